What follows belongs to an exercise in optimizing a design on an open flow for small area and a short achievable clock period; a production flow would make more cautious choices. Where RTL was checked, it was by simulation tests only, not by an equivalence proof against the original. Runs are listed by start time; runs that overlapped did not see each other's results, and the first one shown may already differ from the original design. Not every run is shown, and edits may drop behaviour that the tests do not exercise. Function not checked in runs 2, 4, 10 to 13, 18 to 23, 25 and 26: the RTL went through the layout flow alone. No activity file was given, so power comes from the tool's default toggle rates.

`design/flow/run.sh`:
```
#!/bin/bash
# synth_recipe.tcl (not shown) runs the flow's synth.tcl, then flattens the netlist and writes it again
# the make line also repeats each setting of config.mk as NAME=value (left out here)
make -C /OpenROAD-flow-scripts/flow DESIGN_CONFIG=/design/flow/config.mk WORK_HOME=/design/flow/orfs CLKGATE_MAP_FILE= SYNTH_SCRIPT=/design/flow/synth_recipe.tcl finish
```
`design/flow/design.v`:
```
module ksa16(
    input  [15:0] a,
    input  [15:0] b,
    output [16:0] sum
);
    wire [15:0] g, p;   
    wire [15:0] c;      
    assign g = a & b;
    assign p = a ^ b;
    assign c[0]  = g[0];
    assign c[1]  = g[1] | (p[1] & g[0]);
    assign c[2]  = g[2] | (p[2] & g[1]) | (p[2] & p[1] & g[0]);
    assign c[3]  = g[3] | (p[3] & g[2]) | (p[3] & p[2] & g[1]) | (p[3] & p[2] & p[1] & g[0]);
    assign c[4]  = g[4] | (p[4] & g[3]) | (p[4] & p[3] & g[2]) | (p[4] & p[3] & p[2] & g[1]) | (p[4] & p[3] & p[2] & p[1] & g[0]);
    assign c[5]  = g[5] | (p[5] & g[4]) | (p[5] & p[4] & g[3]) | (p[5] & p[4] & p[3] & g[2]) | (p[5] & p[4] & p[3] & p[2] & g[1]) | (p[5] & p[4] & p[3] & p[2] & p[1] & g[0]);
    assign c[6]  = g[6] | (p[6] & g[5]) | (p[6] & p[5] & g[4]) | (p[6] & p[5] & p[4] & g[3]) | (p[6] & p[5] & p[4] & p[3] & g[2]) | (p[6] & p[5] & p[4] & p[3] & p[2] & g[1]) | (p[6] & p[5] & p[4] & p[3] & p[2] & p[1] & g[0]);
    assign c[7]  = g[7] | (p[7] & g[6]) | (p[7] & p[6] & g[5]) | (p[7] & p[6] & p[5] & g[4]) | (p[7] & p[6] & p[5] & p[4] & g[3]) | (p[7] & p[6] & p[5] & p[4] & p[3] & g[2]) | (p[7] & p[6] & p[5] & p[4] & p[3] & p[2] & g[1]) | (p[7] & p[6] & p[5] & p[4] & p[3] & p[2] & p[1] & g[0]);
    assign c[8]  = g[8] | (p[8] & g[7]) | (p[8] & p[7] & g[6]) | (p[8] & p[7] & p[6] & g[5]) | (p[8] & p[7] & p[6] & p[5] & g[4]) | (p[8] & p[7] & p[6] & p[5] & p[4] & g[3]) | (p[8] & p[7] & p[6] & p[5] & p[4] & p[3] & g[2]) | (p[8] & p[7] & p[6] & p[5] & p[4] & p[3] & p[2] & g[1]) | (p[8] & p[7] & p[6] & p[5] & p[4] & p[3] & p[2] & p[1] & g[0]);
    assign c[9]  = g[9] | (p[9] & g[8]) | (p[9] & p[8] & g[7]) | (p[9] & p[8] & p[7] & g[6]) | (p[9] & p[8] & p[7] & p[6] & g[5]) | (p[9] & p[8] & p[7] & p[6] & p[5] & g[4]) | (p[9] & p[8] & p[7] & p[6] & p[5] & p[4] & g[3]) | (p[9] & p[8] & p[7] & p[6] & p[5] & p[4] & p[3] & g[2]) | (p[9] & p[8] & p[7] & p[6] & p[5] & p[4] & p[3] & p[2] & g[1]) | (p[9] & p[8] & p[7] & p[6] & p[5] & p[4] & p[3] & p[2] & p[1] & g[0]);
    assign c[10] = g[10] | (p[10] & g[9]) | (p[10] & p[9] & g[8]) | (p[10] & p[9] & p[8] & g[7]) | (p[10] & p[9] & p[8] & p[7] & g[6]) | (p[10] & p[9] & p[8] & p[7] & p[6] & g[5]) | (p[10] & p[9] & p[8] & p[7] & p[6] & p[5] & g[4]) | (p[10] & p[9] & p[8] & p[7] & p[6] & p[5] & p[4] & g[3]) | (p[10] & p[9] & p[8] & p[7] & p[6] & p[5] & p[4] & p[3] & g[2]) | (p[10] & p[9] & p[8] & p[7] & p[6] & p[5] & p[4] & p[3] & p[2] & g[1]) | (p[10] & p[9] & p[8] & p[7] & p[6] & p[5] & p[4] & p[3] & p[2] & p[1] & g[0]);
    assign c[11] = g[11] | (p[11] & g[10]) | (p[11] & p[10] & g[9]) | (p[11] & p[10] & p[9] & g[8]) | (p[11] & p[10] & p[9] & p[8] & g[7]) | (p[11] & p[10] & p[9] & p[8] & p[7] & g[6]) | (p[11] & p[10] & p[9] & p[8] & p[7] & p[6] & g[5]) | (p[11] & p[10] & p[9] & p[8] & p[7] & p[6] & p[5] & g[4]) | (p[11] & p[10] & p[9] & p[8] & p[7] & p[6] & p[5] & p[4] & g[3]) | (p[11] & p[10] & p[9] & p[8] & p[7] & p[6] & p[5] & p[4] & p[3] & g[2]) | (p[11] & p[10] & p[9] & p[8] & p[7] & p[6] & p[5] & p[4] & p[3] & p[2] & g[1]) | (p[11] & p[10] & p[9] & p[8] & p[7] & p[6] & p[5] & p[4] & p[3] & p[2] & p[1] & g[0]);
    assign c[12] = g[12] | (p[12]&g[11]) | (p[12]&p[11]&g[10]) | (p[12]&p[11]&p[10]&g[9]) | (p[12]&p[11]&p[10]&p[9]&g[8]) | (p[12]&p[11]&p[10]&p[9]&p[8]&g[7]) | (p[12]&p[11]&p[10]&p[9]&p[8]&p[7]&g[6]) | (p[12]&p[11]&p[10]&p[9]&p[8]&p[7]&p[6]&g[5]) | (p[12]&p[11]&p[10]&p[9]&p[8]&p[7]&p[6]&p[5]&g[4]) | (p[12]&p[11]&p[10]&p[9]&p[8]&p[7]&p[6]&p[5]&p[4]&g[3]) | (p[12]&p[11]&p[10]&p[9]&p[8]&p[7]&p[6]&p[5]&p[4]&p[3]&g[2]) | (p[12]&p[11]&p[10]&p[9]&p[8]&p[7]&p[6]&p[5]&p[4]&p[3]&p[2]&g[1]) | (p[12]&p[11]&p[10]&p[9]&p[8]&p[7]&p[6]&p[5]&p[4]&p[3]&p[2]&p[1]&g[0]);
    assign c[13] = g[13] | (p[13]&g[12]) | (p[13]&p[12]&g[11]) | (p[13]&p[12]&p[11]&g[10]) | (p[13]&p[12]&p[11]&p[10]&g[9]) | (p[13]&p[12]&p[11]&p[10]&p[9]&g[8]) | (p[13]&p[12]&p[11]&p[10]&p[9]&p[8]&g[7]) | (p[13]&p[12]&p[11]&p[10]&p[9]&p[8]&p[7]&g[6]) | (p[13]&p[12]&p[11]&p[10]&p[9]&p[8]&p[7]&p[6]&g[5]) | (p[13]&p[12]&p[11]&p[10]&p[9]&p[8]&p[7]&p[6]&p[5]&g[4]) | (p[13]&p[12]&p[11]&p[10]&p[9]&p[8]&p[7]&p[6]&p[5]&p[4]&g[3]) | (p[13]&p[12]&p[11]&p[10]&p[9]&p[8]&p[7]&p[6]&p[5]&p[4]&p[3]&g[2]) | (p[13]&p[12]&p[11]&p[10]&p[9]&p[8]&p[7]&p[6]&p[5]&p[4]&p[3]&p[2]&g[1]) | (p[13]&p[12]&p[11]&p[10]&p[9]&p[8]&p[7]&p[6]&p[5]&p[4]&p[3]&p[2]&p[1]&g[0]);
    assign c[14] = g[14] | (p[14]&g[13]) | (p[14]&p[13]&g[12]) | (p[14]&p[13]&p[12]&g[11]) | (p[14]&p[13]&p[12]&p[11]&g[10]) | (p[14]&p[13]&p[12]&p[11]&p[10]&g[9]) | (p[14]&p[13]&p[12]&p[11]&p[10]&p[9]&g[8]) | (p[14]&p[13]&p[12]&p[11]&p[10]&p[9]&p[8]&g[7]) | (p[14]&p[13]&p[12]&p[11]&p[10]&p[9]&p[8]&p[7]&g[6]) | (p[14]&p[13]&p[12]&p[11]&p[10]&p[9]&p[8]&p[7]&p[6]&g[5]) | (p[14]&p[13]&p[12]&p[11]&p[10]&p[9]&p[8]&p[7]&p[6]&p[5]&g[4]) | (p[14]&p[13]&p[12]&p[11]&p[10]&p[9]&p[8]&p[7]&p[6]&p[5]&p[4]&g[3]) | (p[14]&p[13]&p[12]&p[11]&p[10]&p[9]&p[8]&p[7]&p[6]&p[5]&p[4]&p[3]&g[2]) | (p[14]&p[13]&p[12]&p[11]&p[10]&p[9]&p[8]&p[7]&p[6]&p[5]&p[4]&p[3]&p[2]&g[1]) | (p[14]&p[13]&p[12]&p[11]&p[10]&p[9]&p[8]&p[7]&p[6]&p[5]&p[4]&p[3]&p[2]&p[1]&g[0]);
    assign c[15] = g[15] | (p[15]&g[14]) | (p[15]&p[14]&g[13]) | (p[15]&p[14]&p[13]&g[12]) | (p[15]&p[14]&p[13]&p[12]&g[11]) | (p[15]&p[14]&p[13]&p[12]&p[11]&g[10]) | (p[15]&p[14]&p[13]&p[12]&p[11]&p[10]&g[9]) | (p[15]&p[14]&p[13]&p[12]&p[11]&p[10]&p[9]&g[8]) | (p[15]&p[14]&p[13]&p[12]&p[11]&p[10]&p[9]&p[8]&g[7]) | (p[15]&p[14]&p[13]&p[12]&p[11]&p[10]&p[9]&p[8]&p[7]&g[6]) | (p[15]&p[14]&p[13]&p[12]&p[11]&p[10]&p[9]&p[8]&p[7]&p[6]&g[5]) | (p[15]&p[14]&p[13]&p[12]&p[11]&p[10]&p[9]&p[8]&p[7]&p[6]&p[5]&g[4]) | (p[15]&p[14]&p[13]&p[12]&p[11]&p[10]&p[9]&p[8]&p[7]&p[6]&p[5]&p[4]&g[3]) | (p[15]&p[14]&p[13]&p[12]&p[11]&p[10]&p[9]&p[8]&p[7]&p[6]&p[5]&p[4]&p[3]&g[2]) | (p[15]&p[14]&p[13]&p[12]&p[11]&p[10]&p[9]&p[8]&p[7]&p[6]&p[5]&p[4]&p[3]&p[2]&g[1]) | (p[15]&p[14]&p[13]&p[12]&p[11]&p[10]&p[9]&p[8]&p[7]&p[6]&p[5]&p[4]&p[3]&p[2]&p[1]&g[0]);
    assign sum[0]  = p[0];
    assign sum[1]  = p[1]  ^ c[0];
    assign sum[2]  = p[2]  ^ c[1];
    assign sum[3]  = p[3]  ^ c[2];
    assign sum[4]  = p[4]  ^ c[3];
    assign sum[5]  = p[5]  ^ c[4];
    assign sum[6]  = p[6]  ^ c[5];
    assign sum[7]  = p[7]  ^ c[6];
    assign sum[8]  = p[8]  ^ c[7];
    assign sum[9]  = p[9]  ^ c[8];
    assign sum[10] = p[10] ^ c[9];
    assign sum[11] = p[11] ^ c[10];
    assign sum[12] = p[12] ^ c[11];
    assign sum[13] = p[13] ^ c[12];
    assign sum[14] = p[14] ^ c[13];
    assign sum[15] = p[15] ^ c[14];
    assign sum[16] = c[15];   
endmodule
module my_mult #(parameter N=8)(
	input [N-1:0]a,
	input [N-1:0]b,
	output [2*N-1:0]y
	);
wire [N-1:0]rt[N-2:0];
assign {rt[0],y[0]} = { N-1 + 1{b[0]}} & a;
genvar i;
generate
	for (i=1;i<N-1;i=i+1) begin
		assign {rt[i],y[i]} = rt[i-1] + ( { N-1 + 1{b[i]}} & a);
	end
	endgenerate
assign y[15:7] = rt[6] + ({N-1 +1{b[N-1]}} & a);
endmodule
module top #(N=4) (
	input clk,
	input rst,
	input [N*8-1:0] a,
	input [N*8-1:0] b,
	output [N*17-1:0] y
	);
	reg [7:0] p [1:N];
	reg [7:0] q [1:N];
	always @(posedge clk or posedge rst) begin
		if(rst) begin		
			p[1]<=0;
			p[2]<=0;
			p[3]<=0;
			p[4]<=0;
			q[1]<=0;
			q[2]<=0;
			q[3]<=0;
			q[4]<=0;
		end
		else begin	 
			p[1]<= a[7:0];
			p[2]<= a[15:8];
			p[3]<= a[23:16];
			p[4]<= a[31:24];
			q[1]<= b[7:0];
			q[2]<= b[15:8];
			q[3]<= b[23:16];
			q[4]<= b[31:24];
	end
	end
	wire [15:0] x [1:2*N];
	wire [16:0] z [1:N];
	my_mult mut_inst1(p[1],q[1],x[1]);
	my_mult mut_inst2(p[2],q[3],x[2]);
	my_mult mut_inst3(p[1],q[2],x[3]);
	my_mult mut_inst4(p[2],q[4],x[4]);
	my_mult mut_inst5(p[3],q[1],x[5]);
	my_mult mut_inst6(p[4],q[3],x[6]);
	my_mult mut_inst7(p[3],q[2],x[7]);
	my_mult mut_inst8(p[4],q[4],x[8]);
	(*dont_touch ="true" *)ksa16 ksa_i1(x[1],x[2],z[1]);
	(*dont_touch ="true" *)ksa16 ksa_i2(x[3],x[4],z[2]);
	(*dont_touch ="true" *)ksa16 ksa_i3(x[5],x[6],z[3]);
	(*dont_touch ="true" *)ksa16 ksa_i4(x[7],x[8],z[4]);
	assign y[16:0]=z[1];
	assign y[33:17]=z[2];
	assign y[50:34]=z[3];
	assign y[67:51]=z[4];
	endmodule
```
`design/flow/constraint.sdc`:
```
create_clock -name core_clock -period 12.0 [get_ports {clk}]
set_input_delay 2.4000 -clock core_clock [delete_from_list [all_inputs] [get_ports {clk}]]
set_output_delay 2.4000 -clock core_clock [all_outputs]
set_load 0.01 [all_outputs]
```
`design/flow/config.mk`:
```
export PLATFORM = sky130hd
export DESIGN_NAME = top
export DESIGN_NICKNAME = top
export VERILOG_FILES = /design/flow/design.v
export SDC_FILE = /design/flow/constraint.sdc
export NUM_CORES = 4
export LEC_CHECK = 0
export CAP_MARGIN = 20
export CORE_MARGIN = 2
export CORE_UTILIZATION = 40
export SLEW_MARGIN = 20
```
==> out/results.ini, run 1 <==
[grt]
antenna_found_initial=5
globalRouteTotalUtil_pct=19.79
grt_max_degree=65
overflow=0
grt_pass1_vias=20100
grt_pass1_wl_um=96920

[synthesis]
yosysWarnings=5
avgSynthCellArea_um2=7.883
synth_edf_count=0
yosysSeqAreaShare_pct=6.969
synth_most_common_cell=ha_1
netlist_area_um2=22980
synth_cell_types=45
synth_cells=2915
synth_seq_cells=64
ys.flop_type=dfrtp_1
synth_area_leaders=ha_1, and2_1, xnor2_1
synthTopCellsByCount=ha_1, and2_1, xnor2_1
async_flop_share_pct=100.0
yosysTopAreaCell=ha_1
syn_nets=3545
synth.top_cell.area_share_pct=27.44

[cts]
cts_resized=0
holdBufCountCts=0
clkSlewWorstSetupHoldPaths_ps=70
cts_buffer_depth=2
cts_buffers=9
ctsRootBufferMaster=clkbuf_16
post-cts-setup-buffers=0
clkSinkCount=64
htree_levels=3
cts_tree=done

[floorplanning]
coreArea_um2=56600
initial_core_util_pct=40.60
die-area_um2=59380
io_pins=134
row_count=87
die_x_um=243.7
fp.dieH_um=243.7

[setup_path]
worstSetupEndpoint=y[15]
startpoint_type=flop
cp_common_cell=ha_1
crit_path_end_kind=output pin
critPathSlowestCell=clkdlybuf4s50_1
required_ps=9600
path_class=flop to output pin
worst-path-max-fanout=16
cp_slowest_stage_delay_ps=550
worstPathArrival_ps=9000
crit_start=p[1][0]$_DFF_PP0_

[run_status]
outcome=complete, no violations

[route]
drc=0
drt_iter0_markers=616
vias=19860
routedWlPerCell_um=15.44
vias_per_cell=5.267
postRouteAntennaNets=0
finalWirelength_um=58240
firstDrtPassIters=5

[finish]
post-route-util_pct=45.10
layout-drive-gt1-share_pct=2.027
syn_to_final_growth_pct=11.10
layout.nets=3635
fin_cells=3771

[timing]
clock.fmax_mhz=87.71
relSlewSlack_pct=49.74
fin_crit_ps=11400
whs_ps=2438
hold_violations=0
worst_pin_slew_ps=753.9
report.final.slew_viol_count=0
setup_ws_ps=598.9
post-route-period-util_pct=95.01
setup_viol=0

[worst_hold_path]
hp-start=b[7]
hold_class=input port to flop

[placement]
port_buffers=133
dp_cells=3750
place_ws_ps=695.4
place.gp.congestion=0.8654
dp.final_hpwl_um=48370

[flow_run]
drv_cap=0

[worst min path at each step]
stage | to | slack [ps] | depth (start not counted)
global placement | q[3][7]$_DFF_PP0_ | 2850 | 1
finish | q[1][7]$_DFF_PP0_ | 2440 | 1
detailed placement | q[3][7]$_DFF_PP0_ | 2850 | 1
global route | p[1][4]$_DFF_PP0_ | 2420 | 1
floorplan | p[1][0]$_DFF_PP0_ | 2430 | 0
CTS | q[1][7]$_DFF_PP0_ | 2410 | 1
[cell type report]
| type | instances | area (um2) |
|---|---|---|
| diodes | 5 | 12.51 |
| clock buffers | 9 | 225.2 |
| clock inverters | 7 | 101.3 |
| fillers | 5672 | 31070 |
| inverters | 214 | 804.5 |
| multi-input cells | 2573 | 20420 |
| flip-flops and latches | 64 | 1614 |
| well taps | 756 | 945.9 |
| repair buffers | 143 | 1410 |
[placed cells by master, fill, tap and decap left out, types with 3 or more instances in the layout]
cell,synthesis,layout
or3_1,3,3
nand2_1,118,118
dfrtp_1,64,54
nand3_1,4,4
a211oi_1,5,5
and2_1,466,466
o41a_1,11,11
nor2_1,196,196
nand4_1,3,3
a21o_1,127,127
o211ai_1,3,3
clkdlybuf4s50_1,0,133
xor2_1,88,87
o21ai_0,103,103
buf_4,0,9
fa_1,60,60
o21a_1,61,61
o41ai_2,2,12
a31oi_1,3,3
ha_1,504,504
nand2b_1,54,54
nor2b_1,98,98
o21ai_1,6,6
inv_1,214,213
xnor2_1,298,298
o21bai_1,18,18
clkbuf_16,0,9
o41ai_1,45,35
nor4_1,4,4
a21oi_1,210,210
dfrtp_2,0,10
nor3_1,59,59
diode_2,0,5
inv_6,0,3
[layer usage]
| metal | GRT usage [%] | vias to the layer above | wire length [um] |
|---|---|---|---|
| li1 | - | 10110 | - |
| met1 | 25.00 | 9449 | 27060 |
| met2 | 35.59 | 236 | 28220 |
| met3 | 2.148 | 64 | 1715 |
| met4 | 5.093 | 0 | 1238 |
| met5 | 0 | - | 0 |
[sequential cells by signal, indices dropped and copies added, names as in the netlist]
name	count
p	32
q	32
[worst max-delay path: cells and delay by family (launching register included)]
family | cells | cell delay (ps)
AO/OA/AOI/OAI | 11 | 2740
XOR/XNOR | 6 | 950
adder cells (fa/ha/maj) | 10 | 2980
buffers and inverters | 1 | 550
flip-flops | 1 | 540
AND/OR/NAND/NOR | 4 | 830
[logic make-up (layout without fill, tap and decap cells)]
logic type	count (synthesis)	after routing	share of synthesized area, %
buffers and inverters	278	373	4.541
adder cells (fa/ha/maj)	564	564	32.67
other	0	5	0
flip-flops	64	64	6.969
AND/OR/NAND/NOR	1007	1007	23.66
XOR/XNOR	386	386	14.71
AO/OA/AOI/OAI	616	616	17.45
[through the flow]
step | TNS, ps | area (um2)
2_1_floorplan | 0 | 22980
3_3_place_gp | 0 | 25090
3_5_place_dp | 0 | 25090
4_1_cts | 0 | 25420
5_1_grt | -13.88 | 25520
6_report | 0 | 25530
Power of run 1 is left out: the tool's default activity adds up to more than one toggle a clock period on the data nets, which glitch-free logic cannot reach.
==> run 2, diff against run 1 <==
==> design/flow/design.v (replaced) <==
module top (
  input         clk,
  input         rst,
  input  [31:0] a,
  input  [31:0] b,
  output [67:0] y
);
  reg [7:0] p0, p1, p2, p3;
  reg [7:0] q0, q1, q2, q3;
  always @(posedge clk or posedge rst) begin
    if (rst) begin
      p0 <= 8'd0; p1 <= 8'd0; p2 <= 8'd0; p3 <= 8'd0;
    end else begin
      p0 <= a[7:0]; p1 <= a[15:8]; p2 <= a[23:16]; p3 <= a[31:24];
    end
  end
  always @(posedge clk) begin
    q0 <= b[7:0]; q1 <= b[15:8]; q2 <= b[23:16]; q3 <= b[31:24];
  end
  wire c11_pp1 = p0[0] & q0[0];
  wire c11_pp2 = p0[0] & q0[1];
  wire c11_pp3 = p0[0] & q0[2];
  wire c11_pp4 = p0[0] & q0[3];
  wire c11_pp5 = p0[0] & q0[4];
  wire c11_pp6 = p0[0] & q0[5];
  wire c11_pp7 = p0[0] & q0[6];
  wire c11_pp8 = p0[0] & q0[7];
  wire c11_pp9 = p0[1] & q0[0];
  wire c11_pp10 = p0[1] & q0[1];
  wire c11_pp11 = p0[1] & q0[2];
  wire c11_pp12 = p0[1] & q0[3];
  wire c11_pp13 = p0[1] & q0[4];
  wire c11_pp14 = p0[1] & q0[5];
  wire c11_pp15 = p0[1] & q0[6];
  wire c11_pp16 = p0[1] & q0[7];
  wire c11_pp17 = p0[2] & q0[0];
  wire c11_pp18 = p0[2] & q0[1];
  wire c11_pp19 = p0[2] & q0[2];
  wire c11_pp20 = p0[2] & q0[3];
  wire c11_pp21 = p0[2] & q0[4];
  wire c11_pp22 = p0[2] & q0[5];
  wire c11_pp23 = p0[2] & q0[6];
  wire c11_pp24 = p0[2] & q0[7];
  wire c11_pp25 = p0[3] & q0[0];
  wire c11_pp26 = p0[3] & q0[1];
  wire c11_pp27 = p0[3] & q0[2];
  wire c11_pp28 = p0[3] & q0[3];
  wire c11_pp29 = p0[3] & q0[4];
  wire c11_pp30 = p0[3] & q0[5];
  wire c11_pp31 = p0[3] & q0[6];
  wire c11_pp32 = p0[3] & q0[7];
  wire c11_pp33 = p0[4] & q0[0];
  wire c11_pp34 = p0[4] & q0[1];
  wire c11_pp35 = p0[4] & q0[2];
  wire c11_pp36 = p0[4] & q0[3];
  wire c11_pp37 = p0[4] & q0[4];
  wire c11_pp38 = p0[4] & q0[5];
  wire c11_pp39 = p0[4] & q0[6];
  wire c11_pp40 = p0[4] & q0[7];
  wire c11_pp41 = p0[5] & q0[0];
  wire c11_pp42 = p0[5] & q0[1];
  wire c11_pp43 = p0[5] & q0[2];
  wire c11_pp44 = p0[5] & q0[3];
  wire c11_pp45 = p0[5] & q0[4];
  wire c11_pp46 = p0[5] & q0[5];
  wire c11_pp47 = p0[5] & q0[6];
  wire c11_pp48 = p0[5] & q0[7];
  wire c11_pp49 = p0[6] & q0[0];
  wire c11_pp50 = p0[6] & q0[1];
  wire c11_pp51 = p0[6] & q0[2];
  wire c11_pp52 = p0[6] & q0[3];
  wire c11_pp53 = p0[6] & q0[4];
  wire c11_pp54 = p0[6] & q0[5];
  wire c11_pp55 = p0[6] & q0[6];
  wire c11_pp56 = p0[6] & q0[7];
  wire c11_pp57 = p0[7] & q0[0];
  wire c11_pp58 = p0[7] & q0[1];
  wire c11_pp59 = p0[7] & q0[2];
  wire c11_pp60 = p0[7] & q0[3];
  wire c11_pp61 = p0[7] & q0[4];
  wire c11_pp62 = p0[7] & q0[5];
  wire c11_pp63 = p0[7] & q0[6];
  wire c11_pp64 = p0[7] & q0[7];
  wire c11_pp65 = p1[0] & q2[0];
  wire c11_pp66 = p1[0] & q2[1];
  wire c11_pp67 = p1[0] & q2[2];
  wire c11_pp68 = p1[0] & q2[3];
  wire c11_pp69 = p1[0] & q2[4];
  wire c11_pp70 = p1[0] & q2[5];
  wire c11_pp71 = p1[0] & q2[6];
  wire c11_pp72 = p1[0] & q2[7];
  wire c11_pp73 = p1[1] & q2[0];
  wire c11_pp74 = p1[1] & q2[1];
  wire c11_pp75 = p1[1] & q2[2];
  wire c11_pp76 = p1[1] & q2[3];
  wire c11_pp77 = p1[1] & q2[4];
  wire c11_pp78 = p1[1] & q2[5];
  wire c11_pp79 = p1[1] & q2[6];
  wire c11_pp80 = p1[1] & q2[7];
  wire c11_pp81 = p1[2] & q2[0];
  wire c11_pp82 = p1[2] & q2[1];
  wire c11_pp83 = p1[2] & q2[2];
  wire c11_pp84 = p1[2] & q2[3];
  wire c11_pp85 = p1[2] & q2[4];
  wire c11_pp86 = p1[2] & q2[5];
  wire c11_pp87 = p1[2] & q2[6];
  wire c11_pp88 = p1[2] & q2[7];
  wire c11_pp89 = p1[3] & q2[0];
  wire c11_pp90 = p1[3] & q2[1];
  wire c11_pp91 = p1[3] & q2[2];
  wire c11_pp92 = p1[3] & q2[3];
  wire c11_pp93 = p1[3] & q2[4];
  wire c11_pp94 = p1[3] & q2[5];
  wire c11_pp95 = p1[3] & q2[6];
  wire c11_pp96 = p1[3] & q2[7];
  wire c11_pp97 = p1[4] & q2[0];
  wire c11_pp98 = p1[4] & q2[1];
  wire c11_pp99 = p1[4] & q2[2];
  wire c11_pp100 = p1[4] & q2[3];
  wire c11_pp101 = p1[4] & q2[4];
  wire c11_pp102 = p1[4] & q2[5];
  wire c11_pp103 = p1[4] & q2[6];
  wire c11_pp104 = p1[4] & q2[7];
  wire c11_pp105 = p1[5] & q2[0];
  wire c11_pp106 = p1[5] & q2[1];
  wire c11_pp107 = p1[5] & q2[2];
  wire c11_pp108 = p1[5] & q2[3];
  wire c11_pp109 = p1[5] & q2[4];
  wire c11_pp110 = p1[5] & q2[5];
  wire c11_pp111 = p1[5] & q2[6];
  wire c11_pp112 = p1[5] & q2[7];
  wire c11_pp113 = p1[6] & q2[0];
  wire c11_pp114 = p1[6] & q2[1];
  wire c11_pp115 = p1[6] & q2[2];
  wire c11_pp116 = p1[6] & q2[3];
  wire c11_pp117 = p1[6] & q2[4];
  wire c11_pp118 = p1[6] & q2[5];
  wire c11_pp119 = p1[6] & q2[6];
  wire c11_pp120 = p1[6] & q2[7];
  wire c11_pp121 = p1[7] & q2[0];
  wire c11_pp122 = p1[7] & q2[1];
  wire c11_pp123 = p1[7] & q2[2];
  wire c11_pp124 = p1[7] & q2[3];
  wire c11_pp125 = p1[7] & q2[4];
  wire c11_pp126 = p1[7] & q2[5];
  wire c11_pp127 = p1[7] & q2[6];
  wire c11_pp128 = p1[7] & q2[7];
  wire c11_s129 = c11_pp7 ^ c11_pp14;
  wire c11_c130 = c11_pp7 & c11_pp14;
  wire c11_s131, c11_c132;
  assign {c11_c132, c11_s131} = c11_pp8 + c11_pp15 + c11_pp22;
  wire c11_s133, c11_c134;
  assign {c11_c134, c11_s133} = c11_pp29 + c11_pp36 + c11_pp43;
  wire c11_s135, c11_c136;
  assign {c11_c136, c11_s135} = c11_pp16 + c11_pp23 + c11_pp30;
  wire c11_s137 = c11_pp37 ^ c11_pp44;
  wire c11_c138 = c11_pp37 & c11_pp44;
  wire c11_s139 = c11_pp24 ^ c11_pp31;
  wire c11_c140 = c11_pp24 & c11_pp31;
  wire c11_s141 = c11_pp5 ^ c11_pp12;
  wire c11_c142 = c11_pp5 & c11_pp12;
  wire c11_s143, c11_c144;
  assign {c11_c144, c11_s143} = c11_pp6 + c11_pp13 + c11_pp20;
  wire c11_s145, c11_c146;
  assign {c11_c146, c11_s145} = c11_pp27 + c11_pp34 + c11_pp41;
  wire c11_s147, c11_c148;
  assign {c11_c148, c11_s147} = c11_pp21 + c11_pp28 + c11_pp35;
  wire c11_s149, c11_c150;
  assign {c11_c150, c11_s149} = c11_pp42 + c11_pp49 + c11_pp71;
  wire c11_s151, c11_c152;
  assign {c11_c152, c11_s151} = c11_pp78 + c11_pp85 + c11_pp92;
  wire c11_s153, c11_c154;
  assign {c11_c154, c11_s153} = c11_pp50 + c11_pp57 + c11_pp72;
  wire c11_s155, c11_c156;
  assign {c11_c156, c11_s155} = c11_pp79 + c11_pp86 + c11_pp93;
  wire c11_s157, c11_c158;
  assign {c11_c158, c11_s157} = c11_pp100 + c11_pp107 + c11_pp114;
  wire c11_s159 = c11_pp121 ^ c11_c130;
  wire c11_c160 = c11_pp121 & c11_c130;
  wire c11_s161, c11_c162;
  assign {c11_c162, c11_s161} = c11_pp51 + c11_pp58 + c11_pp80;
  wire c11_s163, c11_c164;
  assign {c11_c164, c11_s163} = c11_pp87 + c11_pp94 + c11_pp101;
  wire c11_s165, c11_c166;
  assign {c11_c166, c11_s165} = c11_pp108 + c11_pp115 + c11_pp122;
  wire c11_s167, c11_c168;
  assign {c11_c168, c11_s167} = c11_s137 + c11_c132 + c11_c134;
  wire c11_s169, c11_c170;
  assign {c11_c170, c11_s169} = c11_pp38 + c11_pp45 + c11_pp52;
  wire c11_s171, c11_c172;
  assign {c11_c172, c11_s171} = c11_pp59 + c11_pp88 + c11_pp95;
  wire c11_s173, c11_c174;
  assign {c11_c174, c11_s173} = c11_pp102 + c11_pp109 + c11_pp116;
  wire c11_s175, c11_c176;
  assign {c11_c176, c11_s175} = c11_pp123 + c11_c138 + c11_s139;
  wire c11_s177, c11_c178;
  assign {c11_c178, c11_s177} = c11_pp32 + c11_pp39 + c11_pp46;
  wire c11_s179, c11_c180;
  assign {c11_c180, c11_s179} = c11_pp53 + c11_pp60 + c11_pp96;
  wire c11_s181, c11_c182;
  assign {c11_c182, c11_s181} = c11_pp103 + c11_pp110 + c11_pp117;
  wire c11_s183, c11_c184;
  assign {c11_c184, c11_s183} = c11_pp40 + c11_pp47 + c11_pp54;
  wire c11_s185, c11_c186;
  assign {c11_c186, c11_s185} = c11_pp4 + c11_pp11 + c11_pp18;
  wire c11_s187, c11_c188;
  assign {c11_c188, c11_s187} = c11_pp19 + c11_pp26 + c11_pp33;
  wire c11_s189, c11_c190;
  assign {c11_c190, c11_s189} = c11_pp69 + c11_pp76 + c11_pp83;
  wire c11_s191, c11_c192;
  assign {c11_c192, c11_s191} = c11_pp70 + c11_pp77 + c11_pp84;
  wire c11_s193, c11_c194;
  assign {c11_c194, c11_s193} = c11_pp91 + c11_pp98 + c11_pp105;
  wire c11_s195 = c11_c142 ^ c11_s143;
  wire c11_c196 = c11_c142 & c11_s143;
  wire c11_s197, c11_c198;
  assign {c11_c198, c11_s197} = c11_pp99 + c11_pp106 + c11_pp113;
  wire c11_s199, c11_c200;
  assign {c11_c200, c11_s199} = c11_s129 + c11_c144 + c11_c146;
  wire c11_s201, c11_c202;
  assign {c11_c202, c11_s201} = c11_s147 + c11_s149 + c11_s151;
  wire c11_s203, c11_c204;
  assign {c11_c204, c11_s203} = c11_c148 + c11_c150 + c11_c152;
  wire c11_s205, c11_c206;
  assign {c11_c206, c11_s205} = c11_s153 + c11_s155 + c11_s157;
  wire c11_s207, c11_c208;
  assign {c11_c208, c11_s207} = c11_s131 + c11_s133 + c11_s159;
  wire c11_s209, c11_c210;
  assign {c11_c210, c11_s209} = c11_c154 + c11_c156 + c11_c158;
  wire c11_s211, c11_c212;
  assign {c11_c212, c11_s211} = c11_c160 + c11_s161 + c11_s163;
  wire c11_s213, c11_c214;
  assign {c11_c214, c11_s213} = c11_s165 + c11_s135 + c11_s167;
  wire c11_s215, c11_c216;
  assign {c11_c216, c11_s215} = c11_c162 + c11_c164 + c11_c166;
  wire c11_s217, c11_c218;
  assign {c11_c218, c11_s217} = c11_c136 + c11_s169 + c11_s171;
  wire c11_s219, c11_c220;
  assign {c11_c220, c11_s219} = c11_s173 + c11_c168 + c11_s175;
  wire c11_s221, c11_c222;
  assign {c11_c222, c11_s221} = c11_pp124 + c11_c140 + c11_c170;
  wire c11_s223, c11_c224;
  assign {c11_c224, c11_s223} = c11_c172 + c11_c174 + c11_s177;
  wire c11_s225, c11_c226;
  assign {c11_c226, c11_s225} = c11_s179 + c11_s181 + c11_c176;
  wire c11_s227, c11_c228;
  assign {c11_c228, c11_s227} = c11_pp61 + c11_pp104 + c11_pp111;
  wire c11_s229, c11_c230;
  assign {c11_c230, c11_s229} = c11_pp118 + c11_pp125 + c11_c178;
  wire c11_s231, c11_c232;
  assign {c11_c232, c11_s231} = c11_c180 + c11_c182 + c11_s183;
  wire c11_s233, c11_c234;
  assign {c11_c234, c11_s233} = c11_pp48 + c11_pp55 + c11_pp62;
  wire c11_s235, c11_c236;
  assign {c11_c236, c11_s235} = c11_pp112 + c11_pp119 + c11_pp126;
  wire c11_s237, c11_c238;
  assign {c11_c238, c11_s237} = c11_pp3 + c11_pp10 + c11_pp17;
  wire c11_s239, c11_c240;
  assign {c11_c240, c11_s239} = c11_pp25 + c11_pp68 + c11_pp75;
  wire c11_s241 = c11_pp82 ^ c11_pp89;
  wire c11_c242 = c11_pp82 & c11_pp89;
  wire c11_s243, c11_c244;
  assign {c11_c244, c11_s243} = c11_pp90 + c11_pp97 + c11_s141;
  wire c11_s245, c11_c246;
  assign {c11_c246, c11_s245} = c11_c186 + c11_s187 + c11_s189;
  wire c11_s247, c11_c248;
  assign {c11_c248, c11_s247} = c11_c188 + c11_c190 + c11_s191;
  wire c11_s249, c11_c250;
  assign {c11_c250, c11_s249} = c11_s193 + c11_s145 + c11_s195;
  wire c11_s251, c11_c252;
  assign {c11_c252, c11_s251} = c11_c192 + c11_c194 + c11_s197;
  wire c11_s253, c11_c254;
  assign {c11_c254, c11_s253} = c11_c196 + c11_s199 + c11_s201;
  wire c11_s255, c11_c256;
  assign {c11_c256, c11_s255} = c11_c198 + c11_c200 + c11_c202;
  wire c11_s257, c11_c258;
  assign {c11_c258, c11_s257} = c11_s203 + c11_s205 + c11_s207;
  wire c11_s259, c11_c260;
  assign {c11_c260, c11_s259} = c11_c204 + c11_c206 + c11_s209;
  wire c11_s261, c11_c262;
  assign {c11_c262, c11_s261} = c11_c208 + c11_s211 + c11_s213;
  wire c11_s263, c11_c264;
  assign {c11_c264, c11_s263} = c11_c210 + c11_c212 + c11_s215;
  wire c11_s265, c11_c266;
  assign {c11_c266, c11_s265} = c11_s217 + c11_c214 + c11_s219;
  wire c11_s267, c11_c268;
  assign {c11_c268, c11_s267} = c11_c216 + c11_c218 + c11_s221;
  wire c11_s269, c11_c270;
  assign {c11_c270, c11_s269} = c11_s223 + c11_c220 + c11_s225;
  wire c11_s271, c11_c272;
  assign {c11_c272, c11_s271} = c11_s227 + c11_c222 + c11_c224;
  wire c11_s273, c11_c274;
  assign {c11_c274, c11_s273} = c11_s229 + c11_s231 + c11_c226;
  wire c11_s275, c11_c276;
  assign {c11_c276, c11_s275} = c11_c228 + c11_c184 + c11_s233;
  wire c11_s277, c11_c278;
  assign {c11_c278, c11_s277} = c11_s235 + c11_c230 + c11_c232;
  wire c11_s279, c11_c280;
  assign {c11_c280, c11_s279} = c11_pp56 + c11_pp63 + c11_pp120;
  wire c11_s281, c11_c282;
  assign {c11_c282, c11_s281} = c11_pp127 + c11_c234 + c11_c236;
  wire c11_s283 = c11_pp2 ^ c11_pp9;
  wire c11_c284 = c11_pp2 & c11_pp9;
  wire c11_s285, c11_c286;
  assign {c11_c286, c11_s285} = c11_pp67 + c11_pp74 + c11_pp81;
  wire c11_s287, c11_c288;
  assign {c11_c288, c11_s287} = c11_s241 + c11_c238 + c11_s239;
  wire c11_s289, c11_c290;
  assign {c11_c290, c11_s289} = c11_c242 + c11_c240 + c11_s243;
  wire c11_s291, c11_c292;
  assign {c11_c292, c11_s291} = c11_c244 + c11_c246 + c11_s247;
  wire c11_s293, c11_c294;
  assign {c11_c294, c11_s293} = c11_c248 + c11_s251 + c11_c250;
  wire c11_s295, c11_c296;
  assign {c11_c296, c11_s295} = c11_c252 + c11_c254 + c11_s255;
  wire c11_s297, c11_c298;
  assign {c11_c298, c11_s297} = c11_c256 + c11_s259 + c11_c258;
  wire c11_s299, c11_c300;
  assign {c11_c300, c11_s299} = c11_c260 + c11_s263 + c11_c262;
  wire c11_s301, c11_c302;
  assign {c11_c302, c11_s301} = c11_c264 + c11_s267 + c11_c266;
  wire c11_s303, c11_c304;
  assign {c11_c304, c11_s303} = c11_c268 + c11_s271 + c11_c270;
  wire c11_s305, c11_c306;
  assign {c11_c306, c11_s305} = c11_s275 + c11_c272 + c11_s277;
  wire c11_s307, c11_c308;
  assign {c11_c308, c11_s307} = c11_s279 + c11_c276 + c11_s281;
  wire c11_s309, c11_c310;
  assign {c11_c310, c11_s309} = c11_pp64 + c11_pp128 + c11_c280;
  wire c11_s311 = c11_pp66 ^ c11_pp73;
  wire c11_c312 = c11_pp66 & c11_pp73;
  wire c11_s313, c11_c314;
  assign {c11_c314, c11_s313} = c11_c284 + c11_s285 + c11_s237;
  wire c11_s315, c11_c316;
  assign {c11_c316, c11_s315} = c11_c286 + c11_s185 + c11_s287;
  wire c11_s317, c11_c318;
  assign {c11_c318, c11_s317} = c11_c288 + c11_s245 + c11_s289;
  wire c11_s319, c11_c320;
  assign {c11_c320, c11_s319} = c11_c290 + c11_s249 + c11_s291;
  wire c11_s321, c11_c322;
  assign {c11_c322, c11_s321} = c11_c292 + c11_s253 + c11_s293;
  wire c11_s323, c11_c324;
  assign {c11_c324, c11_s323} = c11_s257 + c11_c294 + c11_s295;
  wire c11_s325, c11_c326;
  assign {c11_c326, c11_s325} = c11_c296 + c11_s261 + c11_s297;
  wire c11_s327, c11_c328;
  assign {c11_c328, c11_s327} = c11_s265 + c11_c298 + c11_s299;
  wire c11_s329, c11_c330;
  assign {c11_c330, c11_s329} = c11_s269 + c11_c300 + c11_s301;
  wire c11_s331, c11_c332;
  assign {c11_c332, c11_s331} = c11_s273 + c11_c302 + c11_s303;
  wire c11_s333, c11_c334;
  assign {c11_c334, c11_s333} = c11_c274 + c11_s305 + c11_c304;
  wire c11_s335, c11_c336;
  assign {c11_c336, c11_s335} = c11_c278 + c11_s307 + c11_c306;
  wire c11_s337, c11_c338;
  assign {c11_c338, c11_s337} = c11_c282 + c11_s309 + c11_c308;
  assign y[16:0] = {1'b0, c11_c338, c11_c336, c11_c334, c11_c332, c11_c330, c11_c328, c11_c326, c11_c324, c11_c322, c11_c320, c11_c318, c11_c316, c11_c314, c11_c312, c11_s311, c11_pp1} + {1'b0, c11_c310, c11_s337, c11_s335, c11_s333, c11_s331, c11_s329, c11_s327, c11_s325, c11_s323, c11_s321, c11_s319, c11_s317, c11_s315, c11_s313, c11_s283, c11_pp65};
  wire c12_pp339 = p0[0] & q1[0];
  wire c12_pp340 = p0[0] & q1[1];
  wire c12_pp341 = p0[0] & q1[2];
  wire c12_pp342 = p0[0] & q1[3];
  wire c12_pp343 = p0[0] & q1[4];
  wire c12_pp344 = p0[0] & q1[5];
  wire c12_pp345 = p0[0] & q1[6];
  wire c12_pp346 = p0[0] & q1[7];
  wire c12_pp347 = p0[1] & q1[0];
  wire c12_pp348 = p0[1] & q1[1];
  wire c12_pp349 = p0[1] & q1[2];
  wire c12_pp350 = p0[1] & q1[3];
  wire c12_pp351 = p0[1] & q1[4];
  wire c12_pp352 = p0[1] & q1[5];
  wire c12_pp353 = p0[1] & q1[6];
  wire c12_pp354 = p0[1] & q1[7];
  wire c12_pp355 = p0[2] & q1[0];
  wire c12_pp356 = p0[2] & q1[1];
  wire c12_pp357 = p0[2] & q1[2];
  wire c12_pp358 = p0[2] & q1[3];
  wire c12_pp359 = p0[2] & q1[4];
  wire c12_pp360 = p0[2] & q1[5];
  wire c12_pp361 = p0[2] & q1[6];
  wire c12_pp362 = p0[2] & q1[7];
  wire c12_pp363 = p0[3] & q1[0];
  wire c12_pp364 = p0[3] & q1[1];
  wire c12_pp365 = p0[3] & q1[2];
  wire c12_pp366 = p0[3] & q1[3];
  wire c12_pp367 = p0[3] & q1[4];
  wire c12_pp368 = p0[3] & q1[5];
  wire c12_pp369 = p0[3] & q1[6];
  wire c12_pp370 = p0[3] & q1[7];
  wire c12_pp371 = p0[4] & q1[0];
  wire c12_pp372 = p0[4] & q1[1];
  wire c12_pp373 = p0[4] & q1[2];
  wire c12_pp374 = p0[4] & q1[3];
  wire c12_pp375 = p0[4] & q1[4];
  wire c12_pp376 = p0[4] & q1[5];
  wire c12_pp377 = p0[4] & q1[6];
  wire c12_pp378 = p0[4] & q1[7];
  wire c12_pp379 = p0[5] & q1[0];
  wire c12_pp380 = p0[5] & q1[1];
  wire c12_pp381 = p0[5] & q1[2];
  wire c12_pp382 = p0[5] & q1[3];
  wire c12_pp383 = p0[5] & q1[4];
  wire c12_pp384 = p0[5] & q1[5];
  wire c12_pp385 = p0[5] & q1[6];
  wire c12_pp386 = p0[5] & q1[7];
  wire c12_pp387 = p0[6] & q1[0];
  wire c12_pp388 = p0[6] & q1[1];
  wire c12_pp389 = p0[6] & q1[2];
  wire c12_pp390 = p0[6] & q1[3];
  wire c12_pp391 = p0[6] & q1[4];
  wire c12_pp392 = p0[6] & q1[5];
  wire c12_pp393 = p0[6] & q1[6];
  wire c12_pp394 = p0[6] & q1[7];
  wire c12_pp395 = p0[7] & q1[0];
  wire c12_pp396 = p0[7] & q1[1];
  wire c12_pp397 = p0[7] & q1[2];
  wire c12_pp398 = p0[7] & q1[3];
  wire c12_pp399 = p0[7] & q1[4];
  wire c12_pp400 = p0[7] & q1[5];
  wire c12_pp401 = p0[7] & q1[6];
  wire c12_pp402 = p0[7] & q1[7];
  wire c12_pp403 = p1[0] & q3[0];
  wire c12_pp404 = p1[0] & q3[1];
  wire c12_pp405 = p1[0] & q3[2];
  wire c12_pp406 = p1[0] & q3[3];
  wire c12_pp407 = p1[0] & q3[4];
  wire c12_pp408 = p1[0] & q3[5];
  wire c12_pp409 = p1[0] & q3[6];
  wire c12_pp410 = p1[0] & q3[7];
  wire c12_pp411 = p1[1] & q3[0];
  wire c12_pp412 = p1[1] & q3[1];
  wire c12_pp413 = p1[1] & q3[2];
  wire c12_pp414 = p1[1] & q3[3];
  wire c12_pp415 = p1[1] & q3[4];
  wire c12_pp416 = p1[1] & q3[5];
  wire c12_pp417 = p1[1] & q3[6];
  wire c12_pp418 = p1[1] & q3[7];
  wire c12_pp419 = p1[2] & q3[0];
  wire c12_pp420 = p1[2] & q3[1];
  wire c12_pp421 = p1[2] & q3[2];
  wire c12_pp422 = p1[2] & q3[3];
  wire c12_pp423 = p1[2] & q3[4];
  wire c12_pp424 = p1[2] & q3[5];
  wire c12_pp425 = p1[2] & q3[6];
  wire c12_pp426 = p1[2] & q3[7];
  wire c12_pp427 = p1[3] & q3[0];
  wire c12_pp428 = p1[3] & q3[1];
  wire c12_pp429 = p1[3] & q3[2];
  wire c12_pp430 = p1[3] & q3[3];
  wire c12_pp431 = p1[3] & q3[4];
  wire c12_pp432 = p1[3] & q3[5];
  wire c12_pp433 = p1[3] & q3[6];
  wire c12_pp434 = p1[3] & q3[7];
  wire c12_pp435 = p1[4] & q3[0];
  wire c12_pp436 = p1[4] & q3[1];
  wire c12_pp437 = p1[4] & q3[2];
  wire c12_pp438 = p1[4] & q3[3];
  wire c12_pp439 = p1[4] & q3[4];
  wire c12_pp440 = p1[4] & q3[5];
  wire c12_pp441 = p1[4] & q3[6];
  wire c12_pp442 = p1[4] & q3[7];
  wire c12_pp443 = p1[5] & q3[0];
  wire c12_pp444 = p1[5] & q3[1];
  wire c12_pp445 = p1[5] & q3[2];
  wire c12_pp446 = p1[5] & q3[3];
  wire c12_pp447 = p1[5] & q3[4];
  wire c12_pp448 = p1[5] & q3[5];
  wire c12_pp449 = p1[5] & q3[6];
  wire c12_pp450 = p1[5] & q3[7];
  wire c12_pp451 = p1[6] & q3[0];
  wire c12_pp452 = p1[6] & q3[1];
  wire c12_pp453 = p1[6] & q3[2];
  wire c12_pp454 = p1[6] & q3[3];
  wire c12_pp455 = p1[6] & q3[4];
  wire c12_pp456 = p1[6] & q3[5];
  wire c12_pp457 = p1[6] & q3[6];
  wire c12_pp458 = p1[6] & q3[7];
  wire c12_pp459 = p1[7] & q3[0];
  wire c12_pp460 = p1[7] & q3[1];
  wire c12_pp461 = p1[7] & q3[2];
  wire c12_pp462 = p1[7] & q3[3];
  wire c12_pp463 = p1[7] & q3[4];
  wire c12_pp464 = p1[7] & q3[5];
  wire c12_pp465 = p1[7] & q3[6];
  wire c12_pp466 = p1[7] & q3[7];
  wire c12_s467 = c12_pp345 ^ c12_pp352;
  wire c12_c468 = c12_pp345 & c12_pp352;
  wire c12_s469, c12_c470;
  assign {c12_c470, c12_s469} = c12_pp346 + c12_pp353 + c12_pp360;
  wire c12_s471, c12_c472;
  assign {c12_c472, c12_s471} = c12_pp367 + c12_pp374 + c12_pp381;
  wire c12_s473, c12_c474;
  assign {c12_c474, c12_s473} = c12_pp354 + c12_pp361 + c12_pp368;
  wire c12_s475 = c12_pp375 ^ c12_pp382;
  wire c12_c476 = c12_pp375 & c12_pp382;
  wire c12_s477 = c12_pp362 ^ c12_pp369;
  wire c12_c478 = c12_pp362 & c12_pp369;
  wire c12_s479 = c12_pp343 ^ c12_pp350;
  wire c12_c480 = c12_pp343 & c12_pp350;
  wire c12_s481, c12_c482;
  assign {c12_c482, c12_s481} = c12_pp344 + c12_pp351 + c12_pp358;
  wire c12_s483, c12_c484;
  assign {c12_c484, c12_s483} = c12_pp365 + c12_pp372 + c12_pp379;
  wire c12_s485, c12_c486;
  assign {c12_c486, c12_s485} = c12_pp359 + c12_pp366 + c12_pp373;
  wire c12_s487, c12_c488;
  assign {c12_c488, c12_s487} = c12_pp380 + c12_pp387 + c12_pp409;
  wire c12_s489, c12_c490;
  assign {c12_c490, c12_s489} = c12_pp416 + c12_pp423 + c12_pp430;
  wire c12_s491, c12_c492;
  assign {c12_c492, c12_s491} = c12_pp388 + c12_pp395 + c12_pp410;
  wire c12_s493, c12_c494;
  assign {c12_c494, c12_s493} = c12_pp417 + c12_pp424 + c12_pp431;
  wire c12_s495, c12_c496;
  assign {c12_c496, c12_s495} = c12_pp438 + c12_pp445 + c12_pp452;
  wire c12_s497 = c12_pp459 ^ c12_c468;
  wire c12_c498 = c12_pp459 & c12_c468;
  wire c12_s499, c12_c500;
  assign {c12_c500, c12_s499} = c12_pp389 + c12_pp396 + c12_pp418;
  wire c12_s501, c12_c502;
  assign {c12_c502, c12_s501} = c12_pp425 + c12_pp432 + c12_pp439;
  wire c12_s503, c12_c504;
  assign {c12_c504, c12_s503} = c12_pp446 + c12_pp453 + c12_pp460;
  wire c12_s505, c12_c506;
  assign {c12_c506, c12_s505} = c12_s475 + c12_c470 + c12_c472;
  wire c12_s507, c12_c508;
  assign {c12_c508, c12_s507} = c12_pp376 + c12_pp383 + c12_pp390;
  wire c12_s509, c12_c510;
  assign {c12_c510, c12_s509} = c12_pp397 + c12_pp426 + c12_pp433;
  wire c12_s511, c12_c512;
  assign {c12_c512, c12_s511} = c12_pp440 + c12_pp447 + c12_pp454;
  wire c12_s513, c12_c514;
  assign {c12_c514, c12_s513} = c12_pp461 + c12_c476 + c12_s477;
  wire c12_s515, c12_c516;
  assign {c12_c516, c12_s515} = c12_pp370 + c12_pp377 + c12_pp384;
  wire c12_s517, c12_c518;
  assign {c12_c518, c12_s517} = c12_pp391 + c12_pp398 + c12_pp434;
  wire c12_s519, c12_c520;
  assign {c12_c520, c12_s519} = c12_pp441 + c12_pp448 + c12_pp455;
  wire c12_s521, c12_c522;
  assign {c12_c522, c12_s521} = c12_pp378 + c12_pp385 + c12_pp392;
  wire c12_s523, c12_c524;
  assign {c12_c524, c12_s523} = c12_pp342 + c12_pp349 + c12_pp356;
  wire c12_s525, c12_c526;
  assign {c12_c526, c12_s525} = c12_pp357 + c12_pp364 + c12_pp371;
  wire c12_s527, c12_c528;
  assign {c12_c528, c12_s527} = c12_pp407 + c12_pp414 + c12_pp421;
  wire c12_s529, c12_c530;
  assign {c12_c530, c12_s529} = c12_pp408 + c12_pp415 + c12_pp422;
  wire c12_s531, c12_c532;
  assign {c12_c532, c12_s531} = c12_pp429 + c12_pp436 + c12_pp443;
  wire c12_s533 = c12_c480 ^ c12_s481;
  wire c12_c534 = c12_c480 & c12_s481;
  wire c12_s535, c12_c536;
  assign {c12_c536, c12_s535} = c12_pp437 + c12_pp444 + c12_pp451;
  wire c12_s537, c12_c538;
  assign {c12_c538, c12_s537} = c12_s467 + c12_c482 + c12_c484;
  wire c12_s539, c12_c540;
  assign {c12_c540, c12_s539} = c12_s485 + c12_s487 + c12_s489;
  wire c12_s541, c12_c542;
  assign {c12_c542, c12_s541} = c12_c486 + c12_c488 + c12_c490;
  wire c12_s543, c12_c544;
  assign {c12_c544, c12_s543} = c12_s491 + c12_s493 + c12_s495;
  wire c12_s545, c12_c546;
  assign {c12_c546, c12_s545} = c12_s469 + c12_s471 + c12_s497;
  wire c12_s547, c12_c548;
  assign {c12_c548, c12_s547} = c12_c492 + c12_c494 + c12_c496;
  wire c12_s549, c12_c550;
  assign {c12_c550, c12_s549} = c12_c498 + c12_s499 + c12_s501;
  wire c12_s551, c12_c552;
  assign {c12_c552, c12_s551} = c12_s503 + c12_s473 + c12_s505;
  wire c12_s553, c12_c554;
  assign {c12_c554, c12_s553} = c12_c500 + c12_c502 + c12_c504;
  wire c12_s555, c12_c556;
  assign {c12_c556, c12_s555} = c12_c474 + c12_s507 + c12_s509;
  wire c12_s557, c12_c558;
  assign {c12_c558, c12_s557} = c12_s511 + c12_c506 + c12_s513;
  wire c12_s559, c12_c560;
  assign {c12_c560, c12_s559} = c12_pp462 + c12_c478 + c12_c508;
  wire c12_s561, c12_c562;
  assign {c12_c562, c12_s561} = c12_c510 + c12_c512 + c12_s515;
  wire c12_s563, c12_c564;
  assign {c12_c564, c12_s563} = c12_s517 + c12_s519 + c12_c514;
  wire c12_s565, c12_c566;
  assign {c12_c566, c12_s565} = c12_pp399 + c12_pp442 + c12_pp449;
  wire c12_s567, c12_c568;
  assign {c12_c568, c12_s567} = c12_pp456 + c12_pp463 + c12_c516;
  wire c12_s569, c12_c570;
  assign {c12_c570, c12_s569} = c12_c518 + c12_c520 + c12_s521;
  wire c12_s571, c12_c572;
  assign {c12_c572, c12_s571} = c12_pp386 + c12_pp393 + c12_pp400;
  wire c12_s573, c12_c574;
  assign {c12_c574, c12_s573} = c12_pp450 + c12_pp457 + c12_pp464;
  wire c12_s575, c12_c576;
  assign {c12_c576, c12_s575} = c12_pp341 + c12_pp348 + c12_pp355;
  wire c12_s577, c12_c578;
  assign {c12_c578, c12_s577} = c12_pp363 + c12_pp406 + c12_pp413;
  wire c12_s579 = c12_pp420 ^ c12_pp427;
  wire c12_c580 = c12_pp420 & c12_pp427;
  wire c12_s581, c12_c582;
  assign {c12_c582, c12_s581} = c12_pp428 + c12_pp435 + c12_s479;
  wire c12_s583, c12_c584;
  assign {c12_c584, c12_s583} = c12_c524 + c12_s525 + c12_s527;
  wire c12_s585, c12_c586;
  assign {c12_c586, c12_s585} = c12_c526 + c12_c528 + c12_s529;
  wire c12_s587, c12_c588;
  assign {c12_c588, c12_s587} = c12_s531 + c12_s483 + c12_s533;
  wire c12_s589, c12_c590;
  assign {c12_c590, c12_s589} = c12_c530 + c12_c532 + c12_s535;
  wire c12_s591, c12_c592;
  assign {c12_c592, c12_s591} = c12_c534 + c12_s537 + c12_s539;
  wire c12_s593, c12_c594;
  assign {c12_c594, c12_s593} = c12_c536 + c12_c538 + c12_c540;
  wire c12_s595, c12_c596;
  assign {c12_c596, c12_s595} = c12_s541 + c12_s543 + c12_s545;
  wire c12_s597, c12_c598;
  assign {c12_c598, c12_s597} = c12_c542 + c12_c544 + c12_s547;
  wire c12_s599, c12_c600;
  assign {c12_c600, c12_s599} = c12_c546 + c12_s549 + c12_s551;
  wire c12_s601, c12_c602;
  assign {c12_c602, c12_s601} = c12_c548 + c12_c550 + c12_s553;
  wire c12_s603, c12_c604;
  assign {c12_c604, c12_s603} = c12_s555 + c12_c552 + c12_s557;
  wire c12_s605, c12_c606;
  assign {c12_c606, c12_s605} = c12_c554 + c12_c556 + c12_s559;
  wire c12_s607, c12_c608;
  assign {c12_c608, c12_s607} = c12_s561 + c12_c558 + c12_s563;
  wire c12_s609, c12_c610;
  assign {c12_c610, c12_s609} = c12_s565 + c12_c560 + c12_c562;
  wire c12_s611, c12_c612;
  assign {c12_c612, c12_s611} = c12_s567 + c12_s569 + c12_c564;
  wire c12_s613, c12_c614;
  assign {c12_c614, c12_s613} = c12_c566 + c12_c522 + c12_s571;
  wire c12_s615, c12_c616;
  assign {c12_c616, c12_s615} = c12_s573 + c12_c568 + c12_c570;
  wire c12_s617, c12_c618;
  assign {c12_c618, c12_s617} = c12_pp394 + c12_pp401 + c12_pp458;
  wire c12_s619, c12_c620;
  assign {c12_c620, c12_s619} = c12_pp465 + c12_c572 + c12_c574;
  wire c12_s621 = c12_pp340 ^ c12_pp347;
  wire c12_c622 = c12_pp340 & c12_pp347;
  wire c12_s623, c12_c624;
  assign {c12_c624, c12_s623} = c12_pp405 + c12_pp412 + c12_pp419;
  wire c12_s625, c12_c626;
  assign {c12_c626, c12_s625} = c12_s579 + c12_c576 + c12_s577;
  wire c12_s627, c12_c628;
  assign {c12_c628, c12_s627} = c12_c580 + c12_c578 + c12_s581;
  wire c12_s629, c12_c630;
  assign {c12_c630, c12_s629} = c12_c582 + c12_c584 + c12_s585;
  wire c12_s631, c12_c632;
  assign {c12_c632, c12_s631} = c12_c586 + c12_s589 + c12_c588;
  wire c12_s633, c12_c634;
  assign {c12_c634, c12_s633} = c12_c590 + c12_c592 + c12_s593;
  wire c12_s635, c12_c636;
  assign {c12_c636, c12_s635} = c12_c594 + c12_s597 + c12_c596;
  wire c12_s637, c12_c638;
  assign {c12_c638, c12_s637} = c12_c598 + c12_s601 + c12_c600;
  wire c12_s639, c12_c640;
  assign {c12_c640, c12_s639} = c12_c602 + c12_s605 + c12_c604;
  wire c12_s641, c12_c642;
  assign {c12_c642, c12_s641} = c12_c606 + c12_s609 + c12_c608;
  wire c12_s643, c12_c644;
  assign {c12_c644, c12_s643} = c12_s613 + c12_c610 + c12_s615;
  wire c12_s645, c12_c646;
  assign {c12_c646, c12_s645} = c12_s617 + c12_c614 + c12_s619;
  wire c12_s647, c12_c648;
  assign {c12_c648, c12_s647} = c12_pp402 + c12_pp466 + c12_c618;
  wire c12_s649 = c12_pp404 ^ c12_pp411;
  wire c12_c650 = c12_pp404 & c12_pp411;
  wire c12_s651, c12_c652;
  assign {c12_c652, c12_s651} = c12_c622 + c12_s623 + c12_s575;
  wire c12_s653, c12_c654;
  assign {c12_c654, c12_s653} = c12_c624 + c12_s523 + c12_s625;
  wire c12_s655, c12_c656;
  assign {c12_c656, c12_s655} = c12_c626 + c12_s583 + c12_s627;
  wire c12_s657, c12_c658;
  assign {c12_c658, c12_s657} = c12_c628 + c12_s587 + c12_s629;
  wire c12_s659, c12_c660;
  assign {c12_c660, c12_s659} = c12_c630 + c12_s591 + c12_s631;
  wire c12_s661, c12_c662;
  assign {c12_c662, c12_s661} = c12_s595 + c12_c632 + c12_s633;
  wire c12_s663, c12_c664;
  assign {c12_c664, c12_s663} = c12_c634 + c12_s599 + c12_s635;
  wire c12_s665, c12_c666;
  assign {c12_c666, c12_s665} = c12_s603 + c12_c636 + c12_s637;
  wire c12_s667, c12_c668;
  assign {c12_c668, c12_s667} = c12_s607 + c12_c638 + c12_s639;
  wire c12_s669, c12_c670;
  assign {c12_c670, c12_s669} = c12_s611 + c12_c640 + c12_s641;
  wire c12_s671, c12_c672;
  assign {c12_c672, c12_s671} = c12_c612 + c12_s643 + c12_c642;
  wire c12_s673, c12_c674;
  assign {c12_c674, c12_s673} = c12_c616 + c12_s645 + c12_c644;
  wire c12_s675, c12_c676;
  assign {c12_c676, c12_s675} = c12_c620 + c12_s647 + c12_c646;
  assign y[33:17] = {1'b0, c12_c676, c12_c674, c12_c672, c12_c670, c12_c668, c12_c666, c12_c664, c12_c662, c12_c660, c12_c658, c12_c656, c12_c654, c12_c652, c12_c650, c12_s649, c12_pp339} + {1'b0, c12_c648, c12_s675, c12_s673, c12_s671, c12_s669, c12_s667, c12_s665, c12_s663, c12_s661, c12_s659, c12_s657, c12_s655, c12_s653, c12_s651, c12_s621, c12_pp403};
  wire c21_pp677 = p2[0] & q0[0];
  wire c21_pp678 = p2[0] & q0[1];
  wire c21_pp679 = p2[0] & q0[2];
  wire c21_pp680 = p2[0] & q0[3];
  wire c21_pp681 = p2[0] & q0[4];
  wire c21_pp682 = p2[0] & q0[5];
  wire c21_pp683 = p2[0] & q0[6];
  wire c21_pp684 = p2[0] & q0[7];
  wire c21_pp685 = p2[1] & q0[0];
  wire c21_pp686 = p2[1] & q0[1];
  wire c21_pp687 = p2[1] & q0[2];
  wire c21_pp688 = p2[1] & q0[3];
  wire c21_pp689 = p2[1] & q0[4];
  wire c21_pp690 = p2[1] & q0[5];
  wire c21_pp691 = p2[1] & q0[6];
  wire c21_pp692 = p2[1] & q0[7];
  wire c21_pp693 = p2[2] & q0[0];
  wire c21_pp694 = p2[2] & q0[1];
  wire c21_pp695 = p2[2] & q0[2];
  wire c21_pp696 = p2[2] & q0[3];
  wire c21_pp697 = p2[2] & q0[4];
  wire c21_pp698 = p2[2] & q0[5];
  wire c21_pp699 = p2[2] & q0[6];
  wire c21_pp700 = p2[2] & q0[7];
  wire c21_pp701 = p2[3] & q0[0];
  wire c21_pp702 = p2[3] & q0[1];
  wire c21_pp703 = p2[3] & q0[2];
  wire c21_pp704 = p2[3] & q0[3];
  wire c21_pp705 = p2[3] & q0[4];
  wire c21_pp706 = p2[3] & q0[5];
  wire c21_pp707 = p2[3] & q0[6];
  wire c21_pp708 = p2[3] & q0[7];
  wire c21_pp709 = p2[4] & q0[0];
  wire c21_pp710 = p2[4] & q0[1];
  wire c21_pp711 = p2[4] & q0[2];
  wire c21_pp712 = p2[4] & q0[3];
  wire c21_pp713 = p2[4] & q0[4];
  wire c21_pp714 = p2[4] & q0[5];
  wire c21_pp715 = p2[4] & q0[6];
  wire c21_pp716 = p2[4] & q0[7];
  wire c21_pp717 = p2[5] & q0[0];
  wire c21_pp718 = p2[5] & q0[1];
  wire c21_pp719 = p2[5] & q0[2];
  wire c21_pp720 = p2[5] & q0[3];
  wire c21_pp721 = p2[5] & q0[4];
  wire c21_pp722 = p2[5] & q0[5];
  wire c21_pp723 = p2[5] & q0[6];
  wire c21_pp724 = p2[5] & q0[7];
  wire c21_pp725 = p2[6] & q0[0];
  wire c21_pp726 = p2[6] & q0[1];
  wire c21_pp727 = p2[6] & q0[2];
  wire c21_pp728 = p2[6] & q0[3];
  wire c21_pp729 = p2[6] & q0[4];
  wire c21_pp730 = p2[6] & q0[5];
  wire c21_pp731 = p2[6] & q0[6];
  wire c21_pp732 = p2[6] & q0[7];
  wire c21_pp733 = p2[7] & q0[0];
  wire c21_pp734 = p2[7] & q0[1];
  wire c21_pp735 = p2[7] & q0[2];
  wire c21_pp736 = p2[7] & q0[3];
  wire c21_pp737 = p2[7] & q0[4];
  wire c21_pp738 = p2[7] & q0[5];
  wire c21_pp739 = p2[7] & q0[6];
  wire c21_pp740 = p2[7] & q0[7];
  wire c21_pp741 = p3[0] & q2[0];
  wire c21_pp742 = p3[0] & q2[1];
  wire c21_pp743 = p3[0] & q2[2];
  wire c21_pp744 = p3[0] & q2[3];
  wire c21_pp745 = p3[0] & q2[4];
  wire c21_pp746 = p3[0] & q2[5];
  wire c21_pp747 = p3[0] & q2[6];
  wire c21_pp748 = p3[0] & q2[7];
  wire c21_pp749 = p3[1] & q2[0];
  wire c21_pp750 = p3[1] & q2[1];
  wire c21_pp751 = p3[1] & q2[2];
  wire c21_pp752 = p3[1] & q2[3];
  wire c21_pp753 = p3[1] & q2[4];
  wire c21_pp754 = p3[1] & q2[5];
  wire c21_pp755 = p3[1] & q2[6];
  wire c21_pp756 = p3[1] & q2[7];
  wire c21_pp757 = p3[2] & q2[0];
  wire c21_pp758 = p3[2] & q2[1];
  wire c21_pp759 = p3[2] & q2[2];
  wire c21_pp760 = p3[2] & q2[3];
  wire c21_pp761 = p3[2] & q2[4];
  wire c21_pp762 = p3[2] & q2[5];
  wire c21_pp763 = p3[2] & q2[6];
  wire c21_pp764 = p3[2] & q2[7];
  wire c21_pp765 = p3[3] & q2[0];
  wire c21_pp766 = p3[3] & q2[1];
  wire c21_pp767 = p3[3] & q2[2];
  wire c21_pp768 = p3[3] & q2[3];
  wire c21_pp769 = p3[3] & q2[4];
  wire c21_pp770 = p3[3] & q2[5];
  wire c21_pp771 = p3[3] & q2[6];
  wire c21_pp772 = p3[3] & q2[7];
  wire c21_pp773 = p3[4] & q2[0];
  wire c21_pp774 = p3[4] & q2[1];
  wire c21_pp775 = p3[4] & q2[2];
  wire c21_pp776 = p3[4] & q2[3];
  wire c21_pp777 = p3[4] & q2[4];
  wire c21_pp778 = p3[4] & q2[5];
  wire c21_pp779 = p3[4] & q2[6];
  wire c21_pp780 = p3[4] & q2[7];
  wire c21_pp781 = p3[5] & q2[0];
  wire c21_pp782 = p3[5] & q2[1];
  wire c21_pp783 = p3[5] & q2[2];
  wire c21_pp784 = p3[5] & q2[3];
  wire c21_pp785 = p3[5] & q2[4];
  wire c21_pp786 = p3[5] & q2[5];
  wire c21_pp787 = p3[5] & q2[6];
  wire c21_pp788 = p3[5] & q2[7];
  wire c21_pp789 = p3[6] & q2[0];
  wire c21_pp790 = p3[6] & q2[1];
  wire c21_pp791 = p3[6] & q2[2];
  wire c21_pp792 = p3[6] & q2[3];
  wire c21_pp793 = p3[6] & q2[4];
  wire c21_pp794 = p3[6] & q2[5];
  wire c21_pp795 = p3[6] & q2[6];
  wire c21_pp796 = p3[6] & q2[7];
  wire c21_pp797 = p3[7] & q2[0];
  wire c21_pp798 = p3[7] & q2[1];
  wire c21_pp799 = p3[7] & q2[2];
  wire c21_pp800 = p3[7] & q2[3];
  wire c21_pp801 = p3[7] & q2[4];
  wire c21_pp802 = p3[7] & q2[5];
  wire c21_pp803 = p3[7] & q2[6];
  wire c21_pp804 = p3[7] & q2[7];
  wire c21_s805 = c21_pp683 ^ c21_pp690;
  wire c21_c806 = c21_pp683 & c21_pp690;
  wire c21_s807, c21_c808;
  assign {c21_c808, c21_s807} = c21_pp684 + c21_pp691 + c21_pp698;
  wire c21_s809, c21_c810;
  assign {c21_c810, c21_s809} = c21_pp705 + c21_pp712 + c21_pp719;
  wire c21_s811, c21_c812;
  assign {c21_c812, c21_s811} = c21_pp692 + c21_pp699 + c21_pp706;
  wire c21_s813 = c21_pp713 ^ c21_pp720;
  wire c21_c814 = c21_pp713 & c21_pp720;
  wire c21_s815 = c21_pp700 ^ c21_pp707;
  wire c21_c816 = c21_pp700 & c21_pp707;
  wire c21_s817 = c21_pp681 ^ c21_pp688;
  wire c21_c818 = c21_pp681 & c21_pp688;
  wire c21_s819, c21_c820;
  assign {c21_c820, c21_s819} = c21_pp682 + c21_pp689 + c21_pp696;
  wire c21_s821, c21_c822;
  assign {c21_c822, c21_s821} = c21_pp703 + c21_pp710 + c21_pp717;
  wire c21_s823, c21_c824;
  assign {c21_c824, c21_s823} = c21_pp697 + c21_pp704 + c21_pp711;
  wire c21_s825, c21_c826;
  assign {c21_c826, c21_s825} = c21_pp718 + c21_pp725 + c21_pp747;
  wire c21_s827, c21_c828;
  assign {c21_c828, c21_s827} = c21_pp754 + c21_pp761 + c21_pp768;
  wire c21_s829, c21_c830;
  assign {c21_c830, c21_s829} = c21_pp726 + c21_pp733 + c21_pp748;
  wire c21_s831, c21_c832;
  assign {c21_c832, c21_s831} = c21_pp755 + c21_pp762 + c21_pp769;
  wire c21_s833, c21_c834;
  assign {c21_c834, c21_s833} = c21_pp776 + c21_pp783 + c21_pp790;
  wire c21_s835 = c21_pp797 ^ c21_c806;
  wire c21_c836 = c21_pp797 & c21_c806;
  wire c21_s837, c21_c838;
  assign {c21_c838, c21_s837} = c21_pp727 + c21_pp734 + c21_pp756;
  wire c21_s839, c21_c840;
  assign {c21_c840, c21_s839} = c21_pp763 + c21_pp770 + c21_pp777;
  wire c21_s841, c21_c842;
  assign {c21_c842, c21_s841} = c21_pp784 + c21_pp791 + c21_pp798;
  wire c21_s843, c21_c844;
  assign {c21_c844, c21_s843} = c21_s813 + c21_c808 + c21_c810;
  wire c21_s845, c21_c846;
  assign {c21_c846, c21_s845} = c21_pp714 + c21_pp721 + c21_pp728;
  wire c21_s847, c21_c848;
  assign {c21_c848, c21_s847} = c21_pp735 + c21_pp764 + c21_pp771;
  wire c21_s849, c21_c850;
  assign {c21_c850, c21_s849} = c21_pp778 + c21_pp785 + c21_pp792;
  wire c21_s851, c21_c852;
  assign {c21_c852, c21_s851} = c21_pp799 + c21_c814 + c21_s815;
  wire c21_s853, c21_c854;
  assign {c21_c854, c21_s853} = c21_pp708 + c21_pp715 + c21_pp722;
  wire c21_s855, c21_c856;
  assign {c21_c856, c21_s855} = c21_pp729 + c21_pp736 + c21_pp772;
  wire c21_s857, c21_c858;
  assign {c21_c858, c21_s857} = c21_pp779 + c21_pp786 + c21_pp793;
  wire c21_s859, c21_c860;
  assign {c21_c860, c21_s859} = c21_pp716 + c21_pp723 + c21_pp730;
  wire c21_s861, c21_c862;
  assign {c21_c862, c21_s861} = c21_pp680 + c21_pp687 + c21_pp694;
  wire c21_s863, c21_c864;
  assign {c21_c864, c21_s863} = c21_pp695 + c21_pp702 + c21_pp709;
  wire c21_s865, c21_c866;
  assign {c21_c866, c21_s865} = c21_pp745 + c21_pp752 + c21_pp759;
  wire c21_s867, c21_c868;
  assign {c21_c868, c21_s867} = c21_pp746 + c21_pp753 + c21_pp760;
  wire c21_s869, c21_c870;
  assign {c21_c870, c21_s869} = c21_pp767 + c21_pp774 + c21_pp781;
  wire c21_s871 = c21_c818 ^ c21_s819;
  wire c21_c872 = c21_c818 & c21_s819;
  wire c21_s873, c21_c874;
  assign {c21_c874, c21_s873} = c21_pp775 + c21_pp782 + c21_pp789;
  wire c21_s875, c21_c876;
  assign {c21_c876, c21_s875} = c21_s805 + c21_c820 + c21_c822;
  wire c21_s877, c21_c878;
  assign {c21_c878, c21_s877} = c21_s823 + c21_s825 + c21_s827;
  wire c21_s879, c21_c880;
  assign {c21_c880, c21_s879} = c21_c824 + c21_c826 + c21_c828;
  wire c21_s881, c21_c882;
  assign {c21_c882, c21_s881} = c21_s829 + c21_s831 + c21_s833;
  wire c21_s883, c21_c884;
  assign {c21_c884, c21_s883} = c21_s807 + c21_s809 + c21_s835;
  wire c21_s885, c21_c886;
  assign {c21_c886, c21_s885} = c21_c830 + c21_c832 + c21_c834;
  wire c21_s887, c21_c888;
  assign {c21_c888, c21_s887} = c21_c836 + c21_s837 + c21_s839;
  wire c21_s889, c21_c890;
  assign {c21_c890, c21_s889} = c21_s841 + c21_s811 + c21_s843;
  wire c21_s891, c21_c892;
  assign {c21_c892, c21_s891} = c21_c838 + c21_c840 + c21_c842;
  wire c21_s893, c21_c894;
  assign {c21_c894, c21_s893} = c21_c812 + c21_s845 + c21_s847;
  wire c21_s895, c21_c896;
  assign {c21_c896, c21_s895} = c21_s849 + c21_c844 + c21_s851;
  wire c21_s897, c21_c898;
  assign {c21_c898, c21_s897} = c21_pp800 + c21_c816 + c21_c846;
  wire c21_s899, c21_c900;
  assign {c21_c900, c21_s899} = c21_c848 + c21_c850 + c21_s853;
  wire c21_s901, c21_c902;
  assign {c21_c902, c21_s901} = c21_s855 + c21_s857 + c21_c852;
  wire c21_s903, c21_c904;
  assign {c21_c904, c21_s903} = c21_pp737 + c21_pp780 + c21_pp787;
  wire c21_s905, c21_c906;
  assign {c21_c906, c21_s905} = c21_pp794 + c21_pp801 + c21_c854;
  wire c21_s907, c21_c908;
  assign {c21_c908, c21_s907} = c21_c856 + c21_c858 + c21_s859;
  wire c21_s909, c21_c910;
  assign {c21_c910, c21_s909} = c21_pp724 + c21_pp731 + c21_pp738;
  wire c21_s911, c21_c912;
  assign {c21_c912, c21_s911} = c21_pp788 + c21_pp795 + c21_pp802;
  wire c21_s913, c21_c914;
  assign {c21_c914, c21_s913} = c21_pp679 + c21_pp686 + c21_pp693;
  wire c21_s915, c21_c916;
  assign {c21_c916, c21_s915} = c21_pp701 + c21_pp744 + c21_pp751;
  wire c21_s917 = c21_pp758 ^ c21_pp765;
  wire c21_c918 = c21_pp758 & c21_pp765;
  wire c21_s919, c21_c920;
  assign {c21_c920, c21_s919} = c21_pp766 + c21_pp773 + c21_s817;
  wire c21_s921, c21_c922;
  assign {c21_c922, c21_s921} = c21_c862 + c21_s863 + c21_s865;
  wire c21_s923, c21_c924;
  assign {c21_c924, c21_s923} = c21_c864 + c21_c866 + c21_s867;
  wire c21_s925, c21_c926;
  assign {c21_c926, c21_s925} = c21_s869 + c21_s821 + c21_s871;
  wire c21_s927, c21_c928;
  assign {c21_c928, c21_s927} = c21_c868 + c21_c870 + c21_s873;
  wire c21_s929, c21_c930;
  assign {c21_c930, c21_s929} = c21_c872 + c21_s875 + c21_s877;
  wire c21_s931, c21_c932;
  assign {c21_c932, c21_s931} = c21_c874 + c21_c876 + c21_c878;
  wire c21_s933, c21_c934;
  assign {c21_c934, c21_s933} = c21_s879 + c21_s881 + c21_s883;
  wire c21_s935, c21_c936;
  assign {c21_c936, c21_s935} = c21_c880 + c21_c882 + c21_s885;
  wire c21_s937, c21_c938;
  assign {c21_c938, c21_s937} = c21_c884 + c21_s887 + c21_s889;
  wire c21_s939, c21_c940;
  assign {c21_c940, c21_s939} = c21_c886 + c21_c888 + c21_s891;
  wire c21_s941, c21_c942;
  assign {c21_c942, c21_s941} = c21_s893 + c21_c890 + c21_s895;
  wire c21_s943, c21_c944;
  assign {c21_c944, c21_s943} = c21_c892 + c21_c894 + c21_s897;
  wire c21_s945, c21_c946;
  assign {c21_c946, c21_s945} = c21_s899 + c21_c896 + c21_s901;
  wire c21_s947, c21_c948;
  assign {c21_c948, c21_s947} = c21_s903 + c21_c898 + c21_c900;
  wire c21_s949, c21_c950;
  assign {c21_c950, c21_s949} = c21_s905 + c21_s907 + c21_c902;
  wire c21_s951, c21_c952;
  assign {c21_c952, c21_s951} = c21_c904 + c21_c860 + c21_s909;
  wire c21_s953, c21_c954;
  assign {c21_c954, c21_s953} = c21_s911 + c21_c906 + c21_c908;
  wire c21_s955, c21_c956;
  assign {c21_c956, c21_s955} = c21_pp732 + c21_pp739 + c21_pp796;
  wire c21_s957, c21_c958;
  assign {c21_c958, c21_s957} = c21_pp803 + c21_c910 + c21_c912;
  wire c21_s959 = c21_pp678 ^ c21_pp685;
  wire c21_c960 = c21_pp678 & c21_pp685;
  wire c21_s961, c21_c962;
  assign {c21_c962, c21_s961} = c21_pp743 + c21_pp750 + c21_pp757;
  wire c21_s963, c21_c964;
  assign {c21_c964, c21_s963} = c21_s917 + c21_c914 + c21_s915;
  wire c21_s965, c21_c966;
  assign {c21_c966, c21_s965} = c21_c918 + c21_c916 + c21_s919;
  wire c21_s967, c21_c968;
  assign {c21_c968, c21_s967} = c21_c920 + c21_c922 + c21_s923;
  wire c21_s969, c21_c970;
  assign {c21_c970, c21_s969} = c21_c924 + c21_s927 + c21_c926;
  wire c21_s971, c21_c972;
  assign {c21_c972, c21_s971} = c21_c928 + c21_c930 + c21_s931;
  wire c21_s973, c21_c974;
  assign {c21_c974, c21_s973} = c21_c932 + c21_s935 + c21_c934;
  wire c21_s975, c21_c976;
  assign {c21_c976, c21_s975} = c21_c936 + c21_s939 + c21_c938;
  wire c21_s977, c21_c978;
  assign {c21_c978, c21_s977} = c21_c940 + c21_s943 + c21_c942;
  wire c21_s979, c21_c980;
  assign {c21_c980, c21_s979} = c21_c944 + c21_s947 + c21_c946;
  wire c21_s981, c21_c982;
  assign {c21_c982, c21_s981} = c21_s951 + c21_c948 + c21_s953;
  wire c21_s983, c21_c984;
  assign {c21_c984, c21_s983} = c21_s955 + c21_c952 + c21_s957;
  wire c21_s985, c21_c986;
  assign {c21_c986, c21_s985} = c21_pp740 + c21_pp804 + c21_c956;
  wire c21_s987 = c21_pp742 ^ c21_pp749;
  wire c21_c988 = c21_pp742 & c21_pp749;
  wire c21_s989, c21_c990;
  assign {c21_c990, c21_s989} = c21_c960 + c21_s961 + c21_s913;
  wire c21_s991, c21_c992;
  assign {c21_c992, c21_s991} = c21_c962 + c21_s861 + c21_s963;
  wire c21_s993, c21_c994;
  assign {c21_c994, c21_s993} = c21_c964 + c21_s921 + c21_s965;
  wire c21_s995, c21_c996;
  assign {c21_c996, c21_s995} = c21_c966 + c21_s925 + c21_s967;
  wire c21_s997, c21_c998;
  assign {c21_c998, c21_s997} = c21_c968 + c21_s929 + c21_s969;
  wire c21_s999, c21_c1000;
  assign {c21_c1000, c21_s999} = c21_s933 + c21_c970 + c21_s971;
  wire c21_s1001, c21_c1002;
  assign {c21_c1002, c21_s1001} = c21_c972 + c21_s937 + c21_s973;
  wire c21_s1003, c21_c1004;
  assign {c21_c1004, c21_s1003} = c21_s941 + c21_c974 + c21_s975;
  wire c21_s1005, c21_c1006;
  assign {c21_c1006, c21_s1005} = c21_s945 + c21_c976 + c21_s977;
  wire c21_s1007, c21_c1008;
  assign {c21_c1008, c21_s1007} = c21_s949 + c21_c978 + c21_s979;
  wire c21_s1009, c21_c1010;
  assign {c21_c1010, c21_s1009} = c21_c950 + c21_s981 + c21_c980;
  wire c21_s1011, c21_c1012;
  assign {c21_c1012, c21_s1011} = c21_c954 + c21_s983 + c21_c982;
  wire c21_s1013, c21_c1014;
  assign {c21_c1014, c21_s1013} = c21_c958 + c21_s985 + c21_c984;
  assign y[50:34] = {1'b0, c21_c1014, c21_c1012, c21_c1010, c21_c1008, c21_c1006, c21_c1004, c21_c1002, c21_c1000, c21_c998, c21_c996, c21_c994, c21_c992, c21_c990, c21_c988, c21_s987, c21_pp677} + {1'b0, c21_c986, c21_s1013, c21_s1011, c21_s1009, c21_s1007, c21_s1005, c21_s1003, c21_s1001, c21_s999, c21_s997, c21_s995, c21_s993, c21_s991, c21_s989, c21_s959, c21_pp741};
  wire c22_pp1015 = p2[0] & q1[0];
  wire c22_pp1016 = p2[0] & q1[1];
  wire c22_pp1017 = p2[0] & q1[2];
  wire c22_pp1018 = p2[0] & q1[3];
  wire c22_pp1019 = p2[0] & q1[4];
  wire c22_pp1020 = p2[0] & q1[5];
  wire c22_pp1021 = p2[0] & q1[6];
  wire c22_pp1022 = p2[0] & q1[7];
  wire c22_pp1023 = p2[1] & q1[0];
  wire c22_pp1024 = p2[1] & q1[1];
  wire c22_pp1025 = p2[1] & q1[2];
  wire c22_pp1026 = p2[1] & q1[3];
  wire c22_pp1027 = p2[1] & q1[4];
  wire c22_pp1028 = p2[1] & q1[5];
  wire c22_pp1029 = p2[1] & q1[6];
  wire c22_pp1030 = p2[1] & q1[7];
  wire c22_pp1031 = p2[2] & q1[0];
  wire c22_pp1032 = p2[2] & q1[1];
  wire c22_pp1033 = p2[2] & q1[2];
  wire c22_pp1034 = p2[2] & q1[3];
  wire c22_pp1035 = p2[2] & q1[4];
  wire c22_pp1036 = p2[2] & q1[5];
  wire c22_pp1037 = p2[2] & q1[6];
  wire c22_pp1038 = p2[2] & q1[7];
  wire c22_pp1039 = p2[3] & q1[0];
  wire c22_pp1040 = p2[3] & q1[1];
  wire c22_pp1041 = p2[3] & q1[2];
  wire c22_pp1042 = p2[3] & q1[3];
  wire c22_pp1043 = p2[3] & q1[4];
  wire c22_pp1044 = p2[3] & q1[5];
  wire c22_pp1045 = p2[3] & q1[6];
  wire c22_pp1046 = p2[3] & q1[7];
  wire c22_pp1047 = p2[4] & q1[0];
  wire c22_pp1048 = p2[4] & q1[1];
  wire c22_pp1049 = p2[4] & q1[2];
  wire c22_pp1050 = p2[4] & q1[3];
  wire c22_pp1051 = p2[4] & q1[4];
  wire c22_pp1052 = p2[4] & q1[5];
  wire c22_pp1053 = p2[4] & q1[6];
  wire c22_pp1054 = p2[4] & q1[7];
  wire c22_pp1055 = p2[5] & q1[0];
  wire c22_pp1056 = p2[5] & q1[1];
  wire c22_pp1057 = p2[5] & q1[2];
  wire c22_pp1058 = p2[5] & q1[3];
  wire c22_pp1059 = p2[5] & q1[4];
  wire c22_pp1060 = p2[5] & q1[5];
  wire c22_pp1061 = p2[5] & q1[6];
  wire c22_pp1062 = p2[5] & q1[7];
  wire c22_pp1063 = p2[6] & q1[0];
  wire c22_pp1064 = p2[6] & q1[1];
  wire c22_pp1065 = p2[6] & q1[2];
  wire c22_pp1066 = p2[6] & q1[3];
  wire c22_pp1067 = p2[6] & q1[4];
  wire c22_pp1068 = p2[6] & q1[5];
  wire c22_pp1069 = p2[6] & q1[6];
  wire c22_pp1070 = p2[6] & q1[7];
  wire c22_pp1071 = p2[7] & q1[0];
  wire c22_pp1072 = p2[7] & q1[1];
  wire c22_pp1073 = p2[7] & q1[2];
  wire c22_pp1074 = p2[7] & q1[3];
  wire c22_pp1075 = p2[7] & q1[4];
  wire c22_pp1076 = p2[7] & q1[5];
  wire c22_pp1077 = p2[7] & q1[6];
  wire c22_pp1078 = p2[7] & q1[7];
  wire c22_pp1079 = p3[0] & q3[0];
  wire c22_pp1080 = p3[0] & q3[1];
  wire c22_pp1081 = p3[0] & q3[2];
  wire c22_pp1082 = p3[0] & q3[3];
  wire c22_pp1083 = p3[0] & q3[4];
  wire c22_pp1084 = p3[0] & q3[5];
  wire c22_pp1085 = p3[0] & q3[6];
  wire c22_pp1086 = p3[0] & q3[7];
  wire c22_pp1087 = p3[1] & q3[0];
  wire c22_pp1088 = p3[1] & q3[1];
  wire c22_pp1089 = p3[1] & q3[2];
  wire c22_pp1090 = p3[1] & q3[3];
  wire c22_pp1091 = p3[1] & q3[4];
  wire c22_pp1092 = p3[1] & q3[5];
  wire c22_pp1093 = p3[1] & q3[6];
  wire c22_pp1094 = p3[1] & q3[7];
  wire c22_pp1095 = p3[2] & q3[0];
  wire c22_pp1096 = p3[2] & q3[1];
  wire c22_pp1097 = p3[2] & q3[2];
  wire c22_pp1098 = p3[2] & q3[3];
  wire c22_pp1099 = p3[2] & q3[4];
  wire c22_pp1100 = p3[2] & q3[5];
  wire c22_pp1101 = p3[2] & q3[6];
  wire c22_pp1102 = p3[2] & q3[7];
  wire c22_pp1103 = p3[3] & q3[0];
  wire c22_pp1104 = p3[3] & q3[1];
  wire c22_pp1105 = p3[3] & q3[2];
  wire c22_pp1106 = p3[3] & q3[3];
  wire c22_pp1107 = p3[3] & q3[4];
  wire c22_pp1108 = p3[3] & q3[5];
  wire c22_pp1109 = p3[3] & q3[6];
  wire c22_pp1110 = p3[3] & q3[7];
  wire c22_pp1111 = p3[4] & q3[0];
  wire c22_pp1112 = p3[4] & q3[1];
  wire c22_pp1113 = p3[4] & q3[2];
  wire c22_pp1114 = p3[4] & q3[3];
  wire c22_pp1115 = p3[4] & q3[4];
  wire c22_pp1116 = p3[4] & q3[5];
  wire c22_pp1117 = p3[4] & q3[6];
  wire c22_pp1118 = p3[4] & q3[7];
  wire c22_pp1119 = p3[5] & q3[0];
  wire c22_pp1120 = p3[5] & q3[1];
  wire c22_pp1121 = p3[5] & q3[2];
  wire c22_pp1122 = p3[5] & q3[3];
  wire c22_pp1123 = p3[5] & q3[4];
  wire c22_pp1124 = p3[5] & q3[5];
  wire c22_pp1125 = p3[5] & q3[6];
  wire c22_pp1126 = p3[5] & q3[7];
  wire c22_pp1127 = p3[6] & q3[0];
  wire c22_pp1128 = p3[6] & q3[1];
  wire c22_pp1129 = p3[6] & q3[2];
  wire c22_pp1130 = p3[6] & q3[3];
  wire c22_pp1131 = p3[6] & q3[4];
  wire c22_pp1132 = p3[6] & q3[5];
  wire c22_pp1133 = p3[6] & q3[6];
  wire c22_pp1134 = p3[6] & q3[7];
  wire c22_pp1135 = p3[7] & q3[0];
  wire c22_pp1136 = p3[7] & q3[1];
  wire c22_pp1137 = p3[7] & q3[2];
  wire c22_pp1138 = p3[7] & q3[3];
  wire c22_pp1139 = p3[7] & q3[4];
  wire c22_pp1140 = p3[7] & q3[5];
  wire c22_pp1141 = p3[7] & q3[6];
  wire c22_pp1142 = p3[7] & q3[7];
  wire c22_s1143 = c22_pp1021 ^ c22_pp1028;
  wire c22_c1144 = c22_pp1021 & c22_pp1028;
  wire c22_s1145, c22_c1146;
  assign {c22_c1146, c22_s1145} = c22_pp1022 + c22_pp1029 + c22_pp1036;
  wire c22_s1147, c22_c1148;
  assign {c22_c1148, c22_s1147} = c22_pp1043 + c22_pp1050 + c22_pp1057;
  wire c22_s1149, c22_c1150;
  assign {c22_c1150, c22_s1149} = c22_pp1030 + c22_pp1037 + c22_pp1044;
  wire c22_s1151 = c22_pp1051 ^ c22_pp1058;
  wire c22_c1152 = c22_pp1051 & c22_pp1058;
  wire c22_s1153 = c22_pp1038 ^ c22_pp1045;
  wire c22_c1154 = c22_pp1038 & c22_pp1045;
  wire c22_s1155 = c22_pp1019 ^ c22_pp1026;
  wire c22_c1156 = c22_pp1019 & c22_pp1026;
  wire c22_s1157, c22_c1158;
  assign {c22_c1158, c22_s1157} = c22_pp1020 + c22_pp1027 + c22_pp1034;
  wire c22_s1159, c22_c1160;
  assign {c22_c1160, c22_s1159} = c22_pp1041 + c22_pp1048 + c22_pp1055;
  wire c22_s1161, c22_c1162;
  assign {c22_c1162, c22_s1161} = c22_pp1035 + c22_pp1042 + c22_pp1049;
  wire c22_s1163, c22_c1164;
  assign {c22_c1164, c22_s1163} = c22_pp1056 + c22_pp1063 + c22_pp1085;
  wire c22_s1165, c22_c1166;
  assign {c22_c1166, c22_s1165} = c22_pp1092 + c22_pp1099 + c22_pp1106;
  wire c22_s1167, c22_c1168;
  assign {c22_c1168, c22_s1167} = c22_pp1064 + c22_pp1071 + c22_pp1086;
  wire c22_s1169, c22_c1170;
  assign {c22_c1170, c22_s1169} = c22_pp1093 + c22_pp1100 + c22_pp1107;
  wire c22_s1171, c22_c1172;
  assign {c22_c1172, c22_s1171} = c22_pp1114 + c22_pp1121 + c22_pp1128;
  wire c22_s1173 = c22_pp1135 ^ c22_c1144;
  wire c22_c1174 = c22_pp1135 & c22_c1144;
  wire c22_s1175, c22_c1176;
  assign {c22_c1176, c22_s1175} = c22_pp1065 + c22_pp1072 + c22_pp1094;
  wire c22_s1177, c22_c1178;
  assign {c22_c1178, c22_s1177} = c22_pp1101 + c22_pp1108 + c22_pp1115;
  wire c22_s1179, c22_c1180;
  assign {c22_c1180, c22_s1179} = c22_pp1122 + c22_pp1129 + c22_pp1136;
  wire c22_s1181, c22_c1182;
  assign {c22_c1182, c22_s1181} = c22_s1151 + c22_c1146 + c22_c1148;
  wire c22_s1183, c22_c1184;
  assign {c22_c1184, c22_s1183} = c22_pp1052 + c22_pp1059 + c22_pp1066;
  wire c22_s1185, c22_c1186;
  assign {c22_c1186, c22_s1185} = c22_pp1073 + c22_pp1102 + c22_pp1109;
  wire c22_s1187, c22_c1188;
  assign {c22_c1188, c22_s1187} = c22_pp1116 + c22_pp1123 + c22_pp1130;
  wire c22_s1189, c22_c1190;
  assign {c22_c1190, c22_s1189} = c22_pp1137 + c22_c1152 + c22_s1153;
  wire c22_s1191, c22_c1192;
  assign {c22_c1192, c22_s1191} = c22_pp1046 + c22_pp1053 + c22_pp1060;
  wire c22_s1193, c22_c1194;
  assign {c22_c1194, c22_s1193} = c22_pp1067 + c22_pp1074 + c22_pp1110;
  wire c22_s1195, c22_c1196;
  assign {c22_c1196, c22_s1195} = c22_pp1117 + c22_pp1124 + c22_pp1131;
  wire c22_s1197, c22_c1198;
  assign {c22_c1198, c22_s1197} = c22_pp1054 + c22_pp1061 + c22_pp1068;
  wire c22_s1199, c22_c1200;
  assign {c22_c1200, c22_s1199} = c22_pp1018 + c22_pp1025 + c22_pp1032;
  wire c22_s1201, c22_c1202;
  assign {c22_c1202, c22_s1201} = c22_pp1033 + c22_pp1040 + c22_pp1047;
  wire c22_s1203, c22_c1204;
  assign {c22_c1204, c22_s1203} = c22_pp1083 + c22_pp1090 + c22_pp1097;
  wire c22_s1205, c22_c1206;
  assign {c22_c1206, c22_s1205} = c22_pp1084 + c22_pp1091 + c22_pp1098;
  wire c22_s1207, c22_c1208;
  assign {c22_c1208, c22_s1207} = c22_pp1105 + c22_pp1112 + c22_pp1119;
  wire c22_s1209 = c22_c1156 ^ c22_s1157;
  wire c22_c1210 = c22_c1156 & c22_s1157;
  wire c22_s1211, c22_c1212;
  assign {c22_c1212, c22_s1211} = c22_pp1113 + c22_pp1120 + c22_pp1127;
  wire c22_s1213, c22_c1214;
  assign {c22_c1214, c22_s1213} = c22_s1143 + c22_c1158 + c22_c1160;
  wire c22_s1215, c22_c1216;
  assign {c22_c1216, c22_s1215} = c22_s1161 + c22_s1163 + c22_s1165;
  wire c22_s1217, c22_c1218;
  assign {c22_c1218, c22_s1217} = c22_c1162 + c22_c1164 + c22_c1166;
  wire c22_s1219, c22_c1220;
  assign {c22_c1220, c22_s1219} = c22_s1167 + c22_s1169 + c22_s1171;
  wire c22_s1221, c22_c1222;
  assign {c22_c1222, c22_s1221} = c22_s1145 + c22_s1147 + c22_s1173;
  wire c22_s1223, c22_c1224;
  assign {c22_c1224, c22_s1223} = c22_c1168 + c22_c1170 + c22_c1172;
  wire c22_s1225, c22_c1226;
  assign {c22_c1226, c22_s1225} = c22_c1174 + c22_s1175 + c22_s1177;
  wire c22_s1227, c22_c1228;
  assign {c22_c1228, c22_s1227} = c22_s1179 + c22_s1149 + c22_s1181;
  wire c22_s1229, c22_c1230;
  assign {c22_c1230, c22_s1229} = c22_c1176 + c22_c1178 + c22_c1180;
  wire c22_s1231, c22_c1232;
  assign {c22_c1232, c22_s1231} = c22_c1150 + c22_s1183 + c22_s1185;
  wire c22_s1233, c22_c1234;
  assign {c22_c1234, c22_s1233} = c22_s1187 + c22_c1182 + c22_s1189;
  wire c22_s1235, c22_c1236;
  assign {c22_c1236, c22_s1235} = c22_pp1138 + c22_c1154 + c22_c1184;
  wire c22_s1237, c22_c1238;
  assign {c22_c1238, c22_s1237} = c22_c1186 + c22_c1188 + c22_s1191;
  wire c22_s1239, c22_c1240;
  assign {c22_c1240, c22_s1239} = c22_s1193 + c22_s1195 + c22_c1190;
  wire c22_s1241, c22_c1242;
  assign {c22_c1242, c22_s1241} = c22_pp1075 + c22_pp1118 + c22_pp1125;
  wire c22_s1243, c22_c1244;
  assign {c22_c1244, c22_s1243} = c22_pp1132 + c22_pp1139 + c22_c1192;
  wire c22_s1245, c22_c1246;
  assign {c22_c1246, c22_s1245} = c22_c1194 + c22_c1196 + c22_s1197;
  wire c22_s1247, c22_c1248;
  assign {c22_c1248, c22_s1247} = c22_pp1062 + c22_pp1069 + c22_pp1076;
  wire c22_s1249, c22_c1250;
  assign {c22_c1250, c22_s1249} = c22_pp1126 + c22_pp1133 + c22_pp1140;
  wire c22_s1251, c22_c1252;
  assign {c22_c1252, c22_s1251} = c22_pp1017 + c22_pp1024 + c22_pp1031;
  wire c22_s1253, c22_c1254;
  assign {c22_c1254, c22_s1253} = c22_pp1039 + c22_pp1082 + c22_pp1089;
  wire c22_s1255 = c22_pp1096 ^ c22_pp1103;
  wire c22_c1256 = c22_pp1096 & c22_pp1103;
  wire c22_s1257, c22_c1258;
  assign {c22_c1258, c22_s1257} = c22_pp1104 + c22_pp1111 + c22_s1155;
  wire c22_s1259, c22_c1260;
  assign {c22_c1260, c22_s1259} = c22_c1200 + c22_s1201 + c22_s1203;
  wire c22_s1261, c22_c1262;
  assign {c22_c1262, c22_s1261} = c22_c1202 + c22_c1204 + c22_s1205;
  wire c22_s1263, c22_c1264;
  assign {c22_c1264, c22_s1263} = c22_s1207 + c22_s1159 + c22_s1209;
  wire c22_s1265, c22_c1266;
  assign {c22_c1266, c22_s1265} = c22_c1206 + c22_c1208 + c22_s1211;
  wire c22_s1267, c22_c1268;
  assign {c22_c1268, c22_s1267} = c22_c1210 + c22_s1213 + c22_s1215;
  wire c22_s1269, c22_c1270;
  assign {c22_c1270, c22_s1269} = c22_c1212 + c22_c1214 + c22_c1216;
  wire c22_s1271, c22_c1272;
  assign {c22_c1272, c22_s1271} = c22_s1217 + c22_s1219 + c22_s1221;
  wire c22_s1273, c22_c1274;
  assign {c22_c1274, c22_s1273} = c22_c1218 + c22_c1220 + c22_s1223;
  wire c22_s1275, c22_c1276;
  assign {c22_c1276, c22_s1275} = c22_c1222 + c22_s1225 + c22_s1227;
  wire c22_s1277, c22_c1278;
  assign {c22_c1278, c22_s1277} = c22_c1224 + c22_c1226 + c22_s1229;
  wire c22_s1279, c22_c1280;
  assign {c22_c1280, c22_s1279} = c22_s1231 + c22_c1228 + c22_s1233;
  wire c22_s1281, c22_c1282;
  assign {c22_c1282, c22_s1281} = c22_c1230 + c22_c1232 + c22_s1235;
  wire c22_s1283, c22_c1284;
  assign {c22_c1284, c22_s1283} = c22_s1237 + c22_c1234 + c22_s1239;
  wire c22_s1285, c22_c1286;
  assign {c22_c1286, c22_s1285} = c22_s1241 + c22_c1236 + c22_c1238;
  wire c22_s1287, c22_c1288;
  assign {c22_c1288, c22_s1287} = c22_s1243 + c22_s1245 + c22_c1240;
  wire c22_s1289, c22_c1290;
  assign {c22_c1290, c22_s1289} = c22_c1242 + c22_c1198 + c22_s1247;
  wire c22_s1291, c22_c1292;
  assign {c22_c1292, c22_s1291} = c22_s1249 + c22_c1244 + c22_c1246;
  wire c22_s1293, c22_c1294;
  assign {c22_c1294, c22_s1293} = c22_pp1070 + c22_pp1077 + c22_pp1134;
  wire c22_s1295, c22_c1296;
  assign {c22_c1296, c22_s1295} = c22_pp1141 + c22_c1248 + c22_c1250;
  wire c22_s1297 = c22_pp1016 ^ c22_pp1023;
  wire c22_c1298 = c22_pp1016 & c22_pp1023;
  wire c22_s1299, c22_c1300;
  assign {c22_c1300, c22_s1299} = c22_pp1081 + c22_pp1088 + c22_pp1095;
  wire c22_s1301, c22_c1302;
  assign {c22_c1302, c22_s1301} = c22_s1255 + c22_c1252 + c22_s1253;
  wire c22_s1303, c22_c1304;
  assign {c22_c1304, c22_s1303} = c22_c1256 + c22_c1254 + c22_s1257;
  wire c22_s1305, c22_c1306;
  assign {c22_c1306, c22_s1305} = c22_c1258 + c22_c1260 + c22_s1261;
  wire c22_s1307, c22_c1308;
  assign {c22_c1308, c22_s1307} = c22_c1262 + c22_s1265 + c22_c1264;
  wire c22_s1309, c22_c1310;
  assign {c22_c1310, c22_s1309} = c22_c1266 + c22_c1268 + c22_s1269;
  wire c22_s1311, c22_c1312;
  assign {c22_c1312, c22_s1311} = c22_c1270 + c22_s1273 + c22_c1272;
  wire c22_s1313, c22_c1314;
  assign {c22_c1314, c22_s1313} = c22_c1274 + c22_s1277 + c22_c1276;
  wire c22_s1315, c22_c1316;
  assign {c22_c1316, c22_s1315} = c22_c1278 + c22_s1281 + c22_c1280;
  wire c22_s1317, c22_c1318;
  assign {c22_c1318, c22_s1317} = c22_c1282 + c22_s1285 + c22_c1284;
  wire c22_s1319, c22_c1320;
  assign {c22_c1320, c22_s1319} = c22_s1289 + c22_c1286 + c22_s1291;
  wire c22_s1321, c22_c1322;
  assign {c22_c1322, c22_s1321} = c22_s1293 + c22_c1290 + c22_s1295;
  wire c22_s1323, c22_c1324;
  assign {c22_c1324, c22_s1323} = c22_pp1078 + c22_pp1142 + c22_c1294;
  wire c22_s1325 = c22_pp1080 ^ c22_pp1087;
  wire c22_c1326 = c22_pp1080 & c22_pp1087;
  wire c22_s1327, c22_c1328;
  assign {c22_c1328, c22_s1327} = c22_c1298 + c22_s1299 + c22_s1251;
  wire c22_s1329, c22_c1330;
  assign {c22_c1330, c22_s1329} = c22_c1300 + c22_s1199 + c22_s1301;
  wire c22_s1331, c22_c1332;
  assign {c22_c1332, c22_s1331} = c22_c1302 + c22_s1259 + c22_s1303;
  wire c22_s1333, c22_c1334;
  assign {c22_c1334, c22_s1333} = c22_c1304 + c22_s1263 + c22_s1305;
  wire c22_s1335, c22_c1336;
  assign {c22_c1336, c22_s1335} = c22_c1306 + c22_s1267 + c22_s1307;
  wire c22_s1337, c22_c1338;
  assign {c22_c1338, c22_s1337} = c22_s1271 + c22_c1308 + c22_s1309;
  wire c22_s1339, c22_c1340;
  assign {c22_c1340, c22_s1339} = c22_c1310 + c22_s1275 + c22_s1311;
  wire c22_s1341, c22_c1342;
  assign {c22_c1342, c22_s1341} = c22_s1279 + c22_c1312 + c22_s1313;
  wire c22_s1343, c22_c1344;
  assign {c22_c1344, c22_s1343} = c22_s1283 + c22_c1314 + c22_s1315;
  wire c22_s1345, c22_c1346;
  assign {c22_c1346, c22_s1345} = c22_s1287 + c22_c1316 + c22_s1317;
  wire c22_s1347, c22_c1348;
  assign {c22_c1348, c22_s1347} = c22_c1288 + c22_s1319 + c22_c1318;
  wire c22_s1349, c22_c1350;
  assign {c22_c1350, c22_s1349} = c22_c1292 + c22_s1321 + c22_c1320;
  wire c22_s1351, c22_c1352;
  assign {c22_c1352, c22_s1351} = c22_c1296 + c22_s1323 + c22_c1322;
  assign y[67:51] = {1'b0, c22_c1352, c22_c1350, c22_c1348, c22_c1346, c22_c1344, c22_c1342, c22_c1340, c22_c1338, c22_c1336, c22_c1334, c22_c1332, c22_c1330, c22_c1328, c22_c1326, c22_s1325, c22_pp1015} + {1'b0, c22_c1324, c22_s1351, c22_s1349, c22_s1347, c22_s1345, c22_s1343, c22_s1341, c22_s1339, c22_s1337, c22_s1335, c22_s1333, c22_s1331, c22_s1329, c22_s1327, c22_s1297, c22_pp1079};
endmodule
==> out/results.ini, run 2 <==
[cts]
cts_buffers=9  ; unchanged
cts_resized=0  ; unchanged
ctsRootBufferMaster=clkbuf_16
clkSinkCount=64  ; unchanged
cts_tree=done
clkSlewWorstSetupHoldPaths_ps=60  ; about the same
post-cts-setup-buffers=0  ; unchanged
cts_buffer_depth=2  ; unchanged
holdBufCountCts=0  ; unchanged
htree_levels=3  ; unchanged

[synthesis]
synth_most_common_cell=fa_1
synth.top_cell.area_share_pct=46.62  ; +19 points
synth_area_leaders=fa_1, and2_1, ha_1
synth_cells=1789  ; -39%
synth_edf_count=0  ; unchanged
yosysWarnings=1  ; -4
avgSynthCellArea_um2=9.312  ; +18%
netlist_area_um2=16660  ; -28%
async_flop_share_pct=50.00  ; -50 points
syn_nets=2343  ; -34%
synthTopCellsByCount=fa_1, inv_1, nand2_1
yosysTopAreaCell=fa_1
synth_cell_types=63  ; +40%
yosysSeqAreaShare_pct=8.652  ; +1.7 points
ys.flop_type=dfxtp_1
synth_seq_cells=64  ; unchanged

[grt]
grt_max_degree=33  ; -49%
overflow=0  ; unchanged
grt_pass1_wl_um=69140  ; -29%
grt_pass1_vias=13560  ; -33%
antenna_found_initial=0  ; -5
globalRouteTotalUtil_pct=20.12  ; +0.32 points

[setup_path]
startpoint_type=flop
crit_start=q0[3]$_DFF_P_
worstPathArrival_ps=6300  ; -2700 ps
critPathSlowestCell=dfxtp_1
cp_slowest_stage_delay_ps=760  ; +210 ps
cp_common_cell=fa_1
crit_path_end_kind=output pin
required_ps=9600  ; about the same
worst-path-max-fanout=16  ; unchanged
cp_cell_sequence=and2_1, fa_1, inv_1, fa_1, fa_1, fa_1, fa_1, fa_1, inv_1, ha_1, o21ai_0, a21oi_1, o21ai_0, a32o_1, a311oi_1, clkdlybuf4s50_1
path_class=flop to output pin

[timing]
clock.fmax_mhz=114.9  ; +31%
final.setup.tns_ps=0  ; unchanged
fin_crit_ps=8704  ; -2697 ps
hold_violations=0  ; unchanged
report.final.slew_viol_count=0  ; unchanged
worst_pin_slew_ps=844.5  ; +90.60 ps
rsz0062_at_grt=no
whs_ps=2431  ; -6.250 ps
relSlewSlack_pct=43.62  ; -6.1 points
setup_viol=0  ; unchanged
post-route-period-util_pct=72.53  ; -22 points

[finish]
multi_input_area_um2=13820  ; -32%
num-fill-cells=3930  ; -31%
final_common_cell=fa_1
layout-drive-gt1-share_pct=1.607  ; -0.42 points
seq_area_um2=1441  ; -11%
diodes=0  ; -5
syn_to_final_growth_pct=12.50
layout_common_cells=fa_1, inv_1, nand2_1
post-route-util_pct=45.69  ; +0.59 points
layout.nets=2416  ; -34%

[floorplanning]
initial_core_util_pct=40.62  ; about the same
coreArea_um2=41020  ; -28%
io_pins=134  ; unchanged
die-area_um2=43300  ; -27%
die_x_um=208.1  ; -15%
row_count=74  ; -15%
fp.dieH_um=208.1  ; -15%

[route]
routedWlPerCell_um=17.16  ; +11%
postRouteAntennaNets=0  ; unchanged
finalWirelength_um=41170  ; -29%
drt_iter0_markers=595  ; -3.4%
vias=12320  ; -38%
vias_per_cell=5.133  ; -2.5%
firstDrtPassIters=5  ; unchanged
drc=0  ; unchanged

[worst_hold_path]
hold_class=input port to async pin

[placement]
dp.final_hpwl_um=33860  ; -30%
port_buffers=133  ; unchanged
place.gp.congestion=0.8327  ; -3.8%

[run_status]
outcome=complete, no violations

[flow_run]
drv_cap=0  ; unchanged

run 2: cell types whose count changed after synthesis, sizes merged, moves of 73 or more:
| cell | delta |
|---|---|
| ha | -404 |
| fa | +328 |
| xnor2 | -269 |
| and2 | -205 |
| nand2 | +169 |
| a21oi | -161 |
| nor2 | -158 |
| a21o | -108 |
| nor2b | -88 |
| inv | +86 |
| o21ai | -80 |
| xor2 | -73 |
run 2: path summary, 6_finish.rpt:
check | end
min | p3[6]$_DFF_PP0_
max | y[48]
min in group core_clock | p3[3]$_DFF_PP0_
max in group asynchronous | p2[0]$_DFF_PP0_
run 2: stage by stage:
stage                     cells  area (um2)  worst slack, ps
after floorplan            1789       16660             4405
after global placement     2383       18390             3736
after detailed placement   2383       18390             3639
after CTS                  2399       18740             3258
after global routing       2399       18740             2897
final                      2399       18740             3296
run 2: cell families (layout without fill, tap and decap cells):
logic type	after synthesis	after routing	share of synthesized area, %
AO/OA/AOI/OAI	170	170	6.895
buffers and inverters	372	450	8.397
XOR/XNOR	44	44	2.313
flip-flops	64	64	8.652
AND/OR/NAND/NOR	649	649	19.48
multiplexers	2	2	0.1277
adder cells (fa/ha/maj)	488	488	54.13
run 2: cell type report:
| type | count | area share, % |
|---|---|---|
| repair buffers | 134 | 7.143 |
| clock inverters | 7 | 0.6676 |
| flip-flops and latches | 64 | 7.691 |
| inverters | 300 | 6.008 |
| clock buffers | 9 | 1.202 |
| well taps | 532 | 3.552 |
| multi-input cells | 1353 | 73.74 |
run 2: worst max-delay path: cells and delay by family, from the launching register on:
family / cells / cell delay [ps]
and+or+nand+nor: 1 / 250
DFF: 1 / 760
adders and majority gates: 7 / 3070
buffers and inverters: 3 / 690
AOI/OAI and AO/OA: 5 / 1180
run 2: routing by layer:
| metal | track usage [%] | share of wire [%] | vias to the layer above |
|---|---|---|---|
| met5 | 0 | 0 | - |
| met4 | 4.887 | 2.2 | 0 |
| met3 | 2.928 | 5.3 | 56 |
| met2 | 35.35 | 51 | 360 |
| met1 | 26.19 | 42 | 6326 |
| li1 | - | - | 5573 |
Power of run 2 is not shown: the default activity estimate is doubtful for this run.
==> run 3: too many edits to list; what changed since run 2 <==
design/flow/design.v: 1376 -> 1429 lines; modules unchanged: 0
  top: edited, 1376 -> 1429 lines, shown in part
==> module top, changes in run 3, first 66 of 1137 lines <==
@@ -5,146 +5,183 @@
   input  [31:0] b,
   output [67:0] y
 );
-  reg [7:0] p0, p1, p2, p3;
-  reg [7:0] q0, q1, q2, q3;
+  reg [6:0] c11_ql;
+  reg [10:0] c11_q0;
+  reg [10:0] c11_q1;
+  reg [6:0] c12_ql;
+  reg [10:0] c12_q0;
+  reg [10:0] c12_q1;
+  reg [6:0] c21_ql;
+  reg [10:0] c21_q0;
+  reg [10:0] c21_q1;
+  reg [6:0] c22_ql;
+  reg [10:0] c22_q0;
+  reg [10:0] c22_q1;
   always @(posedge clk or posedge rst) begin
     if (rst) begin
-      p0 <= 8'd0; p1 <= 8'd0; p2 <= 8'd0; p3 <= 8'd0;
+      c11_ql <= 7'd0;
+      c11_q0 <= 11'd0;
+      c11_q1 <= 11'd0;
+      c12_ql <= 7'd0;
+      c12_q0 <= 11'd0;
+      c12_q1 <= 11'd0;
+      c21_ql <= 7'd0;
+      c21_q0 <= 11'd0;
+      c21_q1 <= 11'd0;
+      c22_ql <= 7'd0;
+      c22_q0 <= 11'd0;
+      c22_q1 <= 11'd0;
     end else begin
-      p0 <= a[7:0]; p1 <= a[15:8]; p2 <= a[23:16]; p3 <= a[31:24];
+      c11_ql <= c11_ql_d;
+      c11_q0 <= c11_q0_d;
+      c11_q1 <= c11_q1_d;
+      c12_ql <= c12_ql_d;
+      c12_q0 <= c12_q0_d;
+      c12_q1 <= c12_q1_d;
+      c21_ql <= c21_ql_d;
+      c21_q0 <= c21_q0_d;
+      c21_q1 <= c21_q1_d;
+      c22_ql <= c22_ql_d;
+      c22_q0 <= c22_q0_d;
+      c22_q1 <= c22_q1_d;
     end
   end
-  always @(posedge clk) begin
-    q0 <= b[7:0]; q1 <= b[15:8]; q2 <= b[23:16]; q3 <= b[31:24];
-  end
-  wire c11_pp1 = p0[0] & q0[0];
-  wire c11_pp2 = p0[0] & q0[1];
-  wire c11_pp3 = p0[0] & q0[2];
-  wire c11_pp4 = p0[0] & q0[3];
-  wire c11_pp5 = p0[0] & q0[4];
-  wire c11_pp6 = p0[0] & q0[5];
-  wire c11_pp7 = p0[0] & q0[6];
-  wire c11_pp8 = p0[0] & q0[7];
-  wire c11_pp9 = p0[1] & q0[0];
-  wire c11_pp10 = p0[1] & q0[1];
-  wire c11_pp11 = p0[1] & q0[2];
-  wire c11_pp12 = p0[1] & q0[3];
-  wire c11_pp13 = p0[1] & q0[4];
-  wire c11_pp14 = p0[1] & q0[5];
==> out/results.ini, run 3 <==
[route]
drc=0  ; unchanged
vias_per_cell=4.921  ; -4.1%
postRouteAntennaNets=0  ; unchanged
finalWirelength_um=43850  ; +6.5%
drt_iter0_markers=669  ; +12%
firstDrtPassIters=5  ; unchanged
vias=11790  ; -4.3%
routedWlPerCell_um=18.31  ; +6.7%

[synthesis]
yosysTopAreaCell=fa_1
synth-xor-area-share_pct=2.211  ; -0.10 points
synth_seq_cells=108  ; +69%
synth_cells=1745  ; -2.5%
avgSynthCellArea_um2=9.990  ; +7.3%
synth_most_common_cell=fa_1
synth_cell_types=35  ; -44%
synth.top_cell.area_share_pct=45.48  ; -1.1 points
syn_nets=2303  ; -1.7%
yosys.area_share.simple_pct=16.28  ; -3.2 points
synth_top_family_by_area=adder cells
yosysWarnings=1  ; unchanged
synth_adder_area_share_pct=52.37  ; -1.8 points
synth_edf_count=0  ; unchanged
synth_compound_gate_area_share_pct=3.948  ; -2.9 points
yosysSeqAreaShare_pct=15.50  ; +6.9 points
async_flop_share_pct=100.0  ; +50 points
synthTopCellsByCount=fa_1, inv_1, nand2_1
ys.flop_type=dfrtp_1
synth_area_leaders=fa_1, dfrtp_1, and2_1
netlist_area_um2=17430  ; +4.6%
synthMuxAreaShare_pct=0  ; -0.13 points

[cts]
holdBufCountCts=0  ; unchanged
cts_resized=0  ; unchanged
clkSinkCount=108  ; +69%
clkSlewWorstSetupHoldPaths_ps=80  ; +20 ps
cts_buffer_depth=2  ; unchanged
post-cts-setup-buffers=0  ; unchanged
cts_tree=done
htree_levels=3  ; unchanged
ctsRootBufferMaster=clkbuf_16
cts_buffers=9  ; unchanged

[timing]
clock.fmax_mhz=159.2  ; +39%
final.setup.tns_ps=0  ; unchanged
relSlewSlack_pct=37.70  ; -5.9 points
worst_pin_slew_ps=931.7  ; +87.12 ps
hold_violations=0  ; unchanged
fin_crit_ps=6283  ; -2421 ps
post-route-period-util_pct=52.36  ; -20 points
rsz0062_at_grt=no
setup_viol=0  ; unchanged
report.final.slew_viol_count=0  ; unchanged

[setup_path]
path_class=input port to flop
cp_slowest_stage_delay_ps=1000  ; +240 ps
critPathSlowestCell=clkdlybuf4s50_1
crit_path_end_kind=flop
cp_num_buf_inv=2  ; -1
cp_common_cell=fa_1
startpoint_type=input port
required_ps=12300  ; +2700 ps
critPathTopFamily=adder cells
cp_cell_sequence=clkdlybuf4s50_1, nand2_1, fa_1, fa_1, fa_1, fa_1, fa_1, fa_1, inv_1
worst-path-max-fanout=16  ; unchanged
worstPathArrival_ps=6580  ; +280 ps

[run_status]
outcome=complete, no violations

[grt]
overflow=0  ; unchanged
grt_max_degree=59  ; +79%
grt_pass1_wl_um=71970  ; +4.1%
grt_pass1_vias=13070  ; -3.6%
globalRouteTotalUtil_pct=21.15  ; +1.0 points
antenna_found_initial=0  ; unchanged

[placement]
dp.final_hpwl_um=32480  ; -4.1%
dp_cells=2379  ; -0.17%
place.gp.congestion=0.8214  ; -1.4%
port_buffers=133  ; unchanged

[floorplanning]
initial_core_util_pct=40.47  ; -0.15 points
coreArea_um2=43080  ; +5.0%
row_count=76  ; +2.7%
die-area_um2=45260  ; +4.5%
die_x_um=212.8  ; +2.2%
io_pins=134  ; unchanged
fp.dieH_um=212.8  ; +2.2%

[worst_hold_path]
hold_class=input port to async pin

[finish]
syn_to_final_growth_pct=11.29
layout.nets=2363  ; -2.2%
layout-drive-gt1-share_pct=1.436  ; -0.17 points
diodes=0  ; unchanged
layout_common_cells=fa_1, inv_1, nand2_1
fin_cells=2395  ; -0.17%
final_common_cell=fa_1

[power]
peakVddDrop_v=0.0002173
power.density_nw_per_um2=188.1
leakage_nw=8.956

[flow_run]
drv_cap=0  ; unchanged

-- run 3: cell types whose count changed after synthesis, sizes merged, moves of 11 or more --
cell / change
o21ai: -12
dfxtp: -32
a21oi: -14
dfrtp: +76
nor2: -16
and3: -11
inv: +35
buf: +22
nand2: -25
-- run 3: kinds of logic (layout without fill, tap and decap cells) --
kind of cell	after synthesis	in the layout
fa+ha+maj	492	492
flops	108	108
compound gates	106	106
simple gates	569	569
xor+xnor	44	44
buf+inv	426	491
-- run 3: final timing paths --
kind | cells after the start | slack [ps] | end | start
hold / removal | 2 | 2480 | c22_ql[3]$_DFF_PP0_ | rst
max in group asynchronous | 3 | 8320 | c12_q0[6]$_DFF_PP0_ | rst
setup / recovery | 9 | 5720 | c22_q1[3]$_DFF_PP0_ | b[12]
min in group core_clock | 6 | 3300 | c12_ql[2]$_DFF_PP0_ | b[25]
-- run 3: area by class of cell --
| class | count | area (um2) |
|---|---|---|
| Fill cell | 4106 | 23680 |
| Timing Repair Buffer | 140 | 1384 |
| Multi-Input combinational cell | 1211 | 13040 |
| Clock buffer | 13 | 260.3 |
| Sequential cell | 108 | 2703 |
| Inverter | 335 | 1260 |
| Clock inverter | 3 | 21.27 |
| Tap cell | 585 | 732.0 |
-- run 3: power breakdown --
group	total [mW]	switching, mW	internal [mW]
Combinational	2.74	1.40	1.33
Clock	0.308	0.156	0.152
Sequential	0.604	0.0595	0.545
Total	3.65	1.62	2.03
-- run 3: through the flow --
stage	setup WS (ps)	hold WS, ps	instance area [um2]	util [%]	total power, mW
final	5717	2480	19400	45.04	3.649
after global placement	5409	2944	19120	44.38	3.348
after floorplan	6223	2640	17430	-	2.376
after detailed placement	5336	2960	19120	44.38	3.384
after CTS	5764	2516	19400	45.04	3.727
after global routing	5597	2552	19400	45.04	4.095
-- run 3: metal layers --
layer	up-vias	track usage, %	part of all wire [%]
li1	5199	-	-
met1	6172	30.92	46
met2	394	32.45	45
met3	20	5.015	8.0
met4	0	3.714	0.94
met5	-	0	0
==> run 4, diff against run 3 <==
==> design/flow/design.v: back to that of run 2 <==
--- a/design/flow/config.mk
+++ b/design/flow/config.mk
@@ -8,4 +8,5 @@
 export CAP_MARGIN = 20
 export CORE_MARGIN = 2
 export CORE_UTILIZATION = 40
+export SETUP_SLACK_MARGIN = 5
 export SLEW_MARGIN = 20
==> out/results.ini, run 4 <==
[run_status]
outcome=complete, no violations

[placement]
dp_cells=2383  ; +0.17%
port_buffers=133  ; unchanged
place.gp.congestion=0.8547  ; +4.1%
placed_cell_area_um2=18510  ; -3.2%
dp.final_hpwl_um=34290  ; +5.6%

[timing]
setup_viol=0  ; unchanged
worst_pin_slew_ps=461.0  ; -470.7 ps
hold_violations=0  ; unchanged
final.setup.tns_ps=0  ; unchanged
relSlewSlack_pct=69.27  ; +32 points
clock.fmax_mhz=129.9  ; -18%
post-route-period-util_pct=64.15  ; +12 points
fin_crit_ps=7698  ; +1415 ps
report.final.slew_viol_count=0  ; unchanged
rsz0062_at_grt=yes

[synthesis]
synth_cell_types=63  ; +80%
synth.top_cell.area_share_pct=46.62  ; +1.1 points
avgSynthCellArea_um2=9.312  ; -6.8%
synth_seq_cells=64  ; -41%
yosysSeqAreaShare_pct=8.652  ; -6.9 points
synth_area_leaders=fa_1, and2_1, ha_1
yosysWarnings=1  ; unchanged
netlist_area_um2=16660  ; -4.4%
async_flop_share_pct=50.00  ; -50 points
syn_nets=2343  ; +1.7%
synth_edf_count=0  ; unchanged
yosysTopAreaCell=fa_1
synth_cells=1789  ; +2.5%
ys.flop_type=dfxtp_1
synth_most_common_cell=fa_1
synthTopCellsByCount=fa_1, inv_1, nand2_1

[setup_path]
cp_common_cell=fa_2
crit_path_end_kind=output pin
path_class=flop to output pin
cp_num_cells=17  ; +8
startpoint_type=flop
critPathTopFamily=adder cells
critPathSlowestCell=fa_2
worst-path-max-fanout=6  ; -10
required_ps=9600  ; -2700 ps
cp_slowest_stage_delay_ps=590  ; -410 ps
cp_num_buf_inv=5  ; +3
cp_cell_sequence=buf_6, and2_4, ha_4, fa_1, inv_1, fa_2, fa_2, fa_2, fa_1, inv_1, ha_4, buf_4, nand2_1, o211ai_2, a221o_1, or4b_4, buf_6
worstPathArrival_ps=5300  ; -1280 ps

[finish]
syn_to_final_growth_pct=29.52
num-fill-cells=3701  ; -9.9%
final_area_um2=21580  ; +11%
fin_cells=2578  ; +7.6%
layout-drive-gt1-share_pct=27.52  ; +26 points
final_common_cell=fa_1
layout.nets=2595  ; +9.8%
layout_common_cells=fa_1, inv_1, nand2_1
diodes=0  ; unchanged

[grt]
grt_pass1_wl_um=77580  ; +7.8%
grt_pass1_vias=15010  ; +15%
antenna_found_initial=0  ; unchanged
globalRouteTotalUtil_pct=22.62  ; +1.5 points
grt_max_degree=33  ; -44%
overflow=0  ; unchanged

[flow_run]
drv_cap=0  ; unchanged

[route]
vias_per_cell=5.179  ; +5.3%
routedWlPerCell_um=18.29  ; about the same
finalWirelength_um=47160  ; +7.5%
drc=0  ; unchanged
drt_iter0_markers=693  ; +3.6%
postRouteAntennaNets=0  ; unchanged
firstDrtPassIters=5  ; unchanged
vias=13350  ; +13%

[cts]
htree_levels=3  ; unchanged
cts_buffer_depth=2  ; unchanged
clkSinkCount=64  ; -41%
cts_tree=done
cts_buffers=9  ; unchanged
clkSlewWorstSetupHoldPaths_ps=70  ; about the same
ctsRootBufferMaster=clkbuf_16
holdBufCountCts=0  ; unchanged

[worst_hold_path]
hold_class=input port to async pin

[floorplanning]
io_pins=134  ; unchanged
die-area_um2=43300  ; -4.3%
row_count=74  ; -2.6%
fp.dieH_um=208.1  ; -2.2%
initial_core_util_pct=40.62  ; +0.15 points
coreArea_um2=41020  ; -4.8%
die_x_um=208.1  ; -2.2%

[run 4: worst max-delay path by stage]
stage,end,startpoint,slack (ps)
after floorplan,y[65],p2[0]$_DFF_PP0_,4760
after global placement,y[12],q0[3]$_DFF_P_,3950
after detailed placement,y[12],q0[3]$_DFF_P_,3870
after CTS,y[65],p2[0]$_DFF_PP0_,4270
after global routing,y[65],p2[4]$_DFF_PP0_,4150
final,y[65],p2[2]$_DFF_PP0_,4300
[run 4: area by class of cell]
cell class | instances | area (um2) | area share (%)
multi-input combinational | 1353 | 15160 | 70.28
timing repair buffer | 313 | 2700 | 12.51
sequential | 64 | 1592 | 7.376
inverter | 300 | 1129 | 5.231
tap | 532 | 665.6 | 3.085
clock buffer | 9 | 225.2 | 1.044
clock inverter | 7 | 102.6 | 0.4755
[run 4: logic make-up after synthesis]
| family | count (synthesis) | share of synthesized area, % |
|---|---|---|
| AND/OR/NAND/NOR | 649 | 19.48 |
| XOR/XNOR | 44 | 2.313 |
| buffers and inverters | 372 | 8.397 |
| flip-flops | 64 | 8.652 |
| multiplexers | 2 | 0.1277 |
| adder cells (fa/ha/maj) | 488 | 54.13 |
| AO/OA/AOI/OAI | 170 | 6.895 |
[run 4: routing by layer]
layer	GRT usage, %	part of all wire, %	routed length [um]
met1	28.40	41	19120
met4	4.341	1.7	816
met5	0	0	0
met3	3.804	5.3	2499
met2	41.11	52	24720
[run 4: timing repair]
item                                   CTS  global route
resized for setup                      477           120
endpoints found under the hold margin    0             0
setup endpoints to repair               47            45
pin swaps                              142            95
buffers inserted                       144            35
gates cloned                             0             0
[run 4: through the flow]
| step | worst slack [ps] | hold slack, ps | utilization, % |
|---|---|---|---|
| 2_1_floorplan | 4759 | 2428 | - |
| 3_3_place_gp | 3948 | 2820 | 45.14 |
| 3_5_place_dp | 3871 | 2848 | 45.14 |
| 4_1_cts | 4275 | 2459 | 51.15 |
| 5_1_grt | 4149 | 2463 | 52.61 |
| 6_report | 4302 | 2455 | 52.61 |
Power of run 4 is not shown: default switching activity piles up to over one toggle a cycle in this logic, so the estimate is an artifact.
==> run 5, diff against run 4 <==
==> design/flow/design.v: back to that of run 3 <==
--- a/design/flow/config.mk
+++ b/design/flow/config.mk
@@ -5,8 +5,8 @@
 export SDC_FILE = /design/flow/constraint.sdc
 export NUM_CORES = 4
 export LEC_CHECK = 0
+export ABC_CLOCK_PERIOD_IN_PS = 1500
 export CAP_MARGIN = 20
 export CORE_MARGIN = 2
 export CORE_UTILIZATION = 40
-export SETUP_SLACK_MARGIN = 5
 export SLEW_MARGIN = 20
==> out/results.ini, run 5 <==
[synthesis]
async_flop_share_pct=100.0  ; +50 points
syn_nets=2303  ; -1.7%
yosysWarnings=1  ; unchanged
synth_edf_count=0  ; unchanged
avgSynthCellArea_um2=9.990  ; +7.3%
synth_area_leaders=fa_1, dfrtp_1, and2_1
synth_cell_types=35  ; -44%
ys.flop_type=dfrtp_1
yosysSeqAreaShare_pct=15.50  ; +6.9 points
synth_most_common_cell=fa_1
synthTopCellsByCount=fa_1, inv_1, nand2_1
yosysTopAreaCell=fa_1
synth_seq_cells=108  ; +69%
netlist_area_um2=17430  ; +4.6%
synth.top_cell.area_share_pct=45.48  ; -1.1 points
synth_cells=1745  ; -2.5%

[power]
internal_power_mw=2.029
swShare_pct=44.40
pwr-share-comb_pct=75.0
leakage_nw=8.956
sequentialPowerShare_pct=16.6
power.density_nw_per_um2=188.1
peakVddDrop_v=0.0002173
p_sw_mw=1.620
p_clk_share_pct=8.5

[setup_path]
path_class=input port to flop
critPathTopFamily=adder cells
cp_common_cell=fa_1
cp_slowest_stage_delay_ps=1000  ; +410 ps
critPathSlowestCell=clkdlybuf4s50_1
required_ps=12300  ; +2700 ps
crit_path_end_kind=flop
cp_cell_sequence=clkdlybuf4s50_1, nand2_1, fa_1, fa_1, fa_1, fa_1, fa_1, fa_1, inv_1
startpoint_type=input port
worst-path-max-fanout=16  ; +10
cp_num_buf_inv=2  ; -3
worstPathArrival_ps=6580  ; +1280 ps

[cts]
htree_levels=3  ; unchanged
clkSinkCount=108  ; +69%
clkSlewWorstSetupHoldPaths_ps=80  ; about the same
cts_tree=done
ctsRootBufferMaster=clkbuf_16
cts_resized=0  ; -100%
post-cts-setup-buffers=0  ; -100%
holdBufCountCts=0  ; unchanged
cts_buffers=9  ; unchanged
cts_buffer_depth=2  ; unchanged

[route]
firstDrtPassIters=5  ; unchanged
drc=0  ; unchanged
vias=11790  ; -12%
drt_iter0_markers=669  ; -3.5%
finalWirelength_um=43850  ; -7.0%
routedWlPerCell_um=18.31  ; about the same
postRouteAntennaNets=0  ; unchanged
vias_per_cell=4.921  ; -5.0%

[timing]
report.final.slew_viol_count=0  ; unchanged
hold_violations=0  ; unchanged
fin_crit_ps=6283  ; -1415 ps
rsz0062_at_grt=no
whs_ps=2480  ; +25.16 ps
relSlewSlack_pct=37.70  ; -32 points
post-route-period-util_pct=52.36  ; -12 points
final.setup.tns_ps=0  ; unchanged
clock.fmax_mhz=159.2  ; +23%
setup_viol=0  ; unchanged
worst_pin_slew_ps=931.7  ; +470.7 ps

[finish]
layout-drive-gt1-share_pct=1.436  ; -26 points
layout.nets=2363  ; -8.9%
diodes=0  ; unchanged
layout_common_cells=fa_1, inv_1, nand2_1
syn_to_final_growth_pct=11.29
final_common_cell=fa_1

[floorplanning]
io_pins=134  ; unchanged
initial_core_util_pct=40.47  ; -0.15 points
coreArea_um2=43080  ; +5.0%
row_count=76  ; +2.7%
fp.dieH_um=212.8  ; +2.2%
die-area_um2=45260  ; +4.5%
die_x_um=212.8  ; +2.2%

[grt]
grt_pass1_vias=13070  ; -13%
overflow=0  ; unchanged
grt_pass1_wl_um=71970  ; -7.2%
antenna_found_initial=0  ; unchanged
grt_max_degree=59  ; +79%
globalRouteTotalUtil_pct=21.15  ; -1.5 points

[placement]
place.gp.congestion=0.8214  ; -3.9%
port_buffers=133  ; unchanged
dp.final_hpwl_um=32480  ; -5.3%

[run_status]
outcome=complete, no violations

[worst_hold_path]
hold_class=input port to async pin

[flow_run]
drv_cap=0  ; unchanged

-- run 5: changes by cell type after synthesis, moves of 16 or more --
cell / change
nand2_1: -25
nor2_1: -16
dfxtp_1: -32
inv_1: +35
buf_4: +24
dfrtp_1: +76
-- run 5: cell type report --
type | count | area, um2
Fill cell | 4106 | 23680
Clock inverter | 3 | 21.27
Tap cell | 585 | 732.0
Multi-Input combinational cell | 1211 | 13040
Clock buffer | 13 | 260.3
Sequential cell | 108 | 2703
Timing Repair Buffer | 140 | 1384
Inverter | 335 | 1260
-- run 5: power groups by stage --
| stage | combinational, mW | sequential, mW | clock, mW |
|---|---|---|---|
| final | 2.74 | 0.604 | 0.308 |
| after global routing | 3.14 | 0.621 | 0.336 |
| after CTS | 2.80 | 0.607 | 0.324 |
| after detailed placement | 2.77 | 0.612 | 0 |
| after global placement | 2.74 | 0.613 | 0 |
| after floorplan | 1.78 | 0.593 | 0 |
-- run 5: final timing paths --
| path | startpoint | to | slack [ps] | cells past startpoint |
|---|---|---|---|---|
| min | rst | c22_ql[3]$_DFF_PP0_ | 2480 | 2 |
| max in group asynchronous | rst | c12_q0[6]$_DFF_PP0_ | 8320 | 3 |
| max | b[12] | c22_q1[3]$_DFF_PP0_ | 5720 | 9 |
| min in group core_clock | b[25] | c12_ql[2]$_DFF_PP0_ | 3300 | 6 |
-- run 5: cells by family after synthesis --
group | count (synthesis) | share of synthesized area, %
adder cells (fa/ha/maj) | 492 | 52.37
XOR/XNOR | 44 | 2.211
buffers and inverters | 426 | 9.690
flip-flops | 108 | 15.50
AND/OR/NAND/NOR | 569 | 16.28
AO/OA/AOI/OAI | 106 | 3.948
-- run 5: metal layers --
layer	global-route usage, %	share of wire (%)	vias up
met2	32.45	45	394
met4	3.714	0.94	0
met5	0	0	-
met1	30.92	46	6172
met3	5.015	8.0	20
li1	-	-	5199
-- run 5: through the flow --
step | total power, mW | std cells | worst slack (ps) | cell area, um2 | util [%]
after floorplan | 2.376 | 1745 | 6223 | 17430 | -
after global placement | 3.348 | 2379 | 5409 | 19120 | 44.38
after detailed placement | 3.384 | 2379 | 5336 | 19120 | 44.38
after CTS | 3.727 | 2395 | 5764 | 19400 | 45.04
after global routing | 4.095 | 2395 | 5597 | 19400 | 45.04
final | 3.649 | 2395 | 5717 | 19400 | 45.04
==> run 6, diff against run 5 <==
==> design/flow/config.mk (replaced) <==
export PLATFORM = sky130hd
export DESIGN_NAME = top
export DESIGN_NICKNAME = top
export VERILOG_FILES = /design/flow/design.v
export SDC_FILE = /design/flow/constraint.sdc
export NUM_CORES = 4
export LEC_CHECK = 0
export CAP_MARGIN = 20
export CORE_MARGIN = 2
export CORE_UTILIZATION = 40
export SLEW_MARGIN = 70
==> out/results.ini, run 6 <==
[floorplanning]
io_pins=134  ; unchanged
die_x_um=212.8  ; unchanged
fp.dieH_um=212.8  ; unchanged
coreArea_um2=43080  ; unchanged
initial_core_util_pct=40.47  ; unchanged
die-area_um2=45260  ; unchanged
row_count=76  ; unchanged

[finish]
layout_common_cells=fa_1, inv_1, nand2_1
final_common_cell=fa_1
layout-drive-gt1-share_pct=4.857  ; +3.4 points
num-fill-cells=4164  ; +1.4%
diodes=0  ; unchanged
seq_area_um2=2703  ; unchanged
multi_input_area_um2=13040  ; unchanged
layout.nets=2366  ; +0.13%
fin_cells=2397  ; +0.084%
syn_to_final_growth_pct=10.43

[timing]
worst_pin_slew_ps=446.1  ; -485.6 ps
relSlewSlack_pct=70.08  ; +32 points
clock.fmax_mhz=169.5  ; +6.5%
fin_crit_ps=5898  ; -384.9 ps
final.setup.tns_ps=0  ; unchanged
setup_viol=0  ; unchanged
report.final.slew_viol_count=0  ; unchanged
rsz0062_at_grt=no
hold_violations=0  ; unchanged
post-route-period-util_pct=49.15  ; -3.2 points

[synthesis]
synth_top_family_by_area=adder cells
synth_area_leaders=fa_1, dfrtp_1, and2_1
synth_adder_area_share_pct=52.37  ; unchanged
synth_most_common_cell=fa_1
synthMuxAreaShare_pct=0  ; unchanged
synth-xor-area-share_pct=2.211  ; unchanged
synth_cell_types=35  ; unchanged
yosys.area_share.simple_pct=16.28  ; unchanged
synth_seq_cells=108  ; unchanged
synth_edf_count=0  ; unchanged
async_flop_share_pct=100.0  ; unchanged
yosysWarnings=1  ; unchanged
yosysTopAreaCell=fa_1
synthTopCellsByCount=fa_1, inv_1, nand2_1
avgSynthCellArea_um2=9.990  ; unchanged
synth.top_cell.area_share_pct=45.48  ; unchanged
yosysSeqAreaShare_pct=15.50  ; unchanged
synth_cells=1745  ; unchanged
synth_compound_gate_area_share_pct=3.948  ; unchanged
ys.flop_type=dfrtp_1
netlist_area_um2=17430  ; unchanged
syn_nets=2303  ; unchanged

[cts]
ctsRootBufferMaster=clkbuf_16
cts_tree=done
clkSinkCount=108  ; unchanged
holdBufCountCts=0  ; unchanged
cts_resized=0  ; unchanged
clkSlewWorstSetupHoldPaths_ps=80  ; about the same
cts_buffers=9  ; unchanged
htree_levels=3  ; unchanged
post-cts-setup-buffers=0  ; unchanged
cts_buffer_depth=2  ; unchanged

[grt]
grt_pass1_vias=13050  ; -0.15%
grt_pass1_wl_um=71860  ; -0.15%
grt_max_degree=59  ; unchanged
antenna_found_initial=0  ; unchanged
globalRouteTotalUtil_pct=21.18  ; +0.033 points
overflow=0  ; unchanged

[setup_path]
startpoint_type=input port
worstPathArrival_ps=6190  ; -390 ps
worst-path-max-fanout=16  ; unchanged
crit_path_end_kind=flop
required_ps=12290  ; about the same
path_class=input port to flop

[power]
p_clk_share_pct=9.8  ; +1.3 points
leakage_nw=9.025  ; +0.77%
sequentialPowerShare_pct=16.4  ; -0.2 points
swShare_pct=43.81  ; -0.59 points
peakVddDrop_v=0.0002083  ; -4.1%
internal_power_mw=2.076  ; +2.3%
power.density_nw_per_um2=191.9  ; +2.0%
pwr-share-comb_pct=73.8  ; -1.2 points
p_sw_mw=1.619  ; -0.11%

[route]
vias=11850  ; +0.58%
drt_iter0_markers=652  ; -2.5%
finalWirelength_um=43930  ; +0.19%
vias_per_cell=4.945  ; +0.49%
postRouteAntennaNets=0  ; unchanged
firstDrtPassIters=7  ; +2
drc=0  ; unchanged
routedWlPerCell_um=18.33  ; +0.10%

[placement]
dp_cells=2379  ; unchanged
port_buffers=133  ; unchanged
place.gp.congestion=0.8214  ; unchanged
dp.final_hpwl_um=32610  ; +0.40%

[run_status]
outcome=complete, no violations

[flow_run]
drv_cap=0  ; unchanged

[worst_hold_path]
hold_class=input port to async pin

-- run 6: cell types whose count changed in the layout (fill, tap and decap cells not counted), sizes merged --
cell	previous run	this run
buf	7	68
clkbuf	13	10
bufinv	0	3
clkdlybuf4s50	133	75
clkinvlp	1	0
-- run 6: routing by layer --
metal	vias up	global-route usage, %	wire [um]
li1	5198	-	-
met1	6242	31.11	20550
met5	-	0	0
met3	25	4.574	3076
met4	0	4.630	581
met2	388	32.26	19730
-- run 6: worst max-delay path, stage by stage --
cell,delay (ps)
clkdlybuf4s50_1,460
buf_4,260
nand2_1,120
fa_1,440
fa_1,580
fa_1,460
fa_1,430
fa_1,490
fa_1,520
inv_1,40
-- run 6: power by group through the flow --
stage | sequential (mW) | clock [mW] | combinational (mW)
final | 0.605 | 0.362 | 2.73
after global routing | 0.622 | 0.389 | 3.12
after CTS | 0.607 | 0.378 | 2.79
after detailed placement | 0.612 | 0 | 2.76
after global placement | 0.613 | 0 | 2.74
after floorplan | 0.593 | 0 | 1.78
-- run 6: cell type report --
class                   count  area share, %
inverters                 335          6.597
flip-flops and latches    108          14.04
well taps                 585          3.802
clock buffers              10          1.241
repair buffers            143          6.058
clock inverters             5         0.5200
multi-input cells        1211          67.74
-- run 6: through the flow --
step           total power [mW]  cell area, um2  hold WS, ps  setup WS, ps  utilization, %
2_1_floorplan             2.376           17430         2640          6223               -
3_3_place_gp              3.348           19120         2944          5409           44.38
3_5_place_dp              3.376           18850         2880          5682           43.76
4_1_cts                   3.772           19190         2436          6112           44.54
5_1_grt                   4.135           19250         2476          5996           44.69
6_report                  3.695           19250         2440          6102           44.69
-- run 6: cells by family after synthesis --
| family | after synthesis |
|---|---|
| adder cells (fa/ha/maj) | 492 |
| AND/OR/NAND/NOR | 569 |
| XOR/XNOR | 44 |
| AO/OA/AOI/OAI | 106 |
| flip-flops | 108 |
| buffers and inverters | 426 |
-- run 6: final timing paths --
check | startpoint | endpoint | slack, ps | cells after the start
worst max-delay path | b[10] | c22_q1[3]$_DFF_PP0_ | 6100 | 10
worst min-delay path | rst | c22_ql[4]$_DFF_PP0_ | 2440 | 2
max in group asynchronous | rst | c12_q0[6]$_DFF_PP0_ | 8810 | 4
min in group core_clock | a[24] | c21_ql[0]$_DFF_PP0_ | 2650 | 3
==> run 7, diff against run 6 <==
--- a/design/flow/config.mk
+++ b/design/flow/config.mk
@@ -8,4 +8,4 @@
 export CAP_MARGIN = 20
 export CORE_MARGIN = 2
 export CORE_UTILIZATION = 40
-export SLEW_MARGIN = 70
+export SLEW_MARGIN = 90
==> out/results.ini, run 7 <==
[cts]
clkSlewWorstSetupHoldPaths_ps=80  ; about the same
cts_buffer_depth=2  ; unchanged
clkSinkCount=108  ; unchanged
cts_tree=done
cts_buffers=9  ; unchanged
htree_levels=3  ; unchanged
ctsRootBufferMaster=clkbuf_16
holdBufCountCts=0  ; unchanged

[route]
wl_met2_um=22540  ; +14%
firstDrtPassIters=5  ; -2
finalWirelength_um=48110  ; +9.5%
wl_met1_um=22080  ; +7.5%
vias=12560  ; +5.9%
drc=0  ; unchanged
vias_per_cell=4.855  ; -1.8%
routedWlPerCell_um=18.60  ; +1.5%
wl_met3_um=2863  ; -6.9%
postRouteAntennaNets=0  ; unchanged
top_layer=met4
drt_iter0_markers=722  ; +11%

[run_status]
outcome=complete, no violations

[placement]
place_ws_ps=318.6  ; -5363 ps
place.gp.congestion=0.8214  ; unchanged
dp.final_hpwl_um=40230  ; +23%
port_buffers=133  ; unchanged

[finish]
syn_to_final_growth_pct=39.87
num-fill-cells=3554  ; -15%
layout_common_cells=fa_1, inv_1, and2_1
diodes=0  ; unchanged
layout.nets=2555  ; +8.0%
layout-drive-gt1-share_pct=31.93  ; +27 points
post-route-util_pct=56.60  ; +12 points
final_common_cell=fa_1

[floorplanning]
io_pins=134  ; unchanged
fp.dieH_um=212.8  ; unchanged
row_count=76  ; unchanged
initial_core_util_pct=40.47  ; unchanged
die-area_um2=45260  ; unchanged
die_x_um=212.8  ; unchanged
coreArea_um2=43080  ; unchanged

[timing]
worst_pin_slew_ps=221.9  ; -224.1 ps
post-route-period-util_pct=93.88  ; +45 points
setup_ws_ps=734.7  ; -5367 ps
clock.fmax_mhz=88.77  ; -48%
fin_crit_ps=11270  ; +5367 ps
final.setup.tns_ps=0  ; unchanged
report.final.slew_viol_count=0  ; unchanged
hold_violations=0  ; unchanged
rsz0062_at_grt=no
setup_viol=0  ; unchanged
relSlewSlack_pct=85.20  ; +15 points

[flow_run]
drv_cap=0  ; unchanged

[grt]
antenna_found_initial=0  ; unchanged
globalRouteTotalUtil_pct=22.72  ; +1.5 points
grt_pass1_vias=14130  ; +8.2%
grt_max_degree=20  ; -66%
grt_pass1_wl_um=77550  ; +7.9%
overflow=0  ; unchanged

[synthesis]
synthTopCellsByCount=fa_1, inv_1, nand2_1
syn_nets=2303  ; unchanged
synth_area_leaders=fa_1, dfrtp_1, and2_1
avgSynthCellArea_um2=9.990  ; unchanged
yosysWarnings=1  ; unchanged
synth.top_cell.area_share_pct=45.48  ; unchanged
synth_most_common_cell=fa_1
async_flop_share_pct=100.0  ; unchanged
synth_cell_types=35  ; unchanged
ys.flop_type=dfrtp_1
netlist_area_um2=17430  ; unchanged
synth_cells=1745  ; unchanged
synth_seq_cells=108  ; unchanged
synth_edf_count=0  ; unchanged
yosysTopAreaCell=fa_1
yosysSeqAreaShare_pct=15.50  ; unchanged

[setup_path]
worst-path-max-fanout=2  ; -14
startpoint_type=flop
path_class=flop to output pin
crit_path_end_kind=output pin
required_ps=9600  ; -2690 ps
worstPathArrival_ps=8870  ; +2680 ps

[worst_hold_path]
hold_class=input port to async pin

[power]
power.density_nw_per_um2=200.1  ; +4.2%
leakage_nw=11.27  ; +25%
finalPower_mw=4.878  ; +32%
peakVddDrop_v=0.0002447  ; +17%

## run 7: changes by cell type in the layout (fill, tap and decap cells not counted), moves of 34 or more
cell / before / now
nand2_4: 0 / 158
buf_8: 1 / 82
ha_1: 96 / 53
nand2_1: 262 / 26
nand2_2: 0 / 78
buf_2: 49 / 15
buf_6: 2 / 79
## run 7: per-layer routing
| layer | up-vias | track usage, % |
|---|---|---|
| li1 | 5597 | - |
| met1 | 6585 | 33.30 |
| met2 | 340 | 35.72 |
| met3 | 33 | 4.427 |
| met4 | 0 | 3.617 |
| met5 | - | 0 |
## run 7: layout make-up
type / instances / area [um2] / share of cell area, %
clock inverters: 2 / 10.01 / 0.04105
well taps: 585 / 732.0 / 3.002
inverters: 335 / 1274 / 5.224
flip-flops and latches: 108 / 2706 / 11.10
clock buffers: 13 / 260.3 / 1.067
multi-input cells: 1211 / 15810 / 64.83
repair buffers: 332 / 3593 / 14.74
## run 7: report_power, final
part           total [mW]  internal [mW]  leakage [nW]  switching, mW
Clock               0.309          0.151         0.135          0.158
Sequential          0.644          0.547          1.31         0.0969
Combinational        3.93           2.07          9.82           1.85
Total                4.88           2.77          11.3           2.11
## run 7: timing repair
action,in CTS,in global routing
hold endpoints to repair,0,0
setup buffers,1,0
endpoints found under the setup margin,1,2
resized for setup,1,5
pin swaps,1,2
## run 7: kinds of logic after synthesis
kind of cell             synth area share [%]
AO/OA/AOI/OAI                           3.948
AND/OR/NAND/NOR                         16.28
XOR/XNOR                                2.211
flip-flops                              15.50
adder cells (fa/ha/maj)                 52.37
buffers and inverters                   9.690
## run 7: worst paths after layout
path / from / to / slack (ps) / depth (start not counted)
max in group asynchronous: rst / c12_q1[7]$_DFF_PP0_ / 9200 / 7
min: rst / c22_ql[4]$_DFF_PP0_ / 1890 / 2
max: c22_ql[6]$_DFF_PP0_ / y[65] / 730 / 25
min in group core_clock: b[0] / c11_ql[0]$_DFF_PP0_ / 2390 / 3
## run 7: worst max-delay path: stages, from the launching register on
cell and delay [ps]:
dfrtp_1 370, inv_1 80, fa_4 300, inv_1 70, fa_2 370, a21o_1 200
a21oi_4 160, clkbuf_2 150, o21ai_4 60, clkbuf_2 120, a221oi_4 240, clkdlybuf4s50_1 570
clkdlybuf4s50_1 500, clkdlybuf4s50_1 490, clkdlybuf4s50_1 500, clkdlybuf4s50_1 490, clkdlybuf4s50_1 480, clkdlybuf4s50_1 480
clkdlybuf4s50_1 470, clkdlybuf4s50_1 480, clkdlybuf4s50_1 490, clkdlybuf4s50_1 490, clkdlybuf4s50_1 500, dlymetal6s2s_1 150
xnor2_2 120, clkbuf_2 150
## run 7: through the flow
stage | cells | hold WS (ps) | cell area, um2
after floorplan | 1745 | 2640 | 17430
after global placement | 2379 | 2944 | 19120
after detailed placement | 2536 | 2318 | 23260
after CTS | 2551 | 1869 | 23540
after global routing | 2586 | 1873 | 24380
final | 2586 | 1893 | 24380
==> run 8, diff against run 7 <==
==> design/flow/config.mk (replaced) <==
export PLATFORM = sky130hd
export DESIGN_NAME = top
export DESIGN_NICKNAME = top
export VERILOG_FILES = /design/flow/design.v
export SDC_FILE = /design/flow/constraint.sdc
export NUM_CORES = 4
export LEC_CHECK = 0
export CAP_MARGIN = 60
export CORE_MARGIN = 2
export CORE_UTILIZATION = 40
export SLEW_MARGIN = 70
==> out/results.ini, run 8 <==
[run_status]
outcome=complete, no violations

[synthesis]
avgSynthCellArea_um2=9.990  ; unchanged
synth_edf_count=0  ; unchanged
async_flop_share_pct=100.0  ; unchanged
netlist_area_um2=17430  ; unchanged
synth.top_cell.area_share_pct=45.48  ; unchanged
synth_cells=1745  ; unchanged
synth_most_common_cell=fa_1
yosysTopAreaCell=fa_1
yosysWarnings=1  ; unchanged
syn_nets=2303  ; unchanged
yosysSeqAreaShare_pct=15.50  ; unchanged
synthTopCellsByCount=fa_1, inv_1, nand2_1
ys.flop_type=dfrtp_1
synth_area_leaders=fa_1, dfrtp_1, and2_1
synth_seq_cells=108  ; unchanged
synth_cell_types=35  ; unchanged

[floorplanning]
die_x_um=212.8  ; unchanged
io_pins=134  ; unchanged
fp.dieH_um=212.8  ; unchanged
die-area_um2=45260  ; unchanged
coreArea_um2=43080  ; unchanged
row_count=76  ; unchanged
initial_core_util_pct=40.47  ; unchanged

[timing]
worst_pin_slew_ps=446.1  ; +224.1 ps
report.final.slew_viol_count=0  ; unchanged
post-route-period-util_pct=49.15  ; -45 points
hold_violations=0  ; unchanged
fin_crit_ps=5898  ; -5367 ps
setup_viol=0  ; unchanged
rsz0062_at_grt=no
relSlewSlack_pct=70.08  ; -15 points
clock.fmax_mhz=169.5  ; +91%
final.setup.tns_ps=0  ; unchanged

[grt]
globalRouteTotalUtil_pct=21.18  ; -1.5 points
antenna_found_initial=0  ; unchanged
grt_pass1_vias=13050  ; -7.6%
overflow=0  ; unchanged
grt_max_degree=59  ; +200%
grt_pass1_wl_um=71860  ; -7.3%

[setup_path]
required_ps=12290  ; +2690 ps
startpoint_type=input port
critPathSlowestCell=fa_1
cp_common_cell=fa_1
cp_num_cells=10  ; -60%
worst-path-max-fanout=16  ; +14
cp_slowest_stage_delay_ps=580  ; about the same
crit_start=b[10]
critPathTopFamily=adder cells
crit_path_end_kind=flop
path_class=input port to flop
worstPathArrival_ps=6190  ; -2680 ps
cp_num_buf_inv=3  ; -15
cp_cell_sequence=clkdlybuf4s50_1, buf_4, nand2_1, fa_1, fa_1, fa_1, fa_1, fa_1, fa_1, inv_1

[finish]
layout-drive-gt1-share_pct=4.857  ; -27 points
syn_to_final_growth_pct=10.43
layout.nets=2366  ; -7.4%
num-fill-cells=4164  ; +17%
layout_common_cells=fa_1, inv_1, nand2_1
final_common_cell=fa_1
diodes=0  ; unchanged

[power]
power.density_nw_per_um2=191.9  ; -4.1%
peakVddDrop_v=0.0002083  ; -15%
finalPower_mw=3.695  ; -24%
leakage_nw=9.025  ; -20%

[route]
vias=11850  ; -5.6%
vias_per_cell=4.945  ; +1.9%
wl_met2_um=19730  ; -12%
postRouteAntennaNets=0  ; unchanged
wl_met1_um=20550  ; -7.0%
routedWlPerCell_um=18.33  ; -1.5%
wl_met3_um=3076  ; +7.4%
drt_iter0_markers=652  ; -9.7%
drc=0  ; unchanged
finalWirelength_um=43930  ; -8.7%
firstDrtPassIters=7  ; +2
top_layer=met4

[cts]
clkSlewWorstSetupHoldPaths_ps=80  ; about the same
post-cts-setup-buffers=0  ; -1
cts_resized=0  ; -1
cts_buffer_depth=2  ; unchanged
htree_levels=3  ; unchanged
cts_buffers=9  ; unchanged
holdBufCountCts=0  ; unchanged
ctsRootBufferMaster=clkbuf_16
cts_tree=done
clkSinkCount=108  ; unchanged

[placement]
place.gp.congestion=0.8214  ; unchanged
dp.final_hpwl_um=32610  ; -19%
port_buffers=133  ; unchanged

[worst_hold_path]
hold_class=input port to async pin

[flow_run]
drv_cap=0  ; unchanged

## run 8: worst paths after layout
check	slack (ps)	end
min	2440	c22_ql[4]$_DFF_PP0_
max	6100	c22_q1[3]$_DFF_PP0_
min in group core_clock	2650	c21_ql[0]$_DFF_PP0_
max in group asynchronous	8810	c12_q0[6]$_DFF_PP0_
## run 8: cell families after synthesis
group / synth area share [%]
AND/OR/NAND/NOR: 16.28
adder cells (fa/ha/maj): 52.37
buffers and inverters: 9.690
flip-flops: 15.50
AO/OA/AOI/OAI: 3.948
XOR/XNOR: 2.211
## run 8: where the power goes
group / internal, mW / leakage (nW) / switching [mW]
Combinational: 1.32 / 7.54 / 1.40
Clock: 0.208 / 0.168 / 0.154
Sequential: 0.545 / 1.31 / 0.0602
## run 8: per-stage QoR
step	cell area [um2]	instances	hold WS (ps)	util, %	setup WS [ps]
6_report	19250	2397	2440	44.69	6102
5_1_grt	19250	2397	2476	44.69	5996
4_1_cts	19190	2394	2436	44.54	6112
3_5_place_dp	18850	2379	2880	43.76	5682
3_3_place_gp	19120	2379	2944	44.38	5409
2_1_floorplan	17430	1745	2640	-	6223
## run 8: area by class of cell
class,instances,area [um2],area share [%]
clock inverter,5,100.1,0.5200
tap,585,732.0,3.802
sequential,108,2703,14.04
clock buffer,10,239.0,1.241
inverter,335,1270,6.597
multi-input combinational,1211,13040,67.74
timing repair buffer,143,1166,6.058
## run 8: layer usage
layer	global-route usage [%]	vias to the layer above
li1	-	5198
met1	31.11	6242
met2	32.26	388
met3	4.574	25
met4	4.630	0
met5	0	-
==> run 9, diff against run 8 <==
==> design/flow/flow/run.sh (new file) <==
#!/bin/bash
# Own layout flow: the standard flow, with two changes.
#  1. After the standard synthesis, polarity.py removes inverters around the full adders
#     (a netlist rewrite that keeps every register and the logic function).
#  2. Port buffers are buf_2 cells instead of the default delay-buffer cells.
# Each tool's output goes to a log file of its own in this folder.
set -euo pipefail
here=$(pwd)
R=$here/orfs/results/$FLOW_PLATFORM/top/base
bash standard.sh "$R/1_2_yosys.v" > synth.log 2>&1
cp "$R/1_2_yosys.v" "$here/1_2_yosys.std.v"
python3 flow/polarity.py "$here/1_2_yosys.std.v" "$R/1_2_yosys.v" > polarity.log 2>&1
export BUFFER_PORTS_ARGS="-buffer_cell sky130_fd_sc_hd__buf_2"
bash standard.sh > layout.log 2>&1
==> design/flow/flow/polarity.py (new file) <==
#!/usr/bin/env python3
"""Remove inverters around full adders in a flat sky130hd netlist from Yosys.

A full adder is self-dual: inverting its three inputs inverts both outputs. Yosys's
full-adder extraction often leaves an inverter between two adders. For each full adder
this pass checks whether computing it on inverted inputs (and so giving inverted outputs)
needs fewer inverters, counting AND2<->NAND2 swaps of single-load partial products, and
rewires it when the cell area goes down. The logic function of every register input and
output port is unchanged. Usage: polarity.py IN.v OUT.v"""
import re, sys
from collections import defaultdict

P = 'sky130_fd_sc_hd__'
AREA = {'inv': 3.7536, 'and2': 6.256, 'nand2': 3.7536}
OUTPINS = {'X', 'Y', 'Q', 'Q_N', 'COUT', 'SUM', 'HI', 'LO'}

src = open(sys.argv[1]).read()
m = re.search(r'^module\s+(\w+)\s*\(', src, re.M)
start = m.start()
endm = src.index('endmodule', start)
body = src[start:endm]
pre, post = src[:start], src[endm:]

decl_lines, ports = [], set()
cells = {}          # name -> [type, {pin: net}]
order = []
cell_re = re.compile(r'^\s*(\S+)\s+(\S+)\s*\((.*?)\);', re.S | re.M)
pin_re = re.compile(r'\.(\w+)\s*\(\s*(.*?)\s*\)\s*(?:,|$)', re.S)
header_end = body.index(';') + 1
header = body[:header_end]
rest = body[header_end:]
pos = 0
for st in re.finditer(r'[^;]*;', rest, re.S):
    s = st.group(0).strip()
    if not s:
        continue
    if re.match(r'(input|output|inout)\b', s):
        decl_lines.append(s)
        for nm in re.findall(r'([\\\w][^\s,;]*)\s*(?=[,;]|$)', s.split(']')[-1] if ']' in s else s[len(s.split()[0]):]):
            ports.add(nm.strip())
        continue
    if re.match(r'wire\b', s):
        w = re.match(r'wire\s+(\[[^\]]*\]\s*)?(.*);', s, re.S)
        nm = w.group(2).strip()
        if nm in ports:
            decl_lines.append(s)
        continue
    if s.startswith('assign'):
        raise SystemExit('polarity.py: unexpected assign: ' + s[:80])
    mm = re.match(r'(\S+)\s+(\\\S+\s|\S+)\s*\((.*)\)\s*;', s, re.S)
    if not mm:
        raise SystemExit('polarity.py: cannot parse: ' + s[:120])
    typ, name, pins = mm.group(1), mm.group(2).strip(), mm.group(3)
    pd = {}
    for pm in re.finditer(r'\.(\w+)\s*\(\s*((?:\\\S+\s)|[^()]*?)\s*\)', pins):
        pd[pm.group(1)] = pm.group(2).strip()
    cells[name] = [typ, pd]
    order.append(name)

def base(t):
    return t[len(P):].rsplit('_', 1)[0] if t.startswith(P) else t

def is_port_net(n):
    return n.split('[')[0] in ports or n in ports

drv, loads = {}, defaultdict(set)
def rebuild():
    drv.clear(); loads.clear()
    for c, (t, pd) in cells.items():
        for p, n in pd.items():
            if p in OUTPINS:
                drv[n] = (c, p)
            else:
                loads[n].add((c, p))
rebuild()

cnt = [0]
def newnet():
    cnt[0] += 1
    return f'_pol{cnt[0]}_'
def newcell():
    cnt[0] += 1
    return f'_polc{cnt[0]}_'

def connect(c, p, n):
    old = cells[c][1][p]
    if p in OUTPINS:
        if drv.get(old) == (c, p):
            del drv[old]
        drv[n] = (c, p)
    else:
        loads[old].discard((c, p))
        loads[n].add((c, p))
    cells[c][1][p] = n

def add_inv(a, y):
    c = newcell()
    cells[c] = [P + 'inv_1', {'A': a, 'Y': y}]
    order.append(c)
    drv[y] = (c, 'Y'); loads[a].add((c, 'A'))
    return c

def del_cell(c):
    t, pd = cells.pop(c)
    for p, n in pd.items():
        if p in OUTPINS:
            if drv.get(n) == (c, p):
                del drv[n]
        else:
            loads[n].discard((c, p))

def inv_loads(n):
    return [c for (c, p) in loads[n] if base(cells[c][0]) in ('inv', 'clkinv')]

def plan_input(n, fa):
    """cost and action to get ~n at one input of fa"""
    d = drv.get(n)
    if d and base(cells[d[0]][0]) in ('inv', 'clkinv'):
        m = cells[d[0]][1]['A']
        others = [l for l in loads[n] if l[0] != fa]
        cost = -AREA['inv'] if not others and not is_port_net(n) else 0.0
        return cost, ('use', m, d[0] if cost else None)
    il = inv_loads(n)
    if il:
        return 0.0, ('use', cells[il[0]][1]['Y'], None)
    if d and not is_port_net(n) and len(loads[n]) == 1:
        b = base(cells[d[0]][0])
        if b == 'and2':
            return AREA['nand2'] - AREA['and2'], ('swap', d[0], 'nand2')
        if b == 'nand2':
            return AREA['and2'] - AREA['nand2'], ('swap', d[0], 'and2')
    return AREA['inv'], ('newinv', n)

def plan_output(o):
    il = [c for c in inv_loads(o) if not is_port_net(cells[c][1]['Y'])]
    pil = [c for c in inv_loads(o) if is_port_net(cells[c][1]['Y'])]
    if len(pil) > 1:
        return None
    invs = pil + il
    rest = [l for l in loads[o] if l[0] not in invs]
    cost = -AREA['inv'] * len(invs)
    if rest or is_port_net(o) or not invs:
        cost += AREA['inv']
    return cost

def flip(fa):
    t, pd = cells[fa]
    for p in ('A', 'B', 'CIN'):
        n = pd[p]
        cost, act = plan_input(n, fa)
        if act[0] == 'use':
            connect(fa, p, act[1])
            if act[2] and not loads[n]:
                del_cell(act[2])
        elif act[0] == 'swap':
            dc = act[1]
            dt, dpd = cells[dc]
            op = 'X' if 'X' in dpd else 'Y'
            out = dpd.pop(op)
            del drv[out]
            np_ = 'Y' if act[2] == 'nand2' else 'X'
            dpd[np_] = out
            drv[out] = (dc, np_)
            cells[dc][0] = P + act[2] + '_1'
        else:
            m = newnet()
            add_inv(n, m)
            connect(fa, p, m)
    for p in ('SUM', 'COUT'):
        o = pd[p]
        il = inv_loads(o)
        pil = [c for c in il if is_port_net(cells[c][1]['Y'])]
        il = pil + [c for c in il if c not in pil]
        if il:
            target = cells[il[0]][1]['Y']
            del_cell(il[0])
            for c in il[1:]:
                q = cells[c][1]['Y']
                del_cell(c)
                for (lc, lp) in list(loads[q]):
                    connect(lc, lp, target)
            connect(fa, p, target)
            if loads[o] or is_port_net(o):
                add_inv(target, o)
        else:
            m = newnet()
            connect(fa, p, m)
            add_inv(m, o)

def area():
    a = 0
    for t, _ in cells.values():
        b = base(t)
        if b in AREA:
            a += AREA[b]
    return a

a0 = area()
for it in range(30):
    changed = 0
    for fa in list(order):
        if fa not in cells or base(cells[fa][0]) != 'fa':
            continue
        pd = cells[fa][1]
        cost = 0.0
        ok = True
        seen = set()
        for p in ('A', 'B', 'CIN'):
            n = pd[p]
            c, act = plan_input(n, fa)
            if n in seen:
                ok = False
            seen.add(n)
            cost += c
        for p in ('SUM', 'COUT'):
            c = plan_output(pd[p])
            if c is None:
                ok = False
                break
            cost += c
        if ok and cost < -0.5:
            flip(fa)
            changed += 1
    if not changed:
        break
order = [c for c in order if c in cells]
a1 = area()
sys.stderr.write(f'polarity.py: {it+1} passes, inv/and2/nand2 area {a0:.1f} -> {a1:.1f}\n')

nets = set()
for c in order:
    for n in cells[c][1].values():
        if not n.startswith("1'") and not is_port_net(n):
            nets.add(n)
out = [pre, header, '\n']
for d in decl_lines:
    out.append('  ' + d + '\n')
for n in sorted(nets):
    out.append(f'  wire {n}{" " if n.startswith(chr(92)) else ""};\n')
for c in order:
    t, pd = cells[c]
    pins = ',\n'.join(f'    .{p}({n}{" " if n.startswith(chr(92)) else ""})' for p, n in pd.items())
    out.append(f'  {t} {c}{" " if c.startswith(chr(92)) else ""} (\n{pins}\n  );\n')
out.append(post)
open(sys.argv[2], 'w').write(''.join(out))
==> design/flow/standard.sh (new file) <==
#!/bin/bash
# synth_recipe.tcl (not shown) runs the flow's synth.tcl, then flattens the netlist and writes it again
# the make line also repeats each setting of config.mk as NAME=value (left out here)
make -C /OpenROAD-flow-scripts/flow DESIGN_CONFIG=/design/flow/config.mk WORK_HOME=/design/flow/orfs CLKGATE_MAP_FILE= SYNTH_SCRIPT=/design/flow/synth_recipe.tcl "${@:-finish}"
--- a/design/flow/config.mk
+++ b/design/flow/config.mk
@@ -5,7 +5,7 @@
 export SDC_FILE = /design/flow/constraint.sdc
 export NUM_CORES = 4
 export LEC_CHECK = 0
-export CAP_MARGIN = 60
+export CAP_MARGIN = 20
 export CORE_MARGIN = 2
 export CORE_UTILIZATION = 40
 export SLEW_MARGIN = 70
removed: design/flow/run.sh
==> out/results.ini, run 9 <==
[run_status]
outcome=complete, no violations

[finish]
layout_common_cells=nand2_1, fa_1, inv_1
multi_input_area_um2=12580  ; -3.5%
final_common_cell=nand2_1
layout.nets=2203  ; -6.9%
post-route-util_pct=43.43  ; -1.3 points
fin_cells=2185  ; -8.8%
syn_to_final_growth_pct=7.734
num-fill-cells=3888  ; -6.6%
final_area_um2=17650  ; -8.3%
layout-drive-gt1-share_pct=9.576  ; +4.7 points
seq_area_um2=2703  ; unchanged

[timing]
worst_pin_slew_ps=439.8  ; -6.306 ps
fin_crit_ps=5583  ; -315.2 ps
report.final.slew_viol_count=0  ; unchanged
setup_ws_ps=6417  ; +315.2 ps
post-route-period-util_pct=46.52  ; -2.6 points
hold_violations=0  ; unchanged
clock.fmax_mhz=179.1  ; +5.6%
relSlewSlack_pct=70.68  ; +0.60 points
setup_viol=0  ; unchanged
final.setup.tns_ps=0  ; unchanged
rsz0062_at_grt=no

[route]
routedWlPerCell_um=17.24  ; -5.9%
vias_per_cell=5.141  ; +4.0%
finalWirelength_um=37670  ; -14%
postRouteAntennaNets=0  ; unchanged
vias=11230  ; -5.2%
drt_iter0_markers=641  ; -1.7%
firstDrtPassIters=5  ; -2
drc=0  ; unchanged

[placement]
dp_cells=2163  ; -9.1%
placed_cell_area_um2=17310  ; -8.2%
place.gp.congestion=0.8026  ; -2.3%
place_ws_ps=6037  ; +354.7 ps
dp.final_hpwl_um=31140  ; -4.5%
port_buffers=133  ; unchanged

[setup_path]
cp_slowest_stage_delay_ps=590  ; about the same
crit_path_end_kind=flop
cp_cell_sequence=buf_2, nand2_1, fa_1, fa_1, fa_1, fa_1, fa_1, fa_1, inv_1
required_ps=12280  ; about the same
worst-path-max-fanout=16  ; unchanged
critPathTopFamily=adder cells
cp_num_buf_inv=2  ; -1
worstPathArrival_ps=5860  ; -330 ps
critPathSlowestCell=fa_1
path_class=input port to flop
startpoint_type=input port
cp_common_cell=fa_1

[worst_hold_path]
hold_class=input port to async pin

[cts]
htree_levels=3  ; unchanged
clkSlewWorstSetupHoldPaths_ps=80  ; about the same
clkSinkCount=108  ; unchanged
cts_tree=done
ctsRootBufferMaster=clkbuf_16
cts_buffers=9  ; unchanged
holdBufCountCts=0  ; unchanged
post-cts-setup-buffers=0  ; unchanged
cts_buffer_depth=2  ; unchanged
cts_resized=0  ; unchanged

[floorplanning]
initial_core_util_pct=40.32  ; -0.15 points
row_count=74  ; -2.6%
die_x_um=206.4  ; -3.0%
coreArea_um2=40650  ; -5.6%
die-area_um2=42600  ; -5.9%
io_pins=134  ; unchanged
fp.dieH_um=206.4  ; -3.0%

[synthesis]
syn_nets=2146  ; -6.8%
avgSynthCellArea_um2=10.32  ; +3.3%
synth_cells=1588  ; -9.0%
yosysWarnings=1  ; unchanged
netlist_area_um2=16390  ; -6.0%

[grt]
overflow=0  ; unchanged
grt_max_degree=56  ; -5.1%
grt_pass1_vias=12590  ; -3.5%
globalRouteTotalUtil_pct=19.41  ; -1.8 points
antenna_found_initial=2  ; +2
grt_pass1_wl_um=63910  ; -11%

[power]
power.density_nw_per_um2=186.6  ; -2.8%
leakage_nw=7.813  ; -13%
peakVddDrop_v=0.0001278  ; -39%

[flow_run]
drv_cap=0  ; unchanged

## run 9: layout make-up
| type | count | share of cell area [%] |
|---|---|---|
| Tap cell | 532 | 3.770 |
| Inverter | 178 | 3.855 |
| Clock buffer | 10 | 1.354 |
| Antenna cell | 3 | 0.04252 |
| Timing Repair Buffer | 137 | 4.125 |
| Clock inverter | 6 | 0.2622 |
| Multi-Input combinational cell | 1211 | 71.28 |
| Sequential cell | 108 | 15.31 |
## run 9: per-stage QoR
stage               hold slack (ps)  power (mW)
floorplan                      2640       2.384
global placement               2525       3.048
detailed placement             2426       3.088
CTS                            2008       3.399
global route                   1981       3.729
finish                         1960       3.294
## run 9: final timing paths
path                       start                   to  slack [ps]  cells after the start
hold / removal               rst  c11_ql[1]$_DFF_PP0_        1960                      2
setup / recovery            a[3]  c11_q1[3]$_DFF_PP0_        6420                      9
min in group core_clock    a[31]  c22_q1[9]$_DFF_PP0_        2610                      4
max in group asynchronous    rst  c22_q0[9]$_DFF_PP0_        9330                      4
## run 9: routing by layer
metal,global-route usage (%),routed length [um],vias up
met5,0,7,-
met4,5.306,846,2
met3,2.870,2236,54
met2,34.79,20060,360
met1,24.36,14520,5935
li1,-,-,4883
## run 9: power breakdown
part	leakage (nW)	switching (mW)	internal [mW]	total (mW)
Combinational	6.36	1.34	1.06	2.40
Sequential	1.31	0.0567	0.545	0.602
Clock	0.136	0.148	0.148	0.296
Total	7.81	1.54	1.75	3.29
==> run 10, diff against run 9 <==
--- a/design/flow/design.v
+++ b/design/flow/design.v
@@ -1422,8 +1422,12 @@
   wire [6:0] c22_ql_d = c22_lo;
   wire [10:0] c22_q0_d = {1'b0, c22_c1352, c22_c1350, c22_c1348, c22_c1346, c22_c1344, c22_c1342, c22_c1340, c22_c1338, c22_c1336, c22_c1334};
   wire [10:0] c22_q1_d = {1'b0, c22_c1324, c22_s1351, c22_s1349, c22_s1347, c22_s1345, c22_s1343, c22_s1341, c22_s1339, c22_s1337, c22_s1335};
-  assign y[16:0] = {c11_q0 + c11_q1 + c11_ql[6], c11_ql[5:0]};
-  assign y[33:17] = {c12_q0 + c12_q1 + c12_ql[6], c12_ql[5:0]};
-  assign y[50:34] = {c21_q0 + c21_q1 + c21_ql[6], c21_ql[5:0]};
-  assign y[67:51] = {c22_q0 + c22_q1 + c22_ql[6], c22_ql[5:0]};
+  wire [12:0] c11_hs = {1'b0, c11_q0, c11_ql[6]} + {1'b0, c11_q1, c11_ql[6]};
+  assign y[16:0] = {c11_hs[11:1], c11_ql[5:0]};
+  wire [12:0] c12_hs = {1'b0, c12_q0, c12_ql[6]} + {1'b0, c12_q1, c12_ql[6]};
+  assign y[33:17] = {c12_hs[11:1], c12_ql[5:0]};
+  wire [12:0] c21_hs = {1'b0, c21_q0, c21_ql[6]} + {1'b0, c21_q1, c21_ql[6]};
+  assign y[50:34] = {c21_hs[11:1], c21_ql[5:0]};
+  wire [12:0] c22_hs = {1'b0, c22_q0, c22_ql[6]} + {1'b0, c22_q1, c22_ql[6]};
+  assign y[67:51] = {c22_hs[11:1], c22_ql[5:0]};
 endmodule
==> out/results.ini, run 10 <==
[route]
top_layer=met4
drc=0  ; unchanged
vias_per_cell=5.186  ; +0.87%
routedWlPerCell_um=17.27  ; +0.16%
wl_met2_um=19890  ; -0.85%
finalWirelength_um=38270  ; +1.6%
vias=11490  ; +2.3%
postRouteAntennaNets=0  ; unchanged
firstDrtPassIters=4  ; -1
drt_iter0_markers=706  ; +10%
wl_met1_um=15600  ; +7.4%
wl_met3_um=1809  ; -19%

[grt]
antenna_found_initial=0  ; -2
grt_pass1_vias=12940  ; +2.7%
grt_pass1_wl_um=65720  ; +2.8%
overflow=0  ; unchanged
grt_max_degree=50  ; -11%
globalRouteTotalUtil_pct=19.24  ; -0.16 points

[setup_path]
startpoint_type=input port
critPathSlowestCell=fa_1
cp_cell_sequence=buf_2, nand2_1, fa_1, fa_1, fa_1, fa_1, fa_1, fa_1, inv_1
cp_num_buf_inv=2  ; unchanged
cp_common_cell=fa_1
critPathTopFamily=adder cells
cp_slowest_stage_delay_ps=580  ; about the same
required_ps=12280  ; about the same
crit_path_end_kind=flop
worst-path-max-fanout=16  ; unchanged
worstPathArrival_ps=5820  ; -40 ps
path_class=input port to flop

[placement]
port_buffers=133  ; unchanged
place.gp.congestion=0.8298  ; +3.4%
dp.final_hpwl_um=31420  ; +0.88%

[finish]
seq_area_um2=2703  ; unchanged
syn_to_final_growth_pct=7.699  ; about the same
final_common_cell=nand2_1
multi_input_area_um2=12880  ; +2.3%
num-fill-cells=3963  ; +1.9%
diodes=0  ; -3
layout_common_cells=nand2_1, fa_1, inv_1
layout.nets=2237  ; +1.5%
layout-drive-gt1-share_pct=9.976  ; +0.40 points

[synthesis]
avgSynthCellArea_um2=10.27  ; -0.50%
yosysWarnings=1  ; unchanged
syn_nets=2185  ; +1.8%
synth_cells=1627  ; +2.5%
netlist_area_um2=16710  ; +1.9%

[timing]
rsz0062_at_grt=no
relSlewSlack_pct=69.86  ; -0.83 points
worst_pin_slew_ps=452.2  ; +12.39 ps
setup_viol=0  ; unchanged
post-route-period-util_pct=46.14  ; -0.39 points
hold_violations=0  ; unchanged
final.setup.tns_ps=0  ; unchanged
report.final.slew_viol_count=0  ; unchanged
whs_ps=2003  ; +42.58 ps
clock.fmax_mhz=180.6  ; +0.84%
fin_crit_ps=5536  ; -46.47 ps

[cts]
holdBufCountCts=0  ; unchanged
cts_tree=done
clkSinkCount=108  ; unchanged
cts_resized=0  ; unchanged
cts_buffer_depth=2  ; unchanged
clkSlewWorstSetupHoldPaths_ps=70  ; about the same
post-cts-setup-buffers=0  ; unchanged
htree_levels=3  ; unchanged
cts_buffers=9  ; unchanged
ctsRootBufferMaster=clkbuf_16

[floorplanning]
fp.dieH_um=208.4  ; +0.95%
die-area_um2=43420  ; +1.9%
row_count=74  ; unchanged
io_pins=134  ; unchanged
die_x_um=208.4  ; +0.95%
coreArea_um2=41020  ; +0.91%
initial_core_util_pct=40.73  ; +0.41 points

[worst_hold_path]
hold_class=input port to async pin

[flow_run]
drv_cap=0  ; unchanged

[power]
leakage_nw=7.991  ; +2.3%
power.density_nw_per_um2=194.7  ; +4.3%
peakVddDrop_v=0.00009377  ; -27%

[run_status]
outcome=complete, no violations

run 10: worst paths after layout:
kind | from | to | slack, ps | cells past startpoint
max | b[4] | c21_q1[3]$_DFF_PP0_ | 6460 | 9
min | rst | c12_ql[6]$_DFF_PP0_ | 2000 | 2
max in group asynchronous | rst | c21_q1[8]$_DFF_PP0_ | 9230 | 4
min in group core_clock | a[0] | c12_ql[0]$_DFF_PP0_ | 2630 | 3
run 10: report_power, final:
part | switching (mW) | internal, mW | leakage (nW) | total, mW
registers | 0.0527 | 0.545 | 1.31 | 0.598
logic | 1.42 | 1.13 | 6.51 | 2.55
clock network | 0.141 | 0.209 | 0.169 | 0.350
run 10: layer usage:
layer	vias to the layer above	global-route usage, %
li1	5014	-
met1	6100	25.00
met2	324	33.65
met3	54	2.355
met4	0	6.003
met5	-	0
run 10: through the flow:
stage                     utilization [%]  setup WS, ps  instance area [um2]  power (mW)  cells
after floorplan                         -          6224                16710       2.512   1627
after global placement              42.91          6076                17600       3.212   2199
after detailed placement            42.99          6061                17630       3.246   2200
after CTS                           43.85          6473                17980       3.612   2216
after global routing                43.87          6289                17990       3.954   2216
final                               43.87          6464                17990       3.502   2216
run 10: cell type report:
cell class | instances | share of cell area (%)
Multi-Input combinational cell | 1242 | 71.56
Sequential cell | 108 | 15.02
Timing Repair Buffer | 135 | 3.908
Inverter | 183 | 3.860
Tap cell | 532 | 3.700
Clock buffer | 10 | 1.328
Clock inverter | 6 | 0.6189
## Run 11: large edit since run 10, in outline
design/flow/design.v: 1433 -> 1385 lines; modules unchanged: 0
  top: edited, 1433 -> 1385 lines, shown in part
==> module top, changes in run 11, first 72 of 2719 lines <==
@@ -5,1429 +5,1381 @@
   input  [31:0] b,
   output [67:0] y
 );
-  reg [6:0] c11_ql;
-  reg [10:0] c11_q0;
-  reg [10:0] c11_q1;
-  reg [6:0] c12_ql;
-  reg [10:0] c12_q0;
-  reg [10:0] c12_q1;
-  reg [6:0] c21_ql;
-  reg [10:0] c21_q0;
-  reg [10:0] c21_q1;
-  reg [6:0] c22_ql;
-  reg [10:0] c22_q0;
-  reg [10:0] c22_q1;
+  reg [35:0] c11_r;
+  reg [35:0] c12_r;
+  reg [35:0] c21_r;
+  reg [35:0] c22_r;
   always @(posedge clk or posedge rst) begin
     if (rst) begin
-      c11_ql <= 7'd0;
-      c11_q0 <= 11'd0;
-      c11_q1 <= 11'd0;
-      c12_ql <= 7'd0;
-      c12_q0 <= 11'd0;
-      c12_q1 <= 11'd0;
-      c21_ql <= 7'd0;
-      c21_q0 <= 11'd0;
-      c21_q1 <= 11'd0;
-      c22_ql <= 7'd0;
-      c22_q0 <= 11'd0;
-      c22_q1 <= 11'd0;
+      c11_r <= 36'd0;
+      c12_r <= 36'd0;
+      c21_r <= 36'd0;
+      c22_r <= 36'd0;
     end else begin
-      c11_ql <= c11_ql_d;
-      c11_q0 <= c11_q0_d;
-      c11_q1 <= c11_q1_d;
-      c12_ql <= c12_ql_d;
-      c12_q0 <= c12_q0_d;
-      c12_q1 <= c12_q1_d;
-      c21_ql <= c21_ql_d;
-      c21_q0 <= c21_q0_d;
-      c21_q1 <= c21_q1_d;
-      c22_ql <= c22_ql_d;
-      c22_q0 <= c22_q0_d;
-      c22_q1 <= c22_q1_d;
+      c11_r <= c11_d;
+      c12_r <= c12_d;
+      c21_r <= c21_d;
+      c22_r <= c22_d;
     end
   end
-  wire [7:0] ea0 = a[7:0];
-  wire [7:0] eb0 = b[7:0];
-  wire [7:0] ea1 = a[15:8];
-  wire [7:0] eb1 = b[15:8];
-  wire [7:0] ea2 = a[23:16];
-  wire [7:0] eb2 = b[23:16];
-  wire [7:0] ea3 = a[31:24];
-  wire [7:0] eb3 = b[31:24];
-  wire c11_pp1 = ea0[0] & eb0[0];
-  wire c11_pp2 = ea0[0] & eb0[1];
-  wire c11_pp3 = ea0[0] & eb0[2];
-  wire c11_pp4 = ea0[0] & eb0[3];
-  wire c11_pp5 = ea0[0] & eb0[4];
-  wire c11_pp6 = ea0[0] & eb0[5];
-  wire c11_pp7 = ea0[0] & eb0[6];
--- a/design/flow/flow/polarity.py
+++ b/design/flow/flow/polarity.py
@@ -224,6 +224,84 @@
     if not changed:
         break
 order = [c for c in order if c in cells]
+
+# Timing-driven input order of the full adders: the latest input goes to CIN, the fastest
+# pin, and the earliest to A, the slowest. Arrival times come from a rough delay model.
+FA_D = {'A': (0.60, 0.48), 'B': (0.57, 0.46), 'CIN': (0.55, 0.43)}   # (SUM, COUT)
+def cell_delay(t):
+    b = base(t)
+    return {'inv': 0.10, 'clkinv': 0.10, 'nand2': 0.13, 'nor2': 0.15, 'ha': 0.35,
+            'buf': 0.15, 'clkbuf': 0.15}.get(b, 0.20)
+rebuild()
+arr = {}
+SEQ = ('df', 'sdf', 'edf')
+def arrival(n, stack=0):
+    if n in arr:
+        return arr[n]
+    d = drv.get(n)
+    if d is None:
+        arr[n] = 0.4
+        return 0.4
+    c, p = d
+    t, pd = cells[c]
+    b = base(t)
+    if b.startswith(SEQ) or b in ('conb',):
+        arr[n] = 0.4
+        return 0.4
+    ins = [pd[q] for q in pd if q not in OUTPINS]
+    if b == 'fa':
+        ats = {q: arrival(pd[q], stack + 1) for q in ('A', 'B', 'CIN')}
+        res = {}
+        for q in ('A', 'B', 'CIN'):
+            res[q] = ats[q]
+        su = max(res[q] + FA_D[q][0] for q in res)
+        co = max(res[q] + FA_D[q][1] for q in res)
+        arr[pd['SUM']] = su
+        arr[pd['COUT']] = co
+        return arr[n]
+    a = max([arrival(x, stack + 1) for x in ins] or [0.0]) + cell_delay(t)
+    for q in pd:
+        if q in OUTPINS:
+            arr[pd[q]] = a
+    return a
+import sys as _s
+_s.setrecursionlimit(100000)
+swaps = 0
+def fa_topo():
+    seen, out = set(), []
+    def visit(c):
+        if c in seen:
+            return
+        seen.add(c)
+        t, pd = cells[c]
+        if not base(t).startswith(SEQ):
+            for q, n in pd.items():
+                if q not in OUTPINS and n in drv:
+                    visit(drv[n][0])
+        out.append(c)
+    for c in list(cells):
+        visit(c)
+    return out
+for c in fa_topo():
+    t, pd = cells[c]
+    if base(t) == 'fa':
+        nets = [pd['A'], pd['B'], pd['CIN']]
+        ats = sorted(nets, key=lambda n: arrival(n))
+        if ats != nets:
+            for q in ('A', 'B', 'CIN'):
+                loads[pd[q]].discard((c, q))
+            pd['A'], pd['B'], pd['CIN'] = ats
+            for q in ('A', 'B', 'CIN'):
+                loads[pd[q]].add((c, q))
+            swaps += 1
+    # recompute this cell's outputs
+    for q in pd:
+        if q in OUTPINS:
+            arr.pop(pd[q], None)
+    for q in pd:
+        if q in OUTPINS:
+            arrival(pd[q])
+sys.stderr.write(f'polarity.py: reordered the inputs of {swaps} full adders\n')
 a1 = area()
 sys.stderr.write(f'polarity.py: {it+1} passes, inv/and2/nand2 area {a0:.1f} -> {a1:.1f}\n')
 
==> out/results.ini, run 11 <==
[route]
postRouteAntennaNets=0  ; unchanged
firstDrtPassIters=7  ; +3
vias=11210  ; -2.5%
vias_per_cell=5.157  ; -0.56%
drc=0  ; unchanged
routedWlPerCell_um=17.80  ; +3.1%
finalWirelength_um=38670  ; +1.1%
drt_iter0_markers=677  ; -4.1%

[grt]
grtUsageMet1_pct=23.97  ; -1.0 points
grt_busiest_layer=met2
grt_pass1_wl_um=64580  ; -1.7%
grt_pass1_vias=12740  ; -1.6%
met3_usage_pct=3.953  ; +1.6 points
overflow=0  ; unchanged
globalRouteTotalUtil_pct=19.13  ; -0.12 points
grt_max_degree=75  ; +50%
met2_usage_pct=33.67  ; about the same
antenna_found_initial=2  ; +2

[cts]
post-cts-setup-buffers=0  ; unchanged
cts_resized=0  ; unchanged
clkSlewWorstSetupHoldPaths_ps=60  ; about the same
holdBufCountCts=0  ; unchanged
clkSinkCount=144  ; +33%
cts_buffers=17  ; +8
cts_tree=done
htree_levels=4  ; +1
cts_buffer_depth=2  ; unchanged
ctsRootBufferMaster=clkbuf_16

[setup_path]
crit_start=c22_r[9]$_DFF_PP0_
cp_num_buf_inv=1  ; -1
startpoint_type=flop
crit_path_end_kind=output pin
critPathSlowestCell=fa_1
cp_slowest_stage_delay_ps=470  ; -110 ps
worst-path-max-fanout=3  ; -13
required_ps=9600  ; -2680 ps
worstSetupEndpoint=y[66]
cp_num_cells=10  ; +1
critPathTopFamily=adder cells
worstPathArrival_ps=3330  ; -2490 ps
cp_cell_sequence=fa_1, ha_1, fa_1, ha_1, nand2_1, o311ai_4, nand3_1, and3_1, xnor2_1, buf_2
path_class=flop to output pin

[placement]
place.gp.congestion=0.8195  ; -1.2%
dp.final_hpwl_um=31110  ; -0.98%
place_ws_ps=6691  ; +629.6 ps
placed_cell_area_um2=17800  ; +0.97%
port_buffers=133  ; unchanged

[floorplanning]
io_pins=134  ; unchanged
initial_core_util_pct=40.34  ; -0.39 points
fp.dieH_um=209.0  ; +0.29%
die-area_um2=43670  ; +0.59%
die_x_um=209.0  ; +0.29%
row_count=75  ; +1.4%
coreArea_um2=41670  ; +1.6%

[finish]
layout-drive-gt1-share_pct=11.41  ; +1.4 points
layout.nets=2147  ; -4.0%
final_area_um2=18450  ; +2.6%
layout_common_cells=nand2_1, fa_1, dfrtp_1
seq_area_um2=3603  ; +33%
num-fill-cells=3985  ; +0.56%
final_common_cell=nand2_1
syn_to_final_growth_pct=9.790
multi_input_area_um2=12310  ; -4.4%

[synthesis]
syn_nets=2078  ; -4.9%
avgSynthCellArea_um2=10.86  ; +5.7%
synth_cells=1548  ; -4.9%
yosysWarnings=1  ; unchanged
netlist_area_um2=16810  ; +0.60%

[worst_hold_path]
hold_class=input port to async pin

[power]
power.density_nw_per_um2=276.0  ; +42%
peakVddDrop_v=0.0002992  ; +220%
leakage_nw=7.951  ; -0.50%

[timing]
setup_viol=0  ; unchanged
fin_crit_ps=5734  ; +198.0 ps
hold_violations=0  ; unchanged
relSlewSlack_pct=71.87  ; +2.0 points
post-route-period-util_pct=47.79  ; +1.6 points
clock.fmax_mhz=174.4  ; -3.5%
worst_pin_slew_ps=421.9  ; -30.29 ps
setup_ws_ps=6266  ; -198.0 ps
rsz0062_at_grt=no
report.final.slew_viol_count=0  ; unchanged
final.setup.tns_ps=0  ; unchanged

[flow_run]
drv_cap=0  ; unchanged

[run_status]
outcome=complete, no violations

==> run 11: report_power, final <==
group / total [mW] / leakage (nW) / switching, mW / internal (mW)
Sequential: 0.783 / 1.76 / 0.0948 / 0.688
Combinational: 3.76 / 5.91 / 2.10 / 1.65
Clock: 0.550 / 0.289 / 0.218 / 0.332
Total: 5.09 / 7.95 / 2.42 / 2.67
==> run 11: how the worst min path moves through the flow <==
| stage | start | endpoint | slack, ps | cells after the start |
|---|---|---|---|---|
| floorplan | b[0] | c11_r[27]$_DFF_PP0_ | 2640 | 2 |
| global placement | rst | c22_r[31]$_DFF_PP0_ | 2550 | 2 |
| detailed placement | rst | c22_r[32]$_DFF_PP0_ | 2470 | 2 |
| CTS | rst | c22_r[28]$_DFF_PP0_ | 1980 | 2 |
| global route | rst | c22_r[32]$_DFF_PP0_ | 1980 | 2 |
| finish | rst | c22_r[28]$_DFF_PP0_ | 1970 | 2 |
==> run 11: metrics by stage <==
| stage | cells | util, % | hold WS (ps) | total power, mW |
|---|---|---|---|---|
| 6_report | 2173 | 44.29 | 1969 | 5.092 |
| 5_1_grt | 2169 | 44.26 | 1981 | 5.653 |
| 4_1_cts | 2168 | 44.19 | 1982 | 5.223 |
| 3_5_place_dp | 2136 | 42.73 | 2465 | 4.641 |
| 3_3_place_gp | 2135 | 42.63 | 2545 | 4.582 |
| 2_1_floorplan | 1548 | - | 2640 | 3.474 |
==> run 11: area by class of cell <==
| type | instances | share of cell area (%) |
|---|---|---|
| well taps | 539 | 3.655 |
| repair buffers | 136 | 3.886 |
| inverters | 137 | 2.875 |
| diodes | 4 | 0.05425 |
| clock inverters | 13 | 0.8815 |
| clock buffers | 19 | 2.400 |
| flip-flops and latches | 144 | 19.53 |
| multi-input cells | 1181 | 66.72 |
==> run 11: layer usage <==
| layer | up-vias | share of wire (%) |
|---|---|---|
| met3 | 56 | 6.9 |
| met5 | - | 0 |
| li1 | 4781 | - |
| met2 | 410 | 53 |
| met1 | 5959 | 38 |
| met4 | 0 | 2.2 |
==> run 12, diff against run 11 <==
--- a/design/flow/design.v
+++ b/design/flow/design.v
@@ -5,16 +5,16 @@
   input  [31:0] b,
   output [67:0] y
 );
-  reg [35:0] c11_r;
-  reg [35:0] c12_r;
-  reg [35:0] c21_r;
-  reg [35:0] c22_r;
+  reg [34:0] c11_r;
+  reg [34:0] c12_r;
+  reg [34:0] c21_r;
+  reg [34:0] c22_r;
   always @(posedge clk or posedge rst) begin
     if (rst) begin
-      c11_r <= 36'd0;
-      c12_r <= 36'd0;
-      c21_r <= 36'd0;
-      c22_r <= 36'd0;
+      c11_r <= 35'd0;
+      c12_r <= 35'd0;
+      c21_r <= 35'd0;
+      c22_r <= 35'd0;
     end else begin
       c11_r <= c11_d;
       c12_r <= c12_d;
@@ -328,12 +328,14 @@
   assign {c11_c328, c11_s327} = c11_pp127 + c11_c314 + c11_c316;
   wire c11_s329, c11_c330;
   assign {c11_c330, c11_s329} = c11_s325 + c11_c318 + c11_s327;
+  wire c11_s331, c11_c332;
+  assign {c11_c332, c11_s331} = c11_c320 + c11_s329 + c11_c322;
   wire c11_s333, c11_c334;
   assign {c11_c334, c11_s333} = c11_pp64 + c11_pp128 + c11_c326;
   wire c11_s335, c11_c336;
   assign {c11_c336, c11_s335} = c11_c328 + c11_s333 + c11_c330;
   wire [5:0] c11_lo337 = {c11_s159, c11_s145, c11_s135, c11_pp73, c11_pp1} + {1'b0, 1'b0, 1'b0, c11_s129, c11_pp65};
-  wire [35:0] c11_d = {c11_c336, c11_s335, c11_c334, c11_lo337[5], c11_lo337[4], c11_lo337[3], c11_lo337[2], c11_lo337[1], c11_lo337[0], c11_c322, c11_s329, c11_c320, c11_c310, c11_s321, c11_c308, c11_s309, c11_c292, c11_c272, c11_s291, c11_c270, c11_s289, c11_s271, c11_c248, c11_s269, c11_s247, c11_s245, c11_c222, c11_c198, c11_s221, c11_s219, c11_c196, c11_s197, c11_c176, c11_c160, c11_s175, c11_s173};
+  wire [34:0] c11_d = {c11_c332, c11_c336, c11_s331, c11_s335, c11_c334, c11_lo337[5], c11_lo337[4], c11_lo337[3], c11_lo337[2], c11_lo337[1], c11_lo337[0], c11_c310, c11_s321, c11_c308, c11_s309, c11_c292, c11_c272, c11_s291, c11_c270, c11_s289, c11_s271, c11_c248, c11_s269, c11_s247, c11_s245, c11_c222, c11_c198, c11_s221, c11_s219, c11_c196, c11_s197, c11_c176, c11_c160, c11_s175, c11_s173};
   wire c11_s177, c11_c178;
   assign {c11_c178, c11_s177} = c11_r[0] + c11_r[1] + c11_r[2];
   wire c11_s199 = c11_r[3] ^ c11_r[4];
@@ -358,10 +360,8 @@
   assign {c11_c312, c11_s311} = c11_r[19] + c11_r[20] + c11_c294;
   wire c11_s323, c11_c324;
   assign {c11_c324, c11_s323} = c11_r[21] + c11_r[22] + c11_r[23];
-  wire c11_s331, c11_c332;
-  assign {c11_c332, c11_s331} = c11_r[24] + c11_r[25] + c11_r[26];
-  wire [13:0] c11_hs338 = {1'b0, {1'b0, c11_r[33], c11_r[34], c11_s331, c11_s323, c11_s311, c11_s295, c11_s275, c11_c226, c11_s225, c11_c178, c11_s177}, c11_r[32]} + {1'b0, {1'b0, c11_r[35], c11_c332, c11_c324, c11_c312, c11_c296, c11_c276, 1'b0, c11_s251, 1'b0, c11_s199, 1'b0}, c11_r[32]};
-  assign y[16:0] = {c11_hs338[12:1], {c11_r[31], c11_r[30], c11_r[29], c11_r[28], c11_r[27]}};
+  wire [13:0] c11_hs338 = {1'b0, {1'b0, c11_r[30], c11_r[31], c11_r[32], c11_s323, c11_s311, c11_s295, c11_s275, c11_c226, c11_s225, c11_c178, c11_s177}, c11_r[29]} + {1'b0, {1'b0, c11_r[33], c11_r[34], c11_c324, c11_c312, c11_c296, c11_c276, 1'b0, c11_s251, 1'b0, c11_s199, 1'b0}, c11_r[29]};
+  assign y[16:0] = {c11_hs338[12:1], {c11_r[28], c11_r[27], c11_r[26], c11_r[25], c11_r[24]}};
   wire c12_pp1 = a[0] & b[8];
   wire c12_pp2 = a[0] & b[9];
   wire c12_pp3 = a[0] & b[10];
@@ -668,12 +668,14 @@
   assign {c12_c328, c12_s327} = c12_pp127 + c12_c314 + c12_c316;
   wire c12_s329, c12_c330;
   assign {c12_c330, c12_s329} = c12_s325 + c12_c318 + c12_s327;
+  wire c12_s331, c12_c332;
+  assign {c12_c332, c12_s331} = c12_c320 + c12_s329 + c12_c322;
   wire c12_s333, c12_c334;
   assign {c12_c334, c12_s333} = c12_pp64 + c12_pp128 + c12_c326;
   wire c12_s335, c12_c336;
   assign {c12_c336, c12_s335} = c12_c328 + c12_s333 + c12_c330;
   wire [5:0] c12_lo337 = {c12_s159, c12_s145, c12_s135, c12_pp73, c12_pp1} + {1'b0, 1'b0, 1'b0, c12_s129, c12_pp65};
-  wire [35:0] c12_d = {c12_c336, c12_s335, c12_c334, c12_lo337[5], c12_lo337[4], c12_lo337[3], c12_lo337[2], c12_lo337[1], c12_lo337[0], c12_c322, c12_s329, c12_c320, c12_c310, c12_s321, c12_c308, c12_s309, c12_c292, c12_c272, c12_s291, c12_c270, c12_s289, c12_s271, c12_c248, c12_s269, c12_s247, c12_s245, c12_c222, c12_c198, c12_s221, c12_s219, c12_c196, c12_s197, c12_c176, c12_c160, c12_s175, c12_s173};
+  wire [34:0] c12_d = {c12_c332, c12_c336, c12_s331, c12_s335, c12_c334, c12_lo337[5], c12_lo337[4], c12_lo337[3], c12_lo337[2], c12_lo337[1], c12_lo337[0], c12_c310, c12_s321, c12_c308, c12_s309, c12_c292, c12_c272, c12_s291, c12_c270, c12_s289, c12_s271, c12_c248, c12_s269, c12_s247, c12_s245, c12_c222, c12_c198, c12_s221, c12_s219, c12_c196, c12_s197, c12_c176, c12_c160, c12_s175, c12_s173};
   wire c12_s177, c12_c178;
   assign {c12_c178, c12_s177} = c12_r[0] + c12_r[1] + c12_r[2];
   wire c12_s199 = c12_r[3] ^ c12_r[4];
@@ -698,10 +700,8 @@
   assign {c12_c312, c12_s311} = c12_r[19] + c12_r[20] + c12_c294;
   wire c12_s323, c12_c324;
   assign {c12_c324, c12_s323} = c12_r[21] + c12_r[22] + c12_r[23];
-  wire c12_s331, c12_c332;
-  assign {c12_c332, c12_s331} = c12_r[24] + c12_r[25] + c12_r[26];
-  wire [13:0] c12_hs338 = {1'b0, {1'b0, c12_r[33], c12_r[34], c12_s331, c12_s323, c12_s311, c12_s295, c12_s275, c12_c226, c12_s225, c12_c178, c12_s177}, c12_r[32]} + {1'b0, {1'b0, c12_r[35], c12_c332, c12_c324, c12_c312, c12_c296, c12_c276, 1'b0, c12_s251, 1'b0, c12_s199, 1'b0}, c12_r[32]};
-  assign y[33:17] = {c12_hs338[12:1], {c12_r[31], c12_r[30], c12_r[29], c12_r[28], c12_r[27]}};
+  wire [13:0] c12_hs338 = {1'b0, {1'b0, c12_r[30], c12_r[31], c12_r[32], c12_s323, c12_s311, c12_s295, c12_s275, c12_c226, c12_s225, c12_c178, c12_s177}, c12_r[29]} + {1'b0, {1'b0, c12_r[33], c12_r[34], c12_c324, c12_c312, c12_c296, c12_c276, 1'b0, c12_s251, 1'b0, c12_s199, 1'b0}, c12_r[29]};
+  assign y[33:17] = {c12_hs338[12:1], {c12_r[28], c12_r[27], c12_r[26], c12_r[25], c12_r[24]}};
   wire c21_pp1 = a[16] & b[0];
   wire c21_pp2 = a[16] & b[1];
   wire c21_pp3 = a[16] & b[2];
@@ -1008,12 +1008,14 @@
   assign {c21_c328, c21_s327} = c21_pp127 + c21_c314 + c21_c316;
   wire c21_s329, c21_c330;
   assign {c21_c330, c21_s329} = c21_s325 + c21_c318 + c21_s327;
+  wire c21_s331, c21_c332;
+  assign {c21_c332, c21_s331} = c21_c320 + c21_s329 + c21_c322;
   wire c21_s333, c21_c334;
   assign {c21_c334, c21_s333} = c21_pp64 + c21_pp128 + c21_c326;
   wire c21_s335, c21_c336;
   assign {c21_c336, c21_s335} = c21_c328 + c21_s333 + c21_c330;
   wire [5:0] c21_lo337 = {c21_s159, c21_s145, c21_s135, c21_pp73, c21_pp1} + {1'b0, 1'b0, 1'b0, c21_s129, c21_pp65};
-  wire [35:0] c21_d = {c21_c336, c21_s335, c21_c334, c21_lo337[5], c21_lo337[4], c21_lo337[3], c21_lo337[2], c21_lo337[1], c21_lo337[0], c21_c322, c21_s329, c21_c320, c21_c310, c21_s321, c21_c308, c21_s309, c21_c292, c21_c272, c21_s291, c21_c270, c21_s289, c21_s271, c21_c248, c21_s269, c21_s247, c21_s245, c21_c222, c21_c198, c21_s221, c21_s219, c21_c196, c21_s197, c21_c176, c21_c160, c21_s175, c21_s173};
+  wire [34:0] c21_d = {c21_c332, c21_c336, c21_s331, c21_s335, c21_c334, c21_lo337[5], c21_lo337[4], c21_lo337[3], c21_lo337[2], c21_lo337[1], c21_lo337[0], c21_c310, c21_s321, c21_c308, c21_s309, c21_c292, c21_c272, c21_s291, c21_c270, c21_s289, c21_s271, c21_c248, c21_s269, c21_s247, c21_s245, c21_c222, c21_c198, c21_s221, c21_s219, c21_c196, c21_s197, c21_c176, c21_c160, c21_s175, c21_s173};
   wire c21_s177, c21_c178;
   assign {c21_c178, c21_s177} = c21_r[0] + c21_r[1] + c21_r[2];
   wire c21_s199 = c21_r[3] ^ c21_r[4];
@@ -1038,10 +1040,8 @@
   assign {c21_c312, c21_s311} = c21_r[19] + c21_r[20] + c21_c294;
   wire c21_s323, c21_c324;
   assign {c21_c324, c21_s323} = c21_r[21] + c21_r[22] + c21_r[23];
-  wire c21_s331, c21_c332;
-  assign {c21_c332, c21_s331} = c21_r[24] + c21_r[25] + c21_r[26];
-  wire [13:0] c21_hs338 = {1'b0, {1'b0, c21_r[33], c21_r[34], c21_s331, c21_s323, c21_s311, c21_s295, c21_s275, c21_c226, c21_s225, c21_c178, c21_s177}, c21_r[32]} + {1'b0, {1'b0, c21_r[35], c21_c332, c21_c324, c21_c312, c21_c296, c21_c276, 1'b0, c21_s251, 1'b0, c21_s199, 1'b0}, c21_r[32]};
-  assign y[50:34] = {c21_hs338[12:1], {c21_r[31], c21_r[30], c21_r[29], c21_r[28], c21_r[27]}};
+  wire [13:0] c21_hs338 = {1'b0, {1'b0, c21_r[30], c21_r[31], c21_r[32], c21_s323, c21_s311, c21_s295, c21_s275, c21_c226, c21_s225, c21_c178, c21_s177}, c21_r[29]} + {1'b0, {1'b0, c21_r[33], c21_r[34], c21_c324, c21_c312, c21_c296, c21_c276, 1'b0, c21_s251, 1'b0, c21_s199, 1'b0}, c21_r[29]};
+  assign y[50:34] = {c21_hs338[12:1], {c21_r[28], c21_r[27], c21_r[26], c21_r[25], c21_r[24]}};
   wire c22_pp1 = a[16] & b[8];
   wire c22_pp2 = a[16] & b[9];
   wire c22_pp3 = a[16] & b[10];
@@ -1348,12 +1348,14 @@
   assign {c22_c328, c22_s327} = c22_pp127 + c22_c314 + c22_c316;
   wire c22_s329, c22_c330;
   assign {c22_c330, c22_s329} = c22_s325 + c22_c318 + c22_s327;
+  wire c22_s331, c22_c332;
+  assign {c22_c332, c22_s331} = c22_c320 + c22_s329 + c22_c322;
   wire c22_s333, c22_c334;
   assign {c22_c334, c22_s333} = c22_pp64 + c22_pp128 + c22_c326;
   wire c22_s335, c22_c336;
   assign {c22_c336, c22_s335} = c22_c328 + c22_s333 + c22_c330;
   wire [5:0] c22_lo337 = {c22_s159, c22_s145, c22_s135, c22_pp73, c22_pp1} + {1'b0, 1'b0, 1'b0, c22_s129, c22_pp65};
-  wire [35:0] c22_d = {c22_c336, c22_s335, c22_c334, c22_lo337[5], c22_lo337[4], c22_lo337[3], c22_lo337[2], c22_lo337[1], c22_lo337[0], c22_c322, c22_s329, c22_c320, c22_c310, c22_s321, c22_c308, c22_s309, c22_c292, c22_c272, c22_s291, c22_c270, c22_s289, c22_s271, c22_c248, c22_s269, c22_s247, c22_s245, c22_c222, c22_c198, c22_s221, c22_s219, c22_c196, c22_s197, c22_c176, c22_c160, c22_s175, c22_s173};
+  wire [34:0] c22_d = {c22_c332, c22_c336, c22_s331, c22_s335, c22_c334, c22_lo337[5], c22_lo337[4], c22_lo337[3], c22_lo337[2], c22_lo337[1], c22_lo337[0], c22_c310, c22_s321, c22_c308, c22_s309, c22_c292, c22_c272, c22_s291, c22_c270, c22_s289, c22_s271, c22_c248, c22_s269, c22_s247, c22_s245, c22_c222, c22_c198, c22_s221, c22_s219, c22_c196, c22_s197, c22_c176, c22_c160, c22_s175, c22_s173};
   wire c22_s177, c22_c178;
   assign {c22_c178, c22_s177} = c22_r[0] + c22_r[1] + c22_r[2];
   wire c22_s199 = c22_r[3] ^ c22_r[4];
@@ -1378,8 +1380,6 @@
   assign {c22_c312, c22_s311} = c22_r[19] + c22_r[20] + c22_c294;
   wire c22_s323, c22_c324;
   assign {c22_c324, c22_s323} = c22_r[21] + c22_r[22] + c22_r[23];
-  wire c22_s331, c22_c332;
-  assign {c22_c332, c22_s331} = c22_r[24] + c22_r[25] + c22_r[26];
-  wire [13:0] c22_hs338 = {1'b0, {1'b0, c22_r[33], c22_r[34], c22_s331, c22_s323, c22_s311, c22_s295, c22_s275, c22_c226, c22_s225, c22_c178, c22_s177}, c22_r[32]} + {1'b0, {1'b0, c22_r[35], c22_c332, c22_c324, c22_c312, c22_c296, c22_c276, 1'b0, c22_s251, 1'b0, c22_s199, 1'b0}, c22_r[32]};
-  assign y[67:51] = {c22_hs338[12:1], {c22_r[31], c22_r[30], c22_r[29], c22_r[28], c22_r[27]}};
+  wire [13:0] c22_hs338 = {1'b0, {1'b0, c22_r[30], c22_r[31], c22_r[32], c22_s323, c22_s311, c22_s295, c22_s275, c22_c226, c22_s225, c22_c178, c22_s177}, c22_r[29]} + {1'b0, {1'b0, c22_r[33], c22_r[34], c22_c324, c22_c312, c22_c296, c22_c276, 1'b0, c22_s251, 1'b0, c22_s199, 1'b0}, c22_r[29]};
+  assign y[67:51] = {c22_hs338[12:1], {c22_r[28], c22_r[27], c22_r[26], c22_r[25], c22_r[24]}};
 endmodule
==> out/results.ini, run 12 <==
[grt]
grt_pass1_vias=12660  ; -0.60%
overflow=0  ; unchanged
grt_max_degree=74  ; -1.3%
antenna_found_initial=2  ; unchanged
globalRouteTotalUtil_pct=19.33  ; +0.21 points
grt_pass1_wl_um=64820  ; +0.37%

[setup_path]
cp_num_buf_inv=1  ; unchanged
cp_cell_sequence=fa_1, ha_1, fa_1, ha_1, or3_1, and3_1, a21oi_1, xnor2_1, buf_2
startpoint_type=flop
cp_slowest_stage_delay_ps=480  ; about the same
required_ps=9600  ; about the same
crit_path_end_kind=output pin
critPathSlowestCell=fa_1
critPathTopFamily=adder cells
worst-path-max-fanout=5  ; +2
path_class=flop to output pin
cp_num_cells=9  ; -1
worstSetupEndpoint=y[32]
worstPathArrival_ps=3300  ; -30 ps
crit_start=c12_r[9]$_DFF_PP0_

[worst_hold_path]
hold_class=input port to async pin

[route]
vias_per_cell=5.124  ; -0.63%
drt_iter0_markers=654  ; -3.4%
finalWirelength_um=38640  ; about the same
postRouteAntennaNets=0  ; unchanged
firstDrtPassIters=5  ; -2
routedWlPerCell_um=18.01  ; +1.2%
drc=0  ; unchanged
vias=10990  ; -1.9%

[cts]
clkSinkCount=140  ; -2.8%
cts_buffer_depth=2  ; unchanged
ctsRootBufferMaster=clkbuf_16
holdBufCountCts=0  ; unchanged
cts_resized=0  ; unchanged
htree_levels=4  ; unchanged
post-cts-setup-buffers=0  ; unchanged
clkSlewWorstSetupHoldPaths_ps=60  ; about the same
cts_buffers=17  ; unchanged
cts_tree=done

[timing]
relSlewSlack_pct=70.98  ; -0.89 points
rsz0062_at_grt=no
report.final.slew_viol_count=0  ; unchanged
worst_pin_slew_ps=435.3  ; +13.41 ps
fin_crit_ps=5702  ; -32.33 ps
clock.fmax_mhz=175.4  ; +0.57%
final.setup.tns_ps=0  ; unchanged
hold_violations=0  ; unchanged
setup_viol=0  ; unchanged
post-route-period-util_pct=47.52  ; -0.27 points

[floorplanning]
fp.dieH_um=207.4  ; -0.77%
die_x_um=207.4  ; -0.77%
io_pins=134  ; unchanged
die-area_um2=43000  ; -1.5%
coreArea_um2=40830  ; -2.0%
row_count=74  ; -1.3%
initial_core_util_pct=40.51  ; +0.18 points

[finish]
layout.nets=2130  ; -0.79%
layout-drive-gt1-share_pct=10.91  ; -0.50 points
fin_cells=2145  ; -1.3%
num-fill-cells=3903  ; -2.1%
diodes=0  ; -4
final_common_cell=nand2_1
syn_to_final_growth_pct=9.969
layout_common_cells=nand2_1, fa_1, dfrtp_1

[power]
power.density_nw_per_um2=272.7  ; -1.2%
leakage_nw=7.944  ; about the same
peakVddDrop_v=0.0001586  ; -47%

[synthesis]
synth_cells=1531  ; -1.1%
syn_nets=2061  ; -0.82%
netlist_area_um2=16540  ; -1.6%
avgSynthCellArea_um2=10.80  ; -0.48%
yosysWarnings=1  ; unchanged

[placement]
dp_cells=2113  ; -1.1%
port_buffers=133  ; unchanged
dp.final_hpwl_um=30950  ; -0.49%
place.gp.congestion=0.8403  ; +2.5%

[run_status]
outcome=complete, no violations

[flow_run]
drv_cap=0  ; unchanged

## run 12: area by class of cell
type | instances | area [um2] | share of cell area [%]
Clock buffer | 20 | 446.7 | 2.455
Clock inverter | 12 | 193.9 | 1.066
Inverter | 138 | 534.3 | 2.937
Multi-Input combinational cell | 1168 | 12140 | 66.76
Sequential cell | 140 | 3503 | 19.26
Tap cell | 532 | 665.6 | 3.659
Timing Repair Buffer | 135 | 703.2 | 3.865
## run 12: worst min-delay path by stage
stage | start | to | slack [ps] | cells past startpoint
after floorplan | b[0] | c11_r[24]$_DFF_PP0_ | 2640 | 2
after global placement | rst | c22_r[24]$_DFF_PP0_ | 2530 | 2
after detailed placement | rst | c21_r[24]$_DFF_PP0_ | 2450 | 2
after CTS | rst | c12_r[24]$_DFF_PP0_ | 1960 | 2
after global routing | rst | c21_r[25]$_DFF_PP0_ | 1960 | 2
final | rst | c21_r[24]$_DFF_PP0_ | 1950 | 2
## run 12: power breakdown
group	internal, mW	switching, mW
logic	1.58	2.03
clock network	0.373	0.210
registers	0.675	0.0954
total	2.62	2.34
## run 12: per-layer routing
layer	vias up	global-route usage (%)	share of wire (%)
met5	-	0	0.028
met4	2	4.803	1.6
met3	42	3.949	6.5
met2	375	33.85	53
met1	5871	24.60	39
li1	4702	-	-
## run 12: per-stage QoR
step | hold slack (ps) | power (mW) | util, % | setup WS [ps] | cell area, um2
2_1_floorplan | 2640 | 3.296 | - | 5847 | 16540
3_3_place_gp | 2531 | 4.399 | 42.84 | 6689 | 17490
3_5_place_dp | 2446 | 4.490 | 42.97 | 6696 | 17540
4_1_cts | 1960 | 5.104 | 44.54 | 6255 | 18180
5_1_grt | 1962 | 5.532 | 44.55 | 6046 | 18190
6_report | 1953 | 4.960 | 44.55 | 6298 | 18190
==> run 13: too many edits to list; what changed since run 12 <==
design/flow/design.v: 1385 -> 1385 lines; modules unchanged: 0
  top: edited, 1385 -> 1385 lines, shown in part
==> module top, changes in run 13, first 54 of 455 lines <==
@@ -5,16 +5,16 @@
   input  [31:0] b,
   output [67:0] y
 );
-  reg [34:0] c11_r;
-  reg [34:0] c12_r;
-  reg [34:0] c21_r;
-  reg [34:0] c22_r;
+  reg [27:0] c11_r;
+  reg [27:0] c12_r;
+  reg [27:0] c21_r;
+  reg [27:0] c22_r;
   always @(posedge clk or posedge rst) begin
     if (rst) begin
-      c11_r <= 35'd0;
-      c12_r <= 35'd0;
-      c21_r <= 35'd0;
-      c22_r <= 35'd0;
+      c11_r <= 28'd0;
+      c12_r <= 28'd0;
+      c21_r <= 28'd0;
+      c22_r <= 28'd0;
     end else begin
       c11_r <= c11_d;
       c12_r <= c12_d;
@@ -198,6 +198,8 @@
   assign {c11_c174, c11_s173} = c11_s167 + c11_c154 + c11_c156;
   wire c11_s175, c11_c176;
   assign {c11_c176, c11_s175} = c11_s169 + c11_s171 + c11_c158;
+  wire c11_s177, c11_c178;
+  assign {c11_c178, c11_s177} = c11_s173 + c11_s175 + c11_c160;
   wire c11_s179, c11_c180;
   assign {c11_c180, c11_s179} = c11_pp7 + c11_pp14 + c11_pp21;
   wire c11_s181, c11_c182;
@@ -218,6 +220,8 @@
   assign {c11_c196, c11_s195} = c11_c172 + c11_s189 + c11_s191;
   wire c11_s197, c11_c198;
   assign {c11_c198, c11_s197} = c11_c174 + c11_s193 + c11_s195;
+  wire c11_s199 = c11_c176 ^ c11_s197;
+  wire c11_c200 = c11_c176 & c11_s197;
   wire c11_s201, c11_c202;
   assign {c11_c202, c11_s201} = c11_pp8 + c11_pp15 + c11_pp22;
   wire c11_s203, c11_c204;
@@ -240,6 +244,8 @@
   assign {c11_c220, c11_s219} = c11_s211 + c11_c192 + c11_s213;
   wire c11_s221, c11_c222;
   assign {c11_c222, c11_s221} = c11_s215 + c11_c194 + c11_s217;
+  wire c11_s223, c11_c224;
+  assign {c11_c224, c11_s223} = c11_c196 + c11_s219 + c11_s221;
   wire c11_s227, c11_c228;
   assign {c11_c228, c11_s227} = c11_pp16 + c11_pp23 + c11_pp30;
   wire c11_s229, c11_c230;
@@ -262,6 +268,8 @@
   assign {c11_c246, c11_s245} = c11_s237 + c11_s239 + c11_c218;
==> out/results.ini, run 13 <==
[floorplanning]
row_count=72  ; -2.7%
initial_core_util_pct=40.50  ; about the same
die_x_um=201.8  ; -2.7%
coreArea_um2=38650  ; -5.4%
io_pins=134  ; unchanged
fp.dieH_um=201.8  ; -2.7%
die-area_um2=40730  ; -5.3%

[power]
leakage_nw=6.955  ; -12%
power.density_nw_per_um2=209.1  ; -23%
peakVddDrop_v=0.0001709  ; +7.8%
finalPower_mw=3.528  ; -29%

[setup_path]
crit_start=a[19]
path_class=input port to flop
required_ps=12250  ; +2650 ps
worstPathArrival_ps=5710  ; +2410 ps
crit_path_end_kind=flop
critPathSlowestCell=fa_1
worstSetupEndpoint=c22_r[20]$_DFF_PP0_
startpoint_type=input port
worst-path-max-fanout=16  ; +11
cp_cell_sequence=buf_2, nand2_1, fa_1, fa_1, fa_1, fa_1, inv_1, ha_1, ha_1, a31o_2
cp_slowest_stage_delay_ps=580  ; +100 ps
cp_common_cell=fa_1

[grt]
met3_usage_pct=3.176  ; -0.77 points
grt_pass1_wl_um=58280  ; -10%
globalRouteTotalUtil_pct=18.35  ; -0.98 points
antenna_found_initial=6  ; +4
overflow=0  ; unchanged
grt_max_degree=53  ; -28%
met2_usage_pct=31.82  ; -2.0 points
grt_pass1_vias=11640  ; -8.0%
grt_busiest_layer=met2
grtUsageMet1_pct=23.66  ; -0.94 points

[cts]
clkSlewWorstSetupHoldPaths_ps=70  ; about the same
cts_buffer_depth=2  ; unchanged
htree_levels=3  ; -1
ctsRootBufferMaster=clkbuf_16
cts_buffers=9  ; -8
cts_tree=done
clkSinkCount=112  ; -20%
holdBufCountCts=0  ; unchanged
cts_resized=0  ; unchanged
post-cts-setup-buffers=0  ; unchanged

[route]
firstDrtPassIters=5  ; unchanged
routedWlPerCell_um=17.09  ; -5.1%
drt_iter0_markers=539  ; -18%
postRouteAntennaNets=0  ; unchanged
finalWirelength_um=34680  ; -10%
vias_per_cell=5.118  ; -0.13%
vias=10380  ; -5.5%
drc=0  ; unchanged

[synthesis]
netlist_area_um2=15650  ; -5.4%
yosysWarnings=1  ; unchanged
syn_nets=1979  ; -4.0%
avgSynthCellArea_um2=10.80  ; about the same
synth_cells=1449  ; -5.4%

[finish]
num-fill-cells=3647  ; -6.6%
final_common_cell=nand2_1
layout-drive-gt1-share_pct=11.08  ; +0.17 points
layout_common_cells=nand2_1, fa_1, buf_2
syn_to_final_growth_pct=7.809
layout.nets=2033  ; -4.6%

[run_status]
outcome=complete, no violations

[timing]
setup_viol=0  ; unchanged
setup_ws_ps=6543  ; +245.3 ps
rsz0062_at_grt=no
relSlewSlack_pct=72.21  ; +1.2 points
clock.fmax_mhz=183.3  ; +4.5%
whs_ps=2013  ; +60.18 ps
report.final.slew_viol_count=0  ; unchanged
hold_violations=0  ; unchanged
post-route-period-util_pct=45.47  ; -2.0 points
worst_pin_slew_ps=416.9  ; -18.39 ps
final.setup.tns_ps=0  ; unchanged
fin_crit_ps=5457  ; -245.3 ps

[placement]
dp.final_hpwl_um=29190  ; -5.7%
place.gp.congestion=0.8372  ; -0.37%
port_buffers=133  ; unchanged
place_ws_ps=6175  ; -520.4 ps

[flow_run]
drv_cap=0  ; unchanged

[worst_hold_path]
hold_class=input port to async pin

run 13: cell count changes in the layout (fill, tap and decap cells not counted), moves of 5 or more:
cell	delta
inv_1	-36
dfrtp_1	-28
and2_1	-13
nor2_1	-10
clkbuf_16	-8
o21ai_1	+8
a21o_1	-6
nand2_1	+6
o21bai_1	-5
run 13: routing by layer:
layer / share of wire [%] / vias to the layer above
met4: 2.1 / 4
li1: - / 4434
met5: 0.075 / -
met1: 38 / 5520
met2: 53 / 373
met3: 6.9 / 53
run 13: final cells by class:
class                      instances  area (um2)  area share, %
sequential                       112        2803          16.61
inverter                         102       390.4          2.313
clock inverter                     3       40.04         0.2372
clock buffer                      12       266.5          1.579
multi-input combinational       1143       12020          71.21
tap                              518       648.1          3.840
timing repair buffer             135       700.7          4.152
antenna                            4       10.01        0.05931
run 13: worst min path at each step:
| stage | cells after the start | to | slack (ps) | start |
|---|---|---|---|---|
| final | 2 | c21_r[18]$_DFF_PP0_ | 2010 | rst |
| after global routing | 2 | c21_r[18]$_DFF_PP0_ | 2040 | rst |
| after CTS | 2 | c21_r[19]$_DFF_PP0_ | 2020 | rst |
| after detailed placement | 2 | c21_r[19]$_DFF_PP0_ | 2420 | rst |
| after global placement | 2 | c21_r[19]$_DFF_PP0_ | 2510 | rst |
| after floorplan | 2 | c12_r[13]$_DFF_PP0_ | 2640 | b[24] |
run 13: report_power, final:
part           switching [mW]  internal [mW]
sequential             0.0621          0.558
combinational            1.44           1.15
clock                   0.136          0.177
total                    1.64           1.89
run 13: through the flow:
step | utilization [%] | cells | cell area (um2)
3_5_place_dp | 42.85 | 2010 | 16560
4_1_cts | 43.64 | 2025 | 16870
5_1_grt | 43.65 | 2027 | 16870
6_report | 43.67 | 2029 | 16880
3_3_place_gp | 42.76 | 2009 | 16530
2_1_floorplan | - | 1449 | 15650
run 13: worst max-delay path: cells and delay by family:
kind	cells	cell delay [ps]
adders and majority gates	6	2610
buffers and inverters	2	360
AOI/OAI and AO/OA	1	200
and+or+nand+nor	1	130
==> run 14, diff against run 13 <==
--- a/design/flow/design.v
+++ b/design/flow/design.v
@@ -5,16 +5,16 @@
   input  [31:0] b,
   output [67:0] y
 );
-  reg [27:0] c11_r;
-  reg [27:0] c12_r;
-  reg [27:0] c21_r;
-  reg [27:0] c22_r;
+  reg [26:0] c11_r;
+  reg [26:0] c12_r;
+  reg [26:0] c21_r;
+  reg [26:0] c22_r;
   always @(posedge clk or posedge rst) begin
     if (rst) begin
-      c11_r <= 28'd0;
-      c12_r <= 28'd0;
-      c21_r <= 28'd0;
-      c22_r <= 28'd0;
+      c11_r <= 27'd0;
+      c12_r <= 27'd0;
+      c21_r <= 27'd0;
+      c22_r <= 27'd0;
     end else begin
       c11_r <= c11_d;
       c12_r <= c12_d;
@@ -270,6 +270,8 @@
   assign {c11_c248, c11_s247} = c11_s241 + c11_c220 + c11_s243;
   wire c11_s249, c11_c250;
   assign {c11_c250, c11_s249} = c11_c222 + c11_s245 + c11_s247;
+  wire c11_s251 = c11_c224 ^ c11_s249;
+  wire c11_c252 = c11_c224 & c11_s249;
   wire c11_s253, c11_c254;
   assign {c11_c254, c11_s253} = c11_pp24 + c11_pp31 + c11_pp38;
   wire c11_s255, c11_c256;
@@ -324,6 +326,8 @@
   assign {c11_c308, c11_s307} = c11_s301 + c11_s303 + c11_c288;
   wire c11_s309, c11_c310;
   assign {c11_c310, c11_s309} = c11_c290 + c11_s305 + c11_s307;
+  wire c11_s311, c11_c312;
+  assign {c11_c312, c11_s311} = c11_c292 + c11_s309 + c11_c294;
   wire c11_s313, c11_c314;
   assign {c11_c314, c11_s313} = c11_pp48 + c11_pp55 + c11_pp62;
   wire c11_s315, c11_c316;
@@ -349,19 +353,15 @@
   wire c11_s335, c11_c336;
   assign {c11_c336, c11_s335} = c11_c328 + c11_s333 + c11_c330;
   wire [7:0] c11_lo337 = {c11_c178, c11_s177, c11_s159, c11_s145, c11_s135, c11_pp73, c11_pp1} + {c11_s199, 1'b0, 1'b0, 1'b0, 1'b0, c11_s129, c11_pp65};
-  wire [27:0] c11_d = {c11_c324, c11_c332, c11_c336, c11_s323, c11_s331, c11_s335, c11_c334, c11_lo337[7], c11_lo337[6], c11_lo337[5], c11_lo337[4], c11_lo337[3], c11_lo337[2], c11_lo337[1], c11_lo337[0], c11_c294, c11_s309, c11_c292, c11_c274, c11_s293, c11_c272, c11_s273, c11_c250, c11_s249, c11_c224, c11_s223, c11_c200, c11_c198};
+  wire [26:0] c11_d = {c11_s251, c11_c312, c11_c324, c11_c332, c11_c336, c11_s311, c11_s323, c11_s331, c11_s335, c11_c334, c11_lo337[7], c11_lo337[6], c11_lo337[5], c11_lo337[4], c11_lo337[3], c11_lo337[2], c11_lo337[1], c11_lo337[0], c11_c274, c11_s293, c11_c272, c11_c252, c11_s273, c11_c250, c11_s223, c11_c200, c11_c198};
   wire c11_s225, c11_c226;
   assign {c11_c226, c11_s225} = c11_r[0] + c11_r[1] + c11_r[2];
-  wire c11_s251 = c11_r[3] ^ c11_r[4];
-  wire c11_c252 = c11_r[3] & c11_r[4];
   wire c11_s275, c11_c276;
-  assign {c11_c276, c11_s275} = c11_r[5] + c11_r[6] + c11_c252;
+  assign {c11_c276, c11_s275} = c11_r[3] + c11_r[4] + c11_r[5];
   wire c11_s295, c11_c296;
-  assign {c11_c296, c11_s295} = c11_r[7] + c11_r[8] + c11_r[9];
-  wire c11_s311, c11_c312;
-  assign {c11_c312, c11_s311} = c11_r[10] + c11_r[11] + c11_r[12];
-  wire [11:0] c11_hs338 = {1'b0, {1'b0, c11_r[21], c11_r[22], c11_r[23], c11_r[24], c11_s311, c11_s295, c11_s275, c11_c226, c11_s225}, c11_r[20]} + {1'b0, {1'b0, c11_r[25], c11_r[26], c11_r[27], c11_c312, c11_c296, c11_c276, 1'b0, c11_s251, 1'b0}, c11_r[20]};
-  assign y[16:0] = {c11_hs338[10:1], {c11_r[19], c11_r[18], c11_r[17], c11_r[16], c11_r[15], c11_r[14], c11_r[13]}};
+  assign {c11_c296, c11_s295} = c11_r[6] + c11_r[7] + c11_r[8];
+  wire [11:0] c11_hs338 = {1'b0, {1'b0, c11_r[17], c11_r[18], c11_r[19], c11_r[20], c11_r[21], c11_s295, c11_s275, c11_c226, c11_s225}, c11_r[16]} + {1'b0, {1'b0, c11_r[22], c11_r[23], c11_r[24], c11_r[25], c11_c296, c11_c276, 1'b0, c11_r[26], 1'b0}, c11_r[16]};
+  assign y[16:0] = {c11_hs338[10:1], {c11_r[15], c11_r[14], c11_r[13], c11_r[12], c11_r[11], c11_r[10], c11_r[9]}};
   wire c12_pp1 = a[0] & b[8];
   wire c12_pp2 = a[0] & b[9];
   wire c12_pp3 = a[0] & b[10];
@@ -610,6 +610,8 @@
   assign {c12_c248, c12_s247} = c12_s241 + c12_c220 + c12_s243;
   wire c12_s249, c12_c250;
   assign {c12_c250, c12_s249} = c12_c222 + c12_s245 + c12_s247;
+  wire c12_s251 = c12_c224 ^ c12_s249;
+  wire c12_c252 = c12_c224 & c12_s249;
   wire c12_s253, c12_c254;
   assign {c12_c254, c12_s253} = c12_pp24 + c12_pp31 + c12_pp38;
   wire c12_s255, c12_c256;
@@ -664,6 +666,8 @@
   assign {c12_c308, c12_s307} = c12_s301 + c12_s303 + c12_c288;
   wire c12_s309, c12_c310;
   assign {c12_c310, c12_s309} = c12_c290 + c12_s305 + c12_s307;
+  wire c12_s311, c12_c312;
+  assign {c12_c312, c12_s311} = c12_c292 + c12_s309 + c12_c294;
   wire c12_s313, c12_c314;
   assign {c12_c314, c12_s313} = c12_pp48 + c12_pp55 + c12_pp62;
   wire c12_s315, c12_c316;
@@ -689,19 +693,15 @@
   wire c12_s335, c12_c336;
   assign {c12_c336, c12_s335} = c12_c328 + c12_s333 + c12_c330;
   wire [7:0] c12_lo337 = {c12_c178, c12_s177, c12_s159, c12_s145, c12_s135, c12_pp73, c12_pp1} + {c12_s199, 1'b0, 1'b0, 1'b0, 1'b0, c12_s129, c12_pp65};
-  wire [27:0] c12_d = {c12_c324, c12_c332, c12_c336, c12_s323, c12_s331, c12_s335, c12_c334, c12_lo337[7], c12_lo337[6], c12_lo337[5], c12_lo337[4], c12_lo337[3], c12_lo337[2], c12_lo337[1], c12_lo337[0], c12_c294, c12_s309, c12_c292, c12_c274, c12_s293, c12_c272, c12_s273, c12_c250, c12_s249, c12_c224, c12_s223, c12_c200, c12_c198};
+  wire [26:0] c12_d = {c12_s251, c12_c312, c12_c324, c12_c332, c12_c336, c12_s311, c12_s323, c12_s331, c12_s335, c12_c334, c12_lo337[7], c12_lo337[6], c12_lo337[5], c12_lo337[4], c12_lo337[3], c12_lo337[2], c12_lo337[1], c12_lo337[0], c12_c274, c12_s293, c12_c272, c12_c252, c12_s273, c12_c250, c12_s223, c12_c200, c12_c198};
   wire c12_s225, c12_c226;
   assign {c12_c226, c12_s225} = c12_r[0] + c12_r[1] + c12_r[2];
-  wire c12_s251 = c12_r[3] ^ c12_r[4];
-  wire c12_c252 = c12_r[3] & c12_r[4];
   wire c12_s275, c12_c276;
-  assign {c12_c276, c12_s275} = c12_r[5] + c12_r[6] + c12_c252;
+  assign {c12_c276, c12_s275} = c12_r[3] + c12_r[4] + c12_r[5];
   wire c12_s295, c12_c296;
-  assign {c12_c296, c12_s295} = c12_r[7] + c12_r[8] + c12_r[9];
-  wire c12_s311, c12_c312;
-  assign {c12_c312, c12_s311} = c12_r[10] + c12_r[11] + c12_r[12];
-  wire [11:0] c12_hs338 = {1'b0, {1'b0, c12_r[21], c12_r[22], c12_r[23], c12_r[24], c12_s311, c12_s295, c12_s275, c12_c226, c12_s225}, c12_r[20]} + {1'b0, {1'b0, c12_r[25], c12_r[26], c12_r[27], c12_c312, c12_c296, c12_c276, 1'b0, c12_s251, 1'b0}, c12_r[20]};
-  assign y[33:17] = {c12_hs338[10:1], {c12_r[19], c12_r[18], c12_r[17], c12_r[16], c12_r[15], c12_r[14], c12_r[13]}};
+  assign {c12_c296, c12_s295} = c12_r[6] + c12_r[7] + c12_r[8];
+  wire [11:0] c12_hs338 = {1'b0, {1'b0, c12_r[17], c12_r[18], c12_r[19], c12_r[20], c12_r[21], c12_s295, c12_s275, c12_c226, c12_s225}, c12_r[16]} + {1'b0, {1'b0, c12_r[22], c12_r[23], c12_r[24], c12_r[25], c12_c296, c12_c276, 1'b0, c12_r[26], 1'b0}, c12_r[16]};
+  assign y[33:17] = {c12_hs338[10:1], {c12_r[15], c12_r[14], c12_r[13], c12_r[12], c12_r[11], c12_r[10], c12_r[9]}};
   wire c21_pp1 = a[16] & b[0];
   wire c21_pp2 = a[16] & b[1];
   wire c21_pp3 = a[16] & b[2];
@@ -950,6 +950,8 @@
   assign {c21_c248, c21_s247} = c21_s241 + c21_c220 + c21_s243;
   wire c21_s249, c21_c250;
   assign {c21_c250, c21_s249} = c21_c222 + c21_s245 + c21_s247;
+  wire c21_s251 = c21_c224 ^ c21_s249;
+  wire c21_c252 = c21_c224 & c21_s249;
   wire c21_s253, c21_c254;
   assign {c21_c254, c21_s253} = c21_pp24 + c21_pp31 + c21_pp38;
   wire c21_s255, c21_c256;
@@ -1004,6 +1006,8 @@
   assign {c21_c308, c21_s307} = c21_s301 + c21_s303 + c21_c288;
   wire c21_s309, c21_c310;
   assign {c21_c310, c21_s309} = c21_c290 + c21_s305 + c21_s307;
+  wire c21_s311, c21_c312;
+  assign {c21_c312, c21_s311} = c21_c292 + c21_s309 + c21_c294;
   wire c21_s313, c21_c314;
   assign {c21_c314, c21_s313} = c21_pp48 + c21_pp55 + c21_pp62;
   wire c21_s315, c21_c316;
@@ -1029,19 +1033,15 @@
   wire c21_s335, c21_c336;
   assign {c21_c336, c21_s335} = c21_c328 + c21_s333 + c21_c330;
   wire [7:0] c21_lo337 = {c21_c178, c21_s177, c21_s159, c21_s145, c21_s135, c21_pp73, c21_pp1} + {c21_s199, 1'b0, 1'b0, 1'b0, 1'b0, c21_s129, c21_pp65};
-  wire [27:0] c21_d = {c21_c324, c21_c332, c21_c336, c21_s323, c21_s331, c21_s335, c21_c334, c21_lo337[7], c21_lo337[6], c21_lo337[5], c21_lo337[4], c21_lo337[3], c21_lo337[2], c21_lo337[1], c21_lo337[0], c21_c294, c21_s309, c21_c292, c21_c274, c21_s293, c21_c272, c21_s273, c21_c250, c21_s249, c21_c224, c21_s223, c21_c200, c21_c198};
+  wire [26:0] c21_d = {c21_s251, c21_c312, c21_c324, c21_c332, c21_c336, c21_s311, c21_s323, c21_s331, c21_s335, c21_c334, c21_lo337[7], c21_lo337[6], c21_lo337[5], c21_lo337[4], c21_lo337[3], c21_lo337[2], c21_lo337[1], c21_lo337[0], c21_c274, c21_s293, c21_c272, c21_c252, c21_s273, c21_c250, c21_s223, c21_c200, c21_c198};
   wire c21_s225, c21_c226;
   assign {c21_c226, c21_s225} = c21_r[0] + c21_r[1] + c21_r[2];
-  wire c21_s251 = c21_r[3] ^ c21_r[4];
-  wire c21_c252 = c21_r[3] & c21_r[4];
   wire c21_s275, c21_c276;
-  assign {c21_c276, c21_s275} = c21_r[5] + c21_r[6] + c21_c252;
+  assign {c21_c276, c21_s275} = c21_r[3] + c21_r[4] + c21_r[5];
   wire c21_s295, c21_c296;
-  assign {c21_c296, c21_s295} = c21_r[7] + c21_r[8] + c21_r[9];
-  wire c21_s311, c21_c312;
-  assign {c21_c312, c21_s311} = c21_r[10] + c21_r[11] + c21_r[12];
-  wire [11:0] c21_hs338 = {1'b0, {1'b0, c21_r[21], c21_r[22], c21_r[23], c21_r[24], c21_s311, c21_s295, c21_s275, c21_c226, c21_s225}, c21_r[20]} + {1'b0, {1'b0, c21_r[25], c21_r[26], c21_r[27], c21_c312, c21_c296, c21_c276, 1'b0, c21_s251, 1'b0}, c21_r[20]};
-  assign y[50:34] = {c21_hs338[10:1], {c21_r[19], c21_r[18], c21_r[17], c21_r[16], c21_r[15], c21_r[14], c21_r[13]}};
+  assign {c21_c296, c21_s295} = c21_r[6] + c21_r[7] + c21_r[8];
+  wire [11:0] c21_hs338 = {1'b0, {1'b0, c21_r[17], c21_r[18], c21_r[19], c21_r[20], c21_r[21], c21_s295, c21_s275, c21_c226, c21_s225}, c21_r[16]} + {1'b0, {1'b0, c21_r[22], c21_r[23], c21_r[24], c21_r[25], c21_c296, c21_c276, 1'b0, c21_r[26], 1'b0}, c21_r[16]};
+  assign y[50:34] = {c21_hs338[10:1], {c21_r[15], c21_r[14], c21_r[13], c21_r[12], c21_r[11], c21_r[10], c21_r[9]}};
   wire c22_pp1 = a[16] & b[8];
   wire c22_pp2 = a[16] & b[9];
   wire c22_pp3 = a[16] & b[10];
@@ -1290,6 +1290,8 @@
   assign {c22_c248, c22_s247} = c22_s241 + c22_c220 + c22_s243;
   wire c22_s249, c22_c250;
   assign {c22_c250, c22_s249} = c22_c222 + c22_s245 + c22_s247;
+  wire c22_s251 = c22_c224 ^ c22_s249;
+  wire c22_c252 = c22_c224 & c22_s249;
   wire c22_s253, c22_c254;
   assign {c22_c254, c22_s253} = c22_pp24 + c22_pp31 + c22_pp38;
   wire c22_s255, c22_c256;
@@ -1344,6 +1346,8 @@
   assign {c22_c308, c22_s307} = c22_s301 + c22_s303 + c22_c288;
   wire c22_s309, c22_c310;
   assign {c22_c310, c22_s309} = c22_c290 + c22_s305 + c22_s307;
+  wire c22_s311, c22_c312;
+  assign {c22_c312, c22_s311} = c22_c292 + c22_s309 + c22_c294;
   wire c22_s313, c22_c314;
   assign {c22_c314, c22_s313} = c22_pp48 + c22_pp55 + c22_pp62;
   wire c22_s315, c22_c316;
@@ -1369,17 +1373,13 @@
   wire c22_s335, c22_c336;
   assign {c22_c336, c22_s335} = c22_c328 + c22_s333 + c22_c330;
   wire [7:0] c22_lo337 = {c22_c178, c22_s177, c22_s159, c22_s145, c22_s135, c22_pp73, c22_pp1} + {c22_s199, 1'b0, 1'b0, 1'b0, 1'b0, c22_s129, c22_pp65};
-  wire [27:0] c22_d = {c22_c324, c22_c332, c22_c336, c22_s323, c22_s331, c22_s335, c22_c334, c22_lo337[7], c22_lo337[6], c22_lo337[5], c22_lo337[4], c22_lo337[3], c22_lo337[2], c22_lo337[1], c22_lo337[0], c22_c294, c22_s309, c22_c292, c22_c274, c22_s293, c22_c272, c22_s273, c22_c250, c22_s249, c22_c224, c22_s223, c22_c200, c22_c198};
+  wire [26:0] c22_d = {c22_s251, c22_c312, c22_c324, c22_c332, c22_c336, c22_s311, c22_s323, c22_s331, c22_s335, c22_c334, c22_lo337[7], c22_lo337[6], c22_lo337[5], c22_lo337[4], c22_lo337[3], c22_lo337[2], c22_lo337[1], c22_lo337[0], c22_c274, c22_s293, c22_c272, c22_c252, c22_s273, c22_c250, c22_s223, c22_c200, c22_c198};
   wire c22_s225, c22_c226;
   assign {c22_c226, c22_s225} = c22_r[0] + c22_r[1] + c22_r[2];
-  wire c22_s251 = c22_r[3] ^ c22_r[4];
-  wire c22_c252 = c22_r[3] & c22_r[4];
   wire c22_s275, c22_c276;
-  assign {c22_c276, c22_s275} = c22_r[5] + c22_r[6] + c22_c252;
+  assign {c22_c276, c22_s275} = c22_r[3] + c22_r[4] + c22_r[5];
   wire c22_s295, c22_c296;
-  assign {c22_c296, c22_s295} = c22_r[7] + c22_r[8] + c22_r[9];
-  wire c22_s311, c22_c312;
-  assign {c22_c312, c22_s311} = c22_r[10] + c22_r[11] + c22_r[12];
-  wire [11:0] c22_hs338 = {1'b0, {1'b0, c22_r[21], c22_r[22], c22_r[23], c22_r[24], c22_s311, c22_s295, c22_s275, c22_c226, c22_s225}, c22_r[20]} + {1'b0, {1'b0, c22_r[25], c22_r[26], c22_r[27], c22_c312, c22_c296, c22_c276, 1'b0, c22_s251, 1'b0}, c22_r[20]};
-  assign y[67:51] = {c22_hs338[10:1], {c22_r[19], c22_r[18], c22_r[17], c22_r[16], c22_r[15], c22_r[14], c22_r[13]}};
+  assign {c22_c296, c22_s295} = c22_r[6] + c22_r[7] + c22_r[8];
+  wire [11:0] c22_hs338 = {1'b0, {1'b0, c22_r[17], c22_r[18], c22_r[19], c22_r[20], c22_r[21], c22_s295, c22_s275, c22_c226, c22_s225}, c22_r[16]} + {1'b0, {1'b0, c22_r[22], c22_r[23], c22_r[24], c22_r[25], c22_c296, c22_c276, 1'b0, c22_r[26], 1'b0}, c22_r[16]};
+  assign y[67:51] = {c22_hs338[10:1], {c22_r[15], c22_r[14], c22_r[13], c22_r[12], c22_r[11], c22_r[10], c22_r[9]}};
 endmodule
==> out/results.ini, run 14 <==
[cts]
htree_levels=3  ; unchanged
cts_buffers=9  ; unchanged
clkSlewWorstSetupHoldPaths_ps=70  ; about the same
post-cts-setup-buffers=0  ; unchanged
cts_buffer_depth=2  ; unchanged
clkSinkCount=108  ; -3.6%
cts_tree=done
cts_resized=0  ; unchanged
ctsRootBufferMaster=clkbuf_16
holdBufCountCts=0  ; unchanged

[timing]
report.final.slew_viol_count=0  ; unchanged
final.setup.tns_ps=0  ; unchanged
rsz0062_at_grt=no
hold_violations=0  ; unchanged
post-route-period-util_pct=45.70  ; +0.23 points
worst_pin_slew_ps=446.4  ; +29.51 ps
whs_ps=2005  ; -8.310 ps
fin_crit_ps=5484  ; +27.46 ps
clock.fmax_mhz=182.3  ; -0.50%
relSlewSlack_pct=70.24  ; -2.0 points
setup_viol=0  ; unchanged

[finish]
diodes=0  ; -4
layout.nets=2030  ; -0.15%
layout-drive-gt1-share_pct=11.36  ; +0.28 points
final_common_cell=nand2_1
syn_to_final_growth_pct=8.030
layout_common_cells=nand2_1, fa_1, buf_2
fin_cells=2023  ; -0.30%
post-route-util_pct=43.67  ; about the same

[grt]
globalRouteTotalUtil_pct=19.04  ; +0.69 points
grt_max_degree=50  ; -5.7%
grt_busiest_layer=met2
grt_pass1_wl_um=60380  ; +3.6%
grtUsageMet1_pct=24.74  ; +1.1 points
met2_usage_pct=33.37  ; +1.5 points
overflow=0  ; unchanged
antenna_found_initial=2  ; -4
grt_pass1_vias=11820  ; +1.5%
met3_usage_pct=2.964  ; -0.21 points

[floorplanning]
die_x_um=201.2  ; -0.33%
io_pins=134  ; unchanged
row_count=72  ; unchanged
die-area_um2=40470  ; -0.65%
fp.dieH_um=201.2  ; -0.33%
initial_core_util_pct=40.42  ; -0.080 points
coreArea_um2=38470  ; -0.47%

[route]
drt_iter0_markers=716  ; +33%
finalWirelength_um=35510  ; +2.4%
vias=10380  ; unchanged
routedWlPerCell_um=17.55  ; +2.7%
firstDrtPassIters=7  ; +2
drc=0  ; unchanged
postRouteAntennaNets=0  ; unchanged
vias_per_cell=5.133  ; +0.30%

[flow_run]
drv_cap=0  ; unchanged

[synthesis]
yosysWarnings=1  ; unchanged
synth_cells=1446  ; -0.21%
netlist_area_um2=15550  ; -0.66%
syn_nets=1976  ; -0.15%
avgSynthCellArea_um2=10.75  ; -0.46%

[power]
leakage_nw=6.881  ; -1.1%
power.density_nw_per_um2=202.8  ; -3.0%
peakVddDrop_v=0.0001979  ; +16%

[placement]
dp_cells=2007  ; -0.15%
port_buffers=133  ; unchanged
place.gp.congestion=0.8361  ; -0.13%
dp.final_hpwl_um=28970  ; -0.76%

[setup_path]
cp_common_cell=fa_1
cp_num_buf_inv=2  ; unchanged
crit_path_end_kind=flop
cp_slowest_stage_delay_ps=540  ; -40 ps
startpoint_type=input port
cp_cell_sequence=buf_2, nand2_1, fa_1, fa_1, fa_1, fa_1, inv_1, ha_1, ha_1, a31o_2
worstPathArrival_ps=5750  ; +40 ps
critPathTopFamily=adder cells
critPathSlowestCell=fa_1
path_class=input port to flop
worst-path-max-fanout=16  ; unchanged
required_ps=12260  ; about the same

[run_status]
outcome=complete, no violations

[worst_hold_path]
hold_class=input port to async pin

[run 14: final cells by class]
type	count	area (um2)
clock buffer	9	225.2
clock inverter	7	105.1
fill	3700	21670
inverter	98	375.4
multi-input combinational	1148	12040
sequential	108	2703
tap	518	648.1
timing repair buffer	135	700.7
[run 14: per-layer routing]
layer  part of all wire (%)  routed length (um)
met1                     39               13710
met3                    6.5                2292
met5                      0                   0
met2                     53               18820
met4                    2.0                 696
[run 14: where the power goes]
group / switching (mW) / internal [mW] / total, mW
combinational: 1.36 / 1.11 / 2.47
sequential: 0.0595 / 0.542 / 0.602
clock: 0.150 / 0.187 / 0.336
[run 14: per-stage QoR]
| step | area [um2] | setup slack [ps] | power (mW) |
|---|---|---|---|
| floorplan | 15550 | 6359 | 2.465 |
| detailed placement | 16470 | 6127 | 3.156 |
| global route | 16800 | 6363 | 3.832 |
| global placement | 16420 | 6173 | 3.120 |
| finish | 16800 | 6516 | 3.406 |
| CTS | 16800 | 6518 | 3.513 |
[run 14: worst paths after layout]
check | start | to | slack, ps | cells after the start
worst max-delay path | b[11] | c22_r[16]$_DFF_PP0_ | 6520 | 10
min in group core_clock | b[23] | c11_r[17]$_DFF_PP0_ | 2610 | 4
worst min-delay path | rst | c22_r[15]$_DFF_PP0_ | 2000 | 2
max in group asynchronous | rst | c11_r[19]$_DFF_PP0_ | 9260 | 4
==> run 15, diff against run 14 <==
--- a/design/flow/config.mk
+++ b/design/flow/config.mk
@@ -8,4 +8,4 @@
 export CAP_MARGIN = 20
 export CORE_MARGIN = 2
 export CORE_UTILIZATION = 40
-export SLEW_MARGIN = 70
+export SLEW_MARGIN = 40
==> out/results.ini, run 15 <==
[floorplanning]
die_x_um=201.2  ; unchanged
row_count=72  ; unchanged
coreArea_um2=38470  ; unchanged
initial_core_util_pct=40.42  ; unchanged
io_pins=134  ; unchanged
fp.dieH_um=201.2  ; unchanged
die-area_um2=40470  ; unchanged

[timing]
report.final.slew_viol_count=0  ; unchanged
clock.fmax_mhz=182.1  ; -0.15%
post-route-period-util_pct=45.77  ; +0.068 points
worst_pin_slew_ps=588.1  ; +141.7 ps
final.setup.tns_ps=0  ; unchanged
whs_ps=2087  ; +82.49 ps
setup_viol=0  ; unchanged
relSlewSlack_pct=60.79  ; -9.4 points
fin_crit_ps=5492  ; +8.170 ps
rsz0062_at_grt=no
hold_violations=0  ; unchanged

[cts]
clkSinkCount=108  ; unchanged
holdBufCountCts=0  ; unchanged
cts_resized=0  ; unchanged
cts_buffers=9  ; unchanged
post-cts-setup-buffers=0  ; unchanged
htree_levels=3  ; unchanged
ctsRootBufferMaster=clkbuf_16
cts_tree=done
clkSlewWorstSetupHoldPaths_ps=70  ; about the same
cts_buffer_depth=2  ; unchanged

[route]
vias_per_cell=5.127  ; -0.13%
finalWirelength_um=35230  ; -0.77%
vias=10370  ; -0.13%
routedWlPerCell_um=17.42  ; -0.77%
drc=0  ; unchanged
firstDrtPassIters=5  ; -2
postRouteAntennaNets=0  ; unchanged
drt_iter0_markers=634  ; -11%

[power]
peakVddDrop_v=0.0001748  ; -12%
leakage_nw=6.855  ; -0.38%
finalPower_mw=3.358  ; -1.4%
power.density_nw_per_um2=200.9  ; -0.91%

[finish]
final_common_cell=nand2_1
multi_input_area_um2=12030  ; -0.10%
layout.nets=2029  ; -0.049%
syn_to_final_growth_pct=7.483
layout-drive-gt1-share_pct=11.10  ; -0.26 points
layout_common_cells=nand2_1, fa_1, buf_2
seq_area_um2=2703  ; unchanged
num-fill-cells=3699  ; -0.027%

[placement]
place.gp.congestion=0.8361  ; unchanged
port_buffers=133  ; unchanged
dp.final_hpwl_um=28950  ; about the same

[worst_hold_path]
hold_class=input port to async pin

[setup_path]
cp_common_cell=fa_1
critPathTopFamily=adder cells
startpoint_type=input port
cp_num_buf_inv=2  ; unchanged
required_ps=12260  ; about the same
cp_cell_sequence=buf_2, nand2_1, fa_1, fa_1, fa_1, fa_1, fa_1, inv_1, ha_1, a31o_2
worstPathArrival_ps=5750  ; about the same
critPathSlowestCell=fa_1
crit_path_end_kind=flop
cp_slowest_stage_delay_ps=530  ; about the same
worst-path-max-fanout=16  ; unchanged
path_class=input port to flop

[run_status]
outcome=complete, no violations

[flow_run]
drv_cap=0  ; unchanged

[synthesis]
avgSynthCellArea_um2=10.75  ; unchanged
synth_cells=1446  ; unchanged
syn_nets=1976  ; unchanged
yosysWarnings=1  ; unchanged
netlist_area_um2=15550  ; unchanged

[grt]
antenna_found_initial=2  ; unchanged
grt_pass1_vias=11700  ; -1.0%
globalRouteTotalUtil_pct=18.84  ; -0.20 points
grt_max_degree=61  ; +22%
overflow=0  ; unchanged
grt_pass1_wl_um=59710  ; -1.1%

-- run 15: worst max-delay path by stage --
stage / endpoint / from / slack, ps / cells after the start
2_1_floorplan: c11_r[16]$_DFF_PP0_ / a[0] / 6360 / 10
3_3_place_gp: c21_r[16]$_DFF_PP0_ / a[22] / 6170 / 10
3_5_place_dp: c22_r[16]$_DFF_PP0_ / b[11] / 6130 / 10
4_1_cts: c22_r[16]$_DFF_PP0_ / b[11] / 6530 / 10
5_1_grt: c12_r[15]$_DFF_PP0_ / b[26] / 6370 / 9
6_report: c22_r[16]$_DFF_PP0_ / b[11] / 6510 / 10
-- run 15: layout make-up --
| cell class | count | area share (%) |
|---|---|---|
| sequential | 108 | 16.17 |
| inverter | 98 | 2.216 |
| clock inverter | 6 | 0.3294 |
| tap | 518 | 3.878 |
| clock buffer | 10 | 1.370 |
| timing repair buffer | 134 | 4.050 |
| antenna | 1 | 0.01497 |
| multi-input combinational | 1148 | 71.97 |
-- run 15: routing by layer --
metal  wire length (um)  track usage, %  vias to the layer above  share of wire, %
li1                   -               -                     4422                 -
met1              13660           24.35                     5550                39
met2              18780           33.34                      353                53
met3               2145           2.753                       44               6.1
met4                642           4.815                        2               1.8
met5                 11               0                        -             0.031
-- run 15: power breakdown --
part           internal [mW]  total [mW]  switching, mW  leakage [nW]
logic                   1.11        2.46           1.35          5.39
clock network          0.160       0.296          0.136         0.146
registers              0.543       0.602         0.0596          1.32
-- run 15: stage by stage --
stage	utilization (%)	cell area, um2	worst slack (ps)	cells
3_3_place_gp	42.69	16420	6173	2006
6_report	43.45	16710	6508	2023
4_1_cts	43.43	16710	6526	2022
5_1_grt	43.45	16710	6368	2023
3_5_place_dp	42.69	16420	6135	2006
2_1_floorplan	-	15550	6359	1446
==> run 16, diff against run 15 <==
--- a/design/flow/config.mk
+++ b/design/flow/config.mk
@@ -7,5 +7,6 @@
 export LEC_CHECK = 0
 export CAP_MARGIN = 20
 export CORE_MARGIN = 2
-export CORE_UTILIZATION = 40
-export SLEW_MARGIN = 40
+export CORE_UTILIZATION = 60
+export PLACE_DENSITY = 0.75
+export SLEW_MARGIN = 70
==> out/results.ini, run 16 <==
[run_status]
outcome=complete, no violations

[cts]
cts_resized=0  ; unchanged
cts_buffer_depth=2  ; unchanged
holdBufCountCts=0  ; unchanged
cts_buffers=9  ; unchanged
clkSinkCount=108  ; unchanged
post-cts-setup-buffers=0  ; unchanged
htree_levels=3  ; unchanged
clkSlewWorstSetupHoldPaths_ps=70  ; about the same
cts_tree=done
ctsRootBufferMaster=clkbuf_16

[timing]
final.setup.tns_ps=0  ; unchanged
hold_violations=0  ; unchanged
setup_viol=0  ; unchanged
fin_crit_ps=5513  ; +20.49 ps
rsz0062_at_grt=no
worst_pin_slew_ps=437.5  ; -150.6 ps
post-route-period-util_pct=45.94  ; +0.17 points
relSlewSlack_pct=70.83  ; +10 points
clock.fmax_mhz=181.4  ; -0.37%
report.final.slew_viol_count=0  ; unchanged

[power]
leakage_nw=6.870  ; +0.23%
peakVddDrop_v=0.0001314  ; -25%
power.density_nw_per_um2=202.3  ; +0.68%

[floorplanning]
initial_core_util_pct=61.40  ; +21 points
die_x_um=165.0  ; -18%
coreArea_um2=25330  ; -34%
io_pins=134  ; unchanged
fp.dieH_um=165.0  ; -18%
die-area_um2=27220  ; -33%
row_count=58  ; -19%

[synthesis]
synth_cells=1446  ; unchanged
yosysWarnings=1  ; unchanged
netlist_area_um2=15550  ; unchanged
syn_nets=1976  ; unchanged
avgSynthCellArea_um2=10.75  ; unchanged

[route]
wl_met2_um=17980  ; -4.2%
finalWirelength_um=33770  ; -4.2%
drc=0  ; unchanged
vias=10720  ; +3.3%
top_layer=met4
postRouteAntennaNets=0  ; unchanged
vias_per_cell=5.836  ; +14%
routedWlPerCell_um=18.39  ; +5.6%
drt_iter0_markers=912  ; +44%
wl_met3_um=2935  ; +37%
wl_met1_um=11570  ; -15%
firstDrtPassIters=6  ; +1

[finish]
final_common_cell=nand2_1
seq_area_um2=2703  ; unchanged
final_area_um2=16540  ; -1.0%
layout.nets=2030  ; +0.049%
layout_common_cells=nand2_1, fa_1, buf_2
multi_input_area_um2=12040  ; +0.10%
num-fill-cells=1980  ; -46%
layout-drive-gt1-share_pct=11.30  ; +0.19 points
syn_to_final_growth_pct=6.365
post-route-util_pct=65.30  ; +22 points

[flow_run]
drv_cap=0  ; unchanged

[placement]
placed_cell_area_um2=16230  ; -1.2%
dp.final_hpwl_um=27100  ; -6.4%
port_buffers=133  ; unchanged
place.gp.congestion=0.8966  ; +7.2%

[worst_hold_path]
hold_class=input port to async pin

[grt]
grt_pass1_vias=11900  ; +1.8%
grt_pass1_wl_um=57190  ; -4.2%
globalRouteTotalUtil_pct=27.56  ; +8.7 points
overflow=0  ; unchanged
grt_max_degree=45  ; -26%
antenna_found_initial=1  ; -1

[setup_path]
required_ps=12250  ; about the same
crit_path_end_kind=flop
startpoint_type=input port
worstPathArrival_ps=5760  ; about the same
path_class=input port to flop
worst-path-max-fanout=16  ; unchanged

run 16: worst max-delay path, stage by stage:
cell and delay [ps]:
buf_2 320, nand2_1 150, fa_1 520, fa_1 480
fa_1 540, fa_1 500, inv_1 40, ha_1 270
ha_1 300, a31o_2 230
run 16: path summary, 6_finish.rpt:
check / from / end / slack, ps
min in group core_clock: b[23] / c11_r[17]$_DFF_PP0_ / 2640
max in group asynchronous: rst / c11_r[16]$_DFF_PP0_ / 9230
worst max-delay path: b[11] / c12_r[16]$_DFF_PP0_ / 6490
worst min-delay path: rst / c22_r[26]$_DFF_PP0_ / 2010
run 16: area by class of cell:
class                   count  share of cell area (%)
inverters                  98                   2.269
clock buffers              12                   1.551
multi-input cells        1148                   72.80
clock inverters             4                  0.2875
repair buffers            135                   4.236
well taps                 330                   2.496
flip-flops and latches    108                   16.34
diodes                      1                 0.01513
run 16: routing by layer:
metal,GRT usage [%],vias up
li1,-,4430
met2,48.56,552
met3,4.445,99
met4,10.95,0
met5,0,-
met1,34.24,5634
run 16: report_power, final:
group          switching, mW  internal (mW)
Combinational           1.32           1.11
Sequential            0.0591          0.543
Clock                  0.136          0.173
Total                   1.52           1.83
run 16: through the flow:
step / instances / setup slack, ps / hold slack [ps] / total power, mW
after floorplan: 1446 / 6359 / 2640 / 2.465
after global placement: 1818 / 6206 / 2472 / 3.025
after detailed placement: 1819 / 6144 / 2434 / 3.105
after CTS: 1835 / 6523 / 2046 / 3.423
after global routing: 1836 / 6377 / 2036 / 3.774
final: 1836 / 6487 / 2008 / 3.346
==> run 17, diff against run 16 <==
==> design/flow/flow/run.sh (replaced) <==
#!/bin/bash
# Own layout flow: the standard flow, with two changes.
#  1. After the standard synthesis, polarity.py removes inverters around the full adders
#     and orders each full adder's inputs by arrival time (a netlist rewrite that keeps
#     every register and the logic function).
#  2. Input ports get buf_4 buffers (each drives 16 gates) and output ports buf_1
#     buffers, instead of the default delay-buffer cells.
# Each tool's output goes to a log file of its own in this folder.
set -euo pipefail
here=$(pwd)
R=$here/orfs/results/$FLOW_PLATFORM/top/base
bash standard.sh "$R/1_2_yosys.v" > synth.log 2>&1
cp "$R/1_2_yosys.v" "$here/1_2_yosys.std.v"
python3 flow/polarity.py "$here/1_2_yosys.std.v" "$R/1_2_yosys.v" > polarity.log 2>&1
export BUFFER_PORTS_ARGS="-inputs -buffer_cell sky130_fd_sc_hd__buf_4"
export POST_GLOBAL_PLACE_TCL="$here/flow/outbuf.tcl"
bash standard.sh > layout.log 2>&1
==> design/flow/flow/outbuf.tcl (new file) <==
# Buffer the output ports (the input ports were buffered before global placement).
buffer_ports -outputs -buffer_cell sky130_fd_sc_hd__buf_1
--- a/design/flow/config.mk
+++ b/design/flow/config.mk
@@ -7,6 +7,5 @@
 export LEC_CHECK = 0
 export CAP_MARGIN = 20
 export CORE_MARGIN = 2
-export CORE_UTILIZATION = 60
-export PLACE_DENSITY = 0.75
+export CORE_UTILIZATION = 40
 export SLEW_MARGIN = 70
==> out/results.ini, run 17 <==
[flow_run]
drv_cap=0  ; unchanged

[route]
vias=10380  ; -3.2%
vias_per_cell=5.130  ; -12%
postRouteAntennaNets=0  ; unchanged
drc=0  ; unchanged
finalWirelength_um=35770  ; +5.9%
firstDrtPassIters=7  ; +1
drt_iter0_markers=582  ; -36%
routedWlPerCell_um=17.68  ; -3.8%

[floorplanning]
coreArea_um2=38470  ; +52%
initial_core_util_pct=40.42  ; -21 points
io_pins=134  ; unchanged
die-area_um2=40470  ; +49%
fp.dieH_um=201.2  ; +22%
row_count=72  ; +24%
die_x_um=201.2  ; +22%

[grt]
grt_busiest_layer=met2
grt_max_degree=51  ; +13%
met2_usage_pct=33.29  ; -15 points
overflow=0  ; unchanged
globalRouteTotalUtil_pct=18.88  ; -8.7 points
grtUsageMet1_pct=24.56  ; -9.7 points
grt_pass1_vias=11560  ; -2.9%
met3_usage_pct=3.256  ; -1.2 points
antenna_found_initial=0  ; -1
grt_pass1_wl_um=59600  ; +4.2%

[cts]
cts_tree=done
post-cts-setup-buffers=0  ; unchanged
clkSlewWorstSetupHoldPaths_ps=70  ; about the same
htree_levels=3  ; unchanged
cts_buffers=9  ; unchanged
clkSinkCount=108  ; unchanged
ctsRootBufferMaster=clkbuf_16
cts_resized=0  ; unchanged
holdBufCountCts=0  ; unchanged
cts_buffer_depth=2  ; unchanged

[timing]
setup_viol=0  ; unchanged
final.setup.tns_ps=0  ; unchanged
worst_pin_slew_ps=346.5  ; -90.97 ps
relSlewSlack_pct=76.90  ; +6.1 points
hold_violations=0  ; unchanged
whs_ps=2008  ; +0.1200 ps
rsz0062_at_grt=no
fin_crit_ps=5356  ; -156.8 ps
clock.fmax_mhz=186.7  ; +2.9%
setup_ws_ps=6644  ; +156.8 ps
report.final.slew_viol_count=0  ; unchanged
post-route-period-util_pct=44.63  ; -1.3 points

[synthesis]
yosysWarnings=1  ; unchanged
avgSynthCellArea_um2=10.75  ; unchanged
netlist_area_um2=15550  ; unchanged
synth_cells=1446  ; unchanged
syn_nets=1976  ; unchanged

[setup_path]
path_class=input port to flop
startpoint_type=input port
worst-path-max-fanout=16  ; unchanged
worstPathArrival_ps=5610  ; -150 ps
crit_path_end_kind=flop
required_ps=12260  ; about the same

[finish]
num-fill-cells=3662  ; +85%
layout.nets=2030  ; unchanged
layout_common_cells=nand2_1, fa_1, dfrtp_1
diodes=0  ; -1
syn_to_final_growth_pct=8.344
final_common_cell=nand2_1
post-route-util_pct=43.80  ; -22 points
fin_cells=2023  ; +10%
layout-drive-gt1-share_pct=6.844  ; -4.5 points

[placement]
dp.final_hpwl_um=28970  ; +6.9%
dp_cells=2007  ; +10%
place_ws_ps=6261  ; +116.5 ps
port_buffers=133  ; unchanged

[power]
leakage_nw=6.730  ; -2.0%
power.density_nw_per_um2=197.8  ; -2.2%
peakVddDrop_v=0.0001891  ; +44%

[worst_hold_path]
hold_class=input port to async pin

[run_status]
outcome=complete, no violations

-- run 17: cell type report --
type / count / area (um2) / area share, %
inverter: 98 / 375.4 / 2.228
multi-input combinational: 1148 / 12040 / 71.47
clock buffer: 10 / 239.0 / 1.418
tap: 518 / 648.1 / 3.847
timing repair buffer: 135 / 778.2 / 4.619
clock inverter: 6 / 62.56 / 0.3713
sequential: 108 / 2703 / 16.04
-- run 17: path summary, 6_finish.rpt --
path / start / endpoint / cells past startpoint
min in group core_clock: a[16] / c22_r[9]$_DFF_PP0_ / 3
min: rst / c22_r[15]$_DFF_PP0_ / 2
max in group asynchronous: rst / c11_r[18]$_DFF_PP0_ / 4
max: b[8] / c22_r[16]$_DFF_PP0_ / 10
-- run 17: worst max-delay path, stage by stage --
cell     delay [ps]
buf_4           210
nand2_1         110
fa_1            510
fa_1            570
fa_1            440
fa_1            490
inv_1            40
ha_1            270
ha_1            310
a31o_2          240
-- run 17: metrics by stage --
step / cell area, um2 / power (mW)
after floorplan: 15550 / 2.465
after global placement: 16250 / 2.919
after detailed placement: 16550 / 3.118
after CTS: 16850 / 3.447
after global routing: 16850 / 3.773
final: 16850 / 3.333
-- run 17: metal layers --
| metal | up-vias | routed length, um |
|---|---|---|
| li1 | 4423 | - |
| met1 | 5556 | 13820 |
| met2 | 353 | 19000 |
| met3 | 45 | 2330 |
| met4 | 0 | 624 |
| met5 | - | 0 |
-- run 17: power by group --
part / switching, mW / internal, mW
registers: 0.0637 / 0.543
clock network: 0.160 / 0.153
logic: 1.37 / 1.05
==> run 18, diff against run 17 <==
--- a/design/flow/design.v
+++ b/design/flow/design.v
@@ -5,16 +5,16 @@
   input  [31:0] b,
   output [67:0] y
 );
-  reg [26:0] c11_r;
-  reg [26:0] c12_r;
-  reg [26:0] c21_r;
-  reg [26:0] c22_r;
+  reg [28:0] c11_r;
+  reg [28:0] c12_r;
+  reg [28:0] c21_r;
+  reg [28:0] c22_r;
   always @(posedge clk or posedge rst) begin
     if (rst) begin
-      c11_r <= 27'd0;
-      c12_r <= 27'd0;
-      c21_r <= 27'd0;
-      c22_r <= 27'd0;
+      c11_r <= 29'b00000000000000000000000000000;
+      c12_r <= 29'b00000000000000000000000000000;
+      c21_r <= 29'b00000000000000000000000000000;
+      c22_r <= 29'b00000000000000000000000000000;
     end else begin
       c11_r <= c11_d;
       c12_r <= c12_d;
@@ -270,8 +270,6 @@
   assign {c11_c248, c11_s247} = c11_s241 + c11_c220 + c11_s243;
   wire c11_s249, c11_c250;
   assign {c11_c250, c11_s249} = c11_c222 + c11_s245 + c11_s247;
-  wire c11_s251 = c11_c224 ^ c11_s249;
-  wire c11_c252 = c11_c224 & c11_s249;
   wire c11_s253, c11_c254;
   assign {c11_c254, c11_s253} = c11_pp24 + c11_pp31 + c11_pp38;
   wire c11_s255, c11_c256;
@@ -326,8 +324,6 @@
   assign {c11_c308, c11_s307} = c11_s301 + c11_s303 + c11_c288;
   wire c11_s309, c11_c310;
   assign {c11_c310, c11_s309} = c11_c290 + c11_s305 + c11_s307;
-  wire c11_s311, c11_c312;
-  assign {c11_c312, c11_s311} = c11_c292 + c11_s309 + c11_c294;
   wire c11_s313, c11_c314;
   assign {c11_c314, c11_s313} = c11_pp48 + c11_pp55 + c11_pp62;
   wire c11_s315, c11_c316;
@@ -352,16 +348,20 @@
   assign {c11_c334, c11_s333} = c11_pp64 + c11_pp128 + c11_c326;
   wire c11_s335, c11_c336;
   assign {c11_c336, c11_s335} = c11_c328 + c11_s333 + c11_c330;
-  wire [7:0] c11_lo337 = {c11_c178, c11_s177, c11_s159, c11_s145, c11_s135, c11_pp73, c11_pp1} + {c11_s199, 1'b0, 1'b0, 1'b0, 1'b0, c11_s129, c11_pp65};
-  wire [26:0] c11_d = {c11_s251, c11_c312, c11_c324, c11_c332, c11_c336, c11_s311, c11_s323, c11_s331, c11_s335, c11_c334, c11_lo337[7], c11_lo337[6], c11_lo337[5], c11_lo337[4], c11_lo337[3], c11_lo337[2], c11_lo337[1], c11_lo337[0], c11_c274, c11_s293, c11_c272, c11_c252, c11_s273, c11_c250, c11_s223, c11_c200, c11_c198};
+  wire [6:0] c11_lo337 = {c11_s177, c11_s159, c11_s145, c11_s135, c11_pp73, c11_pp1} + {1'b0, 1'b0, 1'b0, 1'b0, c11_s129, c11_pp65};
+  wire [28:0] c11_d = {c11_s199, c11_c324, c11_c332, c11_c336, c11_c178, c11_s323, c11_s331, c11_s335, c11_c334, c11_lo337[6], c11_lo337[5], c11_lo337[4], c11_lo337[3], c11_lo337[2], c11_lo337[1], c11_lo337[0], c11_c294, c11_s309, c11_c292, c11_c274, c11_s293, c11_c272, c11_s273, c11_c250, c11_s249, c11_c224, c11_s223, c11_c200, c11_c198};
   wire c11_s225, c11_c226;
   assign {c11_c226, c11_s225} = c11_r[0] + c11_r[1] + c11_r[2];
+  wire c11_s251 = c11_r[3] ^ c11_r[4];
+  wire c11_c252 = c11_r[3] & c11_r[4];
   wire c11_s275, c11_c276;
-  assign {c11_c276, c11_s275} = c11_r[3] + c11_r[4] + c11_r[5];
+  assign {c11_c276, c11_s275} = c11_r[5] + c11_r[6] + c11_c252;
   wire c11_s295, c11_c296;
-  assign {c11_c296, c11_s295} = c11_r[6] + c11_r[7] + c11_r[8];
-  wire [11:0] c11_hs338 = {1'b0, {1'b0, c11_r[17], c11_r[18], c11_r[19], c11_r[20], c11_r[21], c11_s295, c11_s275, c11_c226, c11_s225}, c11_r[16]} + {1'b0, {1'b0, c11_r[22], c11_r[23], c11_r[24], c11_r[25], c11_c296, c11_c276, 1'b0, c11_r[26], 1'b0}, c11_r[16]};
-  assign y[16:0] = {c11_hs338[10:1], {c11_r[15], c11_r[14], c11_r[13], c11_r[12], c11_r[11], c11_r[10], c11_r[9]}};
+  assign {c11_c296, c11_s295} = c11_r[7] + c11_r[8] + c11_r[9];
+  wire c11_s311, c11_c312;
+  assign {c11_c312, c11_s311} = c11_r[10] + c11_r[11] + c11_r[12];
+  wire [12:0] c11_hs338 = {1'b0, {1'b0, c11_r[20], c11_r[21], c11_r[22], c11_r[23], c11_s311, c11_s295, c11_s275, c11_c226, c11_s225, c11_r[24]}, c11_r[19]} + {1'b0, {1'b0, c11_r[25], c11_r[26], c11_r[27], c11_c312, c11_c296, c11_c276, 1'b0, c11_s251, 1'b0, c11_r[28]}, c11_r[19]};
+  assign y[16:0] = {c11_hs338[11:1], {c11_r[18], c11_r[17], c11_r[16], c11_r[15], c11_r[14], c11_r[13]}};
   wire c12_pp1 = a[0] & b[8];
   wire c12_pp2 = a[0] & b[9];
   wire c12_pp3 = a[0] & b[10];
@@ -610,8 +610,6 @@
   assign {c12_c248, c12_s247} = c12_s241 + c12_c220 + c12_s243;
   wire c12_s249, c12_c250;
   assign {c12_c250, c12_s249} = c12_c222 + c12_s245 + c12_s247;
-  wire c12_s251 = c12_c224 ^ c12_s249;
-  wire c12_c252 = c12_c224 & c12_s249;
   wire c12_s253, c12_c254;
   assign {c12_c254, c12_s253} = c12_pp24 + c12_pp31 + c12_pp38;
   wire c12_s255, c12_c256;
@@ -666,8 +664,6 @@
   assign {c12_c308, c12_s307} = c12_s301 + c12_s303 + c12_c288;
   wire c12_s309, c12_c310;
   assign {c12_c310, c12_s309} = c12_c290 + c12_s305 + c12_s307;
-  wire c12_s311, c12_c312;
-  assign {c12_c312, c12_s311} = c12_c292 + c12_s309 + c12_c294;
   wire c12_s313, c12_c314;
   assign {c12_c314, c12_s313} = c12_pp48 + c12_pp55 + c12_pp62;
   wire c12_s315, c12_c316;
@@ -692,16 +688,20 @@
   assign {c12_c334, c12_s333} = c12_pp64 + c12_pp128 + c12_c326;
   wire c12_s335, c12_c336;
   assign {c12_c336, c12_s335} = c12_c328 + c12_s333 + c12_c330;
-  wire [7:0] c12_lo337 = {c12_c178, c12_s177, c12_s159, c12_s145, c12_s135, c12_pp73, c12_pp1} + {c12_s199, 1'b0, 1'b0, 1'b0, 1'b0, c12_s129, c12_pp65};
-  wire [26:0] c12_d = {c12_s251, c12_c312, c12_c324, c12_c332, c12_c336, c12_s311, c12_s323, c12_s331, c12_s335, c12_c334, c12_lo337[7], c12_lo337[6], c12_lo337[5], c12_lo337[4], c12_lo337[3], c12_lo337[2], c12_lo337[1], c12_lo337[0], c12_c274, c12_s293, c12_c272, c12_c252, c12_s273, c12_c250, c12_s223, c12_c200, c12_c198};
+  wire [6:0] c12_lo337 = {c12_s177, c12_s159, c12_s145, c12_s135, c12_pp73, c12_pp1} + {1'b0, 1'b0, 1'b0, 1'b0, c12_s129, c12_pp65};
+  wire [28:0] c12_d = {c12_s199, c12_c324, c12_c332, c12_c336, c12_c178, c12_s323, c12_s331, c12_s335, c12_c334, c12_lo337[6], c12_lo337[5], c12_lo337[4], c12_lo337[3], c12_lo337[2], c12_lo337[1], c12_lo337[0], c12_c294, c12_s309, c12_c292, c12_c274, c12_s293, c12_c272, c12_s273, c12_c250, c12_s249, c12_c224, c12_s223, c12_c200, c12_c198};
   wire c12_s225, c12_c226;
   assign {c12_c226, c12_s225} = c12_r[0] + c12_r[1] + c12_r[2];
+  wire c12_s251 = c12_r[3] ^ c12_r[4];
+  wire c12_c252 = c12_r[3] & c12_r[4];
   wire c12_s275, c12_c276;
-  assign {c12_c276, c12_s275} = c12_r[3] + c12_r[4] + c12_r[5];
+  assign {c12_c276, c12_s275} = c12_r[5] + c12_r[6] + c12_c252;
   wire c12_s295, c12_c296;
-  assign {c12_c296, c12_s295} = c12_r[6] + c12_r[7] + c12_r[8];
-  wire [11:0] c12_hs338 = {1'b0, {1'b0, c12_r[17], c12_r[18], c12_r[19], c12_r[20], c12_r[21], c12_s295, c12_s275, c12_c226, c12_s225}, c12_r[16]} + {1'b0, {1'b0, c12_r[22], c12_r[23], c12_r[24], c12_r[25], c12_c296, c12_c276, 1'b0, c12_r[26], 1'b0}, c12_r[16]};
-  assign y[33:17] = {c12_hs338[10:1], {c12_r[15], c12_r[14], c12_r[13], c12_r[12], c12_r[11], c12_r[10], c12_r[9]}};
+  assign {c12_c296, c12_s295} = c12_r[7] + c12_r[8] + c12_r[9];
+  wire c12_s311, c12_c312;
+  assign {c12_c312, c12_s311} = c12_r[10] + c12_r[11] + c12_r[12];
+  wire [12:0] c12_hs338 = {1'b0, {1'b0, c12_r[20], c12_r[21], c12_r[22], c12_r[23], c12_s311, c12_s295, c12_s275, c12_c226, c12_s225, c12_r[24]}, c12_r[19]} + {1'b0, {1'b0, c12_r[25], c12_r[26], c12_r[27], c12_c312, c12_c296, c12_c276, 1'b0, c12_s251, 1'b0, c12_r[28]}, c12_r[19]};
+  assign y[33:17] = {c12_hs338[11:1], {c12_r[18], c12_r[17], c12_r[16], c12_r[15], c12_r[14], c12_r[13]}};
   wire c21_pp1 = a[16] & b[0];
   wire c21_pp2 = a[16] & b[1];
   wire c21_pp3 = a[16] & b[2];
@@ -950,8 +950,6 @@
   assign {c21_c248, c21_s247} = c21_s241 + c21_c220 + c21_s243;
   wire c21_s249, c21_c250;
   assign {c21_c250, c21_s249} = c21_c222 + c21_s245 + c21_s247;
-  wire c21_s251 = c21_c224 ^ c21_s249;
-  wire c21_c252 = c21_c224 & c21_s249;
   wire c21_s253, c21_c254;
   assign {c21_c254, c21_s253} = c21_pp24 + c21_pp31 + c21_pp38;
   wire c21_s255, c21_c256;
@@ -1006,8 +1004,6 @@
   assign {c21_c308, c21_s307} = c21_s301 + c21_s303 + c21_c288;
   wire c21_s309, c21_c310;
   assign {c21_c310, c21_s309} = c21_c290 + c21_s305 + c21_s307;
-  wire c21_s311, c21_c312;
-  assign {c21_c312, c21_s311} = c21_c292 + c21_s309 + c21_c294;
   wire c21_s313, c21_c314;
   assign {c21_c314, c21_s313} = c21_pp48 + c21_pp55 + c21_pp62;
   wire c21_s315, c21_c316;
@@ -1032,16 +1028,20 @@
   assign {c21_c334, c21_s333} = c21_pp64 + c21_pp128 + c21_c326;
   wire c21_s335, c21_c336;
   assign {c21_c336, c21_s335} = c21_c328 + c21_s333 + c21_c330;
-  wire [7:0] c21_lo337 = {c21_c178, c21_s177, c21_s159, c21_s145, c21_s135, c21_pp73, c21_pp1} + {c21_s199, 1'b0, 1'b0, 1'b0, 1'b0, c21_s129, c21_pp65};
-  wire [26:0] c21_d = {c21_s251, c21_c312, c21_c324, c21_c332, c21_c336, c21_s311, c21_s323, c21_s331, c21_s335, c21_c334, c21_lo337[7], c21_lo337[6], c21_lo337[5], c21_lo337[4], c21_lo337[3], c21_lo337[2], c21_lo337[1], c21_lo337[0], c21_c274, c21_s293, c21_c272, c21_c252, c21_s273, c21_c250, c21_s223, c21_c200, c21_c198};
+  wire [6:0] c21_lo337 = {c21_s177, c21_s159, c21_s145, c21_s135, c21_pp73, c21_pp1} + {1'b0, 1'b0, 1'b0, 1'b0, c21_s129, c21_pp65};
+  wire [28:0] c21_d = {c21_s199, c21_c324, c21_c332, c21_c336, c21_c178, c21_s323, c21_s331, c21_s335, c21_c334, c21_lo337[6], c21_lo337[5], c21_lo337[4], c21_lo337[3], c21_lo337[2], c21_lo337[1], c21_lo337[0], c21_c294, c21_s309, c21_c292, c21_c274, c21_s293, c21_c272, c21_s273, c21_c250, c21_s249, c21_c224, c21_s223, c21_c200, c21_c198};
   wire c21_s225, c21_c226;
   assign {c21_c226, c21_s225} = c21_r[0] + c21_r[1] + c21_r[2];
+  wire c21_s251 = c21_r[3] ^ c21_r[4];
+  wire c21_c252 = c21_r[3] & c21_r[4];
   wire c21_s275, c21_c276;
-  assign {c21_c276, c21_s275} = c21_r[3] + c21_r[4] + c21_r[5];
+  assign {c21_c276, c21_s275} = c21_r[5] + c21_r[6] + c21_c252;
   wire c21_s295, c21_c296;
-  assign {c21_c296, c21_s295} = c21_r[6] + c21_r[7] + c21_r[8];
-  wire [11:0] c21_hs338 = {1'b0, {1'b0, c21_r[17], c21_r[18], c21_r[19], c21_r[20], c21_r[21], c21_s295, c21_s275, c21_c226, c21_s225}, c21_r[16]} + {1'b0, {1'b0, c21_r[22], c21_r[23], c21_r[24], c21_r[25], c21_c296, c21_c276, 1'b0, c21_r[26], 1'b0}, c21_r[16]};
-  assign y[50:34] = {c21_hs338[10:1], {c21_r[15], c21_r[14], c21_r[13], c21_r[12], c21_r[11], c21_r[10], c21_r[9]}};
+  assign {c21_c296, c21_s295} = c21_r[7] + c21_r[8] + c21_r[9];
+  wire c21_s311, c21_c312;
+  assign {c21_c312, c21_s311} = c21_r[10] + c21_r[11] + c21_r[12];
+  wire [12:0] c21_hs338 = {1'b0, {1'b0, c21_r[20], c21_r[21], c21_r[22], c21_r[23], c21_s311, c21_s295, c21_s275, c21_c226, c21_s225, c21_r[24]}, c21_r[19]} + {1'b0, {1'b0, c21_r[25], c21_r[26], c21_r[27], c21_c312, c21_c296, c21_c276, 1'b0, c21_s251, 1'b0, c21_r[28]}, c21_r[19]};
+  assign y[50:34] = {c21_hs338[11:1], {c21_r[18], c21_r[17], c21_r[16], c21_r[15], c21_r[14], c21_r[13]}};
   wire c22_pp1 = a[16] & b[8];
   wire c22_pp2 = a[16] & b[9];
   wire c22_pp3 = a[16] & b[10];
@@ -1290,8 +1290,6 @@
   assign {c22_c248, c22_s247} = c22_s241 + c22_c220 + c22_s243;
   wire c22_s249, c22_c250;
   assign {c22_c250, c22_s249} = c22_c222 + c22_s245 + c22_s247;
-  wire c22_s251 = c22_c224 ^ c22_s249;
-  wire c22_c252 = c22_c224 & c22_s249;
   wire c22_s253, c22_c254;
   assign {c22_c254, c22_s253} = c22_pp24 + c22_pp31 + c22_pp38;
   wire c22_s255, c22_c256;
@@ -1346,8 +1344,6 @@
   assign {c22_c308, c22_s307} = c22_s301 + c22_s303 + c22_c288;
   wire c22_s309, c22_c310;
   assign {c22_c310, c22_s309} = c22_c290 + c22_s305 + c22_s307;
-  wire c22_s311, c22_c312;
-  assign {c22_c312, c22_s311} = c22_c292 + c22_s309 + c22_c294;
   wire c22_s313, c22_c314;
   assign {c22_c314, c22_s313} = c22_pp48 + c22_pp55 + c22_pp62;
   wire c22_s315, c22_c316;
@@ -1372,14 +1368,18 @@
   assign {c22_c334, c22_s333} = c22_pp64 + c22_pp128 + c22_c326;
   wire c22_s335, c22_c336;
   assign {c22_c336, c22_s335} = c22_c328 + c22_s333 + c22_c330;
-  wire [7:0] c22_lo337 = {c22_c178, c22_s177, c22_s159, c22_s145, c22_s135, c22_pp73, c22_pp1} + {c22_s199, 1'b0, 1'b0, 1'b0, 1'b0, c22_s129, c22_pp65};
-  wire [26:0] c22_d = {c22_s251, c22_c312, c22_c324, c22_c332, c22_c336, c22_s311, c22_s323, c22_s331, c22_s335, c22_c334, c22_lo337[7], c22_lo337[6], c22_lo337[5], c22_lo337[4], c22_lo337[3], c22_lo337[2], c22_lo337[1], c22_lo337[0], c22_c274, c22_s293, c22_c272, c22_c252, c22_s273, c22_c250, c22_s223, c22_c200, c22_c198};
+  wire [6:0] c22_lo337 = {c22_s177, c22_s159, c22_s145, c22_s135, c22_pp73, c22_pp1} + {1'b0, 1'b0, 1'b0, 1'b0, c22_s129, c22_pp65};
+  wire [28:0] c22_d = {c22_s199, c22_c324, c22_c332, c22_c336, c22_c178, c22_s323, c22_s331, c22_s335, c22_c334, c22_lo337[6], c22_lo337[5], c22_lo337[4], c22_lo337[3], c22_lo337[2], c22_lo337[1], c22_lo337[0], c22_c294, c22_s309, c22_c292, c22_c274, c22_s293, c22_c272, c22_s273, c22_c250, c22_s249, c22_c224, c22_s223, c22_c200, c22_c198};
   wire c22_s225, c22_c226;
   assign {c22_c226, c22_s225} = c22_r[0] + c22_r[1] + c22_r[2];
+  wire c22_s251 = c22_r[3] ^ c22_r[4];
+  wire c22_c252 = c22_r[3] & c22_r[4];
   wire c22_s275, c22_c276;
-  assign {c22_c276, c22_s275} = c22_r[3] + c22_r[4] + c22_r[5];
+  assign {c22_c276, c22_s275} = c22_r[5] + c22_r[6] + c22_c252;
   wire c22_s295, c22_c296;
-  assign {c22_c296, c22_s295} = c22_r[6] + c22_r[7] + c22_r[8];
-  wire [11:0] c22_hs338 = {1'b0, {1'b0, c22_r[17], c22_r[18], c22_r[19], c22_r[20], c22_r[21], c22_s295, c22_s275, c22_c226, c22_s225}, c22_r[16]} + {1'b0, {1'b0, c22_r[22], c22_r[23], c22_r[24], c22_r[25], c22_c296, c22_c276, 1'b0, c22_r[26], 1'b0}, c22_r[16]};
-  assign y[67:51] = {c22_hs338[10:1], {c22_r[15], c22_r[14], c22_r[13], c22_r[12], c22_r[11], c22_r[10], c22_r[9]}};
+  assign {c22_c296, c22_s295} = c22_r[7] + c22_r[8] + c22_r[9];
+  wire c22_s311, c22_c312;
+  assign {c22_c312, c22_s311} = c22_r[10] + c22_r[11] + c22_r[12];
+  wire [12:0] c22_hs338 = {1'b0, {1'b0, c22_r[20], c22_r[21], c22_r[22], c22_r[23], c22_s311, c22_s295, c22_s275, c22_c226, c22_s225, c22_r[24]}, c22_r[19]} + {1'b0, {1'b0, c22_r[25], c22_r[26], c22_r[27], c22_c312, c22_c296, c22_c276, 1'b0, c22_s251, 1'b0, c22_r[28]}, c22_r[19]};
+  assign y[67:51] = {c22_hs338[11:1], {c22_r[18], c22_r[17], c22_r[16], c22_r[15], c22_r[14], c22_r[13]}};
 endmodule
==> out/results.ini, run 18 <==
[run_status]
outcome=complete, no violations

[finish]
layout_common_cells=nand2_1, fa_1, dfrtp_1
diodes=0  ; unchanged
fin_cells=2151  ; +6.3%
num-fill-cells=3783  ; +3.3%
syn_to_final_growth_pct=9.892
final_common_cell=nand2_1
final_area_um2=17870  ; +6.1%
layout.nets=2144  ; +5.6%
layout-drive-gt1-share_pct=6.888  ; +0.044 points

[timing]
rsz0062_at_grt=no
relSlewSlack_pct=76.29  ; -0.61 points
worst_pin_slew_ps=346.7  ; +0.1813 ps
hold_violations=0  ; unchanged
post-route-period-util_pct=43.91  ; -0.72 points
fin_crit_ps=5269  ; -86.52 ps
final.setup.tns_ps=0  ; unchanged
clock.fmax_mhz=189.8  ; +1.6%
setup_viol=0  ; unchanged
report.final.slew_viol_count=0  ; unchanged

[floorplanning]
die_x_um=205.7  ; +2.2%
io_pins=134  ; unchanged
coreArea_um2=39910  ; +3.8%
fp.dieH_um=205.7  ; +2.2%
die-area_um2=42290  ; +4.5%
row_count=73  ; +1.4%
initial_core_util_pct=40.75  ; +0.33 points

[grt]
globalRouteTotalUtil_pct=19.48  ; +0.60 points
overflow=0  ; unchanged
antenna_found_initial=0  ; unchanged
grt_max_degree=54  ; +5.9%
grt_pass1_vias=12450  ; +7.8%
grt_pass1_wl_um=63470  ; +6.5%

[route]
vias=11230  ; +8.2%
top_layer=met4
finalWirelength_um=37530  ; +4.9%
routedWlPerCell_um=17.45  ; -1.3%
wl_met1_um=15150  ; +9.6%
drt_iter0_markers=757  ; +30%
drc=0  ; unchanged
wl_met3_um=2382  ; +2.2%
firstDrtPassIters=5  ; -2
postRouteAntennaNets=0  ; unchanged
vias_per_cell=5.222  ; +1.8%
wl_met2_um=19310  ; +1.7%

[placement]
placed_cell_area_um2=17270  ; +4.4%
dp.final_hpwl_um=30540  ; +5.4%
port_buffers=133  ; unchanged
dp_cells=2118  ; +5.5%

[power]
power.density_nw_per_um2=216.9  ; +9.7%
peakVddDrop_v=0.0001481  ; -22%
leakage_nw=7.217  ; +7.2%

[setup_path]
crit_path_end_kind=output pin
required_ps=9600  ; -2660 ps
worst-path-max-fanout=3  ; -13
critPathSlowestCell=a221o_1
critPathTopFamily=adder cells
worstPathArrival_ps=2870  ; -2740 ps
startpoint_type=flop
cp_cell_sequence=ha_1, fa_1, ha_1, nand2_2, a221o_1, a311oi_2, xor2_1, buf_1
cp_num_buf_inv=1  ; -1
cp_slowest_stage_delay_ps=410  ; -160 ps
cp_common_cell=ha_1
cp_num_cells=8  ; -2
path_class=flop to output pin

[flow_run]
drv_cap=0  ; unchanged

[cts]
clkSlewWorstSetupHoldPaths_ps=60  ; about the same
cts_tree=done
holdBufCountCts=0  ; unchanged
cts_resized=0  ; unchanged
cts_buffers=17  ; +8
ctsRootBufferMaster=clkbuf_16
htree_levels=4  ; +1
clkSinkCount=116  ; +7.4%
post-cts-setup-buffers=0  ; unchanged
cts_buffer_depth=2  ; unchanged

[worst_hold_path]
hold_class=input port to async pin

[synthesis]
synth_cells=1554  ; +7.5%
netlist_area_um2=16270  ; +4.6%
avgSynthCellArea_um2=10.47  ; -2.7%
syn_nets=2084  ; +5.5%
yosysWarnings=1  ; unchanged

[run 18: layout make-up]
| type | count | area (um2) | area share [%] |
|---|---|---|---|
| Multi-Input combinational cell | 1231 | 12520 | 70.06 |
| Sequential cell | 116 | 2903 | 16.24 |
| Timing Repair Buffer | 137 | 788.3 | 4.410 |
| Tap cell | 525 | 656.9 | 3.675 |
| Clock buffer | 18 | 439.2 | 2.457 |
| Inverter | 111 | 429.2 | 2.401 |
| Clock inverter | 13 | 135.1 | 0.7560 |
[run 18: through the flow]
stage	hold WS (ps)	utilization, %	worst slack, ps	total power [mW]
after floorplan	2640	-	6512	2.673
after global placement	2521	42.51	6487	3.207
after detailed placement	2427	43.27	6442	3.433
after CTS	1956	44.70	6682	3.971
after global routing	1923	44.78	6551	4.367
final	1908	44.78	6731	3.878
[run 18: worst max path at each step]
stage,start,slack [ps],end
2_1_floorplan,b[7],6510,c21_r[23]$_DFF_PP0_
3_3_place_gp,a[19],6490,c21_r[6]$_DFF_PP0_
3_5_place_dp,a[1],6440,c11_r[23]$_DFF_PP0_
4_1_cts,c21_r[3]$_DFF_PP0_,6680,y[49]
5_1_grt,c21_r[3]$_DFF_PP0_,6550,y[49]
6_report,c21_r[3]$_DFF_PP0_,6730,y[49]
[run 18: power by group]
| group | internal [mW] | switching [mW] | total (mW) |
|---|---|---|---|
| clock network | 0.308 | 0.205 | 0.514 |
| logic | 1.13 | 1.59 | 2.72 |
| registers | 0.573 | 0.0732 | 0.646 |
| total | 2.01 | 1.87 | 3.88 |
[run 18: routing by layer]
| metal | up-vias | track usage (%) |
|---|---|---|
| li1 | 4841 | - |
| met1 | 5962 | 26.14 |
| met2 | 386 | 33.00 |
| met3 | 43 | 3.041 |
| met4 | 0 | 5.190 |
| met5 | - | 0 |
==> run 19, diff against run 18 <==
--- a/design/flow/design.v
+++ b/design/flow/design.v
@@ -220,8 +220,6 @@
   assign {c11_c196, c11_s195} = c11_c172 + c11_s189 + c11_s191;
   wire c11_s197, c11_c198;
   assign {c11_c198, c11_s197} = c11_c174 + c11_s193 + c11_s195;
-  wire c11_s199 = c11_c176 ^ c11_s197;
-  wire c11_c200 = c11_c176 & c11_s197;
   wire c11_s201, c11_c202;
   assign {c11_c202, c11_s201} = c11_pp8 + c11_pp15 + c11_pp22;
   wire c11_s203, c11_c204;
@@ -246,6 +244,8 @@
   assign {c11_c222, c11_s221} = c11_s215 + c11_c194 + c11_s217;
   wire c11_s223, c11_c224;
   assign {c11_c224, c11_s223} = c11_c196 + c11_s219 + c11_s221;
+  wire c11_s225 = c11_c198 ^ c11_s223;
+  wire c11_c226 = c11_c198 & c11_s223;
   wire c11_s227, c11_c228;
   assign {c11_c228, c11_s227} = c11_pp16 + c11_pp23 + c11_pp30;
   wire c11_s229, c11_c230;
@@ -348,20 +348,20 @@
   assign {c11_c334, c11_s333} = c11_pp64 + c11_pp128 + c11_c326;
   wire c11_s335, c11_c336;
   assign {c11_c336, c11_s335} = c11_c328 + c11_s333 + c11_c330;
-  wire [6:0] c11_lo337 = {c11_s177, c11_s159, c11_s145, c11_s135, c11_pp73, c11_pp1} + {1'b0, 1'b0, 1'b0, 1'b0, c11_s129, c11_pp65};
-  wire [28:0] c11_d = {c11_s199, c11_c324, c11_c332, c11_c336, c11_c178, c11_s323, c11_s331, c11_s335, c11_c334, c11_lo337[6], c11_lo337[5], c11_lo337[4], c11_lo337[3], c11_lo337[2], c11_lo337[1], c11_lo337[0], c11_c294, c11_s309, c11_c292, c11_c274, c11_s293, c11_c272, c11_s273, c11_c250, c11_s249, c11_c224, c11_s223, c11_c200, c11_c198};
-  wire c11_s225, c11_c226;
-  assign {c11_c226, c11_s225} = c11_r[0] + c11_r[1] + c11_r[2];
-  wire c11_s251 = c11_r[3] ^ c11_r[4];
-  wire c11_c252 = c11_r[3] & c11_r[4];
-  wire c11_s275, c11_c276;
-  assign {c11_c276, c11_s275} = c11_r[5] + c11_r[6] + c11_c252;
+  wire [5:0] c11_lo337 = {c11_s159, c11_s145, c11_s135, c11_pp73, c11_pp1} + {1'b0, 1'b0, 1'b0, c11_s129, c11_pp65};
+  wire [28:0] c11_d = {c11_s225, c11_c324, c11_c332, c11_c336, c11_s177, c11_s323, c11_s331, c11_s335, c11_c334, c11_lo337[5], c11_lo337[4], c11_lo337[3], c11_lo337[2], c11_lo337[1], c11_lo337[0], c11_c294, c11_s309, c11_c292, c11_c274, c11_s293, c11_c272, c11_s273, c11_c250, c11_c226, c11_s249, c11_c224, c11_c178, c11_s197, c11_c176};
+  wire c11_s199, c11_c200;
+  assign {c11_c200, c11_s199} = c11_r[0] + c11_r[1] + c11_r[2];
+  wire c11_s251, c11_c252;
+  assign {c11_c252, c11_s251} = c11_r[3] + c11_r[4] + c11_r[5];
+  wire c11_s275 = c11_r[6] ^ c11_r[7];
+  wire c11_c276 = c11_r[6] & c11_r[7];
   wire c11_s295, c11_c296;
-  assign {c11_c296, c11_s295} = c11_r[7] + c11_r[8] + c11_r[9];
+  assign {c11_c296, c11_s295} = c11_r[8] + c11_r[9] + c11_r[10];
   wire c11_s311, c11_c312;
-  assign {c11_c312, c11_s311} = c11_r[10] + c11_r[11] + c11_r[12];
-  wire [12:0] c11_hs338 = {1'b0, {1'b0, c11_r[20], c11_r[21], c11_r[22], c11_r[23], c11_s311, c11_s295, c11_s275, c11_c226, c11_s225, c11_r[24]}, c11_r[19]} + {1'b0, {1'b0, c11_r[25], c11_r[26], c11_r[27], c11_c312, c11_c296, c11_c276, 1'b0, c11_s251, 1'b0, c11_r[28]}, c11_r[19]};
-  assign y[16:0] = {c11_hs338[11:1], {c11_r[18], c11_r[17], c11_r[16], c11_r[15], c11_r[14], c11_r[13]}};
+  assign {c11_c312, c11_s311} = c11_r[11] + c11_r[12] + c11_r[13];
+  wire [13:0] c11_hs338 = {1'b0, {1'b0, c11_r[20], c11_r[21], c11_r[22], c11_r[23], c11_s311, c11_c276, c11_s275, c11_s251, c11_c200, c11_s199, c11_r[24]}, c11_r[19]} + {1'b0, {1'b0, c11_r[25], c11_r[26], c11_r[27], c11_c312, c11_c296, c11_s295, c11_c252, 1'b0, c11_r[28], 1'b0, 1'b0}, c11_r[19]};
+  assign y[16:0] = {c11_hs338[12:1], {c11_r[18], c11_r[17], c11_r[16], c11_r[15], c11_r[14]}};
   wire c12_pp1 = a[0] & b[8];
   wire c12_pp2 = a[0] & b[9];
   wire c12_pp3 = a[0] & b[10];
@@ -560,8 +560,6 @@
   assign {c12_c196, c12_s195} = c12_c172 + c12_s189 + c12_s191;
   wire c12_s197, c12_c198;
   assign {c12_c198, c12_s197} = c12_c174 + c12_s193 + c12_s195;
-  wire c12_s199 = c12_c176 ^ c12_s197;
-  wire c12_c200 = c12_c176 & c12_s197;
   wire c12_s201, c12_c202;
   assign {c12_c202, c12_s201} = c12_pp8 + c12_pp15 + c12_pp22;
   wire c12_s203, c12_c204;
@@ -586,6 +584,8 @@
   assign {c12_c222, c12_s221} = c12_s215 + c12_c194 + c12_s217;
   wire c12_s223, c12_c224;
   assign {c12_c224, c12_s223} = c12_c196 + c12_s219 + c12_s221;
+  wire c12_s225 = c12_c198 ^ c12_s223;
+  wire c12_c226 = c12_c198 & c12_s223;
   wire c12_s227, c12_c228;
   assign {c12_c228, c12_s227} = c12_pp16 + c12_pp23 + c12_pp30;
   wire c12_s229, c12_c230;
@@ -688,20 +688,20 @@
   assign {c12_c334, c12_s333} = c12_pp64 + c12_pp128 + c12_c326;
   wire c12_s335, c12_c336;
   assign {c12_c336, c12_s335} = c12_c328 + c12_s333 + c12_c330;
-  wire [6:0] c12_lo337 = {c12_s177, c12_s159, c12_s145, c12_s135, c12_pp73, c12_pp1} + {1'b0, 1'b0, 1'b0, 1'b0, c12_s129, c12_pp65};
-  wire [28:0] c12_d = {c12_s199, c12_c324, c12_c332, c12_c336, c12_c178, c12_s323, c12_s331, c12_s335, c12_c334, c12_lo337[6], c12_lo337[5], c12_lo337[4], c12_lo337[3], c12_lo337[2], c12_lo337[1], c12_lo337[0], c12_c294, c12_s309, c12_c292, c12_c274, c12_s293, c12_c272, c12_s273, c12_c250, c12_s249, c12_c224, c12_s223, c12_c200, c12_c198};
-  wire c12_s225, c12_c226;
-  assign {c12_c226, c12_s225} = c12_r[0] + c12_r[1] + c12_r[2];
-  wire c12_s251 = c12_r[3] ^ c12_r[4];
-  wire c12_c252 = c12_r[3] & c12_r[4];
-  wire c12_s275, c12_c276;
-  assign {c12_c276, c12_s275} = c12_r[5] + c12_r[6] + c12_c252;
+  wire [5:0] c12_lo337 = {c12_s159, c12_s145, c12_s135, c12_pp73, c12_pp1} + {1'b0, 1'b0, 1'b0, c12_s129, c12_pp65};
+  wire [28:0] c12_d = {c12_s225, c12_c324, c12_c332, c12_c336, c12_s177, c12_s323, c12_s331, c12_s335, c12_c334, c12_lo337[5], c12_lo337[4], c12_lo337[3], c12_lo337[2], c12_lo337[1], c12_lo337[0], c12_c294, c12_s309, c12_c292, c12_c274, c12_s293, c12_c272, c12_s273, c12_c250, c12_c226, c12_s249, c12_c224, c12_c178, c12_s197, c12_c176};
+  wire c12_s199, c12_c200;
+  assign {c12_c200, c12_s199} = c12_r[0] + c12_r[1] + c12_r[2];
+  wire c12_s251, c12_c252;
+  assign {c12_c252, c12_s251} = c12_r[3] + c12_r[4] + c12_r[5];
+  wire c12_s275 = c12_r[6] ^ c12_r[7];
+  wire c12_c276 = c12_r[6] & c12_r[7];
   wire c12_s295, c12_c296;
-  assign {c12_c296, c12_s295} = c12_r[7] + c12_r[8] + c12_r[9];
+  assign {c12_c296, c12_s295} = c12_r[8] + c12_r[9] + c12_r[10];
   wire c12_s311, c12_c312;
-  assign {c12_c312, c12_s311} = c12_r[10] + c12_r[11] + c12_r[12];
-  wire [12:0] c12_hs338 = {1'b0, {1'b0, c12_r[20], c12_r[21], c12_r[22], c12_r[23], c12_s311, c12_s295, c12_s275, c12_c226, c12_s225, c12_r[24]}, c12_r[19]} + {1'b0, {1'b0, c12_r[25], c12_r[26], c12_r[27], c12_c312, c12_c296, c12_c276, 1'b0, c12_s251, 1'b0, c12_r[28]}, c12_r[19]};
-  assign y[33:17] = {c12_hs338[11:1], {c12_r[18], c12_r[17], c12_r[16], c12_r[15], c12_r[14], c12_r[13]}};
+  assign {c12_c312, c12_s311} = c12_r[11] + c12_r[12] + c12_r[13];
+  wire [13:0] c12_hs338 = {1'b0, {1'b0, c12_r[20], c12_r[21], c12_r[22], c12_r[23], c12_s311, c12_c276, c12_s275, c12_s251, c12_c200, c12_s199, c12_r[24]}, c12_r[19]} + {1'b0, {1'b0, c12_r[25], c12_r[26], c12_r[27], c12_c312, c12_c296, c12_s295, c12_c252, 1'b0, c12_r[28], 1'b0, 1'b0}, c12_r[19]};
+  assign y[33:17] = {c12_hs338[12:1], {c12_r[18], c12_r[17], c12_r[16], c12_r[15], c12_r[14]}};
   wire c21_pp1 = a[16] & b[0];
   wire c21_pp2 = a[16] & b[1];
   wire c21_pp3 = a[16] & b[2];
@@ -900,8 +900,6 @@
   assign {c21_c196, c21_s195} = c21_c172 + c21_s189 + c21_s191;
   wire c21_s197, c21_c198;
   assign {c21_c198, c21_s197} = c21_c174 + c21_s193 + c21_s195;
-  wire c21_s199 = c21_c176 ^ c21_s197;
-  wire c21_c200 = c21_c176 & c21_s197;
   wire c21_s201, c21_c202;
   assign {c21_c202, c21_s201} = c21_pp8 + c21_pp15 + c21_pp22;
   wire c21_s203, c21_c204;
@@ -926,6 +924,8 @@
   assign {c21_c222, c21_s221} = c21_s215 + c21_c194 + c21_s217;
   wire c21_s223, c21_c224;
   assign {c21_c224, c21_s223} = c21_c196 + c21_s219 + c21_s221;
+  wire c21_s225 = c21_c198 ^ c21_s223;
+  wire c21_c226 = c21_c198 & c21_s223;
   wire c21_s227, c21_c228;
   assign {c21_c228, c21_s227} = c21_pp16 + c21_pp23 + c21_pp30;
   wire c21_s229, c21_c230;
@@ -1028,20 +1028,20 @@
   assign {c21_c334, c21_s333} = c21_pp64 + c21_pp128 + c21_c326;
   wire c21_s335, c21_c336;
   assign {c21_c336, c21_s335} = c21_c328 + c21_s333 + c21_c330;
-  wire [6:0] c21_lo337 = {c21_s177, c21_s159, c21_s145, c21_s135, c21_pp73, c21_pp1} + {1'b0, 1'b0, 1'b0, 1'b0, c21_s129, c21_pp65};
-  wire [28:0] c21_d = {c21_s199, c21_c324, c21_c332, c21_c336, c21_c178, c21_s323, c21_s331, c21_s335, c21_c334, c21_lo337[6], c21_lo337[5], c21_lo337[4], c21_lo337[3], c21_lo337[2], c21_lo337[1], c21_lo337[0], c21_c294, c21_s309, c21_c292, c21_c274, c21_s293, c21_c272, c21_s273, c21_c250, c21_s249, c21_c224, c21_s223, c21_c200, c21_c198};
-  wire c21_s225, c21_c226;
-  assign {c21_c226, c21_s225} = c21_r[0] + c21_r[1] + c21_r[2];
-  wire c21_s251 = c21_r[3] ^ c21_r[4];
-  wire c21_c252 = c21_r[3] & c21_r[4];
-  wire c21_s275, c21_c276;
-  assign {c21_c276, c21_s275} = c21_r[5] + c21_r[6] + c21_c252;
+  wire [5:0] c21_lo337 = {c21_s159, c21_s145, c21_s135, c21_pp73, c21_pp1} + {1'b0, 1'b0, 1'b0, c21_s129, c21_pp65};
+  wire [28:0] c21_d = {c21_s225, c21_c324, c21_c332, c21_c336, c21_s177, c21_s323, c21_s331, c21_s335, c21_c334, c21_lo337[5], c21_lo337[4], c21_lo337[3], c21_lo337[2], c21_lo337[1], c21_lo337[0], c21_c294, c21_s309, c21_c292, c21_c274, c21_s293, c21_c272, c21_s273, c21_c250, c21_c226, c21_s249, c21_c224, c21_c178, c21_s197, c21_c176};
+  wire c21_s199, c21_c200;
+  assign {c21_c200, c21_s199} = c21_r[0] + c21_r[1] + c21_r[2];
+  wire c21_s251, c21_c252;
+  assign {c21_c252, c21_s251} = c21_r[3] + c21_r[4] + c21_r[5];
+  wire c21_s275 = c21_r[6] ^ c21_r[7];
+  wire c21_c276 = c21_r[6] & c21_r[7];
   wire c21_s295, c21_c296;
-  assign {c21_c296, c21_s295} = c21_r[7] + c21_r[8] + c21_r[9];
+  assign {c21_c296, c21_s295} = c21_r[8] + c21_r[9] + c21_r[10];
   wire c21_s311, c21_c312;
-  assign {c21_c312, c21_s311} = c21_r[10] + c21_r[11] + c21_r[12];
-  wire [12:0] c21_hs338 = {1'b0, {1'b0, c21_r[20], c21_r[21], c21_r[22], c21_r[23], c21_s311, c21_s295, c21_s275, c21_c226, c21_s225, c21_r[24]}, c21_r[19]} + {1'b0, {1'b0, c21_r[25], c21_r[26], c21_r[27], c21_c312, c21_c296, c21_c276, 1'b0, c21_s251, 1'b0, c21_r[28]}, c21_r[19]};
-  assign y[50:34] = {c21_hs338[11:1], {c21_r[18], c21_r[17], c21_r[16], c21_r[15], c21_r[14], c21_r[13]}};
+  assign {c21_c312, c21_s311} = c21_r[11] + c21_r[12] + c21_r[13];
+  wire [13:0] c21_hs338 = {1'b0, {1'b0, c21_r[20], c21_r[21], c21_r[22], c21_r[23], c21_s311, c21_c276, c21_s275, c21_s251, c21_c200, c21_s199, c21_r[24]}, c21_r[19]} + {1'b0, {1'b0, c21_r[25], c21_r[26], c21_r[27], c21_c312, c21_c296, c21_s295, c21_c252, 1'b0, c21_r[28], 1'b0, 1'b0}, c21_r[19]};
+  assign y[50:34] = {c21_hs338[12:1], {c21_r[18], c21_r[17], c21_r[16], c21_r[15], c21_r[14]}};
   wire c22_pp1 = a[16] & b[8];
   wire c22_pp2 = a[16] & b[9];
   wire c22_pp3 = a[16] & b[10];
@@ -1240,8 +1240,6 @@
   assign {c22_c196, c22_s195} = c22_c172 + c22_s189 + c22_s191;
   wire c22_s197, c22_c198;
   assign {c22_c198, c22_s197} = c22_c174 + c22_s193 + c22_s195;
-  wire c22_s199 = c22_c176 ^ c22_s197;
-  wire c22_c200 = c22_c176 & c22_s197;
   wire c22_s201, c22_c202;
   assign {c22_c202, c22_s201} = c22_pp8 + c22_pp15 + c22_pp22;
   wire c22_s203, c22_c204;
@@ -1266,6 +1264,8 @@
   assign {c22_c222, c22_s221} = c22_s215 + c22_c194 + c22_s217;
   wire c22_s223, c22_c224;
   assign {c22_c224, c22_s223} = c22_c196 + c22_s219 + c22_s221;
+  wire c22_s225 = c22_c198 ^ c22_s223;
+  wire c22_c226 = c22_c198 & c22_s223;
   wire c22_s227, c22_c228;
   assign {c22_c228, c22_s227} = c22_pp16 + c22_pp23 + c22_pp30;
   wire c22_s229, c22_c230;
@@ -1368,18 +1368,18 @@
   assign {c22_c334, c22_s333} = c22_pp64 + c22_pp128 + c22_c326;
   wire c22_s335, c22_c336;
   assign {c22_c336, c22_s335} = c22_c328 + c22_s333 + c22_c330;
-  wire [6:0] c22_lo337 = {c22_s177, c22_s159, c22_s145, c22_s135, c22_pp73, c22_pp1} + {1'b0, 1'b0, 1'b0, 1'b0, c22_s129, c22_pp65};
-  wire [28:0] c22_d = {c22_s199, c22_c324, c22_c332, c22_c336, c22_c178, c22_s323, c22_s331, c22_s335, c22_c334, c22_lo337[6], c22_lo337[5], c22_lo337[4], c22_lo337[3], c22_lo337[2], c22_lo337[1], c22_lo337[0], c22_c294, c22_s309, c22_c292, c22_c274, c22_s293, c22_c272, c22_s273, c22_c250, c22_s249, c22_c224, c22_s223, c22_c200, c22_c198};
-  wire c22_s225, c22_c226;
-  assign {c22_c226, c22_s225} = c22_r[0] + c22_r[1] + c22_r[2];
-  wire c22_s251 = c22_r[3] ^ c22_r[4];
-  wire c22_c252 = c22_r[3] & c22_r[4];
-  wire c22_s275, c22_c276;
-  assign {c22_c276, c22_s275} = c22_r[5] + c22_r[6] + c22_c252;
+  wire [5:0] c22_lo337 = {c22_s159, c22_s145, c22_s135, c22_pp73, c22_pp1} + {1'b0, 1'b0, 1'b0, c22_s129, c22_pp65};
+  wire [28:0] c22_d = {c22_s225, c22_c324, c22_c332, c22_c336, c22_s177, c22_s323, c22_s331, c22_s335, c22_c334, c22_lo337[5], c22_lo337[4], c22_lo337[3], c22_lo337[2], c22_lo337[1], c22_lo337[0], c22_c294, c22_s309, c22_c292, c22_c274, c22_s293, c22_c272, c22_s273, c22_c250, c22_c226, c22_s249, c22_c224, c22_c178, c22_s197, c22_c176};
+  wire c22_s199, c22_c200;
+  assign {c22_c200, c22_s199} = c22_r[0] + c22_r[1] + c22_r[2];
+  wire c22_s251, c22_c252;
+  assign {c22_c252, c22_s251} = c22_r[3] + c22_r[4] + c22_r[5];
+  wire c22_s275 = c22_r[6] ^ c22_r[7];
+  wire c22_c276 = c22_r[6] & c22_r[7];
   wire c22_s295, c22_c296;
-  assign {c22_c296, c22_s295} = c22_r[7] + c22_r[8] + c22_r[9];
+  assign {c22_c296, c22_s295} = c22_r[8] + c22_r[9] + c22_r[10];
   wire c22_s311, c22_c312;
-  assign {c22_c312, c22_s311} = c22_r[10] + c22_r[11] + c22_r[12];
-  wire [12:0] c22_hs338 = {1'b0, {1'b0, c22_r[20], c22_r[21], c22_r[22], c22_r[23], c22_s311, c22_s295, c22_s275, c22_c226, c22_s225, c22_r[24]}, c22_r[19]} + {1'b0, {1'b0, c22_r[25], c22_r[26], c22_r[27], c22_c312, c22_c296, c22_c276, 1'b0, c22_s251, 1'b0, c22_r[28]}, c22_r[19]};
-  assign y[67:51] = {c22_hs338[11:1], {c22_r[18], c22_r[17], c22_r[16], c22_r[15], c22_r[14], c22_r[13]}};
+  assign {c22_c312, c22_s311} = c22_r[11] + c22_r[12] + c22_r[13];
+  wire [13:0] c22_hs338 = {1'b0, {1'b0, c22_r[20], c22_r[21], c22_r[22], c22_r[23], c22_s311, c22_c276, c22_s275, c22_s251, c22_c200, c22_s199, c22_r[24]}, c22_r[19]} + {1'b0, {1'b0, c22_r[25], c22_r[26], c22_r[27], c22_c312, c22_c296, c22_s295, c22_c252, 1'b0, c22_r[28], 1'b0, 1'b0}, c22_r[19]};
+  assign y[67:51] = {c22_hs338[12:1], {c22_r[18], c22_r[17], c22_r[16], c22_r[15], c22_r[14]}};
 endmodule
==> out/results.ini, run 19 <==
[run_status]
outcome=complete, no violations

[cts]
cts_resized=0  ; unchanged
holdBufCountCts=0  ; unchanged
cts_buffers=17  ; unchanged
ctsRootBufferMaster=clkbuf_16
cts_buffer_depth=2  ; unchanged
cts_tree=done
clkSinkCount=116  ; unchanged
post-cts-setup-buffers=0  ; unchanged
htree_levels=4  ; unchanged
clkSlewWorstSetupHoldPaths_ps=60  ; about the same

[route]
drc=0  ; unchanged
firstDrtPassIters=5  ; unchanged
routedWlPerCell_um=19.98  ; +15%
vias=10880  ; -3.1%
postRouteAntennaNets=0  ; unchanged
drt_iter0_markers=727  ; -4.0%
finalWirelength_um=41800  ; +11%
vias_per_cell=5.202  ; -0.38%

[timing]
clock.fmax_mhz=191.6  ; +0.94%
worst_pin_slew_ps=380.2  ; +33.51 ps
relSlewSlack_pct=74.48  ; -1.8 points
final.setup.tns_ps=0  ; unchanged
setup_ws_ps=6780  ; +49.17 ps
setup_viol=0  ; unchanged
rsz0062_at_grt=no
fin_crit_ps=5220  ; -49.17 ps
hold_violations=0  ; unchanged
report.final.slew_viol_count=0  ; unchanged
post-route-period-util_pct=43.50  ; -0.41 points

[placement]
place_ws_ps=6345  ; -96.86 ps
port_buffers=133  ; unchanged
placed_cell_area_um2=17010  ; -1.5%
dp.final_hpwl_um=31380  ; +2.7%
dp_cells=2060  ; -2.7%

[floorplanning]
die_x_um=203.5  ; -1.0%
initial_core_util_pct=40.27  ; -0.48 points
fp.dieH_um=203.5  ; -1.0%
io_pins=134  ; unchanged
coreArea_um2=39550  ; -0.92%
row_count=73  ; unchanged
die-area_um2=41430  ; -2.0%

[power]
p_clk_share_pct=13.8  ; +0.5 points
swShare_pct=47.98  ; -0.16 points
power.density_nw_per_um2=223.7  ; +3.1%
pwr-share-comb_pct=69.8  ; -0.3 points
leakage_nw=7.105  ; -1.6%
internal_power_mw=2.058  ; +2.3%
peakVddDrop_v=0.0001272  ; -14%
p_sw_mw=1.898  ; +1.7%
sequentialPowerShare_pct=16.4  ; -0.3 points

[grt]
grt_pass1_vias=12320  ; -1.1%
grt_pass1_wl_um=69020  ; +8.7%
antenna_found_initial=0  ; unchanged
grtUsageMet1_pct=31.04  ; +4.9 points
grt_busiest_layer=met2
overflow=0  ; unchanged
grt_max_degree=62  ; +15%
met2_usage_pct=33.18  ; +0.18 points
globalRouteTotalUtil_pct=22.16  ; +2.7 points
met3_usage_pct=7.702  ; +4.7 points

[finish]
num-fill-cells=3673  ; -2.9%
syn_to_final_growth_pct=11.05
post-route-util_pct=44.72  ; -0.061 points
diodes=0  ; unchanged
layout-drive-gt1-share_pct=7.722  ; +0.83 points
final_area_um2=17690  ; -1.0%
layout_common_cells=nand2_1, fa_1, dfrtp_1
final_common_cell=nand2_1
layout.nets=2084  ; -2.8%
fin_cells=2092  ; -2.7%

[flow_run]
drv_cap=0  ; unchanged

[synthesis]
netlist_area_um2=15930  ; -2.1%
avgSynthCellArea_um2=10.72  ; +2.5%
synth_cells=1485  ; -4.4%
syn_nets=2015  ; -3.3%
yosysWarnings=1  ; unchanged

[worst_hold_path]
hold_class=input port to async pin

[setup_path]
required_ps=9600  ; about the same
crit_path_end_kind=output pin
startpoint_type=flop
cp_slowest_stage_delay_ps=450  ; +40 ps
path_class=flop to output pin
critPathSlowestCell=fa_2
worst-path-max-fanout=4  ; +1
cp_cell_sequence=fa_2, ha_1, a311oi_1, o311ai_0, a21oi_1, xnor2_1, buf_1
worstPathArrival_ps=2820  ; -50 ps

-- run 19: metrics by stage --
| step | hold slack [ps] | power [mW] |
|---|---|---|
| finish | 1936 | 3.957 |
| global route | 1954 | 4.417 |
| CTS | 1934 | 3.979 |
| detailed placement | 2419 | 3.392 |
| global placement | 2588 | 3.190 |
| floorplan | 2646 | 2.586 |
-- run 19: path summary, 6_finish.rpt --
check / from / end / slack, ps / cells after the start
hold / removal: rst / c22_r[8]$_DFF_PP0_ / 1940 / 2
max in group asynchronous: rst / c11_r[20]$_DFF_PP0_ / 9280 / 4
setup / recovery: c12_r[0]$_DFF_PP0_ / y[31] / 6780 / 7
min in group core_clock: b[0] / c11_r[14]$_DFF_PP0_ / 2460 / 3
-- run 19: power by group through the flow --
stage	Clock, mW	Combinational [mW]	Sequential [mW]
2_1_floorplan	0	1.95	0.636
3_3_place_gp	0	2.52	0.673
3_5_place_dp	0	2.74	0.656
4_1_cts	0.557	2.77	0.653
5_1_grt	0.574	3.17	0.669
6_report	0.546	2.76	0.650
-- run 19: metal layers --
layer | up-vias | share of wire [%]
met5 | - | 0
met4 | 0 | 1.6
met3 | 39 | 10
met2 | 462 | 45
li1 | 4657 | -
met1 | 5724 | 43
-- run 19: area by class of cell --
type | instances | area (um2) | area share, %
clock buffer | 21 | 470.5 | 2.660
clock inverter | 11 | 151.4 | 0.8560
timing repair buffer | 135 | 778.2 | 4.400
inverter | 110 | 425.4 | 2.405
sequential | 116 | 2903 | 16.41
multi-input combinational | 1174 | 12300 | 69.55
tap | 525 | 656.9 | 3.714
-- run 19: critical path, delay by kind of cell, from the launching register on --
kind / cells / cell delay (ps)
AO/OA/AOI/OAI: 3 / 840
buffers and inverters: 1 / 170
adder cells (fa/ha/maj): 2 / 820
XOR/XNOR: 1 / 170
flip-flops: 1 / 390
==> run 20, diff against run 19 <==
--- a/design/flow/design.v
+++ b/design/flow/design.v
@@ -5,16 +5,16 @@
   input  [31:0] b,
   output [67:0] y
 );
-  reg [28:0] c11_r;
-  reg [28:0] c12_r;
-  reg [28:0] c21_r;
-  reg [28:0] c22_r;
+  reg [27:0] c11_r;
+  reg [27:0] c12_r;
+  reg [27:0] c21_r;
+  reg [27:0] c22_r;
   always @(posedge clk or posedge rst) begin
     if (rst) begin
-      c11_r <= 29'b00000000000000000000000000000;
-      c12_r <= 29'b00000000000000000000000000000;
-      c21_r <= 29'b00000000000000000000000000000;
-      c22_r <= 29'b00000000000000000000000000000;
+      c11_r <= 28'b0000000000000000000000000000;
+      c12_r <= 28'b0000000000000000000000000000;
+      c21_r <= 28'b0000000000000000000000000000;
+      c22_r <= 28'b0000000000000000000000000000;
     end else begin
       c11_r <= c11_d;
       c12_r <= c12_d;
@@ -220,6 +220,8 @@
   assign {c11_c196, c11_s195} = c11_c172 + c11_s189 + c11_s191;
   wire c11_s197, c11_c198;
   assign {c11_c198, c11_s197} = c11_c174 + c11_s193 + c11_s195;
+  wire c11_s199 = c11_c176 ^ c11_s197;
+  wire c11_c200 = c11_c176 & c11_s197;
   wire c11_s201, c11_c202;
   assign {c11_c202, c11_s201} = c11_pp8 + c11_pp15 + c11_pp22;
   wire c11_s203, c11_c204;
@@ -244,8 +246,6 @@
   assign {c11_c222, c11_s221} = c11_s215 + c11_c194 + c11_s217;
   wire c11_s223, c11_c224;
   assign {c11_c224, c11_s223} = c11_c196 + c11_s219 + c11_s221;
-  wire c11_s225 = c11_c198 ^ c11_s223;
-  wire c11_c226 = c11_c198 & c11_s223;
   wire c11_s227, c11_c228;
   assign {c11_c228, c11_s227} = c11_pp16 + c11_pp23 + c11_pp30;
   wire c11_s229, c11_c230;
@@ -270,6 +270,8 @@
   assign {c11_c248, c11_s247} = c11_s241 + c11_c220 + c11_s243;
   wire c11_s249, c11_c250;
   assign {c11_c250, c11_s249} = c11_c222 + c11_s245 + c11_s247;
+  wire c11_s251 = c11_c224 ^ c11_s249;
+  wire c11_c252 = c11_c224 & c11_s249;
   wire c11_s253, c11_c254;
   assign {c11_c254, c11_s253} = c11_pp24 + c11_pp31 + c11_pp38;
   wire c11_s255, c11_c256;
@@ -324,6 +326,8 @@
   assign {c11_c308, c11_s307} = c11_s301 + c11_s303 + c11_c288;
   wire c11_s309, c11_c310;
   assign {c11_c310, c11_s309} = c11_c290 + c11_s305 + c11_s307;
+  wire c11_s311, c11_c312;
+  assign {c11_c312, c11_s311} = c11_c292 + c11_s309 + c11_c294;
   wire c11_s313, c11_c314;
   assign {c11_c314, c11_s313} = c11_pp48 + c11_pp55 + c11_pp62;
   wire c11_s315, c11_c316;
@@ -349,19 +353,15 @@
   wire c11_s335, c11_c336;
   assign {c11_c336, c11_s335} = c11_c328 + c11_s333 + c11_c330;
   wire [5:0] c11_lo337 = {c11_s159, c11_s145, c11_s135, c11_pp73, c11_pp1} + {1'b0, 1'b0, 1'b0, c11_s129, c11_pp65};
-  wire [28:0] c11_d = {c11_s225, c11_c324, c11_c332, c11_c336, c11_s177, c11_s323, c11_s331, c11_s335, c11_c334, c11_lo337[5], c11_lo337[4], c11_lo337[3], c11_lo337[2], c11_lo337[1], c11_lo337[0], c11_c294, c11_s309, c11_c292, c11_c274, c11_s293, c11_c272, c11_s273, c11_c250, c11_c226, c11_s249, c11_c224, c11_c178, c11_s197, c11_c176};
-  wire c11_s199, c11_c200;
-  assign {c11_c200, c11_s199} = c11_r[0] + c11_r[1] + c11_r[2];
-  wire c11_s251, c11_c252;
-  assign {c11_c252, c11_s251} = c11_r[3] + c11_r[4] + c11_r[5];
-  wire c11_s275 = c11_r[6] ^ c11_r[7];
-  wire c11_c276 = c11_r[6] & c11_r[7];
+  wire [27:0] c11_d = {c11_s199, c11_s251, c11_c312, c11_c324, c11_c332, c11_c336, c11_s177, c11_c178, c11_s311, c11_s323, c11_s331, c11_s335, c11_c334, c11_lo337[5], c11_lo337[4], c11_lo337[3], c11_lo337[2], c11_lo337[1], c11_lo337[0], c11_c274, c11_s293, c11_c272, c11_c252, c11_s273, c11_c250, c11_s223, c11_c200, c11_c198};
+  wire c11_s225, c11_c226;
+  assign {c11_c226, c11_s225} = c11_r[0] + c11_r[1] + c11_r[2];
+  wire c11_s275, c11_c276;
+  assign {c11_c276, c11_s275} = c11_r[3] + c11_r[4] + c11_r[5];
   wire c11_s295, c11_c296;
-  assign {c11_c296, c11_s295} = c11_r[8] + c11_r[9] + c11_r[10];
-  wire c11_s311, c11_c312;
-  assign {c11_c312, c11_s311} = c11_r[11] + c11_r[12] + c11_r[13];
-  wire [13:0] c11_hs338 = {1'b0, {1'b0, c11_r[20], c11_r[21], c11_r[22], c11_r[23], c11_s311, c11_c276, c11_s275, c11_s251, c11_c200, c11_s199, c11_r[24]}, c11_r[19]} + {1'b0, {1'b0, c11_r[25], c11_r[26], c11_r[27], c11_c312, c11_c296, c11_s295, c11_c252, 1'b0, c11_r[28], 1'b0, 1'b0}, c11_r[19]};
-  assign y[16:0] = {c11_hs338[12:1], {c11_r[18], c11_r[17], c11_r[16], c11_r[15], c11_r[14]}};
+  assign {c11_c296, c11_s295} = c11_r[6] + c11_r[7] + c11_r[8];
+  wire [13:0] c11_hs338 = {1'b0, {1'b0, c11_r[15], c11_r[16], c11_r[17], c11_r[18], c11_r[19], c11_s295, c11_s275, c11_c226, c11_s225, c11_r[20], c11_r[21]}, c11_r[14]} + {1'b0, {1'b0, c11_r[22], c11_r[23], c11_r[24], c11_r[25], c11_c296, c11_c276, 1'b0, c11_r[26], 1'b0, c11_r[27], 1'b0}, c11_r[14]};
+  assign y[16:0] = {c11_hs338[12:1], {c11_r[13], c11_r[12], c11_r[11], c11_r[10], c11_r[9]}};
   wire c12_pp1 = a[0] & b[8];
   wire c12_pp2 = a[0] & b[9];
   wire c12_pp3 = a[0] & b[10];
@@ -560,6 +560,8 @@
   assign {c12_c196, c12_s195} = c12_c172 + c12_s189 + c12_s191;
   wire c12_s197, c12_c198;
   assign {c12_c198, c12_s197} = c12_c174 + c12_s193 + c12_s195;
+  wire c12_s199 = c12_c176 ^ c12_s197;
+  wire c12_c200 = c12_c176 & c12_s197;
   wire c12_s201, c12_c202;
   assign {c12_c202, c12_s201} = c12_pp8 + c12_pp15 + c12_pp22;
   wire c12_s203, c12_c204;
@@ -584,8 +586,6 @@
   assign {c12_c222, c12_s221} = c12_s215 + c12_c194 + c12_s217;
   wire c12_s223, c12_c224;
   assign {c12_c224, c12_s223} = c12_c196 + c12_s219 + c12_s221;
-  wire c12_s225 = c12_c198 ^ c12_s223;
-  wire c12_c226 = c12_c198 & c12_s223;
   wire c12_s227, c12_c228;
   assign {c12_c228, c12_s227} = c12_pp16 + c12_pp23 + c12_pp30;
   wire c12_s229, c12_c230;
@@ -610,6 +610,8 @@
   assign {c12_c248, c12_s247} = c12_s241 + c12_c220 + c12_s243;
   wire c12_s249, c12_c250;
   assign {c12_c250, c12_s249} = c12_c222 + c12_s245 + c12_s247;
+  wire c12_s251 = c12_c224 ^ c12_s249;
+  wire c12_c252 = c12_c224 & c12_s249;
   wire c12_s253, c12_c254;
   assign {c12_c254, c12_s253} = c12_pp24 + c12_pp31 + c12_pp38;
   wire c12_s255, c12_c256;
@@ -664,6 +666,8 @@
   assign {c12_c308, c12_s307} = c12_s301 + c12_s303 + c12_c288;
   wire c12_s309, c12_c310;
   assign {c12_c310, c12_s309} = c12_c290 + c12_s305 + c12_s307;
+  wire c12_s311, c12_c312;
+  assign {c12_c312, c12_s311} = c12_c292 + c12_s309 + c12_c294;
   wire c12_s313, c12_c314;
   assign {c12_c314, c12_s313} = c12_pp48 + c12_pp55 + c12_pp62;
   wire c12_s315, c12_c316;
@@ -689,19 +693,15 @@
   wire c12_s335, c12_c336;
   assign {c12_c336, c12_s335} = c12_c328 + c12_s333 + c12_c330;
   wire [5:0] c12_lo337 = {c12_s159, c12_s145, c12_s135, c12_pp73, c12_pp1} + {1'b0, 1'b0, 1'b0, c12_s129, c12_pp65};
-  wire [28:0] c12_d = {c12_s225, c12_c324, c12_c332, c12_c336, c12_s177, c12_s323, c12_s331, c12_s335, c12_c334, c12_lo337[5], c12_lo337[4], c12_lo337[3], c12_lo337[2], c12_lo337[1], c12_lo337[0], c12_c294, c12_s309, c12_c292, c12_c274, c12_s293, c12_c272, c12_s273, c12_c250, c12_c226, c12_s249, c12_c224, c12_c178, c12_s197, c12_c176};
-  wire c12_s199, c12_c200;
-  assign {c12_c200, c12_s199} = c12_r[0] + c12_r[1] + c12_r[2];
-  wire c12_s251, c12_c252;
-  assign {c12_c252, c12_s251} = c12_r[3] + c12_r[4] + c12_r[5];
-  wire c12_s275 = c12_r[6] ^ c12_r[7];
-  wire c12_c276 = c12_r[6] & c12_r[7];
+  wire [27:0] c12_d = {c12_s199, c12_s251, c12_c312, c12_c324, c12_c332, c12_c336, c12_s177, c12_c178, c12_s311, c12_s323, c12_s331, c12_s335, c12_c334, c12_lo337[5], c12_lo337[4], c12_lo337[3], c12_lo337[2], c12_lo337[1], c12_lo337[0], c12_c274, c12_s293, c12_c272, c12_c252, c12_s273, c12_c250, c12_s223, c12_c200, c12_c198};
+  wire c12_s225, c12_c226;
+  assign {c12_c226, c12_s225} = c12_r[0] + c12_r[1] + c12_r[2];
+  wire c12_s275, c12_c276;
+  assign {c12_c276, c12_s275} = c12_r[3] + c12_r[4] + c12_r[5];
   wire c12_s295, c12_c296;
-  assign {c12_c296, c12_s295} = c12_r[8] + c12_r[9] + c12_r[10];
-  wire c12_s311, c12_c312;
-  assign {c12_c312, c12_s311} = c12_r[11] + c12_r[12] + c12_r[13];
-  wire [13:0] c12_hs338 = {1'b0, {1'b0, c12_r[20], c12_r[21], c12_r[22], c12_r[23], c12_s311, c12_c276, c12_s275, c12_s251, c12_c200, c12_s199, c12_r[24]}, c12_r[19]} + {1'b0, {1'b0, c12_r[25], c12_r[26], c12_r[27], c12_c312, c12_c296, c12_s295, c12_c252, 1'b0, c12_r[28], 1'b0, 1'b0}, c12_r[19]};
-  assign y[33:17] = {c12_hs338[12:1], {c12_r[18], c12_r[17], c12_r[16], c12_r[15], c12_r[14]}};
+  assign {c12_c296, c12_s295} = c12_r[6] + c12_r[7] + c12_r[8];
+  wire [13:0] c12_hs338 = {1'b0, {1'b0, c12_r[15], c12_r[16], c12_r[17], c12_r[18], c12_r[19], c12_s295, c12_s275, c12_c226, c12_s225, c12_r[20], c12_r[21]}, c12_r[14]} + {1'b0, {1'b0, c12_r[22], c12_r[23], c12_r[24], c12_r[25], c12_c296, c12_c276, 1'b0, c12_r[26], 1'b0, c12_r[27], 1'b0}, c12_r[14]};
+  assign y[33:17] = {c12_hs338[12:1], {c12_r[13], c12_r[12], c12_r[11], c12_r[10], c12_r[9]}};
   wire c21_pp1 = a[16] & b[0];
   wire c21_pp2 = a[16] & b[1];
   wire c21_pp3 = a[16] & b[2];
@@ -900,6 +900,8 @@
   assign {c21_c196, c21_s195} = c21_c172 + c21_s189 + c21_s191;
   wire c21_s197, c21_c198;
   assign {c21_c198, c21_s197} = c21_c174 + c21_s193 + c21_s195;
+  wire c21_s199 = c21_c176 ^ c21_s197;
+  wire c21_c200 = c21_c176 & c21_s197;
   wire c21_s201, c21_c202;
   assign {c21_c202, c21_s201} = c21_pp8 + c21_pp15 + c21_pp22;
   wire c21_s203, c21_c204;
@@ -924,8 +926,6 @@
   assign {c21_c222, c21_s221} = c21_s215 + c21_c194 + c21_s217;
   wire c21_s223, c21_c224;
   assign {c21_c224, c21_s223} = c21_c196 + c21_s219 + c21_s221;
-  wire c21_s225 = c21_c198 ^ c21_s223;
-  wire c21_c226 = c21_c198 & c21_s223;
   wire c21_s227, c21_c228;
   assign {c21_c228, c21_s227} = c21_pp16 + c21_pp23 + c21_pp30;
   wire c21_s229, c21_c230;
@@ -950,6 +950,8 @@
   assign {c21_c248, c21_s247} = c21_s241 + c21_c220 + c21_s243;
   wire c21_s249, c21_c250;
   assign {c21_c250, c21_s249} = c21_c222 + c21_s245 + c21_s247;
+  wire c21_s251 = c21_c224 ^ c21_s249;
+  wire c21_c252 = c21_c224 & c21_s249;
   wire c21_s253, c21_c254;
   assign {c21_c254, c21_s253} = c21_pp24 + c21_pp31 + c21_pp38;
   wire c21_s255, c21_c256;
@@ -1004,6 +1006,8 @@
   assign {c21_c308, c21_s307} = c21_s301 + c21_s303 + c21_c288;
   wire c21_s309, c21_c310;
   assign {c21_c310, c21_s309} = c21_c290 + c21_s305 + c21_s307;
+  wire c21_s311, c21_c312;
+  assign {c21_c312, c21_s311} = c21_c292 + c21_s309 + c21_c294;
   wire c21_s313, c21_c314;
   assign {c21_c314, c21_s313} = c21_pp48 + c21_pp55 + c21_pp62;
   wire c21_s315, c21_c316;
@@ -1029,19 +1033,15 @@
   wire c21_s335, c21_c336;
   assign {c21_c336, c21_s335} = c21_c328 + c21_s333 + c21_c330;
   wire [5:0] c21_lo337 = {c21_s159, c21_s145, c21_s135, c21_pp73, c21_pp1} + {1'b0, 1'b0, 1'b0, c21_s129, c21_pp65};
-  wire [28:0] c21_d = {c21_s225, c21_c324, c21_c332, c21_c336, c21_s177, c21_s323, c21_s331, c21_s335, c21_c334, c21_lo337[5], c21_lo337[4], c21_lo337[3], c21_lo337[2], c21_lo337[1], c21_lo337[0], c21_c294, c21_s309, c21_c292, c21_c274, c21_s293, c21_c272, c21_s273, c21_c250, c21_c226, c21_s249, c21_c224, c21_c178, c21_s197, c21_c176};
-  wire c21_s199, c21_c200;
-  assign {c21_c200, c21_s199} = c21_r[0] + c21_r[1] + c21_r[2];
-  wire c21_s251, c21_c252;
-  assign {c21_c252, c21_s251} = c21_r[3] + c21_r[4] + c21_r[5];
-  wire c21_s275 = c21_r[6] ^ c21_r[7];
-  wire c21_c276 = c21_r[6] & c21_r[7];
+  wire [27:0] c21_d = {c21_s199, c21_s251, c21_c312, c21_c324, c21_c332, c21_c336, c21_s177, c21_c178, c21_s311, c21_s323, c21_s331, c21_s335, c21_c334, c21_lo337[5], c21_lo337[4], c21_lo337[3], c21_lo337[2], c21_lo337[1], c21_lo337[0], c21_c274, c21_s293, c21_c272, c21_c252, c21_s273, c21_c250, c21_s223, c21_c200, c21_c198};
+  wire c21_s225, c21_c226;
+  assign {c21_c226, c21_s225} = c21_r[0] + c21_r[1] + c21_r[2];
+  wire c21_s275, c21_c276;
+  assign {c21_c276, c21_s275} = c21_r[3] + c21_r[4] + c21_r[5];
   wire c21_s295, c21_c296;
-  assign {c21_c296, c21_s295} = c21_r[8] + c21_r[9] + c21_r[10];
-  wire c21_s311, c21_c312;
-  assign {c21_c312, c21_s311} = c21_r[11] + c21_r[12] + c21_r[13];
-  wire [13:0] c21_hs338 = {1'b0, {1'b0, c21_r[20], c21_r[21], c21_r[22], c21_r[23], c21_s311, c21_c276, c21_s275, c21_s251, c21_c200, c21_s199, c21_r[24]}, c21_r[19]} + {1'b0, {1'b0, c21_r[25], c21_r[26], c21_r[27], c21_c312, c21_c296, c21_s295, c21_c252, 1'b0, c21_r[28], 1'b0, 1'b0}, c21_r[19]};
-  assign y[50:34] = {c21_hs338[12:1], {c21_r[18], c21_r[17], c21_r[16], c21_r[15], c21_r[14]}};
+  assign {c21_c296, c21_s295} = c21_r[6] + c21_r[7] + c21_r[8];
+  wire [13:0] c21_hs338 = {1'b0, {1'b0, c21_r[15], c21_r[16], c21_r[17], c21_r[18], c21_r[19], c21_s295, c21_s275, c21_c226, c21_s225, c21_r[20], c21_r[21]}, c21_r[14]} + {1'b0, {1'b0, c21_r[22], c21_r[23], c21_r[24], c21_r[25], c21_c296, c21_c276, 1'b0, c21_r[26], 1'b0, c21_r[27], 1'b0}, c21_r[14]};
+  assign y[50:34] = {c21_hs338[12:1], {c21_r[13], c21_r[12], c21_r[11], c21_r[10], c21_r[9]}};
   wire c22_pp1 = a[16] & b[8];
   wire c22_pp2 = a[16] & b[9];
   wire c22_pp3 = a[16] & b[10];
@@ -1240,6 +1240,8 @@
   assign {c22_c196, c22_s195} = c22_c172 + c22_s189 + c22_s191;
   wire c22_s197, c22_c198;
   assign {c22_c198, c22_s197} = c22_c174 + c22_s193 + c22_s195;
+  wire c22_s199 = c22_c176 ^ c22_s197;
+  wire c22_c200 = c22_c176 & c22_s197;
   wire c22_s201, c22_c202;
   assign {c22_c202, c22_s201} = c22_pp8 + c22_pp15 + c22_pp22;
   wire c22_s203, c22_c204;
@@ -1264,8 +1266,6 @@
   assign {c22_c222, c22_s221} = c22_s215 + c22_c194 + c22_s217;
   wire c22_s223, c22_c224;
   assign {c22_c224, c22_s223} = c22_c196 + c22_s219 + c22_s221;
-  wire c22_s225 = c22_c198 ^ c22_s223;
-  wire c22_c226 = c22_c198 & c22_s223;
   wire c22_s227, c22_c228;
   assign {c22_c228, c22_s227} = c22_pp16 + c22_pp23 + c22_pp30;
   wire c22_s229, c22_c230;
@@ -1290,6 +1290,8 @@
   assign {c22_c248, c22_s247} = c22_s241 + c22_c220 + c22_s243;
   wire c22_s249, c22_c250;
   assign {c22_c250, c22_s249} = c22_c222 + c22_s245 + c22_s247;
+  wire c22_s251 = c22_c224 ^ c22_s249;
+  wire c22_c252 = c22_c224 & c22_s249;
   wire c22_s253, c22_c254;
   assign {c22_c254, c22_s253} = c22_pp24 + c22_pp31 + c22_pp38;
   wire c22_s255, c22_c256;
@@ -1344,6 +1346,8 @@
   assign {c22_c308, c22_s307} = c22_s301 + c22_s303 + c22_c288;
   wire c22_s309, c22_c310;
   assign {c22_c310, c22_s309} = c22_c290 + c22_s305 + c22_s307;
+  wire c22_s311, c22_c312;
+  assign {c22_c312, c22_s311} = c22_c292 + c22_s309 + c22_c294;
   wire c22_s313, c22_c314;
   assign {c22_c314, c22_s313} = c22_pp48 + c22_pp55 + c22_pp62;
   wire c22_s315, c22_c316;
@@ -1369,17 +1373,13 @@
   wire c22_s335, c22_c336;
   assign {c22_c336, c22_s335} = c22_c328 + c22_s333 + c22_c330;
   wire [5:0] c22_lo337 = {c22_s159, c22_s145, c22_s135, c22_pp73, c22_pp1} + {1'b0, 1'b0, 1'b0, c22_s129, c22_pp65};
-  wire [28:0] c22_d = {c22_s225, c22_c324, c22_c332, c22_c336, c22_s177, c22_s323, c22_s331, c22_s335, c22_c334, c22_lo337[5], c22_lo337[4], c22_lo337[3], c22_lo337[2], c22_lo337[1], c22_lo337[0], c22_c294, c22_s309, c22_c292, c22_c274, c22_s293, c22_c272, c22_s273, c22_c250, c22_c226, c22_s249, c22_c224, c22_c178, c22_s197, c22_c176};
-  wire c22_s199, c22_c200;
-  assign {c22_c200, c22_s199} = c22_r[0] + c22_r[1] + c22_r[2];
-  wire c22_s251, c22_c252;
-  assign {c22_c252, c22_s251} = c22_r[3] + c22_r[4] + c22_r[5];
-  wire c22_s275 = c22_r[6] ^ c22_r[7];
-  wire c22_c276 = c22_r[6] & c22_r[7];
+  wire [27:0] c22_d = {c22_s199, c22_s251, c22_c312, c22_c324, c22_c332, c22_c336, c22_s177, c22_c178, c22_s311, c22_s323, c22_s331, c22_s335, c22_c334, c22_lo337[5], c22_lo337[4], c22_lo337[3], c22_lo337[2], c22_lo337[1], c22_lo337[0], c22_c274, c22_s293, c22_c272, c22_c252, c22_s273, c22_c250, c22_s223, c22_c200, c22_c198};
+  wire c22_s225, c22_c226;
+  assign {c22_c226, c22_s225} = c22_r[0] + c22_r[1] + c22_r[2];
+  wire c22_s275, c22_c276;
+  assign {c22_c276, c22_s275} = c22_r[3] + c22_r[4] + c22_r[5];
   wire c22_s295, c22_c296;
-  assign {c22_c296, c22_s295} = c22_r[8] + c22_r[9] + c22_r[10];
-  wire c22_s311, c22_c312;
-  assign {c22_c312, c22_s311} = c22_r[11] + c22_r[12] + c22_r[13];
-  wire [13:0] c22_hs338 = {1'b0, {1'b0, c22_r[20], c22_r[21], c22_r[22], c22_r[23], c22_s311, c22_c276, c22_s275, c22_s251, c22_c200, c22_s199, c22_r[24]}, c22_r[19]} + {1'b0, {1'b0, c22_r[25], c22_r[26], c22_r[27], c22_c312, c22_c296, c22_s295, c22_c252, 1'b0, c22_r[28], 1'b0, 1'b0}, c22_r[19]};
-  assign y[67:51] = {c22_hs338[12:1], {c22_r[18], c22_r[17], c22_r[16], c22_r[15], c22_r[14]}};
+  assign {c22_c296, c22_s295} = c22_r[6] + c22_r[7] + c22_r[8];
+  wire [13:0] c22_hs338 = {1'b0, {1'b0, c22_r[15], c22_r[16], c22_r[17], c22_r[18], c22_r[19], c22_s295, c22_s275, c22_c226, c22_s225, c22_r[20], c22_r[21]}, c22_r[14]} + {1'b0, {1'b0, c22_r[22], c22_r[23], c22_r[24], c22_r[25], c22_c296, c22_c276, 1'b0, c22_r[26], 1'b0, c22_r[27], 1'b0}, c22_r[14]};
+  assign y[67:51] = {c22_hs338[12:1], {c22_r[13], c22_r[12], c22_r[11], c22_r[10], c22_r[9]}};
 endmodule
==> out/results.ini, run 20 <==
[power]
p_clk_share_pct=9.5  ; -4.3 points
swShare_pct=49.35  ; +1.4 points
peakVddDrop_v=0.00009850  ; -23%
p_sw_mw=1.789  ; -5.7%
leakage_nw=7.022  ; -1.2%
pwr-share-comb_pct=73.3  ; +3.5 points
sequentialPowerShare_pct=17.1  ; +0.7 points
power.density_nw_per_um2=207.5  ; -7.2%
internal_power_mw=1.836  ; -11%

[grt]
overflow=0  ; unchanged
globalRouteTotalUtil_pct=20.92  ; -1.2 points
antenna_found_initial=1  ; +1
grt_pass1_wl_um=66940  ; -3.0%
grt_pass1_vias=12690  ; +3.0%
grt_max_degree=51  ; -18%

[timing]
setup_viol=0  ; unchanged
report.final.slew_viol_count=0  ; unchanged
final.setup.tns_ps=0  ; unchanged
fin_crit_ps=5432  ; +211.7 ps
hold_violations=0  ; unchanged
clock.fmax_mhz=184.1  ; -3.9%
relSlewSlack_pct=71.05  ; -3.4 points
post-route-period-util_pct=45.27  ; +1.8 points
worst_pin_slew_ps=430.9  ; +50.68 ps
rsz0062_at_grt=no

[finish]
final_common_cell=nand2_1
layout-drive-gt1-share_pct=6.533  ; -1.2 points
syn_to_final_growth_pct=9.258
layout_common_cells=nand2_1, fa_1, dfrtp_1
num-fill-cells=3779  ; +2.9%
layout.nets=2117  ; +1.6%
fin_cells=2118  ; +1.2%

[cts]
cts_buffers=9  ; -8
holdBufCountCts=0  ; unchanged
htree_levels=3  ; -1
cts_resized=0  ; unchanged
clkSlewWorstSetupHoldPaths_ps=90  ; +30 ps
cts_tree=done
clkSinkCount=112  ; -3.4%
cts_buffer_depth=2  ; unchanged
post-cts-setup-buffers=0  ; unchanged
ctsRootBufferMaster=clkbuf_16

[setup_path]
crit_path_end_kind=output pin
startpoint_type=flop
worst-path-max-fanout=4  ; unchanged
worstPathArrival_ps=3030  ; +210 ps
required_ps=9600  ; about the same
path_class=flop to output pin

[floorplanning]
row_count=73  ; unchanged
initial_core_util_pct=40.43  ; +0.16 points
coreArea_um2=39550  ; unchanged
die_x_um=203.9  ; +0.19%
fp.dieH_um=203.9  ; +0.19%
io_pins=134  ; unchanged
die-area_um2=41590  ; +0.38%

[synthesis]
syn_nets=2060  ; +2.2%
yosysWarnings=1  ; unchanged
avgSynthCellArea_um2=10.45  ; -2.6%
synth_cells=1530  ; +3.0%
netlist_area_um2=15990  ; +0.39%

[placement]
port_buffers=133  ; unchanged
dp.final_hpwl_um=31630  ; +0.80%
dp_cells=2100  ; +1.9%

[route]
wl_met1_um=16290  ; -9.1%
firstDrtPassIters=5  ; unchanged
vias=11320  ; +4.0%
wl_met3_um=2914  ; -32%
vias_per_cell=5.345  ; +2.8%
postRouteAntennaNets=0  ; unchanged
top_layer=met4
finalWirelength_um=40690  ; -2.7%
drc=0  ; unchanged
wl_met2_um=20490  ; +8.1%
routedWlPerCell_um=19.21  ; -3.8%
drt_iter0_markers=853  ; +17%

[flow_run]
drv_cap=0  ; unchanged

[worst_hold_path]
hold_class=input port to async pin

[run_status]
outcome=complete, no violations

-- run 20: worst paths after layout --
check                              startpoint             endpoint  slack [ps]  cells after the start
max                        c11_r[0]$_DFF_PP0_                y[14]        6570                      8
min                                       rst  c12_r[14]$_DFF_PP0_        2010                      2
max in group asynchronous                 rst  c21_r[19]$_DFF_PP0_        9190                      4
min in group core_clock                  b[0]   c21_r[9]$_DFF_PP0_        2530                      3
-- run 20: stage by stage --
stage	total power, mW	util (%)	setup WS [ps]	hold WS (ps)	instance area, um2
after floorplan	2.516	-	6389	2640	15990
after global placement	3.058	42.30	6301	2512	16730
after detailed placement	3.315	43.23	6301	2423	17100
after CTS	3.677	44.06	6597	2021	17430
after global routing	4.065	44.17	6502	2030	17470
final	3.625	44.17	6568	2006	17470
-- run 20: layer usage --
metal / global-route usage, % / vias to the layer above
met4: 5.901 / 0
li1: - / 4766
met1: 27.79 / 6021
met3: 4.114 / 72
met2: 35.09 / 462
met5: 0 / -
-- run 20: layout make-up --
cell class | instances | area, um2 | area share (%)
diodes | 1 | 2.502 | 0.01432
clock buffers | 10 | 239.0 | 1.368
clock inverters | 6 | 91.34 | 0.5228
inverters | 104 | 397.9 | 2.278
multi-input cells | 1222 | 12480 | 71.45
flip-flops and latches | 112 | 2803 | 16.04
well taps | 525 | 656.9 | 3.760
repair buffers | 138 | 797.0 | 4.562
-- run 20: power by group through the flow --
stage	Combinational (mW)	Sequential [mW]	Clock, mW
6_report	2.66	0.621	0.345
3_3_place_gp	2.41	0.648	0
2_1_floorplan	1.90	0.613	0
5_1_grt	3.06	0.639	0.368
4_1_cts	2.70	0.626	0.354
3_5_place_dp	2.68	0.633	0
-- run 20: critical path, cell delays in order (launching register included) --
cell and delay (ps):
dfrtp_1 400, fa_1 420, ha_1 350, a21oi_1 320, o31ai_4 110, clkbuf_4 200, or4_1 430, nand4_1 220
buf_1 190
==> run 21, diff against run 20 <==
--- a/design/flow/design.v
+++ b/design/flow/design.v
@@ -352,16 +352,16 @@
   assign {c11_c334, c11_s333} = c11_pp64 + c11_pp128 + c11_c326;
   wire c11_s335, c11_c336;
   assign {c11_c336, c11_s335} = c11_c328 + c11_s333 + c11_c330;
-  wire [5:0] c11_lo337 = {c11_s159, c11_s145, c11_s135, c11_pp73, c11_pp1} + {1'b0, 1'b0, 1'b0, c11_s129, c11_pp65};
-  wire [27:0] c11_d = {c11_s199, c11_s251, c11_c312, c11_c324, c11_c332, c11_c336, c11_s177, c11_c178, c11_s311, c11_s323, c11_s331, c11_s335, c11_c334, c11_lo337[5], c11_lo337[4], c11_lo337[3], c11_lo337[2], c11_lo337[1], c11_lo337[0], c11_c274, c11_s293, c11_c272, c11_c252, c11_s273, c11_c250, c11_s223, c11_c200, c11_c198};
+  wire [4:0] c11_lo337 = {c11_s145, c11_s135, c11_pp73, c11_pp1} + {1'b0, 1'b0, c11_s129, c11_pp65};
+  wire [27:0] c11_d = {c11_s199, c11_s251, c11_c312, c11_c324, c11_c332, c11_c336, c11_s159, c11_s177, c11_c178, c11_s311, c11_s323, c11_s331, c11_s335, c11_c334, c11_lo337[4], c11_lo337[3], c11_lo337[2], c11_lo337[1], c11_lo337[0], c11_c274, c11_s293, c11_c272, c11_c252, c11_s273, c11_c250, c11_s223, c11_c200, c11_c198};
   wire c11_s225, c11_c226;
   assign {c11_c226, c11_s225} = c11_r[0] + c11_r[1] + c11_r[2];
   wire c11_s275, c11_c276;
   assign {c11_c276, c11_s275} = c11_r[3] + c11_r[4] + c11_r[5];
   wire c11_s295, c11_c296;
   assign {c11_c296, c11_s295} = c11_r[6] + c11_r[7] + c11_r[8];
-  wire [13:0] c11_hs338 = {1'b0, {1'b0, c11_r[15], c11_r[16], c11_r[17], c11_r[18], c11_r[19], c11_s295, c11_s275, c11_c226, c11_s225, c11_r[20], c11_r[21]}, c11_r[14]} + {1'b0, {1'b0, c11_r[22], c11_r[23], c11_r[24], c11_r[25], c11_c296, c11_c276, 1'b0, c11_r[26], 1'b0, c11_r[27], 1'b0}, c11_r[14]};
-  assign y[16:0] = {c11_hs338[12:1], {c11_r[13], c11_r[12], c11_r[11], c11_r[10], c11_r[9]}};
+  wire [14:0] c11_hs338 = {1'b0, {1'b0, c11_r[14], c11_r[15], c11_r[16], c11_r[17], c11_r[18], c11_s295, c11_s275, c11_c226, c11_s225, c11_r[19], c11_r[20], c11_r[21]}, c11_r[13]} + {1'b0, {1'b0, c11_r[22], c11_r[23], c11_r[24], c11_r[25], c11_c296, c11_c276, 1'b0, c11_r[26], 1'b0, c11_r[27], 1'b0, 1'b0}, c11_r[13]};
+  assign y[16:0] = {c11_hs338[13:1], {c11_r[12], c11_r[11], c11_r[10], c11_r[9]}};
   wire c12_pp1 = a[0] & b[8];
   wire c12_pp2 = a[0] & b[9];
   wire c12_pp3 = a[0] & b[10];
@@ -692,16 +692,16 @@
   assign {c12_c334, c12_s333} = c12_pp64 + c12_pp128 + c12_c326;
   wire c12_s335, c12_c336;
   assign {c12_c336, c12_s335} = c12_c328 + c12_s333 + c12_c330;
-  wire [5:0] c12_lo337 = {c12_s159, c12_s145, c12_s135, c12_pp73, c12_pp1} + {1'b0, 1'b0, 1'b0, c12_s129, c12_pp65};
-  wire [27:0] c12_d = {c12_s199, c12_s251, c12_c312, c12_c324, c12_c332, c12_c336, c12_s177, c12_c178, c12_s311, c12_s323, c12_s331, c12_s335, c12_c334, c12_lo337[5], c12_lo337[4], c12_lo337[3], c12_lo337[2], c12_lo337[1], c12_lo337[0], c12_c274, c12_s293, c12_c272, c12_c252, c12_s273, c12_c250, c12_s223, c12_c200, c12_c198};
+  wire [4:0] c12_lo337 = {c12_s145, c12_s135, c12_pp73, c12_pp1} + {1'b0, 1'b0, c12_s129, c12_pp65};
+  wire [27:0] c12_d = {c12_s199, c12_s251, c12_c312, c12_c324, c12_c332, c12_c336, c12_s159, c12_s177, c12_c178, c12_s311, c12_s323, c12_s331, c12_s335, c12_c334, c12_lo337[4], c12_lo337[3], c12_lo337[2], c12_lo337[1], c12_lo337[0], c12_c274, c12_s293, c12_c272, c12_c252, c12_s273, c12_c250, c12_s223, c12_c200, c12_c198};
   wire c12_s225, c12_c226;
   assign {c12_c226, c12_s225} = c12_r[0] + c12_r[1] + c12_r[2];
   wire c12_s275, c12_c276;
   assign {c12_c276, c12_s275} = c12_r[3] + c12_r[4] + c12_r[5];
   wire c12_s295, c12_c296;
   assign {c12_c296, c12_s295} = c12_r[6] + c12_r[7] + c12_r[8];
-  wire [13:0] c12_hs338 = {1'b0, {1'b0, c12_r[15], c12_r[16], c12_r[17], c12_r[18], c12_r[19], c12_s295, c12_s275, c12_c226, c12_s225, c12_r[20], c12_r[21]}, c12_r[14]} + {1'b0, {1'b0, c12_r[22], c12_r[23], c12_r[24], c12_r[25], c12_c296, c12_c276, 1'b0, c12_r[26], 1'b0, c12_r[27], 1'b0}, c12_r[14]};
-  assign y[33:17] = {c12_hs338[12:1], {c12_r[13], c12_r[12], c12_r[11], c12_r[10], c12_r[9]}};
+  wire [14:0] c12_hs338 = {1'b0, {1'b0, c12_r[14], c12_r[15], c12_r[16], c12_r[17], c12_r[18], c12_s295, c12_s275, c12_c226, c12_s225, c12_r[19], c12_r[20], c12_r[21]}, c12_r[13]} + {1'b0, {1'b0, c12_r[22], c12_r[23], c12_r[24], c12_r[25], c12_c296, c12_c276, 1'b0, c12_r[26], 1'b0, c12_r[27], 1'b0, 1'b0}, c12_r[13]};
+  assign y[33:17] = {c12_hs338[13:1], {c12_r[12], c12_r[11], c12_r[10], c12_r[9]}};
   wire c21_pp1 = a[16] & b[0];
   wire c21_pp2 = a[16] & b[1];
   wire c21_pp3 = a[16] & b[2];
@@ -1032,16 +1032,16 @@
   assign {c21_c334, c21_s333} = c21_pp64 + c21_pp128 + c21_c326;
   wire c21_s335, c21_c336;
   assign {c21_c336, c21_s335} = c21_c328 + c21_s333 + c21_c330;
-  wire [5:0] c21_lo337 = {c21_s159, c21_s145, c21_s135, c21_pp73, c21_pp1} + {1'b0, 1'b0, 1'b0, c21_s129, c21_pp65};
-  wire [27:0] c21_d = {c21_s199, c21_s251, c21_c312, c21_c324, c21_c332, c21_c336, c21_s177, c21_c178, c21_s311, c21_s323, c21_s331, c21_s335, c21_c334, c21_lo337[5], c21_lo337[4], c21_lo337[3], c21_lo337[2], c21_lo337[1], c21_lo337[0], c21_c274, c21_s293, c21_c272, c21_c252, c21_s273, c21_c250, c21_s223, c21_c200, c21_c198};
+  wire [4:0] c21_lo337 = {c21_s145, c21_s135, c21_pp73, c21_pp1} + {1'b0, 1'b0, c21_s129, c21_pp65};
+  wire [27:0] c21_d = {c21_s199, c21_s251, c21_c312, c21_c324, c21_c332, c21_c336, c21_s159, c21_s177, c21_c178, c21_s311, c21_s323, c21_s331, c21_s335, c21_c334, c21_lo337[4], c21_lo337[3], c21_lo337[2], c21_lo337[1], c21_lo337[0], c21_c274, c21_s293, c21_c272, c21_c252, c21_s273, c21_c250, c21_s223, c21_c200, c21_c198};
   wire c21_s225, c21_c226;
   assign {c21_c226, c21_s225} = c21_r[0] + c21_r[1] + c21_r[2];
   wire c21_s275, c21_c276;
   assign {c21_c276, c21_s275} = c21_r[3] + c21_r[4] + c21_r[5];
   wire c21_s295, c21_c296;
   assign {c21_c296, c21_s295} = c21_r[6] + c21_r[7] + c21_r[8];
-  wire [13:0] c21_hs338 = {1'b0, {1'b0, c21_r[15], c21_r[16], c21_r[17], c21_r[18], c21_r[19], c21_s295, c21_s275, c21_c226, c21_s225, c21_r[20], c21_r[21]}, c21_r[14]} + {1'b0, {1'b0, c21_r[22], c21_r[23], c21_r[24], c21_r[25], c21_c296, c21_c276, 1'b0, c21_r[26], 1'b0, c21_r[27], 1'b0}, c21_r[14]};
-  assign y[50:34] = {c21_hs338[12:1], {c21_r[13], c21_r[12], c21_r[11], c21_r[10], c21_r[9]}};
+  wire [14:0] c21_hs338 = {1'b0, {1'b0, c21_r[14], c21_r[15], c21_r[16], c21_r[17], c21_r[18], c21_s295, c21_s275, c21_c226, c21_s225, c21_r[19], c21_r[20], c21_r[21]}, c21_r[13]} + {1'b0, {1'b0, c21_r[22], c21_r[23], c21_r[24], c21_r[25], c21_c296, c21_c276, 1'b0, c21_r[26], 1'b0, c21_r[27], 1'b0, 1'b0}, c21_r[13]};
+  assign y[50:34] = {c21_hs338[13:1], {c21_r[12], c21_r[11], c21_r[10], c21_r[9]}};
   wire c22_pp1 = a[16] & b[8];
   wire c22_pp2 = a[16] & b[9];
   wire c22_pp3 = a[16] & b[10];
@@ -1372,14 +1372,14 @@
   assign {c22_c334, c22_s333} = c22_pp64 + c22_pp128 + c22_c326;
   wire c22_s335, c22_c336;
   assign {c22_c336, c22_s335} = c22_c328 + c22_s333 + c22_c330;
-  wire [5:0] c22_lo337 = {c22_s159, c22_s145, c22_s135, c22_pp73, c22_pp1} + {1'b0, 1'b0, 1'b0, c22_s129, c22_pp65};
-  wire [27:0] c22_d = {c22_s199, c22_s251, c22_c312, c22_c324, c22_c332, c22_c336, c22_s177, c22_c178, c22_s311, c22_s323, c22_s331, c22_s335, c22_c334, c22_lo337[5], c22_lo337[4], c22_lo337[3], c22_lo337[2], c22_lo337[1], c22_lo337[0], c22_c274, c22_s293, c22_c272, c22_c252, c22_s273, c22_c250, c22_s223, c22_c200, c22_c198};
+  wire [4:0] c22_lo337 = {c22_s145, c22_s135, c22_pp73, c22_pp1} + {1'b0, 1'b0, c22_s129, c22_pp65};
+  wire [27:0] c22_d = {c22_s199, c22_s251, c22_c312, c22_c324, c22_c332, c22_c336, c22_s159, c22_s177, c22_c178, c22_s311, c22_s323, c22_s331, c22_s335, c22_c334, c22_lo337[4], c22_lo337[3], c22_lo337[2], c22_lo337[1], c22_lo337[0], c22_c274, c22_s293, c22_c272, c22_c252, c22_s273, c22_c250, c22_s223, c22_c200, c22_c198};
   wire c22_s225, c22_c226;
   assign {c22_c226, c22_s225} = c22_r[0] + c22_r[1] + c22_r[2];
   wire c22_s275, c22_c276;
   assign {c22_c276, c22_s275} = c22_r[3] + c22_r[4] + c22_r[5];
   wire c22_s295, c22_c296;
   assign {c22_c296, c22_s295} = c22_r[6] + c22_r[7] + c22_r[8];
-  wire [13:0] c22_hs338 = {1'b0, {1'b0, c22_r[15], c22_r[16], c22_r[17], c22_r[18], c22_r[19], c22_s295, c22_s275, c22_c226, c22_s225, c22_r[20], c22_r[21]}, c22_r[14]} + {1'b0, {1'b0, c22_r[22], c22_r[23], c22_r[24], c22_r[25], c22_c296, c22_c276, 1'b0, c22_r[26], 1'b0, c22_r[27], 1'b0}, c22_r[14]};
-  assign y[67:51] = {c22_hs338[12:1], {c22_r[13], c22_r[12], c22_r[11], c22_r[10], c22_r[9]}};
+  wire [14:0] c22_hs338 = {1'b0, {1'b0, c22_r[14], c22_r[15], c22_r[16], c22_r[17], c22_r[18], c22_s295, c22_s275, c22_c226, c22_s225, c22_r[19], c22_r[20], c22_r[21]}, c22_r[13]} + {1'b0, {1'b0, c22_r[22], c22_r[23], c22_r[24], c22_r[25], c22_c296, c22_c276, 1'b0, c22_r[26], 1'b0, c22_r[27], 1'b0, 1'b0}, c22_r[13]};
+  assign y[67:51] = {c22_hs338[13:1], {c22_r[12], c22_r[11], c22_r[10], c22_r[9]}};
 endmodule
==> out/results.ini, run 21 <==
[grt]
antenna_found_initial=1  ; unchanged
grt_max_degree=52  ; +2.0%
grt_busiest_layer=met2
met2_usage_pct=33.47  ; -1.6 points
met3_usage_pct=2.886  ; -1.2 points
globalRouteTotalUtil_pct=19.25  ; -1.7 points
overflow=0  ; unchanged
grt_pass1_vias=12090  ; -4.7%
grt_pass1_wl_um=61930  ; -7.5%
grtUsageMet1_pct=25.62  ; -2.2 points

[power]
sequentialPowerShare_pct=17.9  ; +0.8 points
power.density_nw_per_um2=202.7  ; -2.3%
swShare_pct=48.70  ; -0.65 points
p_sw_mw=1.719  ; -3.9%
internal_power_mw=1.810  ; -1.4%
leakage_nw=6.936  ; -1.2%
p_clk_share_pct=9.0  ; -0.5 points
pwr-share-comb_pct=73.1  ; -0.2 points
peakVddDrop_v=0.00009529  ; -3.3%

[cts]
cts_tree=done
htree_levels=3  ; unchanged
post-cts-setup-buffers=0  ; unchanged
ctsRootBufferMaster=clkbuf_16
cts_resized=0  ; unchanged
holdBufCountCts=0  ; unchanged
cts_buffers=9  ; unchanged
cts_buffer_depth=2  ; unchanged
clkSlewWorstSetupHoldPaths_ps=70  ; -20 ps
clkSinkCount=112  ; unchanged

[timing]
hold_violations=0  ; unchanged
relSlewSlack_pct=72.40  ; +1.3 points
final.setup.tns_ps=0  ; unchanged
report.final.slew_viol_count=0  ; unchanged
setup_ws_ps=6691  ; +123.4 ps
worst_pin_slew_ps=413.2  ; -17.67 ps
fin_crit_ps=5309  ; -123.4 ps
clock.fmax_mhz=188.4  ; +2.3%
rsz0062_at_grt=no
setup_viol=0  ; unchanged
post-route-period-util_pct=44.24  ; -1.0 points

[placement]
port_buffers=133  ; unchanged
place_ws_ps=6300  ; -1.770 ps
dp.final_hpwl_um=30120  ; -4.8%
placed_cell_area_um2=17070  ; -0.18%

[floorplanning]
fp.dieH_um=204.0  ; about the same
die_x_um=204.0  ; about the same
die-area_um2=41610  ; about the same
coreArea_um2=39640  ; +0.23%
io_pins=134  ; unchanged
initial_core_util_pct=40.36  ; -0.068 points
row_count=73  ; unchanged

[finish]
final_area_um2=17410  ; -0.34%
layout_common_cells=nand2_1, fa_1, dfrtp_1
seq_area_um2=2803  ; unchanged
layout-drive-gt1-share_pct=7.037  ; +0.50 points
final_common_cell=nand2_1
multi_input_area_um2=12450  ; -0.24%
syn_to_final_growth_pct=8.814
layout.nets=2075  ; -2.0%
num-fill-cells=3775  ; -0.11%

[route]
firstDrtPassIters=5  ; unchanged
vias=10870  ; -4.0%
routedWlPerCell_um=17.78  ; -7.5%
vias_per_cell=5.240  ; -2.0%
drc=0  ; unchanged
postRouteAntennaNets=0  ; unchanged
finalWirelength_um=36890  ; -9.3%
drt_iter0_markers=671  ; -21%

[setup_path]
cp_num_buf_inv=2  ; unchanged
required_ps=12270  ; +2670 ps
startpoint_type=input port
worst-path-max-fanout=16  ; +12
path_class=input port to flop
worstPathArrival_ps=5580  ; +2550 ps
cp_slowest_stage_delay_ps=530  ; +100 ps
cp_cell_sequence=buf_4, nand2_1, fa_1, fa_1, fa_1, fa_1, fa_1, fa_1, inv_1
cp_common_cell=fa_1
critPathSlowestCell=fa_1
critPathTopFamily=adder cells
crit_path_end_kind=flop

[synthesis]
synth_cells=1485  ; -2.9%
syn_nets=2015  ; -2.2%
yosysWarnings=1  ; unchanged
avgSynthCellArea_um2=10.77  ; +3.1%
netlist_area_um2=16000  ; about the same

[run_status]
outcome=complete, no violations

[flow_run]
drv_cap=0  ; unchanged

[worst_hold_path]
hold_class=input port to async pin

run 21: area by class of cell:
cell class	instances	share of cell area [%]
inverter	106	2.357
antenna	1	0.01437
clock inverter	4	0.3090
sequential	112	16.10
multi-input combinational	1181	71.52
clock buffer	11	1.452
tap	525	3.773
timing repair buffer	135	4.470
run 21: routing by layer:
| metal | vias up | share of wire, % |
|---|---|---|
| met4 | 0 | 1.6 |
| li1 | 4674 | - |
| met3 | 38 | 6.6 |
| met2 | 364 | 52 |
| met5 | - | 0 |
| met1 | 5796 | 40 |
run 21: power by group through the flow:
stage                     clock (mW)  combinational (mW)  sequential [mW]
after floorplan                    0                1.95            0.622
after global placement             0                2.41            0.652
after detailed placement           0                2.64            0.644
after CTS                      0.329                2.65            0.637
after global routing           0.345                3.00            0.650
final                          0.318                2.58            0.631
run 21: metrics by stage:
stage / util, % / hold WS (ps) / power, mW / cells
6_report: 43.92 / 1970 / 3.529 / 2075
5_1_grt: 43.91 / 1981 / 3.994 / 2074
4_1_cts: 43.82 / 2013 / 3.615 / 2074
3_5_place_dp: 43.05 / 2420 / 3.282 / 2059
3_3_place_gp: 42.29 / 2507 / 3.066 / 1990
2_1_floorplan: - / 2640 / 2.572 / 1485
run 21: worst paths after layout:
kind / from / end / slack (ps) / cells after the start
max: b[12] / c12_r[18]$_DFF_PP0_ / 6690 / 9
max in group asynchronous: rst / c22_r[4]$_DFF_PP0_ / 9290 / 4
min: rst / c11_r[21]$_DFF_PP0_ / 1970 / 2
min in group core_clock: a[0] / c12_r[9]$_DFF_PP0_ / 2520 / 3
==> run 22, diff against run 21 <==
--- a/design/flow/design.v
+++ b/design/flow/design.v
@@ -5,16 +5,16 @@
   input  [31:0] b,
   output [67:0] y
 );
-  reg [27:0] c11_r;
-  reg [27:0] c12_r;
-  reg [27:0] c21_r;
-  reg [27:0] c22_r;
+  reg [26:0] c11_r;
+  reg [26:0] c12_r;
+  reg [26:0] c21_r;
+  reg [26:0] c22_r;
   always @(posedge clk or posedge rst) begin
     if (rst) begin
-      c11_r <= 28'b0000000000000000000000000000;
-      c12_r <= 28'b0000000000000000000000000000;
-      c21_r <= 28'b0000000000000000000000000000;
-      c22_r <= 28'b0000000000000000000000000000;
+      c11_r <= 27'b000000000000000000000000000;
+      c12_r <= 27'b000000000000000000000000000;
+      c21_r <= 27'b000000000000000000000000000;
+      c22_r <= 27'b000000000000000000000000000;
     end else begin
       c11_r <= c11_d;
       c12_r <= c12_d;
@@ -220,8 +220,8 @@
   assign {c11_c196, c11_s195} = c11_c172 + c11_s189 + c11_s191;
   wire c11_s197, c11_c198;
   assign {c11_c198, c11_s197} = c11_c174 + c11_s193 + c11_s195;
-  wire c11_s199 = c11_c176 ^ c11_s197;
-  wire c11_c200 = c11_c176 & c11_s197;
+  wire c11_s199, c11_c200;
+  assign {c11_c200, c11_s199} = c11_c176 + c11_s197 + c11_c178;
   wire c11_s201, c11_c202;
   assign {c11_c202, c11_s201} = c11_pp8 + c11_pp15 + c11_pp22;
   wire c11_s203, c11_c204;
@@ -246,6 +246,8 @@
   assign {c11_c222, c11_s221} = c11_s215 + c11_c194 + c11_s217;
   wire c11_s223, c11_c224;
   assign {c11_c224, c11_s223} = c11_c196 + c11_s219 + c11_s221;
+  wire c11_s225 = c11_c198 ^ c11_s223;
+  wire c11_c226 = c11_c198 & c11_s223;
   wire c11_s227, c11_c228;
   assign {c11_c228, c11_s227} = c11_pp16 + c11_pp23 + c11_pp30;
   wire c11_s229, c11_c230;
@@ -270,8 +272,6 @@
   assign {c11_c248, c11_s247} = c11_s241 + c11_c220 + c11_s243;
   wire c11_s249, c11_c250;
   assign {c11_c250, c11_s249} = c11_c222 + c11_s245 + c11_s247;
-  wire c11_s251 = c11_c224 ^ c11_s249;
-  wire c11_c252 = c11_c224 & c11_s249;
   wire c11_s253, c11_c254;
   assign {c11_c254, c11_s253} = c11_pp24 + c11_pp31 + c11_pp38;
   wire c11_s255, c11_c256;
@@ -352,16 +352,16 @@
   assign {c11_c334, c11_s333} = c11_pp64 + c11_pp128 + c11_c326;
   wire c11_s335, c11_c336;
   assign {c11_c336, c11_s335} = c11_c328 + c11_s333 + c11_c330;
-  wire [4:0] c11_lo337 = {c11_s145, c11_s135, c11_pp73, c11_pp1} + {1'b0, 1'b0, c11_s129, c11_pp65};
-  wire [27:0] c11_d = {c11_s199, c11_s251, c11_c312, c11_c324, c11_c332, c11_c336, c11_s159, c11_s177, c11_c178, c11_s311, c11_s323, c11_s331, c11_s335, c11_c334, c11_lo337[4], c11_lo337[3], c11_lo337[2], c11_lo337[1], c11_lo337[0], c11_c274, c11_s293, c11_c272, c11_c252, c11_s273, c11_c250, c11_s223, c11_c200, c11_c198};
-  wire c11_s225, c11_c226;
-  assign {c11_c226, c11_s225} = c11_r[0] + c11_r[1] + c11_r[2];
-  wire c11_s275, c11_c276;
-  assign {c11_c276, c11_s275} = c11_r[3] + c11_r[4] + c11_r[5];
+  wire [6:0] c11_lo337 = {c11_s177, c11_s159, c11_s145, c11_s135, c11_pp73, c11_pp1} + {1'b0, 1'b0, 1'b0, 1'b0, c11_s129, c11_pp65};
+  wire [26:0] c11_d = {c11_s225, c11_c312, c11_c324, c11_c332, c11_c336, c11_s199, c11_c200, c11_s311, c11_s323, c11_s331, c11_s335, c11_c334, c11_lo337[6], c11_lo337[5], c11_lo337[4], c11_lo337[3], c11_lo337[2], c11_lo337[1], c11_lo337[0], c11_c274, c11_s293, c11_c272, c11_s273, c11_c250, c11_c226, c11_s249, c11_c224};
+  wire c11_s251, c11_c252;
+  assign {c11_c252, c11_s251} = c11_r[0] + c11_r[1] + c11_r[2];
+  wire c11_s275 = c11_r[3] ^ c11_r[4];
+  wire c11_c276 = c11_r[3] & c11_r[4];
   wire c11_s295, c11_c296;
-  assign {c11_c296, c11_s295} = c11_r[6] + c11_r[7] + c11_r[8];
-  wire [14:0] c11_hs338 = {1'b0, {1'b0, c11_r[14], c11_r[15], c11_r[16], c11_r[17], c11_r[18], c11_s295, c11_s275, c11_c226, c11_s225, c11_r[19], c11_r[20], c11_r[21]}, c11_r[13]} + {1'b0, {1'b0, c11_r[22], c11_r[23], c11_r[24], c11_r[25], c11_c296, c11_c276, 1'b0, c11_r[26], 1'b0, c11_r[27], 1'b0, 1'b0}, c11_r[13]};
-  assign y[16:0] = {c11_hs338[13:1], {c11_r[12], c11_r[11], c11_r[10], c11_r[9]}};
+  assign {c11_c296, c11_s295} = c11_r[5] + c11_r[6] + c11_r[7];
+  wire [12:0] c11_hs338 = {1'b0, {1'b0, c11_r[15], c11_r[16], c11_r[17], c11_r[18], c11_r[19], c11_c276, c11_s275, c11_s251, c11_r[20], c11_r[21]}, c11_r[14]} + {1'b0, {1'b0, c11_r[22], c11_r[23], c11_r[24], c11_r[25], c11_c296, c11_s295, c11_c252, 1'b0, c11_r[26], 1'b0}, c11_r[14]};
+  assign y[16:0] = {c11_hs338[11:1], {c11_r[13], c11_r[12], c11_r[11], c11_r[10], c11_r[9], c11_r[8]}};
   wire c12_pp1 = a[0] & b[8];
   wire c12_pp2 = a[0] & b[9];
   wire c12_pp3 = a[0] & b[10];
@@ -560,8 +560,8 @@
   assign {c12_c196, c12_s195} = c12_c172 + c12_s189 + c12_s191;
   wire c12_s197, c12_c198;
   assign {c12_c198, c12_s197} = c12_c174 + c12_s193 + c12_s195;
-  wire c12_s199 = c12_c176 ^ c12_s197;
-  wire c12_c200 = c12_c176 & c12_s197;
+  wire c12_s199, c12_c200;
+  assign {c12_c200, c12_s199} = c12_c176 + c12_s197 + c12_c178;
   wire c12_s201, c12_c202;
   assign {c12_c202, c12_s201} = c12_pp8 + c12_pp15 + c12_pp22;
   wire c12_s203, c12_c204;
@@ -586,6 +586,8 @@
   assign {c12_c222, c12_s221} = c12_s215 + c12_c194 + c12_s217;
   wire c12_s223, c12_c224;
   assign {c12_c224, c12_s223} = c12_c196 + c12_s219 + c12_s221;
+  wire c12_s225 = c12_c198 ^ c12_s223;
+  wire c12_c226 = c12_c198 & c12_s223;
   wire c12_s227, c12_c228;
   assign {c12_c228, c12_s227} = c12_pp16 + c12_pp23 + c12_pp30;
   wire c12_s229, c12_c230;
@@ -610,8 +612,6 @@
   assign {c12_c248, c12_s247} = c12_s241 + c12_c220 + c12_s243;
   wire c12_s249, c12_c250;
   assign {c12_c250, c12_s249} = c12_c222 + c12_s245 + c12_s247;
-  wire c12_s251 = c12_c224 ^ c12_s249;
-  wire c12_c252 = c12_c224 & c12_s249;
   wire c12_s253, c12_c254;
   assign {c12_c254, c12_s253} = c12_pp24 + c12_pp31 + c12_pp38;
   wire c12_s255, c12_c256;
@@ -692,16 +692,16 @@
   assign {c12_c334, c12_s333} = c12_pp64 + c12_pp128 + c12_c326;
   wire c12_s335, c12_c336;
   assign {c12_c336, c12_s335} = c12_c328 + c12_s333 + c12_c330;
-  wire [4:0] c12_lo337 = {c12_s145, c12_s135, c12_pp73, c12_pp1} + {1'b0, 1'b0, c12_s129, c12_pp65};
-  wire [27:0] c12_d = {c12_s199, c12_s251, c12_c312, c12_c324, c12_c332, c12_c336, c12_s159, c12_s177, c12_c178, c12_s311, c12_s323, c12_s331, c12_s335, c12_c334, c12_lo337[4], c12_lo337[3], c12_lo337[2], c12_lo337[1], c12_lo337[0], c12_c274, c12_s293, c12_c272, c12_c252, c12_s273, c12_c250, c12_s223, c12_c200, c12_c198};
-  wire c12_s225, c12_c226;
-  assign {c12_c226, c12_s225} = c12_r[0] + c12_r[1] + c12_r[2];
-  wire c12_s275, c12_c276;
-  assign {c12_c276, c12_s275} = c12_r[3] + c12_r[4] + c12_r[5];
+  wire [6:0] c12_lo337 = {c12_s177, c12_s159, c12_s145, c12_s135, c12_pp73, c12_pp1} + {1'b0, 1'b0, 1'b0, 1'b0, c12_s129, c12_pp65};
+  wire [26:0] c12_d = {c12_s225, c12_c312, c12_c324, c12_c332, c12_c336, c12_s199, c12_c200, c12_s311, c12_s323, c12_s331, c12_s335, c12_c334, c12_lo337[6], c12_lo337[5], c12_lo337[4], c12_lo337[3], c12_lo337[2], c12_lo337[1], c12_lo337[0], c12_c274, c12_s293, c12_c272, c12_s273, c12_c250, c12_c226, c12_s249, c12_c224};
+  wire c12_s251, c12_c252;
+  assign {c12_c252, c12_s251} = c12_r[0] + c12_r[1] + c12_r[2];
+  wire c12_s275 = c12_r[3] ^ c12_r[4];
+  wire c12_c276 = c12_r[3] & c12_r[4];
   wire c12_s295, c12_c296;
-  assign {c12_c296, c12_s295} = c12_r[6] + c12_r[7] + c12_r[8];
-  wire [14:0] c12_hs338 = {1'b0, {1'b0, c12_r[14], c12_r[15], c12_r[16], c12_r[17], c12_r[18], c12_s295, c12_s275, c12_c226, c12_s225, c12_r[19], c12_r[20], c12_r[21]}, c12_r[13]} + {1'b0, {1'b0, c12_r[22], c12_r[23], c12_r[24], c12_r[25], c12_c296, c12_c276, 1'b0, c12_r[26], 1'b0, c12_r[27], 1'b0, 1'b0}, c12_r[13]};
-  assign y[33:17] = {c12_hs338[13:1], {c12_r[12], c12_r[11], c12_r[10], c12_r[9]}};
+  assign {c12_c296, c12_s295} = c12_r[5] + c12_r[6] + c12_r[7];
+  wire [12:0] c12_hs338 = {1'b0, {1'b0, c12_r[15], c12_r[16], c12_r[17], c12_r[18], c12_r[19], c12_c276, c12_s275, c12_s251, c12_r[20], c12_r[21]}, c12_r[14]} + {1'b0, {1'b0, c12_r[22], c12_r[23], c12_r[24], c12_r[25], c12_c296, c12_s295, c12_c252, 1'b0, c12_r[26], 1'b0}, c12_r[14]};
+  assign y[33:17] = {c12_hs338[11:1], {c12_r[13], c12_r[12], c12_r[11], c12_r[10], c12_r[9], c12_r[8]}};
   wire c21_pp1 = a[16] & b[0];
   wire c21_pp2 = a[16] & b[1];
   wire c21_pp3 = a[16] & b[2];
@@ -900,8 +900,8 @@
   assign {c21_c196, c21_s195} = c21_c172 + c21_s189 + c21_s191;
   wire c21_s197, c21_c198;
   assign {c21_c198, c21_s197} = c21_c174 + c21_s193 + c21_s195;
-  wire c21_s199 = c21_c176 ^ c21_s197;
-  wire c21_c200 = c21_c176 & c21_s197;
+  wire c21_s199, c21_c200;
+  assign {c21_c200, c21_s199} = c21_c176 + c21_s197 + c21_c178;
   wire c21_s201, c21_c202;
   assign {c21_c202, c21_s201} = c21_pp8 + c21_pp15 + c21_pp22;
   wire c21_s203, c21_c204;
@@ -926,6 +926,8 @@
   assign {c21_c222, c21_s221} = c21_s215 + c21_c194 + c21_s217;
   wire c21_s223, c21_c224;
   assign {c21_c224, c21_s223} = c21_c196 + c21_s219 + c21_s221;
+  wire c21_s225 = c21_c198 ^ c21_s223;
+  wire c21_c226 = c21_c198 & c21_s223;
   wire c21_s227, c21_c228;
   assign {c21_c228, c21_s227} = c21_pp16 + c21_pp23 + c21_pp30;
   wire c21_s229, c21_c230;
@@ -950,8 +952,6 @@
   assign {c21_c248, c21_s247} = c21_s241 + c21_c220 + c21_s243;
   wire c21_s249, c21_c250;
   assign {c21_c250, c21_s249} = c21_c222 + c21_s245 + c21_s247;
-  wire c21_s251 = c21_c224 ^ c21_s249;
-  wire c21_c252 = c21_c224 & c21_s249;
   wire c21_s253, c21_c254;
   assign {c21_c254, c21_s253} = c21_pp24 + c21_pp31 + c21_pp38;
   wire c21_s255, c21_c256;
@@ -1032,16 +1032,16 @@
   assign {c21_c334, c21_s333} = c21_pp64 + c21_pp128 + c21_c326;
   wire c21_s335, c21_c336;
   assign {c21_c336, c21_s335} = c21_c328 + c21_s333 + c21_c330;
-  wire [4:0] c21_lo337 = {c21_s145, c21_s135, c21_pp73, c21_pp1} + {1'b0, 1'b0, c21_s129, c21_pp65};
-  wire [27:0] c21_d = {c21_s199, c21_s251, c21_c312, c21_c324, c21_c332, c21_c336, c21_s159, c21_s177, c21_c178, c21_s311, c21_s323, c21_s331, c21_s335, c21_c334, c21_lo337[4], c21_lo337[3], c21_lo337[2], c21_lo337[1], c21_lo337[0], c21_c274, c21_s293, c21_c272, c21_c252, c21_s273, c21_c250, c21_s223, c21_c200, c21_c198};
-  wire c21_s225, c21_c226;
-  assign {c21_c226, c21_s225} = c21_r[0] + c21_r[1] + c21_r[2];
-  wire c21_s275, c21_c276;
-  assign {c21_c276, c21_s275} = c21_r[3] + c21_r[4] + c21_r[5];
+  wire [6:0] c21_lo337 = {c21_s177, c21_s159, c21_s145, c21_s135, c21_pp73, c21_pp1} + {1'b0, 1'b0, 1'b0, 1'b0, c21_s129, c21_pp65};
+  wire [26:0] c21_d = {c21_s225, c21_c312, c21_c324, c21_c332, c21_c336, c21_s199, c21_c200, c21_s311, c21_s323, c21_s331, c21_s335, c21_c334, c21_lo337[6], c21_lo337[5], c21_lo337[4], c21_lo337[3], c21_lo337[2], c21_lo337[1], c21_lo337[0], c21_c274, c21_s293, c21_c272, c21_s273, c21_c250, c21_c226, c21_s249, c21_c224};
+  wire c21_s251, c21_c252;
+  assign {c21_c252, c21_s251} = c21_r[0] + c21_r[1] + c21_r[2];
+  wire c21_s275 = c21_r[3] ^ c21_r[4];
+  wire c21_c276 = c21_r[3] & c21_r[4];
   wire c21_s295, c21_c296;
-  assign {c21_c296, c21_s295} = c21_r[6] + c21_r[7] + c21_r[8];
-  wire [14:0] c21_hs338 = {1'b0, {1'b0, c21_r[14], c21_r[15], c21_r[16], c21_r[17], c21_r[18], c21_s295, c21_s275, c21_c226, c21_s225, c21_r[19], c21_r[20], c21_r[21]}, c21_r[13]} + {1'b0, {1'b0, c21_r[22], c21_r[23], c21_r[24], c21_r[25], c21_c296, c21_c276, 1'b0, c21_r[26], 1'b0, c21_r[27], 1'b0, 1'b0}, c21_r[13]};
-  assign y[50:34] = {c21_hs338[13:1], {c21_r[12], c21_r[11], c21_r[10], c21_r[9]}};
+  assign {c21_c296, c21_s295} = c21_r[5] + c21_r[6] + c21_r[7];
+  wire [12:0] c21_hs338 = {1'b0, {1'b0, c21_r[15], c21_r[16], c21_r[17], c21_r[18], c21_r[19], c21_c276, c21_s275, c21_s251, c21_r[20], c21_r[21]}, c21_r[14]} + {1'b0, {1'b0, c21_r[22], c21_r[23], c21_r[24], c21_r[25], c21_c296, c21_s295, c21_c252, 1'b0, c21_r[26], 1'b0}, c21_r[14]};
+  assign y[50:34] = {c21_hs338[11:1], {c21_r[13], c21_r[12], c21_r[11], c21_r[10], c21_r[9], c21_r[8]}};
   wire c22_pp1 = a[16] & b[8];
   wire c22_pp2 = a[16] & b[9];
   wire c22_pp3 = a[16] & b[10];
@@ -1240,8 +1240,8 @@
   assign {c22_c196, c22_s195} = c22_c172 + c22_s189 + c22_s191;
   wire c22_s197, c22_c198;
   assign {c22_c198, c22_s197} = c22_c174 + c22_s193 + c22_s195;
-  wire c22_s199 = c22_c176 ^ c22_s197;
-  wire c22_c200 = c22_c176 & c22_s197;
+  wire c22_s199, c22_c200;
+  assign {c22_c200, c22_s199} = c22_c176 + c22_s197 + c22_c178;
   wire c22_s201, c22_c202;
   assign {c22_c202, c22_s201} = c22_pp8 + c22_pp15 + c22_pp22;
   wire c22_s203, c22_c204;
@@ -1266,6 +1266,8 @@
   assign {c22_c222, c22_s221} = c22_s215 + c22_c194 + c22_s217;
   wire c22_s223, c22_c224;
   assign {c22_c224, c22_s223} = c22_c196 + c22_s219 + c22_s221;
+  wire c22_s225 = c22_c198 ^ c22_s223;
+  wire c22_c226 = c22_c198 & c22_s223;
   wire c22_s227, c22_c228;
   assign {c22_c228, c22_s227} = c22_pp16 + c22_pp23 + c22_pp30;
   wire c22_s229, c22_c230;
@@ -1290,8 +1292,6 @@
   assign {c22_c248, c22_s247} = c22_s241 + c22_c220 + c22_s243;
   wire c22_s249, c22_c250;
   assign {c22_c250, c22_s249} = c22_c222 + c22_s245 + c22_s247;
-  wire c22_s251 = c22_c224 ^ c22_s249;
-  wire c22_c252 = c22_c224 & c22_s249;
   wire c22_s253, c22_c254;
   assign {c22_c254, c22_s253} = c22_pp24 + c22_pp31 + c22_pp38;
   wire c22_s255, c22_c256;
@@ -1372,14 +1372,14 @@
   assign {c22_c334, c22_s333} = c22_pp64 + c22_pp128 + c22_c326;
   wire c22_s335, c22_c336;
   assign {c22_c336, c22_s335} = c22_c328 + c22_s333 + c22_c330;
-  wire [4:0] c22_lo337 = {c22_s145, c22_s135, c22_pp73, c22_pp1} + {1'b0, 1'b0, c22_s129, c22_pp65};
-  wire [27:0] c22_d = {c22_s199, c22_s251, c22_c312, c22_c324, c22_c332, c22_c336, c22_s159, c22_s177, c22_c178, c22_s311, c22_s323, c22_s331, c22_s335, c22_c334, c22_lo337[4], c22_lo337[3], c22_lo337[2], c22_lo337[1], c22_lo337[0], c22_c274, c22_s293, c22_c272, c22_c252, c22_s273, c22_c250, c22_s223, c22_c200, c22_c198};
-  wire c22_s225, c22_c226;
-  assign {c22_c226, c22_s225} = c22_r[0] + c22_r[1] + c22_r[2];
-  wire c22_s275, c22_c276;
-  assign {c22_c276, c22_s275} = c22_r[3] + c22_r[4] + c22_r[5];
+  wire [6:0] c22_lo337 = {c22_s177, c22_s159, c22_s145, c22_s135, c22_pp73, c22_pp1} + {1'b0, 1'b0, 1'b0, 1'b0, c22_s129, c22_pp65};
+  wire [26:0] c22_d = {c22_s225, c22_c312, c22_c324, c22_c332, c22_c336, c22_s199, c22_c200, c22_s311, c22_s323, c22_s331, c22_s335, c22_c334, c22_lo337[6], c22_lo337[5], c22_lo337[4], c22_lo337[3], c22_lo337[2], c22_lo337[1], c22_lo337[0], c22_c274, c22_s293, c22_c272, c22_s273, c22_c250, c22_c226, c22_s249, c22_c224};
+  wire c22_s251, c22_c252;
+  assign {c22_c252, c22_s251} = c22_r[0] + c22_r[1] + c22_r[2];
+  wire c22_s275 = c22_r[3] ^ c22_r[4];
+  wire c22_c276 = c22_r[3] & c22_r[4];
   wire c22_s295, c22_c296;
-  assign {c22_c296, c22_s295} = c22_r[6] + c22_r[7] + c22_r[8];
-  wire [14:0] c22_hs338 = {1'b0, {1'b0, c22_r[14], c22_r[15], c22_r[16], c22_r[17], c22_r[18], c22_s295, c22_s275, c22_c226, c22_s225, c22_r[19], c22_r[20], c22_r[21]}, c22_r[13]} + {1'b0, {1'b0, c22_r[22], c22_r[23], c22_r[24], c22_r[25], c22_c296, c22_c276, 1'b0, c22_r[26], 1'b0, c22_r[27], 1'b0, 1'b0}, c22_r[13]};
-  assign y[67:51] = {c22_hs338[13:1], {c22_r[12], c22_r[11], c22_r[10], c22_r[9]}};
+  assign {c22_c296, c22_s295} = c22_r[5] + c22_r[6] + c22_r[7];
+  wire [12:0] c22_hs338 = {1'b0, {1'b0, c22_r[15], c22_r[16], c22_r[17], c22_r[18], c22_r[19], c22_c276, c22_s275, c22_s251, c22_r[20], c22_r[21]}, c22_r[14]} + {1'b0, {1'b0, c22_r[22], c22_r[23], c22_r[24], c22_r[25], c22_c296, c22_s295, c22_c252, 1'b0, c22_r[26], 1'b0}, c22_r[14]};
+  assign y[67:51] = {c22_hs338[11:1], {c22_r[13], c22_r[12], c22_r[11], c22_r[10], c22_r[9], c22_r[8]}};
 endmodule
--- a/design/flow/config.mk
+++ b/design/flow/config.mk
@@ -8,4 +8,4 @@
 export CAP_MARGIN = 20
 export CORE_MARGIN = 2
 export CORE_UTILIZATION = 40
-export SLEW_MARGIN = 70
+export SLEW_MARGIN = 40
==> out/results.ini, run 22 <==
[grt]
globalRouteTotalUtil_pct=19.28  ; +0.034 points
antenna_found_initial=0  ; -1
grt_pass1_vias=11980  ; -0.93%
grt_max_degree=61  ; +17%
overflow=0  ; unchanged
grt_pass1_wl_um=61390  ; -0.87%

[synthesis]
synth_cells=1449  ; -2.4%
yosysWarnings=1  ; unchanged
netlist_area_um2=15570  ; -2.7%
avgSynthCellArea_um2=10.74  ; -0.28%
syn_nets=1979  ; -1.8%

[floorplanning]
io_pins=134  ; unchanged
coreArea_um2=38560  ; -2.7%
initial_core_util_pct=40.38  ; about the same
die-area_um2=40510  ; -2.6%
fp.dieH_um=201.3  ; -1.3%
die_x_um=201.3  ; -1.3%
row_count=72  ; -1.4%

[finish]
final_common_cell=nand2_1
layout-drive-gt1-share_pct=6.155  ; -0.88 points
final_area_um2=16870  ; -3.1%
syn_to_final_growth_pct=8.383
layout_common_cells=nand2_1, fa_1, dfrtp_1
layout.nets=2036  ; -1.9%
diodes=0  ; -1

[cts]
cts_buffers=9  ; unchanged
htree_levels=3  ; unchanged
clkSinkCount=108  ; -3.6%
cts_resized=0  ; unchanged
post-cts-setup-buffers=0  ; unchanged
ctsRootBufferMaster=clkbuf_16
holdBufCountCts=0  ; unchanged
cts_tree=done
clkSlewWorstSetupHoldPaths_ps=80  ; about the same
cts_buffer_depth=2  ; unchanged

[route]
postRouteAntennaNets=0  ; unchanged
drt_iter0_markers=600  ; -11%
routedWlPerCell_um=17.65  ; -0.71%
vias=10530  ; -3.1%
firstDrtPassIters=6  ; +1
drc=0  ; unchanged
vias_per_cell=5.191  ; -0.92%
finalWirelength_um=35820  ; -2.9%

[setup_path]
cp_common_cell=fa_1
cp_cell_sequence=buf_4, nand2_1, fa_1, fa_1, fa_1, fa_1, fa_1, fa_1, inv_1
worst-path-max-fanout=16  ; unchanged
path_class=input port to flop
worstPathArrival_ps=5590  ; about the same
required_ps=12270  ; about the same
crit_path_end_kind=flop
startpoint_type=input port
critPathSlowestCell=fa_1
cp_slowest_stage_delay_ps=510  ; -20 ps

[timing]
fin_crit_ps=5317  ; +7.930 ps
final.setup.tns_ps=0  ; unchanged
clock.fmax_mhz=188.1  ; -0.15%
relSlewSlack_pct=55.17  ; -17 points
rsz0062_at_grt=no
setup_viol=0  ; unchanged
worst_pin_slew_ps=672.4  ; +259.2 ps
report.final.slew_viol_count=0  ; unchanged
post-route-period-util_pct=44.30  ; +0.066 points
hold_violations=0  ; unchanged

[run_status]
outcome=complete, no violations

[worst_hold_path]
hold_class=input port to async pin

[placement]
dp.final_hpwl_um=29220  ; -3.0%
placed_cell_area_um2=16550  ; -3.0%
port_buffers=133  ; unchanged

[power]
leakage_nw=6.733  ; -2.9%
power.density_nw_per_um2=196.2  ; -3.2%
peakVddDrop_v=0.0001473  ; +55%

[flow_run]
drv_cap=0  ; unchanged

==> run 22: worst max path at each step <==
| stage | end | startpoint | slack (ps) | cells after the start |
|---|---|---|---|---|
| after global placement | c12_r[19]$_DFF_PP0_ | a[4] | 6330 | 9 |
| after global routing | y[32] | c12_r[5]$_DFF_PP0_ | 6550 | 8 |
| after CTS | y[63] | c22_r[5]$_DFF_PP0_ | 6690 | 7 |
| after floorplan | c11_r[19]$_DFF_PP0_ | b[7] | 6390 | 9 |
| after detailed placement | c21_r[19]$_DFF_PP0_ | a[20] | 6300 | 9 |
| final | c12_r[19]$_DFF_PP0_ | a[4] | 6680 | 9 |
==> run 22: area by class of cell <==
type / instances / area (um2)
fillers: 3752 / 21680
clock inverters: 6 / 81.33
flip-flops and latches: 108 / 2703
repair buffers: 134 / 754.5
clock buffers: 10 / 239.0
multi-input cells: 1160 / 12100
inverters: 93 / 351.6
well taps: 518 / 648.1
==> run 22: stage by stage <==
step                worst slack, ps  instances  hold slack [ps]  utilization [%]  power (mW)
floorplan                      6391       1449             2640                -       2.424
global placement               6325       1945             2503            42.26       2.890
detailed placement             6297       2013             2512            42.92       3.083
CTS                            6693       2029             2099            43.75       3.422
global route                   6551       2029             2142            43.76       3.760
finish                         6683       2029             2089            43.76       3.310
==> run 22: per-layer routing <==
| metal | part of all wire [%] | track usage (%) |
|---|---|---|
| met1 | 39 | 25.04 |
| met2 | 53 | 33.51 |
| met3 | 6.4 | 3.369 |
| met4 | 2.0 | 5.173 |
| met5 | 0 | 0 |
==> run 22: critical path: cells and delay by family <==
kind	cells	cell delay, ps
buffers and inverters	2	250
adder cells (fa/ha/maj)	6	2800
AND/OR/NAND/NOR	1	110
==> run 22: power by group <==
part,internal [mW],switching [mW],total [mW]
clock network,0.172,0.151,0.322
registers,0.541,0.0574,0.598
logic,1.02,1.37,2.39
total,1.73,1.58,3.31
## Run 23: large edit since run 22, in outline
design/flow/design.v: 1385 -> 1385 lines; modules unchanged: 0
  top: edited, 1385 -> 1385 lines, shown in part
==> module top, changes in run 23, first 48 of 335 lines <==
@@ -5,16 +5,16 @@
   input  [31:0] b,
   output [67:0] y
 );
-  reg [26:0] c11_r;
-  reg [26:0] c12_r;
-  reg [26:0] c21_r;
-  reg [26:0] c22_r;
+  reg [30:0] c11_r;
+  reg [30:0] c12_r;
+  reg [30:0] c21_r;
+  reg [30:0] c22_r;
   always @(posedge clk or posedge rst) begin
     if (rst) begin
-      c11_r <= 27'b000000000000000000000000000;
-      c12_r <= 27'b000000000000000000000000000;
-      c21_r <= 27'b000000000000000000000000000;
-      c22_r <= 27'b000000000000000000000000000;
+      c11_r <= 31'b0000000000000000000000000000000;
+      c12_r <= 31'b0000000000000000000000000000000;
+      c21_r <= 31'b0000000000000000000000000000000;
+      c22_r <= 31'b0000000000000000000000000000000;
     end else begin
       c11_r <= c11_d;
       c12_r <= c12_d;
@@ -220,8 +220,6 @@
   assign {c11_c196, c11_s195} = c11_c172 + c11_s189 + c11_s191;
   wire c11_s197, c11_c198;
   assign {c11_c198, c11_s197} = c11_c174 + c11_s193 + c11_s195;
-  wire c11_s199, c11_c200;
-  assign {c11_c200, c11_s199} = c11_c176 + c11_s197 + c11_c178;
   wire c11_s201, c11_c202;
   assign {c11_c202, c11_s201} = c11_pp8 + c11_pp15 + c11_pp22;
   wire c11_s203, c11_c204;
@@ -246,8 +244,6 @@
   assign {c11_c222, c11_s221} = c11_s215 + c11_c194 + c11_s217;
   wire c11_s223, c11_c224;
   assign {c11_c224, c11_s223} = c11_c196 + c11_s219 + c11_s221;
-  wire c11_s225 = c11_c198 ^ c11_s223;
-  wire c11_c226 = c11_c198 & c11_s223;
   wire c11_s227, c11_c228;
   assign {c11_c228, c11_s227} = c11_pp16 + c11_pp23 + c11_pp30;
   wire c11_s229, c11_c230;
@@ -292,8 +288,6 @@
   assign {c11_c270, c11_s269} = c11_s263 + c11_c242 + c11_s265;
   wire c11_s271, c11_c272;
   assign {c11_c272, c11_s271} = c11_c244 + c11_s267 + c11_c246;
-  wire c11_s273, c11_c274;
==> out/results.ini, run 23 <==
[timing]
setup_viol=0  ; unchanged
post-route-period-util_pct=47.25  ; +2.9 points
relSlewSlack_pct=64.02  ; +8.9 points
final.setup.tns_ps=0  ; unchanged
hold_violations=0  ; unchanged
rsz0062_at_grt=no
worst_pin_slew_ps=539.6  ; -132.8 ps
fin_crit_ps=5670  ; +353.0 ps
report.final.slew_viol_count=0  ; unchanged
clock.fmax_mhz=176.4  ; -6.2%

[cts]
cts_buffers=17  ; +8
clkSlewWorstSetupHoldPaths_ps=60  ; -20 ps
holdBufCountCts=0  ; unchanged
htree_levels=4  ; +1
cts_resized=0  ; unchanged
ctsRootBufferMaster=clkbuf_16
clkSinkCount=124  ; +15%
cts_tree=done
post-cts-setup-buffers=0  ; unchanged
cts_buffer_depth=2  ; unchanged

[setup_path]
worstPathArrival_ps=3270  ; -2320 ps
startpoint_type=flop
required_ps=9600  ; -2670 ps
worst-path-max-fanout=4  ; -12
crit_path_end_kind=output pin
path_class=flop to output pin

[worst_hold_path]
hold_class=input port to async pin

[placement]
dp.final_hpwl_um=30920  ; +5.8%
port_buffers=133  ; unchanged

[route]
finalWirelength_um=40640  ; +13%
drc=0  ; unchanged
firstDrtPassIters=6  ; unchanged
vias=10920  ; +3.7%
routedWlPerCell_um=19.48  ; +10%
postRouteAntennaNets=0  ; unchanged
drt_iter0_markers=791  ; +32%
vias_per_cell=5.235  ; +0.84%

[synthesis]
yosysWarnings=1  ; unchanged
synth_cells=1483  ; +2.3%
netlist_area_um2=16080  ; +3.3%
syn_nets=2013  ; +1.7%
avgSynthCellArea_um2=10.84  ; +0.93%

[floorplanning]
io_pins=134  ; unchanged
initial_core_util_pct=40.47  ; +0.097 points
coreArea_um2=39730  ; +3.0%
row_count=73  ; +1.4%
fp.dieH_um=204.5  ; +1.6%
die_x_um=204.5  ; +1.6%
die-area_um2=41820  ; +3.2%

[finish]
diodes=0  ; unchanged
post-route-util_pct=44.57  ; +0.81 points
layout-drive-gt1-share_pct=7.431  ; +1.3 points
syn_to_final_growth_pct=10.12
layout_common_cells=nand2_1, fa_1, dfrtp_1
final_common_cell=nand2_1
layout.nets=2078  ; +2.1%

[power]
finalPower_mw=4.172  ; +26%
leakage_nw=7.360  ; +9.3%
peakVddDrop_v=0.0002121  ; +44%
power.density_nw_per_um2=235.6  ; +20%

[grt]
grt_max_degree=59  ; -3.3%
globalRouteTotalUtil_pct=21.34  ; +2.1 points
grt_pass1_wl_um=67560  ; +10%
grt_pass1_vias=12080  ; +0.88%
antenna_found_initial=1  ; +1
overflow=0  ; unchanged

[run_status]
outcome=complete, no violations

[flow_run]
drv_cap=0  ; unchanged

-- run 23: metal layers --
metal  part of all wire, %  GRT usage (%)
met1                    45          32.62
met2                    45          31.45
met3                   9.1          4.661
met4                   1.1          4.063
met5                 0.017              0
-- run 23: where the power goes --
part           total [mW]  internal [mW]  switching (mW)
clock               0.550          0.338           0.212
combinational        2.94           1.21            1.73
sequential          0.684          0.607          0.0766
-- run 23: cell type report --
type                       instances  area, um2
fill                            3729      22020
multi-input combinational       1149      12100
tap                              525      656.9
sequential                       124       3103
clock inverter                    13      165.2
clock buffer                      19      452.9
timing repair buffer             135      770.7
inverter                         121      459.2
-- run 23: stage by stage --
stage / hold WS [ps] / cells / cell area, um2 / setup WS [ps]
5_1_grt: 2072 / 2086 / 17710 / 6147
3_3_place_gp: 2564 / 1985 / 16810 / 6575
4_1_cts: 2123 / 2086 / 17700 / 6303
6_report: 2014 / 2086 / 17710 / 6330
3_5_place_dp: 2591 / 2054 / 17090 / 6495
2_1_floorplan: 2640 / 1483 / 16080 / 6301
-- run 23: path summary, 6_finish.rpt --
path,depth (start not counted),end,slack [ps],from
worst min-delay path,2,c12_r[23]$_DFF_PP0_,2010,rst
max in group asynchronous,4,c21_r[14]$_DFF_PP0_,8860,rst
min in group core_clock,3,c11_r[19]$_DFF_PP0_,2470,b[0]
worst max-delay path,9,y[16],6330,c11_r[7]$_DFF_PP0_
-- run 23: worst max-delay path, cell delays in order, from the launching register on --
cell	delay (ps)
dfrtp_1	390
fa_1	440
fa_1	460
ha_1	370
a21o_1	200
a21oi_1	190
o21a_1	210
o21ai_0	170
a31o_2	290
buf_1	120
==> run 24, diff against run 23 <==
==> design/flow/design.v: back to that of run 14 <==
==> out/results.ini, run 24 <==
[cts]
clkSlewWorstSetupHoldPaths_ps=70  ; about the same
cts_buffers=9  ; -8
ctsRootBufferMaster=clkbuf_16
post-cts-setup-buffers=0  ; unchanged
cts_buffer_depth=2  ; unchanged
cts_resized=0  ; unchanged
cts_tree=done
clkSinkCount=108  ; -13%
htree_levels=3  ; -1
holdBufCountCts=0  ; unchanged

[timing]
setup_viol=0  ; unchanged
final.setup.tns_ps=0  ; unchanged
rsz0062_at_grt=no
report.final.slew_viol_count=0  ; unchanged
relSlewSlack_pct=59.08  ; -4.9 points
clock.fmax_mhz=186.7  ; +5.8%
whs_ps=2103  ; +88.12 ps
post-route-period-util_pct=44.64  ; -2.6 points
fin_crit_ps=5357  ; -312.5 ps
worst_pin_slew_ps=613.9  ; +74.23 ps
hold_violations=0  ; unchanged

[grt]
grt_busiest_layer=met2
met2_usage_pct=33.19  ; +1.7 points
grt_pass1_vias=11680  ; -3.3%
overflow=0  ; unchanged
grt_pass1_wl_um=59730  ; -12%
grtUsageMet1_pct=24.46  ; -8.2 points
grt_max_degree=60  ; +1.7%
antenna_found_initial=0  ; -1
globalRouteTotalUtil_pct=18.96  ; -2.4 points
met3_usage_pct=3.499  ; -1.2 points

[setup_path]
critPathSlowestCell=fa_1
cp_cell_sequence=buf_4, nand2_1, fa_1, fa_1, fa_1, fa_1, inv_1, ha_1, ha_1, a31o_2
cp_common_cell=fa_1
startpoint_type=input port
worstPathArrival_ps=5610  ; +2340 ps
cp_slowest_stage_delay_ps=570  ; +110 ps
critPathTopFamily=adder cells
worst-path-max-fanout=16  ; +12
crit_path_end_kind=flop
path_class=input port to flop
cp_num_buf_inv=2  ; +1
required_ps=12260  ; +2660 ps

[floorplanning]
die-area_um2=40470  ; -3.2%
coreArea_um2=38470  ; -3.2%
row_count=72  ; -1.4%
die_x_um=201.2  ; -1.6%
io_pins=134  ; unchanged
fp.dieH_um=201.2  ; -1.6%
initial_core_util_pct=40.42  ; -0.048 points

[route]
postRouteAntennaNets=0  ; unchanged
drc=0  ; unchanged
routedWlPerCell_um=17.59  ; -9.7%
vias_per_cell=5.156  ; -1.5%
drt_iter0_markers=588  ; -26%
vias=10430  ; -4.5%
finalWirelength_um=35560  ; -13%
firstDrtPassIters=5  ; -1

[finish]
multi_input_area_um2=12030  ; -0.58%
layout_common_cells=nand2_1, fa_1, dfrtp_1
syn_to_final_growth_pct=7.974
diodes=0  ; unchanged
post-route-util_pct=43.65  ; -0.92 points
final_common_cell=nand2_1
seq_area_um2=2703  ; -13%
num-fill-cells=3676  ; -1.4%
layout.nets=2029  ; -2.4%
layout-drive-gt1-share_pct=6.582  ; -0.85 points

[power]
peakVddDrop_v=0.0001640  ; -23%
power.density_nw_per_um2=197.6  ; -16%
leakage_nw=6.705  ; -8.9%

[placement]
port_buffers=133  ; unchanged
dp.final_hpwl_um=28970  ; -6.3%

[worst_hold_path]
hold_class=input port to async pin

[run_status]
outcome=complete, no violations

[synthesis]
avgSynthCellArea_um2=10.75  ; -0.82%
netlist_area_um2=15550  ; -3.3%
synth_cells=1446  ; -2.5%
syn_nets=1976  ; -1.8%
yosysWarnings=1  ; unchanged

[flow_run]
drv_cap=0  ; unchanged

-- run 24: where the power goes --
part / switching [mW] / internal, mW / total (mW)
clock network: 0.156 / 0.146 / 0.302
registers: 0.0636 / 0.543 / 0.606
logic: 1.36 / 1.05 / 2.41
total: 1.58 / 1.73 / 3.32
-- run 24: final cells by class --
cell class / count / area share (%)
clock buffer: 10 / 1.364
clock inverter: 6 / 0.3353
inverter: 98 / 2.206
multi-input combinational: 1148 / 71.64
sequential: 108 / 16.10
tap: 518 / 3.860
timing repair buffer: 134 / 4.494
-- run 24: metrics by stage --
step                worst slack [ps]  cells  cell area (um2)  power (mW)
floorplan                       6359   1446            15550       2.465
global placement                6294   1938            16250       2.919
detailed placement              6258   2006            16500       3.114
CTS                             6649   2022            16790       3.434
global route                    6498   2022            16790       3.763
finish                          6643   2022            16790       3.318
-- run 24: per-layer routing --
layer | share of wire (%) | wire length (um)
met2 | 53 | 18810
met1 | 38 | 13530
met4 | 1.9 | 662
met5 | 0 | 0
met3 | 7.2 | 2555
-- run 24: final timing paths --
kind	from	end	slack (ps)	depth (start not counted)
min in group core_clock	a[16]	c22_r[9]$_DFF_PP0_	2530	3
max in group asynchronous	rst	c11_r[20]$_DFF_PP0_	8970	3
hold / removal	rst	c22_r[15]$_DFF_PP0_	2100	2
setup / recovery	b[8]	c22_r[16]$_DFF_PP0_	6640	10
==> run 25, diff against run 24 <==
==> design/flow/design.v: back to that of run 22 <==
--- a/design/flow/flow/run.sh
+++ b/design/flow/flow/run.sh
@@ -14,4 +14,5 @@
 python3 flow/polarity.py "$here/1_2_yosys.std.v" "$R/1_2_yosys.v" > polarity.log 2>&1
 export BUFFER_PORTS_ARGS="-inputs -buffer_cell sky130_fd_sc_hd__buf_4"
 export POST_GLOBAL_PLACE_TCL="$here/flow/outbuf.tcl"
+export SETUP_SLACK_MARGIN=7.2
 bash standard.sh > layout.log 2>&1
==> out/results.ini, run 25 <==
[floorplanning]
die_x_um=201.3  ; about the same
io_pins=134  ; unchanged
initial_core_util_pct=40.38  ; -0.049 points
fp.dieH_um=201.3  ; about the same
row_count=72  ; unchanged
coreArea_um2=38560  ; +0.23%
die-area_um2=40510  ; +0.11%

[placement]
dp.final_hpwl_um=31390  ; +8.3%
port_buffers=133  ; unchanged
dp_cells=2014  ; +0.40%

[cts]
cts_buffer_depth=2  ; unchanged
clkSinkCount=108  ; unchanged
cts_buffers=9  ; unchanged
ctsRootBufferMaster=clkbuf_16
htree_levels=3  ; unchanged
cts_tree=done
clkSlewWorstSetupHoldPaths_ps=80  ; about the same

[finish]
final_common_cell=nand2_1
syn_to_final_growth_pct=38.09
layout.nets=2188  ; +7.8%
post-route-util_pct=55.75  ; +12 points
fin_cells=2180  ; +7.8%
diodes=0  ; unchanged
layout_common_cells=nand2_1, fa_2, fa_1
layout-drive-gt1-share_pct=42.30  ; +36 points

[run_status]
outcome=complete, no violations

[power]
leakage_nw=8.532  ; +27%
power.density_nw_per_um2=198.7  ; +0.58%
peakVddDrop_v=0.0002383  ; +45%

[setup_path]
required_ps=12280  ; +20 ps
startpoint_type=input port
worst-path-max-fanout=8  ; -8
cp_slowest_stage_delay_ps=520  ; -50 ps
cp_cell_sequence=buf_16, buf_4, buf_4, nand2_2, fa_2, fa_2, fa_2, fa_1, fa_2, fa_2, inv_1
cp_common_cell=fa_2
path_class=input port to flop
crit_path_end_kind=flop
worstPathArrival_ps=5370  ; -240 ps
crit_start=b[11]
critPathSlowestCell=fa_2

[route]
firstDrtPassIters=6  ; +1
postRouteAntennaNets=0  ; unchanged
drc=0  ; unchanged
vias=11880  ; +14%
drt_iter0_markers=1038  ; +77%
vias_per_cell=5.449  ; +5.7%
routedWlPerCell_um=22.65  ; +29%
finalWirelength_um=49380  ; +39%

[synthesis]
yosysWarnings=1  ; unchanged
synth_cells=1449  ; +0.21%
avgSynthCellArea_um2=10.74  ; about the same
syn_nets=1979  ; +0.15%
netlist_area_um2=15570  ; +0.11%

[timing]
setup_viol=0  ; unchanged
worst_pin_slew_ps=730.1  ; +116.2 ps
fin_crit_ps=5088  ; -268.7 ps
report.final.slew_viol_count=0  ; unchanged
rsz0062_at_grt=yes
clock.fmax_mhz=196.5  ; +5.3%
whs_ps=2242  ; +139.5 ps
relSlewSlack_pct=51.33  ; -7.7 points
final.setup.tns_ps=0  ; unchanged
hold_violations=0  ; unchanged
post-route-period-util_pct=42.40  ; -2.2 points

[grt]
grt_pass1_vias=12810  ; +9.7%
globalRouteTotalUtil_pct=23.72  ; +4.8 points
overflow=0  ; unchanged
antenna_found_initial=0  ; unchanged
grt_max_degree=58  ; -3.3%
grt_pass1_wl_um=72570  ; +21%

[flow_run]
drv_cap=0  ; unchanged

[worst_hold_path]
hold_class=input port to async pin

## run 25: repair_timing
action | 4_1_cts | 5_1_grt
hold buffers | 0 | 0
pin swaps | 136 | 134
endpoints found under the setup margin | 81 | 69
buffers inserted | 79 | 45
gates resized for setup | 383 | 131
cloned | 17 | 9
## run 25: layout make-up
cell class | count | area [um2]
inverters | 93 | 352.8
flip-flops and latches | 108 | 2703
clock inverters | 6 | 88.84
well taps | 518 | 648.1
fillers | 3173 | 17060
repair buffers | 286 | 3701
multi-input cells | 1160 | 13780
clock buffers | 9 | 225.2
## run 25: stage by stage
| stage | area (um2) | power [mW] | setup WS (ps) |
|---|---|---|---|
| 2_1_floorplan | 17180 | 2.542 | 6658 |
| 3_3_place_gp | 17080 | 3.030 | 6333 |
| 3_5_place_dp | 17330 | 3.236 | 6304 |
| 4_1_cts | 20400 | 4.056 | 6943 |
| 5_1_grt | 21500 | 4.697 | 6837 |
| 6_report | 21500 | 4.272 | 6912 |
## run 25: metal layers
layer	up-vias	GRT usage, %	wire, um
met4	0	8.718	2065
met3	131	5.102	4242
li1	4821	-	-
met2	611	40.06	24850
met5	-	0	0
met1	6316	30.20	18220
## run 25: path summary, 6_finish.rpt
| check | end | slack [ps] | depth (start not counted) |
|---|---|---|---|
| hold / removal | c21_r[21]$_DFF_PP0_ | 2240 | 3 |
| setup / recovery | c12_r[19]$_DFF_PP0_ | 6910 | 11 |
| max in group asynchronous | c12_r[4]$_DFF_PP0_ | 8740 | 5 |
| min in group core_clock | c22_r[8]$_DFF_PP0_ | 2410 | 3 |
## run 25: critical path, delay by kind of cell
family                   cells  cell delay, ps
adder cells (fa/ha/maj)      6            2530
buffers and inverters        4             390
AND/OR/NAND/NOR              1              60
## run 25: power by group
group          switching (mW)  total (mW)  internal (mW)
Sequential             0.0643       0.605          0.541
Combinational            1.75        3.33           1.58
Clock                   0.153       0.335          0.182
Total                    1.97        4.27           2.31
==> run 26, diff against run 25 <==
--- a/design/flow/flow/run.sh
+++ b/design/flow/flow/run.sh
@@ -14,5 +14,5 @@
 python3 flow/polarity.py "$here/1_2_yosys.std.v" "$R/1_2_yosys.v" > polarity.log 2>&1
 export BUFFER_PORTS_ARGS="-inputs -buffer_cell sky130_fd_sc_hd__buf_4"
 export POST_GLOBAL_PLACE_TCL="$here/flow/outbuf.tcl"
-export SETUP_SLACK_MARGIN=7.2
+export SETUP_SLACK_MARGIN=6.9
 bash standard.sh > layout.log 2>&1
==> out/results.ini, run 26 <==
[timing]
hold_violations=0  ; unchanged
worst_pin_slew_ps=637.3  ; -92.76 ps
fin_crit_ps=5063  ; -25.76 ps
post-route-period-util_pct=42.19  ; -0.21 points
setup_viol=0  ; unchanged
relSlewSlack_pct=57.31  ; +6.0 points
final.setup.tns_ps=0  ; unchanged
rsz0062_at_grt=yes
report.final.slew_viol_count=0  ; unchanged
clock.fmax_mhz=197.5  ; +0.51%

[setup_path]
cp_common_cell=fa_2
critPathSlowestCell=fa_2
crit_path_end_kind=flop
path_class=input port to flop
cp_slowest_stage_delay_ps=530  ; about the same
required_ps=12290  ; about the same
worst-path-max-fanout=16  ; +8
worstPathArrival_ps=5350  ; -20 ps
cp_cell_sequence=buf_8, nand2_1, fa_2, fa_2, fa_2, fa_1, fa_2, fa_2, inv_1
startpoint_type=input port

[finish]
fin_cells=2035  ; -6.7%
final_common_cell=nand2_1
diodes=0  ; unchanged
layout.nets=2042  ; -6.7%
num-fill-cells=3565  ; +12%
layout-drive-gt1-share_pct=20.83  ; -21 points
syn_to_final_growth_pct=16.40
post-route-util_pct=47.00  ; -8.8 points
layout_common_cells=nand2_1, fa_1, fa_2

[placement]
dp_cells=2015  ; +0.050%
port_buffers=133  ; unchanged
dp.final_hpwl_um=30660  ; -2.3%

[synthesis]
yosysWarnings=1  ; unchanged
netlist_area_um2=15570  ; unchanged
syn_nets=1979  ; unchanged
synth_cells=1449  ; unchanged
avgSynthCellArea_um2=10.74  ; unchanged

[route]
firstDrtPassIters=5  ; -1
vias=10690  ; -10%
drc=0  ; unchanged
postRouteAntennaNets=0  ; unchanged
finalWirelength_um=39540  ; -20%
vias_per_cell=5.255  ; -3.6%
drt_iter0_markers=552  ; -47%
routedWlPerCell_um=19.43  ; -14%

[cts]
holdBufCountCts=0  ; unchanged
clkSlewWorstSetupHoldPaths_ps=80  ; about the same
clkSinkCount=108  ; unchanged
cts_tree=done
htree_levels=3  ; unchanged
ctsRootBufferMaster=clkbuf_16
cts_buffers=9  ; unchanged
cts_buffer_depth=2  ; unchanged

[grt]
grt_max_degree=61  ; +5.2%
overflow=0  ; unchanged
globalRouteTotalUtil_pct=20.76  ; -3.0 points
grt_pass1_wl_um=64490  ; -11%
antenna_found_initial=0  ; unchanged
grt_pass1_vias=12150  ; -5.1%

[power]
peakVddDrop_v=0.0001415  ; -41%
leakage_nw=7.000  ; -18%
power.density_nw_per_um2=201.8  ; +1.5%

[floorplanning]
die-area_um2=40510  ; unchanged
row_count=72  ; unchanged
initial_core_util_pct=40.38  ; unchanged
coreArea_um2=38560  ; unchanged
fp.dieH_um=201.3  ; unchanged
io_pins=134  ; unchanged
die_x_um=201.3  ; unchanged

[worst_hold_path]
hold_class=input port to async pin

[flow_run]
drv_cap=0  ; unchanged

[run_status]
outcome=complete, no violations

-- run 26: worst max-delay path by stage --
stage / from / end / slack, ps / cells after the start
2_1_floorplan: a[5] / c11_r[19]$_DFF_PP0_ / 6660 / 9
3_3_place_gp: b[4] / c21_r[19]$_DFF_PP0_ / 6350 / 9
3_5_place_dp: b[4] / c21_r[19]$_DFF_PP0_ / 6300 / 9
4_1_cts: c11_r[5]$_DFF_PP0_ / y[16] / 6860 / 8
5_1_grt: c11_r[5]$_DFF_PP0_ / y[16] / 6860 / 8
6_report: a[6] / c12_r[19]$_DFF_PP0_ / 6940 / 9
-- run 26: repair_timing --
| action | in CTS | in global routing |
|---|---|---|
| setup endpoints to repair | 23 | 25 |
| pin swaps | 4 | 23 |
| endpoints found under the hold margin | 0 | 0 |
| gates resized for setup | 76 | 101 |
| setup buffers | 2 | 2 |
-- run 26: routing by layer --
| metal | share of wire [%] | GRT usage (%) | wire length, um | up-vias |
|---|---|---|---|---|
| met4 | 2.1 | 6.591 | 827 | 0 |
| li1 | - | - | - | 4492 |
| met1 | 39 | 26.86 | 15430 | 5778 |
| met2 | 53 | 35.64 | 20770 | 367 |
| met5 | 0 | 0 | 0 | - |
| met3 | 6.4 | 3.693 | 2513 | 56 |
-- run 26: area by class of cell --
class,count,area [um2],share of cell area [%]
sequential,108,2703,14.92
multi-input combinational,1160,12770,70.50
inverter,93,352.8,1.947
clock buffer,12,256.5,1.416
tap,518,648.1,3.577
clock inverter,4,80.08,0.4419
timing repair buffer,140,1305,7.202
-- run 26: critical path, delay by kind of cell --
family | cells | cell delay, ps
buffers and inverters | 2 | 190
and+or+nand+nor | 1 | 110
adders and majority gates | 6 | 2650
-- run 26: stage by stage --
step | setup WS [ps] | instance area [um2] | hold WS [ps] | total power [mW]
4_1_cts | 6861 | 17690 | 1870 | 3.638
5_1_grt | 6864 | 18120 | 1875 | 4.081
6_report | 6937 | 18120 | 1890 | 3.656
3_5_place_dp | 6295 | 17050 | 2300 | 3.190
3_3_place_gp | 6348 | 16740 | 2673 | 2.984
2_1_floorplan | 6658 | 16720 | 2640 | 2.503
-- run 26: report_power, final --
group | switching (mW) | internal [mW] | total [mW]
combinational | 1.49 | 1.22 | 2.71
sequential | 0.0614 | 0.541 | 0.602
clock | 0.148 | 0.196 | 0.344
==> run 27, diff against run 26 <==
==> design/flow/design.v: back to that of run 14 <==
--- a/design/flow/flow/run.sh
+++ b/design/flow/flow/run.sh
@@ -14,5 +14,4 @@
 python3 flow/polarity.py "$here/1_2_yosys.std.v" "$R/1_2_yosys.v" > polarity.log 2>&1
 export BUFFER_PORTS_ARGS="-inputs -buffer_cell sky130_fd_sc_hd__buf_4"
 export POST_GLOBAL_PLACE_TCL="$here/flow/outbuf.tcl"
-export SETUP_SLACK_MARGIN=6.9
 bash standard.sh > layout.log 2>&1
--- a/design/flow/config.mk
+++ b/design/flow/config.mk
@@ -8,4 +8,5 @@
 export CAP_MARGIN = 20
 export CORE_MARGIN = 2
 export CORE_UTILIZATION = 40
+export PLACE_DENSITY = 0.75
 export SLEW_MARGIN = 40
==> out/results.ini, run 27 <==
[timing]
relSlewSlack_pct=59.39  ; +2.1 points
report.final.slew_viol_count=0  ; unchanged
final.setup.tns_ps=0  ; unchanged
clock.fmax_mhz=186.6  ; -5.5%
whs_ps=2110  ; +219.9 ps
worst_pin_slew_ps=609.1  ; -28.20 ps
post-route-period-util_pct=44.65  ; +2.5 points
fin_crit_ps=5358  ; +295.6 ps
rsz0062_at_grt=no
hold_violations=0  ; unchanged
setup_viol=0  ; unchanged

[route]
firstDrtPassIters=6  ; +1
postRouteAntennaNets=0  ; unchanged
drc=0  ; unchanged
drt_iter0_markers=857  ; +55%
vias=10580  ; -1.1%
vias_per_cell=5.232  ; -0.43%
routedWlPerCell_um=17.48  ; -10%
finalWirelength_um=35350  ; -11%

[grt]
grt_pass1_wl_um=60220  ; -6.6%
met2_usage_pct=32.40  ; -3.2 points
grt_max_degree=62  ; +1.6%
met3_usage_pct=3.790  ; +0.097 points
antenna_found_initial=0  ; unchanged
grt_busiest_layer=met2
globalRouteTotalUtil_pct=18.89  ; -1.9 points
grtUsageMet1_pct=24.38  ; -2.5 points
overflow=0  ; unchanged
grt_pass1_vias=11950  ; -1.7%

[finish]
seq_area_um2=2703  ; unchanged
layout-drive-gt1-share_pct=6.649  ; -14 points
layout_common_cells=nand2_1, fa_1, dfrtp_1
diodes=0  ; unchanged
num-fill-cells=3536  ; -0.81%
layout.nets=2029  ; -0.64%
final_common_cell=nand2_1
syn_to_final_growth_pct=8.376
multi_input_area_um2=12030  ; -5.8%

[run_status]
outcome=complete, no violations

[power]
peakVddDrop_v=0.0001823  ; +29%
p_clk_share_pct=10.4  ; +1.0 points
power.density_nw_per_um2=201.2  ; -0.27%
pwr-share-comb_pct=71.7  ; -2.4 points
internal_power_mw=1.791  ; -8.4%
p_sw_mw=1.601  ; -5.9%
swShare_pct=47.20  ; +0.69 points
sequentialPowerShare_pct=17.9  ; +1.4 points
leakage_nw=6.731  ; -3.8%

[floorplanning]
fp.dieH_um=201.2  ; about the same
row_count=72  ; unchanged
io_pins=134  ; unchanged
die-area_um2=40470  ; -0.11%
die_x_um=201.2  ; about the same
coreArea_um2=38470  ; -0.23%
initial_core_util_pct=40.42  ; +0.049 points

[cts]
htree_levels=3  ; unchanged
post-cts-setup-buffers=0  ; -2
cts_tree=done
clkSlewWorstSetupHoldPaths_ps=70  ; about the same
cts_resized=0  ; -100%
holdBufCountCts=0  ; unchanged
cts_buffers=9  ; unchanged
cts_buffer_depth=2  ; unchanged
ctsRootBufferMaster=clkbuf_16
clkSinkCount=108  ; unchanged

[setup_path]
cp_common_cell=fa_1
cp_num_buf_inv=2  ; unchanged
cp_slowest_stage_delay_ps=570  ; +40 ps
critPathTopFamily=adder cells
crit_path_end_kind=flop
startpoint_type=input port
worst-path-max-fanout=16  ; unchanged
critPathSlowestCell=fa_1
worstPathArrival_ps=5620  ; +270 ps
cp_cell_sequence=buf_4, nand2_1, fa_1, fa_1, fa_1, fa_1, inv_1, ha_1, ha_1, a31o_2
path_class=input port to flop
required_ps=12260  ; -30 ps

[placement]
port_buffers=133  ; unchanged
dp.final_hpwl_um=28500  ; -7.0%

[synthesis]
syn_nets=1976  ; -0.15%
synth_cells=1446  ; -0.21%
netlist_area_um2=15550  ; -0.11%
yosysWarnings=1  ; unchanged
avgSynthCellArea_um2=10.75  ; about the same

[flow_run]
drv_cap=0  ; unchanged

[worst_hold_path]
hold_class=input port to async pin

==> run 27: cell type report <==
| cell class | instances | share of cell area (%) |
|---|---|---|
| clock buffer | 9 | 1.336 |
| clock inverter | 7 | 0.7276 |
| inverter | 98 | 2.198 |
| multi-input combinational | 1148 | 71.38 |
| sequential | 108 | 16.04 |
| tap | 518 | 3.846 |
| timing repair buffer | 134 | 4.477 |
==> run 27: layer usage <==
metal,vias up,wire length [um]
li1,4421,-
met1,5510,12640
met2,572,18420
met3,76,3425
met4,0,867
met5,-,0
==> run 27: path summary, 6_finish.rpt <==
kind | endpoint | from | cells past startpoint | slack [ps]
worst min-delay path | c21_r[3]$_DFF_PP0_ | rst | 2 | 2110
min in group core_clock | c21_r[9]$_DFF_PP0_ | a[24] | 3 | 2540
max in group asynchronous | c12_r[21]$_DFF_PP0_ | rst | 3 | 8930
worst max-delay path | c11_r[16]$_DFF_PP0_ | b[0] | 10 | 6640
==> run 27: through the flow <==
step | total power [mW] | utilization [%] | instances | setup slack (ps) | instance area, um2
2_1_floorplan | 2.465 | - | 1446 | 6359 | 15550
3_3_place_gp | 2.911 | 42.23 | 1938 | 6305 | 16250
3_5_place_dp | 3.121 | 42.90 | 2006 | 6292 | 16500
4_1_cts | 3.495 | 43.80 | 2022 | 6677 | 16850
5_1_grt | 3.843 | 43.81 | 2022 | 6527 | 16850
6_report | 3.391 | 43.81 | 2022 | 6642 | 16850
==> run 27: power groups by stage <==
stage          clock, mW  sequential, mW  combinational [mW]
6_report           0.352           0.609                2.43
5_1_grt            0.374           0.627                2.84
4_1_cts            0.362           0.616                2.52
3_5_place_dp           0           0.622                2.50
3_3_place_gp           0           0.645                2.27
2_1_floorplan          0           0.598                1.87
==> run 28, diff against run 27 <==
--- a/design/flow/config.mk
+++ b/design/flow/config.mk
@@ -8,5 +8,5 @@
 export CAP_MARGIN = 20
 export CORE_MARGIN = 2
 export CORE_UTILIZATION = 40
-export PLACE_DENSITY = 0.75
+export GPL_TIMING_DRIVEN = 0
 export SLEW_MARGIN = 40
==> out/results.ini, run 28 <==
[cts]
holdBufCountCts=0  ; unchanged
cts_resized=0  ; unchanged
clkSinkCount=108  ; unchanged
cts_buffers=9  ; unchanged
ctsRootBufferMaster=clkbuf_16
htree_levels=3  ; unchanged
cts_tree=done
post-cts-setup-buffers=0  ; unchanged
clkSlewWorstSetupHoldPaths_ps=70  ; about the same
cts_buffer_depth=2  ; unchanged

[route]
drt_iter0_markers=783  ; -8.6%
vias_per_cell=5.198  ; -0.66%
top_layer=met4
firstDrtPassIters=5  ; -1
routedWlPerCell_um=20.23  ; +16%
vias=10990  ; +3.9%
finalWirelength_um=42780  ; +21%
wl_met1_um=16170  ; +28%
wl_met3_um=4479  ; +31%
wl_met2_um=21100  ; +15%
postRouteAntennaNets=0  ; unchanged
drc=0  ; unchanged

[setup_path]
startpoint_type=input port
crit_path_end_kind=flop
worst-path-max-fanout=10  ; -6
path_class=input port to flop
worstPathArrival_ps=6280  ; +660 ps
required_ps=12270  ; about the same

[synthesis]
synth_cells=1446  ; unchanged
yosysWarnings=1  ; unchanged
avgSynthCellArea_um2=10.75  ; unchanged
syn_nets=1976  ; unchanged
netlist_area_um2=15550  ; unchanged

[floorplanning]
die_x_um=201.2  ; unchanged
row_count=72  ; unchanged
io_pins=134  ; unchanged
initial_core_util_pct=40.42  ; unchanged
die-area_um2=40470  ; unchanged
coreArea_um2=38470  ; unchanged
fp.dieH_um=201.2  ; unchanged

[placement]
dp.final_hpwl_um=35870  ; +26%
port_buffers=133  ; unchanged

[grt]
grt_pass1_vias=12500  ; +4.6%
overflow=0  ; unchanged
antenna_found_initial=0  ; unchanged
globalRouteTotalUtil_pct=22.67  ; +3.8 points
grt_max_degree=62  ; unchanged
grt_pass1_wl_um=68430  ; +14%

[timing]
worst_pin_slew_ps=843.1  ; +234.0 ps
fin_crit_ps=6010  ; +651.4 ps
setup_viol=0  ; unchanged
relSlewSlack_pct=43.79  ; -16 points
whs_ps=1990  ; -119.7 ps
hold_violations=0  ; unchanged
report.final.slew_viol_count=0  ; unchanged
clock.fmax_mhz=166.4  ; -11%
post-route-period-util_pct=50.08  ; +5.4 points
rsz0062_at_grt=no
final.setup.tns_ps=0  ; unchanged

[finish]
multi_input_area_um2=12030  ; unchanged
final_common_cell=nand2_1
syn_to_final_growth_pct=11.07
layout_common_cells=nand2_1, fa_1, dfrtp_1
seq_area_um2=2703  ; unchanged
layout-drive-gt1-share_pct=8.020  ; +1.4 points
layout.nets=2121  ; +4.5%
num-fill-cells=3692  ; +4.4%

[power]
peakVddDrop_v=0.0002036  ; +12%
leakage_nw=6.925  ; +2.9%
power.density_nw_per_um2=197.2  ; -2.0%

[worst_hold_path]
hold_class=input port to async pin

[run_status]
outcome=complete, no violations

[flow_run]
drv_cap=0  ; unchanged

run 28: worst max-delay path by stage:
stage / cells after the start / end / slack, ps / startpoint
floorplan: 10 / c11_r[16]$_DFF_PP0_ / 6360 / a[0]
global placement: 2 / c11_r[18]$_DFF_PP0_ / 5630 / rst
detailed placement: 11 / c22_r[16]$_DFF_PP0_ / 5670 / b[12]
CTS: 11 / c22_r[16]$_DFF_PP0_ / 6080 / b[12]
global route: 11 / c22_r[16]$_DFF_PP0_ / 5930 / b[24]
finish: 11 / c22_r[16]$_DFF_PP0_ / 5990 / b[12]
run 28: stage by stage:
step / util, % / setup slack [ps] / cell area [um2] / instances / total power [mW]
after floorplan: - / 6359 / 15550 / 1446 / 2.465
after global placement: 43.38 / 5633 / 16690 / 2029 / 2.992
after detailed placement: 44.13 / 5671 / 16980 / 2098 / 3.178
after CTS: 44.89 / 6080 / 17270 / 2114 / 3.505
after global routing: 44.89 / 5925 / 17270 / 2114 / 3.837
final: 44.90 / 5990 / 17270 / 2115 / 3.406
run 28: where the power goes:
part | total (mW) | switching [mW] | leakage, nW | internal, mW
Combinational | 2.50 | 1.40 | 5.47 | 1.10
Clock | 0.303 | 0.142 | 0.137 | 0.160
Sequential | 0.603 | 0.0599 | 1.32 | 0.543
run 28: final cells by class:
type	count	share of cell area, %
clock buffer	9	1.304
sequential	108	15.65
tap	518	3.753
timing repair buffer	134	4.462
clock inverter	7	0.3912
buffer	92	2.608
inverter	98	2.173
antenna	1	0.01449
multi-input combinational	1148	69.65
run 28: critical path, cell delays in order:
cell	delay, ps
buf_4	170
clkbuf_1	660
nand2_1	190
fa_1	560
fa_1	460
fa_1	420
fa_1	550
inv_1	40
ha_1	270
ha_1	310
a31o_2	240
run 28: per-layer routing:
layer  vias to the layer above  track usage (%)
met3                        67            6.365
li1                       4622                -
met4                         0            6.614
met2                       498            37.59
met5                         -                0
met1                      5806            29.15
==> run 29, diff against run 28 <==
--- a/design/flow/config.mk
+++ b/design/flow/config.mk
@@ -8,5 +8,4 @@
 export CAP_MARGIN = 20
 export CORE_MARGIN = 2
 export CORE_UTILIZATION = 40
-export GPL_TIMING_DRIVEN = 0
-export SLEW_MARGIN = 40
+export SLEW_MARGIN = 55
==> out/results.ini, run 29 <==
[setup_path]
path_class=input port to flop
worstPathArrival_ps=5620  ; -660 ps
cp_slowest_stage_delay_ps=580  ; -80 ps
required_ps=12260  ; about the same
critPathSlowestCell=fa_1
cp_num_buf_inv=2  ; -1
cp_common_cell=fa_1
critPathTopFamily=adder cells
worst-path-max-fanout=16  ; +6
startpoint_type=input port
cp_cell_sequence=buf_4, nand2_1, fa_1, fa_1, fa_1, fa_1, inv_1, ha_1, ha_1, a31o_2
crit_path_end_kind=flop

[grt]
grt_pass1_wl_um=60160  ; -12%
grt_max_degree=60  ; -3.2%
grtUsageMet1_pct=24.51  ; -4.6 points
overflow=0  ; unchanged
grt_busiest_layer=met2
antenna_found_initial=0  ; unchanged
met3_usage_pct=3.337  ; -3.0 points
met2_usage_pct=33.87  ; -3.7 points
globalRouteTotalUtil_pct=19.07  ; -3.6 points
grt_pass1_vias=11750  ; -6.0%

[route]
vias_per_cell=5.126  ; -1.4%
postRouteAntennaNets=0  ; unchanged
drt_iter0_markers=556  ; -29%
vias=10360  ; -5.8%
drc=0  ; unchanged
firstDrtPassIters=5  ; unchanged
finalWirelength_um=35700  ; -17%
routedWlPerCell_um=17.67  ; -13%

[worst_hold_path]
hold_class=input port to async pin

[floorplanning]
io_pins=134  ; unchanged
die_x_um=201.2  ; unchanged
coreArea_um2=38470  ; unchanged
initial_core_util_pct=40.42  ; unchanged
row_count=72  ; unchanged
fp.dieH_um=201.2  ; unchanged
die-area_um2=40470  ; unchanged

[placement]
port_buffers=133  ; unchanged
dp.final_hpwl_um=28950  ; -19%

[timing]
report.final.slew_viol_count=0  ; unchanged
post-route-period-util_pct=44.63  ; -5.4 points
clock.fmax_mhz=186.7  ; +12%
rsz0062_at_grt=no
worst_pin_slew_ps=539.3  ; -303.8 ps
whs_ps=2037  ; +46.78 ps
hold_violations=0  ; unchanged
final.setup.tns_ps=0  ; unchanged
setup_viol=0  ; unchanged
fin_crit_ps=5356  ; -653.8 ps
relSlewSlack_pct=64.05  ; +20 points

[finish]
diodes=0  ; -1
final_common_cell=nand2_1
layout.nets=2029  ; -4.3%
layout_common_cells=nand2_1, fa_1, dfrtp_1
post-route-util_pct=43.75  ; -1.2 points
layout-drive-gt1-share_pct=6.587  ; -1.4 points
syn_to_final_growth_pct=8.223

[cts]
clkSinkCount=108  ; unchanged
holdBufCountCts=0  ; unchanged
cts_resized=0  ; unchanged
htree_levels=3  ; unchanged
cts_buffer_depth=2  ; unchanged
clkSlewWorstSetupHoldPaths_ps=70  ; about the same
cts_tree=done
cts_buffers=9  ; unchanged
post-cts-setup-buffers=0  ; unchanged
ctsRootBufferMaster=clkbuf_16

[synthesis]
synth_cells=1446  ; unchanged
syn_nets=1976  ; unchanged
netlist_area_um2=15550  ; unchanged
avgSynthCellArea_um2=10.75  ; unchanged
yosysWarnings=1  ; unchanged

[run_status]
outcome=complete, no violations

[power]
leakage_nw=6.722  ; -2.9%
peakVddDrop_v=0.0001797  ; -12%
power.density_nw_per_um2=199.7  ; +1.3%

[flow_run]
drv_cap=0  ; unchanged

==> run 29: area by class of cell <==
| type | instances | area (um2) |
|---|---|---|
| clock buffers | 9 | 225.2 |
| clock inverters | 6 | 96.34 |
| fillers | 3681 | 21640 |
| inverters | 98 | 372.9 |
| multi-input cells | 1148 | 12030 |
| flip-flops and latches | 108 | 2703 |
| well taps | 518 | 648.1 |
| repair buffers | 134 | 754.5 |
==> run 29: metrics by stage <==
stage | cell area, um2 | total power [mW] | instances | setup slack, ps
3_3_place_gp | 16250 | 2.919 | 1938 | 6294
6_report | 16830 | 3.361 | 2021 | 6644
4_1_cts | 16830 | 3.474 | 2021 | 6647
3_5_place_dp | 16500 | 3.117 | 2006 | 6260
2_1_floorplan | 15550 | 2.465 | 1446 | 6359
5_1_grt | 16830 | 3.802 | 2021 | 6488
==> run 29: routing by layer <==
layer  up-vias  part of all wire [%]
met5         -                     0
met4         0                   1.5
met3        38                   6.8
met2       353                    54
met1      5552                    38
li1       4417                     -
==> run 29: where the power goes <==
group / internal, mW / switching, mW / total (mW)
clock network: 0.185 / 0.150 / 0.335
logic: 1.05 / 1.37 / 2.42
registers: 0.543 / 0.0635 / 0.606
total: 1.78 / 1.59 / 3.36
==> run 29: worst max-delay path by stage <==
stage	slack [ps]	endpoint	startpoint	cells past startpoint
final	6640	c12_r[16]$_DFF_PP0_	b[10]	10
after global placement	6290	c12_r[15]$_DFF_PP0_	b[26]	9
after floorplan	6360	c11_r[16]$_DFF_PP0_	a[0]	10
after global routing	6490	c12_r[15]$_DFF_PP0_	b[26]	9
after CTS	6650	c22_r[16]$_DFF_PP0_	b[8]	10
after detailed placement	6260	c12_r[16]$_DFF_PP0_	b[14]	10
==> run 30, diff against run 29 <==
--- a/design/flow/config.mk
+++ b/design/flow/config.mk
@@ -8,4 +8,4 @@
 export CAP_MARGIN = 20
 export CORE_MARGIN = 2
 export CORE_UTILIZATION = 40
-export SLEW_MARGIN = 55
+export SLEW_MARGIN = 20
==> out/results.ini, run 30 <==
[cts]
clkSlewWorstSetupHoldPaths_ps=70  ; about the same
cts_resized=0  ; unchanged
holdBufCountCts=0  ; unchanged
cts_tree=done
ctsRootBufferMaster=clkbuf_16
post-cts-setup-buffers=0  ; unchanged
cts_buffer_depth=2  ; unchanged
clkSinkCount=108  ; unchanged
htree_levels=3  ; unchanged
cts_buffers=9  ; unchanged

[route]
firstDrtPassIters=8  ; +3
wl_met2_um=18780  ; -1.8%
wl_met1_um=13550  ; -0.46%
finalWirelength_um=35530  ; -0.49%
top_layer=met4
drt_iter0_markers=588  ; +5.8%
vias=10390  ; +0.31%
wl_met3_um=2528  ; +4.7%
drc=0  ; unchanged
vias_per_cell=5.139  ; +0.26%
postRouteAntennaNets=0  ; unchanged
routedWlPerCell_um=17.57  ; -0.54%

[setup_path]
cp_cell_sequence=buf_4, nand2_1, fa_1, fa_1, fa_1, fa_1, inv_1, ha_1, ha_1, a31o_2
cp_num_buf_inv=2  ; unchanged
worst-path-max-fanout=16  ; unchanged
worstPathArrival_ps=5610  ; about the same
cp_num_cells=10  ; unchanged
startpoint_type=input port
cp_slowest_stage_delay_ps=580  ; about the same
cp_common_cell=fa_1
critPathTopFamily=adder cells
critPathSlowestCell=fa_1
required_ps=12260  ; about the same
path_class=input port to flop
crit_path_end_kind=flop

[placement]
dp_cells=2006  ; unchanged
port_buffers=133  ; unchanged
dp.final_hpwl_um=28970  ; about the same

[timing]
report.final.slew_viol_count=0  ; unchanged
worst_pin_slew_ps=742.2  ; +202.9 ps
relSlewSlack_pct=50.52  ; -14 points
clock.fmax_mhz=186.9  ; about the same
hold_violations=0  ; unchanged
rsz0062_at_grt=no
final.setup.tns_ps=0  ; unchanged
fin_crit_ps=5351  ; -4.340 ps
setup_viol=0  ; unchanged
post-route-period-util_pct=44.59  ; about the same

[synthesis]
avgSynthCellArea_um2=10.75  ; unchanged
netlist_area_um2=15550  ; unchanged
synth_cells=1446  ; unchanged
yosysWarnings=1  ; unchanged
syn_nets=1976  ; unchanged

[finish]
syn_to_final_growth_pct=7.950
diodes=0  ; unchanged
layout_common_cells=nand2_1, fa_1, dfrtp_1
layout-drive-gt1-share_pct=6.582  ; about the same
final_common_cell=nand2_1
fin_cells=2022  ; +0.049%
layout.nets=2029  ; unchanged
num-fill-cells=3676  ; -0.14%

[grt]
grt_pass1_wl_um=59730  ; -0.72%
globalRouteTotalUtil_pct=18.96  ; -0.11 points
antenna_found_initial=0  ; unchanged
grt_max_degree=60  ; unchanged
overflow=0  ; unchanged
grt_pass1_vias=11680  ; -0.56%

[worst_hold_path]
hold_class=input port to async pin

[floorplanning]
initial_core_util_pct=40.42  ; unchanged
io_pins=134  ; unchanged
die-area_um2=40470  ; unchanged
row_count=72  ; unchanged
fp.dieH_um=201.2  ; unchanged
coreArea_um2=38470  ; unchanged
die_x_um=201.2  ; unchanged

[power]
peakVddDrop_v=0.0001640  ; -8.8%
power.density_nw_per_um2=197.6  ; -1.1%
leakage_nw=6.704  ; -0.27%

[flow_run]
drv_cap=0  ; unchanged

[run_status]
outcome=complete, no violations

## run 30: worst paths after layout
check                      start                   to  slack (ps)
max                        b[10]  c12_r[16]$_DFF_PP0_        6650
min                          rst  c22_r[15]$_DFF_PP0_        2100
max in group asynchronous    rst  c11_r[20]$_DFF_PP0_        8730
min in group core_clock    a[16]   c21_r[9]$_DFF_PP0_        2530
## run 30: final cells by class
cell class / instances / area (um2) / area share (%)
tap: 518 / 648.1 / 3.861
multi-input combinational: 1148 / 12030 / 71.66
clock buffer: 10 / 229.0 / 1.364
sequential: 108 / 2703 / 16.10
inverter: 98 / 370.4 / 2.206
timing repair buffer: 134 / 750.7 / 4.472
clock inverter: 6 / 56.30 / 0.3354
## run 30: power breakdown
| part | total [mW] | internal, mW | switching [mW] |
|---|---|---|---|
| registers | 0.606 | 0.543 | 0.0636 |
| logic | 2.41 | 1.05 | 1.36 |
| clock network | 0.302 | 0.146 | 0.156 |
| total | 3.32 | 1.73 | 1.58 |
## run 30: metrics by stage
step                hold WS [ps]  utilization [%]  setup WS, ps  total power, mW  cell area [um2]
finish                      2100            43.64          6649            3.317            16790
global route                2150            43.64          6498            3.762            16790
CTS                         2117            43.64          6649            3.434            16790
detailed placement          2515            42.90          6258            3.114            16500
global placement            2498            42.23          6294            2.919            16250
floorplan                   2640                -          6359            2.465            15550
## run 30: layer usage
layer / up-vias / global-route usage (%)
met5: - / 0
met4: 0 / 4.577
met3: 37 / 3.499
met2: 370 / 33.19
met1: 5566 / 24.46
li1: 4419 / -

## separate check: timing with driven ports
The flow's constraints put no driver on any port. The routed layouts listed below were extracted and timed again, unchanged, in two steps.
Step 1, drivers: a clkbuf_16 drives clk and a buf_2 each remaining input, both assumed.
Step 2, shift: input delay + t, output delay - t, t = (earliest + latest rising clock arrival at the registers) / 2. This alone moves slack from input paths to output paths.
a / b / c = ideal ports / drivers / drivers and shift; a / b = the first two.
run	shift t [ns]	setup WS [ns]	worst register clock-pin slew, ns	cell pins on the clock port's net
run 1	0.445	0.599 / 0.541 / 0.986	0.07 / 0.07	1
run 2	0.400	3.296 / 3.247 / 3.648	0.07 / 0.07	1
run 3	0.453	5.717 / 5.735 / 5.282	0.08 / 0.08	1
run 4	0.396	4.302 / 4.254 / 4.650	0.07 / 0.07	1
run 5	0.453	5.717 / 5.735 / 5.282	0.08 / 0.08	1
run 6	0.453	6.102 / 6.109 / 5.656	0.08 / 0.08	1
run 7	0.450	0.735 / 0.679 / 1.129	0.08 / 0.08	1
run 8	0.453	6.102 / 6.109 / 5.656	0.08 / 0.08	1
run 9	0.427	6.417 / 6.443 / 6.016	0.08 / 0.08	1
run 10	0.437	6.464 / 6.479 / 6.042	0.07 / 0.07	1
run 11	0.494	6.266 / 6.215 / 6.707	0.06 / 0.06	1
run 12	0.491	6.298 / 6.245 / 6.685	0.07 / 0.07	1
run 13	0.414	6.543 / 6.565 / 6.150	0.07 / 0.07	1
run 14	0.423	6.516 / 6.504 / 6.081	0.08 / 0.08	1
run 15	0.421	6.508 / 6.504 / 6.083	0.07 / 0.07	1
run 16	0.409	6.487 / 6.504 / 6.095	0.07 / 0.07	1
run 17	0.417	6.644 / 6.635 / 6.217	0.09 / 0.09	1
run 18	0.481	6.731 / 6.679 / 6.432	0.06 / 0.06	1
run 19	0.500	6.780 / 6.727 / 6.307	0.06 / 0.06	1
run 20	0.430	6.568 / 6.517 / 6.269	0.09 / 0.09	1
run 21	0.422	6.691 / 6.712 / 6.289	0.07 / 0.07	1
run 22	0.423	6.683 / 6.698 / 6.275	0.08 / 0.08	1
run 23	0.485	6.330 / 6.281 / 6.499	0.06 / 0.06	1
run 24	0.419	6.643 / 6.631 / 6.212	0.09 / 0.09	1
run 25	0.423	6.912 / 6.802 / 6.379	0.08 / 0.08	1
run 26	0.433	6.937 / 6.921 / 6.488	0.08 / 0.08	1
run 27	0.417	6.642 / 6.646 / 6.229	0.07 / 0.07	1
run 28	0.430	5.990 / 6.014 / 5.584	0.07 / 0.07	1
run 29	0.416	6.644 / 6.629 / 6.212	0.08 / 0.08	1
run 30	0.418	6.649 / 6.630 / 6.212	0.09 / 0.09	1
After both steps every run listed still meets setup and hold. For run 25, which loses most, drivers alone change the setup slack by -0.110 ns; drivers and shift together by -0.533 ns.
